Context: an optimization exercise on an open-source flow, tuned for small area, a short achievable clock period and few clock cycles per item. The choices shown serve that exercise and are no tape-out recipe.
RTL that was checked went through simulation tests only; none was proved equivalent to the original.
Runs are listed by start time; runs that overlapped did not see each other's results, and the first one shown may already differ from the original design.
The series may have gaps, and a smaller design here may also do less where the tests do not look.
For runs 3, 7 to 9, 12, 15 to 19, 26, 27, 29 to 31, 40 and 43, only the layout was checked, not whether the RTL still works.
Power figures rest on the tool's default switching activity, not on a simulated workload.

==> flow/design.v <==
`timescale 1ns/100ps
module cache_controller (
    input clock,
    input reset,
    input read,
    input write,
    input [7:0] address,
    input [7:0] writedata,
    input mem_BUSY,
    input [31:0] mem_readdata,
    output [7:0] readdata,
    output reg mem_read, mem_write,
    output reg BUSY,
    output reg [5:0] mem_address,
    output reg [31:0] mem_writedata
);
    reg cache_VALID [7:0];
    reg cache_DIRTY [7:0];
    reg [2:0] cache_TAG [7:0];
    reg [31:0] cache_DATA [7:0];
    integer i;
    wire VALID, DIRTY;
    wire [2:0] TAG;
    reg [31:0] DATA;
    wire compare;
    wire HIT;
    reg read_write_comb;
    parameter IDLE = 2'b00, MEM_READ = 2'b01, MEM_WRITE = 2'b10, CACHE_UPDATE = 2'b11;
    reg [1:0] state, next_state;
    always @ (read, write)
    begin
        if (read || write) begin
            read_write_comb = 1'b1;
        end else begin
            read_write_comb = 1'b0;
        end
    end
    always @ (posedge clock)
    begin
        if (HIT) begin
            BUSY <= 1'b0;
        end else begin
            BUSY <= read_write_comb;
        end
    end
    always @ (*)
    begin
        DATA = cache_DATA[address[4:2]];
    end
    assign VALID = cache_VALID[address[4:2]];
    assign DIRTY = cache_DIRTY[address[4:2]];
    assign TAG = cache_TAG[address[4:2]];
    assign compare = (TAG == address[7:5]) ? 1'b1 : 1'b0;
    assign HIT = compare && VALID;
    assign readdata = ((address[1:0] == 2'b01) && read && HIT) ? DATA[15:8] :
                      ((address[1:0] == 2'b10) && read && HIT) ? DATA[23:16] :
                      ((address[1:0] == 2'b11) && read && HIT) ? DATA[31:24] : DATA[7:0];
    always @ (posedge clock)
    begin
        if (reset) begin
            for (i = 0; i < 8; i = i + 1) begin
                cache_VALID[i] <= 1'd0;
                cache_DIRTY[i] <= 1'd0;
            end
        end else begin
            if (HIT && write) begin
                cache_DIRTY[address[4:2]] <= 1'b1;
                if (address[1:0] == 2'b00) begin
                    cache_DATA[address[4:2]][7:0] <= writedata;
                end else if (address[1:0] == 2'b01) begin
                    cache_DATA[address[4:2]][15:8] <= writedata;
                end else if (address[1:0] == 2'b10) begin
                    cache_DATA[address[4:2]][23:16] <= writedata;
                end else if (address[1:0] == 2'b11) begin
                    cache_DATA[address[4:2]][31:24] <= writedata;
                end
            end else if (state == CACHE_UPDATE) begin
                cache_DATA[address[4:2]] <= mem_readdata;
                cache_TAG[address[4:2]] <= address[7:5];
                cache_VALID[address[4:2]] <= 1'b1;
                cache_DIRTY[address[4:2]] <= 1'b0;
            end
        end
    end
    always @(*)
    begin
        case (state)
            IDLE:
                if ((read || write) && !DIRTY && !HIT)
                    next_state = MEM_READ;
                else if ((read || write) && DIRTY && !HIT)
                    next_state = MEM_WRITE;
                else
                    next_state = IDLE;
            MEM_READ:
                if (mem_BUSY)
                    next_state = MEM_READ;
                else
                    next_state = CACHE_UPDATE;
            MEM_WRITE:
                if (mem_BUSY)
                    next_state = MEM_WRITE;
                else
                    next_state = MEM_READ;
            CACHE_UPDATE:
                next_state = IDLE;
        endcase
    end
    always @(*) begin
        case(state)
            IDLE:
            begin
                mem_read = 0;
                mem_write = 0;
                mem_address = 6'd0;
                mem_writedata = 32'd0;
            end
            MEM_READ:
            begin
                mem_read = 1;
                mem_write = 0;
                mem_address = {address[7:2]};
                mem_writedata = 32'd0;
            end
            MEM_WRITE:
            begin
                mem_read = 0;
                mem_write = 1;
                mem_address = {TAG, address[4:2]};
                mem_writedata = DATA;
            end
            CACHE_UPDATE:
            begin
                mem_read = 0;
                mem_write = 0;
                mem_address = 6'd0;
                mem_writedata = 32'd0;
            end
        endcase
    end
    always @(posedge clock or posedge reset) begin
        if (reset)
            state <= IDLE;
        else
            state <= next_state;
    end
endmodule
==> flow/run.sh <==
#!/bin/bash
# synth_recipe.tcl (not shown) runs the flow's synth.tcl, then flattens the netlist and writes it again
# the make line also repeats each setting of config.mk as NAME=value (left out here)
make -C /OpenROAD-flow-scripts/flow DESIGN_CONFIG=/design/flow/config.mk WORK_HOME=/design/flow/orfs CLKGATE_MAP_FILE= SYNTH_SCRIPT=/design/flow/synth_recipe.tcl finish
==> flow/config.mk <==
export PLATFORM = sky130hd
export DESIGN_NAME = cache_controller
export DESIGN_NICKNAME = cache_controller
export VERILOG_FILES = /design/flow/design.v
export SDC_FILE = /design/flow/constraint.sdc
export NUM_CORES = 4
export LEC_CHECK = 0
export CAP_MARGIN = 20
export CORE_MARGIN = 2
export CORE_UTILIZATION = 40
export PLACE_DENSITY = 0.6
export SLEW_MARGIN = 20
==> flow/constraint.sdc <==
create_clock -name core_clock -period 6.0 [get_ports {clock}]
set_input_delay 1.2000 -clock core_clock [delete_from_list [all_inputs] [get_ports {clock}]]
set_output_delay 1.2000 -clock core_clock [all_outputs]
set_load 0.01 [all_outputs]
==> impl_metrics.json, run 1 <==
{
  "status": "no timing/DRC/antenna violations",
  "rsz0062_at_grt": "no",
  "worstSetupPathType": "in -> out",
  "powerDensity_nw_per_um2": 348,
  "initial_core_util_pct": 40.3,
  "drt-met1-wl_um": 15700,
  "r2r-start": "cache_TAG[3][0]$_DFFE_PP_",
  "drc": 0,
  "rows": 65,
  "io_buffer_count": 101,
  "crit_fanout": 30,
  "grt_max_degree": 35,
  "groute.usage.overall_pct": 22.3,
  "clock_latency_ns": 0.56,
  "via_per_inst": 5.87,
  "hold_violations": 0,
  "clock_skew_ns": 0.0332,
  "dp_slack_ns": 0.511,
  "finalNetCount": 1011,
  "fp.dieW_um": 182,
  "setup_ws_ns": 0.496,
  "maxSlewViolCount": 0,
  "place_hpwl_um": 25500,
  "clk_path_buf_depth": 3,
  "post-synth-top-area-cell": "edfxtp_1",
  "cts_hold_buf": 0,
  "tightest_slew_ns": 1.18,
  "synthesis.area_um2": 12600,
  "wl_met3_um": 3110,
  "synth_cell_type_count": 53,
  "drtPass1Iterations": 6,
  "synth_top_area_share_pct": 68.6,
  "clock_sinks": 299,
  "async_flop_share_pct": 0.669,
  "wl_per_cell_um": 26.8,
  "power.leakage_uw": 0.00520,
  "avgSynthCellArea_um2": 15.1,
  "ys_seq_elements": 299,
  "cts_tree": "built",
  "startpoint": "address[3]",
  "drtIter0Drc": 1043,
  "layout-drive-gt1-share_pct": 14.9,
  "synth-warning-count": 1,
  "grt_pass1_vias": 7792,
  "wl_met2_um": 16600,
  "gp_congestion": 0.898,
  "antenna_found_initial": 0,
  "peakVddDrop_v": 0.000201,
  "max_freq_mhz": 182,
  "clkPwrFrac_pct": 36.6,
  "sw_frac_of_total_pct": 25.9,
  "syn_inst": 835,
  "relSlewSlack_pct": 21.1,
  "synth_flop_cell": "edfxtp_1",
  "drtAntennaViolNets": 0,
  "io_pins": 102,
  "min_from": "cache_VALID[5]$_DFF_P_",
  "synthTopCellsByCount": "edfxtp_1 (288), nor2_1 (102), a21o_1 (41), a22oi_1 (33), mux2i_1 (29)",
  "worstPathRequired_ns": 4.80,
  "core_um2": 31300,
  "internal_power_uw": 3930,
  "ys_top_cells_by_area": "edfxtp_1 (69%), mux4_2 (3.7%), nor2_1 (3.0%)",
  "syn-num-nets": 888,
  "die_height_um": 182,
  "drv_cap": 0,
  "via_count": 8116,
  "worst_ep_arrival_time_ns": 4.30,
  "die_area_um2": 33000,
  "antenna_cells": 0,
  "period_share_pct": 91.7,
  "grt_pass1_wl_um": 53400,
  "hold_path_class": "reg -> reg",
  "post-route-util_pct": 48.7,
  "gr-total-overflow": 0,
  "fin_hold_ws_ns": 0.444,
  "tns_ns": 0,
  "switching_power_uw": 1370,
  "clk_pin_slew_ns": 0.06,
  "worstSetupEndpoint": "readdata[5]",
  "r2r_slack_ns": 2.41,
  "cts_setup_buffers": 0,
  "topRoutingLayerUsed": "met4",
  "setup_violations": 0,
  "areaGrowthSynthToFinish_pct": 20.9,
  "cts_resized": 0,
  "ys_seq_area_share_pct": 70.4,
  "critPathCaptureType": "primary output",
  "cts_root_buf": "clkbuf_16",
  "rr_worst_depth": 7,
  "yosysMostFrequentCell": "edfxtp_1",
  "cts_max_level": 1,
  "synth_edf_count": 288,
  "timing.final.crit_period_ns": 5.50,
  "comb_power_share_pct": 17.1,
  "start_kind": "primary input",
  "seq_power_share_pct": 46.3,
  "wl_um": 37000,
  "reg2reg_to": "cache_DATA[6][30]$_DFFE_PP_",
  "numCtsBuffers": 29
}
-- cell usage in the layout, fill, tap and decap left out, types with 4 or more instances in the layout --
master and n:
nor2b_1 12, bufinv_16 6, a221oi_1 20, a22oi_1 33
nor3_1 7, nor2_1 102, nand2b_1 6, and2_1 20
a21oi_1 19, clkinv_1 4, buf_4 39, and3_1 8
inv_1 5, clkinvlp_4 5, o211ai_1 8, o221ai_1 6
edfxtp_1 288, mux2_2 18, clkdlybuf4s50_1 98, a221o_1 7
mux4_2 21, dfxtp_1 9, clkinv_2 4, mux2i_1 29
nor2_2 6, o21ai_0 28, nand3_1 11, clkbuf_16 29
clkinv_4 4, nand2_1 26, a22o_1 12, a21o_1 41
and2_0 4
-- cell type report --
cell class / count / area, um^2
timing repair buffer: 140 / 1310
inverter: 6 / 22.5
clock inverter: 23 / 293
clock buffer: 31 / 733
sequential: 299 / 8880
tap: 402 / 503
multi-input combinational: 482 / 3500
fill: 2697 / 16100
-- kinds of logic after synthesis --
| logic type | after synthesis | share of synthesized area, % |
|---|---|---|
| buffers and inverters | 54 | 1.96 |
| AND/OR/NAND/NOR | 209 | 7.72 |
| XOR/XNOR | 2 | 0.139 |
| flip-flops | 299 | 70.4 |
| multiplexers | 69 | 7.87 |
| AO/OA/AOI/OAI | 202 | 11.9 |
-- metal layers --
layer / GRT usage, % / up-vias
met5: 0 / -
met4: 9.20 / 0
met3: 4.41 / 85
met2: 34.2 / 445
met1: 31.3 / 4059
li1: - / 3527
-- metrics by stage --
step	total power (uW)	std cells	cell area (um^2)
after floorplan	2940	835	12600
after detailed placement	3400	1328	14200
after CTS	5310	1382	15200
after global placement	3390	1328	14200
after global routing	5460	1383	15200
final	5300	1383	15200
-- how the worst min path moves through the flow --
stage                                   endpoint  slack [ns]  depth (start not counted)
final                     cache_VALID[5]$_DFF_P_        0.44                          1
after floorplan           cache_VALID[5]$_DFF_P_        0.42                          1
after global placement    cache_VALID[5]$_DFF_P_        0.43                          1
after global routing      cache_VALID[5]$_DFF_P_        0.47                          1
after detailed placement  cache_VALID[5]$_DFF_P_        0.43                          1
after CTS                 cache_VALID[5]$_DFF_P_        0.45                          1
-- sequential cells by signal, indices dropped and copies added (netlist names) --
name and cells:
BUSY 1, cache_DATA 256, cache_DIRTY 8, cache_TAG 24, cache_VALID 8, state 2
-- worst max-delay path, stage by stage --
cell             delay [ns]
buf_4                  0.35
buf_4                  0.51
mux2_2                 0.39
a221o_1                0.31
a222oi_1               0.55
nor2_1                 0.10
o21ai_0                0.20
o211ai_1               0.17
clkdlybuf4s50_1        0.51
-- power groups by stage --
stage / Sequential, uW / Clock, uW / Combinational (uW)
after floorplan: 2490 / 0 / 447
after CTS: 2450 / 1960 / 899
after global routing: 2460 / 2040 / 961
after detailed placement: 2500 / 0 / 896
final: 2460 / 1940 / 908
after global placement: 2500 / 0 / 888
Testbench counts, summed over its fixed seeds: cycles 19,812, requests 4,800.
==> run 2, diff against run 1 <==
==> flow/design.v (replaced) <==
`timescale 1ns/100ps
module cache_controller (
    input clock,
    input reset,
    input read,
    input write,
    input [7:0] address,
    input [7:0] writedata,
    input mem_BUSY,
    input [31:0] mem_readdata,
    output reg [7:0] readdata,
    output reg mem_read, mem_write,
    output reg BUSY,
    output reg [5:0] mem_address,
    output reg [31:0] mem_writedata
);
    reg        cache_VALID [7:0];
    reg        cache_DIRTY [7:0];
    reg [2:0]  cache_TAG   [7:0];
    reg [31:0] cache_DATA  [7:0];
    integer i;
    wire [2:0] idx = address[4:2];
    wire       req = read | write;
    wire        VALID = cache_VALID[idx];
    wire        DIRTY = cache_DIRTY[idx];
    wire [2:0]  TAG   = cache_TAG[idx];
    wire [31:0] DATA  = cache_DATA[idx];
    wire        HIT   = VALID && (TAG == address[7:5]);
    reg done;
    wire idle = !(mem_read | mem_write | done);
    wire [2:0] lidx = mem_address[2:0];
    wire [31:0] cache_byte_src = DATA;
    reg  [7:0]  cache_byte, mem_byte;
    always @(*) begin
        case (address[1:0])
            2'd0: begin cache_byte = DATA[7:0];   mem_byte = mem_readdata[7:0];   end
            2'd1: begin cache_byte = DATA[15:8];  mem_byte = mem_readdata[15:8];  end
            2'd2: begin cache_byte = DATA[23:16]; mem_byte = mem_readdata[23:16]; end
            default: begin cache_byte = DATA[31:24]; mem_byte = mem_readdata[31:24]; end
        endcase
    end
    wire miss_clean = idle && req && !HIT && !(VALID && DIRTY);
    wire miss_dirty = idle && req && !HIT && VALID && DIRTY;
    always @(posedge clock or posedge reset) begin
        if (reset) begin
            mem_read  <= 1'b0;
            mem_write <= 1'b0;
            done      <= 1'b0;
        end else begin
            mem_read  <= miss_clean | (mem_write & !mem_BUSY) | (mem_read & mem_BUSY);
            mem_write <= miss_dirty | (mem_write & mem_BUSY);
            done      <= (idle & req & HIT) | (mem_read & !mem_BUSY);
        end
    end
    always @(posedge clock) begin
        BUSY <= mem_read ? mem_BUSY : !(idle & HIT);
        readdata <= mem_read ? mem_byte : cache_byte;
        mem_writedata <= DATA;
        mem_address[2:0] <= idx;
        mem_address[5:3] <= ((idle & VALID & DIRTY) | (mem_write & mem_BUSY)) ? TAG : address[7:5];
    end
    always @(posedge clock) begin
        if (reset) begin
            for (i = 0; i < 8; i = i + 1) begin
                cache_VALID[i] <= 1'b0;
                cache_DIRTY[i] <= 1'b0;
            end
        end else if (mem_read) begin
            cache_VALID[lidx] <= 1'b1;
            cache_DIRTY[lidx] <= 1'b0;
            cache_TAG[lidx]   <= address[7:5];
        end else if (done && write) begin
            cache_DIRTY[lidx] <= 1'b1;
        end
    end
    always @(posedge clock) begin
        if (mem_read) begin
            cache_DATA[lidx] <= mem_readdata;
        end else if (done && write) begin
            case (address[1:0])
                2'd0: cache_DATA[lidx][7:0]   <= writedata;
                2'd1: cache_DATA[lidx][15:8]  <= writedata;
                2'd2: cache_DATA[lidx][23:16] <= writedata;
                default: cache_DATA[lidx][31:24] <= writedata;
            endcase
        end
    end
endmodule
==> impl_metrics.json, run 2 <==
{
  "setup_violations": 0,
  "tns_ns": 0,
  "ys_seq_elements": 346,
  "clock_latency_ns": 0.51,
  "r2r_slack_ns": 3.09,
  "clock_sinks": 346,
  "rr_worst_depth": 4,
  "hold_path_class": "reg -> reg",
  "wl_per_cell_um": 24.6,
  "async_flop_share_pct": 0.867,
  "cts_hold_buf": 0,
  "start_kind": "primary input",
  "io_pins": 102,
  "cts_max_level": 2,
  "worst_path_most_repeated_cell": "nor2_1",
  "antenna_found_initial": 2,
  "timing.final.crit_period_ns": 3.84,
  "synthTopCellsByCount": "edfxtp_1 (288), mux4_2 (70), nor2_1 (63), dfxtp_1 (55), mux2_2 (54)",
  "register_area_um2": 9820,
  "layout-drive-gt1-share_pct": 22.2,
  "worstPathRequired_ns": 6.14,
  "reg2reg_to": "cache_DATA[7][18]$_DFFE_PP_",
  "drc": 0,
  "groute.usage.overall_pct": 18.5,
  "power.leakage_uw": 0.00549,
  "max_freq_mhz": 260,
  "areaGrowthSynthToFinish_pct": 19.8,
  "worst-path-buf-inv": 2,
  "wl_um": 33000,
  "tightest_slew_ns": 1.07,
  "initial_core_util_pct": 40.7,
  "min_from": "cache_VALID[0]$_DFF_P_",
  "status": "no timing/DRC/antenna violations",
  "relSlewSlack_pct": 28.1,
  "min_to": "cache_VALID[0]$_DFF_P_",
  "synth_edf_count": 288,
  "grt_max_degree": 48,
  "gr-total-overflow": 0,
  "rsz0062_at_grt": "no",
  "clock_skew_ns": 0.0118,
  "worst_ep_arrival_time_ns": 3.98,
  "synth_flop_cell": "edfxtp_1",
  "die_height_um": 189,
  "hold_violations": 0,
  "largest_reg_flops": 256,
  "fp.dieW_um": 189,
  "synth_cell_type_count": 46,
  "yosysMostFrequentCell": "edfxtp_1",
  "gp_congestion": 0.818,
  "cts_resized": 0,
  "drtAntennaViolNets": 0,
  "ys_top_cells_by_area": "edfxtp_1 (63%), mux4_2 (12%), dfxtp_1 (8.1%)",
  "drv_cap": 0,
  "worst_path_max_delay_cell": "clkdlybuf4s50_1",
  "placed_cell_area_um2": 15100,
  "cts_root_buf": "clkbuf_16",
  "synth-warning-count": 1,
  "holdPathStages": 1,
  "rows": 67,
  "peakVddDrop_v": 0.000212,
  "finalPower_uw": 6050,
  "period_share_pct": 64.0,
  "via_count": 7451,
  "grt_pass1_vias": 7316,
  "drtIter0Drc": 770,
  "cts_tree": "built",
  "slowest_delay_ns": 1.09,
  "drtPass1Iterations": 8,
  "synth_top_area_share_pct": 63.3,
  "worstSetupPathType": "in -> reg",
  "cts_setup_buffers": 0,
  "multi_input_area_um2": 3580,
  "core_um2": 33600,
  "numCtsBuffers": 38,
  "fillers": 2789,
  "io_buffer_count": 101,
  "critPathCaptureType": "flop",
  "via_per_inst": 5.56,
  "syn_inst": 750,
  "layout_commonest_cell": "edfxtp_1",
  "post-synth-top-area-cell": "edfxtp_1",
  "clk_path_buf_depth": 3,
  "powerDensity_nw_per_um2": 369,
  "ys_seq_area_share_pct": 71.9,
  "path_cells": "clkdlybuf4s50_1 > inv_1 > nor2_1 > a21oi_1 > nor2_1",
  "final_cell_area_um2": 16400,
  "place_hpwl_um": 22400,
  "finalNetCount": 914,
  "antenna_cells": 0,
  "maxSlewViolCount": 0,
  "die_area_um2": 35700,
  "synthesis.area_um2": 13700,
  "post-route-util_pct": 48.7,
  "crit_fanout": 21,
  "avgSynthCellArea_um2": 18.2,
  "clk_pin_slew_ns": 0.06,
  "syn-num-nets": 803,
  "r2r-start": "mem_read$_DFF_PP0_",
  "grt_pass1_wl_um": 48100,
  "final_cell_mix": "edfxtp_1 (288), clkdlybuf4s50_1 (98), mux4_2 (70)",
  "crit_family": "buffers and inverters"
}
[run 2: cell count changes in the layout (fill, tap and decap cells not counted), moves of 20 or more]
cell	change
mux4_2	+49
buf_4	-32
a221oi_1	-20
a21o_1	-33
a22oi_1	-33
dfxtp_1	+46
nor2_1	-39
mux2_2	+36
[run 2: how the worst max path moves through the flow]
stage | start | end | slack [ns] | cells after the start
floorplan | address[0] | cache_DATA[0][10]$_DFFE_PP_ | 3.11 | 4
global placement | address[1] | cache_DATA[1][30]$_DFFE_PP_ | 1.84 | 5
detailed placement | address[1] | cache_DATA[0][25]$_DFFE_PP_ | 1.65 | 5
CTS | address[1] | cache_DATA[0][24]$_DFFE_PP_ | 2.17 | 5
global route | address[1] | cache_DATA[0][27]$_DFFE_PP_ | 1.94 | 5
finish | address[1] | cache_DATA[0][27]$_DFFE_PP_ | 2.16 | 5
[run 2: cell families (layout without fill, tap and decap cells)]
group / count (synthesis) / in the layout / synth area share, %
DFF: 346 / 346 / 71.9
muxes: 159 / 159 / 18.6
and+or+nand+nor: 130 / 130 / 4.27
AOI/OAI and AO/OA: 61 / 61 / 3.04
buffers and inverters: 50 / 191 / 1.93
xor gates and xnor gates: 4 / 4 / 0.256
[run 2: layout make-up]
class | count | area share, %
sequential | 346 | 60.0
multi-input combinational | 354 | 21.9
clock buffer | 55 | 6.77
timing repair buffer | 108 | 6.40
tap | 448 | 3.42
clock inverter | 15 | 1.22
inverter | 13 | 0.298
[run 2: metrics by stage]
stage / hold slack (ns) / setup slack [ns] / instances
5_1_grt: 0.506 / 1.94 / 1339
2_1_floorplan: 0.444 / 3.11 / 750
3_5_place_dp: 0.469 / 1.65 / 1268
4_1_cts: 0.484 / 2.17 / 1338
3_3_place_gp: 0.462 / 1.84 / 1268
6_report: 0.481 / 2.16 / 1339
[run 2: metal layers]
| metal | share of wire [%] | global-route usage, % | vias up |
|---|---|---|---|
| li1 | - | - | 3194 |
| met1 | 42 | 26.3 | 3857 |
| met2 | 47 | 29.1 | 334 |
| met3 | 7.2 | 3.15 | 66 |
| met4 | 3.2 | 6.37 | 0 |
| met5 | 0 | 0 | - |
[run 2: power by group]
group          switching (uW)  leakage, uW  internal, uW
combinational             443      0.00173           321
clock                     904     0.000635          1500
sequential               70.7      0.00312          2810
total                    1420      0.00549          4630
Testbench counts for the RTL of run 2, summed over its fixed seeds: cycles 16,144, requests 4,800.
==> run 3, diff against run 2 <==
--- a/flow/design.v
+++ b/flow/design.v
@@ -9,9 +9,9 @@
     input mem_BUSY,
     input [31:0] mem_readdata,
-    output reg [7:0] readdata,
+    output [7:0] readdata,
     output reg mem_read, mem_write,
     output reg BUSY,
     output reg [5:0] mem_address,
-    output reg [31:0] mem_writedata
+    output [31:0] mem_writedata
 );
     reg        cache_VALID [7:0];
@@ -22,22 +22,17 @@
     wire [2:0] idx = address[4:2];
     wire       req = read | write;
-    wire        VALID = cache_VALID[idx];
-    wire        DIRTY = cache_DIRTY[idx];
-    wire [2:0]  TAG   = cache_TAG[idx];
-    wire [31:0] DATA  = cache_DATA[idx];
-    wire        HIT   = VALID && (TAG == address[7:5]);
+    wire       VALID = cache_VALID[idx];
+    wire       DIRTY = cache_DIRTY[idx];
+    wire [2:0] TAG   = cache_TAG[idx];
+    wire       HIT   = VALID && (TAG == address[7:5]);
     reg done;
     wire idle = !(mem_read | mem_write | done);
     wire [2:0] lidx = mem_address[2:0];
-    wire [31:0] cache_byte_src = DATA;
-    reg  [7:0]  cache_byte, mem_byte;
-    always @(*) begin
-        case (address[1:0])
-            2'd0: begin cache_byte = DATA[7:0];   mem_byte = mem_readdata[7:0];   end
-            2'd1: begin cache_byte = DATA[15:8];  mem_byte = mem_readdata[15:8];  end
-            2'd2: begin cache_byte = DATA[23:16]; mem_byte = mem_readdata[23:16]; end
-            default: begin cache_byte = DATA[31:24]; mem_byte = mem_readdata[31:24]; end
-        endcase
-    end
+    reg  [1:0] bsel;
+    wire [31:0] LINE = cache_DATA[lidx];
+    assign mem_writedata = LINE;
+    assign readdata = (bsel == 2'd0) ? LINE[7:0] :
+                      (bsel == 2'd1) ? LINE[15:8] :
+                      (bsel == 2'd2) ? LINE[23:16] : LINE[31:24];
     wire miss_clean = idle && req && !HIT && !(VALID && DIRTY);
     wire miss_dirty = idle && req && !HIT && VALID && DIRTY;
@@ -55,6 +50,5 @@
     always @(posedge clock) begin
         BUSY <= mem_read ? mem_BUSY : !(idle & HIT);
-        readdata <= mem_read ? mem_byte : cache_byte;
-        mem_writedata <= DATA;
+        bsel <= address[1:0];
         mem_address[2:0] <= idx;
         mem_address[5:3] <= ((idle & VALID & DIRTY) | (mem_write & mem_BUSY)) ? TAG : address[7:5];
@@ -78,5 +72,5 @@
             cache_DATA[lidx] <= mem_readdata;
         end else if (done && write) begin
-            case (address[1:0])
+            case (bsel)
                 2'd0: cache_DATA[lidx][7:0]   <= writedata;
                 2'd1: cache_DATA[lidx][15:8]  <= writedata;
--- a/flow/config.mk
+++ b/flow/config.mk
@@ -10,3 +10,4 @@
 export CORE_UTILIZATION = 40
 export PLACE_DENSITY = 0.6
+export SETUP_SLACK_MARGIN = 3.5
 export SLEW_MARGIN = 20
==> impl_metrics.json, run 3 <==
{
  "antenna_cells": 0,
  "sw_frac_of_total_pct": 26.6,
  "syn_inst": 765,
  "io_buffer_count": 101,
  "synth_flop_cell": "edfxtp_1",
  "clkPwrFrac_pct": 36.5,
  "gr-total-overflow": 0,
  "via_count": 8685,
  "clk_path_buf_depth": 3,
  "drv_cap": 0,
  "cts_tree": "built",
  "rsz0062_at_grt": "yes",
  "register_area_um2": 9080,
  "via_per_inst": 6.01,
  "clock_sinks": 308,
  "grt_pass1_vias": 8418,
  "wl_per_cell_um": 29.3,
  "final_cell_mix": "edfxtp_1 (288), buf_4 (93), buf_6 (60)",
  "max_freq_mhz": 263,
  "drtPass1Iterations": 5,
  "period_share_pct": 63.4,
  "fillers": 2298,
  "synth_edf_count": 288,
  "clk_pin_slew_ns": 0.06,
  "place_hpwl_um": 22800,
  "layout-drive-gt1-share_pct": 48.5,
  "multi_input_area_um2": 4400,
  "clock_skew_ns": 0.0293,
  "tightest_slew_ns": 0.750,
  "gp_congestion": 0.887,
  "crit_fanout": 8,
  "switching_power_uw": 1460,
  "antenna_found_initial": 0,
  "comb_power_share_pct": 17.2,
  "synthTopCellsByCount": "edfxtp_1 (288), nor2_1 (71), mux2_2 (69), a22oi_1 (41), a221oi_1 (33)",
  "die_height_um": 181,
  "numCtsBuffers": 35,
  "async_flop_share_pct": 0.974,
  "dp_slack_ns": 1.41,
  "io_pins": 102,
  "avgSynthCellArea_um2": 16.4,
  "drtIter0Drc": 1172,
  "ys_seq_elements": 308,
  "relSlewSlack_pct": 50.0,
  "rows": 64,
  "syn-num-nets": 818,
  "initial_core_util_pct": 40.7,
  "core_um2": 30700,
  "synth_cell_type_count": 51,
  "hold_violations": 0,
  "power.leakage_uw": 0.00633,
  "drc": 0,
  "ys_seq_area_share_pct": 72.4,
  "cts_root_buf": "clkbuf_16",
  "worstSetupPathType": "reg -> out",
  "post-synth-top-area-cell": "edfxtp_1",
  "clock_latency_ns": 0.53,
  "yosysMostFrequentCell": "edfxtp_1",
  "drtAntennaViolNets": 0,
  "cts_max_level": 2,
  "layout_commonest_cell": "edfxtp_1",
  "worst_ep_arrival_time_ns": 2.60,
  "hold_path_class": "reg -> reg",
  "largest_reg_flops": 256,
  "grt_max_degree": 22,
  "setup_violations": 0,
  "peakVddDrop_v": 0.000253,
  "worstPathRequired_ns": 4.80,
  "die_area_um2": 32700,
  "timing.final.crit_period_ns": 3.80,
  "setup_ws_ns": 2.20,
  "seq_power_share_pct": 46.4,
  "powerDensity_nw_per_um2": 307,
  "synthesis.area_um2": 12500,
  "groute.usage.overall_pct": 25.0,
  "maxSlewViolCount": 0,
  "wl_um": 42300,
  "fp.dieW_um": 181,
  "start_kind": "flop",
  "synth_top_area_share_pct": 69.0,
  "tns_ns": 0,
  "status": "no timing/DRC/antenna violations",
  "cts_hold_buf": 0,
  "synth-warning-count": 1,
  "critPathCaptureType": "primary output",
  "finalNetCount": 1078,
  "grt_pass1_wl_um": 58900,
  "ys_top_cells_by_area": "edfxtp_1 (69%), mux2_2 (6.2%), mux4_2 (2.9%)",
  "areaGrowthSynthToFinish_pct": 42.7,
  "internal_power_uw": 4030
}
==> run 3: cell count changes after synthesis, sizes merged, moves of 6 or more <==
| cell | change |
|---|---|
| clkbuf | +9 |
| mux2 | +13 |
| mux2i | -12 |
| mux4 | -54 |
| nor2 | +8 |
| a22oi | +41 |
| dfxtp | -38 |
| nand2 | -9 |
| nor3 | -6 |
| o21ai | +8 |
| a221oi | +33 |
| nor2b | +6 |
==> run 3: layout make-up <==
cell class | instances | share of cell area [%]
Inverter | 11 | 0.280
Clock inverter | 21 | 0.798
Timing Repair Buffer | 262 | 15.6
Tap cell | 396 | 2.77
Clock buffer | 39 | 5.10
Multi-Input combinational cell | 407 | 24.6
Sequential cell | 308 | 50.8
==> run 3: what timing repair did <==
action / CTS / global route
gates resized for setup: 414 / 105
setup endpoints to repair: 606 / 126
pin swaps: 59 / 61
cloned: 10 / 1
buffers inserted: 109 / 39
==> run 3: cell families (layout without fill, tap and decap cells) <==
logic type      after synthesis  in the layout  synth area share (%)
buf+inv                      53            333                  1.84
compound gates              158            158                  9.53
simple gates                138            141                  5.13
mux                         106            106                  11.0
flops                       308            308                  72.4
xor+xnor                      2              2                 0.140
==> run 3: final timing paths <==
kind                            cells past startpoint                   start  slack, ns                     endpoint
worst max-delay path                                9  mem_address[2]$_DFF_P_       2.20                  readdata[4]
worst min-delay path                                1  cache_VALID[3]$_DFF_P_       0.45       cache_VALID[3]$_DFF_P_
worst max register to register                      7  mem_address[1]$_DFF_P_       3.40  cache_DATA[4][20]$_DFFE_PP_
worst min register to register                      1  cache_VALID[3]$_DFF_P_       0.45       cache_VALID[3]$_DFF_P_
max in group asynchronous                           2                   reset       4.82           mem_read$_DFF_PP0_
min in group asynchronous                           2                   reset       0.96           mem_read$_DFF_PP0_
==> run 3: layer usage <==
layer | GRT usage, % | part of all wire [%]
met3 | 5.76 | 9.2
met1 | 33.4 | 39
met2 | 39.6 | 47
met5 | 0 | 0
met4 | 10.5 | 5.2
==> run 3: power by group through the flow <==
stage / clock network (uW) / logic, uW / registers (uW)
2_1_floorplan: 0 / 354 / 2570
3_3_place_gp: 0 / 597 / 2610
3_5_place_dp: 0 / 600 / 2610
4_1_cts: 2000 / 840 / 2540
5_1_grt: 2100 / 977 / 2550
6_report: 2000 / 943 / 2540
==> run 3: metrics by stage <==
step | hold WS, ns | instance area [um^2] | util, % | std cells | power (uW)
4_1_cts | 0.452 | 17100 | 55.7 | 1404 | 5380
3_5_place_dp | 0.439 | 14000 | 45.6 | 1225 | 3210
2_1_floorplan | 0.421 | 12800 | - | 765 | 2920
5_1_grt | 0.470 | 17900 | 58.1 | 1444 | 5630
6_report | 0.448 | 17900 | 58.1 | 1444 | 5490
3_3_place_gp | 0.430 | 14000 | 45.6 | 1225 | 3200
==> run 3: critical path: stages (launching register included) <==
cell and delay [ns]:
dfxtp_4 0.39, buf_6 0.11, buf_12 0.13, buf_4 0.13
mux2_2 0.36, a221oi_2 0.29, o21ai_2 0.12, o22a_1 0.28
o221a_2 0.16, buf_6 0.12
==> run 4, diff against run 3 <==
==> flow/design.v: back to that of run 2 <==
==> impl_metrics.json, run 4 <==
{
  "worst_path_max_delay_cell": "a31oi_4",
  "layout-drive-gt1-share_pct": 31.3,
  "drc": 0,
  "final_cell_mix": "edfxtp_1 (288), mux4_2 (70), dfxtp_1 (51), dlygate4sd2_1 (51), mux2_2 (48)",
  "post-route-util_pct": 50.7,
  "finalNetCount": 949,
  "tightest_slew_ns": 0.791,
  "setup_ws_ns": 3.49,
  "synthesis.area_um2": 13700,
  "place_inst": 1273,
  "async_flop_share_pct": 0.867,
  "clk_path_buf_depth": 3,
  "fp.dieW_um": 189,
  "worstSetupPathType": "in -> reg",
  "place_hpwl_um": 22500,
  "timing.final.crit_period_ns": 2.51,
  "slowest_delay_ns": 0.50,
  "drv_cap": 0,
  "die_height_um": 189,
  "path_cells": "dlygate4sd2_1 > buf_12 > clkinvlp_4 > a31oi_4 > nor2_2",
  "rsz0062_at_grt": "yes",
  "r2r_slack_ns": 3.80,
  "max_freq_mhz": 399,
  "wl_per_cell_um": 24.9,
  "worst_ep_arrival_time_ns": 2.71,
  "ys_seq_area_share_pct": 71.9,
  "yosysMostFrequentCell": "edfxtp_1",
  "core_um2": 33600,
  "hold_path_class": "reg -> reg",
  "start_kind": "primary input",
  "synth_cell_type_count": 46,
  "use_met3_pct": 2.82,
  "io_pins": 102,
  "areaGrowthSynthToFinish_pct": 24.7,
  "cts_tree": "built",
  "groute.usage.overall_pct": 19.6,
  "fillers": 2737,
  "peakVddDrop_v": 0.000168,
  "post-synth-top-area-cell": "edfxtp_1",
  "clock_latency_ns": 0.53,
  "grt_pass1_vias": 7684,
  "power.leakage_uw": 0.00580,
  "hold_violations": 0,
  "relSlewSlack_pct": 47.1,
  "drtPass1Iterations": 5,
  "synth-warning-count": 1,
  "tns_ns": 0,
  "synth_edf_count": 288,
  "clock_skew_ns": 0.0265,
  "layout_commonest_cell": "edfxtp_1",
  "clk_pin_slew_ns": 0.06,
  "dp_slack_ns": 2.20,
  "crit_fanout": 11,
  "rows": 67,
  "use_met2_pct": 32.2,
  "critPathCaptureType": "flop",
  "status": "no timing/DRC/antenna violations",
  "cts_root_buf": "clkbuf_16",
  "syn-num-nets": 803,
  "clock_sinks": 346,
  "antenna_cells": 0,
  "path_depth": 5,
  "grt_max_degree": 53,
  "grt_busiest_layer": "met2",
  "setup_violations": 0,
  "rr_worst_depth": 6,
  "cts_hold_buf": 0,
  "gp_congestion": 0.782,
  "cts_max_level": 2,
  "ys_top_cells_by_area": "edfxtp_1 (63%), mux4_2 (12%), dfxtp_1 (8.1%)",
  "synth_flop_cell": "edfxtp_1",
  "io_buffer_count": 101,
  "period_share_pct": 41.8,
  "wl_um": 34100,
  "worstPathRequired_ns": 6.20,
  "worst-path-buf-inv": 3,
  "synthTopCellsByCount": "edfxtp_1 (288), mux4_2 (70), nor2_1 (63), dfxtp_1 (55), mux2_2 (54)",
  "finalPower_uw": 5860,
  "holdPathStages": 1,
  "grt_pass1_wl_um": 50600,
  "avgSynthCellArea_um2": 18.2,
  "drtIter0Drc": 545,
  "via_count": 7538,
  "initial_core_util_pct": 40.7,
  "die_area_um2": 35700,
  "syn_inst": 750,
  "powerDensity_nw_per_um2": 344,
  "numCtsBuffers": 37,
  "drtAntennaViolNets": 0,
  "maxSlewViolCount": 0,
  "grt_util_met1_pct": 26.8,
  "gr-total-overflow": 0,
  "antenna_found_initial": 0,
  "via_per_inst": 5.50,
  "crit_family": "buffers and inverters",
  "final_cells": 1371,
  "synth_top_area_share_pct": 63.3,
  "ys_seq_elements": 346,
  "largest_reg_flops": 256
}
==> run 4: metrics by stage <==
stage / hold slack [ns] / instance area, um^2
finish: 0.491 / 17000
global route: 0.510 / 17000
CTS: 0.487 / 17000
detailed placement: 0.474 / 15300
global placement: 0.464 / 15300
floorplan: 0.444 / 13900
==> run 4: cells by family after synthesis <==
logic type      Yosys count  synth area share (%)
flops                   346                  71.9
mux                     159                  18.6
simple gates            130                  4.27
compound gates           61                  3.04
buf+inv                  50                  1.93
xor+xnor                  4                 0.256
==> run 4: worst paths after layout <==
check,start,to
min,cache_VALID[2]$_DFF_P_,cache_VALID[2]$_DFF_P_
max in group asynchronous,reset,mem_read$_DFF_PP0_
min in group asynchronous,reset,mem_write$_DFF_PP0_
max reg2reg,mem_read$_DFF_PP0_,cache_DATA[5][5]$_DFFE_PP_
max,address[1],cache_DATA[5][10]$_DFFE_PP_
min reg2reg,cache_VALID[2]$_DFF_P_,cache_VALID[2]$_DFF_P_
==> run 4: layout make-up <==
type                            instances  area [um^2]  area share (%)
Sequential cell                       346         9830            57.7
Multi-Input combinational cell        354         3980            23.3
Timing Repair Buffer                  144         1520            8.92
Clock buffer                           52         1030            6.06
Tap cell                              448          561            3.29
Clock inverter                         14         71.3           0.418
Inverter                               13         53.8           0.316
==> run 4: what timing repair did <==
action,4_1_cts,5_1_grt
gates cloned,2,0
endpoints found under the setup margin,629,200
pin swaps,10,0
endpoints found under the hold margin,0,0
gates resized for setup,131,8
buffers inserted,30,0
==> run 4: per-layer routing <==
| layer | wire [um] | share of wire [%] |
|---|---|---|
| met2 | 16500 | 48 |
| met5 | 0 | 0 |
| met3 | 1640 | 4.8 |
| met4 | 1100 | 3.2 |
| met1 | 14900 | 44 |
==> run 4: power breakdown <==
| part | total, uW | internal [uW] | switching [uW] | leakage (uW) |
|---|---|---|---|---|
| Sequential | 2870 | 2810 | 61.2 | 0.00312 |
| Combinational | 895 | 342 | 553 | 0.00213 |
| Clock | 2100 | 1200 | 900 | 0.000548 |
Testbench counts for the RTL of run 4, summed over its fixed seeds: cycles 16,144, requests 4,800.
==> run 5, diff against run 4 <==
--- a/flow/design.v
+++ b/flow/design.v
@@ -30,5 +30,5 @@
     wire idle = !(mem_read | mem_write | done);
     wire [2:0] lidx = mem_address[2:0];
-    wire [31:0] cache_byte_src = DATA;
+    reg  [1:0] bsel;
     reg  [7:0]  cache_byte, mem_byte;
     always @(*) begin
@@ -57,4 +57,5 @@
         readdata <= mem_read ? mem_byte : cache_byte;
         mem_writedata <= DATA;
+        bsel <= address[1:0];
         mem_address[2:0] <= idx;
         mem_address[5:3] <= ((idle & VALID & DIRTY) | (mem_write & mem_BUSY)) ? TAG : address[7:5];
@@ -78,5 +79,5 @@
             cache_DATA[lidx] <= mem_readdata;
         end else if (done && write) begin
-            case (address[1:0])
+            case (bsel)
                 2'd0: cache_DATA[lidx][7:0]   <= writedata;
                 2'd1: cache_DATA[lidx][15:8]  <= writedata;
--- a/flow/config.mk
+++ b/flow/config.mk
@@ -10,4 +10,4 @@
 export CORE_UTILIZATION = 40
 export PLACE_DENSITY = 0.6
-export SETUP_SLACK_MARGIN = 3.5
+export SETUP_SLACK_MARGIN = 4.0
 export SLEW_MARGIN = 20
==> impl_metrics.json, run 5 <==
{
  "status": "no timing/DRC/antenna violations",
  "post-synth-top-area-cell": "edfxtp_1",
  "io_buffer_count": 101,
  "drtIter0Drc": 827,
  "worstSetupPathType": "in -> reg",
  "worst_ep_arrival_time_ns": 2.95,
  "yosys.area_share.simple_pct": 3.20,
  "via_count": 7745,
  "place_hpwl_um": 23500,
  "cts_root_buf": "clkbuf_16",
  "rows": 67,
  "worst_path_max_delay_cell": "mux4_2",
  "crit_fanout": 6,
  "peakVddDrop_v": 0.000189,
  "via_per_inst": 5.52,
  "syn-num-nets": 765,
  "synth-warning-count": 1,
  "synth_top_area_share_pct": 63.1,
  "clock_latency_ns": 0.53,
  "gp_congestion": 0.840,
  "ys_seq_area_share_pct": 71.9,
  "ys_top_cells_by_area": "edfxtp_1 (63%), mux4_2 (9.4%), dfxtp_1 (8.3%)",
  "ys_seq_elements": 348,
  "powerDensity_nw_per_um2": 345,
  "syn_inst": 712,
  "fillers": 2513,
  "period_share_pct": 42.6,
  "rsz0062_at_grt": "yes",
  "cts_tree": "built",
  "crit_family": "multiplexers",
  "die_area_um2": 35800,
  "grt_pass1_wl_um": 54100,
  "core_um2": 33600,
  "synth_top_family_by_area": "multiplexers",
  "synthAdderAreaFrac_pct": 0,
  "layout-drive-gt1-share_pct": 48.3,
  "largest_reg_flops": 256,
  "tightest_slew_ns": 0.849,
  "synthTopCellsByCount": "edfxtp_1 (288), mux2_2 (63), dfxtp_1 (57), mux4_2 (57), nor2_1 (55)",
  "relSlewSlack_pct": 43.2,
  "register_area_um2": 9910,
  "cts_max_level": 2,
  "synth_xor_area_share_pct": 0.128,
  "synth_flop_cell": "edfxtp_1",
  "grt_pass1_vias": 7950,
  "grt_max_degree": 26,
  "drtPass1Iterations": 5,
  "numCtsBuffers": 38,
  "drv_cap": 0,
  "fin_hold_ws_ns": 0.450,
  "drc": 0,
  "avgSynthCellArea_um2": 19.3,
  "timing.final.crit_period_ns": 2.56,
  "fp.dieW_um": 189,
  "multi_input_area_um2": 4250,
  "clk_pin_slew_ns": 0.06,
  "initial_core_util_pct": 40.8,
  "areaGrowthSynthToFinish_pct": 35.6,
  "clk_path_buf_depth": 3,
  "wl_um": 38000,
  "hold_violations": 0,
  "path_cells": "buf_16 > buf_12 > mux4_2 > mux2_4 > mux4_2 > mux2_4",
  "maxSlewViolCount": 0,
  "worst-path-buf-inv": 2,
  "clock_skew_ns": 0.0217,
  "synth_cell_type_count": 43,
  "start_kind": "primary input",
  "antenna_found_initial": 0,
  "layout_commonest_cell": "edfxtp_1",
  "final_cell_mix": "edfxtp_1 (288), mux4_2 (69), mux2_4 (52)",
  "drtAntennaViolNets": 0,
  "die_height_um": 189,
  "setup_violations": 0,
  "antenna_cells": 0,
  "synth_compound_area_share_pct": 3.04,
  "clock_sinks": 348,
  "yosysMostFrequentCell": "edfxtp_1",
  "synth_mux_area_share_pct": 19.9,
  "gr-total-overflow": 0,
  "wl_per_cell_um": 27.1,
  "synth_edf_count": 288,
  "hold_path_class": "reg -> reg",
  "max_freq_mhz": 391,
  "tns_ns": 0,
  "critPathCaptureType": "flop",
  "async_flop_share_pct": 0.862,
  "io_pins": 102,
  "slowest_delay_ns": 0.48,
  "power.leakage_uw": 0.00659,
  "worstPathRequired_ns": 6.39,
  "synthesis.area_um2": 13700,
  "finalNetCount": 978,
  "groute.usage.overall_pct": 21.2
}
-- run 5: cells by family after synthesis --
group,Yosys count
buffers and inverters,43
DFF,348
AOI/OAI and AO/OA,63
xor gates and xnor gates,2
muxes,163
and+or+nand+nor,93
-- run 5: where the power goes --
| part | internal [uW] | leakage, uW | switching, uW |
|---|---|---|---|
| Clock | 1370 | 0.000610 | 935 |
| Sequential | 2820 | 0.00314 | 61.9 |
| Combinational | 594 | 0.00283 | 640 |
| Total | 4780 | 0.00659 | 1640 |
-- run 5: final cells by class --
type / instances / area share (%)
Multi-Input combinational cell: 321 / 22.9
Tap cell: 448 / 3.01
Inverter: 10 / 0.235
Clock buffer: 51 / 5.64
Clock inverter: 19 / 1.02
Timing Repair Buffer: 206 / 13.9
Sequential cell: 348 / 53.3
-- run 5: worst paths after layout --
kind / from / to / slack [ns] / cells past startpoint
max: address[2] / readdata[0]$_DFF_P_ / 3.44 / 6
min: cache_VALID[1]$_DFF_P_ / cache_VALID[1]$_DFF_P_ / 0.45 / 1
max reg2reg: mem_read$_DFF_PP0_ / cache_DATA[0][18]$_DFFE_PP_ / 3.96 / 7
min reg2reg: cache_VALID[1]$_DFF_P_ / cache_VALID[1]$_DFF_P_ / 0.45 / 1
max in group asynchronous: reset / done$_DFF_PP0_ / 4.90 / 2
min in group asynchronous: reset / mem_write$_DFF_PP0_ / 0.94 / 2
-- run 5: metal layers --
| metal | GRT usage, % | share of wire [%] |
|---|---|---|
| met2 | 35.6 | 50 |
| met3 | 3.41 | 6.3 |
| met4 | 5.77 | 2.5 |
| met5 | 0 | 0 |
| met1 | 28.7 | 41 |
-- run 5: repair_timing --
action,CTS,global route
endpoints found under the setup margin,656,224
setup buffers,66,18
endpoints found under the hold margin,0,0
gates cloned,6,4
pin swaps,28,4
resized for setup,332,46
hold buffers,0,0
-- run 5: per-stage QoR --
stage / instance area, um^2 / instances / setup WS, ns / total power [uW] / utilization, %
after floorplan: 14300 / 712 / 2.86 / 3480 / -
after global placement: 15700 / 1239 / 2.00 / 3830 / 46.6
after detailed placement: 15700 / 1239 / 1.97 / 3850 / 46.6
after CTS: 18200 / 1381 / 3.45 / 6330 / 54.0
after global routing: 18600 / 1403 / 3.41 / 6620 / 55.3
final: 18600 / 1403 / 3.44 / 6420 / 55.3
Testbench counts for the RTL of run 5, summed over its fixed seeds: cycles 16,144, requests 4,800.
==> run 6, diff against run 5 <==
--- a/flow/config.mk
+++ b/flow/config.mk
@@ -8,6 +8,7 @@
 export CAP_MARGIN = 20
 export CORE_MARGIN = 2
-export CORE_UTILIZATION = 40
-export PLACE_DENSITY = 0.6
+export CORE_UTILIZATION = 55
+export CTS_BUF_LIST = sky130_fd_sc_hd__clkbuf_4 sky130_fd_sc_hd__clkbuf_8
+export PLACE_DENSITY = 0.7
 export SETUP_SLACK_MARGIN = 4.0
 export SLEW_MARGIN = 20
==> impl_metrics.json, run 6 <==
{
  "die_area_um2": 26200,
  "drtAntennaViolNets": 0,
  "hold_path_class": "reg -> reg",
  "clock_skew_ns": 0.0151,
  "internal_power_uw": 4350,
  "drt-met1-wl_um": 14300,
  "synth_cell_type_count": 43,
  "grt_pass1_vias": 7787,
  "rows": 57,
  "fillers": 1475,
  "clock_sinks": 348,
  "path_cells": "buf_16 > buf_12 > buf_16 > mux4_2 > mux2_4 > mux4_2 > mux2_4",
  "wl_per_cell_um": 27.9,
  "max_freq_mhz": 381,
  "wl_met3_um": 3550,
  "topRoutingLayerUsed": "met4",
  "via_count": 7862,
  "drtPass1Iterations": 5,
  "largest_reg_flops": 256,
  "async_flop_share_pct": 0.862,
  "syn_inst": 712,
  "ys_seq_area_share_pct": 71.9,
  "sw_frac_of_total_pct": 26.6,
  "clkPwrFrac_pct": 33.0,
  "syn-num-nets": 765,
  "avgSynthCellArea_um2": 19.3,
  "worstPathRequired_ns": 6.47,
  "groute.usage.overall_pct": 27.2,
  "synth_top_area_share_pct": 63.1,
  "post-synth-top-area-cell": "edfxtp_1",
  "fp.dieW_um": 162,
  "gr-total-overflow": 0,
  "cts_max_level": 2,
  "worst_ep_arrival_time_ns": 3.10,
  "yosysMostFrequentCell": "edfxtp_1",
  "drtIter0Drc": 809,
  "start_kind": "primary input",
  "grt_pass1_wl_um": 50700,
  "synth_edf_count": 288,
  "grt_max_degree": 36,
  "finalNetCount": 963,
  "comb_power_share_pct": 18.3,
  "layout_commonest_cell": "edfxtp_1",
  "layout-drive-gt1-share_pct": 47.7,
  "critPathCaptureType": "flop",
  "seq_power_share_pct": 48.7,
  "timing.final.crit_period_ns": 2.63,
  "synthTopCellsByCount": "edfxtp_1 (288), mux2_2 (63), dfxtp_1 (57), mux4_2 (57), nor2_1 (55)",
  "crit_family": "multiplexers",
  "crit_fanout": 6,
  "io_pins": 102,
  "io_buffer_count": 101,
  "worst_path_max_delay_cell": "mux4_2",
  "switching_power_uw": 1570,
  "wl_met2_um": 16800,
  "synth_flop_cell": "edfxtp_1",
  "clock_latency_ns": 0.58,
  "ys_top_cells_by_area": "edfxtp_1 (63%), mux4_2 (9.4%), dfxtp_1 (8.3%)",
  "clk_pin_slew_ns": 0.06,
  "areaGrowthSynthToFinish_pct": 28.9,
  "final_cell_mix": "edfxtp_1 (288), mux4_2 (68), clkbuf_8 (60)",
  "antenna_found_initial": 0,
  "wl_um": 35600,
  "hold_violations": 0,
  "tightest_slew_ns": 0.747,
  "rsz0062_at_grt": "yes",
  "place_hpwl_um": 22100,
  "synth-warning-count": 1,
  "drc": 0,
  "drv_cap": 0,
  "slowest_delay_ns": 0.48,
  "clk_path_buf_depth": 3,
  "period_share_pct": 43.8,
  "tns_ns": 0,
  "power.leakage_uw": 0.00623,
  "maxSlewViolCount": 0,
  "peakVddDrop_v": 0.000224,
  "powerDensity_nw_per_um2": 335,
  "antenna_cells": 0,
  "gp_congestion": 0.838,
  "synthesis.area_um2": 13700,
  "worstSetupPathType": "in -> reg",
  "numCtsBuffers": 53,
  "cts_tree": "built",
  "initial_core_util_pct": 56.2,
  "core_um2": 24400,
  "relSlewSlack_pct": 50.2,
  "setup_violations": 0,
  "via_per_inst": 6.15,
  "ys_seq_elements": 348,
  "worst-path-buf-inv": 3,
  "cts_root_buf": "clkbuf_8",
  "die_height_um": 162,
  "finalPower_uw": 5930,
  "status": "no timing/DRC/antenna violations",
  "fin_hold_ws_ns": 0.451
}
[run 6: cell type report]
type                            count  area, um^2  share of cell area [%]
Inverter                           10        43.8                   0.248
Tap cell                          324         405                    2.29
Timing Repair Buffer              176        1970                    11.1
Sequential cell                   348        9910                    56.0
Clock buffer                       75         938                    5.31
Multi-Input combinational cell    321        4280                    24.2
Clock inverter                     24         136                   0.772
[run 6: path summary, 6_finish.rpt]
path,cells past startpoint,slack (ns),to,startpoint
setup / recovery,7,3.37,readdata[0]$_DFF_P_,address[2]
hold / removal,1,0.45,cache_VALID[0]$_DFF_P_,cache_VALID[0]$_DFF_P_
setup reg to reg,5,3.92,readdata[5]$_DFF_P_,mem_read$_DFF_PP0_
hold reg to reg,1,0.45,cache_VALID[0]$_DFF_P_,cache_VALID[0]$_DFF_P_
max in group asynchronous,2,4.88,mem_read$_DFF_PP0_,reset
min in group asynchronous,2,0.91,mem_write$_DFF_PP0_,reset
[run 6: power groups by stage]
stage	Combinational [uW]	Sequential (uW)	Clock, uW
after floorplan	546	2930	0
after global placement	882	2920	0
after detailed placement	901	2930	0
after CTS	978	2880	1960
after global routing	1140	2900	2080
final	1090	2890	1960
[run 6: cell families after synthesis]
kind of cell	Yosys count	share of synthesized area [%]
AND/OR/NAND/NOR	93	3.20
multiplexers	163	19.9
flip-flops	348	71.9
buffers and inverters	43	1.79
AO/OA/AOI/OAI	63	3.04
XOR/XNOR	2	0.128
[run 6: per-layer routing]
layer	global-route usage (%)	vias to the layer above
met5	0	-
met4	8.97	0
met3	6.46	78
met2	42.2	448
met1	38.7	4047
li1	-	3289
[run 6: metrics by stage]
step	util (%)	instances	area, um^2	setup WS, ns
detailed placement	63.5	1111	15500	2.25
global placement	63.5	1111	15500	2.28
floorplan	-	712	14300	2.86
CTS	70.2	1244	17100	3.39
global route	72.5	1278	17700	3.34
finish	72.5	1278	17700	3.37
[run 6: repair_timing]
item / in CTS / in global routing
gates resized for setup: 288 / 47
pin swaps: 11 / 19
endpoints found under the hold margin: 0 / 0
hold buffers: 0 / 0
setup buffers: 29 / 32
cloned: 5 / 2
endpoints found under the setup margin: 656 / 379
==> run 7, diff against run 6 <==
--- a/flow/design.v
+++ b/flow/design.v
@@ -9,5 +9,5 @@
     input mem_BUSY,
     input [31:0] mem_readdata,
-    output reg [7:0] readdata,
+    output [7:0] readdata,
     output reg mem_read, mem_write,
     output reg BUSY,
@@ -30,14 +30,9 @@
     wire idle = !(mem_read | mem_write | done);
     wire [2:0] lidx = mem_address[2:0];
-    reg  [1:0] bsel;
-    reg  [7:0]  cache_byte, mem_byte;
-    always @(*) begin
-        case (address[1:0])
-            2'd0: begin cache_byte = DATA[7:0];   mem_byte = mem_readdata[7:0];   end
-            2'd1: begin cache_byte = DATA[15:8];  mem_byte = mem_readdata[15:8];  end
-            2'd2: begin cache_byte = DATA[23:16]; mem_byte = mem_readdata[23:16]; end
-            default: begin cache_byte = DATA[31:24]; mem_byte = mem_readdata[31:24]; end
-        endcase
-    end
+    reg  [3:0] bsel;
+    assign readdata = ({8{bsel[0]}} & mem_writedata[7:0])   |
+                      ({8{bsel[1]}} & mem_writedata[15:8])  |
+                      ({8{bsel[2]}} & mem_writedata[23:16]) |
+                      ({8{bsel[3]}} & mem_writedata[31:24]);
     wire miss_clean = idle && req && !HIT && !(VALID && DIRTY);
     wire miss_dirty = idle && req && !HIT && VALID && DIRTY;
@@ -55,7 +50,6 @@
     always @(posedge clock) begin
         BUSY <= mem_read ? mem_BUSY : !(idle & HIT);
-        readdata <= mem_read ? mem_byte : cache_byte;
-        mem_writedata <= DATA;
-        bsel <= address[1:0];
+        mem_writedata <= mem_read ? mem_readdata : DATA;
+        bsel <= 4'b0001 << address[1:0];
         mem_address[2:0] <= idx;
         mem_address[5:3] <= ((idle & VALID & DIRTY) | (mem_write & mem_BUSY)) ? TAG : address[7:5];
@@ -79,10 +73,8 @@
             cache_DATA[lidx] <= mem_readdata;
         end else if (done && write) begin
-            case (bsel)
-                2'd0: cache_DATA[lidx][7:0]   <= writedata;
-                2'd1: cache_DATA[lidx][15:8]  <= writedata;
-                2'd2: cache_DATA[lidx][23:16] <= writedata;
-                default: cache_DATA[lidx][31:24] <= writedata;
-            endcase
+            if (bsel[0]) cache_DATA[lidx][7:0]   <= writedata;
+            if (bsel[1]) cache_DATA[lidx][15:8]  <= writedata;
+            if (bsel[2]) cache_DATA[lidx][23:16] <= writedata;
+            if (bsel[3]) cache_DATA[lidx][31:24] <= writedata;
         end
     end
--- a/flow/config.mk
+++ b/flow/config.mk
@@ -8,7 +8,9 @@
 export CAP_MARGIN = 20
 export CORE_MARGIN = 2
-export CORE_UTILIZATION = 55
-export CTS_BUF_LIST = sky130_fd_sc_hd__clkbuf_4 sky130_fd_sc_hd__clkbuf_8
-export PLACE_DENSITY = 0.7
-export SETUP_SLACK_MARGIN = 4.0
+export CORE_UTILIZATION = 60
+export CTS_BUF_LIST = sky130_fd_sc_hd__clkbuf_8
+export CTS_CLUSTER_DIAMETER = 50
+export CTS_CLUSTER_SIZE = 15
+export PLACE_DENSITY = 0.75
+export SETUP_SLACK_MARGIN = 3.5
 export SLEW_MARGIN = 20
==> impl_metrics.json, run 7 <==
{
  "status": "no timing/DRC/antenna violations",
  "clk_path_buf_depth": 3,
  "powerDensity_nw_per_um2": 342,
  "post-synth-top-area-cell": "edfxtp_1",
  "synth_cell_type_count": 34,
  "setup_violations": 0,
  "io_pins": 102,
  "place_hpwl_um": 19700,
  "syn_inst": 734,
  "core_um2": 21900,
  "syn-num-nets": 787,
  "antenna_cells": 0,
  "slowest_delay_ns": 0.38,
  "numCtsBuffers": 31,
  "synthesis.area_um2": 13400,
  "largest_reg_flops": 256,
  "synth_edf_count": 288,
  "tns_ns": 0,
  "wl_um": 30700,
  "start_kind": "flop",
  "rsz0062_at_grt": "yes",
  "drc": 0,
  "rows": 54,
  "hold_path_class": "reg -> reg",
  "dp_slack_ns": 2.08,
  "die_area_um2": 23500,
  "clk_pin_slew_ns": 0.08,
  "critPathCaptureType": "primary output",
  "layout_commonest_cell": "edfxtp_1",
  "synthTopCellsByCount": "edfxtp_1 (288), mux4_2 (72), nor2_1 (55), dfxtp_1 (51), nand2_1 (50)",
  "peakVddDrop_v": 0.000222,
  "areaGrowthSynthToFinish_pct": 17.3,
  "max_freq_mhz": 356,
  "gp_congestion": 0.775,
  "relSlewSlack_pct": 47.6,
  "worst_path_max_delay_cell": "dfxtp_4",
  "synth_top_area_share_pct": 64.6,
  "cts_root_buf": "clkbuf_8",
  "drtAntennaViolNets": 0,
  "final_cell_mix": "edfxtp_1 (288), mux4_2 (72), clkdlybuf4s50_1 (48)",
  "setup_ws_ns": 3.19,
  "finalNetCount": 905,
  "yosysMostFrequentCell": "edfxtp_1",
  "power.leakage_uw": 0.00541,
  "fp.dieW_um": 153,
  "path_cells": "buf_12 > a22oi_2 > nand2_1 > buf_2",
  "drtPass1Iterations": 6,
  "io_buffer_count": 101,
  "via_count": 7220,
  "synth-warning-count": 1,
  "drtIter0Drc": 589,
  "antenna_found_initial": 0,
  "clock_latency_ns": 0.57,
  "gr-total-overflow": 0,
  "layout-drive-gt1-share_pct": 30.6,
  "holdPathStages": 1,
  "cts_max_level": 1,
  "timing.final.crit_period_ns": 2.81,
  "cts_tree": "built",
  "clock_skew_ns": 0.0208,
  "hold_violations": 0,
  "clock_sinks": 342,
  "ys_top_cells_by_area": "edfxtp_1 (65%), mux4_2 (12%), dfxtp_1 (7.6%)",
  "wl_per_cell_um": 26.6,
  "worstPathRequired_ns": 4.80,
  "crit_fanout": 4,
  "grt_max_degree": 44,
  "grt_pass1_vias": 7454,
  "maxSlewViolCount": 0,
  "period_share_pct": 46.9,
  "ys_seq_area_share_pct": 72.8,
  "die_height_um": 153,
  "worstSetupPathType": "reg -> out",
  "ys_seq_elements": 342,
  "avgSynthCellArea_um2": 18.2,
  "synth_flop_cell": "edfxtp_1",
  "async_flop_share_pct": 0.877,
  "rr_worst_depth": 4,
  "via_per_inst": 6.25,
  "tightest_slew_ns": 0.783,
  "drv_cap": 0,
  "worst_ep_arrival_time_ns": 1.61,
  "initial_core_util_pct": 61.1,
  "grt_pass1_wl_um": 45500,
  "groute.usage.overall_pct": 26.2
}
run 7: changes by cell type in the layout (fill, tap and decap cells not counted), sizes merged, moves of 4 or more:
cell and delta:
clkbuf -44, o21ai +22, o22ai -4, nand2 +38, inv +4, dfxtp -6, a22oi +10, clkinv -12
o2bb2ai -4, mux2i +19, buf -92, dlygate4sd2 +38, mux2 -31
run 7: logic make-up after synthesis:
logic type,synth area share [%]
flip-flops,72.8
multiplexers,18.3
AND/OR/NAND/NOR,3.72
AO/OA/AOI/OAI,3.68
buffers and inverters,1.36
XOR/XNOR,0.131
run 7: layout make-up:
class / count / area, um^2
flip-flops and latches: 342 / 9790
repair buffers: 122 / 1190
clock buffers: 34 / 468
well taps: 280 / 350
multi-input cells: 349 / 3680
clock inverters: 23 / 208
inverters: 6 / 23.8
fillers: 1327 / 6190
run 7: where the power goes:
part | leakage, uW | internal (uW) | switching (uW) | total (uW)
Sequential | 0.00309 | 2840 | 152 | 2990
Combinational | 0.00196 | 371 | 585 | 956
Clock | 0.000360 | 667 | 759 | 1430
Total | 0.00541 | 3880 | 1500 | 5380
run 7: repair_timing:
action / in CTS / in global routing
buffers inserted: 16 / 0
cloned: 1 / 0
hold buffers: 0 / 0
gates resized for setup: 184 / 5
endpoints found under the setup margin: 624 / 14
pin swaps: 12 / 6
run 7: final timing paths:
| kind | start | to | slack [ns] |
|---|---|---|---|
| max in group asynchronous | reset | mem_read$_DFF_PP0_ | 4.84 |
| max reg2reg | mem_read$_DFF_PP0_ | cache_DATA[0][24]$_DFFE_PP_ | 3.68 |
| min | cache_VALID[5]$_DFF_P_ | cache_VALID[5]$_DFF_P_ | 0.46 |
| max | bsel[3]$_SDFF_PN0_ | readdata[6] | 3.19 |
| min reg2reg | cache_VALID[5]$_DFF_P_ | cache_VALID[5]$_DFF_P_ | 0.46 |
| min in group asynchronous | reset | mem_read$_DFF_PP0_ | 0.91 |
run 7: worst max-delay path: cells and delay by family (launching register included):
kind	cells	cell delay, ns
flops	1	0.38
buf+inv	2	0.28
compound gates	1	0.28
simple gates	1	0.12
run 7: metal layers:
metal / share of wire [%] / up-vias / global-route usage [%] / routed length [um]
met2: 50 / 335 / 44.5 / 15200
met5: 0 / - / 0 / 0
met1: 39 / 3705 / 35.7 / 12100
met4: 2.1 / 0 / 6.20 / 660
li1: - / 3131 / - / -
met3: 9.1 / 49 / 4.99 / 2780
run 7: through the flow:
stage	cell area [um^2]	utilization (%)	total power, uW	cells	hold WS [ns]
floorplan	13500	-	3440	734	0.421
global placement	14600	66.8	3940	1082	0.431
detailed placement	14600	66.8	3970	1082	0.437
CTS	15700	71.7	5390	1156	0.457
global route	15700	71.7	5560	1156	0.466
finish	15700	71.7	5380	1156	0.457
==> run 8, diff against run 7 <==
--- a/flow/config.mk
+++ b/flow/config.mk
@@ -9,7 +9,7 @@
 export CORE_MARGIN = 2
 export CORE_UTILIZATION = 60
-export CTS_BUF_LIST = sky130_fd_sc_hd__clkbuf_8
-export CTS_CLUSTER_DIAMETER = 50
-export CTS_CLUSTER_SIZE = 15
+export CTS_BUF_LIST = sky130_fd_sc_hd__clkbuf_16
+export CTS_CLUSTER_DIAMETER = 60
+export CTS_CLUSTER_SIZE = 25
 export PLACE_DENSITY = 0.75
 export SETUP_SLACK_MARGIN = 3.5
==> impl_metrics.json, run 8 <==
{
  "status": "no timing/DRC/antenna violations",
  "critPathCaptureType": "primary output",
  "antenna_cells": 0,
  "slowest_delay_ns": 0.38,
  "place_hpwl_um": 19700,
  "worst_path_max_delay_cell": "dfxtp_4",
  "cts_tree": "built",
  "layout-drive-gt1-share_pct": 29.5,
  "finalPower_uw": 5550,
  "die_height_um": 153,
  "io_buffer_count": 101,
  "relSlewSlack_pct": 53.3,
  "synth_top_area_share_pct": 64.6,
  "clk_path_buf_depth": 3,
  "maxSlewViolCount": 0,
  "via_per_inst": 6.35,
  "tns_ns": 0,
  "avgSynthCellArea_um2": 18.2,
  "place_inst": 1082,
  "clock_latency_ns": 0.53,
  "antenna_found_initial": 1,
  "core_um2": 21900,
  "yosysMostFrequentCell": "edfxtp_1",
  "power.leakage_uw": 0.00547,
  "drv_cap": 0,
  "clk_pin_slew_ns": 0.08,
  "groute.usage.overall_pct": 26.4,
  "final_cell_mix": "edfxtp_1 (288), mux4_2 (72), clkdlybuf4s50_1 (48)",
  "gp_congestion": 0.775,
  "grt_max_degree": 44,
  "peakVddDrop_v": 0.000194,
  "async_flop_share_pct": 0.877,
  "clock_sinks": 342,
  "synth_edf_count": 288,
  "grt_pass1_wl_um": 45700,
  "timing.final.crit_period_ns": 2.77,
  "ys_top_cells_by_area": "edfxtp_1 (65%), mux4_2 (12%), dfxtp_1 (7.6%)",
  "post-synth-top-area-cell": "edfxtp_1",
  "grt_pass1_vias": 7367,
  "layout_commonest_cell": "edfxtp_1",
  "worstSetupPathType": "reg -> out",
  "via_count": 7260,
  "syn-num-nets": 787,
  "start_kind": "flop",
  "wl_met3_um": 3100,
  "hold_violations": 0,
  "ys_seq_area_share_pct": 72.8,
  "crit_fanout": 5,
  "period_share_pct": 46.2,
  "drt-met1-wl_um": 12000,
  "ys_seq_elements": 342,
  "tightest_slew_ns": 0.698,
  "powerDensity_nw_per_um2": 349,
  "synth_cell_type_count": 34,
  "numCtsBuffers": 22,
  "drtIter0Drc": 695,
  "syn_inst": 734,
  "synth_flop_cell": "edfxtp_1",
  "die_area_um2": 23500,
  "post-route-util_pct": 72.7,
  "worst-path-buf-inv": 2,
  "worstPathRequired_ns": 4.80,
  "path_cells": "buf_12 > a22oi_2 > nand2_1 > buf_2",
  "synth-warning-count": 1,
  "clock_skew_ns": 0.0166,
  "io_pins": 102,
  "topRoutingLayerUsed": "met4",
  "cts_max_level": 1,
  "gr-total-overflow": 0,
  "initial_core_util_pct": 61.1,
  "drtAntennaViolNets": 0,
  "worst_ep_arrival_time_ns": 1.57,
  "drtPass1Iterations": 5,
  "crit_family": "flip-flops",
  "wl_met2_um": 15300,
  "rows": 54,
  "areaGrowthSynthToFinish_pct": 18.9,
  "drc": 0,
  "largest_reg_flops": 256,
  "fp.dieW_um": 153,
  "synthTopCellsByCount": "edfxtp_1 (288), mux4_2 (72), nor2_1 (55), dfxtp_1 (51), nand2_1 (50)",
  "synthesis.area_um2": 13400,
  "final_cells": 1144,
  "setup_violations": 0,
  "cts_hold_buf": 0,
  "rsz0062_at_grt": "yes",
  "wl_per_cell_um": 27.2,
  "max_freq_mhz": 361,
  "wl_um": 31100,
  "finalNetCount": 901,
  "hold_path_class": "reg -> reg",
  "cts_root_buf": "clkbuf_16"
}
run 8: cell counts after synthesis:
No cell type changed its count.
run 8: layer usage:
metal  GRT usage, %  up-vias
li1               -     3133
met1           37.1     3709
met2           43.6      371
met3           5.13       47
met4           6.60        0
met5              0        -
run 8: cell type report:
class / instances / area (um^2)
Fill cell: 1279 / 5980
Inverter: 6 / 23.8
Sequential cell: 342 / 9780
Multi-Input combinational cell: 349 / 3730
Clock buffer: 24 / 601
Clock inverter: 16 / 144
Timing Repair Buffer: 127 / 1280
Tap cell: 280 / 350
run 8: path summary, 6_finish.rpt:
check | from | to | slack [ns] | cells past startpoint
worst max-delay path | bsel[2]$_SDFF_PN0_ | readdata[6] | 3.23 | 4
worst min-delay path | cache_VALID[1]$_DFF_P_ | cache_VALID[1]$_DFF_P_ | 0.45 | 1
worst max register to register | mem_read$_DFF_PP0_ | cache_DATA[0][11]$_DFFE_PP_ | 3.67 | 4
worst min register to register | cache_VALID[1]$_DFF_P_ | cache_VALID[1]$_DFF_P_ | 0.45 | 1
max in group asynchronous | reset | mem_read$_DFF_PP0_ | 4.81 | 2
min in group asynchronous | reset | mem_read$_DFF_PP0_ | 0.94 | 2
run 8: cell families (layout without fill, tap and decap cells):
group / after synthesis / after routing / synth area share [%]
mux: 148 / 148 / 18.3
compound gates: 78 / 78 / 3.68
buf+inv: 43 / 173 / 1.36
flops: 342 / 342 / 72.8
simple gates: 121 / 121 / 3.72
xor+xnor: 2 / 2 / 0.131
run 8: what timing repair did:
action	4_1_cts	5_1_grt
cloned	1	1
endpoints found under the setup margin	624	133
resized for setup	177	24
pin swaps	9	9
buffers inserted	16	4
run 8: metrics by stage:
step | cell area [um^2] | hold WS (ns) | worst slack, ns
CTS | 15800 | 0.456 | 3.24
floorplan | 13500 | 0.421 | 3.30
global placement | 14600 | 0.431 | 2.13
global route | 15900 | 0.464 | 3.17
finish | 15900 | 0.455 | 3.23
detailed placement | 14600 | 0.437 | 2.08
run 8: power breakdown:
| group | switching [uW] | leakage, uW | internal (uW) |
|---|---|---|---|
| Combinational | 594 | 0.00201 | 382 |
| Sequential | 149 | 0.00309 | 2840 |
| Clock | 793 | 0.000371 | 791 |
==> run 9, diff against run 8 <==
--- a/flow/design.v
+++ b/flow/design.v
@@ -9,5 +9,5 @@
     input mem_BUSY,
     input [31:0] mem_readdata,
-    output [7:0] readdata,
+    output reg [7:0] readdata,
     output reg mem_read, mem_write,
     output reg BUSY,
@@ -19,20 +19,41 @@
     reg [2:0]  cache_TAG   [7:0];
     reg [31:0] cache_DATA  [7:0];
-    integer i;
+    integer i, b;
     wire [2:0] idx = address[4:2];
     wire       req = read | write;
-    wire        VALID = cache_VALID[idx];
-    wire        DIRTY = cache_DIRTY[idx];
-    wire [2:0]  TAG   = cache_TAG[idx];
-    wire [31:0] DATA  = cache_DATA[idx];
-    wire        HIT   = VALID && (TAG == address[7:5]);
+    reg [7:0] line_oh;
+    reg [3:0] byte_oh;
+    always @(*) begin
+        for (i = 0; i < 8; i = i + 1) line_oh[i] = (idx == i);
+        for (b = 0; b < 4; b = b + 1) byte_oh[b] = (address[1:0] == b);
+    end
+    reg        VALID, DIRTY, HIT;
+    reg [2:0]  TAG;
+    reg [31:0] DATA;
+    reg [7:0]  cache_byte, mem_byte;
+    always @(*) begin
+        VALID = 1'b0;
+        DIRTY = 1'b0;
+        HIT   = 1'b0;
+        TAG   = 3'd0;
+        DATA  = 32'd0;
+        for (i = 0; i < 8; i = i + 1) begin
+            VALID = VALID | (line_oh[i] & cache_VALID[i]);
+            DIRTY = DIRTY | (line_oh[i] & cache_DIRTY[i]);
+            HIT   = HIT   | (line_oh[i] & cache_VALID[i] & (cache_TAG[i] == address[7:5]));
+            TAG   = TAG   | ({3{line_oh[i]}} & cache_TAG[i]);
+            DATA  = DATA  | ({32{line_oh[i]}} & cache_DATA[i]);
+        end
+        cache_byte = 8'd0;
+        mem_byte   = 8'd0;
+        for (b = 0; b < 4; b = b + 1)
+            cache_byte = cache_byte | ({8{byte_oh[b]}} & DATA[8*b +: 8]);
+        for (b = 0; b < 4; b = b + 1)
+            mem_byte = mem_byte | ({8{byte_oh[b]}} & mem_readdata[8*b +: 8]);
+    end
     reg done;
     wire idle = !(mem_read | mem_write | done);
     wire [2:0] lidx = mem_address[2:0];
-    reg  [3:0] bsel;
-    assign readdata = ({8{bsel[0]}} & mem_writedata[7:0])   |
-                      ({8{bsel[1]}} & mem_writedata[15:8])  |
-                      ({8{bsel[2]}} & mem_writedata[23:16]) |
-                      ({8{bsel[3]}} & mem_writedata[31:24]);
+    reg  [1:0] bsel;
     wire miss_clean = idle && req && !HIT && !(VALID && DIRTY);
     wire miss_dirty = idle && req && !HIT && VALID && DIRTY;
@@ -50,6 +71,7 @@
     always @(posedge clock) begin
         BUSY <= mem_read ? mem_BUSY : !(idle & HIT);
-        mem_writedata <= mem_read ? mem_readdata : DATA;
-        bsel <= 4'b0001 << address[1:0];
+        readdata <= mem_read ? mem_byte : cache_byte;
+        mem_writedata <= DATA;
+        bsel <= address[1:0];
         mem_address[2:0] <= idx;
         mem_address[5:3] <= ((idle & VALID & DIRTY) | (mem_write & mem_BUSY)) ? TAG : address[7:5];
@@ -73,8 +95,10 @@
             cache_DATA[lidx] <= mem_readdata;
         end else if (done && write) begin
-            if (bsel[0]) cache_DATA[lidx][7:0]   <= writedata;
-            if (bsel[1]) cache_DATA[lidx][15:8]  <= writedata;
-            if (bsel[2]) cache_DATA[lidx][23:16] <= writedata;
-            if (bsel[3]) cache_DATA[lidx][31:24] <= writedata;
+            case (bsel)
+                2'd0: cache_DATA[lidx][7:0]   <= writedata;
+                2'd1: cache_DATA[lidx][15:8]  <= writedata;
+                2'd2: cache_DATA[lidx][23:16] <= writedata;
+                default: cache_DATA[lidx][31:24] <= writedata;
+            endcase
         end
     end
--- a/flow/config.mk
+++ b/flow/config.mk
@@ -9,8 +9,8 @@
 export CORE_MARGIN = 2
 export CORE_UTILIZATION = 60
-export CTS_BUF_LIST = sky130_fd_sc_hd__clkbuf_16
-export CTS_CLUSTER_DIAMETER = 60
-export CTS_CLUSTER_SIZE = 25
+export CTS_BUF_LIST = sky130_fd_sc_hd__clkbuf_8
+export CTS_CLUSTER_DIAMETER = 50
+export CTS_CLUSTER_SIZE = 15
 export PLACE_DENSITY = 0.75
-export SETUP_SLACK_MARGIN = 3.5
+export SETUP_SLACK_MARGIN = 3.8
 export SLEW_MARGIN = 20
==> impl_metrics.json, run 9 <==
{
  "status": "no timing/DRC/antenna violations",
  "power.leakage_uw": 0.00655,
  "start_kind": "primary input",
  "clk_path_buf_depth": 3,
  "die_height_um": 158,
  "syn_inst": 897,
  "cts_max_level": 2,
  "gr-total-overflow": 0,
  "synth_top_area_share_pct": 60.8,
  "synthesis.area_um2": 14200,
  "hold_path_class": "reg -> reg",
  "clock_sinks": 348,
  "post-synth-top-area-cell": "edfxtp_1",
  "synth_edf_count": 288,
  "grt_pass1_vias": 9038,
  "drtIter0Drc": 1189,
  "syn-num-nets": 950,
  "tightest_slew_ns": 0.930,
  "wl_met2_um": 20300,
  "via_count": 9331,
  "io_pins": 102,
  "setup_violations": 0,
  "avgSynthCellArea_um2": 15.8,
  "wl_um": 42600,
  "clock_skew_ns": 0.0322,
  "drv_cap": 0,
  "setup_ws_ns": 3.62,
  "period_share_pct": 39.7,
  "worst-path-buf-inv": 2,
  "antenna_found_initial": 0,
  "crit_fanout": 5,
  "layout_commonest_cell": "edfxtp_1",
  "areaGrowthSynthToFinish_pct": 29.1,
  "core_um2": 23300,
  "grt_pass1_wl_um": 59400,
  "die_area_um2": 24900,
  "antenna_cells": 0,
  "crit_family": "multiplexers",
  "max_freq_mhz": 420,
  "relSlewSlack_pct": 37.8,
  "ys_seq_area_share_pct": 69.4,
  "initial_core_util_pct": 60.9,
  "wl_met3_um": 4580,
  "groute.usage.overall_pct": 33.8,
  "hold_violations": 0,
  "topRoutingLayerUsed": "met4",
  "powerDensity_nw_per_um2": 307,
  "worstSetupPathType": "in -> reg",
  "clk_pin_slew_ns": 0.09,
  "rsz0062_at_grt": "yes",
  "tns_ns": 0,
  "numCtsBuffers": 34,
  "critPathCaptureType": "flop",
  "worst_path_max_delay_cell": "mux2_2",
  "cts_root_buf": "clkbuf_8",
  "synth_cell_type_count": 73,
  "synth_flop_cell": "edfxtp_1",
  "peakVddDrop_v": 0.000240,
  "wl_per_cell_um": 30.1,
  "final_cell_mix": "edfxtp_1 (288), buf_4 (48), mux2_4 (43), clkdlybuf4s50_1 (43)",
  "clock_latency_ns": 0.57,
  "worstPathRequired_ns": 6.43,
  "fp.dieW_um": 158,
  "fillers": 1262,
  "timing.final.crit_period_ns": 2.38,
  "synth-warning-count": 1,
  "worst_ep_arrival_time_ns": 2.82,
  "ys_top_cells_by_area": "edfxtp_1 (61%), dfxtp_1 (8.0%), mux2_2 (6.3%)",
  "drc": 0,
  "finalNetCount": 1122,
  "ys_seq_elements": 348,
  "maxSlewViolCount": 0,
  "slowest_delay_ns": 0.38,
  "rows": 56,
  "largest_reg_flops": 256,
  "worst_path_most_repeated_cell": "buf_16",
  "drtAntennaViolNets": 0,
  "gp_congestion": 0.896,
  "place_hpwl_um": 25200,
  "dp_slack_ns": 2.13,
  "grt_max_degree": 33,
  "synthTopCellsByCount": "edfxtp_1 (288), mux2_2 (79), nor2_1 (77), dfxtp_1 (57), nand2_1 (53)",
  "layout-drive-gt1-share_pct": 41.8,
  "cts_tree": "built",
  "path_cells": "buf_16 > buf_16 > mux4_2 > mux2i_1 > a21o_1 > o41ai_4 > mux2_2",
  "io_buffer_count": 101,
  "yosysMostFrequentCell": "edfxtp_1",
  "async_flop_share_pct": 0.862,
  "via_per_inst": 6.60,
  "drt-met1-wl_um": 15800,
  "drtPass1Iterations": 5
}
==> run 9: cell types whose count changed after synthesis, sizes merged, moves of 11 or more <==
cell	previous run	this run
mux4	72	31
a221oi	0	11
nor2	55	77
mux2	35	79
xor2	0	21
o21ai	42	18
buf	18	30
o22ai	1	21
==> run 9: kinds of logic (layout without fill, tap and decap cells) <==
| group | count (synthesis) | after routing | synth area share, % |
|---|---|---|---|
| AO/OA/AOI/OAI | 142 | 142 | 7.52 |
| XOR/XNOR | 24 | 24 | 1.48 |
| multiplexers | 142 | 142 | 13.6 |
| AND/OR/NAND/NOR | 179 | 179 | 5.78 |
| buffers and inverters | 62 | 260 | 2.25 |
| flip-flops | 348 | 348 | 69.4 |
==> run 9: power by group <==
| group | switching, uW | internal, uW | total (uW) |
|---|---|---|---|
| registers | 83.3 | 2820 | 2900 |
| clock network | 870 | 727 | 1600 |
| logic | 684 | 449 | 1130 |
| total | 1640 | 3990 | 5630 |
==> run 9: through the flow <==
| step | util [%] | hold WS, ns | total power (uW) | std cells | area, um^2 |
|---|---|---|---|---|---|
| finish | 78.7 | 0.481 | 5630 | 1414 | 18400 |
| global route | 78.7 | 0.492 | 5760 | 1414 | 18400 |
| CTS | 75.9 | 0.487 | 5480 | 1383 | 17700 |
| detailed placement | 68.2 | 0.464 | 3820 | 1280 | 15900 |
| global placement | 68.2 | 0.452 | 3810 | 1280 | 15900 |
| floorplan | - | 0.441 | 3450 | 897 | 14900 |
==> run 9: worst paths after layout <==
| check | cells after the start | start | slack, ns | to |
|---|---|---|---|---|
| max in group asynchronous | 2 | reset | 4.79 | mem_write$_DFF_PP0_ |
| worst min register to register | 1 | cache_VALID[2]$_DFF_P_ | 0.48 | cache_VALID[2]$_DFF_P_ |
| worst min-delay path | 1 | cache_VALID[2]$_DFF_P_ | 0.48 | cache_VALID[2]$_DFF_P_ |
| worst max register to register | 6 | mem_read$_DFF_PP0_ | 3.81 | readdata[1]$_DFF_P_ |
| min in group asynchronous | 2 | reset | 0.93 | done$_DFF_PP0_ |
| worst max-delay path | 7 | address[3] | 3.62 | mem_address[4]$_DFF_P_ |
==> run 9: cell type report <==
type                       count  area [um^2]  area share, %
clock buffer                  37          509           2.77
clock inverter                25          225           1.23
inverter                      16         78.8          0.429
multi-input combinational    487         5060           27.6
sequential                   348         9910           54.0
tap                          319          399           2.17
timing repair buffer         182         2170           11.8
==> run 9: timing repair <==
item,in CTS,in global routing
hold buffers,0,0
resized for setup,390,83
cloned,12,1
endpoints found under the setup margin,651,230
pin swaps,17,26
hold endpoints to repair,0,0
setup buffers,29,30
==> run 9: worst reg2reg max path, delay by kind of cell, from the launching register on <==
kind,cells,cell delay (ns)
and+or+nand+nor,2,0.34
buffers and inverters,3,1.04
AOI/OAI and AO/OA,1,0.34
DFF,1,0.37
==> run 9: metal layers <==
layer  global-route usage [%]  vias to the layer above
met5                        0                        -
met4                     14.3                        0
met3                     7.28                      134
met2                     53.8                      674
met1                     45.8                     4671
li1                         -                     3852
==> run 10, diff against run 9 <==
--- a/flow/design.v
+++ b/flow/design.v
@@ -19,41 +19,25 @@
     reg [2:0]  cache_TAG   [7:0];
     reg [31:0] cache_DATA  [7:0];
-    integer i, b;
+    integer i;
     wire [2:0] idx = address[4:2];
     wire       req = read | write;
-    reg [7:0] line_oh;
-    reg [3:0] byte_oh;
-    always @(*) begin
-        for (i = 0; i < 8; i = i + 1) line_oh[i] = (idx == i);
-        for (b = 0; b < 4; b = b + 1) byte_oh[b] = (address[1:0] == b);
-    end
-    reg        VALID, DIRTY, HIT;
-    reg [2:0]  TAG;
-    reg [31:0] DATA;
-    reg [7:0]  cache_byte, mem_byte;
-    always @(*) begin
-        VALID = 1'b0;
-        DIRTY = 1'b0;
-        HIT   = 1'b0;
-        TAG   = 3'd0;
-        DATA  = 32'd0;
-        for (i = 0; i < 8; i = i + 1) begin
-            VALID = VALID | (line_oh[i] & cache_VALID[i]);
-            DIRTY = DIRTY | (line_oh[i] & cache_DIRTY[i]);
-            HIT   = HIT   | (line_oh[i] & cache_VALID[i] & (cache_TAG[i] == address[7:5]));
-            TAG   = TAG   | ({3{line_oh[i]}} & cache_TAG[i]);
-            DATA  = DATA  | ({32{line_oh[i]}} & cache_DATA[i]);
-        end
-        cache_byte = 8'd0;
-        mem_byte   = 8'd0;
-        for (b = 0; b < 4; b = b + 1)
-            cache_byte = cache_byte | ({8{byte_oh[b]}} & DATA[8*b +: 8]);
-        for (b = 0; b < 4; b = b + 1)
-            mem_byte = mem_byte | ({8{byte_oh[b]}} & mem_readdata[8*b +: 8]);
-    end
+    wire        VALID = cache_VALID[idx];
+    wire        DIRTY = cache_DIRTY[idx];
+    wire [2:0]  TAG   = cache_TAG[idx];
+    wire [31:0] DATA  = cache_DATA[idx];
+    wire        HIT   = VALID && (TAG == address[7:5]);
     reg done;
     wire idle = !(mem_read | mem_write | done);
     wire [2:0] lidx = mem_address[2:0];
     reg  [1:0] bsel;
+    reg  [7:0]  cache_byte, mem_byte;
+    always @(*) begin
+        case (address[1:0])
+            2'd0: begin cache_byte = DATA[7:0];   mem_byte = mem_readdata[7:0];   end
+            2'd1: begin cache_byte = DATA[15:8];  mem_byte = mem_readdata[15:8];  end
+            2'd2: begin cache_byte = DATA[23:16]; mem_byte = mem_readdata[23:16]; end
+            default: begin cache_byte = DATA[31:24]; mem_byte = mem_readdata[31:24]; end
+        endcase
+    end
     wire miss_clean = idle && req && !HIT && !(VALID && DIRTY);
     wire miss_dirty = idle && req && !HIT && VALID && DIRTY;
--- a/flow/config.mk
+++ b/flow/config.mk
@@ -13,4 +13,4 @@
 export CTS_CLUSTER_SIZE = 15
 export PLACE_DENSITY = 0.75
-export SETUP_SLACK_MARGIN = 3.8
+export SETUP_SLACK_MARGIN = 3.5
 export SLEW_MARGIN = 20
==> impl_metrics.json, run 10 <==
{
  "final_cell_mix": "edfxtp_1 (288), mux4_2 (69), dfxtp_1 (53)",
  "io_buffer_count": 101,
  "die_height_um": 155,
  "layout_commonest_cell": "edfxtp_1",
  "ys_top_cells_by_area": "edfxtp_1 (63%), mux4_2 (9.4%), dfxtp_1 (8.3%)",
  "initial_core_util_pct": 60.8,
  "dp_slack_ns": 2.14,
  "status": "no timing/DRC/antenna violations",
  "slowest_delay_ns": 0.57,
  "largest_reg_flops": 256,
  "clock_sinks": 348,
  "drc": 0,
  "timing.final.crit_period_ns": 2.55,
  "layout-drive-gt1-share_pct": 33.6,
  "tns_ns": 0,
  "synth_flop_cell": "edfxtp_1",
  "via_per_inst": 6.48,
  "via_count": 7540,
  "wl_um": 34400,
  "peakVddDrop_v": 0.000280,
  "min_to": "cache_VALID[5]$_DFF_P_",
  "synthesis.area_um2": 13700,
  "max_freq_mhz": 392,
  "ys_seq_elements": 348,
  "hold_path_class": "reg -> reg",
  "cts_max_level": 2,
  "power.leakage_uw": 0.00571,
  "cts_hold_buf": 0,
  "grt_max_degree": 41,
  "drv_cap": 0,
  "holdPathStages": 1,
  "setup_violations": 0,
  "async_flop_share_pct": 0.862,
  "ys_seq_area_share_pct": 71.9,
  "worst_ep_arrival_time_ns": 2.98,
  "setup_ws_ns": 3.45,
  "avgSynthCellArea_um2": 19.3,
  "synth_edf_count": 288,
  "gr-total-overflow": 0,
  "rr_worst_depth": 5,
  "clock_latency_ns": 0.57,
  "antenna_found_initial": 0,
  "hold_violations": 0,
  "clk_path_buf_depth": 3,
  "worstPathRequired_ns": 6.43,
  "clock_skew_ns": 0.0272,
  "wl_per_cell_um": 29.5,
  "start_kind": "primary input",
  "r2r_slack_ns": 3.88,
  "io_pins": 102,
  "period_share_pct": 42.5,
  "relSlewSlack_pct": 48.1,
  "synth-warning-count": 1,
  "critPathCaptureType": "flop",
  "r2r-start": "cache_DATA[5][18]$_DFFE_PP_",
  "finalNetCount": 907,
  "drtIter0Drc": 776,
  "post-synth-top-area-cell": "edfxtp_1",
  "min_from": "cache_VALID[5]$_DFF_P_",
  "synth_cell_type_count": 43,
  "drtAntennaViolNets": 0,
  "areaGrowthSynthToFinish_pct": 21.3,
  "path_cells": "buf_16 > mux4_1 > nor2b_1 > a221oi_1 > mux4_2 > mux2_4",
  "core_um2": 22600,
  "numCtsBuffers": 34,
  "maxSlewViolCount": 0,
  "fp.dieW_um": 155,
  "tightest_slew_ns": 0.776,
  "syn-num-nets": 765,
  "drtPass1Iterations": 6,
  "gp_congestion": 0.831,
  "die_area_um2": 24100,
  "place_hpwl_um": 21400,
  "cts_root_buf": "clkbuf_8",
  "worstSetupPathType": "in -> reg",
  "clk_pin_slew_ns": 0.09,
  "worst_path_max_delay_cell": "mux4_1",
  "cts_tree": "built",
  "powerDensity_nw_per_um2": 323,
  "antenna_cells": 0,
  "crit_fanout": 6,
  "synthTopCellsByCount": "edfxtp_1 (288), mux2_2 (63), dfxtp_1 (57), mux4_2 (57), nor2_1 (55)",
  "synth_top_area_share_pct": 63.1,
  "grt_pass1_wl_um": 47200,
  "reg2reg_to": "readdata[2]$_DFF_P_",
  "syn_inst": 712,
  "groute.usage.overall_pct": 27.4,
  "rsz0062_at_grt": "no",
  "grt_pass1_vias": 7648,
  "rows": 55,
  "yosysMostFrequentCell": "edfxtp_1"
}
[run 10: cell types whose count changed after synthesis, sizes merged, moves of 11 or more]
cell | before | now
nor2 | 77 | 55
mux2 | 79 | 66
nand2 | 54 | 12
o22ai | 21 | 5
xor2 | 21 | 0
mux4 | 31 | 75
buf | 30 | 19
[run 10: power breakdown]
group,switching (uW),internal (uW)
Clock,844,727
Sequential,57.0,2810
Combinational,563,372
[run 10: per-stage QoR]
| step | util, % | hold slack [ns] | total power [uW] | instance area (um^2) | instances |
|---|---|---|---|---|---|
| global route | 73.7 | 0.482 | 5530 | 16600 | 1164 |
| finish | 73.7 | 0.460 | 5370 | 16600 | 1164 |
| global placement | 66.3 | 0.428 | 3670 | 15000 | 1076 |
| detailed placement | 66.3 | 0.438 | 3700 | 15000 | 1076 |
| floorplan | - | 0.421 | 3360 | 13800 | 712 |
| CTS | 70.8 | 0.460 | 5240 | 16000 | 1143 |
[run 10: cells by family (layout without fill, tap and decap cells)]
family                 count (synthesis)  in the layout  synth area share (%)
flip-flops                           348            348                  71.9
multiplexers                         163            163                  19.9
AND/OR/NAND/NOR                       93             93                  3.20
AO/OA/AOI/OAI                         63             63                  3.04
buffers and inverters                 43            210                  1.79
XOR/XNOR                               2              2                 0.128
[run 10: worst max path at each step]
| stage | startpoint | to | slack (ns) | depth (start not counted) |
|---|---|---|---|---|
| 2_1_floorplan | address[2] | readdata[0]$_DFF_P_ | 2.86 | 7 |
| 3_3_place_gp | address[2] | readdata[4]$_DFF_P_ | 2.29 | 7 |
| 3_5_place_dp | address[2] | readdata[1]$_DFF_P_ | 2.14 | 7 |
| 4_1_cts | write | cache_DATA[5][2]$_DFFE_PP_ | 3.26 | 4 |
| 5_1_grt | address[2] | readdata[2]$_DFF_P_ | 3.46 | 6 |
| 6_report | address[2] | readdata[2]$_DFF_P_ | 3.45 | 6 |
[run 10: area by class of cell]
cell class / instances / area, um^2
clock buffer: 37 / 509
timing repair buffer: 139 / 1640
fill: 1312 / 5940
clock inverter: 24 / 219
inverter: 10 / 42.5
sequential: 348 / 9870
multi-input combinational: 321 / 3990
tap: 285 / 357
[run 10: what timing repair did]
action	CTS	global route
gates cloned	2	3
setup endpoints to repair	595	552
setup buffers	4	18
pin swaps	3	20
gates resized for setup	122	63
hold endpoints to repair	0	0
[run 10: routing by layer]
metal / vias up / track usage (%) / wire length [um]
li1: 3157 / - / -
met1: 3839 / 38.1 / 13100
met2: 449 / 43.9 / 16900
met3: 95 / 5.60 / 3240
met4: 0 / 9.96 / 1140
met5: - / 0 / 0
[run 10: critical path, delay by kind of cell]
family,cells,cell delay [ns]
AND/OR/NAND/NOR,1,0.17
multiplexers,3,1.34
buffers and inverters,1,0.12
AO/OA/AOI/OAI,1,0.14
Testbench counts for the RTL of run 10, summed over its fixed seeds: cycles 16,144, requests 4,800.
==> run 11, diff against run 10 <==
==> flow/flow/run.sh (new file) <==
#!/bin/bash
# Standard layout, with the ports buffered by a small plain buffer instead of
# the delay cell buffer_ports picks by default.
cp standard.sh standard_sh_copy.log
export BUFFER_PORTS_ARGS="-buffer_cell sky130_fd_sc_hd__buf_2"
bash standard.sh > standard.log 2>&1
==> flow/standard.sh (new file) <==
#!/bin/bash
# synth_recipe.tcl (not shown) runs the flow's synth.tcl, then flattens the netlist and writes it again
# the make line also repeats each setting of config.mk as NAME=value (left out here)
make -C /OpenROAD-flow-scripts/flow DESIGN_CONFIG=/design/flow/config.mk WORK_HOME=/design/flow/orfs CLKGATE_MAP_FILE= SYNTH_SCRIPT=/design/flow/synth_recipe.tcl "${@:-finish}"
removed: flow/run.sh
==> impl_metrics.json, run 11 <==
{
  "status": "no timing/DRC/antenna violations",
  "rsz0062_at_grt": "yes",
  "drtPass1Iterations": 5,
  "relSlewSlack_pct": 28.3,
  "clk_pin_slew_ns": 0.09,
  "synth_flop_cell": "edfxtp_1",
  "placed_cell_area_um2": 14400,
  "antenna_cells": 0,
  "setup_violations": 0,
  "r2r_slack_ns": 3.67,
  "period_share_pct": 41.5,
  "critPathCaptureType": "flop",
  "io_buffer_count": 101,
  "grt_max_degree": 31,
  "post-synth-top-area-cell": "edfxtp_1",
  "layout_commonest_cell": "edfxtp_1",
  "internal_power_uw": 3610,
  "ys_seq_area_share_pct": 71.9,
  "via_per_inst": 6.49,
  "drtAntennaViolNets": 0,
  "startpoint": "write",
  "groute.usage.overall_pct": 27.1,
  "avgSynthCellArea_um2": 19.3,
  "gr-total-overflow": 0,
  "grt_pass1_wl_um": 46900,
  "final_cell_area_um2": 15300,
  "timing.final.crit_period_ns": 2.49,
  "dp_slack_ns": 2.09,
  "fillers": 1453,
  "worst-path-buf-inv": 1,
  "synthesis.area_um2": 13700,
  "sw_frac_of_total_pct": 26.5,
  "holdPathStages": 1,
  "r2r-start": "mem_read$_DFF_PP0_",
  "syn_inst": 712,
  "place_hpwl_um": 21100,
  "multi_input_area_um2": 3650,
  "synth_cell_type_count": 43,
  "core_um2": 22600,
  "clock_sinks": 348,
  "peakVddDrop_v": 0.000257,
  "crit_family": "simple AND/OR/NAND/NOR gates",
  "ys_seq_elements": 348,
  "clk_path_buf_depth": 3,
  "cts_max_level": 1,
  "yosysMostFrequentCell": "edfxtp_1",
  "antenna_found_initial": 1,
  "finalNetCount": 877,
  "layout-drive-gt1-share_pct": 36.8,
  "powerDensity_nw_per_um2": 321,
  "drc": 0,
  "synth_edf_count": 288,
  "clkPwrFrac_pct": 26.5,
  "via_count": 7351,
  "worst_path_max_delay_cell": "nor2_1",
  "start_kind": "primary input",
  "die_area_um2": 24100,
  "slowest_delay_ns": 0.88,
  "worst_ep_arrival_time_ns": 2.69,
  "tns_ns": 0,
  "setup_ws_ns": 3.51,
  "cts_tree": "built",
  "worstSetupPathType": "in -> reg",
  "cts_hold_buf": 0,
  "max_freq_mhz": 401,
  "grt_pass1_vias": 7423,
  "worstSetupEndpoint": "cache_DATA[3][26]$_DFFE_PP_",
  "finalPower_uw": 4910,
  "wl_um": 32100,
  "clock_skew_ns": 0.0224,
  "numCtsBuffers": 30,
  "post-route-util_pct": 67.8,
  "crit_fanout": 8,
  "rr_worst_depth": 3,
  "min_from": "cache_VALID[6]$_DFF_P_",
  "comb_power_share_pct": 14.9,
  "tightest_slew_ns": 1.07,
  "fp.dieW_um": 155,
  "wl_per_cell_um": 28.3,
  "async_flop_share_pct": 0.862,
  "ys_top_cells_by_area": "edfxtp_1 (63%), mux4_2 (9.4%), dfxtp_1 (8.3%)",
  "initial_core_util_pct": 60.8,
  "io_pins": 102,
  "power.leakage_uw": 0.00532,
  "drtIter0Drc": 696,
  "gp_congestion": 0.880,
  "path_cells": "buf_2 > and2_1 > a31oi_1 > nor2_1",
  "seq_power_share_pct": 58.6,
  "syn-num-nets": 765,
  "clock_latency_ns": 0.59,
  "synth-warning-count": 1,
  "path_depth": 4,
  "maxSlewViolCount": 0,
  "rows": 55,
  "areaGrowthSynthToFinish_pct": 11.5,
  "register_area_um2": 9870,
  "die_height_um": 155,
  "switching_power_uw": 1300,
  "hold_violations": 0,
  "worstPathRequired_ns": 6.20,
  "cts_root_buf": "clkbuf_8",
  "largest_reg_flops": 256,
  "final_cell_mix": "edfxtp_1 (288), buf_2 (98), mux4_2 (69)",
  "reg2reg_to": "cache_DATA[1][27]$_DFFE_PP_",
  "synthTopCellsByCount": "edfxtp_1 (288), mux2_2 (63), dfxtp_1 (57), mux4_2 (57), nor2_1 (55)",
  "drv_cap": 0,
  "synth_top_area_share_pct": 63.1,
  "hold_path_class": "reg -> reg"
}
-- run 11: changes by cell type in the layout (fill, tap and decap cells not counted), sizes merged --
cell           before  now
clkdlybuf4s50      48    0
clkinv              6    7
bufbuf              0    2
clkdlybuf4s15       1    0
bufinv              3    0
buf                38  111
clkbuf             40   33
dlygate4sd2        48    0
dlymetal6s2s        1    0
-- run 11: routing by layer --
metal / up-vias / wire length [um] / track usage [%]
met4: 0 / 775 / 7.08
met5: - / 0 / 0
met2: 450 / 15800 / 44.3
met3: 63 / 3070 / 6.43
met1: 3754 / 12400 / 37.4
li1: 3084 / - / -
-- run 11: how the worst min path moves through the flow --
stage,endpoint,slack [ns]
after global routing,cache_VALID[6]$_DFF_P_,0.48
after detailed placement,cache_VALID[6]$_DFF_P_,0.44
after floorplan,cache_VALID[4]$_DFF_P_,0.42
after global placement,cache_VALID[2]$_DFF_P_,0.43
after CTS,cache_VALID[4]$_DFF_P_,0.46
final,cache_VALID[6]$_DFF_P_,0.46
-- run 11: power by group through the flow --
| stage | sequential (uW) | combinational [uW] | clock [uW] |
|---|---|---|---|
| final | 2880 | 732 | 1300 |
| after global routing | 2890 | 777 | 1390 |
| after CTS | 2880 | 717 | 1300 |
| after detailed placement | 2930 | 693 | 0 |
| after global placement | 2920 | 681 | 0 |
| after floorplan | 2930 | 424 | 0 |
-- run 11: timing repair --
action                     in CTS  in global routing
buffers inserted                0                  1
setup endpoints to repair      30                131
pin swaps                       0                  1
gates cloned                    4                  0
resized for setup              28                 18
-- run 11: cells by family after synthesis --
family	Yosys count	share of synthesized area [%]
DFF	348	71.9
muxes	163	19.9
and+or+nand+nor	93	3.20
AOI/OAI and AO/OA	63	3.04
buffers and inverters	43	1.79
xor gates and xnor gates	2	0.128
-- run 11: area by class of cell --
cell class / count / area share, %
flip-flops and latches: 348 / 64.5
multi-input cells: 321 / 23.8
inverters: 10 / 0.245
well taps: 285 / 2.33
clock buffers: 33 / 2.97
repair buffers: 113 / 5.35
clock inverters: 22 / 0.744
-- run 11: worst reg2reg max path: stages, from the launching register on --
cell and delay (ns):
dfrtp_1 0.45, buf_4 0.27, nor4_4 0.82, mux2_2 0.51
-- run 11: stage by stage --
step                instances  hold slack [ns]
floorplan                 712            0.421
global placement         1071            0.429
detailed placement       1071            0.439
CTS                      1130            0.461
global route             1132            0.477
finish                   1132            0.458
==> run 12, diff against run 11 <==
--- a/flow/design.v
+++ b/flow/design.v
@@ -19,25 +19,41 @@
     reg [2:0]  cache_TAG   [7:0];
     reg [31:0] cache_DATA  [7:0];
-    integer i;
+    integer i, b;
     wire [2:0] idx = address[4:2];
     wire       req = read | write;
-    wire        VALID = cache_VALID[idx];
-    wire        DIRTY = cache_DIRTY[idx];
-    wire [2:0]  TAG   = cache_TAG[idx];
-    wire [31:0] DATA  = cache_DATA[idx];
-    wire        HIT   = VALID && (TAG == address[7:5]);
+    reg [7:0] line_oh;
+    reg [3:0] byte_oh;
+    always @(*) begin
+        for (i = 0; i < 8; i = i + 1) line_oh[i] = (idx == i);
+        for (b = 0; b < 4; b = b + 1) byte_oh[b] = (address[1:0] == b);
+    end
+    reg        VALID, DIRTY, HIT;
+    reg [2:0]  TAG;
+    reg [31:0] DATA;
+    reg [7:0]  cache_byte, mem_byte;
+    always @(*) begin
+        VALID = 1'b0;
+        DIRTY = 1'b0;
+        HIT   = 1'b0;
+        TAG   = 3'd0;
+        DATA  = 32'd0;
+        for (i = 0; i < 8; i = i + 1) begin
+            VALID = VALID | (line_oh[i] & cache_VALID[i]);
+            DIRTY = DIRTY | (line_oh[i] & cache_DIRTY[i]);
+            HIT   = HIT   | (line_oh[i] & cache_VALID[i] & (cache_TAG[i] == address[7:5]));
+            TAG   = TAG   | ({3{line_oh[i]}} & cache_TAG[i]);
+            DATA  = DATA  | ({32{line_oh[i]}} & cache_DATA[i]);
+        end
+        cache_byte = 8'd0;
+        mem_byte   = 8'd0;
+        for (b = 0; b < 4; b = b + 1)
+            cache_byte = cache_byte | ({8{byte_oh[b]}} & DATA[8*b +: 8]);
+        for (b = 0; b < 4; b = b + 1)
+            mem_byte = mem_byte | ({8{byte_oh[b]}} & mem_readdata[8*b +: 8]);
+    end
     reg done;
     wire idle = !(mem_read | mem_write | done);
     wire [2:0] lidx = mem_address[2:0];
     reg  [1:0] bsel;
-    reg  [7:0]  cache_byte, mem_byte;
-    always @(*) begin
-        case (address[1:0])
-            2'd0: begin cache_byte = DATA[7:0];   mem_byte = mem_readdata[7:0];   end
-            2'd1: begin cache_byte = DATA[15:8];  mem_byte = mem_readdata[15:8];  end
-            2'd2: begin cache_byte = DATA[23:16]; mem_byte = mem_readdata[23:16]; end
-            default: begin cache_byte = DATA[31:24]; mem_byte = mem_readdata[31:24]; end
-        endcase
-    end
     wire miss_clean = idle && req && !HIT && !(VALID && DIRTY);
     wire miss_dirty = idle && req && !HIT && VALID && DIRTY;
--- a/flow/config.mk
+++ b/flow/config.mk
@@ -13,4 +13,4 @@
 export CTS_CLUSTER_SIZE = 15
 export PLACE_DENSITY = 0.75
-export SETUP_SLACK_MARGIN = 3.5
+export SETUP_SLACK_MARGIN = 3.7
 export SLEW_MARGIN = 20
==> impl_metrics.json, run 12 <==
{
  "rows": 56,
  "rsz0062_at_grt": "yes",
  "timing.final.crit_period_ns": 2.39,
  "grt_pass1_vias": 8394,
  "powerDensity_nw_per_um2": 316,
  "worstPathRequired_ns": 6.44,
  "worstSetupPathType": "in -> reg",
  "place_hpwl_um": 23900,
  "drv_cap": 0,
  "hold_path_class": "reg -> reg",
  "grt_pass1_wl_um": 55000,
  "worst_path_max_delay_cell": "mux4_2",
  "maxSlewViolCount": 0,
  "io_buffer_count": 101,
  "wl_per_cell_um": 28.4,
  "drtAntennaViolNets": 0,
  "cts_tree": "built",
  "placed_cell_area_um2": 15200,
  "dp_slack_ns": 2.09,
  "io_pins": 102,
  "synthesis.area_um2": 14200,
  "numCtsBuffers": 34,
  "largest_reg_flops": 256,
  "drtIter0Drc": 907,
  "startpoint": "address[3]",
  "r2r-start": "mem_address[1]$_DFF_P_",
  "syn-num-nets": 950,
  "groute.usage.overall_pct": 31.1,
  "synth_top_area_share_pct": 60.8,
  "clk_path_buf_depth": 3,
  "switching_power_uw": 1500,
  "period_share_pct": 39.8,
  "power.leakage_uw": 0.00596,
  "clk_pin_slew_ns": 0.09,
  "worst_ep_arrival_time_ns": 2.83,
  "setup_ws_ns": 3.61,
  "ys_top_cells_by_area": "edfxtp_1 (61%), dfxtp_1 (8.0%), mux2_2 (6.3%)",
  "synth_cell_type_count": 73,
  "initial_core_util_pct": 60.9,
  "tightest_slew_ns": 0.744,
  "die_area_um2": 24900,
  "hold_violations": 0,
  "avgSynthCellArea_um2": 15.8,
  "synth_edf_count": 288,
  "layout_commonest_cell": "edfxtp_1",
  "critPathCaptureType": "flop",
  "start_kind": "primary input",
  "async_flop_share_pct": 0.862,
  "clock_skew_ns": 0.0304,
  "final_cell_mix": "edfxtp_1 (288), buf_2 (94), mux2_2 (61)",
  "ys_seq_area_share_pct": 69.4,
  "seq_power_share_pct": 54.2,
  "die_height_um": 158,
  "clock_sinks": 348,
  "gp_congestion": 0.878,
  "crit_fanout": 5,
  "tns_ns": 0,
  "core_um2": 23300,
  "via_count": 8863,
  "comb_power_share_pct": 17.0,
  "wl_um": 38800,
  "via_per_inst": 6.48,
  "setup_violations": 0,
  "path_cells": "bufbuf_16 > buf_8 > mux4_2 > nand2_2 > nand2_2 > mux2_4 > a221o_1",
  "grt_max_degree": 42,
  "worst_path_most_repeated_cell": "nand2_2",
  "layout-drive-gt1-share_pct": 37.8,
  "synth_flop_cell": "edfxtp_1",
  "drc": 0,
  "cts_hold_buf": 0,
  "sw_frac_of_total_pct": 28.3,
  "areaGrowthSynthToFinish_pct": 18.2,
  "syn_inst": 897,
  "gr-total-overflow": 0,
  "cts_root_buf": "clkbuf_8",
  "final_cell_area_um2": 16800,
  "max_freq_mhz": 419,
  "slowest_delay_ns": 0.50,
  "synth-warning-count": 1,
  "synthTopCellsByCount": "edfxtp_1 (288), mux2_2 (79), nor2_1 (77), dfxtp_1 (57), nand2_1 (53)",
  "crit_family": "multiplexers",
  "antenna_found_initial": 0,
  "internal_power_uw": 3810,
  "antenna_cells": 0,
  "worst-path-buf-inv": 2,
  "drtPass1Iterations": 7,
  "peakVddDrop_v": 0.000291,
  "post-synth-top-area-cell": "edfxtp_1",
  "ys_seq_elements": 348,
  "cts_max_level": 2,
  "status": "no timing/DRC/antenna violations",
  "min_from": "cache_VALID[4]$_DFF_P_",
  "yosysMostFrequentCell": "edfxtp_1",
  "relSlewSlack_pct": 50.2,
  "finalNetCount": 1076,
  "clock_latency_ns": 0.56,
  "fp.dieW_um": 158,
  "clkPwrFrac_pct": 28.9
}
run 12: cell types whose count changed after synthesis, moves of 8 or more:
cell	previous run	this run
o22ai_1	5	21
mux2_2	63	79
a221o_1	0	9
nand2_1	12	53
xor2_1	0	21
mux2i_1	22	32
mux4_2	57	25
mux4_1	18	6
a221oi_1	3	11
buf_2	4	18
nor2_1	55	77
run 12: layer usage:
layer	part of all wire [%]	routed length [um]	GRT usage [%]
met5	0	0	0
met4	3.5	1380	10.8
met2	48	18500	49.2
met3	9.9	3830	5.75
met1	39	15100	44.1
run 12: worst paths after layout:
| check | to | slack [ns] | cells past startpoint |
|---|---|---|---|
| worst min-delay path | cache_VALID[4]$_DFF_P_ | 0.50 | 1 |
| worst max-delay path | readdata[0]$_DFF_P_ | 3.61 | 7 |
| worst max register to register | cache_DATA[5][7]$_DFFE_PP_ | 3.83 | 3 |
| min in group asynchronous | mem_read$_DFF_PP0_ | 0.67 | 2 |
| worst min register to register | cache_VALID[4]$_DFF_P_ | 0.50 | 1 |
| max in group asynchronous | mem_write$_DFF_PP0_ | 4.97 | 2 |
run 12: cell type report:
cell class,count,area (um^2)
fillers,1483,6540
inverters,16,77.6
clock inverters,23,179
multi-input cells,487,4590
clock buffers,38,523
well taps,319,399
repair buffers,136,1150
flip-flops and latches,348,9880
run 12: stage by stage:
step | util, % | hold slack [ns] | power [uW] | instances
floorplan | - | 0.441 | 3430 | 897
global placement | 65.2 | 0.451 | 3690 | 1275
detailed placement | 65.2 | 0.463 | 3710 | 1275
CTS | 71.0 | 0.488 | 5260 | 1359
global route | 72.0 | 0.516 | 5440 | 1367
finish | 72.0 | 0.499 | 5310 | 1367
run 12: kinds of logic after synthesis:
| family | share of synthesized area, % |
|---|---|
| AOI/OAI and AO/OA | 7.52 |
| xor gates and xnor gates | 1.48 |
| buffers and inverters | 2.25 |
| DFF | 69.4 |
| muxes | 13.6 |
| and+or+nand+nor | 5.78 |
run 12: power groups by stage:
| stage | Combinational (uW) | Clock, uW | Sequential [uW] |
|---|---|---|---|
| 6_report | 900 | 1530 | 2880 |
| 5_1_grt | 941 | 1620 | 2890 |
| 4_1_cts | 854 | 1530 | 2870 |
| 3_5_place_dp | 777 | 0 | 2930 |
| 3_3_place_gp | 766 | 0 | 2930 |
| 2_1_floorplan | 495 | 0 | 2930 |
run 12: repair_timing:
action / in CTS / in global routing
endpoints found under the setup margin: 350 / 120
gates cloned: 6 / 1
setup buffers: 17 / 7
pin swaps: 5 / 7
resized for setup: 74 / 33
==> run 13, diff against run 12 <==
--- a/flow/design.v
+++ b/flow/design.v
@@ -19,41 +19,26 @@
     reg [2:0]  cache_TAG   [7:0];
     reg [31:0] cache_DATA  [7:0];
-    integer i, b;
+    integer i;
     wire [2:0] idx = address[4:2];
     wire       req = read | write;
-    reg [7:0] line_oh;
-    reg [3:0] byte_oh;
-    always @(*) begin
-        for (i = 0; i < 8; i = i + 1) line_oh[i] = (idx == i);
-        for (b = 0; b < 4; b = b + 1) byte_oh[b] = (address[1:0] == b);
-    end
-    reg        VALID, DIRTY, HIT;
-    reg [2:0]  TAG;
-    reg [31:0] DATA;
-    reg [7:0]  cache_byte, mem_byte;
-    always @(*) begin
-        VALID = 1'b0;
-        DIRTY = 1'b0;
-        HIT   = 1'b0;
-        TAG   = 3'd0;
-        DATA  = 32'd0;
-        for (i = 0; i < 8; i = i + 1) begin
-            VALID = VALID | (line_oh[i] & cache_VALID[i]);
-            DIRTY = DIRTY | (line_oh[i] & cache_DIRTY[i]);
-            HIT   = HIT   | (line_oh[i] & cache_VALID[i] & (cache_TAG[i] == address[7:5]));
-            TAG   = TAG   | ({3{line_oh[i]}} & cache_TAG[i]);
-            DATA  = DATA  | ({32{line_oh[i]}} & cache_DATA[i]);
-        end
-        cache_byte = 8'd0;
-        mem_byte   = 8'd0;
-        for (b = 0; b < 4; b = b + 1)
-            cache_byte = cache_byte | ({8{byte_oh[b]}} & DATA[8*b +: 8]);
-        for (b = 0; b < 4; b = b + 1)
-            mem_byte = mem_byte | ({8{byte_oh[b]}} & mem_readdata[8*b +: 8]);
-    end
+    wire        VALID = cache_VALID[idx];
+    wire        DIRTY = cache_DIRTY[idx];
+    wire [2:0]  TAG   = cache_TAG[idx];
+    wire [31:0] DATA  = cache_DATA[idx];
+    wire        HIT   = VALID && (TAG == address[7:5]);
     reg done;
     wire idle = !(mem_read | mem_write | done);
     wire [2:0] lidx = mem_address[2:0];
     reg  [1:0] bsel;
+    reg        wr;
+    reg  [7:0]  cache_byte, mem_byte;
+    always @(*) begin
+        case (address[1:0])
+            2'd0: begin cache_byte = DATA[7:0];   mem_byte = mem_readdata[7:0];   end
+            2'd1: begin cache_byte = DATA[15:8];  mem_byte = mem_readdata[15:8];  end
+            2'd2: begin cache_byte = DATA[23:16]; mem_byte = mem_readdata[23:16]; end
+            default: begin cache_byte = DATA[31:24]; mem_byte = mem_readdata[31:24]; end
+        endcase
+    end
     wire miss_clean = idle && req && !HIT && !(VALID && DIRTY);
     wire miss_dirty = idle && req && !HIT && VALID && DIRTY;
@@ -74,4 +59,5 @@
         mem_writedata <= DATA;
         bsel <= address[1:0];
+        wr <= write;
         mem_address[2:0] <= idx;
         mem_address[5:3] <= ((idle & VALID & DIRTY) | (mem_write & mem_BUSY)) ? TAG : address[7:5];
@@ -87,5 +73,5 @@
             cache_DIRTY[lidx] <= 1'b0;
             cache_TAG[lidx]   <= address[7:5];
-        end else if (done && write) begin
+        end else if (done && wr) begin
             cache_DIRTY[lidx] <= 1'b1;
         end
@@ -94,5 +80,5 @@
         if (mem_read) begin
             cache_DATA[lidx] <= mem_readdata;
-        end else if (done && write) begin
+        end else if (done && wr) begin
             case (bsel)
                 2'd0: cache_DATA[lidx][7:0]   <= writedata;
--- a/flow/config.mk
+++ b/flow/config.mk
@@ -13,4 +13,4 @@
 export CTS_CLUSTER_SIZE = 15
 export PLACE_DENSITY = 0.75
-export SETUP_SLACK_MARGIN = 3.7
+export SETUP_SLACK_MARGIN = 3.5
 export SLEW_MARGIN = 20
==> impl_metrics.json, run 13 <==
{
  "die_area_um2": 23900,
  "hold_violations": 0,
  "synth_cell_type_count": 45,
  "use_met3_pct": 6.98,
  "via_per_inst": 6.52,
  "clock_sinks": 349,
  "grt_busiest_layer": "met2",
  "initial_core_util_pct": 60.7,
  "max_freq_mhz": 400,
  "gp_congestion": 0.830,
  "relSlewSlack_pct": 22.3,
  "hold_path_class": "reg -> reg",
  "startpoint": "address[3]",
  "crit_family": "compound AO/OA/AOI/OAI gates",
  "io_pins": 102,
  "final_cell_mix": "edfxtp_1 (288), buf_2 (96), mux4_2 (77)",
  "tns_ns": 0,
  "start_kind": "primary input",
  "worst_ep_arrival_time_ns": 2.97,
  "syn_inst": 702,
  "yosysMostFrequentCell": "edfxtp_1",
  "clock_skew_ns": 0.0224,
  "setup_ws_ns": 3.50,
  "rows": 55,
  "layout-drive-gt1-share_pct": 36.9,
  "worst_path_max_delay_cell": "mux2_1",
  "fin_hold_ws_ns": 0.468,
  "areaGrowthSynthToFinish_pct": 11.1,
  "grt_max_degree": 69,
  "clk_pin_slew_ns": 0.08,
  "worstPathRequired_ns": 6.47,
  "via_count": 7298,
  "r2r-start": "mem_read$_DFF_PP0_",
  "ys_seq_area_share_pct": 72.6,
  "placed_cell_area_um2": 14400,
  "rsz0062_at_grt": "yes",
  "period_share_pct": 41.7,
  "peakVddDrop_v": 0.000248,
  "synthTopCellsByCount": "edfxtp_1 (288), mux4_2 (77), mux2_2 (65), dfxtp_1 (58), nor2_1 (56)",
  "synth_xor_area_share_pct": 0.257,
  "largest_reg_flops": 256,
  "yosys.area_share.simple_pct": 3.13,
  "clock_latency_ns": 0.60,
  "synth_mux_area_share_pct": 19.7,
  "antenna_found_initial": 1,
  "setup_violations": 0,
  "synth_compound_area_share_pct": 2.87,
  "grt_util_met1_pct": 37.8,
  "core_um2": 22400,
  "tightest_slew_ns": 1.16,
  "synth_top_area_share_pct": 63.5,
  "synth_flop_cell": "edfxtp_1",
  "powerDensity_nw_per_um2": 332,
  "synth_top_family_by_area": "multiplexers",
  "clk_path_buf_depth": 3,
  "timing.final.crit_period_ns": 2.50,
  "ys_seq_elements": 349,
  "syn-num-nets": 755,
  "layout_commonest_cell": "edfxtp_1",
  "gr-total-overflow": 0,
  "drtIter0Drc": 836,
  "antenna_cells": 0,
  "groute.usage.overall_pct": 27.4,
  "critPathCaptureType": "flop",
  "wl_per_cell_um": 28.4,
  "fillers": 1436,
  "cts_root_buf": "clkbuf_8",
  "drtPass1Iterations": 5,
  "worst-path-buf-inv": 2,
  "power.leakage_uw": 0.00527,
  "fp.dieW_um": 155,
  "grt_pass1_wl_um": 47000,
  "dp_slack_ns": 2.14,
  "numCtsBuffers": 29,
  "slowest_delay_ns": 0.37,
  "final_cell_area_um2": 15100,
  "status": "no timing/DRC/antenna violations",
  "min_from": "cache_VALID[5]$_DFF_P_",
  "synth_edf_count": 288,
  "drv_cap": 0,
  "grt_pass1_vias": 7435,
  "place_hpwl_um": 21000,
  "maxSlewViolCount": 0,
  "async_flop_share_pct": 0.860,
  "ys_top_cells_by_area": "edfxtp_1 (63%), mux4_2 (13%), dfxtp_1 (8.5%)",
  "worstSetupPathType": "in -> reg",
  "cts_max_level": 1,
  "drc": 0,
  "cts_hold_buf": 0,
  "use_met2_pct": 42.7,
  "io_buffer_count": 101,
  "drtAntennaViolNets": 0,
  "post-synth-top-area-cell": "edfxtp_1",
  "cts_tree": "built",
  "synthesis.area_um2": 13600,
  "synthAdderAreaFrac_pct": 0,
  "path_cells": "buf_4 > buf_8 > a311o_1 > a21o_1 > a32oi_2 > mux2_1",
  "avgSynthCellArea_um2": 19.4,
  "crit_fanout": 24,
  "die_height_um": 155,
  "finalNetCount": 865,
  "synth-warning-count": 1,
  "r2r_slack_ns": 3.55,
  "wl_um": 31800
}
run 13: changes by cell type after synthesis, sizes merged, moves of 10 or more:
cell   previous run  this run
mux4             31        77
nand2            54        16
nor2             77        56
xor2             21         1
o22ai            21         4
mux2             79        66
a22oi            12         0
mux2i            32        21
buf              30        20
run 13: worst reg2reg max path, cell delays in order (launching register included):
cell and delay, ns:
dfrtp_2 0.44, buf_4 0.21, nor4_2 1.00, mux2_2 0.52
run 13: what timing repair did:
action,CTS,global route
buffers inserted,2,0
gates resized for setup,16,8
gates cloned,1,0
endpoints found under the setup margin,47,8
endpoints found under the hold margin,0,0
pin swaps,0,0
run 13: cells by family after synthesis:
logic type | Yosys count
flops | 349
mux | 164
simple gates | 93
compound gates | 53
buf+inv | 39
xor+xnor | 4
run 13: worst paths after layout:
| kind | end | cells past startpoint |
|---|---|---|
| worst max-delay path | mem_address[4]$_DFF_P_ | 6 |
| max in group asynchronous | mem_read$_DFF_PP0_ | 2 |
| worst min register to register | cache_VALID[5]$_DFF_P_ | 1 |
| worst min-delay path | cache_VALID[5]$_DFF_P_ | 1 |
| worst max register to register | cache_DATA[2][30]$_DFFE_PP_ | 3 |
| min in group asynchronous | mem_read$_DFF_PP0_ | 2 |
run 13: final cells by class:
class / count / area [um^2] / area share [%]
flip-flops and latches: 349 / 9890 / 65.3
multi-input cells: 314 / 3570 / 23.6
repair buffers: 110 / 681 / 4.50
clock buffers: 31 / 427 / 2.82
well taps: 285 / 357 / 2.36
clock inverters: 23 / 183 / 1.21
inverters: 8 / 30.0 / 0.198
run 13: routing by layer:
| metal | vias up | routed length, um | share of wire, % |
|---|---|---|---|
| met5 | - | 0 | 0 |
| met4 | 0 | 1240 | 3.9 |
| met3 | 82 | 3590 | 11 |
| met2 | 435 | 14900 | 47 |
| met1 | 3737 | 12100 | 38 |
| li1 | 3044 | - | - |
run 13: where the power goes:
part	leakage [uW]	internal [uW]	switching, uW
registers	0.00315	2830	60.4
clock network	0.000355	614	772
logic	0.00177	276	471
run 13: per-stage QoR:
stage	std cells	total power [uW]	util [%]
floorplan	702	3350	-
global route	1120	5180	67.5
finish	1120	5020	67.5
global placement	1063	3620	64.1
CTS	1120	5020	67.3
detailed placement	1063	3650	64.1
Testbench counts for the RTL of run 13, summed over its fixed seeds: cycles 16,144, requests 4,800.
==> run 14, diff against run 13 <==
--- a/flow/config.mk
+++ b/flow/config.mk
@@ -13,4 +13,4 @@
 export CTS_CLUSTER_SIZE = 15
 export PLACE_DENSITY = 0.75
-export SETUP_SLACK_MARGIN = 3.5
+export SETUP_SLACK_MARGIN = 3.65
 export SLEW_MARGIN = 20
==> impl_metrics.json, run 14 <==
{
  "status": "no timing/DRC/antenna violations",
  "setup_violations": 0,
  "synth_edf_count": 288,
  "synth_top_family_by_area": "multiplexers",
  "areaGrowthSynthToFinish_pct": 13.6,
  "tns_ns": 0,
  "ys_seq_elements": 349,
  "via_per_inst": 6.51,
  "post-route-util_pct": 69.0,
  "wl_met3_um": 2950,
  "io_pins": 102,
  "clock_latency_ns": 0.60,
  "core_um2": 22400,
  "wl_um": 32600,
  "cts_tree": "built",
  "drt-met1-wl_um": 12500,
  "worstSetupPathType": "reg -> out",
  "setup_ws_ns": 3.63,
  "drv_cap": 0,
  "powerDensity_nw_per_um2": 331,
  "critPathCaptureType": "primary output",
  "cts_max_level": 1,
  "syn_inst": 702,
  "rows": 55,
  "cts_root_buf": "clkbuf_8",
  "maxSlewViolCount": 0,
  "grt_pass1_wl_um": 46900,
  "synth_xor_area_share_pct": 0.257,
  "wl_met2_um": 15700,
  "tightest_slew_ns": 1.17,
  "worst_path_max_delay_cell": "dfrtp_2",
  "die_height_um": 155,
  "synth_cell_type_count": 45,
  "finalPower_uw": 5120,
  "post-synth-top-area-cell": "edfxtp_1",
  "synth_mux_area_share_pct": 19.7,
  "comb_power_share_pct": 15.1,
  "worst_ep_arrival_time_ns": 1.17,
  "fp.dieW_um": 155,
  "die_area_um2": 23900,
  "finalNetCount": 878,
  "crit_fanout": 4,
  "period_share_pct": 39.6,
  "largest_reg_flops": 256,
  "hold_violations": 0,
  "peakVddDrop_v": 0.000294,
  "drtIter0Drc": 742,
  "layout-drive-gt1-share_pct": 38.9,
  "worstPathRequired_ns": 4.80,
  "timing.final.crit_period_ns": 2.37,
  "place_hpwl_um": 20800,
  "start_kind": "flop",
  "crit_family": "flip-flops",
  "power.leakage_uw": 0.00543,
  "yosys.area_share.simple_pct": 3.13,
  "drc": 0,
  "max_freq_mhz": 421,
  "drtAntennaViolNets": 0,
  "ys_top_cells_by_area": "edfxtp_1 (63%), mux4_2 (13%), dfxtp_1 (8.5%)",
  "syn-num-nets": 755,
  "synth-warning-count": 1,
  "yosysMostFrequentCell": "edfxtp_1",
  "synth_flop_cell": "edfxtp_1",
  "switching_power_uw": 1320,
  "clock_sinks": 349,
  "rsz0062_at_grt": "yes",
  "antenna_found_initial": 1,
  "grt_pass1_vias": 7464,
  "layout_commonest_cell": "edfxtp_1",
  "path_cells": "buf_6",
  "clock_skew_ns": 0.0254,
  "final_cell_mix": "edfxtp_1 (288), buf_2 (96), mux4_2 (77)",
  "internal_power_uw": 3800,
  "wl_per_cell_um": 28.8,
  "clk_path_buf_depth": 3,
  "synth_compound_area_share_pct": 2.87,
  "numCtsBuffers": 30,
  "via_count": 7378,
  "relSlewSlack_pct": 21.5,
  "antenna_cells": 0,
  "drtPass1Iterations": 5,
  "ys_seq_area_share_pct": 72.6,
  "seq_power_share_pct": 56.5,
  "clkPwrFrac_pct": 28.4,
  "io_buffer_count": 101,
  "sw_frac_of_total_pct": 25.7,
  "grt_max_degree": 43,
  "hold_path_class": "reg -> reg",
  "async_flop_share_pct": 0.860,
  "groute.usage.overall_pct": 27.4,
  "slowest_delay_ns": 0.45,
  "topRoutingLayerUsed": "met5",
  "synthAdderAreaFrac_pct": 0,
  "clk_pin_slew_ns": 0.10,
  "dp_slack_ns": 2.19,
  "gr-total-overflow": 0,
  "initial_core_util_pct": 60.7,
  "synthesis.area_um2": 13600,
  "gp_congestion": 0.865,
  "avgSynthCellArea_um2": 19.4,
  "worst-path-buf-inv": 1,
  "synthTopCellsByCount": "edfxtp_1 (288), mux4_2 (77), mux2_2 (65), dfxtp_1 (58), nor2_1 (56)",
  "synth_top_area_share_pct": 63.5
}
-- run 14: cell count changes in the layout (fill, tap and decap cells not counted), moves of 3 or more --
cell / before / now
buf_4: 5 / 11
buf_16: 2 / 6
clkinv_2: 4 / 1
dfxtp_1: 55 / 52
dfxtp_4: 0 / 3
-- run 14: layout make-up --
class	instances	area [um^2]
flip-flops and latches	349	9900
repair buffers	122	921
clock inverters	24	220
multi-input cells	314	3600
inverters	8	30.0
clock buffers	32	440
fillers	1477	6960
well taps	285	357
-- run 14: per-layer routing --
metal / vias to the layer above / GRT usage [%]
met4: 2 / 11.5
met3: 95 / 4.62
li1: 3077 / -
met2: 434 / 43.6
met1: 3770 / 38.6
met5: - / 0
-- run 14: power groups by stage --
stage	Combinational (uW)	Clock, uW	Sequential, uW
5_1_grt	809	1550	2910
2_1_floorplan	403	0	2950
3_3_place_gp	674	0	2940
6_report	771	1450	2890
3_5_place_dp	693	0	2950
4_1_cts	730	1460	2890
-- run 14: final timing paths --
check / cells past startpoint / end / slack [ns] / start
worst max-delay path: 1 / mem_read / 3.63 / mem_read$_DFF_PP0_
worst min-delay path: 1 / cache_VALID[1]$_DFF_P_ / 0.47 / cache_VALID[1]$_DFF_P_
worst max register to register: 3 / cache_DATA[1][6]$_DFFE_PP_ / 3.71 / mem_read$_DFF_PP0_
worst min register to register: 1 / cache_VALID[1]$_DFF_P_ / 0.47 / cache_VALID[1]$_DFF_P_
max in group asynchronous: 2 / mem_read$_DFF_PP0_ / 5.10 / reset
min in group asynchronous: 2 / done$_DFF_PP0_ / 0.58 / reset
-- run 14: logic make-up (layout without fill, tap and decap cells) --
logic type	Yosys count	in the layout
mux	164	164
buf+inv	39	186
simple gates	93	93
flops	349	349
xor+xnor	4	4
compound gates	53	53
-- run 14: per-stage QoR --
stage | area (um^2) | hold WS [ns] | cells
6_report | 15500 | 0.469 | 1134
5_1_grt | 15500 | 0.480 | 1134
4_1_cts | 15300 | 0.471 | 1126
3_5_place_dp | 14400 | 0.449 | 1063
3_3_place_gp | 14400 | 0.437 | 1062
2_1_floorplan | 13700 | 0.426 | 702
-- run 14: repair_timing --
action | 4_1_cts | 5_1_grt
gates resized for setup | 29 | 14
buffers inserted | 2 | 7
hold buffers | 0 | 0
pin swaps | 2 | 2
gates cloned | 5 | 1
endpoints found under the setup margin | 84 | 128
==> run 15, diff against run 14 <==
--- a/flow/design.v
+++ b/flow/design.v
@@ -41,6 +41,6 @@
         endcase
     end
-    wire miss_clean = idle && req && !HIT && !(VALID && DIRTY);
-    wire miss_dirty = idle && req && !HIT && VALID && DIRTY;
+    wire miss_clean = idle && req && !HIT && !DIRTY;
+    wire miss_dirty = idle && req && !HIT && DIRTY;
     always @(posedge clock or posedge reset) begin
         if (reset) begin
@@ -61,5 +61,5 @@
         wr <= write;
         mem_address[2:0] <= idx;
-        mem_address[5:3] <= ((idle & VALID & DIRTY) | (mem_write & mem_BUSY)) ? TAG : address[7:5];
+        mem_address[5:3] <= ((idle & DIRTY) | (mem_write & mem_BUSY)) ? TAG : address[7:5];
     end
     always @(posedge clock) begin
==> impl_metrics.json, run 15 <==
{
  "clock_latency_ns": 0.62,
  "hold_path_class": "reg -> reg",
  "seq_power_share_pct": 58.6,
  "max_freq_mhz": 414,
  "post-route-util_pct": 67.9,
  "drtAntennaViolNets": 0,
  "wl_per_cell_um": 27.2,
  "layout-drive-gt1-share_pct": 38.4,
  "die_height_um": 155,
  "cts_root_buf": "clkbuf_8",
  "clk_path_buf_depth": 3,
  "worstSetupPathType": "reg -> out",
  "final_cell_mix": "edfxtp_1 (288), buf_2 (97), mux4_2 (74)",
  "power.leakage_uw": 0.00534,
  "synthesis.area_um2": 13700,
  "synth-warning-count": 1,
  "register_area_um2": 9920,
  "hold_violations": 0,
  "tns_ns": 0,
  "synth_top_area_share_pct": 62.9,
  "synthTopCellsByCount": "edfxtp_1 (288), mux4_2 (73), mux2_2 (64), dfxtp_1 (58), nor2_1 (58)",
  "r2r-start": "mem_address[2]$_DFF_P_",
  "ys_seq_area_share_pct": 71.9,
  "tightest_slew_ns": 1.03,
  "io_pins": 102,
  "cts_hold_buf": 0,
  "crit_family": "flip-flops",
  "crit_fanout": 2,
  "numCtsBuffers": 31,
  "drtPass1Iterations": 6,
  "rows": 55,
  "synth_flop_cell": "edfxtp_1",
  "yosysMostFrequentCell": "edfxtp_1",
  "comb_power_share_pct": 12.1,
  "avgSynthCellArea_um2": 19.2,
  "groute.usage.overall_pct": 26.2,
  "cts_tree": "built",
  "areaGrowthSynthToFinish_pct": 11.5,
  "drtIter0Drc": 883,
  "period_share_pct": 40.2,
  "switching_power_uw": 1190,
  "clk_pin_slew_ns": 0.08,
  "start_kind": "flop",
  "maxSlewViolCount": 0,
  "cts_max_level": 1,
  "clkPwrFrac_pct": 29.3,
  "syn_inst": 716,
  "grt_pass1_vias": 7310,
  "core_um2": 22600,
  "powerDensity_nw_per_um2": 315,
  "ys_seq_elements": 349,
  "min_from": "cache_VALID[0]$_DFF_P_",
  "largest_reg_flops": 256,
  "worst_ep_arrival_time_ns": 1.21,
  "peakVddDrop_v": 0.000217,
  "post-synth-top-area-cell": "edfxtp_1",
  "wl_um": 30900,
  "layout_commonest_cell": "edfxtp_1",
  "via_count": 7219,
  "place_hpwl_um": 20300,
  "synth_edf_count": 288,
  "relSlewSlack_pct": 30.8,
  "die_area_um2": 24100,
  "rsz0062_at_grt": "yes",
  "worst_path_max_delay_cell": "dfrtp_4",
  "finalNetCount": 880,
  "grt_pass1_wl_um": 45700,
  "antenna_found_initial": 0,
  "sw_frac_of_total_pct": 24.7,
  "grt_max_degree": 47,
  "drc": 0,
  "critPathCaptureType": "primary output",
  "drv_cap": 0,
  "antenna_cells": 0,
  "multi_input_area_um2": 3610,
  "initial_core_util_pct": 60.9,
  "clock_skew_ns": 0.0239,
  "gp_congestion": 0.814,
  "startpoint": "mem_read$_DFF_PP0_",
  "worst-path-buf-inv": 1,
  "ys_top_cells_by_area": "edfxtp_1 (63%), mux4_2 (12%), dfxtp_1 (8.5%)",
  "via_per_inst": 6.35,
  "fillers": 1449,
  "slowest_delay_ns": 0.49,
  "timing.final.crit_period_ns": 2.41,
  "syn-num-nets": 769,
  "async_flop_share_pct": 0.860,
  "fp.dieW_um": 155,
  "gr-total-overflow": 0,
  "synth_cell_type_count": 49,
  "io_buffer_count": 101,
  "status": "no timing/DRC/antenna violations",
  "clock_sinks": 349,
  "worstPathRequired_ns": 4.80,
  "setup_violations": 0,
  "internal_power_uw": 3630,
  "path_cells": "buf_6"
}
[run 15: kinds of logic after synthesis]
group           Yosys count  synth area share (%)
compound gates           57                  2.91
xor+xnor                  1                0.0638
buf+inv                  43                  2.05
flops                   349                  71.9
mux                     164                  19.7
simple gates            102                  3.35
[run 15: area by class of cell]
cell class	count	area share, %
flip-flops and latches	349	64.7
multi-input cells	324	23.6
repair buffers	113	4.93
clock buffers	34	3.05
well taps	285	2.33
clock inverters	24	1.18
inverters	8	0.196
[run 15: repair_timing]
item,4_1_cts,5_1_grt
hold endpoints to repair,0,0
pin swaps,0,0
gates resized for setup,33,9
setup buffers,5,1
cloned,2,0
setup endpoints to repair,517,26
[run 15: power groups by stage]
stage | Clock [uW] | Sequential [uW] | Combinational (uW)
after global routing | 1520 | 2830 | 619
final | 1410 | 2830 | 581
after CTS | 1420 | 2820 | 578
after detailed placement | 0 | 2890 | 529
after global placement | 0 | 2890 | 513
after floorplan | 0 | 2880 | 327
[run 15: routing by layer]
layer	share of wire [%]	GRT usage [%]	up-vias
li1	-	-	3090
met1	39	35.5	3703
met2	50	44.4	343
met3	7.0	3.54	83
met4	3.9	9.52	0
met5	0	0	-
[run 15: stage by stage]
step | area (um^2) | total power, uW | worst slack [ns] | hold slack [ns] | std cells
global route | 15300 | 4970 | 3.56 | 0.491 | 1137
detailed placement | 14400 | 3420 | 2.24 | 0.443 | 1071
floorplan | 13800 | 3210 | 3.37 | 0.425 | 716
finish | 15300 | 4820 | 3.59 | 0.459 | 1137
global placement | 14400 | 3400 | 2.32 | 0.431 | 1071
CTS | 15300 | 4830 | 3.57 | 0.464 | 1136
[run 15: final timing paths]
path                            slack (ns)  depth (start not counted)                         end
max in group asynchronous             5.04                          2          mem_read$_DFF_PP0_
worst max-delay path                  3.59                          1                    mem_read
min in group asynchronous             0.61                          2         mem_write$_DFF_PP0_
worst min register to register        0.46                          1      cache_VALID[0]$_DFF_P_
worst max register to register        3.72                          3  cache_DATA[2][0]$_DFFE_PP_
worst min-delay path                  0.46                          1      cache_VALID[0]$_DFF_P_
[run 15: worst reg2reg max path: cells and delay by family (launching register included)]
family / cells / cell delay (ns)
buffers and inverters: 1 / 0.15
flip-flops: 1 / 0.35
AND/OR/NAND/NOR: 2 / 1.41
==> run 16, diff against run 15 <==
--- a/flow/config.mk
+++ b/flow/config.mk
@@ -6,4 +6,5 @@
 export NUM_CORES = 4
 export LEC_CHECK = 0
+export ABC_AREA = 1
 export CAP_MARGIN = 20
 export CORE_MARGIN = 2
==> impl_metrics.json, run 16 <==
{
  "final_cell_mix": "edfxtp_1 (288), nor2_1 (282), nand2_1 (160)",
  "core_um2": 23400,
  "powerDensity_nw_per_um2": 305,
  "synth_cell_type_count": 30,
  "cts_root_buf": "clkbuf_8",
  "yosys.area_share.simple_pct": 16.4,
  "clk_pin_slew_ns": 0.09,
  "layout_commonest_cell": "edfxtp_1",
  "synth_xor_area_share_pct": 0,
  "synth_flop_cell": "edfxtp_1",
  "die_height_um": 158,
  "areaGrowthSynthToFinish_pct": 10.1,
  "fin_hold_ws_ns": 0.468,
  "tightest_slew_ns": 1.06,
  "drv_cap": 0,
  "rows": 56,
  "avgSynthCellArea_um2": 10.9,
  "synth_edf_count": 288,
  "rsz0062_at_grt": "yes",
  "power.leakage_uw": 0.00582,
  "place_hpwl_um": 23200,
  "maxSlewViolCount": 0,
  "period_share_pct": 40.2,
  "synthAdderAreaFrac_pct": 0,
  "ys_seq_elements": 349,
  "crit_fanout": 4,
  "worst_path_max_delay_cell": "dfrtp_4",
  "worst_ep_arrival_time_ns": 1.21,
  "drc": 0,
  "synth_top_family_by_area": "simple AND/OR/NAND/NOR gates",
  "initial_core_util_pct": 61.1,
  "gp_congestion": 0.935,
  "synth_top_area_share_pct": 60.5,
  "ys_top_cells_by_area": "edfxtp_1 (60%), dfxtp_1 (8.1%), nor2_1 (7.5%)",
  "max_freq_mhz": 415,
  "yosysMostFrequentCell": "edfxtp_1",
  "gr-total-overflow": 0,
  "ys_seq_area_share_pct": 69.1,
  "async_flop_share_pct": 0.860,
  "worst-path-buf-inv": 1,
  "worstSetupPathType": "reg -> out",
  "largest_reg_flops": 256,
  "finalNetCount": 1452,
  "synth_compound_area_share_pct": 9.69,
  "cts_max_level": 1,
  "crit_family": "flip-flops",
  "via_per_inst": 5.95,
  "grt_pass1_wl_um": 54800,
  "path_cells": "buf_6",
  "io_buffer_count": 101,
  "synthesis.area_um2": 14300,
  "clock_sinks": 349,
  "start_kind": "flop",
  "synthTopCellsByCount": "edfxtp_1 (288), nor2_1 (284), o21ai_0 (172), nand2_1 (160), inv_1 (75)",
  "clock_skew_ns": 0.0318,
  "setup_violations": 0,
  "syn_inst": 1315,
  "relSlewSlack_pct": 28.8,
  "fp.dieW_um": 158,
  "critPathCaptureType": "primary output",
  "drtIter0Drc": 1388,
  "worstPathRequired_ns": 4.80,
  "synth-warning-count": 1,
  "via_count": 10400,
  "numCtsBuffers": 31,
  "cts_tree": "built",
  "wl_per_cell_um": 21.4,
  "peakVddDrop_v": 0.000330,
  "syn-num-nets": 1368,
  "clock_latency_ns": 0.60,
  "die_area_um2": 25100,
  "antenna_cells": 0,
  "cts_hold_buf": 0,
  "fillers": 1767,
  "slowest_delay_ns": 0.50,
  "layout-drive-gt1-share_pct": 13.3,
  "hold_violations": 0,
  "tns_ns": 0,
  "drtAntennaViolNets": 0,
  "post-synth-top-area-cell": "edfxtp_1",
  "io_pins": 102,
  "clk_path_buf_depth": 3,
  "wl_um": 37300,
  "groute.usage.overall_pct": 29.5,
  "grt_max_degree": 87,
  "hold_path_class": "reg -> reg",
  "grt_pass1_vias": 9644,
  "timing.final.crit_period_ns": 2.41,
  "status": "no timing/DRC/antenna violations",
  "drtPass1Iterations": 5,
  "synth_mux_area_share_pct": 0,
  "antenna_found_initial": 1
}
[run 16: cell types whose count changed in the layout (fill, tap and decap cells not counted), sizes merged, moves of 65 or more]
cell	previous run	this run
mux4	77	0
o21ai	14	211
nand2	18	162
inv	20	90
nor2	58	286
mux2	65	0
nand3	2	75
[run 16: per-layer routing]
layer	track usage (%)	routed length [um]	vias to the layer above	part of all wire (%)
met5	0	13	-	0.035
met4	12.1	1470	2	3.9
met3	6.45	4410	117	12
met2	45.5	17000	662	46
met1	41.4	14400	4892	39
li1	-	-	4693	-
[run 16: cells by family (layout without fill, tap and decap cells)]
family	count (synthesis)	after routing
AOI/OAI and AO/OA	254	254
DFF	349	349
and+or+nand+nor	567	567
buffers and inverters	145	252
[run 16: final cells by class]
cell class | count | area, um^2 | share of cell area (%)
timing repair inverter | 1 | 8.76 | 0.0556
timing repair buffer | 117 | 768 | 4.88
clock buffer | 33 | 454 | 2.88
inverter | 78 | 318 | 2.02
clock inverter | 23 | 159 | 1.01
sequential | 349 | 9900 | 62.8
tap | 319 | 399 | 2.53
multi-input combinational | 821 | 3750 | 23.8
[run 16: metrics by stage]
stage / area, um^2 / util (%) / setup WS, ns / instances / power (uW)
after floorplan: 14300 / - / 3.68 / 1315 / 3200
after global placement: 14900 / 63.5 / 2.12 / 1674 / 3410
after detailed placement: 14900 / 63.5 / 2.11 / 1675 / 3420
after CTS: 15700 / 66.9 / 3.57 / 1738 / 4770
after global routing: 15800 / 67.3 / 3.50 / 1741 / 4950
final: 15800 / 67.3 / 3.59 / 1741 / 4800
[run 16: worst paths after layout]
check	cells past startpoint	slack [ns]	end	startpoint
setup / recovery	1	3.59	mem_read	mem_read$_DFF_PP0_
hold / removal	2	0.47	cache_VALID[4]$_DFF_P_	cache_VALID[4]$_DFF_P_
setup reg to reg	4	3.66	cache_DATA[6][12]$_DFFE_PP_	done$_DFF_PP0_
hold reg to reg	2	0.47	cache_VALID[4]$_DFF_P_	cache_VALID[4]$_DFF_P_
max in group asynchronous	2	5.10	mem_read$_DFF_PP0_	reset
min in group asynchronous	2	0.60	mem_write$_DFF_PP0_	reset
[run 16: repair_timing]
action / in CTS / in global routing
cloned: 2 / 1
gates resized for setup: 33 / 27
setup buffers: 5 / 2
endpoints found under the setup margin: 330 / 201
pin swaps: 0 / 2
[run 16: where the power goes]
| part | switching (uW) | total (uW) | internal (uW) | leakage [uW] |
|---|---|---|---|---|
| Combinational | 438 | 611 | 173 | 0.00233 |
| Sequential | 46.4 | 2820 | 2770 | 0.00315 |
| Clock | 804 | 1370 | 570 | 0.000339 |
==> run 17, diff against run 16 <==
--- a/flow/design.v
+++ b/flow/design.v
@@ -27,6 +27,6 @@
     wire [31:0] DATA  = cache_DATA[idx];
     wire        HIT   = VALID && (TAG == address[7:5]);
-    reg done;
-    wire idle = !(mem_read | mem_write | done);
+    reg st_rd, st_wb, done;
+    wire idle = !(st_rd | st_wb | done);
     wire [2:0] lidx = mem_address[2:0];
     reg  [1:0] bsel;
@@ -43,23 +43,29 @@
     wire miss_clean = idle && req && !HIT && !DIRTY;
     wire miss_dirty = idle && req && !HIT && DIRTY;
+    wire rd_next = miss_clean | (st_wb & !mem_BUSY) | (st_rd & mem_BUSY);
+    wire wb_next = miss_dirty | (st_wb & mem_BUSY);
     always @(posedge clock or posedge reset) begin
         if (reset) begin
-            mem_read  <= 1'b0;
-            mem_write <= 1'b0;
-            done      <= 1'b0;
+            st_rd <= 1'b0;
+            st_wb <= 1'b0;
+            done  <= 1'b0;
         end else begin
-            mem_read  <= miss_clean | (mem_write & !mem_BUSY) | (mem_read & mem_BUSY);
-            mem_write <= miss_dirty | (mem_write & mem_BUSY);
-            done      <= (idle & req & HIT) | (mem_read & !mem_BUSY);
+            st_rd <= rd_next;
+            st_wb <= wb_next;
+            done  <= (idle & req & HIT) | (st_rd & !mem_BUSY);
         end
     end
     always @(posedge clock) begin
-        BUSY <= mem_read ? mem_BUSY : !(idle & HIT);
-        readdata <= mem_read ? mem_byte : cache_byte;
+        mem_read  <= !reset & rd_next;
+        mem_write <= !reset & wb_next;
+    end
+    always @(posedge clock) begin
+        BUSY <= st_rd ? mem_BUSY : !(idle & HIT);
+        readdata <= st_rd ? mem_byte : cache_byte;
         mem_writedata <= DATA;
         bsel <= address[1:0];
         wr <= write;
         mem_address[2:0] <= idx;
-        mem_address[5:3] <= ((idle & DIRTY) | (mem_write & mem_BUSY)) ? TAG : address[7:5];
+        mem_address[5:3] <= ((idle & DIRTY) | (st_wb & mem_BUSY)) ? TAG : address[7:5];
     end
     always @(posedge clock) begin
@@ -69,5 +75,5 @@
                 cache_DIRTY[i] <= 1'b0;
             end
-        end else if (mem_read) begin
+        end else if (st_rd) begin
             cache_VALID[lidx] <= 1'b1;
             cache_DIRTY[lidx] <= 1'b0;
@@ -78,5 +84,5 @@
     end
     always @(posedge clock) begin
-        if (mem_read) begin
+        if (st_rd) begin
             cache_DATA[lidx] <= mem_readdata;
         end else if (done && wr) begin
==> impl_metrics.json, run 17 <==
{
  "drtPass1Iterations": 6,
  "setup_violations": 0,
  "worst-path-buf-inv": 0,
  "worst_path_most_repeated_cell": "nor2_1",
  "drc": 0,
  "avgSynthCellArea_um2": 10.8,
  "r2r-start": "done$_DFF_PP0_",
  "syn_inst": 1311,
  "synth_cell_type_count": 25,
  "clock_sinks": 351,
  "synth-warning-count": 1,
  "rows": 56,
  "final_cell_area_um2": 16000,
  "worst_ep_arrival_time_ns": 2.52,
  "wl_per_cell_um": 21.0,
  "drt-met1-wl_um": 14600,
  "fp.dieW_um": 158,
  "hold_path_class": "reg -> reg",
  "groute.usage.overall_pct": 28.8,
  "clk_path_buf_depth": 3,
  "synthTopCellsByCount": "edfxtp_1 (288), nor2_1 (270), nand2_1 (204), o21ai_0 (179), inv_1 (78)",
  "clkPwrFrac_pct": 30.9,
  "grt_pass1_wl_um": 52800,
  "tns_ns": 0,
  "cts_root_buf": "clkbuf_8",
  "internal_power_uw": 3670,
  "ys_seq_area_share_pct": 70.1,
  "syn-num-nets": 1364,
  "maxSlewViolCount": 0,
  "hold_violations": 0,
  "wl_met3_um": 4010,
  "post-synth-top-area-cell": "edfxtp_1",
  "synthesis.area_um2": 14200,
  "rr_worst_depth": 4,
  "period_share_pct": 39.2,
  "relSlewSlack_pct": 31.0,
  "synth_flop_cell": "edfxtp_1",
  "seq_power_share_pct": 57.1,
  "die_area_um2": 24900,
  "max_freq_mhz": 425,
  "worst_path_max_delay_cell": "nor2_1",
  "core_um2": 23300,
  "worstPathRequired_ns": 6.17,
  "clock_latency_ns": 0.55,
  "wl_um": 36800,
  "synth_top_area_share_pct": 61.1,
  "async_flop_share_pct": 0.855,
  "yosysMostFrequentCell": "edfxtp_1",
  "via_count": 10200,
  "powerDensity_nw_per_um2": 311,
  "min_from": "cache_VALID[7]$_DFF_P_",
  "worstSetupPathType": "reg -> reg",
  "fillers": 1738,
  "drtAntennaViolNets": 0,
  "place_hpwl_um": 22300,
  "layout-drive-gt1-share_pct": 14.1,
  "topRoutingLayerUsed": "met4",
  "crit_fanout": 8,
  "holdPathStages": 2,
  "finalNetCount": 1456,
  "layout_commonest_cell": "edfxtp_1",
  "tightest_slew_ns": 1.02,
  "cts_tree": "built",
  "io_buffer_count": 101,
  "via_per_inst": 5.85,
  "comb_power_share_pct": 12.0,
  "largest_reg_flops": 256,
  "antenna_found_initial": 0,
  "ys_seq_elements": 351,
  "critPathCaptureType": "flop",
  "status": "no timing/DRC/antenna violations",
  "start_kind": "flop",
  "reg2reg_to": "cache_DATA[1][8]$_DFFE_PP_",
  "io_pins": 102,
  "wl_met2_um": 17200,
  "drv_cap": 0,
  "switching_power_uw": 1310,
  "antenna_cells": 0,
  "min_to": "cache_VALID[7]$_DFF_P_",
  "numCtsBuffers": 34,
  "slowest_delay_ns": 0.72,
  "cts_max_level": 2,
  "drtIter0Drc": 1348,
  "rsz0062_at_grt": "yes",
  "clk_pin_slew_ns": 0.08,
  "initial_core_util_pct": 60.7,
  "peakVddDrop_v": 0.000213,
  "die_height_um": 158,
  "grt_max_degree": 99,
  "placed_cell_area_um2": 14800,
  "crit_family": "simple AND/OR/NAND/NOR gates",
  "power.leakage_uw": 0.00601,
  "grt_pass1_vias": 9435,
  "synth_edf_count": 288,
  "sw_frac_of_total_pct": 26.2,
  "ys_top_cells_by_area": "edfxtp_1 (61%), dfxtp_1 (8.5%), nor2_1 (7.2%)",
  "r2r_slack_ns": 3.65,
  "gp_congestion": 1.00,
  "timing.final.crit_period_ns": 2.35,
  "gr-total-overflow": 0,
  "path_cells": "nand2_1 > nor3_1 > nor2_1 > nor2_1",
  "cts_hold_buf": 0,
  "final_cell_mix": "edfxtp_1 (288), nor2_1 (258), nand2_1 (201)",
  "areaGrowthSynthToFinish_pct": 12.9,
  "clock_skew_ns": 0.0200
}
==> run 17: changes by cell type after synthesis, sizes merged, moves of 11 or more <==
cell	previous run	this run
clkbuf	25	37
buf	42	29
o21a	0	26
nand2	162	204
o21ai	211	200
nor2	286	270
and2	23	0
o211ai	24	1
o22ai	3	29
nand3	75	54
==> run 17: metal layers <==
| metal | global-route usage [%] | vias to the layer above |
|---|---|---|
| met5 | 0 | - |
| met4 | 8.92 | 0 |
| met3 | 5.67 | 86 |
| met2 | 46.0 | 629 |
| met1 | 40.4 | 4814 |
| li1 | - | 4693 |
==> run 17: cell families after synthesis <==
kind of cell	Yosys count	synth area share (%)
flip-flops	351	70.1
AO/OA/AOI/OAI	270	10.5
buffers and inverters	148	4.48
AND/OR/NAND/NOR	542	15.0
==> run 17: area by class of cell <==
cell class / count / area (um^2) / area share (%)
inverters: 82 / 372 / 2.32
repair buffers: 119 / 853 / 5.34
flip-flops and latches: 351 / 9930 / 62.1
clock inverters: 25 / 220 / 1.38
multi-input cells: 812 / 3680 / 23.0
well taps: 319 / 399 / 2.50
repair inverters: 3 / 38.8 / 0.243
clock buffers: 36 / 495 / 3.10
==> run 17: worst max-delay path by stage <==
stage | start | end | slack (ns) | cells after the start
2_1_floorplan | address[2] | readdata[6]$_DFF_P_ | 3.67 | 11
3_3_place_gp | address[2] | mem_read$_DFF_P_ | 1.89 | 13
3_5_place_dp | address[2] | mem_read$_DFF_P_ | 1.78 | 13
4_1_cts | done$_DFF_PP0_ | cache_DATA[3][9]$_DFFE_PP_ | 3.64 | 4
5_1_grt | done$_DFF_PP0_ | cache_DATA[7][14]$_DFFE_PP_ | 3.54 | 4
6_report | done$_DFF_PP0_ | cache_DATA[1][8]$_DFFE_PP_ | 3.65 | 4
==> run 17: worst min-delay path, stage by stage (launching register included) <==
cell     delay [ns]
dfxtp_1        0.33
nand2_1        0.05
o21ai_0        0.05
==> run 17: stage by stage <==
stage                     total power, uW  std cells  setup slack (ns)  utilization (%)  hold WS, ns
after floorplan                      3200       1311              3.67                -        0.429
after global placement               3410       1672              1.89             63.5        0.439
after detailed placement             3420       1672              1.78             63.5        0.446
after CTS                            4920       1735              3.64             67.4        0.466
after global routing                 5120       1747              3.54             68.5        0.479
final                                4970       1747              3.65             68.5        0.462
==> run 17: timing repair <==
action	CTS	global route
gates cloned	2	7
setup buffers	0	5
setup endpoints to repair	331	225
pin swaps	0	0
gates resized for setup	47	27
==> run 17: power by group through the flow <==
| stage | sequential, uW | clock [uW] | combinational (uW) |
|---|---|---|---|
| after detailed placement | 2890 | 0 | 531 |
| after CTS | 2840 | 1540 | 548 |
| after global placement | 2890 | 0 | 520 |
| final | 2840 | 1540 | 596 |
| after global routing | 2850 | 1620 | 647 |
| after floorplan | 2890 | 0 | 311 |
==> run 18, diff against run 17 <==
--- a/flow/config.mk
+++ b/flow/config.mk
@@ -6,5 +6,4 @@
 export NUM_CORES = 4
 export LEC_CHECK = 0
-export ABC_AREA = 1
 export CAP_MARGIN = 20
 export CORE_MARGIN = 2
==> impl_metrics.json, run 18 <==
{
  "setup_violations": 0,
  "status": "no timing/DRC/antenna violations",
  "grt_pass1_vias": 7465,
  "via_count": 7494,
  "internal_power_uw": 3750,
  "synth_edf_count": 288,
  "crit_fanout": 17,
  "period_share_pct": 39.5,
  "layout_commonest_cell": "edfxtp_1",
  "fillers": 1390,
  "initial_core_util_pct": 61.3,
  "worstSetupPathType": "reg -> reg",
  "peakVddDrop_v": 0.000223,
  "antenna_found_initial": 0,
  "synth-warning-count": 1,
  "dp_slack_ns": 2.11,
  "multi_input_area_um2": 3780,
  "ys_seq_area_share_pct": 71.5,
  "worstPathRequired_ns": 6.15,
  "switching_power_uw": 1380,
  "synth_cell_type_count": 43,
  "comb_power_share_pct": 15.3,
  "fp.dieW_um": 156,
  "largest_reg_flops": 256,
  "drv_cap": 0,
  "areaGrowthSynthToFinish_pct": 14.6,
  "groute.usage.overall_pct": 27.5,
  "io_buffer_count": 101,
  "max_freq_mhz": 422,
  "register_area_um2": 9930,
  "async_flop_share_pct": 0.855,
  "place_hpwl_um": 21500,
  "worst_ep_arrival_time_ns": 2.52,
  "seq_power_share_pct": 57.1,
  "die_area_um2": 24400,
  "relSlewSlack_pct": 31.3,
  "finalNetCount": 907,
  "maxSlewViolCount": 0,
  "io_pins": 102,
  "clk_pin_slew_ns": 0.09,
  "clock_skew_ns": 0.0162,
  "layout-drive-gt1-share_pct": 41.8,
  "grt_max_degree": 39,
  "yosysMostFrequentCell": "edfxtp_1",
  "rsz0062_at_grt": "yes",
  "synth_flop_cell": "edfxtp_1",
  "rows": 55,
  "cts_hold_buf": 0,
  "cts_root_buf": "clkbuf_8",
  "ys_top_cells_by_area": "edfxtp_1 (62%), dfxtp_1 (8.7%), mux4_2 (8.3%)",
  "synthTopCellsByCount": "edfxtp_1 (288), nor2_1 (69), mux2_2 (63), dfxtp_1 (60), mux4_2 (51)",
  "cts_max_level": 2,
  "gr-total-overflow": 0,
  "drtPass1Iterations": 5,
  "hold_violations": 0,
  "power.leakage_uw": 0.00562,
  "setup_ws_ns": 3.63,
  "sw_frac_of_total_pct": 26.9,
  "die_height_um": 156,
  "gp_congestion": 0.840,
  "critPathCaptureType": "flop",
  "synth_top_area_share_pct": 62.3,
  "core_um2": 22600,
  "tns_ns": 0,
  "clock_sinks": 351,
  "drtIter0Drc": 940,
  "syn_inst": 708,
  "r2r_slack_ns": 3.63,
  "numCtsBuffers": 34,
  "grt_pass1_wl_um": 47800,
  "final_cell_mix": "edfxtp_1 (288), buf_2 (98), mux4_2 (71)",
  "wl_um": 33700,
  "timing.final.crit_period_ns": 2.37,
  "via_per_inst": 6.44,
  "tightest_slew_ns": 1.03,
  "powerDensity_nw_per_um2": 323,
  "clkPwrFrac_pct": 27.6,
  "drtAntennaViolNets": 0,
  "post-synth-top-area-cell": "edfxtp_1",
  "clock_latency_ns": 0.53,
  "hold_path_class": "reg -> reg",
  "start_kind": "flop",
  "ys_seq_elements": 351,
  "drc": 0,
  "clk_path_buf_depth": 3,
  "syn-num-nets": 761,
  "wl_per_cell_um": 29.0,
  "synthesis.area_um2": 13900,
  "cts_tree": "built",
  "avgSynthCellArea_um2": 19.6
}
## run 18: path summary, 6_finish.rpt
kind                                         from                          end  cells past startpoint
max in group asynchronous                   reset              st_rd$_DFF_PP0_                      2
hold reg to reg            cache_VALID[5]$_DFF_P_       cache_VALID[5]$_DFF_P_                      1
hold / removal             cache_VALID[5]$_DFF_P_       cache_VALID[5]$_DFF_P_                      1
min in group asynchronous                   reset              st_wb$_DFF_PP0_                      2
setup reg to reg                  st_rd$_DFF_PP0_  cache_DATA[0][12]$_DFFE_PP_                      3
setup / recovery                  st_rd$_DFF_PP0_  cache_DATA[0][12]$_DFFE_PP_                      3
## run 18: cells by family after synthesis
kind of cell           count (synthesis)  synth area share, %
AO/OA/AOI/OAI                         46                 2.40
flip-flops                           351                 71.5
buffers and inverters                 43                 2.25
AND/OR/NAND/NOR                      101                 3.31
XOR/XNOR                               3                0.189
multiplexers                         164                 20.3
## run 18: critical path, stage by stage, from the launching register on
cell and delay, ns:
dfrtp_1 0.55, buf_4 0.37, a31oi_1 0.21, nor2_1 0.86
## run 18: repair_timing
| action | CTS | global route |
|---|---|---|
| setup buffers | 9 | 15 |
| setup endpoints to repair | 149 | 167 |
| gates resized for setup | 47 | 28 |
| cloned | 4 | 4 |
| pin swaps | 5 | 5 |
## run 18: metrics by stage
| stage | hold slack, ns | instances | area (um^2) | total power [uW] | util, % |
|---|---|---|---|---|---|
| after CTS | 0.470 | 1144 | 15600 | 5090 | 68.7 |
| after global routing | 0.488 | 1163 | 15900 | 5290 | 70.2 |
| final | 0.468 | 1164 | 15900 | 5130 | 70.3 |
| after global placement | 0.432 | 1071 | 14500 | 3640 | 64.2 |
| after detailed placement | 0.442 | 1071 | 14500 | 3670 | 64.2 |
| after floorplan | 0.425 | 708 | 13900 | 3400 | - |
## run 18: layer usage
metal | part of all wire, % | global-route usage (%) | vias to the layer above
li1 | - | - | 3131
met1 | 38 | 39.1 | 3815
met2 | 49 | 44.6 | 483
met3 | 10 | 5.14 | 65
met4 | 3.2 | 7.91 | 0
met5 | 0 | 0 | -
## run 18: final cells by class
cell class / count / area share, %
Inverter: 11 / 0.315
Clock inverter: 23 / 0.881
Sequential cell: 351 / 62.4
Timing Repair Buffer: 142 / 7.11
Multi-Input combinational cell: 314 / 23.8
Antenna cell: 1 / 0.0157
Tap cell: 285 / 2.24
Clock buffer: 37 / 3.20
## run 18: power by group through the flow
| stage | Clock (uW) | Sequential [uW] | Combinational [uW] |
|---|---|---|---|
| 2_1_floorplan | 0 | 2970 | 429 |
| 3_3_place_gp | 0 | 2970 | 673 |
| 3_5_place_dp | 0 | 2980 | 693 |
| 4_1_cts | 1430 | 2920 | 734 |
| 5_1_grt | 1520 | 2940 | 834 |
| 6_report | 1420 | 2930 | 784 |
==> run 19, diff against run 18 <==
--- a/flow/config.mk
+++ b/flow/config.mk
@@ -9,7 +9,7 @@
 export CORE_MARGIN = 2
 export CORE_UTILIZATION = 60
-export CTS_BUF_LIST = sky130_fd_sc_hd__clkbuf_8
-export CTS_CLUSTER_DIAMETER = 50
-export CTS_CLUSTER_SIZE = 15
+export CTS_BUF_LIST = sky130_fd_sc_hd__clkbuf_16
+export CTS_CLUSTER_DIAMETER = 60
+export CTS_CLUSTER_SIZE = 25
 export PLACE_DENSITY = 0.75
 export SETUP_SLACK_MARGIN = 3.65
==> impl_metrics.json, run 19 <==
{
  "syn-num-nets": 761,
  "tightest_slew_ns": 1.00,
  "ys_seq_elements": 351,
  "rsz0062_at_grt": "yes",
  "initial_core_util_pct": 61.3,
  "yosysMostFrequentCell": "edfxtp_1",
  "largest_reg_flops": 256,
  "synth_edf_count": 288,
  "clock_skew_ns": 0.0221,
  "hold_path_class": "reg -> reg",
  "switching_power_uw": 1430,
  "clk_pin_slew_ns": 0.09,
  "clk_path_buf_depth": 3,
  "via_count": 7555,
  "areaGrowthSynthToFinish_pct": 16.0,
  "period_share_pct": 40.1,
  "comb_power_share_pct": 15.0,
  "drtAntennaViolNets": 0,
  "grt_max_degree": 29,
  "gp_congestion": 0.840,
  "worstSetupPathType": "reg -> reg",
  "synth_flop_cell": "edfxtp_1",
  "drv_cap": 0,
  "wl_per_cell_um": 29.6,
  "drtPass1Iterations": 5,
  "via_per_inst": 6.61,
  "cts_max_level": 1,
  "post-synth-top-area-cell": "edfxtp_1",
  "power.leakage_uw": 0.00567,
  "finalNetCount": 895,
  "crit_fanout": 17,
  "powerDensity_nw_per_um2": 333,
  "core_um2": 22600,
  "synth_top_area_share_pct": 62.3,
  "setup_violations": 0,
  "io_buffer_count": 101,
  "final_cell_mix": "edfxtp_1 (288), buf_2 (98), mux4_2 (71)",
  "fp.dieW_um": 156,
  "grt_pass1_wl_um": 48200,
  "drtIter0Drc": 876,
  "die_area_um2": 24400,
  "rr_worst_depth": 3,
  "die_height_um": 156,
  "max_freq_mhz": 416,
  "gr-total-overflow": 0,
  "worst_ep_arrival_time_ns": 2.58,
  "drc": 0,
  "status": "no timing/DRC/antenna violations",
  "wl_um": 33800,
  "synth-warning-count": 1,
  "cts_root_buf": "clkbuf_16",
  "clock_sinks": 351,
  "maxSlewViolCount": 0,
  "clkPwrFrac_pct": 30.4,
  "layout-drive-gt1-share_pct": 42.3,
  "groute.usage.overall_pct": 27.9,
  "start_kind": "flop",
  "ys_top_cells_by_area": "edfxtp_1 (62%), dfxtp_1 (8.7%), mux4_2 (8.3%)",
  "hold_violations": 0,
  "synth_cell_type_count": 43,
  "internal_power_uw": 3930,
  "numCtsBuffers": 22,
  "rows": 55,
  "async_flop_share_pct": 0.855,
  "antenna_found_initial": 0,
  "timing.final.crit_period_ns": 2.40,
  "layout_commonest_cell": "edfxtp_1",
  "seq_power_share_pct": 54.6,
  "clock_latency_ns": 0.54,
  "relSlewSlack_pct": 32.8,
  "holdPathStages": 1,
  "ys_seq_area_share_pct": 71.5,
  "synthTopCellsByCount": "edfxtp_1 (288), nor2_1 (69), mux2_2 (63), dfxtp_1 (60), mux4_2 (51)",
  "cts_tree": "built",
  "grt_pass1_vias": 7398,
  "worstPathRequired_ns": 6.18,
  "avgSynthCellArea_um2": 19.6,
  "antenna_cells": 0,
  "sw_frac_of_total_pct": 26.6,
  "peakVddDrop_v": 0.000234,
  "fin_hold_ws_ns": 0.476,
  "critPathCaptureType": "flop",
  "syn_inst": 708,
  "tns_ns": 0,
  "synthesis.area_um2": 13900,
  "io_pins": 102,
  "place_hpwl_um": 21500
}
## run 19: cell type report
type,instances,area (um^2)
sequential,351,9930
fill,1362,6540
multi-input combinational,314,3820
timing repair buffer,142,1180
clock buffer,24,601
tap,285,357
clock inverter,16,161
inverter,11,50.0
## run 19: critical path, stage by stage, from the launching register on
cell and delay, ns:
dfrtp_1 0.51, buf_4 0.29, a31oi_1 0.77, nor2_1 0.47
## run 19: stage by stage
step                cells  cell area (um^2)  util (%)  total power, uW  setup slack, ns
floorplan             708             13900         -             3400             3.16
global placement     1071             14500      64.2             3640             2.24
CTS                  1128             15800      69.7             5310             3.57
detailed placement   1071             14500      64.2             3670             2.11
global route         1143             16100      71.1             5510             3.52
finish               1143             16100      71.1             5360             3.60
## run 19: logic make-up after synthesis
logic type | after synthesis | share of synthesized area [%]
AOI/OAI and AO/OA | 46 | 2.40
xor gates and xnor gates | 3 | 0.189
buffers and inverters | 43 | 2.25
DFF | 351 | 71.5
muxes | 164 | 20.3
and+or+nand+nor | 101 | 3.31
## run 19: repair_timing
item                                    CTS  global route
resized for setup                        48            37
hold buffers                              0             0
buffers inserted                         11            12
cloned                                    6             3
pin swaps                                 5             7
endpoints found under the setup margin  157           219
## run 19: path summary, 6_finish.rpt
check | start | to | slack (ns)
worst max-delay path | st_rd$_DFF_PP0_ | cache_DATA[6][11]$_DFFE_PP_ | 3.60
worst min-delay path | cache_VALID[2]$_DFF_P_ | cache_VALID[2]$_DFF_P_ | 0.48
worst max register to register | st_rd$_DFF_PP0_ | cache_DATA[6][11]$_DFFE_PP_ | 3.60
worst min register to register | cache_VALID[2]$_DFF_P_ | cache_VALID[2]$_DFF_P_ | 0.48
max in group asynchronous | reset | done$_DFF_PP0_ | 5.09
min in group asynchronous | reset | st_rd$_DFF_PP0_ | 0.68
## run 19: per-layer routing
metal | share of wire [%] | vias up | track usage (%) | routed length [um]
met5 | 0 | - | 0 | 0
met4 | 4.4 | 0 | 11.0 | 1490
met3 | 9.4 | 76 | 4.31 | 3180
met2 | 48 | 483 | 44.6 | 16400
met1 | 38 | 3880 | 39.7 | 12800
li1 | - | 3116 | - | -
## run 19: power by group through the flow
stage	combinational [uW]	sequential [uW]	clock, uW
after global placement	673	2970	0
after global routing	849	2940	1720
final	802	2930	1630
after CTS	749	2930	1630
after floorplan	429	2970	0
after detailed placement	693	2980	0
==> run 20, diff against run 19 <==
--- a/flow/design.v
+++ b/flow/design.v
@@ -29,7 +29,7 @@
     reg st_rd, st_wb, done;
     wire idle = !(st_rd | st_wb | done);
-    wire [2:0] lidx = mem_address[2:0];
+    reg  [2:0] lidx;
     reg  [1:0] bsel;
-    reg        wr;
+    reg        wbyte;
     reg  [7:0]  cache_byte, mem_byte;
     always @(*) begin
@@ -64,6 +64,7 @@
         readdata <= st_rd ? mem_byte : cache_byte;
         mem_writedata <= DATA;
+        lidx <= idx;
         bsel <= address[1:0];
-        wr <= write;
+        wbyte <= write & ((idle & req & HIT) | (st_rd & !mem_BUSY));
         mem_address[2:0] <= idx;
         mem_address[5:3] <= ((idle & DIRTY) | (st_wb & mem_BUSY)) ? TAG : address[7:5];
@@ -79,5 +80,5 @@
             cache_DIRTY[lidx] <= 1'b0;
             cache_TAG[lidx]   <= address[7:5];
-        end else if (done && wr) begin
+        end else if (wbyte) begin
             cache_DIRTY[lidx] <= 1'b1;
         end
@@ -86,5 +87,5 @@
         if (st_rd) begin
             cache_DATA[lidx] <= mem_readdata;
-        end else if (done && wr) begin
+        end else if (wbyte) begin
             case (bsel)
                 2'd0: cache_DATA[lidx][7:0]   <= writedata;
--- a/flow/config.mk
+++ b/flow/config.mk
@@ -9,8 +9,8 @@
 export CORE_MARGIN = 2
 export CORE_UTILIZATION = 60
-export CTS_BUF_LIST = sky130_fd_sc_hd__clkbuf_16
-export CTS_CLUSTER_DIAMETER = 60
-export CTS_CLUSTER_SIZE = 25
+export CTS_BUF_LIST = sky130_fd_sc_hd__clkbuf_8
+export CTS_CLUSTER_DIAMETER = 50
+export CTS_CLUSTER_SIZE = 15
 export PLACE_DENSITY = 0.75
-export SETUP_SLACK_MARGIN = 3.65
+export SETUP_SLACK_MARGIN = 3.8
 export SLEW_MARGIN = 20
==> impl_metrics.json, run 20 <==
{
  "synthesis.area_um2": 13800,
  "post-synth-top-area-cell": "edfxtp_1",
  "via_per_inst": 6.42,
  "groute.usage.overall_pct": 27.1,
  "drt-met1-wl_um": 12700,
  "synth-warning-count": 1,
  "rsz0062_at_grt": "yes",
  "place_hpwl_um": 20100,
  "initial_core_util_pct": 61.0,
  "status": "no timing/DRC/antenna violations",
  "areaGrowthSynthToFinish_pct": 17.0,
  "async_flop_share_pct": 0.855,
  "powerDensity_nw_per_um2": 323,
  "ys_seq_elements": 351,
  "via_count": 7404,
  "clk_pin_slew_ns": 0.10,
  "drv_cap": 0,
  "worst_ep_arrival_time_ns": 1.10,
  "max_freq_mhz": 436,
  "wl_um": 32800,
  "yosysMostFrequentCell": "edfxtp_1",
  "synthAdderAreaFrac_pct": 0,
  "synth_xor_area_share_pct": 0.191,
  "cts_tree": "built",
  "final_cells": 1153,
  "yosys.area_share.simple_pct": 3.60,
  "relSlewSlack_pct": 37.5,
  "synth_mux_area_share_pct": 19.8,
  "peakVddDrop_v": 0.000210,
  "cts_root_buf": "clkbuf_8",
  "power.leakage_uw": 0.00563,
  "drtAntennaViolNets": 0,
  "setup_ws_ns": 3.70,
  "gr-total-overflow": 0,
  "grt_pass1_vias": 7469,
  "r2r-start": "mem_address[2]$_DFF_P_",
  "synthTopCellsByCount": "edfxtp_1 (288), mux4_2 (75), nor2_1 (66), mux2_2 (63), dfxtp_1 (60)",
  "r2r_slack_ns": 3.77,
  "finalNetCount": 897,
  "largest_reg_flops": 256,
  "die_area_um2": 24200,
  "start_kind": "flop",
  "holdPathStages": 1,
  "avgSynthCellArea_um2": 19.2,
  "setup_violations": 0,
  "critPathCaptureType": "primary output",
  "die_height_um": 156,
  "core_um2": 22600,
  "cts_max_level": 1,
  "timing.final.crit_period_ns": 2.30,
  "tightest_slew_ns": 0.934,
  "worstSetupPathType": "reg -> out",
  "drtIter0Drc": 793,
  "final_cell_mix": "edfxtp_1 (288), mux4_2 (78), buf_2 (63)",
  "rr_worst_depth": 4,
  "maxSlewViolCount": 0,
  "slowest_delay_ns": 0.38,
  "ys_seq_area_share_pct": 72.0,
  "worst-path-buf-inv": 1,
  "tns_ns": 0,
  "io_pins": 102,
  "io_buffer_count": 101,
  "fp.dieW_um": 156,
  "syn-num-nets": 771,
  "rows": 55,
  "synth_cell_type_count": 40,
  "hold_violations": 0,
  "synth_edf_count": 288,
  "numCtsBuffers": 31,
  "clock_skew_ns": 0.0281,
  "antenna_found_initial": 0,
  "clock_latency_ns": 0.60,
  "grt_pass1_wl_um": 47000,
  "grt_max_degree": 37,
  "worstPathRequired_ns": 4.80,
  "drc": 0,
  "layout-drive-gt1-share_pct": 46.8,
  "ys_top_cells_by_area": "edfxtp_1 (63%), mux4_2 (12%), dfxtp_1 (8.7%)",
  "crit_fanout": 1,
  "period_share_pct": 38.3,
  "dp_slack_ns": 2.08,
  "synth_flop_cell": "edfxtp_1",
  "crit_family": "flip-flops",
  "hold_path_class": "reg -> reg",
  "reg2reg_to": "cache_DATA[7][28]$_DFFE_PP_",
  "clock_sinks": 351,
  "synth_top_area_share_pct": 62.8,
  "synth_top_family_by_area": "multiplexers",
  "syn_inst": 718,
  "min_from": "cache_VALID[1]$_DFF_P_",
  "drtPass1Iterations": 5,
  "wl_per_cell_um": 28.4,
  "path_cells": "buf_6",
  "wl_met2_um": 16000,
  "wl_met3_um": 3280,
  "gp_congestion": 0.876,
  "worst_path_max_delay_cell": "dfxtp_4",
  "place_inst": 1071,
  "topRoutingLayerUsed": "met4",
  "clk_path_buf_depth": 3,
  "min_to": "cache_VALID[1]$_DFF_P_",
  "synth_compound_area_share_pct": 2.32,
  "layout_commonest_cell": "edfxtp_1"
}
run 20: per-stage QoR:
stage	hold WS (ns)	power, uW	util (%)	cell area (um^2)
3_3_place_gp	0.436	3620	64.0	14400
3_5_place_dp	0.443	3640	64.0	14400
5_1_grt	0.487	5350	71.4	16100
6_report	0.468	5200	71.4	16100
4_1_cts	0.464	5130	70.1	15800
2_1_floorplan	0.425	3380	-	13800
run 20: how the worst max path moves through the flow:
stage                                   start             endpoint  slack (ns)  cells past startpoint
floorplan                          address[2]  readdata[7]$_DFF_P_        3.12                      8
global placement                   address[2]  readdata[1]$_DFF_P_        2.10                      7
detailed placement                 address[2]  readdata[1]$_DFF_P_        2.08                      7
CTS                  mem_writedata[3]$_DFF_P_     mem_writedata[3]        3.70                      1
global route         mem_writedata[7]$_DFF_P_     mem_writedata[7]        3.67                      1
finish              mem_writedata[23]$_DFF_P_    mem_writedata[23]        3.70                      1
run 20: cell families after synthesis:
logic type                after synthesis
muxes                                 164
and+or+nand+nor                       108
DFF                                   351
AOI/OAI and AO/OA                      44
xor gates and xnor gates                3
buffers and inverters                  48
run 20: cell type report:
type                            count  area (um^2)
Inverter                           10         45.0
Fill cell                        1309         6450
Multi-Input combinational cell    319         3800
Tap cell                          285          357
Clock inverter                     23          178
Clock buffer                       33          454
Timing Repair Buffer              131         1300
Antenna cell                        1         2.50
Sequential cell                   351         9980
run 20: what timing repair did:
action / in CTS / in global routing
hold buffers: 0 / 0
gates cloned: 7 / 2
endpoints found under the setup margin: 424 / 244
pin swaps: 2 / 2
resized for setup: 112 / 63
buffers inserted: 13 / 3
run 20: per-layer routing:
| metal | vias up | global-route usage, % |
|---|---|---|
| li1 | 3125 | - |
| met1 | 3799 | 39.0 |
| met2 | 433 | 43.7 |
| met3 | 47 | 5.13 |
| met4 | 0 | 6.99 |
| met5 | - | 0 |
run 20: power by group:
group | leakage [uW] | total (uW) | switching (uW) | internal (uW)
Combinational | 0.00210 | 845 | 482 | 363
Clock | 0.000363 | 1420 | 811 | 611
Sequential | 0.00317 | 2930 | 79.8 | 2850
Testbench counts for the RTL of run 20, summed over its fixed seeds: cycles 16,144, requests 4,800.
==> run 21, diff against run 20 <==
--- a/flow/config.mk
+++ b/flow/config.mk
@@ -13,4 +13,4 @@
 export CTS_CLUSTER_SIZE = 15
 export PLACE_DENSITY = 0.75
-export SETUP_SLACK_MARGIN = 3.8
+export SETUP_SLACK_MARGIN = 3.72
 export SLEW_MARGIN = 20
==> impl_metrics.json, run 21 <==
{
  "grt_pass1_vias": 7245,
  "antenna_found_initial": 0,
  "via_per_inst": 6.32,
  "areaGrowthSynthToFinish_pct": 14.2,
  "clkPwrFrac_pct": 26.9,
  "sw_frac_of_total_pct": 25.8,
  "tns_ns": 0,
  "clock_skew_ns": 0.0197,
  "switching_power_uw": 1310,
  "register_area_um2": 9980,
  "setup_violations": 0,
  "core_um2": 22600,
  "max_freq_mhz": 433,
  "io_buffer_count": 101,
  "grt_max_degree": 37,
  "synthTopCellsByCount": "edfxtp_1 (288), mux4_2 (75), nor2_1 (66), mux2_2 (63), dfxtp_1 (60)",
  "clock_latency_ns": 0.60,
  "start_kind": "flop",
  "finalNetCount": 889,
  "avgSynthCellArea_um2": 19.2,
  "ys_seq_elements": 351,
  "fp.dieW_um": 156,
  "synth_cell_type_count": 40,
  "die_height_um": 156,
  "post-synth-top-area-cell": "edfxtp_1",
  "worstSetupPathType": "reg -> reg",
  "io_pins": 102,
  "syn_inst": 718,
  "layout-drive-gt1-share_pct": 42.6,
  "layout_commonest_cell": "edfxtp_1",
  "syn-num-nets": 771,
  "synth_edf_count": 288,
  "peakVddDrop_v": 0.000205,
  "gr-total-overflow": 0,
  "drc": 0,
  "hold_violations": 0,
  "drtAntennaViolNets": 0,
  "synthesis.area_um2": 13800,
  "hold_path_class": "reg -> reg",
  "powerDensity_nw_per_um2": 322,
  "wl_per_cell_um": 27.2,
  "fillers": 1411,
  "worstPathRequired_ns": 6.22,
  "grt_pass1_wl_um": 45400,
  "worst_ep_arrival_time_ns": 2.53,
  "seq_power_share_pct": 57.8,
  "critPathCaptureType": "flop",
  "finalPower_uw": 5060,
  "place_hpwl_um": 20300,
  "tightest_slew_ns": 0.984,
  "cts_hold_buf": 0,
  "crit_fanout": 8,
  "via_count": 7239,
  "cts_max_level": 1,
  "fin_hold_ws_ns": 0.470,
  "timing.final.crit_period_ns": 2.31,
  "synth_top_area_share_pct": 62.8,
  "drv_cap": 0,
  "ys_seq_area_share_pct": 72.0,
  "groute.usage.overall_pct": 26.1,
  "comb_power_share_pct": 15.3,
  "cts_root_buf": "clkbuf_8",
  "power.leakage_uw": 0.00547,
  "synth_flop_cell": "edfxtp_1",
  "drtIter0Drc": 699,
  "drtPass1Iterations": 5,
  "period_share_pct": 38.5,
  "die_area_um2": 24200,
  "relSlewSlack_pct": 34.1,
  "status": "no timing/DRC/antenna violations",
  "largest_reg_flops": 256,
  "internal_power_uw": 3760,
  "maxSlewViolCount": 0,
  "rows": 55,
  "numCtsBuffers": 30,
  "min_from": "cache_VALID[7]$_DFF_P_",
  "clk_path_buf_depth": 3,
  "multi_input_area_um2": 3660,
  "r2r-start": "lidx[1]$_DFF_P_",
  "clock_sinks": 351,
  "async_flop_share_pct": 0.855,
  "cts_tree": "built",
  "yosysMostFrequentCell": "edfxtp_1",
  "gp_congestion": 0.886,
  "startpoint": "lidx[1]$_DFF_P_",
  "rsz0062_at_grt": "yes",
  "clk_pin_slew_ns": 0.09,
  "synth-warning-count": 1,
  "wl_um": 31200,
  "final_cell_mix": "edfxtp_1 (288), mux4_2 (77), buf_2 (71)",
  "initial_core_util_pct": 61.0,
  "ys_top_cells_by_area": "edfxtp_1 (63%), mux4_2 (12%), dfxtp_1 (8.7%)"
}
## run 21: cell counts after synthesis
Identical to the previous run, type by type.
## run 21: worst paths after layout
path / depth (start not counted) / slack (ns) / endpoint
min in group asynchronous: 2 / 0.63 / st_rd$_DFF_PP0_
worst max-delay path: 4 / 3.69 / cache_DATA[5][4]$_DFFE_PP_
max in group asynchronous: 2 / 5.14 / done$_DFF_PP0_
worst min-delay path: 1 / 0.47 / cache_VALID[7]$_DFF_P_
worst min register to register: 1 / 0.47 / cache_VALID[7]$_DFF_P_
worst max register to register: 4 / 3.69 / cache_DATA[5][4]$_DFFE_PP_
## run 21: power by group through the flow
stage	registers (uW)	clock network [uW]	logic, uW
2_1_floorplan	2970	0	410
3_3_place_gp	2960	0	661
3_5_place_dp	2960	0	682
4_1_cts	2920	1380	741
5_1_grt	2940	1470	829
6_report	2930	1360	774
## run 21: critical path: stages (launching register included)
cell and delay [ns]:
dfxtp_4 0.36, buf_4 0.14, buf_4 0.14, nand3b_1 0.43, nor2_1 0.88
## run 21: through the flow
step | setup WS (ns) | std cells | area [um^2] | util [%]
after global routing | 3.65 | 1145 | 15700 | 69.7
final | 3.69 | 1146 | 15700 | 69.7
after floorplan | 3.12 | 718 | 13800 | -
after CTS | 3.68 | 1135 | 15500 | 68.5
after detailed placement | 2.06 | 1072 | 14400 | 64.0
after global placement | 2.07 | 1072 | 14400 | 64.0
## run 21: layout make-up
class	instances	share of cell area, %
clock buffers	35	3.06
well taps	285	2.27
diodes	1	0.0159
multi-input cells	319	23.3
inverters	10	0.262
repair buffers	124	6.90
clock inverters	21	0.819
flip-flops and latches	351	63.4
## run 21: logic make-up (layout without fill, tap and decap cells)
logic type	Yosys count	count (layout)	synth area share, %
flops	351	351	72.0
mux	164	164	19.8
simple gates	108	108	3.60
buf+inv	48	190	2.04
compound gates	44	44	2.32
xor+xnor	3	3	0.191
other cells	0	1	0
## run 21: layer usage
| layer | vias to the layer above | wire (um) | track usage, % |
|---|---|---|---|
| met5 | - | 0 | 0 |
| met4 | 0 | 878 | 8.48 |
| met3 | 55 | 2940 | 6.77 |
| met2 | 373 | 15200 | 41.2 |
| met1 | 3702 | 12100 | 36.2 |
| li1 | 3109 | - | - |
## run 21: repair_timing
item                       CTS  global route
gates resized for setup     79            36
pin swaps                    1             0
cloned                       2             2
buffers inserted             5             8
setup endpoints to repair  139           314
==> run 22, diff against run 21 <==
--- a/flow/config.mk
+++ b/flow/config.mk
@@ -8,9 +8,9 @@
 export CAP_MARGIN = 20
 export CORE_MARGIN = 2
-export CORE_UTILIZATION = 60
+export CORE_UTILIZATION = 70
 export CTS_BUF_LIST = sky130_fd_sc_hd__clkbuf_8
 export CTS_CLUSTER_DIAMETER = 50
 export CTS_CLUSTER_SIZE = 15
-export PLACE_DENSITY = 0.75
-export SETUP_SLACK_MARGIN = 3.72
+export PLACE_DENSITY = 0.85
+export SETUP_SLACK_MARGIN = 3.65
 export SLEW_MARGIN = 20
==> impl_metrics.json, run 22 <==
{
  "power.leakage_uw": 0.00538,
  "wl_per_cell_um": 27.8,
  "synth_edf_count": 288,
  "cts_root_buf": "clkbuf_8",
  "internal_power_uw": 3590,
  "synth_compound_area_share_pct": 2.32,
  "grt_pass1_wl_um": 45000,
  "sw_frac_of_total_pct": 26.2,
  "finalNetCount": 882,
  "yosysMostFrequentCell": "edfxtp_1",
  "io_pins": 102,
  "peakVddDrop_v": 0.000300,
  "worstPathRequired_ns": 6.47,
  "grt_pass1_vias": 7380,
  "yosys.area_share.simple_pct": 3.60,
  "place_hpwl_um": 19700,
  "grt_max_degree": 42,
  "layout_commonest_cell": "edfxtp_1",
  "drtAntennaViolNets": 0,
  "crit_fanout": 10,
  "timing.final.crit_period_ns": 2.35,
  "clkPwrFrac_pct": 25.2,
  "slowest_delay_ns": 0.56,
  "synth_xor_area_share_pct": 0.191,
  "gp_congestion": 0.867,
  "drc": 0,
  "setup_violations": 0,
  "critPathCaptureType": "flop",
  "tightest_slew_ns": 1.05,
  "hold_violations": 0,
  "final_cell_mix": "edfxtp_1 (288), buf_2 (97), mux4_2 (77)",
  "powerDensity_nw_per_um2": 317,
  "clk_path_buf_depth": 3,
  "die_height_um": 144,
  "areaGrowthSynthToFinish_pct": 11.4,
  "rsz0062_at_grt": "no",
  "start_kind": "primary input",
  "relSlewSlack_pct": 29.8,
  "largest_reg_flops": 256,
  "setup_ws_ns": 3.65,
  "via_per_inst": 6.65,
  "ys_top_cells_by_area": "edfxtp_1 (63%), mux4_2 (12%), dfxtp_1 (8.7%)",
  "synth_cell_type_count": 40,
  "wl_um": 31000,
  "period_share_pct": 39.2,
  "numCtsBuffers": 29,
  "post-synth-top-area-cell": "edfxtp_1",
  "io_buffer_count": 101,
  "cts_tree": "built",
  "core_um2": 19400,
  "drtPass1Iterations": 8,
  "ys_seq_area_share_pct": 72.0,
  "path_cells": "clkbuf_4 > buf_12 > mux4_2 > xnor2_2 > nor4_4 > buf_4 > o31ai_1",
  "syn-num-nets": 771,
  "avgSynthCellArea_um2": 19.2,
  "max_freq_mhz": 425,
  "async_flop_share_pct": 0.855,
  "antenna_found_initial": 0,
  "clock_latency_ns": 0.59,
  "drtIter0Drc": 944,
  "fp.dieW_um": 144,
  "via_count": 7422,
  "initial_core_util_pct": 71.0,
  "synth_top_family_by_area": "multiplexers",
  "syn_inst": 718,
  "rows": 51,
  "gr-total-overflow": 0,
  "synthTopCellsByCount": "edfxtp_1 (288), mux4_2 (75), nor2_1 (66), mux2_2 (63), dfxtp_1 (60)",
  "antenna_cells": 0,
  "comb_power_share_pct": 14.9,
  "groute.usage.overall_pct": 30.5,
  "dp_slack_ns": 2.12,
  "clk_pin_slew_ns": 0.09,
  "ys_seq_elements": 351,
  "clock_skew_ns": 0.0252,
  "synth_top_area_share_pct": 62.8,
  "synth-warning-count": 1,
  "worst_path_max_delay_cell": "mux4_2",
  "hold_path_class": "reg -> reg",
  "drv_cap": 0,
  "worstSetupPathType": "in -> reg",
  "layout-drive-gt1-share_pct": 37.0,
  "maxSlewViolCount": 0,
  "status": "no timing/DRC/antenna violations",
  "cts_max_level": 1,
  "synth_flop_cell": "edfxtp_1",
  "synthesis.area_um2": 13800,
  "synthAdderAreaFrac_pct": 0,
  "die_area_um2": 20800,
  "tns_ns": 0,
  "synth_mux_area_share_pct": 19.8,
  "seq_power_share_pct": 59.9,
  "switching_power_uw": 1270,
  "worst_ep_arrival_time_ns": 2.82,
  "clock_sinks": 351
}
run 22: final cells by class:
type                            count  area (um^2)
Inverter                           10         41.3
Clock inverter                     24          115
Clock buffer                       29          399
Tap cell                          265          332
Fill cell                        1041         4050
Multi-Input combinational cell    319         3600
Sequential cell                   351         9940
Timing Repair Buffer              118          918
run 22: worst max-delay path: cells and delay by family:
family | cells | cell delay [ns]
multiplexers | 1 | 0.56
buffers and inverters | 3 | 0.55
AO/OA/AOI/OAI | 1 | 0.27
XOR/XNOR | 1 | 0.19
AND/OR/NAND/NOR | 1 | 0.06
run 22: kinds of logic after synthesis:
group                  after synthesis
AO/OA/AOI/OAI                       44
buffers and inverters               48
XOR/XNOR                             3
AND/OR/NAND/NOR                    108
flip-flops                         351
multiplexers                       164
run 22: final timing paths:
check                                       start                          end  slack (ns)  cells after the start
max                                    address[4]              st_rd$_DFF_PP0_        3.65                      7
min                        cache_VALID[6]$_DFF_P_       cache_VALID[6]$_DFF_P_        0.46                      1
max reg2reg                       st_rd$_DFF_PP0_  cache_DATA[5][24]$_DFFE_PP_        3.73                      4
min reg2reg                cache_VALID[6]$_DFF_P_       cache_VALID[6]$_DFF_P_        0.46                      1
max in group asynchronous                   reset              st_wb$_DFF_PP0_        5.14                      2
min in group asynchronous                   reset              st_rd$_DFF_PP0_        0.63                      2
run 22: power groups by stage:
| stage | combinational, uW | sequential (uW) | clock, uW |
|---|---|---|---|
| after floorplan | 410 | 2970 | 0 |
| after global placement | 653 | 2950 | 0 |
| after detailed placement | 675 | 2960 | 0 |
| after CTS | 700 | 2910 | 1220 |
| after global routing | 772 | 2920 | 1310 |
| final | 724 | 2910 | 1230 |
run 22: repair_timing:
item / CTS / global route
setup endpoints to repair: 55 / 35
pin swaps: 1 / 0
gates resized for setup: 33 / 10
buffers inserted: 3 / 3
gates cloned: 4 / 2
hold endpoints to repair: 0 / 0
hold buffers: 0 / 0
run 22: per-stage QoR:
step | hold slack [ns] | instances | utilization [%] | power, uW | cell area [um^2]
after global routing | 0.491 | 1116 | 79.1 | 5010 | 15300
after CTS | 0.464 | 1111 | 78.5 | 4830 | 15200
after detailed placement | 0.443 | 1051 | 74.3 | 3640 | 14400
after floorplan | 0.425 | 718 | - | 3380 | 13800
after global placement | 0.430 | 1051 | 74.3 | 3600 | 14400
final | 0.464 | 1116 | 79.1 | 4860 | 15300
run 22: metal layers:
metal	vias up	GRT usage [%]	part of all wire, %
li1	3090	-	-
met1	3758	42.9	37
met2	510	50.4	50
met3	64	5.76	11
met4	0	8.48	2.5
met5	-	0	0
==> run 23, diff against run 22 <==
--- a/flow/config.mk
+++ b/flow/config.mk
@@ -8,9 +8,9 @@
 export CAP_MARGIN = 20
 export CORE_MARGIN = 2
-export CORE_UTILIZATION = 70
+export CORE_UTILIZATION = 60
 export CTS_BUF_LIST = sky130_fd_sc_hd__clkbuf_8
 export CTS_CLUSTER_DIAMETER = 50
 export CTS_CLUSTER_SIZE = 15
-export PLACE_DENSITY = 0.85
+export PLACE_DENSITY = 0.75
 export SETUP_SLACK_MARGIN = 3.65
 export SLEW_MARGIN = 20
==> impl_metrics.json, run 23 <==
{
  "status": "no timing/DRC/antenna violations",
  "wl_per_cell_um": 26.8,
  "finalPower_uw": 4990,
  "worstSetupPathType": "in -> reg",
  "relSlewSlack_pct": 26.2,
  "hold_violations": 0,
  "io_buffer_count": 101,
  "synth-warning-count": 1,
  "cts_tree": "built",
  "place_hpwl_um": 20300,
  "finalNetCount": 889,
  "cts_root_buf": "clkbuf_8",
  "clk_path_buf_depth": 3,
  "peakVddDrop_v": 0.000208,
  "synth_top_area_share_pct": 62.8,
  "hold_path_class": "reg -> reg",
  "grt_pass1_wl_um": 45200,
  "synth_cell_type_count": 40,
  "antenna_found_initial": 0,
  "layout-drive-gt1-share_pct": 39.0,
  "drc": 0,
  "numCtsBuffers": 30,
  "die_area_um2": 24200,
  "groute.usage.overall_pct": 26.0,
  "final_cell_mix": "edfxtp_1 (288), buf_2 (98), mux4_2 (77)",
  "ys_seq_elements": 351,
  "synthTopCellsByCount": "edfxtp_1 (288), mux4_2 (75), nor2_1 (66), mux2_2 (63), dfxtp_1 (60)",
  "async_flop_share_pct": 0.855,
  "ys_seq_area_share_pct": 72.0,
  "critPathCaptureType": "flop",
  "areaGrowthSynthToFinish_pct": 12.1,
  "avgSynthCellArea_um2": 19.2,
  "io_pins": 102,
  "via_per_inst": 6.29,
  "post-route-util_pct": 68.4,
  "rows": 55,
  "post-synth-top-area-cell": "edfxtp_1",
  "startpoint": "address[2]",
  "drtIter0Drc": 762,
  "period_share_pct": 38.8,
  "ys_top_cells_by_area": "edfxtp_1 (63%), mux4_2 (12%), dfxtp_1 (8.7%)",
  "setup_violations": 0,
  "clk_pin_slew_ns": 0.09,
  "rsz0062_at_grt": "yes",
  "drtPass1Iterations": 5,
  "synth_flop_cell": "edfxtp_1",
  "max_freq_mhz": 429,
  "tightest_slew_ns": 1.10,
  "tns_ns": 0,
  "min_from": "cache_VALID[0]$_DFF_P_",
  "core_um2": 22600,
  "syn_inst": 718,
  "fp.dieW_um": 156,
  "grt_max_degree": 37,
  "fillers": 1458,
  "synthesis.area_um2": 13800,
  "cts_max_level": 1,
  "gp_congestion": 0.886,
  "maxSlewViolCount": 0,
  "antenna_cells": 0,
  "r2r-start": "lidx[1]$_DFF_P_",
  "wl_um": 30700,
  "grt_pass1_vias": 7190,
  "clock_sinks": 351,
  "via_count": 7204,
  "syn-num-nets": 771,
  "powerDensity_nw_per_um2": 323,
  "power.leakage_uw": 0.00540,
  "drv_cap": 0,
  "timing.final.crit_period_ns": 2.33,
  "worstSetupEndpoint": "st_wb$_DFF_PP0_",
  "clock_latency_ns": 0.60,
  "die_height_um": 156,
  "rr_worst_depth": 3,
  "worstPathRequired_ns": 6.48,
  "drtAntennaViolNets": 0,
  "initial_core_util_pct": 61.0,
  "clock_skew_ns": 0.0194,
  "largest_reg_flops": 256,
  "worst_ep_arrival_time_ns": 2.81,
  "gr-total-overflow": 0,
  "yosysMostFrequentCell": "edfxtp_1",
  "start_kind": "primary input",
  "crit_fanout": 13,
  "reg2reg_to": "cache_DATA[4][5]$_DFFE_PP_",
  "synth_edf_count": 288,
  "r2r_slack_ns": 3.68,
  "layout_commonest_cell": "edfxtp_1"
}
## run 23: logic make-up after synthesis
family                 synth area share (%)
multiplexers                           19.8
AO/OA/AOI/OAI                          2.32
AND/OR/NAND/NOR                        3.60
flip-flops                             72.0
buffers and inverters                  2.04
XOR/XNOR                              0.191
## run 23: cell type report
cell class	instances	area, um^2	share of cell area (%)
repair buffers	124	878	5.69
clock inverters	21	129	0.835
clock buffers	35	482	3.12
well taps	285	357	2.31
inverters	10	41.3	0.267
multi-input cells	319	3610	23.4
flip-flops and latches	351	9950	64.4
## run 23: what timing repair did
| action | CTS | global route |
|---|---|---|
| hold buffers | 0 | 0 |
| pin swaps | 1 | 0 |
| hold endpoints to repair | 0 | 0 |
| setup endpoints to repair | 60 | 172 |
| cloned | 2 | 1 |
| gates resized for setup | 35 | 12 |
| buffers inserted | 4 | 9 |
## run 23: how the worst min path moves through the flow
stage | end | cells past startpoint | slack (ns)
global route | cache_VALID[5]$_DFF_P_ | 1 | 0.49
CTS | cache_VALID[3]$_DFF_P_ | 1 | 0.47
finish | cache_VALID[0]$_DFF_P_ | 1 | 0.47
floorplan | cache_VALID[2]$_DFF_P_ | 1 | 0.43
global placement | cache_VALID[5]$_DFF_P_ | 1 | 0.43
detailed placement | cache_VALID[3]$_DFF_P_ | 1 | 0.44
## run 23: report_power, final
group | total (uW) | switching (uW) | internal (uW) | leakage [uW]
Combinational | 719 | 444 | 276 | 0.00188
Clock | 1360 | 770 | 585 | 0.000353
Sequential | 2910 | 68.3 | 2850 | 0.00316
## run 23: per-stage QoR
stage          instance area (um^2)  setup WS (ns)  hold slack [ns]  cells
3_3_place_gp                  14400           2.07            0.432   1072
6_report                      15400           3.67            0.473   1145
2_1_floorplan                 13800           3.12            0.425    718
5_1_grt                       15400           3.62            0.495   1145
3_5_place_dp                  14400           2.06            0.439   1072
4_1_cts                       15300           3.66            0.468   1134
## run 23: per-layer routing
metal / routed length (um) / track usage, %
met1: 12100 / 36.4
met2: 15000 / 41.5
met3: 2800 / 6.32
met4: 786 / 7.38
met5: 0 / 0
## run 23: worst max-delay path, stage by stage
cell,delay (ns)
buf_16,0.15
buf_4,0.15
mux2i_1,0.11
mux4_2,0.52
xnor2_2,0.20
nor4_4,0.05
buf_4,0.17
o31ai_1,0.25
==> run 24, diff against run 23 <==
==> flow/flow/run.sh (replaced) <==
#!/bin/bash
# Standard layout, with the ports buffered by the smallest plain buffer instead of
# the delay cell buffer_ports picks by default.
cp standard.sh standard_sh_copy.log
export BUFFER_PORTS_ARGS="-buffer_cell sky130_fd_sc_hd__buf_1"
bash standard.sh > standard.log 2>&1
==> impl_metrics.json, run 24 <==
{
  "synth-warning-count": 1,
  "gp_congestion": 0.842,
  "synthesis.area_um2": 13800,
  "power.leakage_uw": 0.00518,
  "max_freq_mhz": 429,
  "grt_pass1_vias": 7295,
  "gr-total-overflow": 0,
  "syn_inst": 718,
  "final_cell_area_um2": 15400,
  "layout-drive-gt1-share_pct": 29.0,
  "timing.final.crit_period_ns": 2.33,
  "synth_compound_area_share_pct": 2.32,
  "layout_commonest_cell": "edfxtp_1",
  "initial_core_util_pct": 61.0,
  "drc": 0,
  "grt_max_degree": 43,
  "drtIter0Drc": 642,
  "min_from": "cache_VALID[2]$_DFF_P_",
  "numCtsBuffers": 31,
  "die_area_um2": 24200,
  "slowest_delay_ns": 0.40,
  "tns_ns": 0,
  "synthAdderAreaFrac_pct": 0,
  "clk_path_buf_depth": 3,
  "maxSlewViolCount": 0,
  "clk_pin_slew_ns": 0.09,
  "synth_flop_cell": "edfxtp_1",
  "start_kind": "flop",
  "reg2reg_to": "cache_DATA[0][2]$_DFFE_PP_",
  "cts_root_buf": "clkbuf_8",
  "synth_top_area_share_pct": 62.8,
  "clock_latency_ns": 0.60,
  "fillers": 1430,
  "worst-path-buf-inv": 1,
  "yosys.area_share.simple_pct": 3.60,
  "largest_reg_flops": 256,
  "clock_sinks": 351,
  "relSlewSlack_pct": 27.5,
  "synthTopCellsByCount": "edfxtp_1 (288), mux4_2 (75), nor2_1 (66), mux2_2 (63), dfxtp_1 (60)",
  "clock_skew_ns": 0.0212,
  "synth_edf_count": 288,
  "synth_cell_type_count": 40,
  "worst_ep_arrival_time_ns": 1.13,
  "avgSynthCellArea_um2": 19.2,
  "io_pins": 102,
  "critPathCaptureType": "primary output",
  "post-synth-top-area-cell": "edfxtp_1",
  "synth_top_family_by_area": "multiplexers",
  "syn-num-nets": 771,
  "yosysMostFrequentCell": "edfxtp_1",
  "final_cell_mix": "edfxtp_1 (288), buf_1 (83), mux4_2 (77)",
  "ys_seq_area_share_pct": 72.0,
  "io_buffer_count": 101,
  "setup_violations": 0,
  "worstPathRequired_ns": 4.80,
  "worstSetupPathType": "reg -> out",
  "drv_cap": 0,
  "grt_pass1_wl_um": 44900,
  "crit_fanout": 6,
  "ys_top_cells_by_area": "edfxtp_1 (63%), mux4_2 (12%), dfxtp_1 (8.7%)",
  "via_per_inst": 6.41,
  "status": "no timing/DRC/antenna violations",
  "crit_family": "flip-flops",
  "tightest_slew_ns": 1.08,
  "worst_path_max_delay_cell": "dfxtp_4",
  "core_um2": 22600,
  "antenna_cells": 0,
  "wl_um": 31300,
  "synth_xor_area_share_pct": 0.191,
  "async_flop_share_pct": 0.855,
  "fp.dieW_um": 156,
  "r2r-start": "lidx[1]$_DFF_P_",
  "rsz0062_at_grt": "no",
  "cts_tree": "built",
  "drtAntennaViolNets": 0,
  "groute.usage.overall_pct": 25.7,
  "ys_seq_elements": 351,
  "place_hpwl_um": 19900,
  "cts_hold_buf": 0,
  "cts_max_level": 1,
  "drtPass1Iterations": 5,
  "min_to": "cache_VALID[2]$_DFF_P_",
  "via_count": 7319,
  "path_cells": "buf_2",
  "powerDensity_nw_per_um2": 332,
  "wl_per_cell_um": 27.4,
  "peakVddDrop_v": 0.000192,
  "holdPathStages": 1,
  "synth_mux_area_share_pct": 19.8,
  "rr_worst_depth": 3,
  "path_depth": 1,
  "hold_violations": 0,
  "hold_path_class": "reg -> reg",
  "r2r_slack_ns": 3.74,
  "placed_cell_area_um2": 14300,
  "period_share_pct": 38.8,
  "antenna_found_initial": 0,
  "areaGrowthSynthToFinish_pct": 11.8,
  "finalNetCount": 885,
  "die_height_um": 156,
  "rows": 55
}
==> run 24: changes by cell type in the layout (fill, tap and decap cells not counted), sizes merged <==
cell    delta
bufinv     +3
buf       -11
bufbuf     -1
clkinv     -1
clkbuf     +6
==> run 24: where the power goes <==
| group | internal [uW] | switching (uW) |
|---|---|---|
| clock | 707 | 790 |
| combinational | 260 | 455 |
| sequential | 2840 | 66.1 |
| total | 3810 | 1310 |
==> run 24: worst max-delay path by stage <==
stage	start	to	slack, ns
floorplan	address[2]	readdata[7]$_DFF_P_	3.12
global placement	address[3]	readdata[7]$_DFF_P_	2.19
detailed placement	address[3]	readdata[3]$_DFF_P_	2.17
CTS	st_rd$_DFF_PP0_	cache_DATA[6][10]$_DFFE_PP_	3.64
global route	address[2]	readdata[2]$_DFF_P_	3.63
finish	lidx[1]$_DFF_P_	mem_address[1]	3.67
==> run 24: repair_timing <==
item	CTS	global route
resized for setup	35	24
setup endpoints to repair	117	244
pin swaps	1	2
setup buffers	3	4
cloned	3	2
==> run 24: through the flow <==
stage / std cells / power (uW) / util (%) / setup WS, ns / hold WS [ns]
after floorplan: 718 / 3380 / - / 3.12 / 0.425
after global placement: 1072 / 3590 / 63.5 / 2.19 / 0.430
after detailed placement: 1072 / 3620 / 63.5 / 2.17 / 0.443
after CTS: 1135 / 5100 / 67.5 / 3.64 / 0.463
after global routing: 1141 / 5290 / 68.3 / 3.63 / 0.469
final: 1141 / 5120 / 68.3 / 3.67 / 0.463
==> run 24: cell type report <==
| class | count | area [um^2] | area share (%) |
|---|---|---|---|
| sequential | 351 | 9940 | 64.5 |
| multi-input combinational | 319 | 3660 | 23.8 |
| timing repair buffer | 119 | 714 | 4.64 |
| clock buffer | 34 | 468 | 3.04 |
| tap | 285 | 357 | 2.31 |
| clock inverter | 23 | 223 | 1.45 |
| inverter | 10 | 41.3 | 0.268 |
==> run 24: logic make-up (layout without fill, tap and decap cells) <==
family | after synthesis | in the layout
simple gates | 108 | 108
buf+inv | 48 | 186
mux | 164 | 164
compound gates | 44 | 44
flops | 351 | 351
xor+xnor | 3 | 3
==> run 24: layer usage <==
layer / vias to the layer above / global-route usage [%] / routed length (um)
li1: 3099 / - / -
met1: 3730 / 36.8 / 12100
met2: 437 / 40.7 / 15100
met3: 53 / 5.46 / 3270
met4: 0 / 7.78 / 797
met5: - / 0 / 0
==> run 25, diff against run 24 <==
--- a/flow/config.mk
+++ b/flow/config.mk
@@ -13,4 +13,4 @@
 export CTS_CLUSTER_SIZE = 15
 export PLACE_DENSITY = 0.75
-export SETUP_SLACK_MARGIN = 3.65
+export SETUP_SLACK_MARGIN = 3.75
 export SLEW_MARGIN = 20
==> impl_metrics.json, run 25 <==
{
  "status": "no timing/DRC/antenna violations",
  "layout-drive-gt1-share_pct": 38.4,
  "io_pins": 102,
  "max_freq_mhz": 436,
  "async_flop_share_pct": 0.855,
  "rr_worst_depth": 4,
  "post-synth-top-area-cell": "edfxtp_1",
  "gp_congestion": 0.798,
  "internal_power_uw": 3810,
  "grt_pass1_vias": 7475,
  "die_height_um": 156,
  "hold_violations": 0,
  "worstPathRequired_ns": 6.49,
  "maxSlewViolCount": 0,
  "crit_family": "multiplexers",
  "synth_top_family_by_area": "multiplexers",
  "final_cell_area_um2": 15800,
  "switching_power_uw": 1330,
  "start_kind": "primary input",
  "final_cells": 1144,
  "largest_reg_flops": 256,
  "ys_seq_elements": 351,
  "tns_ns": 0,
  "power.leakage_uw": 0.00540,
  "clkPwrFrac_pct": 27.6,
  "seq_power_share_pct": 56.9,
  "hold_path_class": "reg -> reg",
  "synth_cell_type_count": 40,
  "cts_tree": "built",
  "cts_hold_buf": 0,
  "drc": 0,
  "synth_xor_area_share_pct": 0.191,
  "path_cells": "clkbuf_16 > mux4_2 > mux2_4 > o311ai_4 > a21oi_2 > a31o_1",
  "grt_max_degree": 37,
  "place_hpwl_um": 20300,
  "dp_slack_ns": 2.04,
  "worst_ep_arrival_time_ns": 2.78,
  "cts_root_buf": "clkbuf_8",
  "areaGrowthSynthToFinish_pct": 14.7,
  "finalNetCount": 888,
  "rows": 55,
  "yosysMostFrequentCell": "edfxtp_1",
  "io_buffer_count": 101,
  "ys_top_cells_by_area": "edfxtp_1 (63%), mux4_2 (12%), dfxtp_1 (8.7%)",
  "synthTopCellsByCount": "edfxtp_1 (288), mux4_2 (75), nor2_1 (66), mux2_2 (63), dfxtp_1 (60)",
  "synth_edf_count": 288,
  "wl_per_cell_um": 28.0,
  "finalPower_uw": 5140,
  "cts_max_level": 1,
  "groute.usage.overall_pct": 26.6,
  "via_count": 7429,
  "tightest_slew_ns": 1.03,
  "synthAdderAreaFrac_pct": 0,
  "core_um2": 22600,
  "fp.dieW_um": 156,
  "relSlewSlack_pct": 31.1,
  "timing.final.crit_period_ns": 2.29,
  "grt_pass1_wl_um": 46500,
  "setup_ws_ns": 3.71,
  "worstSetupPathType": "in -> reg",
  "antenna_found_initial": 0,
  "reg2reg_to": "cache_DATA[2][5]$_DFFE_PP_",
  "ys_seq_area_share_pct": 72.0,
  "r2r_slack_ns": 3.73,
  "clock_latency_ns": 0.59,
  "synth_flop_cell": "edfxtp_1",
  "die_area_um2": 24200,
  "crit_fanout": 8,
  "drtAntennaViolNets": 0,
  "avgSynthCellArea_um2": 19.2,
  "holdPathStages": 1,
  "synthesis.area_um2": 13800,
  "clk_pin_slew_ns": 0.10,
  "yosys.area_share.simple_pct": 3.60,
  "clock_sinks": 351,
  "slowest_delay_ns": 0.50,
  "synth_top_area_share_pct": 62.8,
  "powerDensity_nw_per_um2": 325,
  "rsz0062_at_grt": "yes",
  "final_cell_mix": "edfxtp_1 (288), mux4_2 (77), mux2_2 (61)",
  "synth_compound_area_share_pct": 2.32,
  "min_to": "cache_VALID[2]$_DFF_P_",
  "antenna_cells": 0,
  "synth-warning-count": 1,
  "period_share_pct": 38.2,
  "place_inst": 1073,
  "setup_violations": 0,
  "sw_frac_of_total_pct": 25.9,
  "clock_skew_ns": 0.0206,
  "drtPass1Iterations": 5,
  "wl_um": 32100,
  "initial_core_util_pct": 61.0,
  "critPathCaptureType": "flop",
  "r2r-start": "st_rd$_DFF_PP0_",
  "min_from": "cache_VALID[2]$_DFF_P_",
  "syn_inst": 718,
  "syn-num-nets": 771,
  "placed_cell_area_um2": 14300,
  "worst_path_max_delay_cell": "mux4_2",
  "via_per_inst": 6.49,
  "worst-path-buf-inv": 1,
  "drtIter0Drc": 632,
  "numCtsBuffers": 30,
  "drv_cap": 0,
  "synth_mux_area_share_pct": 19.8,
  "gr-total-overflow": 0,
  "peakVddDrop_v": 0.000226,
  "layout_commonest_cell": "edfxtp_1",
  "comb_power_share_pct": 15.5,
  "clk_path_buf_depth": 3
}
-- run 25: cell counts after synthesis --
Identical to the previous run, type by type.
-- run 25: area by class of cell --
| type | count | area, um^2 |
|---|---|---|
| fillers | 1376 | 6770 |
| inverters | 10 | 42.5 |
| repair buffers | 123 | 1080 |
| well taps | 285 | 357 |
| flip-flops and latches | 351 | 9980 |
| multi-input cells | 319 | 3720 |
| clock buffers | 31 | 427 |
| clock inverters | 25 | 201 |
-- run 25: cells by family after synthesis --
family | Yosys count
xor gates and xnor gates | 3
muxes | 164
DFF | 351
and+or+nand+nor | 108
AOI/OAI and AO/OA | 44
buffers and inverters | 48
-- run 25: how the worst max path moves through the flow --
stage / start / endpoint / slack, ns / cells past startpoint
after CTS: address[2] / readdata[1]$_DFF_P_ / 3.70 / 7
after floorplan: address[2] / readdata[7]$_DFF_P_ / 3.12 / 8
after detailed placement: address[2] / readdata[1]$_DFF_P_ / 2.04 / 7
final: address[2] / readdata[7]$_DFF_P_ / 3.71 / 6
after global routing: st_rd$_DFF_PP0_ / cache_DATA[6][13]$_DFFE_PP_ / 3.67 / 3
after global placement: address[2] / readdata[4]$_DFF_P_ / 2.12 / 7
-- run 25: routing by layer --
layer	vias up	routed length, um	GRT usage [%]
met2	415	15300	41.7
met4	0	1170	9.09
met5	-	0	0
met3	78	3030	5.46
met1	3829	12600	38.3
li1	3107	-	-
-- run 25: what timing repair did --
item,4_1_cts,5_1_grt
resized for setup,158,34
setup buffers,6,2
endpoints found under the setup margin,368,321
pin swaps,1,3
gates cloned,5,2
-- run 25: worst reg2reg max path: cells and delay by family, from the launching register on --
kind	cells	cell delay, ns
AND/OR/NAND/NOR	2	0.89
buffers and inverters	1	0.26
flip-flops	1	0.37
multiplexers	1	0.47
-- run 25: per-stage QoR --
step	util [%]	hold WS (ns)
4_1_cts	69.2	0.462
5_1_grt	70.0	0.476
2_1_floorplan	-	0.425
3_3_place_gp	63.5	0.431
6_report	70.0	0.460
3_5_place_dp	63.5	0.439
-- run 25: power groups by stage --
stage	Clock, uW	Sequential (uW)	Combinational [uW]
global placement	0	2960	642
floorplan	0	2970	410
detailed placement	0	2970	660
finish	1420	2930	797
CTS	1420	2920	763
global route	1510	2940	846
==> run 26, diff against run 25 <==
--- a/flow/design.v
+++ b/flow/design.v
@@ -22,8 +22,17 @@
     wire [2:0] idx = address[4:2];
     wire       req = read | write;
-    wire        VALID = cache_VALID[idx];
-    wire        DIRTY = cache_DIRTY[idx];
-    wire [2:0]  TAG   = cache_TAG[idx];
-    wire [31:0] DATA  = cache_DATA[idx];
+    wire [7:0] line_oh = 8'd1 << idx;
+    wire [3:0] byte_oh = 4'd1 << address[1:0];
+    wire [8*37-1:0] lines;
+    genvar g;
+    generate
+        for (g = 0; g < 8; g = g + 1) begin : g_line
+            assign lines[37*g +: 37] = {cache_VALID[g], cache_DIRTY[g], cache_TAG[g], cache_DATA[g]};
+        end
+    endgenerate
+    wire        VALID, DIRTY;
+    wire [2:0]  TAG;
+    wire [31:0] DATA;
+    cache_sel #(.N(8), .W(37)) u_line (.sel(line_oh), .in(lines), .out({VALID, DIRTY, TAG, DATA}));
     wire        HIT   = VALID && (TAG == address[7:5]);
     reg st_rd, st_wb, done;
@@ -32,13 +41,7 @@
     reg  [1:0] bsel;
     reg        wbyte;
-    reg  [7:0]  cache_byte, mem_byte;
-    always @(*) begin
-        case (address[1:0])
-            2'd0: begin cache_byte = DATA[7:0];   mem_byte = mem_readdata[7:0];   end
-            2'd1: begin cache_byte = DATA[15:8];  mem_byte = mem_readdata[15:8];  end
-            2'd2: begin cache_byte = DATA[23:16]; mem_byte = mem_readdata[23:16]; end
-            default: begin cache_byte = DATA[31:24]; mem_byte = mem_readdata[31:24]; end
-        endcase
-    end
+    wire [7:0] cache_byte, mem_byte;
+    cache_sel #(.N(4), .W(8)) u_cbyte (.sel(byte_oh), .in(DATA), .out(cache_byte));
+    cache_sel #(.N(4), .W(8)) u_mbyte (.sel(byte_oh), .in(mem_readdata), .out(mem_byte));
     wire miss_clean = idle && req && !HIT && !DIRTY;
     wire miss_dirty = idle && req && !HIT && DIRTY;
@@ -97,2 +100,14 @@
     end
 endmodule
+module cache_sel #(parameter N = 8, parameter W = 32) (
+    input  [N-1:0]   sel,
+    input  [N*W-1:0] in,
+    output reg [W-1:0] out
+);
+    integer k;
+    always @(*) begin
+        out = {W{1'b0}};
+        for (k = 0; k < N; k = k + 1)
+            out = out | ({W{sel[k]}} & in[W*k +: W]);
+    end
+endmodule
--- a/flow/config.mk
+++ b/flow/config.mk
@@ -13,4 +13,6 @@
 export CTS_CLUSTER_SIZE = 15
 export PLACE_DENSITY = 0.75
-export SETUP_SLACK_MARGIN = 3.75
+export SETUP_SLACK_MARGIN = 3.65
 export SLEW_MARGIN = 20
+export SYNTH_HIERARCHICAL = 1
+export SYNTH_MINIMUM_KEEP_SIZE = 0
==> impl_metrics.json, run 26 <==
{
  "path_cells": "buf_16 > nor3b_4 > buf_12 > buf_12 > a22oi_2 > nand4_1 > a22oi_2 > nand2_1 > mux2_2",
  "max_freq_mhz": 418,
  "async_flop_share_pct": 0.855,
  "cts_max_level": 1,
  "avgSynthCellArea_um2": 16.6,
  "switching_power_uw": 1320,
  "tightest_slew_ns": 1.10,
  "finalNetCount": 1005,
  "clkPwrFrac_pct": 26.6,
  "synth_edf_count": 288,
  "status": "no timing/DRC/antenna violations",
  "synth_top_area_share_pct": 65.0,
  "synth_flop_cell": "edfxtp_1",
  "place_hpwl_um": 19700,
  "worstPathRequired_ns": 6.50,
  "crit_fanout": 8,
  "holdPathStages": 1,
  "setup_ws_ns": 3.61,
  "drtAntennaViolNets": 0,
  "power.leakage_uw": 0.00509,
  "relSlewSlack_pct": 26.3,
  "rsz0062_at_grt": "yes",
  "tns_ns": 0,
  "worstSetupPathType": "in -> reg",
  "drv_cap": 0,
  "via_count": 8358,
  "largest_reg_flops": 256,
  "fp.dieW_um": 153,
  "cts_tree": "built",
  "start_kind": "primary input",
  "clock_latency_ns": 0.61,
  "r2r-start": "st_rd$_DFF_PP0_",
  "synth_cell_type_count": 41,
  "cts_root_buf": "clkbuf_8",
  "grt_pass1_wl_um": 49200,
  "final_cells": 1256,
  "antenna_found_initial": 0,
  "min_from": "cache_VALID[3]$_DFF_P_",
  "multi_input_area_um2": 3370,
  "maxSlewViolCount": 0,
  "post-synth-top-area-cell": "edfxtp_1",
  "crit_family": "compound AO/OA/AOI/OAI gates",
  "timing.final.crit_period_ns": 2.39,
  "core_um2": 21800,
  "synthTopCellsByCount": "edfxtp_1 (288), a22oi_1 (168), dfxtp_1 (60), nor2_1 (51), mux2_2 (43)",
  "worst-path-buf-inv": 3,
  "clock_sinks": 351,
  "setup_violations": 0,
  "comb_power_share_pct": 13.7,
  "slowest_delay_ns": 0.35,
  "die_height_um": 153,
  "worst_path_max_delay_cell": "a22oi_2",
  "grt_max_degree": 38,
  "gr-total-overflow": 0,
  "groute.usage.overall_pct": 28.8,
  "seq_power_share_pct": 59.7,
  "rr_worst_depth": 2,
  "hold_path_class": "reg -> reg",
  "die_area_um2": 23400,
  "drtIter0Drc": 1046,
  "synth-warning-count": 9,
  "worst_ep_arrival_time_ns": 2.89,
  "initial_core_util_pct": 61.0,
  "dp_slack_ns": 2.25,
  "internal_power_uw": 3590,
  "antenna_cells": 0,
  "startpoint": "address[4]",
  "fillers": 1371,
  "via_per_inst": 6.65,
  "drtPass1Iterations": 6,
  "numCtsBuffers": 30,
  "sw_frac_of_total_pct": 26.8,
  "layout-drive-gt1-share_pct": 28.3,
  "clock_skew_ns": 0.0210,
  "ys_seq_elements": 351,
  "place_inst": 1141,
  "cts_hold_buf": 0,
  "wl_um": 35700,
  "clk_path_buf_depth": 3,
  "period_share_pct": 39.8,
  "rows": 54,
  "peakVddDrop_v": 0.000279,
  "register_area_um2": 9940,
  "layout_commonest_cell": "edfxtp_1",
  "io_buffer_count": 101,
  "syn-num-nets": 855,
  "ys_seq_area_share_pct": 74.6,
  "syn_inst": 802,
  "wl_per_cell_um": 28.4,
  "fin_hold_ws_ns": 0.468,
  "io_pins": 102,
  "hold_violations": 0,
  "synthesis.area_um2": 13300,
  "clk_pin_slew_ns": 0.09,
  "final_cell_mix": "edfxtp_1 (288), a22oi_1 (112), buf_1 (91)",
  "ys_top_cells_by_area": "edfxtp_1 (65%), a22oi_1 (9.5%), dfxtp_1 (9.0%)",
  "drc": 0,
  "powerDensity_nw_per_um2": 317,
  "grt_pass1_vias": 7901,
  "areaGrowthSynthToFinish_pct": 16.4,
  "yosysMostFrequentCell": "edfxtp_1",
  "critPathCaptureType": "flop",
  "gp_congestion": 0.862,
  "path_depth": 9
}
==> run 26: cell count changes in the layout (fill, tap and decap cells not counted), moves of 28 or more <==
cell     before  now
a22oi_1       0  112
a22oi_2       0   68
buf_1        48   91
buf_4        10   39
buf_6        35    4
dfxtp_1      26   56
dfxtp_2      29    1
mux4_2       77    0
nand4_1       0   38
==> run 26: final cells by class <==
| type | count | share of cell area (%) |
|---|---|---|
| sequential | 351 | 64.2 |
| multi-input combinational | 401 | 21.8 |
| clock buffer | 33 | 2.93 |
| inverter | 5 | 0.121 |
| tap | 280 | 2.26 |
| timing repair buffer | 163 | 7.98 |
| clock inverter | 23 | 0.743 |
==> run 26: cells by family after synthesis <==
family / count (synthesis) / synth area share (%)
AND/OR/NAND/NOR: 138 / 5.48
AO/OA/AOI/OAI: 210 / 12.1
XOR/XNOR: 3 / 0.198
flip-flops: 351 / 74.6
buffers and inverters: 56 / 3.93
multiplexers: 44 / 3.72
==> run 26: worst paths after layout <==
check,to,slack [ns]
min reg2reg,cache_VALID[3]$_DFF_P_,0.47
max in group asynchronous,st_rd$_DFF_PP0_,4.80
min,cache_VALID[3]$_DFF_P_,0.47
max reg2reg,cache_DATA[1][9]$_DFFE_PP_,3.77
max,readdata[2]$_DFF_P_,3.61
min in group asynchronous,st_wb$_DFF_PP0_,0.74
==> run 26: metrics by stage <==
step	utilization [%]	power [uW]	cell area, um^2
2_1_floorplan	-	3310	13400
3_3_place_gp	62.9	3500	13700
3_5_place_dp	62.9	3510	13700
4_1_cts	68.4	4830	14900
5_1_grt	71.0	5050	15500
6_report	71.0	4910	15500
==> run 26: routing by layer <==
metal  vias up  wire [um]  track usage (%)
met5         -          0                0
met2       584      16900             45.1
li1       3546          -                -
met3       100       4390             7.14
met4         0       1310             11.6
met1      4128      13000             39.3
==> run 26: power by group through the flow <==
stage / combinational [uW] / sequential [uW] / clock [uW]
floorplan: 346 / 2960 / 0
global placement: 527 / 2970 / 0
detailed placement: 535 / 2980 / 0
CTS: 602 / 2920 / 1300
global route: 711 / 2940 / 1400
finish: 675 / 2930 / 1310
==> run 26: repair_timing <==
item,CTS,global route
cloned,7,7
hold endpoints to repair,0,0
pin swaps,22,37
gates resized for setup,68,71
setup buffers,30,15
setup endpoints to repair,147,342
==> run 27, diff against run 26 <==
--- a/flow/config.mk
+++ b/flow/config.mk
@@ -6,5 +6,5 @@
 export NUM_CORES = 4
 export LEC_CHECK = 0
-export CAP_MARGIN = 20
+export CAP_MARGIN = 40
 export CORE_MARGIN = 2
 export CORE_UTILIZATION = 60
@@ -14,5 +14,5 @@
 export PLACE_DENSITY = 0.75
 export SETUP_SLACK_MARGIN = 3.65
-export SLEW_MARGIN = 20
+export SLEW_MARGIN = 60
 export SYNTH_HIERARCHICAL = 1
 export SYNTH_MINIMUM_KEEP_SIZE = 0
==> impl_metrics.json, run 27 <==
{
  "syn-num-nets": 855,
  "drtAntennaViolNets": 0,
  "powerDensity_nw_per_um2": 324,
  "syn_inst": 802,
  "holdPathStages": 1,
  "layout-drive-gt1-share_pct": 29.1,
  "largest_reg_flops": 256,
  "wl_per_cell_um": 27.1,
  "power.leakage_uw": 0.00506,
  "avgSynthCellArea_um2": 16.6,
  "relSlewSlack_pct": 61.5,
  "max_freq_mhz": 413,
  "ys_seq_elements": 351,
  "areaGrowthSynthToFinish_pct": 17.1,
  "cts_hold_buf": 0,
  "grt_max_degree": 38,
  "period_share_pct": 40.3,
  "slowest_delay_ns": 0.29,
  "wl_um": 33900,
  "setup_violations": 0,
  "multi_input_area_um2": 3370,
  "synthesis.area_um2": 13300,
  "r2r-start": "st_rd$_DFF_PP0_",
  "path_cells": "buf_8 > and3b_4 > buf_16 > buf_16 > a22oi_2 > nand4_1 > a22oi_2 > nand2_1 > mux2_4",
  "tightest_slew_ns": 0.577,
  "drtPass1Iterations": 5,
  "ys_seq_area_share_pct": 74.6,
  "grt_pass1_vias": 7811,
  "clock_sinks": 351,
  "synth_top_area_share_pct": 65.0,
  "critPathCaptureType": "flop",
  "start_kind": "primary input",
  "hold_path_class": "reg -> reg",
  "groute.usage.overall_pct": 27.6,
  "clk_pin_slew_ns": 0.09,
  "gp_congestion": 0.862,
  "ys_top_cells_by_area": "edfxtp_1 (65%), a22oi_1 (9.5%), dfxtp_1 (9.0%)",
  "peakVddDrop_v": 0.000239,
  "worst_ep_arrival_time_ns": 2.90,
  "synth_cell_type_count": 41,
  "final_cell_mix": "edfxtp_1 (288), a22oi_1 (118), buf_1 (90)",
  "synthTopCellsByCount": "edfxtp_1 (288), a22oi_1 (168), dfxtp_1 (60), nor2_1 (51), mux2_2 (43)",
  "maxSlewViolCount": 0,
  "synth-warning-count": 9,
  "via_per_inst": 6.53,
  "core_um2": 21800,
  "reg2reg_to": "cache_DATA[2][12]$_DFFE_PP_",
  "antenna_cells": 0,
  "rr_worst_depth": 3,
  "die_height_um": 153,
  "drv_cap": 0,
  "min_from": "cache_VALID[6]$_DFF_P_",
  "place_inst": 1148,
  "rows": 54,
  "fp.dieW_um": 153,
  "worst_path_max_delay_cell": "a22oi_2",
  "fillers": 1365,
  "rsz0062_at_grt": "yes",
  "initial_core_util_pct": 61.0,
  "cts_tree": "built",
  "post-route-util_pct": 71.4,
  "r2r_slack_ns": 3.78,
  "io_pins": 102,
  "tns_ns": 0,
  "register_area_um2": 9940,
  "crit_fanout": 9,
  "io_buffer_count": 101,
  "layout_commonest_cell": "edfxtp_1",
  "worstSetupPathType": "in -> reg",
  "clk_path_buf_depth": 3,
  "grt_pass1_wl_um": 47700,
  "hold_violations": 0,
  "post-synth-top-area-cell": "edfxtp_1",
  "place_hpwl_um": 20200,
  "synth_flop_cell": "edfxtp_1",
  "numCtsBuffers": 30,
  "yosysMostFrequentCell": "edfxtp_1",
  "drtIter0Drc": 874,
  "clock_skew_ns": 0.0146,
  "drc": 0,
  "worstPathRequired_ns": 6.48,
  "via_count": 8181,
  "antenna_found_initial": 0,
  "cts_max_level": 1,
  "timing.final.crit_period_ns": 2.42,
  "min_to": "cache_VALID[6]$_DFF_P_",
  "final_cells": 1252,
  "synth_edf_count": 288,
  "status": "no timing/DRC/antenna violations",
  "async_flop_share_pct": 0.855,
  "finalNetCount": 1001,
  "die_area_um2": 23400,
  "cts_root_buf": "clkbuf_8",
  "clock_latency_ns": 0.60,
  "gr-total-overflow": 0
}
==> run 27: cells by family (layout without fill, tap and decap cells) <==
logic type / Yosys count / count (layout) / share of synthesized area (%)
simple gates: 138 / 138 / 5.48
mux: 44 / 44 / 3.72
buf+inv: 56 / 226 / 3.93
compound gates: 210 / 210 / 12.1
xor+xnor: 3 / 3 / 0.198
flops: 351 / 351 / 74.6
==> run 27: worst max-delay path: cells and delay by family <==
family                 cells  cell delay (ns)
AOI/OAI and AO/OA          2             0.40
buffers and inverters      3             0.44
muxes                      1             0.27
and+or+nand+nor            3             0.58
==> run 27: how the worst max path moves through the flow <==
stage,start,endpoint,slack (ns),cells after the start
CTS,address[3],mem_read$_DFF_P_,3.64,8
floorplan,address[4],mem_address[3]$_DFF_P_,3.36,7
finish,address[2],readdata[0]$_DFF_P_,3.58,9
detailed placement,address[4],mem_read$_DFF_P_,2.52,8
global route,address[2],readdata[0]$_DFF_P_,3.60,10
global placement,address[4],mem_read$_DFF_P_,2.38,7
==> run 27: where the power goes <==
group	total [uW]	internal [uW]	leakage (uW)	switching [uW]
registers	2940	2840	0.00316	100
clock network	1420	630	0.000366	786
logic	691	246	0.00153	445
==> run 27: layer usage <==
metal	GRT usage, %	part of all wire (%)
met1	37.4	38
met2	42.9	47
met3	8.39	11
met4	10.4	3.5
met5	0	0
==> run 27: layout make-up <==
type                            count  area share [%]
Sequential cell                   351            63.8
Multi-Input combinational cell    395            21.7
Timing Repair Buffer              165            8.06
Clock buffer                       35            3.09
Tap cell                          280            2.25
Clock inverter                     21            1.00
Inverter                            5           0.120
==> run 27: per-stage QoR <==
step / power, uW / cell area (um^2) / setup slack [ns] / hold slack (ns)
after floorplan: 3310 / 13400 / 3.36 / 0.431
after global placement: 3500 / 13700 / 2.38 / 0.437
after detailed placement: 3570 / 14000 / 2.52 / 0.446
after CTS: 4980 / 15100 / 3.64 / 0.467
after global routing: 5190 / 15600 / 3.60 / 0.489
final: 5050 / 15600 / 3.58 / 0.465
==> run 27: repair_timing <==
action	4_1_cts	5_1_grt
cloned	3	5
gates resized for setup	56	45
setup buffers	23	16
pin swaps	25	42
endpoints found under the setup margin	21	24
==> run 28, diff against run 27 <==
--- a/flow/design.v
+++ b/flow/design.v
@@ -22,17 +22,8 @@
     wire [2:0] idx = address[4:2];
     wire       req = read | write;
-    wire [7:0] line_oh = 8'd1 << idx;
-    wire [3:0] byte_oh = 4'd1 << address[1:0];
-    wire [8*37-1:0] lines;
-    genvar g;
-    generate
-        for (g = 0; g < 8; g = g + 1) begin : g_line
-            assign lines[37*g +: 37] = {cache_VALID[g], cache_DIRTY[g], cache_TAG[g], cache_DATA[g]};
-        end
-    endgenerate
-    wire        VALID, DIRTY;
-    wire [2:0]  TAG;
-    wire [31:0] DATA;
-    cache_sel #(.N(8), .W(37)) u_line (.sel(line_oh), .in(lines), .out({VALID, DIRTY, TAG, DATA}));
+    wire        VALID = cache_VALID[idx];
+    wire        DIRTY = cache_DIRTY[idx];
+    wire [2:0]  TAG   = cache_TAG[idx];
+    wire [31:0] DATA  = cache_DATA[idx];
     wire        HIT   = VALID && (TAG == address[7:5]);
     reg st_rd, st_wb, done;
@@ -41,7 +32,13 @@
     reg  [1:0] bsel;
     reg        wbyte;
-    wire [7:0] cache_byte, mem_byte;
-    cache_sel #(.N(4), .W(8)) u_cbyte (.sel(byte_oh), .in(DATA), .out(cache_byte));
-    cache_sel #(.N(4), .W(8)) u_mbyte (.sel(byte_oh), .in(mem_readdata), .out(mem_byte));
+    reg  [7:0]  cache_byte, mem_byte;
+    always @(*) begin
+        case (address[1:0])
+            2'd0: begin cache_byte = DATA[7:0];   mem_byte = mem_readdata[7:0];   end
+            2'd1: begin cache_byte = DATA[15:8];  mem_byte = mem_readdata[15:8];  end
+            2'd2: begin cache_byte = DATA[23:16]; mem_byte = mem_readdata[23:16]; end
+            default: begin cache_byte = DATA[31:24]; mem_byte = mem_readdata[31:24]; end
+        endcase
+    end
     wire miss_clean = idle && req && !HIT && !DIRTY;
     wire miss_dirty = idle && req && !HIT && DIRTY;
@@ -100,14 +97,2 @@
     end
 endmodule
-module cache_sel #(parameter N = 8, parameter W = 32) (
-    input  [N-1:0]   sel,
-    input  [N*W-1:0] in,
-    output reg [W-1:0] out
-);
-    integer k;
-    always @(*) begin
-        out = {W{1'b0}};
-        for (k = 0; k < N; k = k + 1)
-            out = out | ({W{sel[k]}} & in[W*k +: W]);
-    end
-endmodule
--- a/flow/config.mk
+++ b/flow/config.mk
@@ -15,4 +15,2 @@
 export SETUP_SLACK_MARGIN = 3.65
 export SLEW_MARGIN = 60
-export SYNTH_HIERARCHICAL = 1
-export SYNTH_MINIMUM_KEEP_SIZE = 0
==> impl_metrics.json, run 28 <==
{
  "yosysMostFrequentCell": "edfxtp_1",
  "synthesis.area_um2": 13800,
  "r2r-start": "wbyte$_DFF_P_",
  "rows": 55,
  "final_cell_area_um2": 15700,
  "drtAntennaViolNets": 0,
  "switching_power_uw": 1360,
  "drtIter0Drc": 722,
  "synth_cell_type_count": 40,
  "comb_power_share_pct": 15.7,
  "tightest_slew_ns": 0.576,
  "layout-drive-gt1-share_pct": 34.5,
  "wl_um": 31500,
  "via_count": 7334,
  "initial_core_util_pct": 61.0,
  "fillers": 1404,
  "gr-total-overflow": 0,
  "ys_seq_area_share_pct": 72.0,
  "start_kind": "flop",
  "io_buffer_count": 101,
  "cts_max_level": 1,
  "placed_cell_area_um2": 14500,
  "path_cells": "buf_1",
  "status": "no timing/DRC/antenna violations",
  "hold_path_class": "reg -> reg",
  "clk_pin_slew_ns": 0.09,
  "synth_edf_count": 288,
  "hold_violations": 0,
  "antenna_found_initial": 0,
  "register_area_um2": 9950,
  "cts_tree": "built",
  "maxSlewViolCount": 0,
  "avgSynthCellArea_um2": 19.2,
  "worst-path-buf-inv": 1,
  "place_hpwl_um": 20100,
  "worstPathRequired_ns": 4.80,
  "synth-warning-count": 1,
  "slowest_delay_ns": 0.35,
  "largest_reg_flops": 256,
  "worst_ep_arrival_time_ns": 1.12,
  "internal_power_uw": 3780,
  "relSlewSlack_pct": 61.2,
  "clk_path_buf_depth": 3,
  "seq_power_share_pct": 56.7,
  "rr_worst_depth": 3,
  "synth_top_area_share_pct": 62.8,
  "fp.dieW_um": 156,
  "numCtsBuffers": 30,
  "gp_congestion": 0.842,
  "drc": 0,
  "multi_input_area_um2": 3910,
  "rsz0062_at_grt": "yes",
  "worstSetupPathType": "reg -> out",
  "post-synth-top-area-cell": "edfxtp_1",
  "layout_commonest_cell": "edfxtp_1",
  "grt_pass1_vias": 7228,
  "synth_flop_cell": "edfxtp_1",
  "path_depth": 1,
  "power.leakage_uw": 0.00521,
  "max_freq_mhz": 432,
  "ys_seq_elements": 351,
  "timing.final.crit_period_ns": 2.32,
  "syn-num-nets": 771,
  "critPathCaptureType": "primary output",
  "clock_sinks": 351,
  "clock_skew_ns": 0.0195,
  "die_area_um2": 24200,
  "drv_cap": 0,
  "syn_inst": 718,
  "r2r_slack_ns": 3.79,
  "tns_ns": 0,
  "grt_max_degree": 43,
  "sw_frac_of_total_pct": 26.4,
  "via_per_inst": 6.38,
  "cts_root_buf": "clkbuf_8",
  "crit_family": "flip-flops",
  "finalNetCount": 892,
  "crit_fanout": 1,
  "powerDensity_nw_per_um2": 328,
  "setup_violations": 0,
  "clkPwrFrac_pct": 27.6,
  "async_flop_share_pct": 0.855,
  "peakVddDrop_v": 0.000207,
  "grt_pass1_wl_um": 45300,
  "period_share_pct": 38.6,
  "core_um2": 22600,
  "reg2reg_to": "cache_DATA[5][10]$_DFFE_PP_",
  "startpoint": "mem_writedata[22]$_DFF_P_",
  "clock_latency_ns": 0.60,
  "worstSetupEndpoint": "mem_writedata[22]",
  "areaGrowthSynthToFinish_pct": 13.7,
  "wl_per_cell_um": 27.4,
  "die_height_um": 156,
  "ys_top_cells_by_area": "edfxtp_1 (63%), mux4_2 (12%), dfxtp_1 (8.7%)",
  "synthTopCellsByCount": "edfxtp_1 (288), mux4_2 (75), nor2_1 (66), mux2_2 (63), dfxtp_1 (60)",
  "drtPass1Iterations": 5,
  "groute.usage.overall_pct": 25.9,
  "io_pins": 102,
  "worst_path_max_delay_cell": "dfxtp_1",
  "final_cell_mix": "edfxtp_1 (288), buf_1 (82), mux4_2 (77)"
}
run 28: cell types whose count changed after synthesis, sizes merged, moves of 5 or more:
cell / previous run / this run
o311ai: 0 / 8
nand4: 39 / 0
nand2: 22 / 17
nor2: 51 / 66
mux2: 43 / 64
clkbuf: 6 / 12
mux4: 0 / 79
or4: 0 / 7
buf: 45 / 26
mux2i: 1 / 21
a22oi: 180 / 0
run 28: cell families after synthesis:
| family | Yosys count | share of synthesized area (%) |
|---|---|---|
| buffers and inverters | 48 | 2.04 |
| AO/OA/AOI/OAI | 44 | 2.32 |
| flip-flops | 351 | 72.0 |
| AND/OR/NAND/NOR | 108 | 3.60 |
| XOR/XNOR | 3 | 0.191 |
| multiplexers | 164 | 19.8 |
run 28: worst min path at each step:
stage | startpoint | end | slack, ns | depth (start not counted)
2_1_floorplan | cache_VALID[2]$_DFF_P_ | cache_VALID[2]$_DFF_P_ | 0.43 | 1
3_3_place_gp | cache_VALID[5]$_DFF_P_ | cache_VALID[5]$_DFF_P_ | 0.43 | 1
3_5_place_dp | cache_VALID[2]$_DFF_P_ | cache_VALID[2]$_DFF_P_ | 0.44 | 1
4_1_cts | cache_VALID[2]$_DFF_P_ | cache_VALID[2]$_DFF_P_ | 0.46 | 1
5_1_grt | cache_VALID[2]$_DFF_P_ | cache_VALID[2]$_DFF_P_ | 0.47 | 1
6_report | cache_VALID[7]$_DFF_P_ | cache_VALID[7]$_DFF_P_ | 0.47 | 1
run 28: cell type report:
cell class	instances	area share [%]
diodes	1	0.0160
clock buffers	33	2.90
clock inverters	23	1.17
inverters	10	0.240
multi-input cells	319	25.0
flip-flops and latches	351	63.5
well taps	285	2.28
repair buffers	127	4.94
run 28: layer usage:
metal / global-route usage [%] / share of wire (%) / up-vias
met5: 0 / 0 / -
met4: 5.99 / 2.0 / 0
met3: 4.37 / 9.3 / 43
met2: 42.4 / 49 / 397
met1: 37.5 / 39 / 3780
li1: - / - / 3114
run 28: stage by stage:
step / hold slack, ns / worst slack [ns] / cells / total power [uW] / utilization, %
after floorplan: 0.425 / 3.12 / 718 / 3380 / -
after global placement: 0.430 / 2.19 / 1072 / 3590 / 63.5
after detailed placement: 0.443 / 2.50 / 1073 / 3680 / 64.4
after CTS: 0.464 / 3.65 / 1136 / 5080 / 68.1
after global routing: 0.471 / 3.63 / 1148 / 5300 / 69.4
final: 0.468 / 3.68 / 1149 / 5130 / 69.4
run 28: power groups by stage:
| stage | Clock, uW | Sequential, uW | Combinational, uW |
|---|---|---|---|
| 3_5_place_dp | 0 | 2960 | 716 |
| 5_1_grt | 1520 | 2920 | 857 |
| 2_1_floorplan | 0 | 2970 | 410 |
| 4_1_cts | 1430 | 2910 | 741 |
| 6_report | 1420 | 2910 | 808 |
| 3_3_place_gp | 0 | 2950 | 642 |
run 28: what timing repair did:
action,in CTS,in global routing
endpoints found under the hold margin,0,0
buffers inserted,4,6
gates cloned,3,2
pin swaps,2,3
endpoints found under the setup margin,40,30
resized for setup,24,27
hold buffers,0,0
Testbench counts for the RTL of run 28, summed over its fixed seeds: cycles 16,144, requests 4,800.
==> run 29, diff against run 28 <==
--- a/flow/design.v
+++ b/flow/design.v
@@ -22,8 +22,17 @@
     wire [2:0] idx = address[4:2];
     wire       req = read | write;
-    wire        VALID = cache_VALID[idx];
-    wire        DIRTY = cache_DIRTY[idx];
-    wire [2:0]  TAG   = cache_TAG[idx];
-    wire [31:0] DATA  = cache_DATA[idx];
+    wire [7:0] line_oh = 8'd1 << idx;
+    wire [3:0] byte_oh = 4'd1 << address[1:0];
+    wire [8*37-1:0] lines;
+    genvar g;
+    generate
+        for (g = 0; g < 8; g = g + 1) begin : g_line
+            assign lines[37*g +: 37] = {cache_VALID[g], cache_DIRTY[g], cache_TAG[g], cache_DATA[g]};
+        end
+    endgenerate
+    wire        VALID, DIRTY;
+    wire [2:0]  TAG;
+    wire [31:0] DATA;
+    cache_sel #(.N(8), .W(37)) u_line (.sel(line_oh), .in(lines), .out({VALID, DIRTY, TAG, DATA}));
     wire        HIT   = VALID && (TAG == address[7:5]);
     reg st_rd, st_wb, done;
@@ -32,13 +41,7 @@
     reg  [1:0] bsel;
     reg        wbyte;
-    reg  [7:0]  cache_byte, mem_byte;
-    always @(*) begin
-        case (address[1:0])
-            2'd0: begin cache_byte = DATA[7:0];   mem_byte = mem_readdata[7:0];   end
-            2'd1: begin cache_byte = DATA[15:8];  mem_byte = mem_readdata[15:8];  end
-            2'd2: begin cache_byte = DATA[23:16]; mem_byte = mem_readdata[23:16]; end
-            default: begin cache_byte = DATA[31:24]; mem_byte = mem_readdata[31:24]; end
-        endcase
-    end
+    wire [7:0] rbyte;
+    cache_sel #(.N(8), .W(8)) u_rbyte (.sel({byte_oh & {4{st_rd}}, byte_oh & {4{!st_rd}}}),
+                                       .in({mem_readdata, DATA}), .out(rbyte));
     wire miss_clean = idle && req && !HIT && !DIRTY;
     wire miss_dirty = idle && req && !HIT && DIRTY;
@@ -62,5 +65,5 @@
     always @(posedge clock) begin
         BUSY <= st_rd ? mem_BUSY : !(idle & HIT);
-        readdata <= st_rd ? mem_byte : cache_byte;
+        readdata <= rbyte;
         mem_writedata <= DATA;
         lidx <= idx;
@@ -97,2 +100,14 @@
     end
 endmodule
+module cache_sel #(parameter N = 8, parameter W = 32) (
+    input  [N-1:0]   sel,
+    input  [N*W-1:0] in,
+    output reg [W-1:0] out
+);
+    integer k;
+    always @(*) begin
+        out = {W{1'b0}};
+        for (k = 0; k < N; k = k + 1)
+            out = out | ({W{sel[k]}} & in[W*k +: W]);
+    end
+endmodule
--- a/flow/config.mk
+++ b/flow/config.mk
@@ -6,5 +6,5 @@
 export NUM_CORES = 4
 export LEC_CHECK = 0
-export CAP_MARGIN = 40
+export CAP_MARGIN = 20
 export CORE_MARGIN = 2
 export CORE_UTILIZATION = 60
@@ -14,3 +14,5 @@
 export PLACE_DENSITY = 0.75
 export SETUP_SLACK_MARGIN = 3.65
-export SLEW_MARGIN = 60
+export SLEW_MARGIN = 20
+export SYNTH_HIERARCHICAL = 1
+export SYNTH_MINIMUM_KEEP_SIZE = 0
==> impl_metrics.json, run 29 <==
{
  "status": "no timing/DRC/antenna violations",
  "tns_ns": 0,
  "fin_hold_ws_ns": 0.468,
  "cts_hold_buf": 0,
  "largest_reg_flops": 256,
  "synth_flop_cell": "edfxtp_1",
  "rows": 54,
  "final_cell_area_um2": 14800,
  "gr-total-overflow": 0,
  "clk_path_buf_depth": 3,
  "worstSetupPathType": "in -> reg",
  "cts_root_buf": "clkbuf_8",
  "drc": 0,
  "wl_per_cell_um": 28.9,
  "max_freq_mhz": 408,
  "place_inst": 1127,
  "io_buffer_count": 101,
  "hold_violations": 0,
  "fp.dieW_um": 152,
  "drtAntennaViolNets": 0,
  "worst_path_max_delay_cell": "bufbuf_16",
  "avgSynthCellArea_um2": 16.6,
  "relSlewSlack_pct": 26.7,
  "drv_cap": 0,
  "numCtsBuffers": 30,
  "finalPower_uw": 4970,
  "reg2reg_to": "cache_DATA[1][22]$_DFFE_PP_",
  "die_height_um": 152,
  "layout-drive-gt1-share_pct": 19.0,
  "grt_pass1_wl_um": 50800,
  "min_to": "cache_VALID[5]$_DFF_P_",
  "grt_pass1_vias": 8037,
  "areaGrowthSynthToFinish_pct": 12.6,
  "r2r_slack_ns": 3.73,
  "cts_max_level": 1,
  "ys_top_cells_by_area": "edfxtp_1 (66%), a22oi_1 (10%), dfxtp_1 (9.1%)",
  "rsz0062_at_grt": "yes",
  "slowest_delay_ns": 0.31,
  "final_cells": 1225,
  "core_um2": 21700,
  "tightest_slew_ns": 1.10,
  "powerDensity_nw_per_um2": 335,
  "die_area_um2": 23200,
  "setup_violations": 0,
  "hold_path_class": "reg -> reg",
  "synth_edf_count": 288,
  "placed_cell_area_um2": 13500,
  "finalNetCount": 974,
  "worstPathRequired_ns": 6.44,
  "clock_latency_ns": 0.60,
  "io_pins": 102,
  "crit_family": "buffers and inverters",
  "place_hpwl_um": 19800,
  "groute.usage.overall_pct": 29.8,
  "syn-num-nets": 845,
  "antenna_found_initial": 0,
  "start_kind": "primary input",
  "synth-warning-count": 9,
  "cts_tree": "built",
  "drtIter0Drc": 1070,
  "peakVddDrop_v": 0.000246,
  "critPathCaptureType": "flop",
  "gp_congestion": 0.884,
  "r2r-start": "mem_address[2]$_DFF_P_",
  "antenna_cells": 0,
  "drtPass1Iterations": 6,
  "synth_top_area_share_pct": 65.7,
  "worst-path-buf-inv": 3,
  "crit_fanout": 18,
  "maxSlewViolCount": 0,
  "ys_seq_elements": 351,
  "fillers": 1396,
  "rr_worst_depth": 4,
  "wl_um": 35400,
  "via_count": 8256,
  "timing.final.crit_period_ns": 2.45,
  "final_cell_mix": "edfxtp_1 (288), a22oi_1 (157), buf_1 (95)",
  "holdPathStages": 1,
  "clock_skew_ns": 0.0268,
  "syn_inst": 792,
  "power.leakage_uw": 0.00480,
  "post-synth-top-area-cell": "edfxtp_1",
  "ys_seq_area_share_pct": 75.4,
  "initial_core_util_pct": 60.7,
  "via_per_inst": 6.74,
  "min_from": "cache_VALID[5]$_DFF_P_",
  "grt_max_degree": 24,
  "layout_commonest_cell": "edfxtp_1",
  "synthesis.area_um2": 13200,
  "period_share_pct": 40.9,
  "async_flop_share_pct": 0.855,
  "synthTopCellsByCount": "edfxtp_1 (288), a22oi_1 (177), dfxtp_1 (60), nor2_1 (54), nand4_1 (46)",
  "clk_pin_slew_ns": 0.10,
  "clock_sinks": 351,
  "yosysMostFrequentCell": "edfxtp_1",
  "synth_cell_type_count": 41,
  "path_cells": "buf_6 > nor3b_4 > buf_4 > bufbuf_16 > a22oi_1 > nand4_1 > a22oi_1 > nand4_1",
  "worst_ep_arrival_time_ns": 2.90
}
==> run 29: per-layer routing <==
layer | wire length (um) | global-route usage (%) | vias to the layer above
met5 | 0 | 0 | -
met4 | 1670 | 13.0 | 0
met3 | 4250 | 7.51 | 109
met2 | 16900 | 47.8 | 592
met1 | 12600 | 39.1 | 4073
li1 | - | - | 3482
==> run 29: per-stage QoR <==
step | utilization, % | setup WS [ns]
final | 68.4 | 3.55
after global routing | 68.4 | 3.56
after CTS | 67.3 | 3.63
after detailed placement | 62.3 | 2.30
after global placement | 62.3 | 2.42
after floorplan | - | 3.35
==> run 29: worst max-delay path by stage <==
stage                           from                      to  slack (ns)  cells after the start
after floorplan           address[2]  mem_address[3]$_DFF_P_        3.35                      7
after global routing      address[2]     readdata[3]$_DFF_P_        3.56                      8
final                     address[4]     readdata[5]$_DFF_P_        3.55                      8
after global placement    address[4]        mem_read$_DFF_P_        2.42                      8
after detailed placement  address[4]        mem_read$_DFF_P_        2.30                      8
after CTS                 address[4]     readdata[1]$_DFF_P_        3.63                      8
==> run 29: what timing repair did <==
item / CTS / global route
resized for setup: 46 / 23
cloned: 8 / 0
pin swaps: 10 / 11
setup endpoints to repair: 53 / 193
setup buffers: 17 / 17
==> run 29: kinds of logic after synthesis <==
group | synth area share (%)
AOI/OAI and AO/OA | 11.8
xor gates and xnor gates | 0.200
buffers and inverters | 3.86
DFF | 75.4
muxes | 3.07
and+or+nand+nor | 5.67
==> run 29: where the power goes <==
group / internal, uW / switching (uW) / total [uW] / leakage [uW]
clock: 606 / 786 / 1390 / 0.000368
sequential: 2840 / 86.1 / 2930 / 0.00316
combinational: 193 / 454 / 647 / 0.00127
==> run 29: cell type report <==
type	instances	area (um^2)	area share, %
timing repair buffer	143	896	6.04
clock buffer	33	454	3.06
sequential	351	9940	67.0
clock inverter	23	165	1.11
tap	280	350	2.36
multi-input combinational	390	3010	20.3
inverter	5	22.5	0.152
==> run 30, diff against run 29 <==
--- a/flow/design.v
+++ b/flow/design.v
@@ -24,16 +24,18 @@
     wire [7:0] line_oh = 8'd1 << idx;
     wire [3:0] byte_oh = 4'd1 << address[1:0];
-    wire [8*37-1:0] lines;
+    wire [8*39-1:0] lines;
     genvar g;
     generate
         for (g = 0; g < 8; g = g + 1) begin : g_line
-            assign lines[37*g +: 37] = {cache_VALID[g], cache_DIRTY[g], cache_TAG[g], cache_DATA[g]};
+            wire hit_g = cache_VALID[g] & (cache_TAG[g] == address[7:5]);
+            assign lines[39*g +: 39] = {hit_g, !hit_g & cache_DIRTY[g], !hit_g & !cache_DIRTY[g],
+                                        cache_DIRTY[g], cache_TAG[g], cache_DATA[g]};
         end
     endgenerate
-    wire        VALID, DIRTY;
+    wire        HIT, MISS_DIRTY, MISS_CLEAN, DIRTY;
     wire [2:0]  TAG;
     wire [31:0] DATA;
-    cache_sel #(.N(8), .W(37)) u_line (.sel(line_oh), .in(lines), .out({VALID, DIRTY, TAG, DATA}));
-    wire        HIT   = VALID && (TAG == address[7:5]);
+    cache_sel #(.N(8), .W(39)) u_line (.sel(line_oh), .in(lines),
+                                       .out({HIT, MISS_DIRTY, MISS_CLEAN, DIRTY, TAG, DATA}));
     reg st_rd, st_wb, done;
     wire idle = !(st_rd | st_wb | done);
@@ -44,6 +46,6 @@
     cache_sel #(.N(8), .W(8)) u_rbyte (.sel({byte_oh & {4{st_rd}}, byte_oh & {4{!st_rd}}}),
                                        .in({mem_readdata, DATA}), .out(rbyte));
-    wire miss_clean = idle && req && !HIT && !DIRTY;
-    wire miss_dirty = idle && req && !HIT && DIRTY;
+    wire miss_clean = idle && req && MISS_CLEAN;
+    wire miss_dirty = idle && req && MISS_DIRTY;
     wire rd_next = miss_clean | (st_wb & !mem_BUSY) | (st_rd & mem_BUSY);
     wire wb_next = miss_dirty | (st_wb & mem_BUSY);
@@ -71,5 +73,8 @@
         wbyte <= write & ((idle & req & HIT) | (st_rd & !mem_BUSY));
         mem_address[2:0] <= idx;
-        mem_address[5:3] <= ((idle & DIRTY) | (st_wb & mem_BUSY)) ? TAG : address[7:5];
+        if (idle)
+            mem_address[5:3] <= DIRTY ? TAG : address[7:5];
+        else if (!(st_wb & mem_BUSY))
+            mem_address[5:3] <= address[7:5];
     end
     always @(posedge clock) begin
==> impl_metrics.json, run 30 <==
{
  "core_um2": 22500,
  "clock_latency_ns": 0.60,
  "rows": 55,
  "crit_fanout": 9,
  "grt_util_met1_pct": 44.2,
  "clkPwrFrac_pct": 27.8,
  "internal_power_uw": 3650,
  "status": "no timing/DRC/antenna violations",
  "grt_busiest_layer": "met2",
  "cts_max_level": 1,
  "comb_power_share_pct": 13.5,
  "wl_per_cell_um": 29.6,
  "clk_path_buf_depth": 3,
  "via_per_inst": 6.98,
  "drtPass1Iterations": 8,
  "async_flop_share_pct": 0.855,
  "die_area_um2": 24000,
  "areaGrowthSynthToFinish_pct": 14.1,
  "synth_edf_count": 291,
  "r2r_slack_ns": 3.72,
  "place_hpwl_um": 23700,
  "grt_pass1_wl_um": 54700,
  "max_freq_mhz": 410,
  "synth-warning-count": 9,
  "hold_violations": 0,
  "sw_frac_of_total_pct": 27.2,
  "io_buffer_count": 101,
  "period_share_pct": 40.6,
  "largest_reg_flops": 256,
  "slowest_delay_ns": 0.78,
  "initial_core_util_pct": 60.8,
  "via_count": 8940,
  "drtIter0Drc": 1107,
  "power.leakage_uw": 0.00497,
  "finalNetCount": 1024,
  "tightest_slew_ns": 0.915,
  "yosysMostFrequentCell": "edfxtp_1",
  "groute.usage.overall_pct": 31.2,
  "cts_root_buf": "clkbuf_8",
  "use_met2_pct": 48.1,
  "synthTopCellsByCount": "edfxtp_1 (291), a22oi_1 (185), dfxtp_1 (57), nand4_1 (47), mux2_2 (35)",
  "synthesis.area_um2": 13700,
  "syn-num-nets": 916,
  "ys_top_cells_by_area": "edfxtp_1 (64%), a22oi_1 (10%), dfxtp_1 (8.3%)",
  "maxSlewViolCount": 0,
  "seq_power_share_pct": 58.7,
  "start_kind": "primary input",
  "synth_flop_cell": "edfxtp_1",
  "die_height_um": 155,
  "synth_cell_type_count": 42,
  "powerDensity_nw_per_um2": 321,
  "clock_skew_ns": 0.0220,
  "gr-total-overflow": 0,
  "timing.final.crit_period_ns": 2.44,
  "final_cell_mix": "edfxtp_1 (291), a22oi_1 (181), buf_1 (86)",
  "ys_seq_elements": 351,
  "crit_family": "simple AND/OR/NAND/NOR gates",
  "fp.dieW_um": 155,
  "setup_violations": 0,
  "layout_commonest_cell": "edfxtp_1",
  "worstPathRequired_ns": 6.54,
  "clock_sinks": 351,
  "antenna_found_initial": 0,
  "cts_tree": "built",
  "numCtsBuffers": 30,
  "ys_seq_area_share_pct": 72.8,
  "path_cells": "buf_1 > nor3b_2 > a22oi_1 > nand4_1",
  "drc": 0,
  "drtAntennaViolNets": 0,
  "gp_congestion": 0.888,
  "rsz0062_at_grt": "yes",
  "tns_ns": 0,
  "worst_path_max_delay_cell": "nor3b_2",
  "layout-drive-gt1-share_pct": 21.9,
  "synth_top_area_share_pct": 63.9,
  "post-synth-top-area-cell": "edfxtp_1",
  "grt_max_degree": 28,
  "relSlewSlack_pct": 38.7,
  "grt_pass1_vias": 8654,
  "critPathCaptureType": "flop",
  "clk_pin_slew_ns": 0.09,
  "worstSetupPathType": "in -> reg",
  "worst-path-buf-inv": 1,
  "io_pins": 102,
  "drv_cap": 0,
  "wl_um": 37800,
  "worst_ep_arrival_time_ns": 2.98,
  "switching_power_uw": 1360,
  "cts_hold_buf": 0,
  "use_met3_pct": 7.08,
  "syn_inst": 863,
  "fin_hold_ws_ns": 0.502,
  "hold_path_class": "reg -> reg",
  "avgSynthCellArea_um2": 15.8,
  "peakVddDrop_v": 0.000190,
  "antenna_cells": 0
}
run 30: changes by cell type after synthesis, moves of 8 or more:
cell,change
a41oi_1,+16
buf_2,+25
a21oi_1,+23
buf_6,-22
a22oi_1,+8
nor2_1,-27
xnor2_1,+21
run 30: power by group through the flow:
stage | Sequential, uW | Combinational, uW | Clock [uW]
floorplan | 2970 | 379 | 0
global placement | 2990 | 569 | 0
detailed placement | 2990 | 584 | 0
CTS | 2940 | 638 | 1390
global route | 2960 | 712 | 1480
finish | 2940 | 676 | 1390
run 30: worst paths after layout:
path,cells after the start,start,to
setup / recovery,4,address[0],readdata[7]$_DFF_P_
hold / removal,1,cache_VALID[6]$_DFF_P_,cache_VALID[6]$_DFF_P_
setup reg to reg,4,st_rd$_DFF_PP0_,readdata[5]$_DFF_P_
hold reg to reg,1,cache_VALID[6]$_DFF_P_,cache_VALID[6]$_DFF_P_
max in group asynchronous,2,reset,st_rd$_DFF_PP0_
min in group asynchronous,2,reset,st_rd$_DFF_PP0_
run 30: logic make-up (layout without fill, tap and decap cells):
logic type | after synthesis | count (layout) | share of synthesized area [%]
and+or+nand+nor | 123 | 131 | 5.71
DFF | 351 | 351 | 72.8
AOI/OAI and AO/OA | 255 | 255 | 13.6
muxes | 36 | 36 | 2.96
xor gates and xnor gates | 24 | 24 | 1.54
buffers and inverters | 74 | 198 | 3.37
run 30: what timing repair did:
action	CTS	global route
endpoints found under the setup margin	313	38
gates cloned	8	1
setup buffers	18	4
pin swaps	8	4
resized for setup	72	27
run 30: stage by stage:
step           power [uW]  utilization (%)  instance area [um^2]  setup WS [ns]  instances
2_1_floorplan        3350                -                 14000           3.31        863
3_3_place_gp         3560             63.9                 14400           2.02       1193
3_5_place_dp         3580             64.0                 14400           1.92       1193
4_1_cts              4970             68.7                 15500           3.57       1275
5_1_grt              5150             69.3                 15600           3.59       1280
6_report             5010             69.3                 15600           3.56       1280
run 30: routing by layer:
metal  share of wire [%]  up-vias  wire length [um]
li1                    -     3769                 -
met4                 3.5        0              1320
met1                  38     4430             14300
met3                  12      104              4680
met2                  46      637             17500
met5                   0        -                 0
run 30: area by class of cell:
type | instances | area [um^2]
well taps | 285 | 357
flip-flops and latches | 351 | 9970
repair buffers | 132 | 769
fillers | 1508 | 6900
clock inverters | 23 | 165
multi-input cells | 446 | 3840
clock buffers | 33 | 454
inverters | 10 | 42.5
==> run 31, diff against run 30 <==
--- a/flow/design.v
+++ b/flow/design.v
@@ -24,18 +24,16 @@
     wire [7:0] line_oh = 8'd1 << idx;
     wire [3:0] byte_oh = 4'd1 << address[1:0];
-    wire [8*39-1:0] lines;
+    wire [8*37-1:0] lines;
     genvar g;
     generate
         for (g = 0; g < 8; g = g + 1) begin : g_line
-            wire hit_g = cache_VALID[g] & (cache_TAG[g] == address[7:5]);
-            assign lines[39*g +: 39] = {hit_g, !hit_g & cache_DIRTY[g], !hit_g & !cache_DIRTY[g],
-                                        cache_DIRTY[g], cache_TAG[g], cache_DATA[g]};
+            assign lines[37*g +: 37] = {cache_VALID[g], cache_DIRTY[g], cache_TAG[g], cache_DATA[g]};
         end
     endgenerate
-    wire        HIT, MISS_DIRTY, MISS_CLEAN, DIRTY;
+    wire        VALID, DIRTY;
     wire [2:0]  TAG;
     wire [31:0] DATA;
-    cache_sel #(.N(8), .W(39)) u_line (.sel(line_oh), .in(lines),
-                                       .out({HIT, MISS_DIRTY, MISS_CLEAN, DIRTY, TAG, DATA}));
+    cache_sel #(.N(8), .W(37)) u_line (.sel(line_oh), .in(lines), .out({VALID, DIRTY, TAG, DATA}));
+    wire        HIT   = VALID && (TAG == address[7:5]);
     reg st_rd, st_wb, done;
     wire idle = !(st_rd | st_wb | done);
@@ -46,6 +44,6 @@
     cache_sel #(.N(8), .W(8)) u_rbyte (.sel({byte_oh & {4{st_rd}}, byte_oh & {4{!st_rd}}}),
                                        .in({mem_readdata, DATA}), .out(rbyte));
-    wire miss_clean = idle && req && MISS_CLEAN;
-    wire miss_dirty = idle && req && MISS_DIRTY;
+    wire miss_clean = idle && req && !HIT && !DIRTY;
+    wire miss_dirty = idle && req && !HIT && DIRTY;
     wire rd_next = miss_clean | (st_wb & !mem_BUSY) | (st_rd & mem_BUSY);
     wire wb_next = miss_dirty | (st_wb & mem_BUSY);
@@ -73,8 +71,5 @@
         wbyte <= write & ((idle & req & HIT) | (st_rd & !mem_BUSY));
         mem_address[2:0] <= idx;
-        if (idle)
-            mem_address[5:3] <= DIRTY ? TAG : address[7:5];
-        else if (!(st_wb & mem_BUSY))
-            mem_address[5:3] <= address[7:5];
+        mem_address[5:3] <= ((idle & DIRTY) | (st_wb & mem_BUSY)) ? TAG : address[7:5];
     end
     always @(posedge clock) begin
--- a/flow/config.mk
+++ b/flow/config.mk
@@ -6,5 +6,5 @@
 export NUM_CORES = 4
 export LEC_CHECK = 0
-export CAP_MARGIN = 20
+export CAP_MARGIN = 40
 export CORE_MARGIN = 2
 export CORE_UTILIZATION = 60
@@ -14,5 +14,5 @@
 export PLACE_DENSITY = 0.75
 export SETUP_SLACK_MARGIN = 3.65
-export SLEW_MARGIN = 20
+export SLEW_MARGIN = 60
 export SYNTH_HIERARCHICAL = 1
 export SYNTH_MINIMUM_KEEP_SIZE = 0
==> impl_metrics.json, run 31 <==
{
  "status": "no timing/DRC/antenna violations",
  "cts_max_level": 1,
  "rr_worst_depth": 3,
  "power.leakage_uw": 0.00485,
  "async_flop_share_pct": 0.855,
  "period_share_pct": 39.8,
  "holdPathStages": 1,
  "min_from": "cache_VALID[5]$_DFF_P_",
  "powerDensity_nw_per_um2": 332,
  "setup_ws_ns": 3.61,
  "comb_power_share_pct": 14.2,
  "drc": 0,
  "clock_sinks": 351,
  "setup_violations": 0,
  "clk_path_buf_depth": 3,
  "r2r-start": "st_rd$_DFF_PP0_",
  "via_count": 8313,
  "final_cell_mix": "edfxtp_1 (288), a22oi_1 (150), buf_1 (94)",
  "switching_power_uw": 1380,
  "areaGrowthSynthToFinish_pct": 15.0,
  "fp.dieW_um": 152,
  "path_cells": "buf_12 > nand2_2 > nor2_4 > buf_6 > buf_8 > buf_8 > a22oi_2 > nand4_1 > a22oi_2 > nand4_1",
  "max_freq_mhz": 419,
  "layout-drive-gt1-share_pct": 24.6,
  "min_to": "cache_VALID[5]$_DFF_P_",
  "maxSlewViolCount": 0,
  "drtAntennaViolNets": 0,
  "seq_power_share_pct": 58.4,
  "place_hpwl_um": 21000,
  "synth_edf_count": 288,
  "rows": 54,
  "clock_latency_ns": 0.59,
  "antenna_found_initial": 0,
  "synth-warning-count": 9,
  "yosysMostFrequentCell": "edfxtp_1",
  "fillers": 1347,
  "relSlewSlack_pct": 57.4,
  "ys_seq_elements": 351,
  "groute.usage.overall_pct": 29.2,
  "synth_top_area_share_pct": 65.7,
  "timing.final.crit_period_ns": 2.39,
  "post-synth-top-area-cell": "edfxtp_1",
  "clock_skew_ns": 0.0242,
  "clk_pin_slew_ns": 0.09,
  "reg2reg_to": "cache_DATA[4][18]$_DFFE_PP_",
  "cts_root_buf": "clkbuf_8",
  "drv_cap": 0,
  "slowest_delay_ns": 0.32,
  "grt_pass1_vias": 8069,
  "ys_seq_area_share_pct": 75.4,
  "layout_commonest_cell": "edfxtp_1",
  "syn-num-nets": 845,
  "avgSynthCellArea_um2": 16.6,
  "numCtsBuffers": 30,
  "cts_tree": "built",
  "internal_power_uw": 3650,
  "wl_per_cell_um": 28.4,
  "gp_congestion": 0.884,
  "gr-total-overflow": 0,
  "worst_path_max_delay_cell": "a22oi_2",
  "hold_violations": 0,
  "tightest_slew_ns": 0.638,
  "synth_flop_cell": "edfxtp_1",
  "clkPwrFrac_pct": 27.5,
  "io_buffer_count": 101,
  "start_kind": "primary input",
  "synthesis.area_um2": 13200,
  "finalNetCount": 979,
  "core_um2": 21700,
  "worstPathRequired_ns": 6.46,
  "drtPass1Iterations": 6,
  "synthTopCellsByCount": "edfxtp_1 (288), a22oi_1 (177), dfxtp_1 (60), nor2_1 (54), nand4_1 (46)",
  "worst_ep_arrival_time_ns": 2.84,
  "cts_hold_buf": 0,
  "critPathCaptureType": "flop",
  "drtIter0Drc": 961,
  "die_height_um": 152,
  "sw_frac_of_total_pct": 27.4,
  "grt_max_degree": 24,
  "synth_cell_type_count": 41,
  "largest_reg_flops": 256,
  "peakVddDrop_v": 0.000229,
  "grt_pass1_wl_um": 50100,
  "initial_core_util_pct": 60.7,
  "dp_slack_ns": 2.52,
  "die_area_um2": 23200,
  "rsz0062_at_grt": "yes",
  "final_cells": 1231,
  "ys_top_cells_by_area": "edfxtp_1 (66%), a22oi_1 (10%), dfxtp_1 (9.1%)",
  "io_pins": 102,
  "tns_ns": 0,
  "wl_um": 34900,
  "r2r_slack_ns": 3.76,
  "crit_fanout": 13,
  "place_inst": 1139,
  "via_per_inst": 6.75,
  "worstSetupPathType": "in -> reg",
  "hold_path_class": "reg -> reg",
  "syn_inst": 792
}
==> run 31: critical path, delay by kind of cell <==
family,cells,cell delay [ns]
and+or+nand+nor,4,0.53
buffers and inverters,4,0.61
AOI/OAI and AO/OA,2,0.50
==> run 31: power by group through the flow <==
stage               registers [uW]  clock network, uW  logic [uW]
floorplan                     2970                  0         349
global placement              2970                  0         541
detailed placement            2980                  0         608
CTS                           2930               1370         650
global route                  2950               1450         746
finish                        2930               1380         712
==> run 31: what timing repair did <==
action	in CTS	in global routing
buffers inserted	15	13
cloned	5	1
pin swaps	18	20
gates resized for setup	38	30
endpoints found under the setup margin	21	46
==> run 31: logic make-up after synthesis <==
family | count (synthesis) | synth area share, %
compound gates | 210 | 11.8
simple gates | 137 | 5.67
flops | 351 | 75.4
mux | 36 | 3.07
buf+inv | 55 | 3.86
xor+xnor | 3 | 0.200
==> run 31: worst max path at each step <==
stage                     startpoint                      to  slack, ns
after floorplan           address[2]  mem_address[3]$_DFF_P_       3.35
after global placement    address[4]        mem_read$_DFF_P_       2.42
after detailed placement  address[2]        mem_read$_DFF_P_       2.52
after CTS                 address[3]     readdata[4]$_DFF_P_       3.60
after global routing      address[4]        mem_read$_DFF_P_       3.60
final                     address[4]     readdata[4]$_DFF_P_       3.61
==> run 31: per-stage QoR <==
step	area, um^2	hold slack (ns)	total power [uW]	utilization (%)
2_1_floorplan	13200	0.431	3320	-
5_1_grt	15100	0.480	5150	69.8
4_1_cts	14800	0.466	4940	68.4
3_3_place_gp	13500	0.437	3510	62.3
6_report	15100	0.470	5030	69.8
3_5_place_dp	13800	0.445	3590	63.8
==> run 31: final cells by class <==
class | count | area, um^2 | area share, %
diodes | 1 | 2.50 | 0.0165
well taps | 280 | 350 | 2.31
flip-flops and latches | 351 | 9940 | 65.6
inverters | 5 | 18.8 | 0.124
multi-input cells | 387 | 3190 | 21.1
clock buffers | 35 | 482 | 3.18
repair buffers | 151 | 1030 | 6.78
clock inverters | 21 | 129 | 0.851
==> run 31: layer usage <==
layer | global-route usage [%] | vias up | routed length, um
met1 | 39.5 | 4141 | 13000
li1 | - | 3494 | -
met3 | 6.17 | 109 | 3700
met4 | 13.3 | 0 | 1580
met2 | 46.3 | 569 | 16600
met5 | 0 | - | 0
==> run 32, diff against run 31 <==
--- a/flow/design.v
+++ b/flow/design.v
@@ -22,11 +22,14 @@
     wire [2:0] idx = address[4:2];
     wire       req = read | write;
-    wire [7:0] line_oh = 8'd1 << idx;
     wire [3:0] byte_oh = 4'd1 << address[1:0];
-    wire [8*37-1:0] lines;
-    genvar g;
+    wire [8*5-1:0] ctl_lines;
+    wire [8*8-1:0] data_lines [0:3];
+    genvar g, h;
     generate
         for (g = 0; g < 8; g = g + 1) begin : g_line
-            assign lines[37*g +: 37] = {cache_VALID[g], cache_DIRTY[g], cache_TAG[g], cache_DATA[g]};
+            assign ctl_lines[5*g +: 5] = {cache_VALID[g], cache_DIRTY[g], cache_TAG[g]};
+            for (h = 0; h < 4; h = h + 1) begin : g_lane
+                assign data_lines[h][8*g +: 8] = cache_DATA[g][8*h +: 8];
+            end
         end
     endgenerate
@@ -34,5 +37,10 @@
     wire [2:0]  TAG;
     wire [31:0] DATA;
-    cache_sel #(.N(8), .W(37)) u_line (.sel(line_oh), .in(lines), .out({VALID, DIRTY, TAG, DATA}));
+    cache_lsel #(.W(5)) u_ctl (.idx(idx), .in(ctl_lines), .out({VALID, DIRTY, TAG}));
+    generate
+        for (h = 0; h < 4; h = h + 1) begin : g_lsel
+            cache_lsel #(.W(8)) u_lane (.idx(idx), .in(data_lines[h]), .out(DATA[8*h +: 8]));
+        end
+    endgenerate
     wire        HIT   = VALID && (TAG == address[7:5]);
     reg st_rd, st_wb, done;
@@ -112,2 +120,10 @@
     end
 endmodule
+module cache_lsel #(parameter W = 8) (
+    input  [2:0]     idx,
+    input  [8*W-1:0] in,
+    output [W-1:0]   out
+);
+    wire [7:0] oh = 8'd1 << idx;
+    cache_sel #(.N(8), .W(W)) u_sel (.sel(oh), .in(in), .out(out));
+endmodule
--- a/flow/config.mk
+++ b/flow/config.mk
@@ -6,5 +6,5 @@
 export NUM_CORES = 4
 export LEC_CHECK = 0
-export CAP_MARGIN = 40
+export CAP_MARGIN = 20
 export CORE_MARGIN = 2
 export CORE_UTILIZATION = 60
@@ -14,5 +14,5 @@
 export PLACE_DENSITY = 0.75
 export SETUP_SLACK_MARGIN = 3.65
-export SLEW_MARGIN = 60
+export SLEW_MARGIN = 20
 export SYNTH_HIERARCHICAL = 1
 export SYNTH_MINIMUM_KEEP_SIZE = 0
==> impl_metrics.json, run 32 <==
{
  "status": "no timing/DRC/antenna violations",
  "clock_skew_ns": 0.0198,
  "final_cell_mix": "edfxtp_1 (288), a22oi_1 (146), buf_1 (85)",
  "powerDensity_nw_per_um2": 335,
  "yosysMostFrequentCell": "edfxtp_1",
  "setup_violations": 0,
  "drtPass1Iterations": 5,
  "syn_inst": 820,
  "synth_flop_cell": "edfxtp_1",
  "layout_commonest_cell": "edfxtp_1",
  "worst_ep_arrival_time_ns": 2.85,
  "relSlewSlack_pct": 36.1,
  "largest_reg_flops": 256,
  "hold_violations": 0,
  "reg2reg_to": "cache_DATA[7][21]$_DFFE_PP_",
  "synth_compound_area_share_pct": 12.1,
  "place_hpwl_um": 23100,
  "synth_edf_count": 288,
  "cts_max_level": 1,
  "worstSetupEndpoint": "mem_read$_DFF_P_",
  "crit_fanout": 11,
  "r2r_slack_ns": 3.75,
  "antenna_found_initial": 0,
  "areaGrowthSynthToFinish_pct": 12.4,
  "hold_path_class": "reg -> reg",
  "drv_cap": 0,
  "worstPathRequired_ns": 6.50,
  "fp.dieW_um": 154,
  "maxSlewViolCount": 0,
  "clock_sinks": 351,
  "drtAntennaViolNets": 0,
  "ys_seq_elements": 351,
  "post-route-util_pct": 68.9,
  "rsz0062_at_grt": "yes",
  "final_cell_area_um2": 15100,
  "rr_worst_depth": 2,
  "cts_hold_buf": 0,
  "wl_per_cell_um": 27.7,
  "grt_max_degree": 24,
  "numCtsBuffers": 31,
  "drc": 0,
  "clk_path_buf_depth": 3,
  "groute.usage.overall_pct": 28.1,
  "synth_top_area_share_pct": 64.4,
  "post-synth-top-area-cell": "edfxtp_1",
  "die_height_um": 154,
  "ys_top_cells_by_area": "edfxtp_1 (64%), a22oi_1 (9.2%), dfxtp_1 (9.0%)",
  "io_buffer_count": 101,
  "rows": 54,
  "avgSynthCellArea_um2": 16.4,
  "worstSetupPathType": "in -> reg",
  "grt_pass1_vias": 7903,
  "synth_mux_area_share_pct": 3.01,
  "tightest_slew_ns": 0.954,
  "die_area_um2": 23600,
  "synth-warning-count": 9,
  "wl_um": 34200,
  "synthesis.area_um2": 13400,
  "initial_core_util_pct": 61.3,
  "start_kind": "primary input",
  "finalNetCount": 983,
  "critPathCaptureType": "flop",
  "startpoint": "address[4]",
  "gr-total-overflow": 0,
  "synth_top_family_by_area": "compound AO/OA/AOI/OAI gates",
  "drtIter0Drc": 980,
  "r2r-start": "st_rd$_DFF_PP0_",
  "core_um2": 21900,
  "peakVddDrop_v": 0.000282,
  "antenna_cells": 0,
  "async_flop_share_pct": 0.855,
  "via_count": 8328,
  "ys_seq_area_share_pct": 74.0,
  "layout-drive-gt1-share_pct": 22.1,
  "clk_pin_slew_ns": 0.09,
  "period_share_pct": 39.1,
  "yosys.area_share.simple_pct": 7.57,
  "max_freq_mhz": 427,
  "grt_pass1_wl_um": 49400,
  "power.leakage_uw": 0.00489,
  "timing.final.crit_period_ns": 2.34,
  "io_pins": 102,
  "synthAdderAreaFrac_pct": 0,
  "clock_latency_ns": 0.61,
  "syn-num-nets": 873,
  "synth_cell_type_count": 44,
  "gp_congestion": 0.828,
  "tns_ns": 0,
  "via_per_inst": 6.75,
  "synth_xor_area_share_pct": 0.196,
  "synthTopCellsByCount": "edfxtp_1 (288), a22oi_1 (165), dfxtp_1 (60), nor2_1 (49), nand4_1 (46)",
  "placed_cell_area_um2": 13800,
  "cts_root_buf": "clkbuf_8",
  "cts_tree": "built"
}
==> run 32: report_power, final <==
group          switching, uW  leakage, uW  internal (uW)
Combinational            446      0.00135            200
Clock                    800     0.000372            676
Sequential              91.2      0.00316           2840
==> run 32: layer usage <==
| layer | global-route usage, % | vias to the layer above | routed length [um] | part of all wire [%] |
|---|---|---|---|---|
| met1 | 40.0 | 4137 | 13200 | 39 |
| met2 | 44.4 | 533 | 16100 | 47 |
| met5 | 0 | - | 0 | 0 |
| met3 | 4.96 | 93 | 3480 | 10 |
| li1 | - | 3565 | - | - |
| met4 | 10.4 | 0 | 1370 | 4.0 |
==> run 32: how the worst min path moves through the flow <==
stage	start	cells after the start	to
detailed placement	cache_VALID[1]$_DFF_P_	1	cache_VALID[1]$_DFF_P_
global route	cache_VALID[1]$_DFF_P_	1	cache_VALID[1]$_DFF_P_
floorplan	cache_VALID[1]$_DFF_P_	1	cache_VALID[1]$_DFF_P_
CTS	cache_VALID[1]$_DFF_P_	1	cache_VALID[1]$_DFF_P_
global placement	cache_VALID[1]$_DFF_P_	1	cache_VALID[1]$_DFF_P_
finish	cache_VALID[1]$_DFF_P_	1	cache_VALID[1]$_DFF_P_
==> run 32: repair_timing <==
action                                  in CTS  in global routing
setup buffers                                6                 10
endpoints found under the setup margin      61                 34
cloned                                       3                  1
pin swaps                                   19                 10
gates resized for setup                     77                 26
==> run 32: layout make-up <==
class	instances	area [um^2]
fillers	1473	6800
multi-input cells	414	3330
inverters	5	22.5
well taps	280	350
repair buffers	127	761
clock inverters	22	196
flip-flops and latches	351	9940
clock buffers	35	482
==> run 32: worst max-delay path, cell delays in order <==
cell and delay, ns:
buf_6 0.13, buf_12 0.15, nor3b_2 0.39, a22oi_1 0.17
nand4_1 0.20, xnor2_2 0.10, and4_4 0.21, o41ai_1 0.28
==> run 32: stage by stage <==
step | hold WS (ns) | cells | worst slack, ns | total power [uW]
floorplan | 0.431 | 820 | 3.53 | 3310
global placement | 0.436 | 1157 | 2.12 | 3540
detailed placement | 0.445 | 1157 | 2.01 | 3560
CTS | 0.465 | 1223 | 3.64 | 5020
global route | 0.477 | 1234 | 3.55 | 5200
finish | 0.465 | 1234 | 3.66 | 5060
==> run 32: kinds of logic after synthesis <==
kind of cell / count (synthesis)
compound gates: 210
flops: 351
simple gates: 165
mux: 36
xor+xnor: 3
buf+inv: 55
Testbench counts for the RTL of run 32, summed over its fixed seeds: cycles 16,144, requests 4,800.
==> run 33, diff against run 32 <==
--- a/flow/config.mk
+++ b/flow/config.mk
@@ -6,5 +6,5 @@
 export NUM_CORES = 4
 export LEC_CHECK = 0
-export CAP_MARGIN = 20
+export CAP_MARGIN = 40
 export CORE_MARGIN = 2
 export CORE_UTILIZATION = 60
@@ -14,5 +14,5 @@
 export PLACE_DENSITY = 0.75
 export SETUP_SLACK_MARGIN = 3.65
-export SLEW_MARGIN = 20
+export SLEW_MARGIN = 60
 export SYNTH_HIERARCHICAL = 1
 export SYNTH_MINIMUM_KEEP_SIZE = 0
==> impl_metrics.json, run 33 <==
{
  "status": "no timing/DRC/antenna violations",
  "cts_max_level": 1,
  "final_cell_mix": "edfxtp_1 (288), a22oi_1 (137), buf_1 (79)",
  "io_buffer_count": 101,
  "clk_pin_slew_ns": 0.08,
  "fillers": 1453,
  "ys_seq_area_share_pct": 74.0,
  "hold_path_class": "reg -> reg",
  "largest_reg_flops": 256,
  "core_um2": 21900,
  "io_pins": 102,
  "async_flop_share_pct": 0.855,
  "drtIter0Drc": 909,
  "ys_top_cells_by_area": "edfxtp_1 (64%), a22oi_1 (9.2%), dfxtp_1 (9.0%)",
  "synth_cell_type_count": 44,
  "avgSynthCellArea_um2": 16.4,
  "antenna_found_initial": 2,
  "ys_seq_elements": 351,
  "maxSlewViolCount": 0,
  "die_height_um": 154,
  "synth_edf_count": 288,
  "cts_tree": "built",
  "timing.final.crit_period_ns": 2.38,
  "max_freq_mhz": 421,
  "drv_cap": 0,
  "synth_flop_cell": "edfxtp_1",
  "start_kind": "primary input",
  "groute.usage.overall_pct": 28.5,
  "setup_violations": 0,
  "holdPathStages": 1,
  "worstSetupPathType": "in -> reg",
  "grt_pass1_wl_um": 50100,
  "wl_per_cell_um": 27.4,
  "drtPass1Iterations": 6,
  "worst_ep_arrival_time_ns": 2.89,
  "final_cell_area_um2": 15400,
  "peakVddDrop_v": 0.000302,
  "layout_commonest_cell": "edfxtp_1",
  "synthesis.area_um2": 13400,
  "numCtsBuffers": 30,
  "grt_max_degree": 24,
  "place_hpwl_um": 23700,
  "via_count": 8444,
  "period_share_pct": 39.6,
  "clock_latency_ns": 0.61,
  "gp_congestion": 0.828,
  "power.leakage_uw": 0.00500,
  "die_area_um2": 23600,
  "tns_ns": 0,
  "relSlewSlack_pct": 60.0,
  "rr_worst_depth": 3,
  "fp.dieW_um": 154,
  "drtAntennaViolNets": 0,
  "placed_cell_area_um2": 14100,
  "drc": 0,
  "syn-num-nets": 873,
  "finalNetCount": 1002,
  "r2r_slack_ns": 3.78,
  "worstPathRequired_ns": 6.51,
  "grt_pass1_vias": 8238,
  "synth-warning-count": 9,
  "tightest_slew_ns": 0.601,
  "syn_inst": 820,
  "synth_top_area_share_pct": 64.4,
  "clk_path_buf_depth": 3,
  "powerDensity_nw_per_um2": 328,
  "cts_hold_buf": 0,
  "post-synth-top-area-cell": "edfxtp_1",
  "hold_violations": 0,
  "rsz0062_at_grt": "yes",
  "clock_sinks": 351,
  "layout-drive-gt1-share_pct": 29.4,
  "via_per_inst": 6.75,
  "synthTopCellsByCount": "edfxtp_1 (288), a22oi_1 (165), dfxtp_1 (60), nor2_1 (49), nand4_1 (46)",
  "crit_fanout": 5,
  "gr-total-overflow": 0,
  "yosysMostFrequentCell": "edfxtp_1",
  "wl_um": 34300,
  "initial_core_util_pct": 61.3,
  "rows": 54,
  "cts_root_buf": "clkbuf_8",
  "clock_skew_ns": 0.0175,
  "antenna_cells": 0,
  "areaGrowthSynthToFinish_pct": 14.4,
  "critPathCaptureType": "flop"
}
run 33: metrics by stage:
step	hold WS [ns]	util [%]	setup slack, ns	instances	power, uW
6_report	0.465	70.2	3.62	1251	5030
5_1_grt	0.478	70.2	3.60	1251	5170
4_1_cts	0.466	68.7	3.62	1238	4980
3_5_place_dp	0.445	64.5	2.51	1170	3620
3_3_place_gp	0.436	63.1	2.12	1157	3540
2_1_floorplan	0.431	-	3.53	820	3310
run 33: cell type report:
type,count,area (um^2),share of cell area [%]
clock buffers,32,440,2.87
clock inverters,22,159,1.03
inverters,5,18.8,0.122
multi-input cells,414,3570,23.2
flip-flops and latches,351,9950,64.8
well taps,280,350,2.28
repair buffers,147,877,5.71
run 33: logic make-up (layout without fill, tap and decap cells):
group | Yosys count | count (layout) | synth area share [%]
compound gates | 210 | 210 | 12.1
mux | 36 | 36 | 3.01
buf+inv | 55 | 206 | 3.20
xor+xnor | 3 | 3 | 0.196
flops | 351 | 351 | 74.0
simple gates | 165 | 165 | 7.57
run 33: timing repair:
| item | CTS | global route |
|---|---|---|
| gates resized for setup | 50 | 47 |
| pin swaps | 22 | 23 |
| gates cloned | 3 | 1 |
| endpoints found under the hold margin | 0 | 0 |
| buffers inserted | 11 | 11 |
| setup endpoints to repair | 33 | 30 |
run 33: per-layer routing:
| metal | vias up | global-route usage [%] | routed length [um] |
|---|---|---|---|
| li1 | 3608 | - | - |
| met1 | 4204 | 39.8 | 13100 |
| met2 | 528 | 44.2 | 16000 |
| met3 | 102 | 6.00 | 3440 |
| met4 | 2 | 11.8 | 1730 |
| met5 | - | 0 | 13 |
run 33: final timing paths:
kind	startpoint	endpoint
max	address[4]	done$_DFF_PP0_
min	cache_VALID[1]$_DFF_P_	cache_VALID[1]$_DFF_P_
max reg2reg	st_rd$_DFF_PP0_	cache_DATA[7][22]$_DFFE_PP_
min reg2reg	cache_VALID[1]$_DFF_P_	cache_VALID[1]$_DFF_P_
max in group asynchronous	reset	st_rd$_DFF_PP0_
min in group asynchronous	reset	st_wb$_DFF_PP0_
run 33: power breakdown:
part / leakage (uW) / internal (uW) / switching [uW] / total [uW]
Clock: 0.000342 / 588 / 787 / 1370
Sequential: 0.00316 / 2840 / 104 / 2950
Combinational: 0.00149 / 231 / 478 / 708
Total: 0.00500 / 3660 / 1370 / 5030
run 33: critical path, cell delays in order:
cell       delay [ns]
buf_6            0.14
clkbuf_16        0.17
nor3b_2          0.41
a22oi_2          0.15
nand4_1          0.20
xnor2_2          0.15
buf_4            0.14
nand4_1          0.14
o22ai_1          0.18
==> run 34, diff against run 33 <==
--- a/flow/config.mk
+++ b/flow/config.mk
@@ -6,5 +6,5 @@
 export NUM_CORES = 4
 export LEC_CHECK = 0
-export CAP_MARGIN = 40
+export CAP_MARGIN = 20
 export CORE_MARGIN = 2
 export CORE_UTILIZATION = 60
@@ -13,6 +13,6 @@
 export CTS_CLUSTER_SIZE = 15
 export PLACE_DENSITY = 0.75
-export SETUP_SLACK_MARGIN = 3.65
-export SLEW_MARGIN = 60
+export SETUP_SLACK_MARGIN = 3.7
+export SLEW_MARGIN = 20
 export SYNTH_HIERARCHICAL = 1
 export SYNTH_MINIMUM_KEEP_SIZE = 0
==> impl_metrics.json, run 34 <==
{
  "die_height_um": 154,
  "synth_mux_area_share_pct": 3.01,
  "cts_tree": "built",
  "synthAdderAreaFrac_pct": 0,
  "post-synth-top-area-cell": "edfxtp_1",
  "drc": 0,
  "internal_power_uw": 3780,
  "areaGrowthSynthToFinish_pct": 15.5,
  "gr-total-overflow": 0,
  "synth-warning-count": 9,
  "place_hpwl_um": 23100,
  "startpoint": "address[4]",
  "cts_hold_buf": 0,
  "groute.usage.overall_pct": 28.5,
  "ys_seq_elements": 351,
  "setup_violations": 0,
  "gp_congestion": 0.828,
  "start_kind": "primary input",
  "tns_ns": 0,
  "numCtsBuffers": 31,
  "synth_flop_cell": "edfxtp_1",
  "antenna_found_initial": 0,
  "peakVddDrop_v": 0.000288,
  "clk_pin_slew_ns": 0.09,
  "largest_reg_flops": 256,
  "clock_latency_ns": 0.60,
  "yosys.area_share.simple_pct": 7.57,
  "syn-num-nets": 873,
  "relSlewSlack_pct": 39.7,
  "fp.dieW_um": 154,
  "drtIter0Drc": 1023,
  "comb_power_share_pct": 14.0,
  "synth_cell_type_count": 44,
  "io_pins": 102,
  "clkPwrFrac_pct": 28.7,
  "reg2reg_to": "cache_DATA[1][29]$_DFFE_PP_",
  "avgSynthCellArea_um2": 16.4,
  "powerDensity_nw_per_um2": 332,
  "r2r-start": "mem_address[1]$_DFF_P_",
  "cts_max_level": 1,
  "io_buffer_count": 101,
  "power.leakage_uw": 0.00512,
  "seq_power_share_pct": 57.3,
  "ys_top_cells_by_area": "edfxtp_1 (64%), a22oi_1 (9.2%), dfxtp_1 (9.0%)",
  "drtPass1Iterations": 5,
  "fillers": 1437,
  "antenna_cells": 0,
  "tightest_slew_ns": 0.902,
  "hold_path_class": "reg -> reg",
  "rr_worst_depth": 4,
  "finalNetCount": 992,
  "critPathCaptureType": "flop",
  "rsz0062_at_grt": "yes",
  "async_flop_share_pct": 0.855,
  "worstSetupEndpoint": "mem_address[5]$_DFF_P_",
  "worstSetupPathType": "in -> reg",
  "ys_seq_area_share_pct": 74.0,
  "synth_top_family_by_area": "compound AO/OA/AOI/OAI gates",
  "status": "no timing/DRC/antenna violations",
  "drtAntennaViolNets": 0,
  "grt_max_degree": 25,
  "wl_per_cell_um": 28.0,
  "synth_top_area_share_pct": 64.4,
  "hold_violations": 0,
  "setup_ws_ns": 3.67,
  "drv_cap": 0,
  "min_from": "cache_VALID[1]$_DFF_P_",
  "r2r_slack_ns": 3.69,
  "maxSlewViolCount": 0,
  "worstPathRequired_ns": 6.49,
  "via_per_inst": 6.74,
  "grt_pass1_wl_um": 50100,
  "synth_xor_area_share_pct": 0.196,
  "worst_ep_arrival_time_ns": 2.82,
  "cts_root_buf": "clkbuf_8",
  "core_um2": 21900,
  "timing.final.crit_period_ns": 2.33,
  "wl_um": 34800,
  "die_area_um2": 23600,
  "crit_fanout": 6,
  "yosysMostFrequentCell": "edfxtp_1",
  "synth_edf_count": 288,
  "final_cell_mix": "edfxtp_1 (288), a22oi_1 (136), buf_1 (56)",
  "clock_sinks": 351,
  "layout_commonest_cell": "edfxtp_1",
  "syn_inst": 820,
  "period_share_pct": 38.9,
  "rows": 54,
  "grt_pass1_vias": 8038,
  "clock_skew_ns": 0.0191,
  "initial_core_util_pct": 61.3,
  "switching_power_uw": 1360,
  "via_count": 8378,
  "clk_path_buf_depth": 3,
  "synth_compound_area_share_pct": 12.1,
  "sw_frac_of_total_pct": 26.4,
  "dp_slack_ns": 2.01,
  "layout-drive-gt1-share_pct": 29.1,
  "max_freq_mhz": 429,
  "synthesis.area_um2": 13400,
  "synthTopCellsByCount": "edfxtp_1 (288), a22oi_1 (165), dfxtp_1 (60), nor2_1 (49), nand4_1 (46)"
}
run 34: cell counts after synthesis:
Identical to the previous run, type by type.
run 34: final cells by class:
type | instances | area (um^2) | share of cell area [%]
sequential | 351 | 9960 | 64.3
timing repair inverter | 1 | 5.00 | 0.0323
multi-input combinational | 414 | 3460 | 22.3
clock inverter | 22 | 196 | 1.27
tap | 280 | 350 | 2.26
clock buffer | 35 | 482 | 3.11
inverter | 5 | 22.5 | 0.145
timing repair buffer | 135 | 1020 | 6.58
run 34: cells by family (layout without fill, tap and decap cells):
group                     count (synthesis)  after routing
DFF                                     351            351
AOI/OAI and AO/OA                       210            210
and+or+nand+nor                         165            165
buffers and inverters                    55            198
muxes                                    36             36
xor gates and xnor gates                  3              3
run 34: through the flow:
| stage | util (%) | instance area (um^2) | std cells | hold slack, ns | power, uW |
|---|---|---|---|---|---|
| 2_1_floorplan | - | 13400 | 820 | 0.431 | 3310 |
| 3_3_place_gp | 63.1 | 13800 | 1157 | 0.436 | 3540 |
| 3_5_place_dp | 63.1 | 13800 | 1157 | 0.445 | 3560 |
| 4_1_cts | 69.0 | 15100 | 1235 | 0.465 | 5070 |
| 5_1_grt | 70.8 | 15500 | 1243 | 0.477 | 5280 |
| 6_report | 70.8 | 15500 | 1243 | 0.465 | 5140 |
run 34: worst min path at each step:
stage | end | slack (ns) | depth (start not counted)
after global placement | cache_VALID[1]$_DFF_P_ | 0.44 | 1
final | cache_VALID[1]$_DFF_P_ | 0.47 | 1
after global routing | cache_VALID[1]$_DFF_P_ | 0.48 | 1
after detailed placement | cache_VALID[1]$_DFF_P_ | 0.44 | 1
after CTS | cache_VALID[1]$_DFF_P_ | 0.46 | 1
after floorplan | cache_VALID[1]$_DFF_P_ | 0.43 | 1
run 34: metal layers:
layer | wire, um | share of wire [%] | GRT usage, %
met1 | 13300 | 38 | 40.5
met2 | 16200 | 47 | 44.4
met3 | 3660 | 10 | 4.82
met4 | 1620 | 4.7 | 11.8
met5 | 0 | 0 | 0
run 34: timing repair:
item / CTS / global route
setup endpoints to repair: 74 / 105
gates cloned: 5 / 3
resized for setup: 124 / 71
pin swaps: 18 / 24
setup buffers: 16 / 5
run 34: critical path: stages:
cell	delay [ns]
buf_12	0.13
buf_12	0.14
and3b_2	0.26
a22oi_2	0.20
nand4_1	0.26
a21boi_4	0.30
mux2_4	0.33
run 34: power groups by stage:
stage               logic, uW  registers, uW  clock network [uW]
floorplan                 339           2980                   0
global placement          557           2980                   0
detailed placement        572           2990                   0
CTS                       652           2940                1470
global route              757           2960                1560
finish                    719           2950                1470
==> run 35, diff against run 34 <==
--- a/flow/config.mk
+++ b/flow/config.mk
@@ -8,10 +8,10 @@
 export CAP_MARGIN = 20
 export CORE_MARGIN = 2
-export CORE_UTILIZATION = 60
+export CORE_UTILIZATION = 70
 export CTS_BUF_LIST = sky130_fd_sc_hd__clkbuf_8
 export CTS_CLUSTER_DIAMETER = 50
 export CTS_CLUSTER_SIZE = 15
-export PLACE_DENSITY = 0.75
-export SETUP_SLACK_MARGIN = 3.7
+export PLACE_DENSITY = 0.85
+export SETUP_SLACK_MARGIN = 3.65
 export SLEW_MARGIN = 20
 export SYNTH_HIERARCHICAL = 1
==> impl_metrics.json, run 35 <==
{
  "ys_seq_area_share_pct": 74.0,
  "cts_max_level": 1,
  "clock_latency_ns": 0.59,
  "via_per_inst": 7.36,
  "dp_slack_ns": 2.02,
  "rows": 50,
  "grt_util_met1_pct": 46.1,
  "synthesis.area_um2": 13400,
  "fp.dieW_um": 142,
  "clock_sinks": 351,
  "layout_commonest_cell": "edfxtp_1",
  "cts_hold_buf": 0,
  "synth_top_family_by_area": "compound AO/OA/AOI/OAI gates",
  "wl_per_cell_um": 29.7,
  "maxSlewViolCount": 0,
  "synth_xor_area_share_pct": 0.196,
  "place_hpwl_um": 23200,
  "relSlewSlack_pct": 35.8,
  "worst_path_max_delay_cell": "nor3b_4",
  "via_count": 8740,
  "areaGrowthSynthToFinish_pct": 11.7,
  "io_pins": 102,
  "peakVddDrop_v": 0.000238,
  "avgSynthCellArea_um2": 16.4,
  "synth-warning-count": 9,
  "slowest_delay_ns": 0.42,
  "final_cell_mix": "edfxtp_1 (288), a22oi_1 (138), buf_1 (87)",
  "tightest_slew_ns": 0.959,
  "powerDensity_nw_per_um2": 325,
  "use_met3_pct": 7.77,
  "power.leakage_uw": 0.00487,
  "setup_violations": 0,
  "start_kind": "primary input",
  "clk_path_buf_depth": 3,
  "multi_input_area_um2": 3370,
  "worst_path_most_repeated_cell": "buf_12",
  "numCtsBuffers": 28,
  "rsz0062_at_grt": "yes",
  "synth_top_area_share_pct": 64.4,
  "worst_ep_arrival_time_ns": 2.98,
  "synth_flop_cell": "edfxtp_1",
  "synth_compound_area_share_pct": 12.1,
  "cts_root_buf": "clkbuf_8",
  "post-synth-top-area-cell": "edfxtp_1",
  "register_area_um2": 9940,
  "fillers": 981,
  "gr-total-overflow": 0,
  "cts_tree": "built",
  "ys_top_cells_by_area": "edfxtp_1 (64%), a22oi_1 (9.2%), dfxtp_1 (9.0%)",
  "critPathCaptureType": "flop",
  "yosys.area_share.simple_pct": 7.57,
  "grt_pass1_vias": 8165,
  "antenna_found_initial": 2,
  "status": "no timing/DRC/antenna violations",
  "placed_cell_area_um2": 13800,
  "final_cell_area_um2": 15000,
  "drtPass1Iterations": 7,
  "synth_cell_type_count": 44,
  "core_um2": 18800,
  "initial_core_util_pct": 71.5,
  "use_met2_pct": 53.3,
  "die_height_um": 142,
  "die_area_um2": 20300,
  "clk_pin_slew_ns": 0.10,
  "tns_ns": 0,
  "ys_seq_elements": 351,
  "async_flop_share_pct": 0.855,
  "drv_cap": 0,
  "fin_hold_ws_ns": 0.467,
  "timing.final.crit_period_ns": 2.52,
  "yosysMostFrequentCell": "edfxtp_1",
  "period_share_pct": 42.0,
  "worstSetupPathType": "in -> reg",
  "max_freq_mhz": 397,
  "wl_um": 35300,
  "io_buffer_count": 101,
  "synthTopCellsByCount": "edfxtp_1 (288), a22oi_1 (165), dfxtp_1 (60), nor2_1 (49), nand4_1 (46)",
  "grt_max_degree": 30,
  "clock_skew_ns": 0.0192,
  "hold_violations": 0,
  "gp_congestion": 0.978,
  "grt_busiest_layer": "met2",
  "groute.usage.overall_pct": 33.1,
  "drtIter0Drc": 1204,
  "drtAntennaViolNets": 0,
  "synth_mux_area_share_pct": 3.01,
  "path_cells": "buf_16 > buf_12 > buf_12 > nor3b_4 > a22oi_2 > nand4_1 > xnor2_1 > and4_4 > o31ai_1",
  "drc": 0,
  "syn_inst": 820,
  "synthAdderAreaFrac_pct": 0,
  "synth_edf_count": 288,
  "largest_reg_flops": 256,
  "setup_ws_ns": 3.48,
  "layout-drive-gt1-share_pct": 21.6,
  "finalNetCount": 983,
  "worstPathRequired_ns": 6.46,
  "hold_path_class": "reg -> reg",
  "crit_fanout": 15,
  "syn-num-nets": 873,
  "grt_pass1_wl_um": 49100
}
[run 35: cell counts after synthesis]
Identical to the previous run, type by type.
[run 35: timing repair]
item,4_1_cts,5_1_grt
pin swaps,4,30
setup endpoints to repair,67,57
setup buffers,3,13
resized for setup,56,49
gates cloned,1,4
[run 35: power breakdown]
| part | switching, uW | total, uW | leakage [uW] | internal [uW] |
|---|---|---|---|---|
| logic | 459 | 665 | 0.00138 | 205 |
| clock network | 746 | 1260 | 0.000333 | 517 |
| registers | 99.0 | 2940 | 0.00316 | 2840 |
| total | 1300 | 4870 | 0.00487 | 3570 |
[run 35: kinds of logic (layout without fill, tap and decap cells)]
kind of cell | count (synthesis) | after routing
DFF | 351 | 351
other | 0 | 2
buffers and inverters | 55 | 187
AOI/OAI and AO/OA | 210 | 210
and+or+nand+nor | 165 | 165
xor gates and xnor gates | 3 | 3
muxes | 36 | 36
[run 35: layout make-up]
type	count	share of cell area [%]
diodes	2	0.0334
clock buffers	34	3.12
clock inverters	18	0.501
inverters	5	0.150
multi-input cells	414	22.5
flip-flops and latches	351	66.3
well taps	234	1.95
repair buffers	130	5.45
[run 35: path summary, 6_finish.rpt]
check	slack, ns	from	cells after the start	endpoint
worst max-delay path	3.48	address[2]	9	st_rd$_DFF_PP0_
worst min-delay path	0.47	cache_VALID[1]$_DFF_P_	1	cache_VALID[1]$_DFF_P_
worst max register to register	3.66	st_rd$_DFF_PP0_	2	cache_DATA[3][0]$_DFFE_PP_
worst min register to register	0.47	cache_VALID[1]$_DFF_P_	1	cache_VALID[1]$_DFF_P_
max in group asynchronous	5.04	reset	2	st_rd$_DFF_PP0_
min in group asynchronous	0.69	reset	2	done$_DFF_PP0_
[run 35: per-layer routing]
metal / part of all wire, % / vias to the layer above / wire [um]
met2: 48 / 739 / 17000
met5: 0 / - / 0
met4: 4.0 / 0 / 1430
met3: 13 / 122 / 4510
met1: 35 / 4316 / 12400
li1: - / 3563 / -
[run 35: metrics by stage]
| stage | utilization (%) | power, uW | instances |
|---|---|---|---|
| after global routing | 79.9 | 4990 | 1187 |
| after global placement | 73.3 | 3520 | 1113 |
| final | 79.9 | 4870 | 1188 |
| after CTS | 77.6 | 4780 | 1169 |
| after floorplan | - | 3310 | 820 |
| after detailed placement | 73.4 | 3550 | 1113 |
[run 35: critical path, delay by kind of cell]
family / cells / cell delay [ns]
buf+inv: 3 / 0.40
simple gates: 3 / 0.79
xor+xnor: 1 / 0.10
compound gates: 2 / 0.47
==> run 36, diff against run 35 <==
==> flow/design.v: back to that of run 20 <==
--- a/flow/config.mk
+++ b/flow/config.mk
@@ -8,11 +8,10 @@
 export CAP_MARGIN = 20
 export CORE_MARGIN = 2
-export CORE_UTILIZATION = 70
+export CORE_UTILIZATION = 60
 export CTS_BUF_LIST = sky130_fd_sc_hd__clkbuf_8
 export CTS_CLUSTER_DIAMETER = 50
 export CTS_CLUSTER_SIZE = 15
-export PLACE_DENSITY = 0.85
+export GPL_ROUTABILITY_DRIVEN = 0
+export PLACE_DENSITY = 0.75
 export SETUP_SLACK_MARGIN = 3.65
 export SLEW_MARGIN = 20
-export SYNTH_HIERARCHICAL = 1
-export SYNTH_MINIMUM_KEEP_SIZE = 0
==> impl_metrics.json, run 36 <==
{
  "drtPass1Iterations": 5,
  "post-synth-top-area-cell": "edfxtp_1",
  "min_from": "cache_VALID[2]$_DFF_P_",
  "fillers": 1430,
  "worst-path-buf-inv": 1,
  "tns_ns": 0,
  "groute.usage.overall_pct": 25.7,
  "synthesis.area_um2": 13800,
  "synth_top_area_share_pct": 62.8,
  "final_cells": 1141,
  "yosysMostFrequentCell": "edfxtp_1",
  "finalNetCount": 885,
  "hold_path_class": "reg -> reg",
  "wl_um": 31300,
  "fp.dieW_um": 156,
  "worst_ep_arrival_time_ns": 1.13,
  "synth_flop_cell": "edfxtp_1",
  "grt_pass1_wl_um": 44900,
  "antenna_cells": 0,
  "r2r_slack_ns": 3.74,
  "gr-total-overflow": 0,
  "cts_root_buf": "clkbuf_8",
  "clock_sinks": 351,
  "tightest_slew_ns": 1.08,
  "clk_pin_slew_ns": 0.09,
  "worstPathRequired_ns": 4.80,
  "avgSynthCellArea_um2": 19.2,
  "rsz0062_at_grt": "no",
  "worst_path_max_delay_cell": "dfxtp_4",
  "finalPower_uw": 5120,
  "crit_family": "flip-flops",
  "wl_per_cell_um": 27.4,
  "io_pins": 102,
  "ys_top_cells_by_area": "edfxtp_1 (63%), mux4_2 (12%), dfxtp_1 (8.7%)",
  "final_cell_mix": "edfxtp_1 (288), buf_1 (83), mux4_2 (77)",
  "holdPathStages": 1,
  "core_um2": 22600,
  "cts_hold_buf": 0,
  "path_cells": "buf_2",
  "maxSlewViolCount": 0,
  "numCtsBuffers": 31,
  "ys_seq_area_share_pct": 72.0,
  "io_buffer_count": 101,
  "syn-num-nets": 771,
  "relSlewSlack_pct": 27.5,
  "reg2reg_to": "cache_DATA[0][2]$_DFFE_PP_",
  "power.leakage_uw": 0.00518,
  "slowest_delay_ns": 0.40,
  "worstSetupPathType": "reg -> out",
  "drtIter0Drc": 642,
  "hold_violations": 0,
  "synth-warning-count": 1,
  "initial_core_util_pct": 61.0,
  "crit_fanout": 6,
  "layout-drive-gt1-share_pct": 29.0,
  "grt_max_degree": 43,
  "max_freq_mhz": 429,
  "layout_commonest_cell": "edfxtp_1",
  "via_per_inst": 6.41,
  "areaGrowthSynthToFinish_pct": 11.8,
  "status": "no timing/DRC/antenna violations",
  "largest_reg_flops": 256,
  "drtAntennaViolNets": 0,
  "cts_max_level": 1,
  "via_count": 7319,
  "die_area_um2": 24200,
  "timing.final.crit_period_ns": 2.33,
  "die_height_um": 156,
  "ys_seq_elements": 351,
  "antenna_found_initial": 0,
  "clk_path_buf_depth": 3,
  "period_share_pct": 38.8,
  "synth_cell_type_count": 40,
  "synthTopCellsByCount": "edfxtp_1 (288), mux4_2 (75), nor2_1 (66), mux2_2 (63), dfxtp_1 (60)",
  "critPathCaptureType": "primary output",
  "grt_pass1_vias": 7295,
  "drc": 0,
  "powerDensity_nw_per_um2": 332,
  "drv_cap": 0,
  "dp_slack_ns": 2.17,
  "async_flop_share_pct": 0.855,
  "syn_inst": 718,
  "r2r-start": "lidx[1]$_DFF_P_",
  "clock_latency_ns": 0.60,
  "place_hpwl_um": 19900,
  "rows": 55,
  "cts_tree": "built",
  "setup_ws_ns": 3.67,
  "min_to": "cache_VALID[2]$_DFF_P_",
  "synth_edf_count": 288,
  "post-route-util_pct": 68.3,
  "start_kind": "flop",
  "place_inst": 1072,
  "clock_skew_ns": 0.0212,
  "peakVddDrop_v": 0.000192,
  "rr_worst_depth": 3,
  "setup_violations": 0
}
-- run 36: what timing repair did --
item / CTS / global route
gates resized for setup: 35 / 24
hold endpoints to repair: 0 / 0
buffers inserted: 3 / 4
endpoints found under the setup margin: 117 / 244
pin swaps: 1 / 2
gates cloned: 3 / 2
-- run 36: final cells by class --
class                   instances  area [um^2]  area share [%]
clock buffers                  34          468            3.04
well taps                     285          357            2.31
clock inverters                23          223            1.45
flip-flops and latches        351         9940            64.5
inverters                      10         41.3           0.268
repair buffers                119          714            4.64
multi-input cells             319         3660            23.8
-- run 36: worst register-to-register path: stages (launching register included) --
cell and delay [ns]:
dfxtp_4 0.38, buf_4 0.15, or3_1 0.53, nor2_1 0.83
-- run 36: worst max-delay path by stage --
stage,startpoint,to,slack [ns],depth (start not counted)
after floorplan,address[2],readdata[7]$_DFF_P_,3.12,8
after global placement,address[3],readdata[7]$_DFF_P_,2.19,7
after detailed placement,address[3],readdata[3]$_DFF_P_,2.17,7
after CTS,st_rd$_DFF_PP0_,cache_DATA[6][10]$_DFFE_PP_,3.64,4
after global routing,address[2],readdata[2]$_DFF_P_,3.63,6
final,lidx[1]$_DFF_P_,mem_address[1],3.67,1
-- run 36: report_power, final --
group / internal (uW) / total, uW / switching (uW)
Sequential: 2840 / 2910 / 66.1
Clock: 707 / 1500 / 790
Combinational: 260 / 715 / 455
-- run 36: kinds of logic (layout without fill, tap and decap cells) --
| logic type | Yosys count | in the layout | synth area share, % |
|---|---|---|---|
| simple gates | 108 | 108 | 3.60 |
| flops | 351 | 351 | 72.0 |
| buf+inv | 48 | 186 | 2.04 |
| mux | 164 | 164 | 19.8 |
| compound gates | 44 | 44 | 2.32 |
| xor+xnor | 3 | 3 | 0.191 |
-- run 36: stage by stage --
stage | hold WS [ns] | cell area [um^2]
floorplan | 0.425 | 13800
global placement | 0.430 | 14300
detailed placement | 0.443 | 14300
CTS | 0.463 | 15200
global route | 0.469 | 15400
finish | 0.463 | 15400
-- run 36: routing by layer --
layer | up-vias | global-route usage, % | share of wire [%]
li1 | 3099 | - | -
met1 | 3730 | 36.8 | 39
met2 | 437 | 40.7 | 48
met3 | 53 | 5.46 | 10
met4 | 0 | 7.78 | 2.5
met5 | - | 0 | 0
Testbench counts for the RTL of run 36, summed over its fixed seeds: cycles 16,144, requests 4,800.
==> run 37, diff against run 36 <==
==> flow/design.v: back to that of run 32 <==
--- a/flow/config.mk
+++ b/flow/config.mk
@@ -16,2 +16,4 @@
 export SETUP_SLACK_MARGIN = 3.65
 export SLEW_MARGIN = 20
+export SYNTH_HIERARCHICAL = 1
+export SYNTH_MINIMUM_KEEP_SIZE = 0
==> impl_metrics.json, run 37 <==
{
  "worstPathRequired_ns": 6.50,
  "path_cells": "buf_6 > buf_12 > nor3b_2 > a22oi_1 > nand4_1 > xnor2_2 > and4_4 > o41ai_1",
  "register_area_um2": 9940,
  "drc": 0,
  "timing.final.crit_period_ns": 2.34,
  "wl_per_cell_um": 27.7,
  "rsz0062_at_grt": "yes",
  "die_area_um2": 23600,
  "via_per_inst": 6.75,
  "cts_hold_buf": 0,
  "rows": 54,
  "worst_path_max_delay_cell": "nor3b_2",
  "gr-total-overflow": 0,
  "peakVddDrop_v": 0.000282,
  "powerDensity_nw_per_um2": 335,
  "die_height_um": 154,
  "crit_fanout": 11,
  "synth-warning-count": 9,
  "worstSetupPathType": "in -> reg",
  "clock_sinks": 351,
  "layout_commonest_cell": "edfxtp_1",
  "max_freq_mhz": 427,
  "status": "no timing/DRC/antenna violations",
  "via_count": 8328,
  "drtPass1Iterations": 5,
  "multi_input_area_um2": 3330,
  "syn_inst": 820,
  "period_share_pct": 39.1,
  "clock_skew_ns": 0.0198,
  "hold_violations": 0,
  "r2r-start": "st_rd$_DFF_PP0_",
  "min_from": "cache_VALID[1]$_DFF_P_",
  "synth_cell_type_count": 44,
  "ys_seq_area_share_pct": 74.0,
  "startpoint": "address[4]",
  "synth_flop_cell": "edfxtp_1",
  "cts_root_buf": "clkbuf_8",
  "placed_cell_area_um2": 13800,
  "ys_top_cells_by_area": "edfxtp_1 (64%), a22oi_1 (9.2%), dfxtp_1 (9.0%)",
  "crit_family": "simple AND/OR/NAND/NOR gates",
  "async_flop_share_pct": 0.855,
  "slowest_delay_ns": 0.39,
  "critPathCaptureType": "flop",
  "drtIter0Drc": 980,
  "place_hpwl_um": 23100,
  "grt_max_degree": 24,
  "fillers": 1473,
  "io_pins": 102,
  "synthesis.area_um2": 13400,
  "initial_core_util_pct": 61.3,
  "cts_tree": "built",
  "io_buffer_count": 101,
  "numCtsBuffers": 31,
  "setup_violations": 0,
  "finalNetCount": 983,
  "layout-drive-gt1-share_pct": 22.1,
  "power.leakage_uw": 0.00489,
  "ys_seq_elements": 351,
  "avgSynthCellArea_um2": 16.4,
  "antenna_found_initial": 0,
  "syn-num-nets": 873,
  "largest_reg_flops": 256,
  "start_kind": "primary input",
  "grt_pass1_wl_um": 49400,
  "drv_cap": 0,
  "tns_ns": 0,
  "groute.usage.overall_pct": 28.1,
  "post-synth-top-area-cell": "edfxtp_1",
  "worst-path-buf-inv": 2,
  "final_cell_mix": "edfxtp_1 (288), a22oi_1 (146), buf_1 (85)",
  "clk_path_buf_depth": 3,
  "hold_path_class": "reg -> reg",
  "yosysMostFrequentCell": "edfxtp_1",
  "cts_max_level": 1,
  "tightest_slew_ns": 0.954,
  "clock_latency_ns": 0.61,
  "grt_pass1_vias": 7903,
  "areaGrowthSynthToFinish_pct": 12.4,
  "final_cell_area_um2": 15100,
  "clk_pin_slew_ns": 0.09,
  "synthTopCellsByCount": "edfxtp_1 (288), a22oi_1 (165), dfxtp_1 (60), nor2_1 (49), nand4_1 (46)",
  "worst_ep_arrival_time_ns": 2.85,
  "synth_edf_count": 288,
  "core_um2": 21900,
  "maxSlewViolCount": 0,
  "synth_top_area_share_pct": 64.4,
  "post-route-util_pct": 68.9,
  "relSlewSlack_pct": 36.1,
  "drtAntennaViolNets": 0,
  "antenna_cells": 0,
  "fp.dieW_um": 154,
  "wl_um": 34200
}
-- run 37: cell count changes after synthesis, moves of 19 or more --
cell | before | now
mux4_2 | 75 | 0
buf_6 | 2 | 25
mux2_2 | 63 | 27
nand4_1 | 0 | 46
mux2i_1 | 21 | 1
nor3b_1 | 0 | 19
a22oi_1 | 0 | 165
-- run 37: repair_timing --
item	in CTS	in global routing
setup buffers	6	10
cloned	3	1
pin swaps	19	10
setup endpoints to repair	61	34
gates resized for setup	77	26
hold endpoints to repair	0	0
-- run 37: cell type report --
class                           instances  share of cell area [%]
Sequential cell                       351                    65.9
Clock buffer                           35                    3.19
Inverter                                5                   0.149
Timing Repair Buffer                  127                    5.04
Tap cell                              280                    2.32
Clock inverter                         22                    1.30
Multi-Input combinational cell        414                    22.1
-- run 37: worst paths after layout --
path | endpoint | slack (ns) | cells past startpoint
worst min register to register | cache_VALID[1]$_DFF_P_ | 0.47 | 1
max in group asynchronous | done$_DFF_PP0_ | 5.10 | 2
worst min-delay path | cache_VALID[1]$_DFF_P_ | 0.47 | 1
worst max register to register | cache_DATA[7][21]$_DFFE_PP_ | 3.75 | 2
worst max-delay path | mem_read$_DFF_P_ | 3.66 | 8
min in group asynchronous | st_rd$_DFF_PP0_ | 0.65 | 2
-- run 37: layer usage --
metal,routed length (um),global-route usage (%),vias to the layer above
li1,-,-,3565
met1,13200,40.0,4137
met2,16100,44.4,533
met3,3480,4.96,93
met4,1370,10.4,0
met5,0,0,-
-- run 37: kinds of logic after synthesis --
family                 synth area share (%)
multiplexers                           3.01
flip-flops                             74.0
XOR/XNOR                              0.196
AND/OR/NAND/NOR                        7.57
buffers and inverters                  3.20
AO/OA/AOI/OAI                          12.1
-- run 37: per-stage QoR --
stage	instances	total power, uW	hold slack [ns]	setup WS (ns)
2_1_floorplan	820	3310	0.431	3.53
4_1_cts	1223	5020	0.465	3.64
6_report	1234	5060	0.465	3.66
3_5_place_dp	1157	3560	0.445	2.01
3_3_place_gp	1157	3540	0.436	2.12
5_1_grt	1234	5200	0.477	3.55
-- run 37: power breakdown --
part	internal (uW)	switching, uW
Clock	676	800
Combinational	200	446
Sequential	2840	91.2
Testbench counts for the RTL of run 37, summed over its fixed seeds: cycles 16,144, requests 4,800.
==> run 38, diff against run 37 <==
==> flow/design.v: back to that of run 20 <==
==> flow/config.mk (replaced) <==
export PLATFORM = sky130hd
export DESIGN_NAME = cache_controller
export DESIGN_NICKNAME = cache_controller
export VERILOG_FILES = /design/flow/design.v
export SDC_FILE = /design/flow/constraint.sdc
export NUM_CORES = 4
export LEC_CHECK = 0
export CAP_MARGIN = 20
export CORE_MARGIN = 2
export CORE_UTILIZATION = 60
export CTS_BUF_LIST = sky130_fd_sc_hd__clkbuf_16
export CTS_CLUSTER_DIAMETER = 60
export CTS_CLUSTER_SIZE = 25
export PLACE_DENSITY = 0.75
export SETUP_SLACK_MARGIN = 3.65
export SLEW_MARGIN = 20
==> impl_metrics.json, run 38 <==
{
  "ys_seq_elements": 351,
  "gp_congestion": 0.842,
  "drtIter0Drc": 813,
  "setup_violations": 0,
  "fin_hold_ws_ns": 0.461,
  "drtAntennaViolNets": 0,
  "slowest_delay_ns": 0.50,
  "drv_cap": 0,
  "initial_core_util_pct": 61.0,
  "wl_um": 30900,
  "areaGrowthSynthToFinish_pct": 11.5,
  "syn-num-nets": 771,
  "grt_pass1_vias": 7229,
  "via_per_inst": 6.43,
  "peakVddDrop_v": 0.000217,
  "tightest_slew_ns": 1.09,
  "min_from": "cache_VALID[7]$_DFF_P_",
  "die_height_um": 156,
  "synth_flop_cell": "edfxtp_1",
  "synth-warning-count": 1,
  "synth_top_area_share_pct": 62.8,
  "synthesis.area_um2": 13800,
  "groute.usage.overall_pct": 26.2,
  "layout_commonest_cell": "edfxtp_1",
  "fillers": 1434,
  "max_freq_mhz": 427,
  "period_share_pct": 39.1,
  "worst_path_max_delay_cell": "mux4_2",
  "final_cells": 1117,
  "start_kind": "primary input",
  "rows": 55,
  "hold_path_class": "reg -> reg",
  "relSlewSlack_pct": 27.0,
  "post-route-util_pct": 68.0,
  "async_flop_share_pct": 0.855,
  "crit_fanout": 6,
  "cts_max_level": 1,
  "ys_top_cells_by_area": "edfxtp_1 (63%), mux4_2 (12%), dfxtp_1 (8.7%)",
  "place_inst": 1072,
  "startpoint": "address[2]",
  "path_cells": "clkbuf_8 > mux4_2 > mux2_4 > o311ai_4 > a21oi_1 > a31o_1",
  "synth_cell_type_count": 40,
  "finalPower_uw": 5120,
  "tns_ns": 0,
  "numCtsBuffers": 20,
  "die_area_um2": 24200,
  "grt_max_degree": 37,
  "grt_pass1_wl_um": 45700,
  "worstPathRequired_ns": 6.43,
  "powerDensity_nw_per_um2": 334,
  "clk_path_buf_depth": 3,
  "io_buffer_count": 101,
  "synth_edf_count": 288,
  "finalNetCount": 871,
  "r2r-start": "lidx[1]$_DFF_P_",
  "wl_per_cell_um": 27.7,
  "core_um2": 22600,
  "critPathCaptureType": "flop",
  "hold_violations": 0,
  "clock_skew_ns": 0.0237,
  "layout-drive-gt1-share_pct": 25.6,
  "clk_pin_slew_ns": 0.09,
  "syn_inst": 718,
  "worstSetupPathType": "in -> reg",
  "place_hpwl_um": 19900,
  "ys_seq_area_share_pct": 72.0,
  "clock_latency_ns": 0.53,
  "drtPass1Iterations": 5,
  "drc": 0,
  "avgSynthCellArea_um2": 19.2,
  "final_cell_mix": "edfxtp_1 (288), buf_1 (97), mux4_2 (77)",
  "yosysMostFrequentCell": "edfxtp_1",
  "timing.final.crit_period_ns": 2.34,
  "antenna_found_initial": 0,
  "power.leakage_uw": 0.00510,
  "rsz0062_at_grt": "yes",
  "gr-total-overflow": 0,
  "clock_sinks": 351,
  "via_count": 7185,
  "cts_hold_buf": 0,
  "cts_tree": "built",
  "fp.dieW_um": 156,
  "io_pins": 102,
  "cts_root_buf": "clkbuf_16",
  "synthTopCellsByCount": "edfxtp_1 (288), mux4_2 (75), nor2_1 (66), mux2_2 (63), dfxtp_1 (60)",
  "worst_ep_arrival_time_ns": 2.77,
  "maxSlewViolCount": 0,
  "largest_reg_flops": 256,
  "antenna_cells": 0,
  "post-synth-top-area-cell": "edfxtp_1",
  "status": "no timing/DRC/antenna violations"
}
-- run 38: cells by family after synthesis --
logic type	count (synthesis)	synth area share, %
AO/OA/AOI/OAI	44	2.32
XOR/XNOR	3	0.191
buffers and inverters	48	2.04
flip-flops	351	72.0
multiplexers	164	19.8
AND/OR/NAND/NOR	108	3.60
-- run 38: worst paths after layout --
kind                            slack (ns)                          end  depth (start not counted)
max in group asynchronous             5.04               done$_DFF_PP0_                          2
worst min-delay path                  0.46       cache_VALID[7]$_DFF_P_                          1
worst min register to register        0.46       cache_VALID[7]$_DFF_P_                          1
min in group asynchronous             0.73              st_wb$_DFF_PP0_                          2
worst max register to register        3.75  cache_DATA[2][16]$_DFFE_PP_                          2
worst max-delay path                  3.66          readdata[7]$_DFF_P_                          6
-- run 38: per-stage QoR --
stage	setup WS (ns)	instance area [um^2]
after CTS	3.63	15300
after floorplan	3.12	13800
after global routing	3.60	15400
after detailed placement	2.17	14300
after global placement	2.19	14300
final	3.66	15400
-- run 38: per-layer routing --
metal	GRT usage (%)	routed length, um	part of all wire [%]
met1	38.3	12200	39
met2	42.1	14900	48
met3	4.32	3010	9.7
met4	6.90	847	2.7
met5	0	0	0
-- run 38: cell type report --
class | count | area, um^2 | share of cell area (%)
Multi-Input combinational cell | 319 | 3660 | 23.8
Inverter | 10 | 45.0 | 0.293
Tap cell | 285 | 357 | 2.32
Clock inverter | 15 | 138 | 0.896
Sequential cell | 351 | 9930 | 64.7
Clock buffer | 21 | 526 | 3.42
Timing Repair Buffer | 116 | 702 | 4.57
-- run 38: critical path: cells and delay by family --
kind,cells,cell delay [ns]
multiplexers,2,0.81
buffers and inverters,1,0.17
AO/OA/AOI/OAI,3,0.58
-- run 38: power breakdown --
group / leakage [uW] / internal, uW / switching (uW) / total [uW]
sequential: 0.00316 / 2840 / 68.5 / 2910
combinational: 0.00159 / 256 / 451 / 707
clock: 0.000347 / 708 / 793 / 1500
total: 0.00510 / 3810 / 1310 / 5120
-- run 38: what timing repair did --
action                                  in CTS  in global routing
pin swaps                                    2                  1
cloned                                       5                  0
gates resized for setup                     28                 12
endpoints found under the setup margin     124                207
endpoints found under the hold margin        0                  0
setup buffers                                4                  0
Testbench counts for the RTL of run 38, summed over its fixed seeds: cycles 16,144, requests 4,800.
==> run 39, diff against run 38 <==
==> flow/design.v: back to that of run 32 <==
--- a/flow/config.mk
+++ b/flow/config.mk
@@ -15,2 +15,4 @@
 export SETUP_SLACK_MARGIN = 3.65
 export SLEW_MARGIN = 20
+export SYNTH_HIERARCHICAL = 1
+export SYNTH_MINIMUM_KEEP_SIZE = 0
==> impl_metrics.json, run 39 <==
{
  "grt_pass1_vias": 7916,
  "synthesis.area_um2": 13400,
  "ys_seq_area_share_pct": 74.0,
  "synth-warning-count": 9,
  "cts_hold_buf": 0,
  "clkPwrFrac_pct": 30.4,
  "synthTopCellsByCount": "edfxtp_1 (288), a22oi_1 (165), dfxtp_1 (60), nor2_1 (49), nand4_1 (46)",
  "worstPathRequired_ns": 6.45,
  "rows": 54,
  "reg2reg_to": "cache_DATA[0][1]$_DFFE_PP_",
  "synth_top_family_by_area": "compound AO/OA/AOI/OAI gates",
  "synth_cell_type_count": 44,
  "r2r_slack_ns": 3.73,
  "maxSlewViolCount": 0,
  "syn-num-nets": 873,
  "via_count": 8385,
  "powerDensity_nw_per_um2": 338,
  "min_from": "cache_VALID[1]$_DFF_P_",
  "yosysMostFrequentCell": "edfxtp_1",
  "drtAntennaViolNets": 0,
  "final_cell_area_um2": 15400,
  "via_per_inst": 6.84,
  "worst_ep_arrival_time_ns": 2.87,
  "io_pins": 102,
  "synth_edf_count": 288,
  "synth_mux_area_share_pct": 3.01,
  "die_height_um": 154,
  "crit_fanout": 13,
  "numCtsBuffers": 22,
  "io_buffer_count": 101,
  "fp.dieW_um": 154,
  "period_share_pct": 40.4,
  "wl_per_cell_um": 28.8,
  "drv_cap": 0,
  "place_hpwl_um": 23100,
  "drc": 0,
  "comb_power_share_pct": 13.1,
  "core_um2": 21900,
  "ys_seq_elements": 351,
  "drtIter0Drc": 963,
  "layout_commonest_cell": "edfxtp_1",
  "gp_congestion": 0.828,
  "grt_pass1_wl_um": 50000,
  "clk_path_buf_depth": 3,
  "grt_max_degree": 27,
  "synth_compound_area_share_pct": 12.1,
  "r2r-start": "st_rd$_DFF_PP0_",
  "clock_latency_ns": 0.55,
  "antenna_found_initial": 0,
  "seq_power_share_pct": 56.5,
  "max_freq_mhz": 413,
  "synth_flop_cell": "edfxtp_1",
  "antenna_cells": 0,
  "areaGrowthSynthToFinish_pct": 14.7,
  "hold_violations": 0,
  "groute.usage.overall_pct": 28.5,
  "rsz0062_at_grt": "yes",
  "synth_xor_area_share_pct": 0.196,
  "largest_reg_flops": 256,
  "path_cells": "buf_16 > buf_12 > and3b_2 > a22oi_2 > nand4_1 > xnor2_2 > and4_4 > o41ai_2",
  "avgSynthCellArea_um2": 16.4,
  "cts_root_buf": "clkbuf_16",
  "synthAdderAreaFrac_pct": 0,
  "internal_power_uw": 3780,
  "status": "no timing/DRC/antenna violations",
  "worst_path_max_delay_cell": "and3b_2",
  "drtPass1Iterations": 6,
  "power.leakage_uw": 0.00499,
  "slowest_delay_ns": 0.28,
  "syn_inst": 820,
  "cts_tree": "built",
  "placed_cell_area_um2": 13800,
  "hold_path_class": "reg -> reg",
  "relSlewSlack_pct": 35.8,
  "async_flop_share_pct": 0.855,
  "clock_skew_ns": 0.0180,
  "timing.final.crit_period_ns": 2.42,
  "startpoint": "address[3]",
  "finalNetCount": 983,
  "peakVddDrop_v": 0.000259,
  "die_area_um2": 23600,
  "min_to": "cache_VALID[1]$_DFF_P_",
  "synth_top_area_share_pct": 64.4,
  "post-route-util_pct": 70.3,
  "tightest_slew_ns": 0.959,
  "setup_violations": 0,
  "gr-total-overflow": 0,
  "worstSetupPathType": "in -> reg",
  "layout-drive-gt1-share_pct": 22.1,
  "rr_worst_depth": 2,
  "switching_power_uw": 1420,
  "yosys.area_share.simple_pct": 7.57,
  "initial_core_util_pct": 61.3,
  "final_cell_mix": "edfxtp_1 (288), a22oi_1 (140), buf_1 (93)",
  "clk_pin_slew_ns": 0.09,
  "sw_frac_of_total_pct": 27.3,
  "start_kind": "primary input",
  "cts_max_level": 1,
  "clock_sinks": 351,
  "critPathCaptureType": "flop",
  "wl_um": 35300,
  "tns_ns": 0,
  "ys_top_cells_by_area": "edfxtp_1 (64%), a22oi_1 (9.2%), dfxtp_1 (9.0%)",
  "post-synth-top-area-cell": "edfxtp_1",
  "holdPathStages": 1
}
==> run 39: cell type report <==
class	count	area, um^2
well taps	280	350
repair buffers	135	907
clock inverters	18	183
flip-flops and latches	351	9930
repair inverters	1	5.00
fillers	1444	6500
multi-input cells	414	3440
inverters	5	22.5
clock buffers	22	551
==> run 39: repair_timing <==
item,CTS,global route
cloned,3,6
setup buffers,9,11
setup endpoints to repair,56,28
resized for setup,75,37
pin swaps,19,16
==> run 39: kinds of logic after synthesis <==
family | count (synthesis)
AND/OR/NAND/NOR | 165
XOR/XNOR | 3
AO/OA/AOI/OAI | 210
buffers and inverters | 55
flip-flops | 351
multiplexers | 36
==> run 39: metal layers <==
| layer | share of wire, % | track usage, % | vias to the layer above |
|---|---|---|---|
| li1 | - | - | 3572 |
| met1 | 38 | 40.8 | 4169 |
| met4 | 4.2 | 10.0 | 0 |
| met5 | 0 | 0 | - |
| met3 | 10 | 4.59 | 95 |
| met2 | 47 | 45.1 | 549 |
==> run 39: worst max path at each step <==
stage | end | slack (ns)
4_1_cts | mem_address[3]$_DFF_P_ | 3.65
2_1_floorplan | mem_address[3]$_DFF_P_ | 3.53
6_report | mem_read$_DFF_P_ | 3.58
3_5_place_dp | readdata[0]$_DFF_P_ | 2.01
5_1_grt | done$_DFF_PP0_ | 3.48
3_3_place_gp | readdata[5]$_DFF_P_ | 2.12
==> run 39: power by group through the flow <==
stage	sequential, uW	combinational, uW	clock [uW]
after floorplan	2980	339	0
after global placement	2980	557	0
after detailed placement	2990	572	0
after CTS	2930	623	1580
after global routing	2950	717	1670
final	2940	679	1580
==> run 39: through the flow <==
stage	hold slack [ns]	total power, uW	instances	setup slack, ns
finish	0.464	5200	1226	3.58
global route	0.476	5340	1226	3.48
detailed placement	0.445	3560	1157	2.01
global placement	0.436	3540	1157	2.12
floorplan	0.431	3310	820	3.53
CTS	0.464	5140	1209	3.65
==> run 39: worst max-delay path, delay by kind of cell <==
kind	cells	cell delay, ns
buffers and inverters	2	0.29
AO/OA/AOI/OAI	2	0.46
AND/OR/NAND/NOR	3	0.71
XOR/XNOR	1	0.20
Testbench counts for the RTL of run 39, summed over its fixed seeds: cycles 16,144, requests 4,800.
==> run 40, diff against run 39 <==
--- a/flow/design.v
+++ b/flow/design.v
@@ -22,14 +22,11 @@
     wire [2:0] idx = address[4:2];
     wire       req = read | write;
+    wire [7:0] line_oh = 8'd1 << idx;
     wire [3:0] byte_oh = 4'd1 << address[1:0];
-    wire [8*5-1:0] ctl_lines;
-    wire [8*8-1:0] data_lines [0:3];
-    genvar g, h;
+    wire [8*37-1:0] lines;
+    genvar g;
     generate
         for (g = 0; g < 8; g = g + 1) begin : g_line
-            assign ctl_lines[5*g +: 5] = {cache_VALID[g], cache_DIRTY[g], cache_TAG[g]};
-            for (h = 0; h < 4; h = h + 1) begin : g_lane
-                assign data_lines[h][8*g +: 8] = cache_DATA[g][8*h +: 8];
-            end
+            assign lines[37*g +: 37] = {cache_VALID[g], cache_DIRTY[g], cache_TAG[g], cache_DATA[g]};
         end
     endgenerate
@@ -37,10 +34,5 @@
     wire [2:0]  TAG;
     wire [31:0] DATA;
-    cache_lsel #(.W(5)) u_ctl (.idx(idx), .in(ctl_lines), .out({VALID, DIRTY, TAG}));
-    generate
-        for (h = 0; h < 4; h = h + 1) begin : g_lsel
-            cache_lsel #(.W(8)) u_lane (.idx(idx), .in(data_lines[h]), .out(DATA[8*h +: 8]));
-        end
-    endgenerate
+    cache_sel #(.N(8), .W(37)) u_line (.sel(line_oh), .in(lines), .out({VALID, DIRTY, TAG, DATA}));
     wire        HIT   = VALID && (TAG == address[7:5]);
     reg st_rd, st_wb, done;
@@ -120,10 +112,2 @@
     end
 endmodule
-module cache_lsel #(parameter W = 8) (
-    input  [2:0]     idx,
-    input  [8*W-1:0] in,
-    output [W-1:0]   out
-);
-    wire [7:0] oh = 8'd1 << idx;
-    cache_sel #(.N(8), .W(W)) u_sel (.sel(oh), .in(in), .out(out));
-endmodule
==> flow/flow/run.sh (replaced) <==
#!/bin/bash
# Standard layout, with the ports buffered by a small plain buffer instead of
# the delay cell buffer_ports picks by default.
cp standard.sh standard_sh_copy.log
export BUFFER_PORTS_ARGS="-buffer_cell sky130_fd_sc_hd__buf_2"
bash standard.sh > standard.log 2>&1
--- a/flow/config.mk
+++ b/flow/config.mk
@@ -9,7 +9,7 @@
 export CORE_MARGIN = 2
 export CORE_UTILIZATION = 60
-export CTS_BUF_LIST = sky130_fd_sc_hd__clkbuf_16
-export CTS_CLUSTER_DIAMETER = 60
-export CTS_CLUSTER_SIZE = 25
+export CTS_BUF_LIST = sky130_fd_sc_hd__clkbuf_8
+export CTS_CLUSTER_DIAMETER = 50
+export CTS_CLUSTER_SIZE = 15
 export PLACE_DENSITY = 0.75
 export SETUP_SLACK_MARGIN = 3.65
==> impl_metrics.json, run 40 <==
{
  "synthesis.area_um2": 13200,
  "layout_commonest_cell": "edfxtp_1",
  "worstSetupPathType": "in -> reg",
  "finalPower_uw": 4930,
  "tightest_slew_ns": 1.06,
  "io_buffer_count": 101,
  "worst_path_max_delay_cell": "o41ai_4",
  "fin_hold_ws_ns": 0.467,
  "switching_power_uw": 1310,
  "largest_reg_flops": 256,
  "die_area_um2": 23200,
  "layout-drive-gt1-share_pct": 28.4,
  "status": "no timing/DRC/antenna violations",
  "dp_slack_ns": 2.44,
  "clk_path_buf_depth": 3,
  "drtIter0Drc": 1254,
  "powerDensity_nw_per_um2": 331,
  "crit_fanout": 19,
  "clk_pin_slew_ns": 0.10,
  "tns_ns": 0,
  "cts_tree": "built",
  "power.leakage_uw": 0.00505,
  "ys_top_cells_by_area": "edfxtp_1 (66%), a22oi_1 (10%), dfxtp_1 (9.1%)",
  "drtPass1Iterations": 6,
  "synthTopCellsByCount": "edfxtp_1 (288), a22oi_1 (177), dfxtp_1 (60), nor2_1 (54), nand4_1 (46)",
  "max_freq_mhz": 424,
  "worst-path-buf-inv": 2,
  "period_share_pct": 39.3,
  "synth_edf_count": 288,
  "internal_power_uw": 3620,
  "grt_pass1_vias": 7984,
  "cts_root_buf": "clkbuf_8",
  "rows": 54,
  "drtAntennaViolNets": 0,
  "avgSynthCellArea_um2": 16.6,
  "async_flop_share_pct": 0.855,
  "final_cell_mix": "edfxtp_1 (288), a22oi_1 (160), buf_2 (98)",
  "rsz0062_at_grt": "yes",
  "clock_latency_ns": 0.61,
  "finalNetCount": 964,
  "via_count": 8317,
  "gr-total-overflow": 0,
  "place_hpwl_um": 21200,
  "grt_max_degree": 38,
  "worstPathRequired_ns": 6.51,
  "comb_power_share_pct": 13.3,
  "numCtsBuffers": 29,
  "syn-num-nets": 845,
  "ys_seq_area_share_pct": 75.4,
  "path_cells": "buf_6 > nor3b_4 > clkbuf_16 > a22oi_2 > nand4_1 > xnor2_2 > and4_4 > o41ai_4",
  "timing.final.crit_period_ns": 2.36,
  "clkPwrFrac_pct": 27.1,
  "maxSlewViolCount": 0,
  "synth-warning-count": 9,
  "slowest_delay_ns": 0.35,
  "cts_hold_buf": 0,
  "wl_per_cell_um": 29.1,
  "placed_cell_area_um2": 13700,
  "sw_frac_of_total_pct": 26.7,
  "initial_core_util_pct": 60.7,
  "synth_cell_type_count": 41,
  "drv_cap": 0,
  "fp.dieW_um": 152,
  "antenna_found_initial": 0,
  "core_um2": 21700,
  "grt_pass1_wl_um": 49600,
  "antenna_cells": 0,
  "setup_violations": 0,
  "crit_family": "simple AND/OR/NAND/NOR gates",
  "final_cell_area_um2": 14900,
  "post-synth-top-area-cell": "edfxtp_1",
  "peakVddDrop_v": 0.000231,
  "setup_ws_ns": 3.64,
  "clock_sinks": 351,
  "yosysMostFrequentCell": "edfxtp_1",
  "syn_inst": 792,
  "drc": 0,
  "hold_violations": 0,
  "ys_seq_elements": 351,
  "critPathCaptureType": "flop",
  "gp_congestion": 0.903,
  "worst_ep_arrival_time_ns": 2.87,
  "seq_power_share_pct": 59.6,
  "synth_flop_cell": "edfxtp_1",
  "wl_um": 35300,
  "hold_path_class": "reg -> reg",
  "start_kind": "primary input",
  "synth_top_area_share_pct": 65.7,
  "via_per_inst": 6.85,
  "clock_skew_ns": 0.0294,
  "die_height_um": 152,
  "areaGrowthSynthToFinish_pct": 13.0,
  "relSlewSlack_pct": 29.2,
  "cts_max_level": 1,
  "io_pins": 102,
  "groute.usage.overall_pct": 28.5
}
[run 40: worst reg2reg max path, delay by kind of cell, from the launching register on]
| kind | cells | cell delay, ns |
|---|---|---|
| buf+inv | 1 | 0.15 |
| flops | 1 | 0.35 |
| simple gates | 2 | 1.41 |
[run 40: path summary, 6_finish.rpt]
path	start	endpoint	slack [ns]	depth (start not counted)
worst min register to register	cache_VALID[5]$_DFF_P_	cache_VALID[5]$_DFF_P_	0.47	1
worst max-delay path	address[3]	mem_read$_DFF_P_	3.64	8
max in group asynchronous	reset	st_rd$_DFF_PP0_	4.83	2
min in group asynchronous	reset	done$_DFF_PP0_	0.72	2
worst min-delay path	cache_VALID[5]$_DFF_P_	cache_VALID[5]$_DFF_P_	0.47	1
worst max register to register	mem_address[2]$_DFF_P_	cache_DATA[3][17]$_DFFE_PP_	3.72	3
[run 40: what timing repair did]
item | 4_1_cts | 5_1_grt
endpoints found under the setup margin | 47 | 190
cloned | 2 | 5
pin swaps | 7 | 16
resized for setup | 49 | 27
endpoints found under the hold margin | 0 | 0
setup buffers | 8 | 13
[run 40: metal layers]
metal / wire [um] / vias to the layer above / GRT usage, %
met5: 0 / - / 0
met1: 12300 / 4113 / 38.1
met4: 1540 / 0 / 10.5
met2: 17100 / 641 / 47.8
met3: 4320 / 111 / 4.66
li1: - / 3452 / -
[run 40: metrics by stage]
step	std cells	util, %
detailed placement	1132	63.0
global placement	1132	63.0
global route	1214	68.6
finish	1214	68.6
floorplan	792	-
CTS	1196	67.1
[run 40: cells by family after synthesis]
group	share of synthesized area [%]
buffers and inverters	3.86
xor gates and xnor gates	0.200
DFF	75.4
muxes	3.07
AOI/OAI and AO/OA	11.8
and+or+nand+nor	5.67
[run 40: power by group through the flow]
| stage | Combinational (uW) | Clock (uW) | Sequential, uW |
|---|---|---|---|
| 2_1_floorplan | 349 | 0 | 2970 |
| 3_3_place_gp | 553 | 0 | 2980 |
| 3_5_place_dp | 575 | 0 | 2990 |
| 4_1_cts | 607 | 1330 | 2930 |
| 5_1_grt | 692 | 1410 | 2950 |
| 6_report | 657 | 1340 | 2940 |
[run 40: area by class of cell]
class / count / area [um^2]
Sequential cell: 351 / 9940
Fill cell: 1401 / 6800
Multi-Input combinational cell: 386 / 2970
Timing Repair Buffer: 138 / 1020
Clock buffer: 30 / 413
Tap cell: 280 / 350
Clock inverter: 24 / 168
Inverter: 5 / 22.5
==> run 41, diff against run 40 <==
--- a/flow/design.v
+++ b/flow/design.v
@@ -22,11 +22,14 @@
     wire [2:0] idx = address[4:2];
     wire       req = read | write;
-    wire [7:0] line_oh = 8'd1 << idx;
     wire [3:0] byte_oh = 4'd1 << address[1:0];
-    wire [8*37-1:0] lines;
-    genvar g;
+    wire [8*5-1:0] ctl_lines;
+    wire [8*8-1:0] data_lines [0:3];
+    genvar g, h;
     generate
         for (g = 0; g < 8; g = g + 1) begin : g_line
-            assign lines[37*g +: 37] = {cache_VALID[g], cache_DIRTY[g], cache_TAG[g], cache_DATA[g]};
+            assign ctl_lines[5*g +: 5] = {cache_VALID[g], cache_DIRTY[g], cache_TAG[g]};
+            for (h = 0; h < 4; h = h + 1) begin : g_lane
+                assign data_lines[h][8*g +: 8] = cache_DATA[g][8*h +: 8];
+            end
         end
     endgenerate
@@ -34,5 +37,10 @@
     wire [2:0]  TAG;
     wire [31:0] DATA;
-    cache_sel #(.N(8), .W(37)) u_line (.sel(line_oh), .in(lines), .out({VALID, DIRTY, TAG, DATA}));
+    cache_lsel #(.W(5)) u_ctl (.idx(idx), .in(ctl_lines), .out({VALID, DIRTY, TAG}));
+    generate
+        for (h = 0; h < 4; h = h + 1) begin : g_lsel
+            cache_lsel #(.W(8)) u_lane (.idx(idx), .in(data_lines[h]), .out(DATA[8*h +: 8]));
+        end
+    endgenerate
     wire        HIT   = VALID && (TAG == address[7:5]);
     reg st_rd, st_wb, done;
@@ -112,2 +120,10 @@
     end
 endmodule
+module cache_lsel #(parameter W = 8) (
+    input  [2:0]     idx,
+    input  [8*W-1:0] in,
+    output [W-1:0]   out
+);
+    wire [7:0] oh = 8'd1 << idx;
+    cache_sel #(.N(8), .W(W)) u_sel (.sel(oh), .in(in), .out(out));
+endmodule
==> impl_metrics.json, run 41 <==
{
  "worst-path-buf-inv": 1,
  "syn-num-nets": 873,
  "yosysMostFrequentCell": "edfxtp_1",
  "cts_max_level": 1,
  "groute.usage.overall_pct": 26.5,
  "largest_reg_flops": 256,
  "io_buffer_count": 101,
  "tns_ns": 0,
  "register_area_um2": 9940,
  "holdPathStages": 1,
  "synthTopCellsByCount": "edfxtp_1 (288), a22oi_1 (165), dfxtp_1 (60), nor2_1 (49), nand4_1 (46)",
  "finalNetCount": 968,
  "antenna_found_initial": 2,
  "slowest_delay_ns": 0.40,
  "worstSetupPathType": "reg -> out",
  "powerDensity_nw_per_um2": 334,
  "clock_latency_ns": 0.60,
  "drv_cap": 0,
  "min_from": "cache_VALID[7]$_DFF_P_",
  "clk_path_buf_depth": 3,
  "rsz0062_at_grt": "yes",
  "antenna_cells": 0,
  "worst_ep_arrival_time_ns": 1.14,
  "worst_path_max_delay_cell": "dfxtp_1",
  "period_share_pct": 39.0,
  "layout_commonest_cell": "edfxtp_1",
  "areaGrowthSynthToFinish_pct": 11.0,
  "clock_skew_ns": 0.0182,
  "path_depth": 1,
  "clk_pin_slew_ns": 0.09,
  "grt_pass1_vias": 7929,
  "drc": 0,
  "fillers": 1524,
  "maxSlewViolCount": 0,
  "max_freq_mhz": 427,
  "wl_per_cell_um": 26.5,
  "gr-total-overflow": 0,
  "io_pins": 102,
  "power.leakage_uw": 0.00500,
  "grt_util_met1_pct": 35.2,
  "tightest_slew_ns": 1.06,
  "ys_seq_elements": 351,
  "grt_busiest_layer": "met2",
  "cts_hold_buf": 0,
  "cts_tree": "built",
  "synth_edf_count": 288,
  "timing.final.crit_period_ns": 2.34,
  "post-route-util_pct": 68.0,
  "worstPathRequired_ns": 4.80,
  "initial_core_util_pct": 61.3,
  "fp.dieW_um": 154,
  "drtIter0Drc": 821,
  "synth_top_area_share_pct": 64.4,
  "rr_worst_depth": 3,
  "ys_seq_area_share_pct": 74.0,
  "peakVddDrop_v": 0.000250,
  "synth-warning-count": 9,
  "grt_pass1_wl_um": 47200,
  "r2r_slack_ns": 3.72,
  "die_area_um2": 23600,
  "ys_top_cells_by_area": "edfxtp_1 (64%), a22oi_1 (9.2%), dfxtp_1 (9.0%)",
  "grt_max_degree": 42,
  "rows": 54,
  "synth_flop_cell": "edfxtp_1",
  "synthesis.area_um2": 13400,
  "setup_violations": 0,
  "start_kind": "flop",
  "place_hpwl_um": 22700,
  "syn_inst": 820,
  "reg2reg_to": "cache_DATA[7][18]$_DFFE_PP_",
  "min_to": "cache_VALID[7]$_DFF_P_",
  "gp_congestion": 0.934,
  "layout-drive-gt1-share_pct": 28.5,
  "synth_cell_type_count": 44,
  "hold_path_class": "reg -> reg",
  "relSlewSlack_pct": 28.9,
  "path_cells": "buf_2",
  "setup_ws_ns": 3.66,
  "drtAntennaViolNets": 0,
  "status": "no timing/DRC/antenna violations",
  "die_height_um": 154,
  "dp_slack_ns": 2.34,
  "cts_root_buf": "clkbuf_8",
  "via_per_inst": 6.65,
  "crit_fanout": 1,
  "r2r-start": "mem_address[1]$_DFF_P_",
  "wl_um": 32300,
  "critPathCaptureType": "primary output",
  "numCtsBuffers": 31,
  "use_met3_pct": 4.76,
  "async_flop_share_pct": 0.855,
  "via_count": 8110,
  "crit_family": "flip-flops",
  "drtPass1Iterations": 5,
  "post-synth-top-area-cell": "edfxtp_1",
  "use_met2_pct": 43.1,
  "avgSynthCellArea_um2": 16.4,
  "clock_sinks": 351,
  "multi_input_area_um2": 3230,
  "final_cell_mix": "edfxtp_1 (288), a22oi_1 (161), buf_2 (95)",
  "core_um2": 21900,
  "hold_violations": 0
}
## run 41: changes by cell type after synthesis, moves of 9 or more
cell / before / now
a22oi_1: 177 / 165
a22oi_2: 3 / 15
and3b_2: 0 / 15
buf_2: 4 / 13
buf_6: 39 / 25
nor3b_1: 6 / 19
## run 41: logic make-up after synthesis
family	share of synthesized area, %
simple gates	7.57
xor+xnor	0.196
mux	3.01
flops	74.0
compound gates	12.1
buf+inv	3.20
## run 41: stage by stage
stage | area, um^2 | std cells | power, uW | hold WS [ns]
after floorplan | 13400 | 820 | 3310 | 0.431
after global placement | 13900 | 1153 | 3560 | 0.437
after detailed placement | 13900 | 1153 | 3570 | 0.447
after CTS | 14700 | 1214 | 4950 | 0.466
after global routing | 14900 | 1219 | 5120 | 0.485
final | 14900 | 1219 | 4980 | 0.463
## run 41: cell type report
class / count / area share, %
flip-flops and latches: 351 / 66.7
multi-input cells: 414 / 21.7
repair buffers: 112 / 4.74
clock buffers: 34 / 3.14
well taps: 280 / 2.35
clock inverters: 23 / 1.18
inverters: 5 / 0.151
## run 41: timing repair
item / 4_1_cts / 5_1_grt
pin swaps: 2 / 3
setup endpoints to repair: 56 / 37
setup buffers: 3 / 4
resized for setup: 35 / 24
cloned: 1 / 1
## run 41: where the power goes
part / total [uW] / internal (uW) / leakage, uW / switching [uW]
logic: 626 / 199 / 0.00148 / 427
clock network: 1410 / 621 / 0.000351 / 789
registers: 2940 / 2840 / 0.00316 / 95.7
## run 41: how the worst max path moves through the flow
stage	start	endpoint	slack, ns
2_1_floorplan	address[3]	mem_address[3]$_DFF_P_	3.53
3_3_place_gp	address[4]	readdata[5]$_DFF_P_	2.48
3_5_place_dp	address[4]	readdata[5]$_DFF_P_	2.34
4_1_cts	address[3]	readdata[4]$_DFF_P_	3.64
5_1_grt	st_rd$_DFF_PP0_	cache_DATA[7][18]$_DFFE_PP_	3.63
6_report	readdata[4]$_DFF_P_	readdata[4]	3.66
## run 41: per-layer routing
metal | share of wire, % | vias to the layer above
li1 | - | 3529
met1 | 38 | 4027
met2 | 49 | 459
met3 | 9.1 | 91
met4 | 4.6 | 4
met5 | 0.093 | -
Testbench counts for the RTL of run 41, summed over its fixed seeds: cycles 16,144, requests 4,800.
==> run 42, diff against run 41 <==
--- a/flow/config.mk
+++ b/flow/config.mk
@@ -13,5 +13,5 @@
 export CTS_CLUSTER_SIZE = 15
 export PLACE_DENSITY = 0.75
-export SETUP_SLACK_MARGIN = 3.65
+export SETUP_SLACK_MARGIN = 3.7
 export SLEW_MARGIN = 20
 export SYNTH_HIERARCHICAL = 1
==> impl_metrics.json, run 42 <==
{
  "critPathCaptureType": "flop",
  "fin_hold_ws_ns": 0.465,
  "holdPathStages": 1,
  "layout_commonest_cell": "edfxtp_1",
  "clock_latency_ns": 0.61,
  "synthesis.area_um2": 13400,
  "min_from": "cache_VALID[7]$_DFF_P_",
  "slowest_delay_ns": 0.91,
  "grt_pass1_vias": 7955,
  "synth_flop_cell": "edfxtp_1",
  "rows": 54,
  "areaGrowthSynthToFinish_pct": 12.3,
  "path_cells": "buf_2 > nor3_1 > a22oi_1 > nand4_1",
  "peakVddDrop_v": 0.000253,
  "tns_ns": 0,
  "relSlewSlack_pct": 25.3,
  "drv_cap": 0,
  "powerDensity_nw_per_um2": 334,
  "clock_skew_ns": 0.0234,
  "grt_max_degree": 42,
  "via_count": 8206,
  "worstSetupPathType": "in -> reg",
  "drtPass1Iterations": 6,
  "start_kind": "primary input",
  "r2r_slack_ns": 3.74,
  "placed_cell_area_um2": 13900,
  "place_hpwl_um": 22700,
  "ys_seq_elements": 351,
  "wl_per_cell_um": 26.9,
  "final_cells": 1221,
  "max_freq_mhz": 433,
  "worstPathRequired_ns": 6.53,
  "cts_root_buf": "clkbuf_8",
  "timing.final.crit_period_ns": 2.31,
  "synth_cell_type_count": 44,
  "grt_pass1_wl_um": 47300,
  "rr_worst_depth": 2,
  "gp_congestion": 0.934,
  "hold_violations": 0,
  "setup_violations": 0,
  "fillers": 1491,
  "worst-path-buf-inv": 1,
  "r2r-start": "st_rd$_DFF_PP0_",
  "drtAntennaViolNets": 0,
  "die_height_um": 154,
  "worst_ep_arrival_time_ns": 2.84,
  "period_share_pct": 38.5,
  "drtIter0Drc": 787,
  "synth-warning-count": 9,
  "hold_path_class": "reg -> reg",
  "numCtsBuffers": 31,
  "antenna_cells": 0,
  "crit_fanout": 9,
  "io_buffer_count": 101,
  "clk_path_buf_depth": 3,
  "wl_um": 32900,
  "avgSynthCellArea_um2": 16.4,
  "maxSlewViolCount": 0,
  "final_cell_area_um2": 15100,
  "via_per_inst": 6.72,
  "yosysMostFrequentCell": "edfxtp_1",
  "drc": 0,
  "syn-num-nets": 873,
  "post-route-util_pct": 68.8,
  "worst_path_max_delay_cell": "nor3_1",
  "cts_max_level": 1,
  "cts_hold_buf": 0,
  "synth_edf_count": 288,
  "antenna_found_initial": 2,
  "synth_top_area_share_pct": 64.4,
  "place_inst": 1153,
  "finalNetCount": 970,
  "ys_seq_area_share_pct": 74.0,
  "crit_family": "simple AND/OR/NAND/NOR gates",
  "min_to": "cache_VALID[7]$_DFF_P_",
  "core_um2": 21900,
  "post-synth-top-area-cell": "edfxtp_1",
  "cts_tree": "built",
  "groute.usage.overall_pct": 26.6,
  "synthTopCellsByCount": "edfxtp_1 (288), a22oi_1 (165), dfxtp_1 (60), nor2_1 (49), nand4_1 (46)",
  "gr-total-overflow": 0,
  "io_pins": 102,
  "die_area_um2": 23600,
  "clock_sinks": 351,
  "async_flop_share_pct": 0.855,
  "clk_pin_slew_ns": 0.09,
  "final_cell_mix": "edfxtp_1 (288), a22oi_1 (158), buf_2 (87)",
  "reg2reg_to": "cache_DATA[0][18]$_DFFE_PP_",
  "syn_inst": 820,
  "largest_reg_flops": 256,
  "power.leakage_uw": 0.00504,
  "status": "no timing/DRC/antenna violations",
  "initial_core_util_pct": 61.3,
  "tightest_slew_ns": 1.11,
  "ys_top_cells_by_area": "edfxtp_1 (64%), a22oi_1 (9.2%), dfxtp_1 (9.0%)",
  "fp.dieW_um": 154,
  "layout-drive-gt1-share_pct": 31.3,
  "rsz0062_at_grt": "yes"
}
[run 42: through the flow]
stage          power [uW]  setup slack (ns)
6_report             5030              3.69
5_1_grt              5170              3.64
4_1_cts              4970              3.63
3_5_place_dp         3570              2.34
3_3_place_gp         3560              2.48
2_1_floorplan        3310              3.53
[run 42: worst max-delay path by stage]
stage / from / to / slack [ns] / cells after the start
global route: address[0] / readdata[7]$_DFF_P_ / 3.64 / 4
CTS: address[2] / readdata[5]$_DFF_P_ / 3.63 / 6
floorplan: address[3] / mem_address[3]$_DFF_P_ / 3.53 / 5
global placement: address[4] / readdata[5]$_DFF_P_ / 2.48 / 6
finish: address[0] / readdata[7]$_DFF_P_ / 3.69 / 4
detailed placement: address[4] / readdata[5]$_DFF_P_ / 2.34 / 6
[run 42: logic make-up (layout without fill, tap and decap cells)]
family,after synthesis,in the layout,share of synthesized area [%]
XOR/XNOR,3,3,0.196
AO/OA/AOI/OAI,210,210,12.1
buffers and inverters,55,176,3.20
multiplexers,36,36,3.01
AND/OR/NAND/NOR,165,165,7.57
flip-flops,351,351,74.0
[run 42: area by class of cell]
| class | count | area [um^2] | area share [%] |
|---|---|---|---|
| flip-flops and latches | 351 | 9970 | 66.2 |
| multi-input cells | 414 | 3270 | 21.7 |
| repair buffers | 114 | 810 | 5.37 |
| clock buffers | 34 | 468 | 3.11 |
| well taps | 280 | 350 | 2.33 |
| clock inverters | 23 | 175 | 1.16 |
| inverters | 5 | 22.5 | 0.150 |
[run 42: power by group]
group | total [uW] | switching, uW | internal (uW) | leakage (uW)
combinational | 664 | 436 | 228 | 0.00153
clock | 1410 | 789 | 621 | 0.000351
sequential | 2950 | 102 | 2850 | 0.00317
total | 5030 | 1330 | 3700 | 0.00504
[run 42: repair_timing]
item,CTS,global route
gates resized for setup,58,39
setup buffers,4,3
pin swaps,2,9
cloned,1,3
setup endpoints to repair,69,113
[run 42: layer usage]
metal / global-route usage [%] / wire [um] / vias to the layer above
met3: 5.02 / 2980 / 98
met1: 35.1 / 12500 / 4095
met5: 0 / 30 / -
met2: 43.3 / 15800 / 482
met4: 12.5 / 1520 / 4
li1: - / - / 3527
==> run 43, diff against run 42 <==
--- a/flow/design.v
+++ b/flow/design.v
@@ -23,10 +23,12 @@
     wire       req = read | write;
     wire [3:0] byte_oh = 4'd1 << address[1:0];
-    wire [8*5-1:0] ctl_lines;
+    wire [8*7-1:0] ctl_lines;
     wire [8*8-1:0] data_lines [0:3];
     genvar g, h;
     generate
         for (g = 0; g < 8; g = g + 1) begin : g_line
-            assign ctl_lines[5*g +: 5] = {cache_VALID[g], cache_DIRTY[g], cache_TAG[g]};
+            wire hit_g = cache_VALID[g] & (cache_TAG[g] == address[7:5]);
+            assign ctl_lines[7*g +: 7] = {hit_g, !hit_g & cache_DIRTY[g], !hit_g & !cache_DIRTY[g],
+                                          cache_DIRTY[g], cache_TAG[g]};
             for (h = 0; h < 4; h = h + 1) begin : g_lane
                 assign data_lines[h][8*g +: 8] = cache_DATA[g][8*h +: 8];
@@ -34,8 +36,8 @@
         end
     endgenerate
-    wire        VALID, DIRTY;
+    wire        HIT, MISS_DIRTY, MISS_CLEAN, DIRTY;
     wire [2:0]  TAG;
     wire [31:0] DATA;
-    cache_lsel #(.W(5)) u_ctl (.idx(idx), .in(ctl_lines), .out({VALID, DIRTY, TAG}));
+    cache_lsel #(.W(7)) u_ctl (.idx(idx), .in(ctl_lines), .out({HIT, MISS_DIRTY, MISS_CLEAN, DIRTY, TAG}));
     generate
         for (h = 0; h < 4; h = h + 1) begin : g_lsel
@@ -43,5 +45,4 @@
         end
     endgenerate
-    wire        HIT   = VALID && (TAG == address[7:5]);
     reg st_rd, st_wb, done;
     wire idle = !(st_rd | st_wb | done);
@@ -52,6 +53,6 @@
     cache_sel #(.N(8), .W(8)) u_rbyte (.sel({byte_oh & {4{st_rd}}, byte_oh & {4{!st_rd}}}),
                                        .in({mem_readdata, DATA}), .out(rbyte));
-    wire miss_clean = idle && req && !HIT && !DIRTY;
-    wire miss_dirty = idle && req && !HIT && DIRTY;
+    wire miss_clean = idle && req && MISS_CLEAN;
+    wire miss_dirty = idle && req && MISS_DIRTY;
     wire rd_next = miss_clean | (st_wb & !mem_BUSY) | (st_rd & mem_BUSY);
     wire wb_next = miss_dirty | (st_wb & mem_BUSY);
--- a/flow/config.mk
+++ b/flow/config.mk
@@ -13,5 +13,5 @@
 export CTS_CLUSTER_SIZE = 15
 export PLACE_DENSITY = 0.75
-export SETUP_SLACK_MARGIN = 3.7
+export SETUP_SLACK_MARGIN = 3.65
 export SLEW_MARGIN = 20
 export SYNTH_HIERARCHICAL = 1
==> impl_metrics.json, run 43 <==
{
  "r2r-start": "st_rd$_DFF_PP0_",
  "startpoint": "mem_writedata[8]$_DFF_P_",
  "grt_pass1_wl_um": 48800,
  "largest_reg_flops": 256,
  "multi_input_area_um2": 3740,
  "post-route-util_pct": 67.4,
  "ys_seq_elements": 351,
  "syn-num-nets": 937,
  "worst-path-buf-inv": 1,
  "final_cell_mix": "edfxtp_1 (288), a22oi_1 (168), buf_2 (95)",
  "final_cells": 1269,
  "crit_fanout": 1,
  "worstPathRequired_ns": 4.80,
  "wl_per_cell_um": 26.1,
  "path_cells": "buf_2",
  "rows": 55,
  "async_flop_share_pct": 0.855,
  "synth_cell_type_count": 41,
  "drtAntennaViolNets": 0,
  "layout-drive-gt1-share_pct": 26.5,
  "via_per_inst": 6.64,
  "cts_tree": "built",
  "synth-warning-count": 9,
  "ys_top_cells_by_area": "edfxtp_1 (62%), a22oi_1 (9.4%), dfxtp_1 (8.7%)",
  "antenna_found_initial": 2,
  "path_depth": 1,
  "place_hpwl_um": 23100,
  "clock_sinks": 351,
  "ys_seq_area_share_pct": 71.6,
  "drv_cap": 0,
  "status": "no timing/DRC/antenna violations",
  "critPathCaptureType": "primary output",
  "layout_commonest_cell": "edfxtp_1",
  "grt_pass1_vias": 7936,
  "clk_path_buf_depth": 3,
  "groute.usage.overall_pct": 27.2,
  "period_share_pct": 39.0,
  "post-synth-top-area-cell": "edfxtp_1",
  "synthesis.area_um2": 13900,
  "cts_root_buf": "clkbuf_8",
  "max_freq_mhz": 427,
  "worst_ep_arrival_time_ns": 1.14,
  "avgSynthCellArea_um2": 15.7,
  "clock_latency_ns": 0.59,
  "maxSlewViolCount": 0,
  "r2r_slack_ns": 3.78,
  "power.leakage_uw": 0.00506,
  "synth_flop_cell": "edfxtp_1",
  "start_kind": "flop",
  "tns_ns": 0,
  "drc": 0,
  "rr_worst_depth": 2,
  "relSlewSlack_pct": 26.2,
  "wl_um": 33200,
  "worstSetupEndpoint": "mem_writedata[8]",
  "drtPass1Iterations": 5,
  "die_area_um2": 24300,
  "clock_skew_ns": 0.0195,
  "io_buffer_count": 101,
  "fillers": 1508,
  "core_um2": 22600,
  "yosysMostFrequentCell": "edfxtp_1",
  "drtIter0Drc": 996,
  "clk_pin_slew_ns": 0.10,
  "powerDensity_nw_per_um2": 324,
  "fp.dieW_um": 156,
  "hold_path_class": "reg -> reg",
  "grt_max_degree": 42,
  "gp_congestion": 0.971,
  "areaGrowthSynthToFinish_pct": 10.1,
  "worstSetupPathType": "reg -> out",
  "numCtsBuffers": 29,
  "cts_max_level": 1,
  "tightest_slew_ns": 1.10,
  "synth_edf_count": 288,
  "gr-total-overflow": 0,
  "slowest_delay_ns": 0.40,
  "synth_top_area_share_pct": 62.4,
  "peakVddDrop_v": 0.000232,
  "setup_violations": 0,
  "rsz0062_at_grt": "yes",
  "via_count": 8426,
  "synthTopCellsByCount": "edfxtp_1 (288), a22oi_1 (174), dfxtp_1 (60), nor2_1 (60), nand4_1 (47)",
  "hold_violations": 0,
  "finalNetCount": 1013,
  "reg2reg_to": "cache_DATA[1][29]$_DFFE_PP_",
  "die_height_um": 156,
  "place_inst": 1213,
  "timing.final.crit_period_ns": 2.34,
  "io_pins": 102,
  "worst_path_max_delay_cell": "dfxtp_1",
  "crit_family": "flip-flops",
  "register_area_um2": 9940,
  "initial_core_util_pct": 61.2,
  "syn_inst": 884
}
==> run 43: final cells by class <==
cell class                 instances  area share [%]
antenna                            2          0.0328
clock buffer                      32            2.89
clock inverter                    21            1.15
inverter                          12           0.295
multi-input combinational        464            24.5
sequential                       351            65.1
tap                              285            2.34
timing repair buffer             102            3.67
==> run 43: how the worst min path moves through the flow <==
stage                      startpoint                endpoint  slack [ns]  cells after the start
3_3_place_gp   cache_VALID[7]$_DFF_P_  cache_VALID[7]$_DFF_P_        0.44                      1
4_1_cts        cache_VALID[7]$_DFF_P_  cache_VALID[7]$_DFF_P_        0.46                      1
2_1_floorplan  cache_VALID[7]$_DFF_P_  cache_VALID[7]$_DFF_P_        0.42                      1
5_1_grt        cache_VALID[7]$_DFF_P_  cache_VALID[7]$_DFF_P_        0.48                      1
6_report       cache_VALID[7]$_DFF_P_  cache_VALID[7]$_DFF_P_        0.47                      1
3_5_place_dp   cache_VALID[7]$_DFF_P_  cache_VALID[7]$_DFF_P_        0.44                      1
==> run 43: logic make-up (layout without fill, tap and decap cells) <==
logic type      count (synthesis)  in the layout  share of synthesized area, %
compound gates                214            214                          11.9
xor+xnor                       24             24                          1.52
buf+inv                        69            167                          3.59
flops                         351            351                          71.6
mux                            36             36                          2.92
other cells                     0              2                             0
simple gates                  190            190                          8.53
==> run 43: timing repair <==
action,CTS,global route
hold buffers,0,0
gates resized for setup,36,27
buffers inserted,0,1
endpoints found under the setup margin,52,231
hold endpoints to repair,0,0
pin swaps,0,5
gates cloned,0,0
==> run 43: layer usage <==
layer	vias up	routed length (um)	part of all wire [%]	GRT usage, %
li1	3698	-	-	-
met1	4183	13500	41	39.8
met2	467	15400	46	41.9
met3	78	3150	9.5	5.33
met4	0	1070	3.2	8.17
met5	-	0	0	0
==> run 43: where the power goes <==
part	switching, uW	internal, uW
Combinational	419	200
Clock	764	628
Sequential	101	2840
==> run 43: per-stage QoR <==
stage	total power [uW]	setup slack [ns]	hold slack, ns	cell area, um^2
after floorplan	3340	3.46	0.423	14000
after global placement	3550	2.46	0.443	14300
after detailed placement	3560	2.34	0.445	14300
after CTS	4920	3.65	0.465	15100
after global routing	5080	3.60	0.484	15300
final	4950	3.66	0.467	15300
==> run 44, diff against run 43 <==
--- a/flow/design.v
+++ b/flow/design.v
@@ -23,12 +23,10 @@
     wire       req = read | write;
     wire [3:0] byte_oh = 4'd1 << address[1:0];
-    wire [8*7-1:0] ctl_lines;
+    wire [8*5-1:0] ctl_lines;
     wire [8*8-1:0] data_lines [0:3];
     genvar g, h;
     generate
         for (g = 0; g < 8; g = g + 1) begin : g_line
-            wire hit_g = cache_VALID[g] & (cache_TAG[g] == address[7:5]);
-            assign ctl_lines[7*g +: 7] = {hit_g, !hit_g & cache_DIRTY[g], !hit_g & !cache_DIRTY[g],
-                                          cache_DIRTY[g], cache_TAG[g]};
+            assign ctl_lines[5*g +: 5] = {cache_VALID[g], cache_DIRTY[g], cache_TAG[g]};
             for (h = 0; h < 4; h = h + 1) begin : g_lane
                 assign data_lines[h][8*g +: 8] = cache_DATA[g][8*h +: 8];
@@ -36,8 +34,8 @@
         end
     endgenerate
-    wire        HIT, MISS_DIRTY, MISS_CLEAN, DIRTY;
+    wire        VALID, DIRTY;
     wire [2:0]  TAG;
     wire [31:0] DATA;
-    cache_lsel #(.W(7)) u_ctl (.idx(idx), .in(ctl_lines), .out({HIT, MISS_DIRTY, MISS_CLEAN, DIRTY, TAG}));
+    cache_lsel #(.W(5)) u_ctl (.idx(idx), .in(ctl_lines), .out({VALID, DIRTY, TAG}));
     generate
         for (h = 0; h < 4; h = h + 1) begin : g_lsel
@@ -45,4 +43,5 @@
         end
     endgenerate
+    wire        HIT   = VALID && (TAG == address[7:5]);
     reg st_rd, st_wb, done;
     wire idle = !(st_rd | st_wb | done);
@@ -53,6 +52,6 @@
     cache_sel #(.N(8), .W(8)) u_rbyte (.sel({byte_oh & {4{st_rd}}, byte_oh & {4{!st_rd}}}),
                                        .in({mem_readdata, DATA}), .out(rbyte));
-    wire miss_clean = idle && req && MISS_CLEAN;
-    wire miss_dirty = idle && req && MISS_DIRTY;
+    wire miss_clean = idle && req && !HIT && !DIRTY;
+    wire miss_dirty = idle && req && !HIT && DIRTY;
     wire rd_next = miss_clean | (st_wb & !mem_BUSY) | (st_rd & mem_BUSY);
     wire wb_next = miss_dirty | (st_wb & mem_BUSY);
--- a/flow/config.mk
+++ b/flow/config.mk
@@ -13,5 +13,5 @@
 export CTS_CLUSTER_SIZE = 15
 export PLACE_DENSITY = 0.75
-export SETUP_SLACK_MARGIN = 3.65
+export SETUP_SLACK_MARGIN = 3.6
 export SLEW_MARGIN = 20
 export SYNTH_HIERARCHICAL = 1
==> impl_metrics.json, run 44 <==
{
  "status": "no timing/DRC/antenna violations",
  "layout-drive-gt1-share_pct": 25.6,
  "synth_edf_count": 288,
  "place_inst": 1156,
  "rr_worst_depth": 2,
  "initial_core_util_pct": 61.3,
  "period_share_pct": 41.1,
  "crit_fanout": 41,
  "cts_max_level": 1,
  "worst-path-buf-inv": 1,
  "core_um2": 21900,
  "groute.usage.overall_pct": 26.9,
  "clock_skew_ns": 0.0216,
  "grt_pass1_vias": 8032,
  "cts_root_buf": "clkbuf_8",
  "r2r_slack_ns": 3.74,
  "via_per_inst": 6.66,
  "startpoint": "address[3]",
  "die_area_um2": 23600,
  "placed_cell_area_um2": 13900,
  "maxSlewViolCount": 0,
  "avgSynthCellArea_um2": 16.4,
  "syn-num-nets": 873,
  "hold_violations": 0,
  "drtIter0Drc": 770,
  "fillers": 1544,
  "grt_max_degree": 42,
  "holdPathStages": 1,
  "clock_sinks": 351,
  "wl_um": 32000,
  "largest_reg_flops": 256,
  "drtAntennaViolNets": 0,
  "synthesis.area_um2": 13400,
  "worst_path_max_delay_cell": "a22oi_1",
  "grt_pass1_wl_um": 47900,
  "io_pins": 102,
  "use_met2_pct": 43.6,
  "max_freq_mhz": 405,
  "ys_seq_elements": 351,
  "synthTopCellsByCount": "edfxtp_1 (288), a22oi_1 (165), dfxtp_1 (60), nor2_1 (49), nand4_1 (46)",
  "drv_cap": 0,
  "path_cells": "buf_12 > and3b_2 > a22oi_1 > nand4_1 > a22oi_1 > nand4_1",
  "synth_compound_area_share_pct": 12.1,
  "rows": 54,
  "crit_family": "simple AND/OR/NAND/NOR gates",
  "relSlewSlack_pct": 32.8,
  "critPathCaptureType": "flop",
  "power.leakage_uw": 0.00493,
  "worstSetupEndpoint": "readdata[5]$_DFF_P_",
  "gp_congestion": 0.874,
  "worst_ep_arrival_time_ns": 2.91,
  "die_height_um": 154,
  "worstSetupPathType": "in -> reg",
  "peakVddDrop_v": 0.000221,
  "hold_path_class": "reg -> reg",
  "synth_top_family_by_area": "compound AO/OA/AOI/OAI gates",
  "cts_hold_buf": 0,
  "start_kind": "primary input",
  "finalPower_uw": 4760,
  "synthAdderAreaFrac_pct": 0,
  "clk_path_buf_depth": 3,
  "use_met3_pct": 5.50,
  "drc": 0,
  "timing.final.crit_period_ns": 2.47,
  "cts_tree": "built",
  "async_flop_share_pct": 0.855,
  "layout_commonest_cell": "edfxtp_1",
  "path_depth": 6,
  "powerDensity_nw_per_um2": 325,
  "reg2reg_to": "cache_DATA[7][6]$_DFFE_PP_",
  "clock_latency_ns": 0.59,
  "setup_ws_ns": 3.53,
  "final_cells": 1213,
  "synth_flop_cell": "edfxtp_1",
  "place_hpwl_um": 22400,
  "grt_util_met1_pct": 36.4,
  "tightest_slew_ns": 1.00,
  "post-synth-top-area-cell": "edfxtp_1",
  "io_buffer_count": 101,
  "ys_top_cells_by_area": "edfxtp_1 (64%), a22oi_1 (9.2%), dfxtp_1 (9.0%)",
  "ys_seq_area_share_pct": 74.0,
  "r2r-start": "st_rd$_DFF_PP0_",
  "synth_cell_type_count": 44,
  "finalNetCount": 963,
  "clk_pin_slew_ns": 0.10,
  "grt_busiest_layer": "met2",
  "worstPathRequired_ns": 6.45,
  "numCtsBuffers": 29,
  "fp.dieW_um": 154,
  "synth_xor_area_share_pct": 0.196,
  "yosysMostFrequentCell": "edfxtp_1",
  "via_count": 8080,
  "synth_top_area_share_pct": 64.4,
  "final_cell_area_um2": 14600,
  "rsz0062_at_grt": "yes",
  "gr-total-overflow": 0,
  "areaGrowthSynthToFinish_pct": 9.13,
  "tns_ns": 0,
  "dp_slack_ns": 2.33,
  "yosys.area_share.simple_pct": 7.57,
  "synth-warning-count": 9,
  "slowest_delay_ns": 0.50,
  "drtPass1Iterations": 5,
  "antenna_found_initial": 2,
  "min_from": "cache_VALID[5]$_DFF_P_",
  "final_cell_mix": "edfxtp_1 (288), a22oi_1 (165), buf_2 (98)",
  "syn_inst": 820,
  "synth_mux_area_share_pct": 3.01,
  "wl_per_cell_um": 26.4,
  "setup_violations": 0
}
run 44: cell types whose count changed in the layout (fill, tap and decap cells not counted), moves of 7 or more:
cell / change
nor4_4: -7
mux2_1: +8
xor2_1: -21
mux2_2: -9
nor2b_1: -9
nor2_1: -8
inv_1: -8
run 44: how the worst min path moves through the flow:
stage	end	slack [ns]
after floorplan	cache_VALID[1]$_DFF_P_	0.43
after global placement	cache_VALID[3]$_DFF_P_	0.44
after detailed placement	cache_VALID[5]$_DFF_P_	0.45
after CTS	cache_VALID[5]$_DFF_P_	0.47
after global routing	cache_VALID[4]$_DFF_P_	0.50
final	cache_VALID[5]$_DFF_P_	0.47
run 44: cell type report:
class	count	area [um^2]	area share (%)
Sequential cell	351	9940	67.8
Clock inverter	24	110	0.752
Inverter	5	22.5	0.154
Multi-Input combinational cell	414	3190	21.8
Tap cell	280	350	2.39
Clock buffer	29	399	2.73
Timing Repair Buffer	109	636	4.34
Antenna cell	1	2.50	0.0171
run 44: routing by layer:
metal  part of all wire, %  wire length [um]  vias up
met4                   4.2              1340        2
met3                   9.2              2940       82
met1                    38             12300     4040
met5                 0.041                13        -
met2                    48             15400      433
li1                      -                 -     3523
run 44: what timing repair did:
| item | 4_1_cts | 5_1_grt |
|---|---|---|
| setup endpoints to repair | 53 | 28 |
| setup buffers | 1 | 1 |
| pin swaps | 1 | 1 |
| resized for setup | 29 | 10 |
| cloned | 0 | 1 |
run 44: metrics by stage:
step | utilization, % | hold WS [ns]
2_1_floorplan | - | 0.431
3_3_place_gp | 63.6 | 0.439
3_5_place_dp | 63.6 | 0.447
4_1_cts | 66.5 | 0.468
5_1_grt | 66.9 | 0.496
6_report | 66.9 | 0.466
run 44: cells by family (layout without fill, tap and decap cells):
| logic type | after synthesis | after routing |
|---|---|---|
| other | 0 | 1 |
| AOI/OAI and AO/OA | 210 | 210 |
| muxes | 36 | 36 |
| buffers and inverters | 55 | 167 |
| and+or+nand+nor | 165 | 165 |
| DFF | 351 | 351 |
| xor gates and xnor gates | 3 | 3 |
run 44: power by group:
| part | internal, uW | leakage [uW] | switching, uW | total, uW |
|---|---|---|---|---|
| logic | 193 | 0.00144 | 418 | 611 |
| clock network | 461 | 0.000319 | 760 | 1220 |
| registers | 2840 | 0.00316 | 91.8 | 2930 |
Testbench counts for the RTL of run 44, summed over its fixed seeds: cycles 16,144, requests 4,800.
==> run 45, diff against run 44 <==
--- a/flow/config.mk
+++ b/flow/config.mk
@@ -11,7 +11,7 @@
 export CTS_BUF_LIST = sky130_fd_sc_hd__clkbuf_8
 export CTS_CLUSTER_DIAMETER = 50
-export CTS_CLUSTER_SIZE = 15
+export CTS_CLUSTER_SIZE = 20
 export PLACE_DENSITY = 0.75
-export SETUP_SLACK_MARGIN = 3.6
+export SETUP_SLACK_MARGIN = 3.65
 export SLEW_MARGIN = 20
 export SYNTH_HIERARCHICAL = 1
==> impl_metrics.json, run 45 <==
{
  "status": "no timing/DRC/antenna violations",
  "die_height_um": 154,
  "critPathCaptureType": "primary output",
  "clock_sinks": 351,
  "ys_top_cells_by_area": "edfxtp_1 (64%), a22oi_1 (9.2%), dfxtp_1 (9.0%)",
  "synth-warning-count": 9,
  "async_flop_share_pct": 0.855,
  "grt_max_degree": 42,
  "dp_slack_ns": 2.34,
  "slowest_delay_ns": 0.40,
  "layout-drive-gt1-share_pct": 29.0,
  "cts_tree": "built",
  "synth_flop_cell": "edfxtp_1",
  "avgSynthCellArea_um2": 16.4,
  "synthAdderAreaFrac_pct": 0,
  "io_buffer_count": 101,
  "synth_compound_area_share_pct": 12.1,
  "rr_worst_depth": 2,
  "synth_xor_area_share_pct": 0.196,
  "post-synth-top-area-cell": "edfxtp_1",
  "antenna_cells": 0,
  "crit_family": "flip-flops",
  "path_cells": "buf_2",
  "hold_path_class": "reg -> reg",
  "synth_cell_type_count": 44,
  "maxSlewViolCount": 0,
  "seq_power_share_pct": 58.1,
  "synth_top_area_share_pct": 64.4,
  "fin_hold_ws_ns": 0.466,
  "drc": 0,
  "drtPass1Iterations": 5,
  "clk_pin_slew_ns": 0.10,
  "rows": 54,
  "relSlewSlack_pct": 28.1,
  "rsz0062_at_grt": "yes",
  "io_pins": 102,
  "die_area_um2": 23600,
  "timing.final.crit_period_ns": 2.34,
  "synth_edf_count": 288,
  "worst_ep_arrival_time_ns": 1.14,
  "clock_skew_ns": 0.0169,
  "power.leakage_uw": 0.00500,
  "path_depth": 1,
  "gr-total-overflow": 0,
  "layout_commonest_cell": "edfxtp_1",
  "clkPwrFrac_pct": 29.5,
  "finalNetCount": 967,
  "tightest_slew_ns": 1.07,
  "worstSetupPathType": "reg -> out",
  "largest_reg_flops": 256,
  "ys_seq_area_share_pct": 74.0,
  "drtAntennaViolNets": 0,
  "start_kind": "flop",
  "final_cell_mix": "edfxtp_1 (288), a22oi_1 (161), buf_2 (95)",
  "grt_pass1_vias": 7919,
  "via_per_inst": 6.66,
  "areaGrowthSynthToFinish_pct": 11.4,
  "drtIter0Drc": 800,
  "comb_power_share_pct": 12.4,
  "numCtsBuffers": 30,
  "holdPathStages": 1,
  "yosys.area_share.simple_pct": 7.57,
  "worst-path-buf-inv": 1,
  "peakVddDrop_v": 0.000273,
  "clk_path_buf_depth": 3,
  "setup_ws_ns": 3.66,
  "wl_um": 32300,
  "gp_congestion": 0.934,
  "period_share_pct": 39.0,
  "cts_root_buf": "clkbuf_8",
  "crit_fanout": 1,
  "place_hpwl_um": 22700,
  "syn_inst": 820,
  "powerDensity_nw_per_um2": 338,
  "syn-num-nets": 873,
  "clock_latency_ns": 0.60,
  "drv_cap": 0,
  "ys_seq_elements": 351,
  "initial_core_util_pct": 61.3,
  "synth_mux_area_share_pct": 3.01,
  "setup_violations": 0,
  "hold_violations": 0,
  "fp.dieW_um": 154,
  "max_freq_mhz": 427,
  "switching_power_uw": 1380,
  "sw_frac_of_total_pct": 27.3,
  "cts_max_level": 1,
  "via_count": 8109,
  "worstPathRequired_ns": 4.80,
  "worst_path_max_delay_cell": "dfxtp_1",
  "antenna_found_initial": 2,
  "groute.usage.overall_pct": 26.5,
  "yosysMostFrequentCell": "edfxtp_1",
  "synth_top_family_by_area": "compound AO/OA/AOI/OAI gates",
  "synthesis.area_um2": 13400,
  "grt_pass1_wl_um": 47200,
  "wl_per_cell_um": 26.5,
  "tns_ns": 0,
  "internal_power_uw": 3680,
  "core_um2": 21900,
  "synthTopCellsByCount": "edfxtp_1 (288), a22oi_1 (165), dfxtp_1 (60), nor2_1 (49), nand4_1 (46)",
  "fillers": 1505
}
## run 45: cell counts after synthesis
No cell type changed its count.
## run 45: routing by layer
layer,track usage (%),wire length (um),vias to the layer above
li1,-,-,3531
met4,11.9,1600,4
met1,35.3,12400,4066
met5,0,30,-
met3,4.57,2740,88
met2,43.3,15500,420
## run 45: final timing paths
| path | startpoint | endpoint | slack (ns) |
|---|---|---|---|
| worst max-delay path | readdata[4]$_DFF_P_ | readdata[4] | 3.66 |
| worst min-delay path | cache_VALID[7]$_DFF_P_ | cache_VALID[7]$_DFF_P_ | 0.47 |
| worst max register to register | st_rd$_DFF_PP0_ | cache_DATA[7][18]$_DFFE_PP_ | 3.73 |
| worst min register to register | cache_VALID[7]$_DFF_P_ | cache_VALID[7]$_DFF_P_ | 0.47 |
| max in group asynchronous | reset | st_rd$_DFF_PP0_ | 5.13 |
| min in group asynchronous | reset | st_wb$_DFF_PP0_ | 0.62 |
## run 45: layout make-up
class                   instances  area (um^2)  share of cell area [%]
well taps                     280          350                    2.34
clock buffers                  32          440                    2.95
repair buffers                112          709                    4.74
clock inverters                24          260                    1.74
multi-input cells             414         3230                    21.6
inverters                       5         22.5                   0.151
flip-flops and latches        351         9940                    66.5
## run 45: kinds of logic after synthesis
| family | count (synthesis) |
|---|---|
| xor gates and xnor gates | 3 |
| DFF | 351 |
| and+or+nand+nor | 165 |
| muxes | 36 |
| AOI/OAI and AO/OA | 210 |
| buffers and inverters | 55 |
## run 45: power by group through the flow
stage / clock network [uW] / registers [uW] / logic (uW)
floorplan: 0 / 2980 / 339
detailed placement: 0 / 2990 / 584
global placement: 0 / 2990 / 569
global route: 1600 / 2950 / 667
CTS: 1500 / 2930 / 600
finish: 1490 / 2940 / 625
## run 45: what timing repair did
| item | in CTS | in global routing |
|---|---|---|
| cloned | 1 | 1 |
| gates resized for setup | 36 | 22 |
| endpoints found under the setup margin | 55 | 37 |
| setup buffers | 2 | 5 |
| hold buffers | 0 | 0 |
| pin swaps | 2 | 3 |
## run 45: through the flow
step                power (uW)  util [%]  instance area [um^2]  std cells
floorplan                 3310         -                 13400        820
global placement          3560      63.5                 13900       1153
detailed placement        3570      63.5                 13900       1153
CTS                       5030      67.6                 14800       1212
global route              5210      68.3                 15000       1218
finish                    5060      68.3                 15000       1218
==> run 46, diff against run 45 <==
--- a/flow/config.mk
+++ b/flow/config.mk
@@ -8,9 +8,9 @@
 export CAP_MARGIN = 20
 export CORE_MARGIN = 2
-export CORE_UTILIZATION = 60
+export CORE_UTILIZATION = 50
 export CTS_BUF_LIST = sky130_fd_sc_hd__clkbuf_8
 export CTS_CLUSTER_DIAMETER = 50
-export CTS_CLUSTER_SIZE = 20
-export PLACE_DENSITY = 0.75
+export CTS_CLUSTER_SIZE = 15
+export PLACE_DENSITY = 0.7
 export SETUP_SLACK_MARGIN = 3.65
 export SLEW_MARGIN = 20
==> impl_metrics.json, run 46 <==
{
  "initial_core_util_pct": 51.2,
  "reg2reg_to": "readdata[3]$_DFF_P_",
  "grt_pass1_vias": 7615,
  "placed_cell_area_um2": 14000,
  "antenna_found_initial": 1,
  "rows": 59,
  "die_height_um": 168,
  "drc": 0,
  "tightest_slew_ns": 1.17,
  "worst_ep_arrival_time_ns": 2.90,
  "clk_path_buf_depth": 3,
  "synthAdderAreaFrac_pct": 0,
  "clock_latency_ns": 0.60,
  "dp_slack_ns": 2.35,
  "drtIter0Drc": 1086,
  "layout_commonest_cell": "edfxtp_1",
  "synth-warning-count": 9,
  "holdPathStages": 1,
  "crit_family": "simple AND/OR/NAND/NOR gates",
  "finalNetCount": 970,
  "cts_max_level": 1,
  "fp.dieW_um": 168,
  "via_count": 8032,
  "tns_ns": 0,
  "post-synth-top-area-cell": "edfxtp_1",
  "synth_edf_count": 288,
  "io_pins": 102,
  "slowest_delay_ns": 0.96,
  "synth_cell_type_count": 44,
  "areaGrowthSynthToFinish_pct": 10.9,
  "rr_worst_depth": 3,
  "clk_pin_slew_ns": 0.10,
  "timing.final.crit_period_ns": 2.36,
  "ys_seq_elements": 351,
  "die_area_um2": 28200,
  "peakVddDrop_v": 0.000139,
  "synth_xor_area_share_pct": 0.196,
  "cts_tree": "built",
  "clock_skew_ns": 0.0231,
  "final_cells": 1276,
  "ys_top_cells_by_area": "edfxtp_1 (64%), a22oi_1 (9.2%), dfxtp_1 (9.0%)",
  "avgSynthCellArea_um2": 16.4,
  "cts_root_buf": "clkbuf_8",
  "drtPass1Iterations": 5,
  "final_cell_area_um2": 14900,
  "cts_hold_buf": 0,
  "drv_cap": 0,
  "powerDensity_nw_per_um2": 328,
  "place_hpwl_um": 23000,
  "path_cells": "buf_2 > nor3b_1 > a22oi_1 > nand4_1",
  "io_buffer_count": 101,
  "yosysMostFrequentCell": "edfxtp_1",
  "synth_top_family_by_area": "compound AO/OA/AOI/OAI gates",
  "synth_compound_area_share_pct": 12.1,
  "worstSetupPathType": "in -> reg",
  "max_freq_mhz": 424,
  "gr-total-overflow": 0,
  "core_um2": 26200,
  "wl_um": 32900,
  "synth_top_area_share_pct": 64.4,
  "setup_violations": 0,
  "async_flop_share_pct": 0.855,
  "wl_per_cell_um": 25.8,
  "worstPathRequired_ns": 6.54,
  "hold_violations": 0,
  "largest_reg_flops": 256,
  "critPathCaptureType": "flop",
  "gp_congestion": 0.884,
  "maxSlewViolCount": 0,
  "drtAntennaViolNets": 0,
  "synthesis.area_um2": 13400,
  "post-route-util_pct": 56.8,
  "synthTopCellsByCount": "edfxtp_1 (288), a22oi_1 (165), dfxtp_1 (60), nor2_1 (49), nand4_1 (46)",
  "clock_sinks": 351,
  "hold_path_class": "reg -> reg",
  "crit_fanout": 9,
  "groute.usage.overall_pct": 22.6,
  "grt_pass1_wl_um": 47800,
  "period_share_pct": 39.3,
  "syn-num-nets": 873,
  "relSlewSlack_pct": 21.8,
  "syn_inst": 820,
  "grt_max_degree": 42,
  "worst_path_max_delay_cell": "nor3b_1",
  "layout-drive-gt1-share_pct": 27.7,
  "min_from": "cache_VALID[4]$_DFF_P_",
  "place_inst": 1211,
  "r2r_slack_ns": 3.71,
  "synth_flop_cell": "edfxtp_1",
  "start_kind": "primary input",
  "worst-path-buf-inv": 1,
  "synth_mux_area_share_pct": 3.01,
  "antenna_cells": 0,
  "status": "no timing/DRC/antenna violations",
  "r2r-start": "st_rd$_DFF_PP0_",
  "via_per_inst": 6.29,
  "yosys.area_share.simple_pct": 7.57,
  "power.leakage_uw": 0.00500,
  "setup_ws_ns": 3.64,
  "final_cell_mix": "edfxtp_1 (288), a22oi_1 (162), buf_2 (98)",
  "ys_seq_area_share_pct": 74.0,
  "numCtsBuffers": 30,
  "min_to": "cache_VALID[4]$_DFF_P_",
  "rsz0062_at_grt": "yes"
}
[run 46: cell types whose count changed in the layout (fill, tap and decap cells not counted), moves of 3 or more]
cell        delta
clkbuf_8       +4
clkinv_8       -3
buf_2          +3
buf_6          -3
clkinv_2       +5
inv_6          -9
inv_1         +10
nor3b_1        +4
nor3b_2        -5
buf_4          +4
clkinvlp_4     -3
[run 46: cell type report]
cell class	count	area [um^2]
multi-input combinational	414	3200
fill	1994	11300
inverter	5	22.5
clock inverter	20	100
timing repair buffer	115	696
tap	335	419
clock buffer	36	495
sequential	351	9940
[run 46: how the worst max path moves through the flow]
stage | startpoint | to | slack (ns) | cells past startpoint
6_report | address[0] | readdata[3]$_DFF_P_ | 3.64 | 4
5_1_grt | address[0] | readdata[3]$_DFF_P_ | 3.61 | 4
4_1_cts | mem_address[1]$_DFF_P_ | mem_address[1] | 3.65 | 1
3_5_place_dp | address[4] | readdata[3]$_DFF_P_ | 2.35 | 6
3_3_place_gp | address[4] | readdata[0]$_DFF_P_ | 2.35 | 6
2_1_floorplan | address[3] | mem_address[3]$_DFF_P_ | 3.53 | 5
[run 46: per-stage QoR]
stage / total power [uW] / hold slack (ns)
3_5_place_dp: 3570 / 0.445
6_report: 4880 / 0.462
2_1_floorplan: 3310 / 0.431
3_3_place_gp: 3550 / 0.440
4_1_cts: 4870 / 0.467
5_1_grt: 5040 / 0.485
[run 46: kinds of logic (layout without fill, tap and decap cells)]
group / after synthesis / count (layout)
buffers and inverters: 55 / 176
xor gates and xnor gates: 3 / 3
muxes: 36 / 36
AOI/OAI and AO/OA: 210 / 210
and+or+nand+nor: 165 / 165
DFF: 351 / 351
[run 46: what timing repair did]
action	CTS	global route
pin swaps	0	5
buffers inserted	0	8
cloned	0	1
resized for setup	37	13
setup endpoints to repair	64	61
[run 46: where the power goes]
part	leakage [uW]	internal, uW	switching, uW
logic	0.00148	196	425
registers	0.00316	2840	83.1
clock network	0.000352	555	781
total	0.00500	3590	1290
[run 46: routing by layer]
metal	routed length (um)	GRT usage [%]	up-vias
met5	0	0	-
met4	967	6.84	0
met3	2770	4.00	66
met2	15600	36.7	400
met1	13500	31.5	4034
li1	-	-	3532

==> separate check: timing with driven ports <==
The results above use ideal ports. As a check the final layouts listed here were re-extracted and re-timed, cells and wires unchanged.
Step 1 (the two cells are an assumption about what drives the block):
set clk [get_ports {clock}]
set_driving_cell -lib_cell sky130_fd_sc_hd__clkbuf_16 $clk
set_driving_cell -lib_cell sky130_fd_sc_hd__buf_2 [delete_from_list [all_inputs] $clk]
Step 2 moves the port delays by t, midway between the first and last clock arrival at a register: inputs arrive t later, outputs are due t later. That takes back most of the time a late clock gives input paths.
Slacks: no drivers / after step 1 / after step 2; pairs: no drivers / after step 1.
| run | shift t [ns] | setup WS [ns] | worst hold slack (ns) | slew at the worst register clock pin (ns) |
|---|---|---|---|---|
| run 1 | 0.597 | 0.496 / 0.462 / 0.462 | 0.444 / 0.444 / 0.444 | 0.07 / 0.07 |
| run 2 | 0.560 | 2.161 / 2.190 / 1.630 | 0.481 / 0.481 / 0.481 | 0.06 / 0.06 |
| run 3 | 0.567 | 2.198 / 2.146 / 2.713 | 0.448 / 0.448 / 0.448 | 0.06 / 0.06 |
| run 4 | 0.562 | 3.491 / 3.494 / 2.932 | 0.491 / 0.491 / 0.491 | 0.06 / 0.06 |
| run 5 | 0.564 | 3.441 / 3.200 / 2.636 | 0.450 / 0.450 / 0.450 | 0.06 / 0.06 |
| run 6 | 0.622 | 3.374 / 3.278 / 2.656 | 0.451 / 0.451 / 0.451 | 0.07 / 0.07 |
| run 7 | 0.601 | 3.189 / 3.149 / 2.838 | 0.457 / 0.457 / 0.457 | 0.10 / 0.10 |
| run 8 | 0.569 | 3.230 / 3.182 / 2.885 | 0.455 / 0.455 / 0.455 | 0.09 / 0.09 |
| run 9 | 0.601 | 3.618 / 3.475 / 2.874 | 0.481 / 0.481 / 0.481 | 0.10 / 0.10 |
| run 10 | 0.591 | 3.449 / 3.123 / 2.531 | 0.460 / 0.460 / 0.460 | 0.10 / 0.10 |
| run 11 | 0.625 | 3.507 / 3.252 / 2.627 | 0.458 / 0.458 / 0.458 | 0.10 / 0.10 |
| run 12 | 0.590 | 3.613 / 3.413 / 2.823 | 0.499 / 0.499 / 0.499 | 0.10 / 0.10 |
| run 13 | 0.627 | 3.500 / 3.341 / 2.715 | 0.468 / 0.468 / 0.468 | 0.11 / 0.11 |
| run 14 | 0.623 | 3.626 / 3.535 / 2.912 | 0.469 / 0.469 / 0.469 | 0.10 / 0.10 |
| run 15 | 0.643 | 3.587 / 3.548 / 2.918 | 0.459 / 0.459 / 0.459 | 0.10 / 0.10 |
| run 16 | 0.636 | 3.590 / 3.541 / 3.072 | 0.468 / 0.468 / 0.468 | 0.10 / 0.10 |
| run 17 | 0.587 | 3.646 / 3.583 / 2.996 | 0.462 / 0.462 / 0.462 | 0.10 / 0.10 |
| run 18 | 0.567 | 3.629 / 3.247 / 2.680 | 0.468 / 0.468 / 0.468 | 0.10 / 0.10 |
| run 19 | 0.577 | 3.595 / 3.268 / 2.691 | 0.476 / 0.476 / 0.476 | 0.09 / 0.09 |
| run 20 | 0.631 | 3.704 / 3.384 / 2.753 | 0.468 / 0.468 / 0.468 | 0.10 / 0.10 |
| run 21 | 0.633 | 3.692 / 3.434 / 2.802 | 0.470 / 0.470 / 0.470 | 0.10 / 0.10 |
| run 22 | 0.625 | 3.647 / 3.450 / 2.825 | 0.464 / 0.464 / 0.464 | 0.10 / 0.10 |
| run 23 | 0.630 | 3.671 / 3.472 / 2.842 | 0.473 / 0.473 / 0.473 | 0.10 / 0.10 |
| run 24 | 0.629 | 3.670 / 3.513 / 2.884 | 0.463 / 0.463 / 0.463 | 0.10 / 0.10 |
| run 25 | 0.629 | 3.709 / 3.473 / 2.844 | 0.460 / 0.460 / 0.460 | 0.11 / 0.11 |
| run 26 | 0.642 | 3.610 / 3.559 / 2.917 | 0.468 / 0.468 / 0.468 | 0.10 / 0.10 |
| run 27 | 0.632 | 3.581 / 3.529 / 2.897 | 0.465 / 0.465 / 0.465 | 0.10 / 0.10 |
| run 28 | 0.634 | 3.684 / 3.482 / 2.848 | 0.468 / 0.468 / 0.468 | 0.09 / 0.09 |
| run 29 | 0.630 | 3.549 / 3.522 / 2.892 | 0.468 / 0.468 / 0.468 | 0.10 / 0.10 |
| run 30 | 0.635 | 3.564 / 3.586 / 2.951 | 0.502 / 0.502 / 0.502 | 0.10 / 0.10 |
| run 31 | 0.625 | 3.611 / 3.610 / 2.984 | 0.470 / 0.470 / 0.470 | 0.10 / 0.10 |
| run 32 | 0.644 | 3.657 / 3.618 / 3.018 | 0.465 / 0.465 / 0.465 | 0.10 / 0.10 |
| run 33 | 0.645 | 3.623 / 3.623 / 2.988 | 0.465 / 0.465 / 0.465 | 0.10 / 0.10 |
| run 34 | 0.640 | 3.667 / 3.568 / 2.928 | 0.465 / 0.465 / 0.465 | 0.10 / 0.10 |
| run 35 | 0.621 | 3.482 / 3.403 / 2.783 | 0.467 / 0.467 / 0.467 | 0.11 / 0.11 |
| run 36 | 0.629 | 3.670 / 3.513 / 2.884 | 0.463 / 0.463 / 0.463 | 0.10 / 0.10 |
| run 37 | 0.644 | 3.657 / 3.618 / 3.018 | 0.465 / 0.465 / 0.465 | 0.10 / 0.10 |
| run 38 | 0.570 | 3.655 / 3.451 / 2.882 | 0.461 / 0.461 / 0.461 | 0.10 / 0.10 |
| run 39 | 0.583 | 3.578 / 3.475 / 2.892 | 0.464 / 0.464 / 0.464 | 0.10 / 0.10 |
| run 40 | 0.635 | 3.642 / 3.613 / 2.993 | 0.467 / 0.467 / 0.467 | 0.10 / 0.10 |
| run 41 | 0.635 | 3.657 / 3.591 / 2.956 | 0.463 / 0.463 / 0.463 | 0.10 / 0.10 |
| run 42 | 0.639 | 3.690 / 3.623 / 2.984 | 0.465 / 0.465 / 0.465 | 0.10 / 0.10 |
| run 43 | 0.623 | 3.658 / 3.614 / 3.053 | 0.467 / 0.467 / 0.467 | 0.10 / 0.10 |
| run 44 | 0.624 | 3.533 / 3.504 / 2.880 | 0.466 / 0.466 / 0.466 | 0.10 / 0.10 |
| run 45 | 0.630 | 3.660 / 3.581 / 2.951 | 0.466 / 0.466 / 0.466 | 0.11 / 0.11 |
| run 46 | 0.633 | 3.640 / 3.534 / 2.901 | 0.462 / 0.462 / 0.462 | 0.10 / 0.10 |
After both steps every run listed still meets setup and hold. The setup slack of run 20, which loses most, moves by -0.320 ns with the drivers and by -0.951 ns with both steps.
